Context: an optimization exercise on an open-source flow, tuned for small area, a short achievable clock period and few clock cycles. The choices shown serve that exercise and are no tape-out recipe.
Where RTL was checked, it was by simulation tests only, not by an equivalence proof against the original.
Order is by start time. A run may have started before the one above it ended, and the first run may already hold edits.
Some runs may be left out. An edit can pass the tests and still lose a function that they never use.
No functional check of the RTL was part of runs 5 to 9, 20, 21 and 24.

==> flow/design.v <==
module float_adder_subtractor(
	inA,
	inB,
	clk,
	op,
	load,
	out,
	valid
);
parameter PRECISION = 32;
input [PRECISION-1:0] inA;
input [PRECISION-1:0] inB;
input clk;
input op;
input load;
output [PRECISION-1:0] out;
output valid;
localparam expSize = (PRECISION==32) ? 8 : 11;
localparam mantSize = (PRECISION==32) ? 23 : 52;
localparam expInf = (PRECISION==32) ? 8'hff : 11'hfff;
localparam mantInf = (PRECISION==32) ? 23'h0 : 52'h0;
localparam expNaN = (PRECISION==32) ? 8'hff : 11'hfff;
localparam mantNaN = (PRECISION==32) ? 23'hffffff : 52'hfffffffffffff;
localparam expZero = (PRECISION==32) ? 8'h0 : 11'h0;
localparam mantZero = (PRECISION==32) ? 23'h0 : 52'h0;
localparam neglectThreshold = (PRECISION==32) ? 5'd23 : 6'd52;
wire wire_signA = inA[PRECISION-1];
wire [expSize-1:0] wire_expA = inA[PRECISION-2:mantSize];
wire [mantSize:0] wire_mantA = {1'b1,inA[mantSize-1:0]};
wire wire_signB = inB[PRECISION-1] ^ op;
wire [expSize-1:0] wire_expB = inB[PRECISION-2:mantSize];
wire [mantSize:0] wire_mantB = {1'b1,inB[mantSize-1:0]};
wire wire_Aisbig = (wire_expA>wire_expB)||(wire_expA==wire_expB && wire_mantA>wire_mantB)?1'b1:1'b0;
wire wire_diffSign = wire_signA ^ wire_signB;
reg signA;
reg [expSize-1:0] expA;
reg [mantSize:0] mantA;
reg signB;
reg [expSize-1:0] expB;
reg [mantSize:0] mantB;
reg signOut;
reg [expSize-1:0] expOut;
reg [mantSize+1:0] mantOut;
reg Aisbig;
reg diffSign;
reg subShiftPhase;
reg addShiftPhase;
reg specialCase;
reg validOutput;
always @(posedge clk) begin
	if (load==1'b1) begin
		signA <= inA[PRECISION-1];
		expA <= inA[PRECISION-2:mantSize];
		mantA <= {1'b1,inA[mantSize-1:0]};
		signB <= inB[PRECISION-1] ^ op;
		expB <= inB[PRECISION-2:mantSize];
		mantB <= {1'b1,inB[mantSize-1:0]};
		if (wire_expA>wire_expB)
			Aisbig <= 1'b1;
		else if (wire_expB>wire_expA)
			Aisbig <= 1'b0;
		else
			if(wire_mantA>wire_mantB)
				Aisbig <= 1'b1;
			else
				Aisbig <= 1'b0;
		diffSign <= wire_signA ^ wire_signB;
		subShiftPhase <= 1'b0;
		addShiftPhase <= 1'b0;
		validOutput <= 1'b0;
		if((wire_expA==expNaN && wire_mantA[mantSize-1]==1'b1) || (wire_expB==expNaN && wire_mantB[mantSize-1]==1'b1)) begin
			signOut <= 1'b0;
			expOut <= expNaN;
			mantOut <= {2'h0,mantNaN};
			specialCase <= 1'b1;
		end
		else if(wire_expA==expInf && wire_mantA[mantSize-1:0]==mantInf) begin
			if(wire_expB==expInf && wire_mantB[mantSize-1:0]==mantInf && wire_diffSign==1'b1) begin
				signOut <= 1'b0;
				expOut <= expNaN;
				mantOut <= {2'h0,mantNaN};
			end
			else begin
				signOut <= wire_signA;
				expOut <= expInf;
				mantOut <= {2'h0,mantInf};
			end
			specialCase <= 1'b1;
		end
		else if(wire_expB==expInf && wire_mantB[mantSize-1]==1'b0) begin
			if(wire_expA==expInf &&wire_mantA[mantSize-1:0]==mantInf && wire_diffSign==1'b1) begin
				signOut <= 1'b0;
				expOut <= expNaN;
				mantOut <= {2'h0,mantNaN};
			end
			else begin
				signOut <= wire_signB;
				expOut <= expInf;
				mantOut <= {2'h0,mantInf};
			end
			specialCase <= 1'b1;
		end
		else if(wire_expA == expZero && wire_mantA[mantSize-1:0] == mantZero) begin
			signOut <= wire_signB;
			expOut <= wire_expB;
			mantOut <= {1'h0,wire_mantB};
			specialCase <= 1'b1;
		end
		else if(wire_expB == expZero && wire_mantB[mantSize-1:0] == mantZero) begin
			signOut <= wire_signA;
			expOut <= wire_expA;
			mantOut <= { 1'h0 , wire_mantA };
			specialCase <= 1'b1;
		end
		else if (wire_Aisbig==1'b1 && wire_expA-wire_expB > neglectThreshold) begin
			signOut <= wire_signA;
			expOut <= wire_expA;
			mantOut <= {1'h0,wire_mantA};
			specialCase <= 1'b1;
		end
		else if (wire_Aisbig==1'b0 && wire_expB-wire_expA > neglectThreshold) begin
			signOut <= wire_signB;
			expOut <= wire_expB;
			mantOut <= {1'h0,wire_mantB};
			specialCase <= 1'b1;
		end
		else
			specialCase <= 1'b0;
	end
	else if(specialCase==1'b1) begin
		validOutput <= 1'b1;
	end
	else if (addShiftPhase==1'b1) begin
		if (validOutput <= 1'b0) begin
			if(expOut+1'b1==expInf) begin
				mantOut <= {2'h0,mantInf};
				expOut <= expInf;
			end
			else if(mantOut[mantSize+1]==1'b1) begin
				mantOut[mantSize-1:0] <= mantOut[mantSize:1];
				expOut <= expOut + 1'b1;
			end
			validOutput <= 1'b1;
		end
	end
	else if (subShiftPhase==1'b1) begin
		if (validOutput <= 1'b0)
			if(mantOut[mantSize:mantSize-3]==4'b0000) begin
				if(expOut<3'h4) begin
					mantOut <= {2'h0,mantZero};
					expOut <= expZero;
					validOutput <= 1'b1;
				end
				else begin
					mantOut[mantSize:0] <= {mantOut[mantSize-4:0],4'b0000};
					expOut <= expOut - 3'h4;
				end
			end
			else if (mantOut[mantSize]==1'b0) begin
				if(expOut==expZero) begin
					mantOut <= {2'h0,mantZero};
					validOutput <= 1'b1;
				end
				else begin
					mantOut[mantSize:0] <= {mantOut[mantSize-1:0],1'b0};
					expOut <= expOut - 1'b1;
				end
			end
			else
				validOutput <= 1'b1;
	end
	else begin	
		if (Aisbig==1'b1) begin
			if (expA==expB) begin
				if(diffSign==1'b1) begin
					mantOut <= mantA - mantB;
					subShiftPhase <= 1'b1;
				end
				else begin
					mantOut <= mantA + mantB;
					addShiftPhase <= 1'b1;
				end
				signOut <= signA;
				expOut <= expA;
			end
			else if (expA-expB<4) begin
				mantB <= {1'b0,mantB[mantSize:1]};
				expB <= expB + 1'b1;
			end
			else begin
				mantB <= {4'b0000,mantB[mantSize:4]};
				expB <= expB + 3'h4;
			end
		end
		else begin
			if (expA==expB) begin
				if(diffSign==1'b1) begin
					mantOut <= mantB - mantA;
					subShiftPhase <= 1'b1;
				end
				else begin
					mantOut <= mantB + mantA;
					addShiftPhase <= 1'b1;
				end
				signOut <= signB;
				expOut <= expB;
			end
			else if (expB-expA<4) begin
				mantA <= {1'b0,mantA[mantSize:1]};
				expA <= expA + 1'b1;
			end
			else begin
				mantA <= {4'b0000,mantA[mantSize:4]};
				expA <= expA + 3'h4;
			end
		end
	end
end
assign out[PRECISION-1] = signOut;
assign out[PRECISION-2:mantSize] = expOut;
assign out[mantSize-1:0] = mantOut[mantSize-1:0];
assign valid = validOutput;
endmodule
module FP_Multiplier( 
Result, A, B); 
parameter N = 32; 
 input [N-1:0] A, B ;  
 output [N-1:0] Result ;  
 wire [N-1:0] Result ;
localparam M = (N==32)?23:52;
localparam E = (N==32)?8:11;
localparam Bias = (N==32)?9'd127 : 12'd1023;
 reg sign ;  
 reg [M-1:0] norm_mul ;  
 reg [E:0] exp_out ;  
 localparam zero ={1'b0,{E{1'b0}},{M{1'b0}}};
 localparam NaN = {1'b0,{E{1'b1}},{M{1'b1}}};
 localparam p_inf = {1'b0,{E{1'b1}},{M{1'b0}}};
 localparam n_inf = {1'b1,{E{1'b1}},{M{1'b0}}};
 wire s1, s2;  
 wire [(M-1):0] m1, m2 ;  
 wire [E:0] e1, e2, sum_e1_e2 ;  
 wire [(2*M+1):0] non_norm_mul ;  
 assign s1 = A[N-1];  
 assign e1 = {1'b0, A[N-2:M]};  
 assign m1 = A[M-1:0] ;  
 assign s2 = B[N-1]; 
 assign e2 = {1'b0, B[N-2:M]};  
 assign m2 = B[M-1:0] ; 
assign non_norm_mul={1'b1,m1}*{1'b1,m2}; 
assign sum_e1_e2 = (non_norm_mul[(2*M)+1] == 1'b1)? e1 + e2 + 1: e1 + e2;  
assign Result = {sign, exp_out[E-1:0], norm_mul} ; 
 always @(*)
 begin
 if (((A==zero)&&((B==p_inf)||(B==n_inf)))||((B==zero)&&((A==p_inf)||(A==n_inf))))
 begin
  sign = NaN[N-1];
 exp_out[E-1:0] = NaN[N-2:M];
 norm_mul[M-1:0] = NaN[M-1:0];
 end
 else if ((A==p_inf && B==p_inf) || (A==n_inf && B==n_inf))
 begin
 sign = 1'b0;
 exp_out[E-1:0] = {E{1'b1}};
 norm_mul[M-1:0] = {M{1'b0}};
 end
 else if (((A==p_inf) && (B==n_inf)) || ((A==n_inf) && (B==p_inf)))
 begin
 sign = 1'b1;
 exp_out[E-1:0] = {E{1'b1}};
 norm_mul[M-1:0] = {M{1'b0}};
 end
 else if (((A==p_inf) || (A==n_inf)) || ((B == p_inf) || (B==n_inf)) && (A!==B))
 begin
 sign = s1 ^ s2;
 exp_out[E-1:0] = {E{1'b1}};
 norm_mul[M-1:0] = {M{1'b0}};
 end
 else if((A==zero) || (B==zero))
 begin
 sign = 1'b0;
 exp_out[E-1:0] = {E{1'b0}};
 norm_mul[M-1:0] = {M{1'b0}};
 end
 else if((A==NaN) || (B==NaN))
 begin 
 sign = NaN[N-1];
 exp_out[E-1:0] = NaN[N-2:M];
 norm_mul[M-1:0] = NaN[M-1:0];
 end
 else
 begin
 sign = s1 ^ s2 ;  
 if (non_norm_mul[(2*M)+1]==1)  
 begin 
 exp_out = (N==32)?sum_e1_e2 - 9'd127:sum_e1_e2 - 11'd1023; 
 norm_mul = non_norm_mul[2*M:M+1];
 end 
else 
 begin 
 exp_out = (N==32)?sum_e1_e2 - 9'd127:sum_e1_e2 - 11'd1023; 
 norm_mul = non_norm_mul[(2*M)-1:M]; 
 end
 if(sum_e1_e2 > 3*Bias)
 begin
 exp_out[E-1:0] = p_inf[N-2:M];
 norm_mul[M-1:0] = p_inf[M-1:0];
 end
 if(sum_e1_e2 < Bias)
 begin
 exp_out[E-1:0] = zero[N-2:M];
 norm_mul[M-1:0] = zero[M-1:0];
 end
 end 
 end
endmodule
module FP_Divider
	#(
		parameter PRECISION = 32
	) (
		input [PRECISION-1:0] A,
		input [PRECISION-1:0] B,
		input Load,
		input Enable,
		input Clk,
		output reg [PRECISION-1:0] Result,  
		output reg Valid,  
		input fromAddValid,
		input [PRECISION-1:0] fromAddOut,
		input [PRECISION-1:0] fromMulResult,
		output reg [PRECISION-1:0] toAddA,
		output reg [PRECISION-1:0] toAddB,
		output reg toAddOp,
		output reg toAddLoad,
		output reg [PRECISION-1:0] toMulA,
		output reg [PRECISION-1:0] toMulB
	);
	localparam S = PRECISION - 1;
	localparam E = (PRECISION == 32) ? 30 : 62;
	localparam M = (PRECISION == 32) ? 22 : 51;
	localparam ZERO = (PRECISION==32) ? 32'b0_00000000_00000000000000000000000 : 64'b0_00000000000_0000000000000000000000000000000000000000000000000000;
	localparam HALF = (PRECISION==32) ? 32'b0_01111110_00000000000000000000000 : 64'b0_01111111110_0000000000000000000000000000000000000000000000000000;
	localparam ONE = (PRECISION==32) ? 32'b0_01111111_00000000000000000000000 : 64'b0_01111111111_0000000000000000000000000000000000000000000000000000;
	localparam THIRTYTWO_OVER_SEVENTEEN = (PRECISION==32) ? 32'b0_01111111_11100001111000011110001 : 64'b0_01111111111_1110000111100001111000011110000111100001111000011110;
	localparam TWO = (PRECISION==32) ? 32'b0_10000000_00000000000000000000000 : 64'b0_10000000000_0000000000000000000000000000000000000000000000000000;
	localparam FORTYEIGHT_OVER_SEVENTEEN = (PRECISION==32) ? 32'b0_10000000_01101001011010010110101 : 64'b0_10000000000_0110100101101001011010010110100101101001011010010111;
	localparam PINF = (PRECISION==32) ? 32'b0_11111111_00000000000000000000000 : 64'b0_11111111111_0000000000000000000000000000000000000000000000000000;
	localparam NINF = (PRECISION==32) ? 32'b1_11111111_00000000000000000000000 : 64'b1_11111111111_0000000000000000000000000000000000000000000000000000;
	localparam NAN = (PRECISION==32) ? 32'b0_11111111_11111111111111111111111 : 64'b0_11111111111_1111111111111111111111111111111111111111111111111111;
	reg [PRECISION-1:0] StoredA;  
	reg [PRECISION-1:0] StoredB;  
	reg [PRECISION-1:0] StoredX;  
	reg [E+1:M+1] ExponentDifference;
	reg [2:0] IterationCounter;
	reg [1:0] StepCounter;
	wire isInf_A = (&A[E:M+1]) & (~|A[M:0]);
	wire isZero_A = ~|A[E:0];
	wire isNaN_A = (&A[E:M+1]) & (|A[M:0]);
	wire isInf_B = (&B[E:M+1]) & (~|B[M:0]);
	wire isZero_B = ~|B[E:0];
	wire isNaN_B = (&B[E:M+1]) & (|B[M:0]);
	wire [E+1:M+1] exponentDifferenceCalculation = A[E:M+1] - B[E:M+1] + {ONE[E-1:M+1], 1'b0};  
	wire [E:M+1] resultExponent = ExponentDifference[E+1:M+1] - {ONE[E:M+1], 1'b0} + fromMulResult[E:M+1];
	always @(posedge Clk) begin
		if (Load & Enable) begin
			StoredA <= {A[S], HALF[E:M+1], A[M:0]};
			StoredB <= {B[S], HALF[E:M+1], B[M:0]};
			ExponentDifference <= exponentDifferenceCalculation;
			StoredX <= {PRECISION{1'b0}};
			toAddA <= {PRECISION{1'b0}};
			toAddB <= {PRECISION{1'b0}};
			toAddOp <= 1'b0;
			toAddLoad <= 1'b0;
			if (isNaN_A | isNaN_B | (isZero_A & isZero_B) | (isInf_A & isInf_B)) begin  
				IterationCounter <= 3'b111;
				StepCounter <= 2'b11;
				Valid <= 1'b1;
				Result <= NAN;
				toMulA <= {PRECISION{1'b0}};
				toMulB <= {PRECISION{1'b0}};
			end
			else if (isZero_A | (exponentDifferenceCalculation < ONE[E+1:M+1])) begin  
				IterationCounter <= 3'b111;
				StepCounter <= 2'b11;
				Valid <= 1'b1;
				Result <= ZERO;
				toMulA <= {PRECISION{1'b0}};
				toMulB <= {PRECISION{1'b0}};
			end
			else if (isInf_A | isZero_B | (exponentDifferenceCalculation > (3 * ONE[E-1:M+1]))) begin  
				IterationCounter <= 3'b111;
				StepCounter <= 2'b11;
				Valid <= 1'b1;
				Result <= {A[S] ^ B[S],PINF[E:0]};
				toMulA <= {PRECISION{1'b0}};
				toMulB <= {PRECISION{1'b0}};
			end
			else begin
				IterationCounter <= 3'b000;
				StepCounter <= 2'b00;
				Valid <= 1'b0;
				Result <= {PRECISION{1'b0}};
				toMulA <= THIRTYTWO_OVER_SEVENTEEN;
				toMulB <= {B[S], HALF[E:M+1], B[M:0]};
			end
		end
		else if (Enable) begin
			case (IterationCounter)
				3'b000: begin
					case (StepCounter)
						2'b00: begin
							StepCounter <= 2'b01;
							toMulA <= ZERO;
							toMulB <= ZERO;
							toAddA <= FORTYEIGHT_OVER_SEVENTEEN;
							toAddB <= fromMulResult;
							toAddOp <= 1'b1;
							toAddLoad <= 1'b1;
						end
						2'b01: begin  
							toAddLoad <= 1'b0;
							if (fromAddValid & ~toAddLoad) begin
								IterationCounter <= 3'b001;
								StepCounter <= 2'b00;
								toAddA <= ZERO;
								toAddB <= ZERO;
								toAddOp <= 1'b0;
								StoredX <= fromAddOut;
								toMulA <= fromAddOut;
								toMulB <= StoredB;
							end
						end
						default: begin
							IterationCounter <= 3'b111;
							StepCounter <= 2'b11;
						end
					endcase
				end
				3'b111: begin
					case (StepCounter)
						2'b00: begin
							StepCounter <= 2'b01;
							toMulA <= StoredA;
							toMulB <= StoredX;
						end
						2'b01: begin  
							StepCounter <= 2'b11;
							Result <= {fromMulResult[S], resultExponent, fromMulResult[M:0]};
							toMulA <= ZERO;
							toMulB <= ZERO;
							Valid <= 1'b1;
						end
						default: begin
							IterationCounter <= 3'b111;
							StepCounter <= 2'b11;
						end
					endcase
				end
				default: begin
					case (StepCounter)
						2'b00: begin
							StepCounter <= 2'b01;
							toMulA <= ZERO;
							toMulB <= ZERO;
							toAddA <= TWO;
							toAddB <= fromMulResult;
							toAddOp <= 1'b1;
							toAddLoad <= 1'b1;
						end
						2'b01: begin  
							toAddLoad <= 1'b0;
							if (fromAddValid & ~toAddLoad) begin
								StepCounter <= 2'b10;
								toAddA <= ZERO;
								toAddB <= ZERO;
								toAddOp <= 1'b0;
								toMulA <= fromAddOut;
								toMulB <= StoredX;
							end
						end
						3'b10: begin
							if (StoredX != fromMulResult)
								IterationCounter <= IterationCounter + 3'b001;
							else
								IterationCounter <= 3'b111;
							StepCounter <= 2'b00;
							StoredX <= fromMulResult;
							toMulA <= fromMulResult;
							toMulB <= StoredB;
						end
						default: begin
							IterationCounter <= 3'b111;
							StepCounter <= 2'b11;
						end
					endcase
				end
			endcase
		end
	end
endmodule
module FPU
	#(
		parameter PRECISION = 32
	) (
		input [PRECISION-1:0] A,
		input [PRECISION-1:0] B,
		input Clk,
		input Reset,
		input [1:0] Operation,
		output [PRECISION-1:0] Result,
		output Done
	);
	reg [PRECISION-1:0] StoredA;
	reg [PRECISION-1:0] StoredB;
	reg [1:0] StoredOperation;
	reg ExternalAddLoad;
	reg LoadDiv;
	wire [PRECISION-1:0] DivToAddA;
	wire [PRECISION-1:0] DivToAddB;
	wire DivToAddOp;
	wire DivToAddLoad;
	wire [PRECISION-1:0] DivToMulA;
	wire [PRECISION-1:0] DivToMulB;
	wire [PRECISION-1:0] DivResult;
	wire DivValid;
	wire [PRECISION-1:0] AddA = (~StoredOperation[1]) ? StoredA : DivToAddA;
	wire [PRECISION-1:0] AddB = (~StoredOperation[1]) ? StoredB : DivToAddB;
	wire AddOp = (~StoredOperation[1]) ? StoredOperation[0] : DivToAddOp;
	wire AddLoad = (~StoredOperation[1]) ? ExternalAddLoad : DivToAddLoad;
	wire [PRECISION-1:0] AddOut;
	wire AddValid;
	wire [PRECISION-1:0] MulA = (~StoredOperation[0]) ? StoredA : DivToMulA;
	wire [PRECISION-1:0] MulB = (~StoredOperation[0]) ? StoredB : DivToMulB;
	wire [PRECISION-1:0] MulResult;
	reg [1:0] counter;
	assign Result =	(LoadDiv | ExternalAddLoad) ? {PRECISION{1'b0}}:
					(~StoredOperation[1]) ? AddOut :
					(~StoredOperation[0]) ? MulResult : DivResult;
	assign Done =	(LoadDiv | ExternalAddLoad) ? 1'b0:
					(~StoredOperation[1]) ? AddValid :
					(~StoredOperation[0]) ? 1'b1 : DivValid;
	always @(negedge Clk) begin
		if (Reset) begin
			StoredA <= A;
			StoredB <= B;
			StoredOperation <= Operation;
			ExternalAddLoad <= ~Operation[1];
			LoadDiv <= &Operation;
			counter <= 2'b00;
		end
		else begin
			if (counter < 2'b10)
				counter <= counter + 2'b01;
			if (counter == 1'b1) begin
				ExternalAddLoad <= 1'b0;
				LoadDiv <= 1'b0;
			end
		end
	end
	float_adder_subtractor #(.PRECISION(PRECISION)) adder (.inA(AddA),.inB(AddB),.clk(Clk),.op(AddOp),.load(AddLoad),.out(AddOut),.valid(AddValid));
	FP_Multiplier #(.N(PRECISION)) multiplier (.Result(MulResult), .A(MulA), .B(MulB));
	FP_Divider #(.PRECISION(PRECISION)) divider (StoredA, StoredB, LoadDiv, &StoredOperation, Clk, DivResult, DivValid, AddValid, AddOut, MulResult, DivToAddA, DivToAddB, DivToAddOp, DivToAddLoad, DivToMulA, DivToMulB);
endmodule
==> flow/run.sh <==
#!/bin/bash
# synth_recipe.tcl (not shown) runs the flow's synth.tcl, then flattens the netlist and writes it again
# the make line also repeats each setting of config.mk as NAME=value (left out here)
make -C /OpenROAD-flow-scripts/flow DESIGN_CONFIG=/design/flow/config.mk WORK_HOME=/design/flow/orfs CLKGATE_MAP_FILE= SYNTH_SCRIPT=/design/flow/synth_recipe.tcl finish
==> flow/config.mk <==
export PLATFORM = sky130hd
export DESIGN_NAME = FPU
export DESIGN_NICKNAME = FPU
export VERILOG_FILES = /design/flow/design.v
export SDC_FILE = /design/flow/constraint.sdc
export NUM_CORES = 4
export LEC_CHECK = 0
export CAP_MARGIN = 20
export CORE_MARGIN = 2
export CORE_UTILIZATION = 40
export SLEW_MARGIN = 20
==> flow/constraint.sdc <==
create_clock -name core_clock -period 40.0 [get_ports {Clk}]
set_input_delay 8.0000 -clock core_clock [delete_from_list [all_inputs] [get_ports {Clk}]]
set_output_delay 8.0000 -clock core_clock [all_outputs]
set_load 0.01 [all_outputs]
==> run_results.csv, run 1 <==
group,metric,value,unit
critical_path,end_kind,"output pin",
routing,postRouteAntennaNets,0,
die,initial_core_util,40.4,%
placed_design,dp_hpwl,145,mm
timing,tightest_slew,1.28,ns
logic_synthesis,synth_simple_gate_area_share,15.6,%
critical_path,cp_top_family,"adder cells",
die,core,120000,µm²
logic_synthesis,synth.area.top_cells,"edfxtp_1 (20%), fa_1 (20%), ha_1 (9.6%)",
clock_network,cts_tree,"done",
logic_synthesis,yosysWarningCount,7,
layout,synthToLayoutAreaGrowth,11.2,%
logic_synthesis,syn_inst,5608,
clock_network,clkTransAtPathRegs,0.07,ns
routing,drtPass1Iterations,6,
logic_synthesis,synth-edff-count,327,
critical_path,crit_slowest_cell,"or4_4",
grt,grt_pass1_vias,42000,
logic_synthesis,ys_seq_elements,432,
routing,wl,184,mm
clock_network,clock_latency,0.64,ns
clock_network,numCtsBuffers,44,
critical_path,crit_buf_inv,8,
placed_design,placedInstanceArea,52000,µm²
logic_synthesis,synth-compound-area-share,15.8,%
clock_network,clockBufferDepth,3,
flow_run,drv_cap,0,
timing,hold_violations,0,
logic_synthesis,syn_area,48600,µm²
layout,fin_area,54100,µm²
die,die_w,353,µm
critical_path,worstPathArrival,31.66,ns
logic_synthesis,muxShareOfSynthArea,3.81,%
logic_synthesis,synth_xor_area_share,2.01,%
placed_design,io_buffers,100,
routing,vias,42900,
logic_synthesis,synth-main-ff-cell,"edfxtp_1",
routing,wl_per_cell,25.0,µm
worst_hold_path,worst_hold_path_type,"flip-flop to flip-flop",
grt,antenna_found_initial,1,
critical_path,slowest_delay,0.66,ns
logic_synthesis,synth_seq_area_share,24.5,%
layout,nets,6652,
timing,slew_headroom,14.7,%
logic_synthesis,synth.largest_area_cell,"edfxtp_1",
timing,setup_viol,0,
die,ios,101,
clock_network,cts_sinks,432,
die,num_rows,127,
logic_synthesis,synthAdderAreaFrac,29.7,%
critical_path,path_max_fanout,13,
logic_synthesis,synth.top_cell.area_share,20.2,%
routing,first_iter_violations,4603,
critical_path,setup.worst_path.start_class,"flip-flop",
die,die-area,124000,µm²
critical_path,crit_type,"flip-flop to output pin",
grt,gr-total-overflow,0,
grt,grt_pass1_wl,273,mm
routing,routed_via_density,5.81,
timing,timing.hold.ws,0.451,ns
clock_network,htreeDepth,2,
grt,grt_use_total,28.9,%
logic_synthesis,synth_top_family_by_area,"adder cells",
logic_synthesis,ys_types,100,
placed_design,gp_congestion,0.999,
critical_path,crit_top_cell,"fa_1",
timing,maxSlewViolCount,0,
outcome,outcome,"finished clean",
logic_synthesis,async_flop_share,0,%
grt,grt_max_degree,93,
critical_path,crit_required,32.00,ns
layout,drive_gt1_share,7.21,%
clock_network,cts-root-buf,"clkbuf_16",
timing,fin_skew,0.0617,ns
die,die-height,353,µm
routing,route.detailed.drc,0,
logic_synthesis,syn_avg_cell_area,8.67,µm²
-- final timing paths --
kind         slack (ns)  cells after the start                            start                         endpoint
max                0.34                     32     StoredOperation[0]$_DFFE_NP_                        Result[1]
min                0.45                      1  divider.toAddA[13]$_SDFFE_PP0P_  divider.toAddA[13]$_SDFFE_PP0P_
max reg2reg        7.90                     42     StoredOperation[0]$_DFFE_NP_     divider.Result[30]$_DFFE_PP_
min reg2reg        0.45                      1  divider.toAddA[13]$_SDFFE_PP0P_  divider.toAddA[13]$_SDFFE_PP0P_
-- synthesized netlist by cell type (15+ instances only) --
cell,number
a2111oi_0,19
o22ai_1,47
a211oi_1,69
o31ai_1,16
xnor2_1,78
xor2_1,30
dfxtp_1,105
o211ai_1,31
nand4_1,63
a21oi_1,411
mux2_2,41
nor2b_1,31
o21ai_0,215
or2_2,18
nor3_1,77
and2_1,39
nor4_1,45
edfxtp_1,327
nand2b_1,19
buf_1,21
or3_1,22
a21o_1,77
and3_1,20
inv_1,791
a31oi_1,30
clkinv_1,15
a22oi_1,51
ha_1,372
mux2i_1,139
o21a_1,32
buf_2,15
a221oi_1,30
nor2_1,678
nand2_1,590
fa_1,489
o21bai_1,24
clkbuf_1,260
nand3_1,62
-- registers in the layout (all words and copies together) (netlist names), 8 cells and up --
signal / flops
divider.toMulA: 32
divider.StoredX: 32
divider.toMulB: 32
divider.toAddA: 32
StoredB: 32
divider.StoredA: 24
divider.StoredB: 24
divider.ExponentDifference: 8
adder.expA: 8
divider.toAddB: 32
adder.mantB: 24
adder.mantA: 24
divider.Result: 32
adder.expOut: 8
adder.expB: 8
StoredA: 32
adder.mantOut: 25
-- cell usage in the layout, fill, tap and decap left out, types with 31 or more instances in the layout --
cell | Yosys | final
o22ai_1 | 47 | 47
a211oi_1 | 69 | 69
clkdlybuf4s50_1 | 0 | 99
nand4_1 | 63 | 63
nand2_1 | 590 | 586
dfxtp_1 | 105 | 105
ha_1 | 372 | 372
nor4_1 | 45 | 45
edfxtp_1 | 327 | 327
a21oi_1 | 411 | 408
nor3_1 | 77 | 77
o21ai_0 | 215 | 215
nand3_1 | 62 | 61
fa_1 | 489 | 489
mux2_2 | 41 | 41
buf_4 | 3 | 194
clkbuf_16 | 0 | 51
a22oi_1 | 51 | 51
inv_1 | 791 | 855
o21a_1 | 32 | 32
a21o_1 | 77 | 77
and2_1 | 39 | 39
nor2_1 | 678 | 676
xnor2_1 | 78 | 78
o211ai_1 | 31 | 31
mux2i_1 | 139 | 127
-- per-layer routing --
metal | share of wire (%) | track usage (%)
met5 | 0 | 0
met4 | 5.6 | 13.8
met3 | 8.0 | 3.25
met2 | 46 | 47.3
met1 | 40 | 38.1
-- layout make-up --
cell class | instances | area, µm²
well taps | 1612 | 2020
multi-input cells | 4071 | 32700
flip-flops and latches | 432 | 11900
clock buffers | 55 | 1310
clock inverters | 97 | 515
fillers | 11900 | 66200
diodes | 1 | 2.50
inverters | 806 | 3050
repair buffers | 298 | 2520
-- cells by family (layout without fill, tap and decap cells) --
| group | count (synthesis) | count (layout) |
|---|---|---|
| flops | 432 | 432 |
| mux | 180 | 180 |
| buf+inv | 1106 | 1256 |
| fa+ha+maj | 861 | 861 |
| other cells | 0 | 1 |
| compound gates | 1199 | 1200 |
| xor+xnor | 110 | 110 |
| simple gates | 1720 | 1720 |
-- metrics by stage --
| step | setup TNS (ns) | std cells | setup WS (ns) | util, % |
|---|---|---|---|---|
| after global routing | -0.000377 | 7371 | -0.000377 | 44.9 |
| after global placement | 0 | 7204 | 0.196 | 43.2 |
| after detailed placement | 0 | 7205 | 0.0511 | 43.2 |
| after floorplan | 0 | 5608 | 1.38 | - |
| after CTS | 0 | 7360 | 0.0637 | 44.8 |
| final | 0 | 7372 | 0.340 | 44.9 |
-- timing repair --
item,CTS,global route
setup endpoints to repair,28,21
pin swaps,0,1
gates resized for setup,1,17
hold buffers,0,0
gates cloned,0,1
setup buffers,4,10
Testbench counts, summed over its fixed seeds: cycles 209,384.
Power of run 1 is not shown: default switching activity piles up to over one toggle a cycle in this logic, so the estimate is an artifact.
==> run 2: changes to the inputs <==
==> flow/design.v (replaced) <==
module fadd_comb (
	input  [31:0] inA,
	input  [31:0] inB,
	input         op,
	output reg [31:0] out
);
	wire       sA = inA[31];
	wire [7:0] eA = inA[30:23];
	wire [23:0] mA = {1'b1, inA[22:0]};
	wire       sB = inB[31] ^ op;
	wire [7:0] eB = inB[30:23];
	wire [23:0] mB = {1'b1, inB[22:0]};
	wire eGt = eA > eB;
	wire eEq = eA == eB;
	wire Aisbig = eGt | (eEq & (mA > mB));
	wire diffSign = sA ^ sB;
	wire [7:0] dAB = eA - eB;
	wire [7:0] dBA = eB - eA;
	wire sBig = Aisbig ? sA : sB;
	wire [7:0] eBig = Aisbig ? eA : eB;
	wire [23:0] mBig = Aisbig ? mA : mB;
	wire [23:0] mSmall = Aisbig ? mB : mA;
	wire [7:0] d = Aisbig ? dAB : dBA;
	wire [23:0] mAl = mSmall >> d[4:0];
	wire [24:0] sum = {1'b0, mBig} + {1'b0, mAl};
	wire [23:0] dif = mBig - mAl;
	reg [4:0] lz;
	integer i;
	always @(*) begin
		lz = 5'd24;
		for (i = 0; i < 24; i = i + 1)
			if (dif[i]) lz = 5'd23 - i[4:0];
	end
	wire [23:0] difN = dif << lz;
	always @(*) begin
		if ((eA == 8'hff && inA[22]) || (eB == 8'hff && inB[22]))
			out = 32'h7fffffff;
		else if (eA == 8'hff && inA[22:0] == 23'd0) begin
			if (eB == 8'hff && inB[22:0] == 23'd0 && diffSign)
				out = 32'h7fffffff;
			else
				out = {sA, 8'hff, 23'd0};
		end
		else if (eB == 8'hff)
			out = {sB, 8'hff, 23'd0};
		else if (eA == 8'd0 && inA[22:0] == 23'd0)
			out = {sB, eB, inB[22:0]};
		else if (eB == 8'd0 && inB[22:0] == 23'd0)
			out = {sA, eA, inA[22:0]};
		else if (d > 8'd23)
			out = {sBig, eBig, mBig[22:0]};
		else if (diffSign) begin
			if (dif == 24'd0 || eBig < {3'd0, lz})
				out = {sBig, 8'd0, 23'd0};
			else
				out = {sBig, eBig - {3'd0, lz}, difN[22:0]};
		end
		else begin
			if (eBig == 8'hfe)
				out = {sBig, 8'hff, 23'd0};
			else if (sum[24])
				out = {sBig, eBig + 8'd1, sum[23:1]};
			else
				out = {sBig, eBig, sum[22:0]};
		end
	end
endmodule
module FP_Multiplier( 
Result, A, B); 
parameter N = 32; 
 input [N-1:0] A, B ;  
 output [N-1:0] Result ;  
 wire [N-1:0] Result ;
localparam M = (N==32)?23:52;
localparam E = (N==32)?8:11;
localparam Bias = (N==32)?9'd127 : 12'd1023;
 reg sign ;  
 reg [M-1:0] norm_mul ;  
 reg [E:0] exp_out ;  
 localparam zero ={1'b0,{E{1'b0}},{M{1'b0}}};
 localparam NaN = {1'b0,{E{1'b1}},{M{1'b1}}};
 localparam p_inf = {1'b0,{E{1'b1}},{M{1'b0}}};
 localparam n_inf = {1'b1,{E{1'b1}},{M{1'b0}}};
 wire s1, s2;  
 wire [(M-1):0] m1, m2 ;  
 wire [E:0] e1, e2, sum_e1_e2 ;  
 wire [(2*M+1):0] non_norm_mul ;  
 assign s1 = A[N-1];  
 assign e1 = {1'b0, A[N-2:M]};  
 assign m1 = A[M-1:0] ;  
 assign s2 = B[N-1]; 
 assign e2 = {1'b0, B[N-2:M]};  
 assign m2 = B[M-1:0] ; 
assign non_norm_mul={1'b1,m1}*{1'b1,m2}; 
assign sum_e1_e2 = (non_norm_mul[(2*M)+1] == 1'b1)? e1 + e2 + 1: e1 + e2;  
assign Result = {sign, exp_out[E-1:0], norm_mul} ; 
 always @(*)
 begin
 if (((A==zero)&&((B==p_inf)||(B==n_inf)))||((B==zero)&&((A==p_inf)||(A==n_inf))))
 begin
  sign = NaN[N-1];
 exp_out[E-1:0] = NaN[N-2:M];
 norm_mul[M-1:0] = NaN[M-1:0];
 end
 else if ((A==p_inf && B==p_inf) || (A==n_inf && B==n_inf))
 begin
 sign = 1'b0;
 exp_out[E-1:0] = {E{1'b1}};
 norm_mul[M-1:0] = {M{1'b0}};
 end
 else if (((A==p_inf) && (B==n_inf)) || ((A==n_inf) && (B==p_inf)))
 begin
 sign = 1'b1;
 exp_out[E-1:0] = {E{1'b1}};
 norm_mul[M-1:0] = {M{1'b0}};
 end
 else if (((A==p_inf) || (A==n_inf)) || ((B == p_inf) || (B==n_inf)) && (A!==B))
 begin
 sign = s1 ^ s2;
 exp_out[E-1:0] = {E{1'b1}};
 norm_mul[M-1:0] = {M{1'b0}};
 end
 else if((A==zero) || (B==zero))
 begin
 sign = 1'b0;
 exp_out[E-1:0] = {E{1'b0}};
 norm_mul[M-1:0] = {M{1'b0}};
 end
 else if((A==NaN) || (B==NaN))
 begin 
 sign = NaN[N-1];
 exp_out[E-1:0] = NaN[N-2:M];
 norm_mul[M-1:0] = NaN[M-1:0];
 end
 else
 begin
 sign = s1 ^ s2 ;  
 if (non_norm_mul[(2*M)+1]==1)  
 begin 
 exp_out = (N==32)?sum_e1_e2 - 9'd127:sum_e1_e2 - 11'd1023; 
 norm_mul = non_norm_mul[2*M:M+1];
 end 
else 
 begin 
 exp_out = (N==32)?sum_e1_e2 - 9'd127:sum_e1_e2 - 11'd1023; 
 norm_mul = non_norm_mul[(2*M)-1:M]; 
 end
 if(sum_e1_e2 > 3*Bias)
 begin
 exp_out[E-1:0] = p_inf[N-2:M];
 norm_mul[M-1:0] = p_inf[M-1:0];
 end
 if(sum_e1_e2 < Bias)
 begin
 exp_out[E-1:0] = zero[N-2:M];
 norm_mul[M-1:0] = zero[M-1:0];
 end
 end 
 end
endmodule
module FP_DivCheck (
	input  [31:0] A,
	input  [31:0] B,
	output        special,
	output [31:0] specialResult,
	output [8:0]  expDiff
);
	wire isInf_A = (&A[30:23]) & (~|A[22:0]);
	wire isZero_A = ~|A[30:0];
	wire isNaN_A = (&A[30:23]) & (|A[22:0]);
	wire isInf_B = (&B[30:23]) & (~|B[22:0]);
	wire isZero_B = ~|B[30:0];
	wire isNaN_B = (&B[30:23]) & (|B[22:0]);
	assign expDiff = A[30:23] - B[30:23] + 9'd254;
	wire nanCase = isNaN_A | isNaN_B | (isZero_A & isZero_B) | (isInf_A & isInf_B);
	wire zeroCase = isZero_A | (expDiff < 9'd127);
	wire infCase = isInf_A | isZero_B | (expDiff > 9'd381);
	assign special = nanCase | zeroCase | infCase;
	assign specialResult = nanCase ? 32'h7fffffff :
	                       zeroCase ? 32'h00000000 :
	                       {A[31] ^ B[31], 31'h7f800000};
endmodule
module FPU
	#(
		parameter PRECISION = 32
	) (
		input [PRECISION-1:0] A,
		input [PRECISION-1:0] B,
		input Clk,
		input Reset,
		input [1:0] Operation,
		output [PRECISION-1:0] Result,
		output Done
	);
	localparam [31:0] HALF_E = 32'h3f000000;
	localparam [31:0] C32 = 32'b0_01111111_11100001111000011110001;
	localparam [31:0] C48 = 32'b0_10000000_01101001011010010110101;
	localparam [31:0] TWO = 32'h40000000;
	localparam [2:0] S_IDLE = 3'd0, S_START = 3'd1, S_A0 = 3'd2, S_T = 3'd3,
	                 S_S = 3'd4, S_X = 3'd5, S_F = 3'd6;
	reg [31:0] rA, rB;
	reg [1:0] rOp;
	reg [31:0] X, Y, R;
	reg [2:0] state;
	reg [2:0] iter;
	reg D;
	wire [31:0] Nq = {rA[31], 8'd126, rA[22:0]};
	wire [31:0] Dq = {rB[31], 8'd126, rB[22:0]};
	wire divSpecial;
	wire [31:0] divSpecialResult;
	wire [8:0] expDiff;
	FP_DivCheck chk (.A(rA), .B(rB), .special(divSpecial), .specialResult(divSpecialResult), .expDiff(expDiff));
	reg [31:0] mulA, mulB;
	wire [31:0] mulR;
	always @(*) begin
		case (state)
			S_START: begin mulA = rOp[0] ? C32 : rA; mulB = rOp[0] ? Dq : rB; end
			S_T:     begin mulA = X;  mulB = Dq; end
			S_X:     begin mulA = Y;  mulB = X;  end
			default: begin mulA = Nq; mulB = X;  end
		endcase
	end
	FP_Multiplier #(.N(32)) mul (.Result(mulR), .A(mulA), .B(mulB));
	wire addDiv = rOp[1];
	wire [31:0] addA = addDiv ? ((state == S_A0) ? C48 : TWO) : rA;
	wire [31:0] addB = addDiv ? Y : rB;
	wire addOp = addDiv | rOp[0];
	wire [31:0] addR;
	fadd_comb add (.inA(addA), .inB(addB), .op(addOp), .out(addR));
	wire [7:0] finalExp = expDiff - 9'd254 + mulR[30:23];
	always @(posedge Clk) begin
		if (Reset) begin
			rA <= A;
			rB <= B;
			rOp <= Operation;
			state <= S_START;
			D <= 1'b0;
		end
		else begin
			case (state)
				S_START: begin
					if (~rOp[1]) begin
						R <= addR;
						D <= 1'b1;
						state <= S_IDLE;
					end
					else if (~rOp[0]) begin
						R <= mulR;
						D <= 1'b1;
						state <= S_IDLE;
					end
					else if (divSpecial) begin
						R <= divSpecialResult;
						D <= 1'b1;
						state <= S_IDLE;
					end
					else begin
						Y <= mulR;
						state <= S_A0;
					end
				end
				S_A0: begin
					X <= addR;
					iter <= 3'd1;
					state <= S_T;
				end
				S_T: begin
					Y <= mulR;
					state <= S_S;
				end
				S_S: begin
					Y <= addR;
					state <= S_X;
				end
				S_X: begin
					X <= mulR;
					iter <= iter + 3'd1;
					if (mulR == X || iter == 3'd6)
						state <= S_F;
					else
						state <= S_T;
				end
				S_F: begin
					R <= {mulR[31], finalExp, mulR[22:0]};
					D <= 1'b1;
					state <= S_IDLE;
				end
				default: ;
			endcase
		end
	end
	assign Result = R;
	assign Done = D;
endmodule
==> run 2 against run 1 <==
  * Sequential cell count down 263
  * Highest routed layer is now met5
  * Still clean on timing, DRC and antenna
  * Die area down 16%
  * Largest cell class unchanged
  * Synthesized area down 16%
==> run_results.csv, run 2 <==
group,metric,value,unit
grt,grt_max_degree,84,
critical_path,crit_slowest_cell,"a21o_1",
clock_network,cts_resized,0,
clock_network,htreeDepth,4,
logic_synthesis,syn_area,40600,µm²
layout,drive_gt1_share,5.62,%
die,num_rows,116,
logic_synthesis,yosysMostFrequentCell,"inv_1",
clock_network,cts_tree,"done",
grt,grt_use_total,34.4,%
logic_synthesis,synth_seq_area_share,12.4,%
timing,setup_slack,25.62,ns
critical_path,setup.worst_path.start_class,"flip-flop",
routing,first_iter_violations,5262,
die,die-height,323,µm
placed_design,io_buffers,100,
layout,register_area,5040,µm²
die,core,100000,µm²
routing,wl,181,mm
timing,setup_viol,0,
placed_design,placedInstanceArea,43200,µm²
clock_network,postCtsSetupBuffers,0,
timing,fin_skew,0.0333,ns
die,ios,101,
placed_design,dp_hpwl,142,mm
layout,antenna_cells,0,
critical_path,crit_top_cell,"fa_1",
logic_synthesis,async_flop_share,0,%
timing,hold_violations,0,
logic_synthesis,yosysWarningCount,3,
flow_run,drv_cap,0,
routing,vias,40200,
routing,route.detailed.drc,0,
critical_path,end_kind,"flip-flop",
layout,nets,5914,
grt,antenna_found_initial,5,
logic_synthesis,ys_types,117,
layout,fill_cells,10200,
critical_path,crit_type,"flip-flop to flip-flop",
clock_network,cts_sinks,169,
logic_synthesis,synth.top_cell.area_share,24.0,%
die,initial_core_util,40.5,%
clock_network,numCtsBuffers,17,
critical_path,path_max_fanout,83,
grt,grt_pass1_wl,261,mm
logic_synthesis,syn_avg_cell_area,8.01,µm²
logic_synthesis,ys_top_cells_by_count,"inv_1 (697), nand2_1 (554), nor2_1 (536)",
timing,max_freq,69.5,MHz
clock_network,cts-root-buf,"clkbuf_16",
clock_network,clock_latency,0.54,ns
timing,slew_headroom,17.4,%
routing,postRouteAntennaNets,0,
outcome,outcome,"finished clean",
grt,gr-total-overflow,0,
layout,final_cell_mix,"inv_1 (697), nand2_1 (553), nor2_1 (533), fa_1 (488), ha_1 (321)",
layout,fin_area,43700,µm²
critical_path,crit_required,40.23,ns
logic_synthesis,synth-main-ff-cell,"edfxtp_1",
logic_synthesis,syn_inst,5072,
timing,tightest_slew,1.23,ns
critical_path,slowest_delay,0.78,ns
logic_synthesis,ys_seq_elements,169,
routing,routed_via_density,6.27,
clock_network,cts_hold_buf,0,
placed_design,post-place-ws,25.83,ns
placed_design,gp_congestion,1.04,
routing,drtPass1Iterations,9,
layout,final_common_cell,"inv_1",
grt,grt_pass1_vias,39000,
worst_hold_path,worst_hold_path_type,"flip-flop to flip-flop",
logic_synthesis,synth-edff-count,165,
clock_network,clockBufferDepth,2,
timing,maxSlewViolCount,0,
timing,fin_crit,14.38,ns
die,die_w,323,µm
die,die-area,104000,µm²
critical_path,worstPathArrival,14.61,ns
clock_network,clkTransAtPathRegs,0.08,ns
layout,synthToLayoutAreaGrowth,7.59,%
layout,multi_input_area,31900,µm²
timing,tns,0,ns
logic_synthesis,synth.area.top_cells,"fa_1 (24%), edfxtp_1 (12%), ha_1 (9.9%)",
routing,wl_per_cell,28.2,µm
logic_synthesis,synth.largest_area_cell,"fa_1",
timing,rsz0062_at_grt,"no",
timing,fin_crit_sh,35.9,%
run 2: cell types whose count changed after synthesis, sizes merged, moves of 51 or more:
cell	previous run	this run
dfxtp	105	4
inv	792	703
nor2	680	537
o21ai	218	269
clkbuf	260	186
edfxtp	327	165
ha	372	321
a21oi	412	295
run 2: final timing paths:
check,from,to,slack [ns],cells after the start
worst max-delay path,state[1]$_SDFFE_PP0P_,R[30]$_DFFE_PP_,25.62,43
worst min-delay path,D$_SDFFE_PP0P_,D$_SDFFE_PP0P_,0.48,2
worst max register to register,state[1]$_SDFFE_PP0P_,R[30]$_DFFE_PP_,25.62,43
worst min register to register,D$_SDFFE_PP0P_,D$_SDFFE_PP0P_,0.48,2
run 2: per-stage QoR:
stage	std cells	hold slack (ns)	util [%]
after floorplan	5072	0.473	-
after global placement	6373	0.471	42.9
after detailed placement	6375	0.473	43.0
after CTS	6407	0.498	43.5
after global routing	6407	0.520	43.5
final	6407	0.482	43.5
run 2: final cells by class:
type / instances / area share, %
Inverter: 715 / 6.14
Tap cell: 1357 / 3.88
Clock inverter: 14 / 0.295
Multi-Input combinational cell: 3924 / 73.0
Clock buffer: 18 / 0.982
Sequential cell: 169 / 11.5
Timing Repair Buffer: 210 / 4.21
run 2: worst max-delay path, delay by kind of cell, from the launching register on:
family,cells,cell delay (ns)
AO/OA/AOI/OAI,16,4.83
AND/OR/NAND/NOR,4,1.66
adder cells (fa/ha/maj),10,4.61
flip-flops,1,0.33
XOR/XNOR,3,0.50
buffers and inverters,10,2.09
run 2: cell families (layout without fill, tap and decap cells):
family,count (synthesis),after routing,share of synthesized area [%]
AO/OA/AOI/OAI,1141,1141,18.7
XOR/XNOR,116,116,2.54
adder cells (fa/ha/maj),809,809,33.9
buffers and inverters,979,957,9.37
flip-flops,169,169,12.4
multiplexers,134,134,3.38
AND/OR/NAND/NOR,1724,1724,19.7
run 2: layer usage:
layer | wire length, µm | GRT usage (%)
met4 | 14500 | 22.9
met5 | 32 | 0
met3 | 19500 | 7.40
met2 | 79100 | 53.8
met1 | 67800 | 42.8
Testbench counts for the RTL of run 2, summed over its fixed seeds: cycles 87,176.
Power of run 2 is left out for the same reason.
==> run 3: changes to the inputs <==
==> flow/design.v (replaced) <==
module fadd_comb (
	input  [31:0] inA,
	input  [31:0] inB,
	input         op,
	output [31:0] out
);
	wire       sA = inA[31];
	wire [7:0] eA = inA[30:23];
	wire [23:0] mA = {1'b1, inA[22:0]};
	wire       sB = inB[31] ^ op;
	wire [7:0] eB = inB[30:23];
	wire [23:0] mB = {1'b1, inB[22:0]};
	wire diffSign = sA ^ sB;
	wire [8:0] dAB9 = {1'b0, eA} - {1'b0, eB};
	wire [7:0] dBA = eB - eA;
	wire eALt = dAB9[8];                
	wire eEq = (eA == eB);
	wire [7:0] d = eALt ? dBA : dAB9[7:0];
	wire neglect = (d > 8'd23);
	wire A_qnan = (eA == 8'hff) & inA[22];
	wire B_qnan = (eB == 8'hff) & inB[22];
	wire A_inf = (eA == 8'hff) & (inA[22:0] == 23'd0);
	wire B_ff = (eB == 8'hff);
	wire B_inf = B_ff & (inB[22:0] == 23'd0);
	wire A_zero = (eA == 8'd0) & (inA[22:0] == 23'd0);
	wire B_zero = (eB == 8'd0) & (inB[22:0] == 23'd0);
	reg [31:0] special;
	reg isSpecial;
	always @(*) begin
		isSpecial = 1'b1;
		if (A_qnan | B_qnan)
			special = 32'h7fffffff;
		else if (A_inf)
			special = (B_inf & diffSign) ? 32'h7fffffff : {sA, 8'hff, 23'd0};
		else if (B_ff)
			special = {sB, 8'hff, 23'd0};
		else if (A_zero)
			special = {sB, eB, inB[22:0]};
		else if (B_zero)
			special = {sA, eA, inA[22:0]};
		else begin
			special = 32'd0;
			isSpecial = 1'b0;
		end
	end
	wire        fS = eALt ? sB : sA;
	wire [7:0]  fE = eALt ? eB : eA;
	wire [23:0] fBig = eALt ? mB : mA;
	wire [23:0] fSmall = eALt ? mA : mB;
	wire [23:0] fAl = fSmall >> d[4:0];
	wire [24:0] fSum = {1'b0, fBig} + {1'b0, fAl};
	wire [23:0] fDif = fBig - fAl;
	reg [31:0] far;
	always @(*) begin
		if (diffSign)
			far = fDif[23] ? {fS, fE, fDif[22:0]} : {fS, fE - 8'd1, fDif[21:0], 1'b0};
		else if (fE == 8'hfe)
			far = {fS, 8'hff, 23'd0};
		else if (fSum[24])
			far = {fS, fE + 8'd1, fSum[23:1]};
		else
			far = {fS, fE, fSum[22:0]};
	end
	wire [23:0] nP = eALt ? mB : mA;
	wire [23:0] nQ = eEq ? mB : (eALt ? {1'b0, mA[23:1]} : {1'b0, mB[23:1]});
	wire [24:0] nR1 = {1'b0, nP} - {1'b0, nQ};
	wire [23:0] nR2 = mB - mA;
	wire useR2 = eEq & (nR1[24] | (nR1[23:0] == 24'd0));
	wire [23:0] nDif = useR2 ? nR2 : nR1[23:0];
	wire nS = eEq ? (useR2 ? sB : sA) : fS;
	reg [4:0] lz;
	integer i;
	always @(*) begin
		lz = 5'd24;
		for (i = 0; i < 24; i = i + 1)
			if (nDif[i]) lz = 5'd23 - i[4:0];
	end
	wire [23:0] nNorm = nDif << lz;
	wire nZero = (nDif == 24'd0) | (fE < {3'd0, lz});
	wire [31:0] near = nZero ? {nS, 31'd0} : {nS, fE - {3'd0, lz}, nNorm[22:0]};
	wire useNear = diffSign & (d[7:1] == 7'd0);
	assign out = isSpecial ? special :
	             neglect ? (eALt ? {sB, eB, inB[22:0]} : {sA, eA, inA[22:0]}) :
	             useNear ? near : far;
endmodule
module FP_Multiplier (
	input  [31:0] A,
	input  [31:0] B,
	input  [7:0]  expAdj,
	output [31:0] Result
);
	wire s1 = A[31];
	wire s2 = B[31];
	wire [8:0] e1 = {1'b0, A[30:23]};
	wire [8:0] e2 = {1'b0, B[30:23]};
	wire [47:0] P = {1'b1, A[22:0]} * {1'b1, B[22:0]};
	wire hi = P[47];
	wire A_zero = (A == 32'h00000000);
	wire B_zero = (B == 32'h00000000);
	wire A_inf = (A[30:0] == 31'h7f800000);
	wire B_inf = (B[30:0] == 31'h7f800000);
	wire A_nan = (A == 32'h7fffffff);
	wire B_nan = (B == 32'h7fffffff);
	wire [8:0] sum0 = e1 + e2;
	wire [8:0] sum1 = e1 + e2 + 9'd1;
	wire ov0 = sum0 > 9'd381;
	wire ov1 = sum1 > 9'd381;
	wire un0 = sum0 < 9'd127;
	wire un1 = sum1 < 9'd127;
	wire [7:0] x0 = sum0[7:0] - 8'd127 + expAdj;
	wire [7:0] x1 = sum1[7:0] - 8'd127 + expAdj;
	wire [7:0] xInf = 8'hff + expAdj;
	wire [7:0] xZero = expAdj;
	wire nanRes = ((A_zero & B_inf) | (B_zero & A_inf)) |
	              (~(A_inf | B_inf) & ~(A_zero | B_zero) & (A_nan | B_nan));
	wire infRes = ~nanRes & (A_inf | B_inf);
	wire zeroRes = ~nanRes & ~infRes & (A_zero | B_zero);
	wire special = nanRes | infRes | zeroRes;
	wire sSpecial = infRes ? (s1 ^ s2) : 1'b0;
	wire [7:0] eSpecial = nanRes ? 8'hff + expAdj : infRes ? xInf : xZero;
	wire [22:0] mSpecial = nanRes ? 23'h7fffff : 23'd0;
	wire ov = hi ? ov1 : ov0;
	wire un = hi ? un1 : un0;
	wire [7:0] eNorm = un ? xZero : ov ? xInf : (hi ? x1 : x0);
	wire [22:0] mNorm = (un | ov) ? 23'd0 : (hi ? P[46:24] : P[45:23]);
	assign Result = special ? {sSpecial, eSpecial, mSpecial} : {s1 ^ s2, eNorm, mNorm};
endmodule
module FP_DivCheck (
	input  [31:0] A,
	input  [31:0] B,
	output        special,
	output [31:0] specialResult,
	output [8:0]  expDiff
);
	wire isInf_A = (&A[30:23]) & (~|A[22:0]);
	wire isZero_A = ~|A[30:0];
	wire isNaN_A = (&A[30:23]) & (|A[22:0]);
	wire isInf_B = (&B[30:23]) & (~|B[22:0]);
	wire isZero_B = ~|B[30:0];
	wire isNaN_B = (&B[30:23]) & (|B[22:0]);
	assign expDiff = A[30:23] - B[30:23] + 9'd254;
	wire nanCase = isNaN_A | isNaN_B | (isZero_A & isZero_B) | (isInf_A & isInf_B);
	wire zeroCase = isZero_A | (expDiff < 9'd127);
	wire infCase = isInf_A | isZero_B | (expDiff > 9'd381);
	assign special = nanCase | zeroCase | infCase;
	assign specialResult = nanCase ? 32'h7fffffff :
	                       zeroCase ? 32'h00000000 :
	                       {A[31] ^ B[31], 31'h7f800000};
endmodule
module FPU
	#(
		parameter PRECISION = 32
	) (
		input [PRECISION-1:0] A,
		input [PRECISION-1:0] B,
		input Clk,
		input Reset,
		input [1:0] Operation,
		output [PRECISION-1:0] Result,
		output Done
	);
	localparam [31:0] C32 = 32'b0_01111111_11100001111000011110001;
	localparam [31:0] C48 = 32'b0_10000000_01101001011010010110101;
	localparam [31:0] TWO = 32'h40000000;
	reg [31:0] rA, rB;
	reg [1:0] rOp;
	reg [31:0] X, Y, R;
	reg [2:0] iter;
	reg D;
	reg sStart, sA0, sT, sS, sX, sF;
	wire [31:0] Nq = {rA[31], 8'd126, rA[22:0]};
	wire [31:0] Dq = {rB[31], 8'd126, rB[22:0]};
	wire divSpecial;
	wire [31:0] divSpecialResult;
	wire [8:0] expDiff;
	FP_DivCheck chk (.A(rA), .B(rB), .special(divSpecial), .specialResult(divSpecialResult), .expDiff(expDiff));
	wire [31:0] mulA = sStart ? (rOp[0] ? C32 : rA) : sT ? X : sX ? Y : Nq;
	wire [31:0] mulB = (sStart | sT) ? {rB[31], ((sStart & ~rOp[0]) ? rB[30:23] : 8'd126), rB[22:0]} : X;
	wire [7:0] mulAdj = sF ? expDiff[7:0] - 8'd254 : 8'd0;
	wire [31:0] mulR;
	FP_Multiplier mul (.A(mulA), .B(mulB), .expAdj(mulAdj), .Result(mulR));
	wire addDiv = rOp[1];
	wire [31:0] addA = addDiv ? (sA0 ? C48 : TWO) : rA;
	wire [31:0] addB = addDiv ? Y : rB;
	wire addOp = addDiv | rOp[0];
	wire [31:0] addR;
	fadd_comb add (.inA(addA), .inB(addB), .op(addOp), .out(addR));
	wire converged = (mulR[31:1] == 31'h1fc00000);
	always @(posedge Clk) begin
		if (Reset) begin
			rA <= A;
			rB <= B;
			rOp <= Operation;
			sStart <= 1'b1;
			sA0 <= 1'b0; sT <= 1'b0; sS <= 1'b0; sX <= 1'b0; sF <= 1'b0;
			D <= 1'b0;
		end
		else begin
			sStart <= 1'b0;
			sA0 <= 1'b0; sT <= 1'b0; sS <= 1'b0; sX <= 1'b0; sF <= 1'b0;
			if (sStart) begin
				if (~rOp[1]) begin
					R <= addR;
					D <= 1'b1;
				end
				else if (~rOp[0]) begin
					R <= mulR;
					D <= 1'b1;
				end
				else if (divSpecial) begin
					R <= divSpecialResult;
					D <= 1'b1;
				end
				else begin
					Y <= mulR;
					sA0 <= 1'b1;
				end
			end
			if (sA0) begin
				X <= addR;
				iter <= 3'd1;
				sT <= 1'b1;
			end
			if (sT) begin
				Y <= mulR;
				if (converged)
					sF <= 1'b1;
				else
					sS <= 1'b1;
			end
			if (sS) begin
				Y <= addR;
				sX <= 1'b1;
			end
			if (sX) begin
				X <= mulR;
				iter <= iter + 3'd1;
				if (mulR == X || iter == 3'd6)
					sF <= 1'b1;
				else
					sT <= 1'b1;
			end
			if (sF) begin
				R <= mulR;
				D <= 1'b1;
			end
		end
	end
	assign Result = R;
	assign Done = D;
endmodule
==> flow/flow/run.sh (new file) <==
#!/bin/bash
# Standard ORFS layout (standard.sh, unchanged synthesis), with
# repair_timing asked to leave a larger setup margin than the default so the
# resizer works on the critical paths although the 40 ns clock is met.
set -euo pipefail
cd "$(dirname "$0")/.."
bash standard.sh SETUP_SLACK_MARGIN=31 finish > standard_flow.log 2>&1
==> flow/standard.sh (new file) <==
#!/bin/bash
# synth_recipe.tcl (not shown) runs the flow's synth.tcl, then flattens the netlist and writes it again
# the make line also repeats each setting of config.mk as NAME=value (left out here)
make -C /OpenROAD-flow-scripts/flow DESIGN_CONFIG=/design/flow/config.mk WORK_HOME=/design/flow/orfs CLKGATE_MAP_FILE= SYNTH_SCRIPT=/design/flow/synth_recipe.tcl "${@:-finish}"
removed: flow/run.sh
==> run 3 against run 2 <==
  * Die area up 5.8%
  * Count of clock-buffer cells in the layout unchanged
  * Critical path type unchanged
  * Sequential cell count up 3
  * Highest routed layer unchanged
  * Via count up 15%
  * Hold slack worse by 0.024 ns
  * First-iteration DRC count up 22%
  * Clock skew down 0.019 ns
  * Register-to-register slack better by 4.8 ns
  * Routed wire length up 12%
  * Setup slack better by 4.8 ns
==> run_results.csv, run 3 <==
group,metric,value,unit
layout,final_common_cell,"inv_1",
grt,grt_use_total,35.2,%
logic_synthesis,syn_area,43000,µm²
layout,final_cell_mix,"inv_1 (682), nand2_1 (642), fa_1 (477), nor2_1 (452), buf_4 (387)",
logic_synthesis,ys_top_cells_by_count,"inv_1 (724), nand2_1 (689), nor2_1 (496)",
placed_design,io_buffers,100,
critical_path,r2r-start,"sT$_SDFF_PP0_",
logic_synthesis,synth-edff-count,165,
die,ios,101,
routing,vias,46400,
logic_synthesis,synth.largest_area_cell,"fa_1",
layout,nets,6746,
logic_synthesis,async_flop_share,0,%
critical_path,crit_type,"flip-flop to flip-flop",
clock_network,cts_tree,"done",
routing,postRouteAntennaNets,0,
critical_path,path_max_fanout,7,
routing,wl,203,mm
logic_synthesis,yosysMostFrequentCell,"inv_1",
clock_network,clkTransAtPathRegs,0.08,ns
layout,register_area,5100,µm²
logic_synthesis,synth-main-ff-cell,"edfxtp_1",
critical_path,slowest_delay,0.52,ns
timing,rsz0062_at_grt,"yes",
placed_design,dp_hpwl,144,mm
layout,fill_cells,10000,
die,die-height,332,µm
logic_synthesis,synth.top_cell.area_share,22.9,%
timing,maxSlewViolCount,0,
clock_network,htreeDepth,4,
routing,route.detailed.drc,0,
critical_path,reg2regPathDepth,43,
critical_path,regToRegSetupSlack,30.40,ns
critical_path,startpoint,"sT$_SDFF_PP0_",
die,initial_core_util,40.2,%
clock_network,cts-root-buf,"clkbuf_16",
critical_path,crit_slowest_cell,"fa_1",
timing,max_freq,104,MHz
timing,fin_skew,0.0143,ns
grt,grt_pass1_vias,44300,
flow_run,drv_cap,0,
logic_synthesis,syn_avg_cell_area,7.90,µm²
routing,first_iter_violations,6443,
clock_network,clock_latency,0.51,ns
layout,drive_gt1_share,23.3,%
outcome,outcome,"finished clean",
grt,grt_pass1_wl,290,mm
grt,grt_max_degree,77,
die,die_w,332,µm
critical_path,setup.worst_path.start_class,"flip-flop",
logic_synthesis,yosysWarningCount,2,
layout,multi_input_area,38300,µm²
logic_synthesis,ys_seq_elements,172,
critical_path,r2r-end,"sF$_SDFF_PP0_",
critical_path,crit_required,40.42,ns
die,num_rows,120,
routing,drtPass1Iterations,9,
critical_path,end_kind,"flip-flop",
logic_synthesis,synth.area.top_cells,"fa_1 (23%), edfxtp_1 (12%), ha_1 (9.8%)",
critical_path,crit_path_end,"sF$_SDFF_PP0_",
critical_path,worstPathArrival,10.02,ns
routing,routed_via_density,6.38,
grt,gr-total-overflow,0,
placed_design,gp_congestion,1.08,
logic_synthesis,syn_inst,5446,
routing,wl_per_cell,28.0,µm
grt,antenna_found_initial,10,
timing,fin_crit,9.60,ns
clock_network,numCtsBuffers,17,
die,core,107000,µm²
timing,fin_crit_sh,24.0,%
layout,synthToLayoutAreaGrowth,28.4,%
die,die-area,110000,µm²
timing,tightest_slew,1.30,ns
clock_network,clockBufferDepth,2,
logic_synthesis,synth_seq_area_share,11.8,%
critical_path,crit_top_cell,"fa_1",
timing,slew_headroom,12.5,%
timing,tns,0,ns
timing,setup_viol,0,
worst_hold_path,worst_hold_path_type,"flip-flop to flip-flop",
clock_network,cts_sinks,172,
logic_synthesis,ys_types,116,
timing,hold_violations,0,
## run 3: cell types whose count changed after synthesis, moves of 21 or more
| cell | change |
|---|---|
| nor2_1 | -40 |
| o21ai_0 | +29 |
| xor2_1 | +21 |
| inv_1 | +27 |
| nor4_1 | -21 |
| clkbuf_1 | +28 |
| nand2_1 | +135 |
| xnor2_1 | +41 |
| a21oi_1 | +68 |
| o21a_1 | +34 |
| mux2i_1 | +55 |
| buf_2 | -31 |
## run 3: logic make-up (layout without fill, tap and decap cells)
kind of cell	count (synthesis)	after routing	synth area share (%)
AND/OR/NAND/NOR	1762	1772	18.7
AO/OA/AOI/OAI	1283	1284	19.2
buffers and inverters	1019	1422	9.12
adder cells (fa/ha/maj)	831	831	32.7
multiplexers	202	203	4.85
XOR/XNOR	177	177	3.62
flip-flops	172	172	11.8
other	0	2	0
## run 3: through the flow
stage          hold slack, ns  instance area [µm²]  instances  setup slack [ns]  util, %
2_1_floorplan           0.465                43700       5446             30.53        -
3_3_place_gp            0.460                45800       6767             27.44     42.8
3_5_place_dp            0.446                45800       6767             27.33     42.8
4_1_cts                 0.460                52000       7105             30.64     48.6
5_1_grt                 0.476                55200       7264             30.19     51.7
6_report                0.458                55200       7266             30.40     51.7
## run 3: worst min-delay path by stage
stage | end | startpoint | cells past startpoint | slack (ns)
finish | D$_SDFFE_PP0P_ | D$_SDFFE_PP0P_ | 1 | 0.46
global route | D$_SDFFE_PP0P_ | D$_SDFFE_PP0P_ | 1 | 0.48
CTS | D$_SDFFE_PP0P_ | D$_SDFFE_PP0P_ | 1 | 0.46
detailed placement | D$_SDFFE_PP0P_ | D$_SDFFE_PP0P_ | 1 | 0.45
global placement | D$_SDFFE_PP0P_ | D$_SDFFE_PP0P_ | 1 | 0.46
floorplan | sT$_SDFF_PP0_ | sA0$_SDFF_PP0_ | 1 | 0.47
## run 3: worst max-delay path: cells and delay by family (launching register included)
kind	cells	cell delay [ns]
multiplexers	1	0.32
adder cells (fa/ha/maj)	8	3.76
XOR/XNOR	1	0.21
AO/OA/AOI/OAI	10	1.72
flip-flops	1	0.39
AND/OR/NAND/NOR	9	1.39
buffers and inverters	14	1.70
## run 3: final cells by class
type	instances	share of cell area [%]
Multi-Input combinational cell	4267	69.4
Inverter	749	5.45
Antenna cell	2	0.00906
Timing Repair Buffer	637	11.6
Clock inverter	14	0.358
Clock buffer	18	0.777
Timing Repair inverter	4	0.0476
Tap cell	1403	3.18
Sequential cell	172	9.24
## run 3: layer usage
layer  track usage, %  vias to the layer above  part of all wire [%]
li1                 -                    19400                     -
met1             43.2                    22300                    35
met2             53.0                     3590                    42
met3             10.6                     1080                    13
met4             24.0                       14                   9.2
met5                0                        -                 0.048
## run 3: timing repair
action | CTS | global route
gates cloned | 33 | 11
hold buffers | 0 | 0
gates resized for setup | 777 | 414
endpoints found under the setup margin | 198 | 195
buffers inserted | 273 | 147
pin swaps | 160 | 190
Testbench counts for the RTL of run 3, summed over its fixed seeds: cycles 84,080.
Power of run 3 is left out for the same reason.
==> run 4: changes to the inputs <==
--- a/flow/flow/run.sh
+++ b/flow/flow/run.sh
@@ -6,2 +6,2 @@
 cd "$(dirname "$0")/.."
-bash standard.sh SETUP_SLACK_MARGIN=31 finish > standard_flow.log 2>&1
+bash standard.sh SETUP_SLACK_MARGIN=30 finish > standard_flow.log 2>&1
==> run 4 against run 3 <==
  * Die area unchanged
  * Synthesized cell count unchanged
  * Via count down 4.9%
  * Synthesized area unchanged
  * Register-to-register slack worse by 0.30 ns
  * Critical path type unchanged
  * Highest routed layer unchanged
==> run_results.csv, run 4 <==
group,metric,value,unit
timing,maxSlewViolCount,0,
logic_synthesis,synth.area.top_cells,"fa_1 (23%), edfxtp_1 (12%), ha_1 (9.8%)",
worst_hold_path,holdCritStartpoint,"D$_SDFFE_PP0P_",
critical_path,r2r-start,"rOp[1]$_DFFE_PP_",
routing,wl_per_cell,27.2,µm
logic_synthesis,ys_types,116,
grt,grt_pass1_wl,275,mm
routing,postRouteAntennaNets,0,
logic_synthesis,yosysMostFrequentCell,"inv_1",
grt,grt_pass1_vias,41800,
logic_synthesis,ys_top_cells_by_count,"inv_1 (724), nand2_1 (689), nor2_1 (496)",
logic_synthesis,syn_inst,5446,
logic_synthesis,syn_area,43000,µm²
critical_path,crit_required,40.24,ns
clock_network,cts-root-buf,"clkbuf_16",
worst_hold_path,hold_end,"D$_SDFFE_PP0P_",
timing,fin_crit_sh,24.7,%
timing,hold_violations,0,
logic_synthesis,ys_seq_elements,172,
die,num_rows,120,
placed_design,dp_hpwl,146,mm
critical_path,r2r-end,"R[28]$_DFFE_PP_",
placed_design,io_buffers,100,
worst_hold_path,whs_path_depth,1,
placed_design,gp_congestion,1.13,
logic_synthesis,synth.top_cell.area_share,22.9,%
logic_synthesis,synth_top_family_by_area,"adder cells",
logic_synthesis,yosysWarningCount,2,
logic_synthesis,synth-main-ff-cell,"edfxtp_1",
critical_path,regToRegSetupSlack,30.10,ns
timing,tightest_slew,1.35,ns
timing,slew_headroom,10.3,%
die,core,107000,µm²
logic_synthesis,synth.largest_area_cell,"fa_1",
logic_synthesis,synth-edff-count,165,
grt,gr-total-overflow,0,
placed_design,placed_cells,6785,
routing,routed_via_density,6.29,
clock_network,numCtsBuffers,17,
clock_network,clkTransAtPathRegs,0.10,ns
grt,grt_use_total,33.1,%
routing,wl,191,mm
layout,final_cells,7011,
routing,drtPass1Iterations,7,
grt,antenna_found_initial,6,
grt,grt_max_degree,58,
critical_path,crit_slowest_cell,"o311ai_0",
layout,fill_cells,10600,
clock_network,clock_latency,0.51,ns
die,die-height,332,µm
logic_synthesis,muxShareOfSynthArea,4.85,%
logic_synthesis,synthAdderAreaFrac,32.7,%
critical_path,path_max_fanout,12,
layout,drive_gt1_share,13.1,%
critical_path,setup.worst_path.start_class,"flip-flop",
timing,fin_skew,0.0296,ns
layout,synthToLayoutAreaGrowth,17.1,%
critical_path,worstPathArrival,10.14,ns
critical_path,crit_type,"flip-flop to flip-flop",
timing,fin_crit,9.90,ns
logic_synthesis,synth-compound-area-share,19.2,%
routing,route.detailed.drc,0,
timing,setup_viol,0,
placed_design,post-place-ws,26.98,ns
logic_synthesis,async_flop_share,0,%
clock_network,clockBufferDepth,2,
clock_network,cts_hold_buf,0,
die,ios,101,
worst_hold_path,worst_hold_path_type,"flip-flop to flip-flop",
outcome,outcome,"finished clean",
critical_path,reg2regPathDepth,37,
logic_synthesis,synth_simple_gate_area_share,18.7,%
die,die-area,110000,µm²
critical_path,slowest_delay,0.88,ns
timing,setup_slack,30.10,ns
clock_network,htreeDepth,4,
clock_network,cts_tree,"done",
critical_path,end_kind,"flip-flop",
die,die_w,332,µm
logic_synthesis,syn_avg_cell_area,7.90,µm²
layout,final_common_cell,"inv_1",
routing,first_iter_violations,5743,
timing,rsz0062_at_grt,"no",
die,initial_core_util,40.2,%
layout,fin_util,47.1,%
logic_synthesis,synth_xor_area_share,3.62,%
logic_synthesis,synth_seq_area_share,11.8,%
clock_network,cts_sinks,172,
layout,nets,6491,
timing,max_freq,101,MHz
layout,final_cell_mix,"inv_1 (709), nand2_1 (678), fa_1 (488), nor2_1 (483), ha_1 (312)",
timing,tns,0,ns
flow_run,drv_cap,0,
routing,vias,44100,
run 4: cell counts after synthesis:
Identical to the previous run, type by type.
run 4: logic make-up after synthesis:
logic type | Yosys count
multiplexers | 202
AO/OA/AOI/OAI | 1283
AND/OR/NAND/NOR | 1762
flip-flops | 172
adder cells (fa/ha/maj) | 831
buffers and inverters | 1019
XOR/XNOR | 177
run 4: area by class of cell:
| class | count | area [µm²] | area share, % |
|---|---|---|---|
| Sequential cell | 172 | 5110 | 10.1 |
| Clock inverter | 15 | 223 | 0.442 |
| Tap cell | 1403 | 1760 | 3.48 |
| Timing Repair Buffer | 393 | 4100 | 8.14 |
| Clock buffer | 17 | 425 | 0.844 |
| Antenna cell | 2 | 5.00 | 0.00993 |
| Multi-Input combinational cell | 4260 | 35800 | 71.1 |
| Inverter | 749 | 2960 | 5.88 |
run 4: timing repair:
item / CTS / global route
endpoints found under the setup margin: 96 / 96
setup buffers: 60 / 107
resized for setup: 244 / 242
gates cloned: 11 / 13
pin swaps: 25 / 66
run 4: per-layer routing:
metal	GRT usage [%]	up-vias	part of all wire, %
li1	-	18900	-
met1	41.8	21300	37
met2	51.9	3088	43
met3	7.09	814	11
met4	20.2	4	8.2
met5	0	-	0.014
run 4: worst max path at each step:
stage | start | end | slack (ns) | depth (start not counted)
finish | rOp[1]$_DFFE_PP_ | R[28]$_DFFE_PP_ | 30.10 | 37
global route | sStart$_DFF_P_ | sF$_SDFF_PP0_ | 29.93 | 40
CTS | rOp[0]$_DFFE_PP_ | sF$_SDFF_PP0_ | 29.94 | 40
detailed placement | sX$_SDFF_PP0_ | sF$_SDFF_PP0_ | 26.98 | 35
global placement | sX$_SDFF_PP0_ | sF$_SDFF_PP0_ | 26.00 | 37
floorplan | sT$_SDFF_PP0_ | sF$_SDFF_PP0_ | 30.01 | 42
run 4: worst max-delay path: cells and delay by family (launching register included):
| kind | cells | cell delay, ns |
|---|---|---|
| AO/OA/AOI/OAI | 18 | 5.56 |
| AND/OR/NAND/NOR | 8 | 1.53 |
| buffers and inverters | 8 | 1.10 |
| adder cells (fa/ha/maj) | 3 | 0.96 |
| flip-flops | 1 | 0.44 |
run 4: stage by stage:
stage          hold WS [ns]  cell area (µm²)
4_1_cts               0.464            48200
3_3_place_gp          0.435            45700
2_1_floorplan         0.465            43300
6_report              0.459            50400
3_5_place_dp          0.442            45700
5_1_grt               0.493            50400
Power of run 4 is left out for the same reason.
==> run 5: changes to the inputs <==
--- a/flow/design.v
+++ b/flow/design.v
@@ -95,3 +95,4 @@
 	wire [8:0] e2 = {1'b0, B[30:23]};
-	wire [47:0] P = {1'b1, A[22:0]} * {1'b1, B[22:0]};
+	wire [47:0] P;
+	mul24_booth mm (.a({1'b1, A[22:0]}), .b({1'b1, B[22:0]}), .p(P));
 	wire hi = P[47];
@@ -127,2 +128,45 @@
 endmodule
+module mul24_booth #(parameter N = 24) (
+	input  [N-1:0] a,
+	input  [N-1:0] b,
+	output [2*N-1:0] p
+);
+	localparam R = N / 2 + 1;           
+	wire [N+1:0] bx = {2'b00, b};
+	wire [2*N-1:0] rows [0:R-1];
+	wire [2*N-1:0] negs [0:R-1];
+	genvar i;
+	generate
+		for (i = 0; i < R; i = i + 1) begin : g
+			wire b2 = bx[2*i+1];
+			wire b1 = bx[2*i];
+			wire b0 = (i == 0) ? 1'b0 : bx[2*i-1];
+			wire one = b1 ^ b0;
+			wire two = (b2 & ~b1 & ~b0) | (~b2 & b1 & b0);
+			wire neg = b2 & ~(b1 & b0);
+			wire [N:0] mag = ({N+1{one}} & {1'b0, a}) | ({N+1{two}} & {a, 1'b0});
+			wire [N:0] x = mag ^ {N+1{neg}};
+			assign rows[i] = {{(2*N){1'b0}}, ~neg, x} << (2*i);
+			assign negs[i] = {{(2*N-1){1'b0}}, neg} << (2*i);
+		end
+	endgenerate
+	function [2*N-1:0] kconst;
+		input dummy;
+		integer j;
+		begin
+			kconst = 0;
+			for (j = 0; j < R; j = j + 1)
+				kconst = kconst - ({{(2*N-1){1'b0}}, 1'b1} << (N + 1 + 2*j));
+		end
+	endfunction
+	localparam [2*N-1:0] K = kconst(1'b0);
+	reg [2*N-1:0] acc;
+	integer k;
+	always @(*) begin
+		acc = K;
+		for (k = 0; k < R; k = k + 1)
+			acc = acc + rows[k] + negs[k];
+	end
+	assign p = acc;
+endmodule
 module FP_DivCheck (
@@ -166,3 +210,3 @@
 	reg [1:0] rOp;
-	reg [31:0] X, Y, R;
+	reg [31:0] X, Y;
 	reg [2:0] iter;
@@ -176,2 +220,3 @@
 	FP_DivCheck chk (.A(rA), .B(rB), .special(divSpecial), .specialResult(divSpecialResult), .expDiff(expDiff));
+	wire isDiv = rOp[1] & rOp[0];
 	wire [31:0] mulA = sStart ? (rOp[0] ? C32 : rA) : sT ? X : sX ? Y : Nq;
@@ -188,2 +233,3 @@
 	wire converged = (mulR[31:1] == 31'h1fc00000);
+	wire stop = (mulR == X) | (iter == 3'd6);
 	always @(posedge Clk) begin
@@ -193,58 +239,26 @@
 			rOp <= Operation;
-			sStart <= 1'b1;
-			sA0 <= 1'b0; sT <= 1'b0; sS <= 1'b0; sX <= 1'b0; sF <= 1'b0;
-			D <= 1'b0;
-		end
-		else begin
-			sStart <= 1'b0;
-			sA0 <= 1'b0; sT <= 1'b0; sS <= 1'b0; sX <= 1'b0; sF <= 1'b0;
-			if (sStart) begin
-				if (~rOp[1]) begin
-					R <= addR;
-					D <= 1'b1;
-				end
-				else if (~rOp[0]) begin
-					R <= mulR;
-					D <= 1'b1;
-				end
-				else if (divSpecial) begin
-					R <= divSpecialResult;
-					D <= 1'b1;
-				end
-				else begin
-					Y <= mulR;
-					sA0 <= 1'b1;
-				end
-			end
-			if (sA0) begin
-				X <= addR;
-				iter <= 3'd1;
-				sT <= 1'b1;
-			end
-			if (sT) begin
-				Y <= mulR;
-				if (converged)
-					sF <= 1'b1;
-				else
-					sS <= 1'b1;
-			end
-			if (sS) begin
-				Y <= addR;
-				sX <= 1'b1;
-			end
-			if (sX) begin
-				X <= mulR;
-				iter <= iter + 3'd1;
-				if (mulR == X || iter == 3'd6)
-					sF <= 1'b1;
-				else
-					sT <= 1'b1;
-			end
-			if (sF) begin
-				R <= mulR;
-				D <= 1'b1;
-			end
-		end
-	end
-	assign Result = R;
+		end
+		sStart <= Reset;
+		sA0 <= ~Reset & sStart & isDiv & ~divSpecial;
+		sT <= ~Reset & (sA0 | (sX & ~stop));
+		sS <= ~Reset & sT & ~converged;
+		sX <= ~Reset & sS;
+		sF <= ~Reset & ((sT & converged) | (sX & stop));
+		D <= ~Reset & (D | (sStart & ~(isDiv & ~divSpecial)) | sF);
+		if (sStart)
+			X <= ~rOp[1] ? addR : ~rOp[0] ? mulR : divSpecialResult;
+		if (sA0)
+			X <= addR;
+		if (sX | sF)
+			X <= mulR;
+		if (sStart | sT)
+			Y <= mulR;
+		if (sS)
+			Y <= addR;
+		if (sA0)
+			iter <= 3'd1;
+		if (sX)
+			iter <= iter + 3'd1;
+	end
+	assign Result = X;
 	assign Done = D;
==> run 5 against run 4 <==
  * Utilization rose by 1.0 points
  * Synthesized cell count fell by 8.1%
  * Sequential cell count fell by 32
  * Register-to-register slack improved by 0.03 ns
  * Die area fell by 8.7%
  * Critical path type is now flip-flop to output pin
==> run_results.csv, run 5 <==
group,metric,value,unit
routing,routed_via_density,6.51,
placed_design,gp_congestion,1.07,
critical_path,setup.worst_path.start_class,"flip-flop",
critical_path,path_max_fanout,7,
outcome,outcome,"finished clean",
die,die-height,317,µm
logic_synthesis,muxShareOfSynthArea,6.80,%
grt,grt_max_degree,66,
routing,first_iter_violations,5454,
logic_synthesis,yosysMostFrequentCell,"inv_1",
clock_network,clock_latency,0.48,ns
routing,wl_per_cell,27.7,µm
layout,synthToLayoutAreaGrowth,19.1,%
critical_path,worstPathArrival,2.04,ns
routing,postRouteAntennaNets,0,
timing,hold_violations,0,
logic_synthesis,yosysWarningCount,3,
clock_network,cts-root-buf,"clkbuf_16",
logic_synthesis,synth-main-ff-cell,"edfxtp_1",
clock_network,numCtsBuffers,17,
timing,tns,0,ns
layout,final_cell_mix,"inv_1 (420), nand2_1 (394), nor2_1 (351), ha_1 (324)",
logic_synthesis,ys_types,105,
grt,antenna_found_initial,3,
clock_network,cts_hold_buf,0,
layout,final_cells,6450,
clock_network,cts_tree,"done",
timing,max_freq,99.6,MHz
grt,grt_use_total,33.6,%
die,num_rows,114,
critical_path,path_cells,"clkdlybuf4s50_1",
layout,fin_util,48.2,%
placed_design,io_buffers,100,
clock_network,cts_sinks,140,
die,die_w,317,µm
logic_synthesis,synth_seq_area_share,10.5,%
die,ios,101,
routing,vias,42000,
critical_path,cp_top_family,"flip-flops",
logic_synthesis,synth_top_family_by_area,"compound AO/OA/AOI/OAI gates",
timing,fin_skew,0.0154,ns
logic_synthesis,synth.area.top_cells,"fa_1 (13%), ha_1 (11%), edfxtp_1 (10%)",
logic_synthesis,synthAdderAreaFrac,24.4,%
logic_synthesis,synth.largest_area_cell,"fa_1",
timing,fin_crit,10.04,ns
logic_synthesis,syn_avg_cell_area,7.84,µm²
grt,gr-total-overflow,0,
timing,rsz0062_at_grt,"yes",
logic_synthesis,ys_top_cells_by_count,"inv_1 (430), nand2_1 (404), nor2_1 (377)",
clock_network,clkTransAtPathRegs,0.07,ns
logic_synthesis,syn_inst,5005,
logic_synthesis,synth-edff-count,133,
critical_path,crit_buf_inv,1,
placed_design,dp_hpwl,130,mm
timing,tightest_slew,1.17,ns
die,core,97000,µm²
logic_synthesis,ys_seq_elements,140,
clock_network,htreeDepth,4,
routing,drtPass1Iterations,9,
critical_path,crit_type,"flip-flop to output pin",
timing,fin_crit_sh,25.1,%
grt,grt_pass1_vias,38800,
flow_run,drv_cap,0,
layout,final_common_cell,"inv_1",
clock_network,clockBufferDepth,2,
logic_synthesis,async_flop_share,0,%
placed_design,placed_cells,6201,
logic_synthesis,synth-compound-area-share,25.1,%
routing,wl,179,mm
layout,nets,5835,
critical_path,slowest_delay,0.87,ns
layout,drive_gt1_share,15.1,%
logic_synthesis,synth_xor_area_share,9.72,%
routing,route.detailed.drc,0,
critical_path,end_kind,"output pin",
logic_synthesis,synth_simple_gate_area_share,16.1,%
worst_hold_path,worst_hold_path_type,"flip-flop to flip-flop",
grt,grt_pass1_wl,254,mm
die,initial_core_util,40.5,%
critical_path,crit_required,32.00,ns
timing,slew_headroom,20.0,%
logic_synthesis,syn_area,39200,µm²
critical_path,crit_slowest_cell,"edfxtp_1",
timing,maxSlewViolCount,0,
logic_synthesis,synth.top_cell.area_share,13.3,%
timing,setup_viol,0,
die,die-area,101000,µm²
-- run 5: final timing paths --
path,from,slack (ns),depth (start not counted),end
worst max-delay path,X[9]$_DFFE_PP_,29.96,1,Result[9]
worst min-delay path,D$_DFF_P_,0.51,2,D$_DFF_P_
worst max register to register,rA[2]$_DFFE_PP_,30.13,33,sF$_DFF_P_
worst min register to register,D$_DFF_P_,0.51,2,D$_DFF_P_
-- run 5: layer usage --
layer / part of all wire (%) / global-route usage [%] / wire length [µm]
met1: 39 / 44.9 / 70200
met2: 42 / 50.4 / 75500
met3: 12 / 7.45 / 21000
met4: 6.7 / 17.8 / 11900
met5: 0 / 0 / 0
-- run 5: logic make-up after synthesis --
logic type	Yosys count
AO/OA/AOI/OAI	1473
XOR/XNOR	434
adder cells (fa/ha/maj)	610
buffers and inverters	750
flip-flops	140
multiplexers	258
AND/OR/NAND/NOR	1340
-- run 5: stage by stage --
| step | cell area, µm² | setup WS, ns | hold slack (ns) |
|---|---|---|---|
| floorplan | 39500 | 30.00 | 0.519 |
| global placement | 41900 | 27.56 | 0.498 |
| detailed placement | 42000 | 27.63 | 0.490 |
| CTS | 44000 | 30.00 | 0.507 |
| global route | 46700 | 29.87 | 0.528 |
| finish | 46700 | 29.96 | 0.506 |
-- run 5: final cells by class --
cell class	instances	area [µm²]
clock buffers	17	425
multi-input cells	4123	34400
diodes	4	10.0
well taps	1276	1600
inverters	438	1690
clock inverters	15	159
flip-flops and latches	140	4140
fillers	9428	50300
repair buffers	437	4360
-- run 5: timing repair --
item	CTS	global route
resized for setup	179	291
pin swaps	27	91
cloned	12	16
setup endpoints to repair	65	66
buffers inserted	58	127
Power of run 5 is left out for the same reason.
==> run 6: changes to the inputs <==
==> flow/design.v (replaced) <==
module fadd_comb (
	input  [31:0] inA,
	input  [31:0] inB,
	input         op,
	output reg [31:0] out
);
	wire       sA = inA[31];
	wire [7:0] eA = inA[30:23];
	wire [23:0] mA = {1'b1, inA[22:0]};
	wire       sB = inB[31] ^ op;
	wire [7:0] eB = inB[30:23];
	wire [23:0] mB = {1'b1, inB[22:0]};
	wire eGt = eA > eB;
	wire eEq = eA == eB;
	wire Aisbig = eGt | (eEq & (mA > mB));
	wire diffSign = sA ^ sB;
	wire [7:0] dAB = eA - eB;
	wire [7:0] dBA = eB - eA;
	wire sBig = Aisbig ? sA : sB;
	wire [7:0] eBig = Aisbig ? eA : eB;
	wire [23:0] mBig = Aisbig ? mA : mB;
	wire [23:0] mSmall = Aisbig ? mB : mA;
	wire [7:0] d = Aisbig ? dAB : dBA;
	wire [23:0] mAl = mSmall >> d[4:0];
	wire [24:0] sum = {1'b0, mBig} + {1'b0, mAl};
	wire [23:0] dif = mBig - mAl;
	reg [4:0] lz;
	integer i;
	always @(*) begin
		lz = 5'd24;
		for (i = 0; i < 24; i = i + 1)
			if (dif[i]) lz = 5'd23 - i[4:0];
	end
	wire [23:0] difN = dif << lz;
	always @(*) begin
		if ((eA == 8'hff && inA[22]) || (eB == 8'hff && inB[22]))
			out = 32'h7fffffff;
		else if (eA == 8'hff && inA[22:0] == 23'd0) begin
			if (eB == 8'hff && inB[22:0] == 23'd0 && diffSign)
				out = 32'h7fffffff;
			else
				out = {sA, 8'hff, 23'd0};
		end
		else if (eB == 8'hff)
			out = {sB, 8'hff, 23'd0};
		else if (eA == 8'd0 && inA[22:0] == 23'd0)
			out = {sB, eB, inB[22:0]};
		else if (eB == 8'd0 && inB[22:0] == 23'd0)
			out = {sA, eA, inA[22:0]};
		else if (d > 8'd23)
			out = {sBig, eBig, mBig[22:0]};
		else if (diffSign) begin
			if (dif == 24'd0 || eBig < {3'd0, lz})
				out = {sBig, 8'd0, 23'd0};
			else
				out = {sBig, eBig - {3'd0, lz}, difN[22:0]};
		end
		else begin
			if (eBig == 8'hfe)
				out = {sBig, 8'hff, 23'd0};
			else if (sum[24])
				out = {sBig, eBig + 8'd1, sum[23:1]};
			else
				out = {sBig, eBig, sum[22:0]};
		end
	end
endmodule
module FP_Multiplier (
	input  [31:0] A,
	input  [31:0] B,
	input  [7:0]  expAdj,
	output [31:0] Result
);
	wire s1 = A[31];
	wire s2 = B[31];
	wire [8:0] e1 = {1'b0, A[30:23]};
	wire [8:0] e2 = {1'b0, B[30:23]};
	wire [47:0] P;
	mul24_dadda mm (.a({1'b1, A[22:0]}), .b({1'b1, B[22:0]}), .p(P));
	wire hi = P[47];
	wire A_zero = (A == 32'h00000000);
	wire B_zero = (B == 32'h00000000);
	wire A_inf = (A[30:0] == 31'h7f800000);
	wire B_inf = (B[30:0] == 31'h7f800000);
	wire A_nan = (A == 32'h7fffffff);
	wire B_nan = (B == 32'h7fffffff);
	wire [8:0] sum0 = e1 + e2;
	wire [8:0] sum1 = e1 + e2 + 9'd1;
	wire ov0 = sum0 > 9'd381;
	wire ov1 = sum1 > 9'd381;
	wire un0 = sum0 < 9'd127;
	wire un1 = sum1 < 9'd127;
	wire [7:0] x0 = sum0[7:0] - 8'd127 + expAdj;
	wire [7:0] x1 = sum1[7:0] - 8'd127 + expAdj;
	wire [7:0] xInf = 8'hff + expAdj;
	wire [7:0] xZero = expAdj;
	wire nanRes = ((A_zero & B_inf) | (B_zero & A_inf)) |
	              (~(A_inf | B_inf) & ~(A_zero | B_zero) & (A_nan | B_nan));
	wire infRes = ~nanRes & (A_inf | B_inf);
	wire zeroRes = ~nanRes & ~infRes & (A_zero | B_zero);
	wire special = nanRes | infRes | zeroRes;
	wire sSpecial = infRes ? (s1 ^ s2) : 1'b0;
	wire [7:0] eSpecial = nanRes ? 8'hff + expAdj : infRes ? xInf : xZero;
	wire [22:0] mSpecial = nanRes ? 23'h7fffff : 23'd0;
	wire ov = hi ? ov1 : ov0;
	wire un = hi ? un1 : un0;
	wire [7:0] eNorm = un ? xZero : ov ? xInf : (hi ? x1 : x0);
	wire [22:0] mNorm = (un | ov) ? 23'd0 : (hi ? P[46:24] : P[45:23]);
	assign Result = special ? {sSpecial, eSpecial, mSpecial} : {s1 ^ s2, eNorm, mNorm};
endmodule
module mul24_dadda (
	input  [23:0] a,
	input  [23:0] b,
	output [47:0] p
);
	wire [25:0] bx = {2'b00, b};
	wire one0 = bx[0] ^ 1'b0;
	wire two0 = (bx[1] & ~bx[0] & ~1'b0) | (~bx[1] & bx[0] & 1'b0);
	wire neg0 = bx[1] & ~(bx[0] & 1'b0);
	wire pp0_0 = ((one0 & a[0]) | (two0 & 1'b0)) ^ neg0;
	wire pp0_1 = ((one0 & a[1]) | (two0 & a[0])) ^ neg0;
	wire pp0_2 = ((one0 & a[2]) | (two0 & a[1])) ^ neg0;
	wire pp0_3 = ((one0 & a[3]) | (two0 & a[2])) ^ neg0;
	wire pp0_4 = ((one0 & a[4]) | (two0 & a[3])) ^ neg0;
	wire pp0_5 = ((one0 & a[5]) | (two0 & a[4])) ^ neg0;
	wire pp0_6 = ((one0 & a[6]) | (two0 & a[5])) ^ neg0;
	wire pp0_7 = ((one0 & a[7]) | (two0 & a[6])) ^ neg0;
	wire pp0_8 = ((one0 & a[8]) | (two0 & a[7])) ^ neg0;
	wire pp0_9 = ((one0 & a[9]) | (two0 & a[8])) ^ neg0;
	wire pp0_10 = ((one0 & a[10]) | (two0 & a[9])) ^ neg0;
	wire pp0_11 = ((one0 & a[11]) | (two0 & a[10])) ^ neg0;
	wire pp0_12 = ((one0 & a[12]) | (two0 & a[11])) ^ neg0;
	wire pp0_13 = ((one0 & a[13]) | (two0 & a[12])) ^ neg0;
	wire pp0_14 = ((one0 & a[14]) | (two0 & a[13])) ^ neg0;
	wire pp0_15 = ((one0 & a[15]) | (two0 & a[14])) ^ neg0;
	wire pp0_16 = ((one0 & a[16]) | (two0 & a[15])) ^ neg0;
	wire pp0_17 = ((one0 & a[17]) | (two0 & a[16])) ^ neg0;
	wire pp0_18 = ((one0 & a[18]) | (two0 & a[17])) ^ neg0;
	wire pp0_19 = ((one0 & a[19]) | (two0 & a[18])) ^ neg0;
	wire pp0_20 = ((one0 & a[20]) | (two0 & a[19])) ^ neg0;
	wire pp0_21 = ((one0 & a[21]) | (two0 & a[20])) ^ neg0;
	wire pp0_22 = ((one0 & a[22]) | (two0 & a[21])) ^ neg0;
	wire pp0_23 = ((one0 & a[23]) | (two0 & a[22])) ^ neg0;
	wire pp0_24 = ((one0 & 1'b0) | (two0 & a[23])) ^ neg0;
	wire ns0 = ~neg0;
	wire one1 = bx[2] ^ bx[1];
	wire two1 = (bx[3] & ~bx[2] & ~bx[1]) | (~bx[3] & bx[2] & bx[1]);
	wire neg1 = bx[3] & ~(bx[2] & bx[1]);
	wire pp1_0 = ((one1 & a[0]) | (two1 & 1'b0)) ^ neg1;
	wire pp1_1 = ((one1 & a[1]) | (two1 & a[0])) ^ neg1;
	wire pp1_2 = ((one1 & a[2]) | (two1 & a[1])) ^ neg1;
	wire pp1_3 = ((one1 & a[3]) | (two1 & a[2])) ^ neg1;
	wire pp1_4 = ((one1 & a[4]) | (two1 & a[3])) ^ neg1;
	wire pp1_5 = ((one1 & a[5]) | (two1 & a[4])) ^ neg1;
	wire pp1_6 = ((one1 & a[6]) | (two1 & a[5])) ^ neg1;
	wire pp1_7 = ((one1 & a[7]) | (two1 & a[6])) ^ neg1;
	wire pp1_8 = ((one1 & a[8]) | (two1 & a[7])) ^ neg1;
	wire pp1_9 = ((one1 & a[9]) | (two1 & a[8])) ^ neg1;
	wire pp1_10 = ((one1 & a[10]) | (two1 & a[9])) ^ neg1;
	wire pp1_11 = ((one1 & a[11]) | (two1 & a[10])) ^ neg1;
	wire pp1_12 = ((one1 & a[12]) | (two1 & a[11])) ^ neg1;
	wire pp1_13 = ((one1 & a[13]) | (two1 & a[12])) ^ neg1;
	wire pp1_14 = ((one1 & a[14]) | (two1 & a[13])) ^ neg1;
	wire pp1_15 = ((one1 & a[15]) | (two1 & a[14])) ^ neg1;
	wire pp1_16 = ((one1 & a[16]) | (two1 & a[15])) ^ neg1;
	wire pp1_17 = ((one1 & a[17]) | (two1 & a[16])) ^ neg1;
	wire pp1_18 = ((one1 & a[18]) | (two1 & a[17])) ^ neg1;
	wire pp1_19 = ((one1 & a[19]) | (two1 & a[18])) ^ neg1;
	wire pp1_20 = ((one1 & a[20]) | (two1 & a[19])) ^ neg1;
	wire pp1_21 = ((one1 & a[21]) | (two1 & a[20])) ^ neg1;
	wire pp1_22 = ((one1 & a[22]) | (two1 & a[21])) ^ neg1;
	wire pp1_23 = ((one1 & a[23]) | (two1 & a[22])) ^ neg1;
	wire pp1_24 = ((one1 & 1'b0) | (two1 & a[23])) ^ neg1;
	wire ns1 = ~neg1;
	wire one2 = bx[4] ^ bx[3];
	wire two2 = (bx[5] & ~bx[4] & ~bx[3]) | (~bx[5] & bx[4] & bx[3]);
	wire neg2 = bx[5] & ~(bx[4] & bx[3]);
	wire pp2_0 = ((one2 & a[0]) | (two2 & 1'b0)) ^ neg2;
	wire pp2_1 = ((one2 & a[1]) | (two2 & a[0])) ^ neg2;
	wire pp2_2 = ((one2 & a[2]) | (two2 & a[1])) ^ neg2;
	wire pp2_3 = ((one2 & a[3]) | (two2 & a[2])) ^ neg2;
	wire pp2_4 = ((one2 & a[4]) | (two2 & a[3])) ^ neg2;
	wire pp2_5 = ((one2 & a[5]) | (two2 & a[4])) ^ neg2;
	wire pp2_6 = ((one2 & a[6]) | (two2 & a[5])) ^ neg2;
	wire pp2_7 = ((one2 & a[7]) | (two2 & a[6])) ^ neg2;
	wire pp2_8 = ((one2 & a[8]) | (two2 & a[7])) ^ neg2;
	wire pp2_9 = ((one2 & a[9]) | (two2 & a[8])) ^ neg2;
	wire pp2_10 = ((one2 & a[10]) | (two2 & a[9])) ^ neg2;
	wire pp2_11 = ((one2 & a[11]) | (two2 & a[10])) ^ neg2;
	wire pp2_12 = ((one2 & a[12]) | (two2 & a[11])) ^ neg2;
	wire pp2_13 = ((one2 & a[13]) | (two2 & a[12])) ^ neg2;
	wire pp2_14 = ((one2 & a[14]) | (two2 & a[13])) ^ neg2;
	wire pp2_15 = ((one2 & a[15]) | (two2 & a[14])) ^ neg2;
	wire pp2_16 = ((one2 & a[16]) | (two2 & a[15])) ^ neg2;
	wire pp2_17 = ((one2 & a[17]) | (two2 & a[16])) ^ neg2;
	wire pp2_18 = ((one2 & a[18]) | (two2 & a[17])) ^ neg2;
	wire pp2_19 = ((one2 & a[19]) | (two2 & a[18])) ^ neg2;
	wire pp2_20 = ((one2 & a[20]) | (two2 & a[19])) ^ neg2;
	wire pp2_21 = ((one2 & a[21]) | (two2 & a[20])) ^ neg2;
	wire pp2_22 = ((one2 & a[22]) | (two2 & a[21])) ^ neg2;
	wire pp2_23 = ((one2 & a[23]) | (two2 & a[22])) ^ neg2;
	wire pp2_24 = ((one2 & 1'b0) | (two2 & a[23])) ^ neg2;
	wire ns2 = ~neg2;
	wire one3 = bx[6] ^ bx[5];
	wire two3 = (bx[7] & ~bx[6] & ~bx[5]) | (~bx[7] & bx[6] & bx[5]);
	wire neg3 = bx[7] & ~(bx[6] & bx[5]);
	wire pp3_0 = ((one3 & a[0]) | (two3 & 1'b0)) ^ neg3;
	wire pp3_1 = ((one3 & a[1]) | (two3 & a[0])) ^ neg3;
	wire pp3_2 = ((one3 & a[2]) | (two3 & a[1])) ^ neg3;
	wire pp3_3 = ((one3 & a[3]) | (two3 & a[2])) ^ neg3;
	wire pp3_4 = ((one3 & a[4]) | (two3 & a[3])) ^ neg3;
	wire pp3_5 = ((one3 & a[5]) | (two3 & a[4])) ^ neg3;
	wire pp3_6 = ((one3 & a[6]) | (two3 & a[5])) ^ neg3;
	wire pp3_7 = ((one3 & a[7]) | (two3 & a[6])) ^ neg3;
	wire pp3_8 = ((one3 & a[8]) | (two3 & a[7])) ^ neg3;
	wire pp3_9 = ((one3 & a[9]) | (two3 & a[8])) ^ neg3;
	wire pp3_10 = ((one3 & a[10]) | (two3 & a[9])) ^ neg3;
	wire pp3_11 = ((one3 & a[11]) | (two3 & a[10])) ^ neg3;
	wire pp3_12 = ((one3 & a[12]) | (two3 & a[11])) ^ neg3;
	wire pp3_13 = ((one3 & a[13]) | (two3 & a[12])) ^ neg3;
	wire pp3_14 = ((one3 & a[14]) | (two3 & a[13])) ^ neg3;
	wire pp3_15 = ((one3 & a[15]) | (two3 & a[14])) ^ neg3;
	wire pp3_16 = ((one3 & a[16]) | (two3 & a[15])) ^ neg3;
	wire pp3_17 = ((one3 & a[17]) | (two3 & a[16])) ^ neg3;
	wire pp3_18 = ((one3 & a[18]) | (two3 & a[17])) ^ neg3;
	wire pp3_19 = ((one3 & a[19]) | (two3 & a[18])) ^ neg3;
	wire pp3_20 = ((one3 & a[20]) | (two3 & a[19])) ^ neg3;
	wire pp3_21 = ((one3 & a[21]) | (two3 & a[20])) ^ neg3;
	wire pp3_22 = ((one3 & a[22]) | (two3 & a[21])) ^ neg3;
	wire pp3_23 = ((one3 & a[23]) | (two3 & a[22])) ^ neg3;
	wire pp3_24 = ((one3 & 1'b0) | (two3 & a[23])) ^ neg3;
	wire ns3 = ~neg3;
	wire one4 = bx[8] ^ bx[7];
	wire two4 = (bx[9] & ~bx[8] & ~bx[7]) | (~bx[9] & bx[8] & bx[7]);
	wire neg4 = bx[9] & ~(bx[8] & bx[7]);
	wire pp4_0 = ((one4 & a[0]) | (two4 & 1'b0)) ^ neg4;
	wire pp4_1 = ((one4 & a[1]) | (two4 & a[0])) ^ neg4;
	wire pp4_2 = ((one4 & a[2]) | (two4 & a[1])) ^ neg4;
	wire pp4_3 = ((one4 & a[3]) | (two4 & a[2])) ^ neg4;
	wire pp4_4 = ((one4 & a[4]) | (two4 & a[3])) ^ neg4;
	wire pp4_5 = ((one4 & a[5]) | (two4 & a[4])) ^ neg4;
	wire pp4_6 = ((one4 & a[6]) | (two4 & a[5])) ^ neg4;
	wire pp4_7 = ((one4 & a[7]) | (two4 & a[6])) ^ neg4;
	wire pp4_8 = ((one4 & a[8]) | (two4 & a[7])) ^ neg4;
	wire pp4_9 = ((one4 & a[9]) | (two4 & a[8])) ^ neg4;
	wire pp4_10 = ((one4 & a[10]) | (two4 & a[9])) ^ neg4;
	wire pp4_11 = ((one4 & a[11]) | (two4 & a[10])) ^ neg4;
	wire pp4_12 = ((one4 & a[12]) | (two4 & a[11])) ^ neg4;
	wire pp4_13 = ((one4 & a[13]) | (two4 & a[12])) ^ neg4;
	wire pp4_14 = ((one4 & a[14]) | (two4 & a[13])) ^ neg4;
	wire pp4_15 = ((one4 & a[15]) | (two4 & a[14])) ^ neg4;
	wire pp4_16 = ((one4 & a[16]) | (two4 & a[15])) ^ neg4;
	wire pp4_17 = ((one4 & a[17]) | (two4 & a[16])) ^ neg4;
	wire pp4_18 = ((one4 & a[18]) | (two4 & a[17])) ^ neg4;
	wire pp4_19 = ((one4 & a[19]) | (two4 & a[18])) ^ neg4;
	wire pp4_20 = ((one4 & a[20]) | (two4 & a[19])) ^ neg4;
	wire pp4_21 = ((one4 & a[21]) | (two4 & a[20])) ^ neg4;
	wire pp4_22 = ((one4 & a[22]) | (two4 & a[21])) ^ neg4;
	wire pp4_23 = ((one4 & a[23]) | (two4 & a[22])) ^ neg4;
	wire pp4_24 = ((one4 & 1'b0) | (two4 & a[23])) ^ neg4;
	wire ns4 = ~neg4;
	wire one5 = bx[10] ^ bx[9];
	wire two5 = (bx[11] & ~bx[10] & ~bx[9]) | (~bx[11] & bx[10] & bx[9]);
	wire neg5 = bx[11] & ~(bx[10] & bx[9]);
	wire pp5_0 = ((one5 & a[0]) | (two5 & 1'b0)) ^ neg5;
	wire pp5_1 = ((one5 & a[1]) | (two5 & a[0])) ^ neg5;
	wire pp5_2 = ((one5 & a[2]) | (two5 & a[1])) ^ neg5;
	wire pp5_3 = ((one5 & a[3]) | (two5 & a[2])) ^ neg5;
	wire pp5_4 = ((one5 & a[4]) | (two5 & a[3])) ^ neg5;
	wire pp5_5 = ((one5 & a[5]) | (two5 & a[4])) ^ neg5;
	wire pp5_6 = ((one5 & a[6]) | (two5 & a[5])) ^ neg5;
	wire pp5_7 = ((one5 & a[7]) | (two5 & a[6])) ^ neg5;
	wire pp5_8 = ((one5 & a[8]) | (two5 & a[7])) ^ neg5;
	wire pp5_9 = ((one5 & a[9]) | (two5 & a[8])) ^ neg5;
	wire pp5_10 = ((one5 & a[10]) | (two5 & a[9])) ^ neg5;
	wire pp5_11 = ((one5 & a[11]) | (two5 & a[10])) ^ neg5;
	wire pp5_12 = ((one5 & a[12]) | (two5 & a[11])) ^ neg5;
	wire pp5_13 = ((one5 & a[13]) | (two5 & a[12])) ^ neg5;
	wire pp5_14 = ((one5 & a[14]) | (two5 & a[13])) ^ neg5;
	wire pp5_15 = ((one5 & a[15]) | (two5 & a[14])) ^ neg5;
	wire pp5_16 = ((one5 & a[16]) | (two5 & a[15])) ^ neg5;
	wire pp5_17 = ((one5 & a[17]) | (two5 & a[16])) ^ neg5;
	wire pp5_18 = ((one5 & a[18]) | (two5 & a[17])) ^ neg5;
	wire pp5_19 = ((one5 & a[19]) | (two5 & a[18])) ^ neg5;
	wire pp5_20 = ((one5 & a[20]) | (two5 & a[19])) ^ neg5;
	wire pp5_21 = ((one5 & a[21]) | (two5 & a[20])) ^ neg5;
	wire pp5_22 = ((one5 & a[22]) | (two5 & a[21])) ^ neg5;
	wire pp5_23 = ((one5 & a[23]) | (two5 & a[22])) ^ neg5;
	wire pp5_24 = ((one5 & 1'b0) | (two5 & a[23])) ^ neg5;
	wire ns5 = ~neg5;
	wire one6 = bx[12] ^ bx[11];
	wire two6 = (bx[13] & ~bx[12] & ~bx[11]) | (~bx[13] & bx[12] & bx[11]);
	wire neg6 = bx[13] & ~(bx[12] & bx[11]);
	wire pp6_0 = ((one6 & a[0]) | (two6 & 1'b0)) ^ neg6;
	wire pp6_1 = ((one6 & a[1]) | (two6 & a[0])) ^ neg6;
	wire pp6_2 = ((one6 & a[2]) | (two6 & a[1])) ^ neg6;
	wire pp6_3 = ((one6 & a[3]) | (two6 & a[2])) ^ neg6;
	wire pp6_4 = ((one6 & a[4]) | (two6 & a[3])) ^ neg6;
	wire pp6_5 = ((one6 & a[5]) | (two6 & a[4])) ^ neg6;
	wire pp6_6 = ((one6 & a[6]) | (two6 & a[5])) ^ neg6;
	wire pp6_7 = ((one6 & a[7]) | (two6 & a[6])) ^ neg6;
	wire pp6_8 = ((one6 & a[8]) | (two6 & a[7])) ^ neg6;
	wire pp6_9 = ((one6 & a[9]) | (two6 & a[8])) ^ neg6;
	wire pp6_10 = ((one6 & a[10]) | (two6 & a[9])) ^ neg6;
	wire pp6_11 = ((one6 & a[11]) | (two6 & a[10])) ^ neg6;
	wire pp6_12 = ((one6 & a[12]) | (two6 & a[11])) ^ neg6;
	wire pp6_13 = ((one6 & a[13]) | (two6 & a[12])) ^ neg6;
	wire pp6_14 = ((one6 & a[14]) | (two6 & a[13])) ^ neg6;
	wire pp6_15 = ((one6 & a[15]) | (two6 & a[14])) ^ neg6;
	wire pp6_16 = ((one6 & a[16]) | (two6 & a[15])) ^ neg6;
	wire pp6_17 = ((one6 & a[17]) | (two6 & a[16])) ^ neg6;
	wire pp6_18 = ((one6 & a[18]) | (two6 & a[17])) ^ neg6;
	wire pp6_19 = ((one6 & a[19]) | (two6 & a[18])) ^ neg6;
	wire pp6_20 = ((one6 & a[20]) | (two6 & a[19])) ^ neg6;
	wire pp6_21 = ((one6 & a[21]) | (two6 & a[20])) ^ neg6;
	wire pp6_22 = ((one6 & a[22]) | (two6 & a[21])) ^ neg6;
	wire pp6_23 = ((one6 & a[23]) | (two6 & a[22])) ^ neg6;
	wire pp6_24 = ((one6 & 1'b0) | (two6 & a[23])) ^ neg6;
	wire ns6 = ~neg6;
	wire one7 = bx[14] ^ bx[13];
	wire two7 = (bx[15] & ~bx[14] & ~bx[13]) | (~bx[15] & bx[14] & bx[13]);
	wire neg7 = bx[15] & ~(bx[14] & bx[13]);
	wire pp7_0 = ((one7 & a[0]) | (two7 & 1'b0)) ^ neg7;
	wire pp7_1 = ((one7 & a[1]) | (two7 & a[0])) ^ neg7;
	wire pp7_2 = ((one7 & a[2]) | (two7 & a[1])) ^ neg7;
	wire pp7_3 = ((one7 & a[3]) | (two7 & a[2])) ^ neg7;
	wire pp7_4 = ((one7 & a[4]) | (two7 & a[3])) ^ neg7;
	wire pp7_5 = ((one7 & a[5]) | (two7 & a[4])) ^ neg7;
	wire pp7_6 = ((one7 & a[6]) | (two7 & a[5])) ^ neg7;
	wire pp7_7 = ((one7 & a[7]) | (two7 & a[6])) ^ neg7;
	wire pp7_8 = ((one7 & a[8]) | (two7 & a[7])) ^ neg7;
	wire pp7_9 = ((one7 & a[9]) | (two7 & a[8])) ^ neg7;
	wire pp7_10 = ((one7 & a[10]) | (two7 & a[9])) ^ neg7;
	wire pp7_11 = ((one7 & a[11]) | (two7 & a[10])) ^ neg7;
	wire pp7_12 = ((one7 & a[12]) | (two7 & a[11])) ^ neg7;
	wire pp7_13 = ((one7 & a[13]) | (two7 & a[12])) ^ neg7;
	wire pp7_14 = ((one7 & a[14]) | (two7 & a[13])) ^ neg7;
	wire pp7_15 = ((one7 & a[15]) | (two7 & a[14])) ^ neg7;
	wire pp7_16 = ((one7 & a[16]) | (two7 & a[15])) ^ neg7;
	wire pp7_17 = ((one7 & a[17]) | (two7 & a[16])) ^ neg7;
	wire pp7_18 = ((one7 & a[18]) | (two7 & a[17])) ^ neg7;
	wire pp7_19 = ((one7 & a[19]) | (two7 & a[18])) ^ neg7;
	wire pp7_20 = ((one7 & a[20]) | (two7 & a[19])) ^ neg7;
	wire pp7_21 = ((one7 & a[21]) | (two7 & a[20])) ^ neg7;
	wire pp7_22 = ((one7 & a[22]) | (two7 & a[21])) ^ neg7;
	wire pp7_23 = ((one7 & a[23]) | (two7 & a[22])) ^ neg7;
	wire pp7_24 = ((one7 & 1'b0) | (two7 & a[23])) ^ neg7;
	wire ns7 = ~neg7;
	wire one8 = bx[16] ^ bx[15];
	wire two8 = (bx[17] & ~bx[16] & ~bx[15]) | (~bx[17] & bx[16] & bx[15]);
	wire neg8 = bx[17] & ~(bx[16] & bx[15]);
	wire pp8_0 = ((one8 & a[0]) | (two8 & 1'b0)) ^ neg8;
	wire pp8_1 = ((one8 & a[1]) | (two8 & a[0])) ^ neg8;
	wire pp8_2 = ((one8 & a[2]) | (two8 & a[1])) ^ neg8;
	wire pp8_3 = ((one8 & a[3]) | (two8 & a[2])) ^ neg8;
	wire pp8_4 = ((one8 & a[4]) | (two8 & a[3])) ^ neg8;
	wire pp8_5 = ((one8 & a[5]) | (two8 & a[4])) ^ neg8;
	wire pp8_6 = ((one8 & a[6]) | (two8 & a[5])) ^ neg8;
	wire pp8_7 = ((one8 & a[7]) | (two8 & a[6])) ^ neg8;
	wire pp8_8 = ((one8 & a[8]) | (two8 & a[7])) ^ neg8;
	wire pp8_9 = ((one8 & a[9]) | (two8 & a[8])) ^ neg8;
	wire pp8_10 = ((one8 & a[10]) | (two8 & a[9])) ^ neg8;
	wire pp8_11 = ((one8 & a[11]) | (two8 & a[10])) ^ neg8;
	wire pp8_12 = ((one8 & a[12]) | (two8 & a[11])) ^ neg8;
	wire pp8_13 = ((one8 & a[13]) | (two8 & a[12])) ^ neg8;
	wire pp8_14 = ((one8 & a[14]) | (two8 & a[13])) ^ neg8;
	wire pp8_15 = ((one8 & a[15]) | (two8 & a[14])) ^ neg8;
	wire pp8_16 = ((one8 & a[16]) | (two8 & a[15])) ^ neg8;
	wire pp8_17 = ((one8 & a[17]) | (two8 & a[16])) ^ neg8;
	wire pp8_18 = ((one8 & a[18]) | (two8 & a[17])) ^ neg8;
	wire pp8_19 = ((one8 & a[19]) | (two8 & a[18])) ^ neg8;
	wire pp8_20 = ((one8 & a[20]) | (two8 & a[19])) ^ neg8;
	wire pp8_21 = ((one8 & a[21]) | (two8 & a[20])) ^ neg8;
	wire pp8_22 = ((one8 & a[22]) | (two8 & a[21])) ^ neg8;
	wire pp8_23 = ((one8 & a[23]) | (two8 & a[22])) ^ neg8;
	wire pp8_24 = ((one8 & 1'b0) | (two8 & a[23])) ^ neg8;
	wire ns8 = ~neg8;
	wire one9 = bx[18] ^ bx[17];
	wire two9 = (bx[19] & ~bx[18] & ~bx[17]) | (~bx[19] & bx[18] & bx[17]);
	wire neg9 = bx[19] & ~(bx[18] & bx[17]);
	wire pp9_0 = ((one9 & a[0]) | (two9 & 1'b0)) ^ neg9;
	wire pp9_1 = ((one9 & a[1]) | (two9 & a[0])) ^ neg9;
	wire pp9_2 = ((one9 & a[2]) | (two9 & a[1])) ^ neg9;
	wire pp9_3 = ((one9 & a[3]) | (two9 & a[2])) ^ neg9;
	wire pp9_4 = ((one9 & a[4]) | (two9 & a[3])) ^ neg9;
	wire pp9_5 = ((one9 & a[5]) | (two9 & a[4])) ^ neg9;
	wire pp9_6 = ((one9 & a[6]) | (two9 & a[5])) ^ neg9;
	wire pp9_7 = ((one9 & a[7]) | (two9 & a[6])) ^ neg9;
	wire pp9_8 = ((one9 & a[8]) | (two9 & a[7])) ^ neg9;
	wire pp9_9 = ((one9 & a[9]) | (two9 & a[8])) ^ neg9;
	wire pp9_10 = ((one9 & a[10]) | (two9 & a[9])) ^ neg9;
	wire pp9_11 = ((one9 & a[11]) | (two9 & a[10])) ^ neg9;
	wire pp9_12 = ((one9 & a[12]) | (two9 & a[11])) ^ neg9;
	wire pp9_13 = ((one9 & a[13]) | (two9 & a[12])) ^ neg9;
	wire pp9_14 = ((one9 & a[14]) | (two9 & a[13])) ^ neg9;
	wire pp9_15 = ((one9 & a[15]) | (two9 & a[14])) ^ neg9;
	wire pp9_16 = ((one9 & a[16]) | (two9 & a[15])) ^ neg9;
	wire pp9_17 = ((one9 & a[17]) | (two9 & a[16])) ^ neg9;
	wire pp9_18 = ((one9 & a[18]) | (two9 & a[17])) ^ neg9;
	wire pp9_19 = ((one9 & a[19]) | (two9 & a[18])) ^ neg9;
	wire pp9_20 = ((one9 & a[20]) | (two9 & a[19])) ^ neg9;
	wire pp9_21 = ((one9 & a[21]) | (two9 & a[20])) ^ neg9;
	wire pp9_22 = ((one9 & a[22]) | (two9 & a[21])) ^ neg9;
	wire pp9_23 = ((one9 & a[23]) | (two9 & a[22])) ^ neg9;
	wire pp9_24 = ((one9 & 1'b0) | (two9 & a[23])) ^ neg9;
	wire ns9 = ~neg9;
	wire one10 = bx[20] ^ bx[19];
	wire two10 = (bx[21] & ~bx[20] & ~bx[19]) | (~bx[21] & bx[20] & bx[19]);
	wire neg10 = bx[21] & ~(bx[20] & bx[19]);
	wire pp10_0 = ((one10 & a[0]) | (two10 & 1'b0)) ^ neg10;
	wire pp10_1 = ((one10 & a[1]) | (two10 & a[0])) ^ neg10;
	wire pp10_2 = ((one10 & a[2]) | (two10 & a[1])) ^ neg10;
	wire pp10_3 = ((one10 & a[3]) | (two10 & a[2])) ^ neg10;
	wire pp10_4 = ((one10 & a[4]) | (two10 & a[3])) ^ neg10;
	wire pp10_5 = ((one10 & a[5]) | (two10 & a[4])) ^ neg10;
	wire pp10_6 = ((one10 & a[6]) | (two10 & a[5])) ^ neg10;
	wire pp10_7 = ((one10 & a[7]) | (two10 & a[6])) ^ neg10;
	wire pp10_8 = ((one10 & a[8]) | (two10 & a[7])) ^ neg10;
	wire pp10_9 = ((one10 & a[9]) | (two10 & a[8])) ^ neg10;
	wire pp10_10 = ((one10 & a[10]) | (two10 & a[9])) ^ neg10;
	wire pp10_11 = ((one10 & a[11]) | (two10 & a[10])) ^ neg10;
	wire pp10_12 = ((one10 & a[12]) | (two10 & a[11])) ^ neg10;
	wire pp10_13 = ((one10 & a[13]) | (two10 & a[12])) ^ neg10;
	wire pp10_14 = ((one10 & a[14]) | (two10 & a[13])) ^ neg10;
	wire pp10_15 = ((one10 & a[15]) | (two10 & a[14])) ^ neg10;
	wire pp10_16 = ((one10 & a[16]) | (two10 & a[15])) ^ neg10;
	wire pp10_17 = ((one10 & a[17]) | (two10 & a[16])) ^ neg10;
	wire pp10_18 = ((one10 & a[18]) | (two10 & a[17])) ^ neg10;
	wire pp10_19 = ((one10 & a[19]) | (two10 & a[18])) ^ neg10;
	wire pp10_20 = ((one10 & a[20]) | (two10 & a[19])) ^ neg10;
	wire pp10_21 = ((one10 & a[21]) | (two10 & a[20])) ^ neg10;
	wire pp10_22 = ((one10 & a[22]) | (two10 & a[21])) ^ neg10;
	wire pp10_23 = ((one10 & a[23]) | (two10 & a[22])) ^ neg10;
	wire pp10_24 = ((one10 & 1'b0) | (two10 & a[23])) ^ neg10;
	wire ns10 = ~neg10;
	wire one11 = bx[22] ^ bx[21];
	wire two11 = (bx[23] & ~bx[22] & ~bx[21]) | (~bx[23] & bx[22] & bx[21]);
	wire neg11 = bx[23] & ~(bx[22] & bx[21]);
	wire pp11_0 = ((one11 & a[0]) | (two11 & 1'b0)) ^ neg11;
	wire pp11_1 = ((one11 & a[1]) | (two11 & a[0])) ^ neg11;
	wire pp11_2 = ((one11 & a[2]) | (two11 & a[1])) ^ neg11;
	wire pp11_3 = ((one11 & a[3]) | (two11 & a[2])) ^ neg11;
	wire pp11_4 = ((one11 & a[4]) | (two11 & a[3])) ^ neg11;
	wire pp11_5 = ((one11 & a[5]) | (two11 & a[4])) ^ neg11;
	wire pp11_6 = ((one11 & a[6]) | (two11 & a[5])) ^ neg11;
	wire pp11_7 = ((one11 & a[7]) | (two11 & a[6])) ^ neg11;
	wire pp11_8 = ((one11 & a[8]) | (two11 & a[7])) ^ neg11;
	wire pp11_9 = ((one11 & a[9]) | (two11 & a[8])) ^ neg11;
	wire pp11_10 = ((one11 & a[10]) | (two11 & a[9])) ^ neg11;
	wire pp11_11 = ((one11 & a[11]) | (two11 & a[10])) ^ neg11;
	wire pp11_12 = ((one11 & a[12]) | (two11 & a[11])) ^ neg11;
	wire pp11_13 = ((one11 & a[13]) | (two11 & a[12])) ^ neg11;
	wire pp11_14 = ((one11 & a[14]) | (two11 & a[13])) ^ neg11;
	wire pp11_15 = ((one11 & a[15]) | (two11 & a[14])) ^ neg11;
	wire pp11_16 = ((one11 & a[16]) | (two11 & a[15])) ^ neg11;
	wire pp11_17 = ((one11 & a[17]) | (two11 & a[16])) ^ neg11;
	wire pp11_18 = ((one11 & a[18]) | (two11 & a[17])) ^ neg11;
	wire pp11_19 = ((one11 & a[19]) | (two11 & a[18])) ^ neg11;
	wire pp11_20 = ((one11 & a[20]) | (two11 & a[19])) ^ neg11;
	wire pp11_21 = ((one11 & a[21]) | (two11 & a[20])) ^ neg11;
	wire pp11_22 = ((one11 & a[22]) | (two11 & a[21])) ^ neg11;
	wire pp11_23 = ((one11 & a[23]) | (two11 & a[22])) ^ neg11;
	wire pp11_24 = ((one11 & 1'b0) | (two11 & a[23])) ^ neg11;
	wire ns11 = ~neg11;
	wire one12 = bx[24] ^ bx[23];
	wire two12 = (bx[25] & ~bx[24] & ~bx[23]) | (~bx[25] & bx[24] & bx[23]);
	wire neg12 = bx[25] & ~(bx[24] & bx[23]);
	wire pp12_0 = bx[23] & a[0];
	wire pp12_1 = bx[23] & a[1];
	wire pp12_2 = bx[23] & a[2];
	wire pp12_3 = bx[23] & a[3];
	wire pp12_4 = bx[23] & a[4];
	wire pp12_5 = bx[23] & a[5];
	wire pp12_6 = bx[23] & a[6];
	wire pp12_7 = bx[23] & a[7];
	wire pp12_8 = bx[23] & a[8];
	wire pp12_9 = bx[23] & a[9];
	wire pp12_10 = bx[23] & a[10];
	wire pp12_11 = bx[23] & a[11];
	wire pp12_12 = bx[23] & a[12];
	wire pp12_13 = bx[23] & a[13];
	wire pp12_14 = bx[23] & a[14];
	wire pp12_15 = bx[23] & a[15];
	wire pp12_16 = bx[23] & a[16];
	wire pp12_17 = bx[23] & a[17];
	wire pp12_18 = bx[23] & a[18];
	wire pp12_19 = bx[23] & a[19];
	wire pp12_20 = bx[23] & a[20];
	wire pp12_21 = bx[23] & a[21];
	wire pp12_22 = bx[23] & a[22];
	wire pp12_23 = bx[23] & a[23];
	wire kf0 = ~ns0;
	wire kf1 = ~pp1_24;
	wire kf2 = ~pp2_24;
	wire kf3 = ~pp3_24;
	wire kf4 = ~pp4_24;
	wire hs0 = pp0_16 ^ pp1_14;
	wire hc0 = pp0_16 & pp1_14;
	wire hs1 = pp0_17 ^ pp1_15;
	wire hc1 = pp0_17 & pp1_15;
	wire fs2 = pp0_18 ^ pp1_16 ^ pp2_14;
	wire fc2 = (pp0_18 & pp1_16) | (pp0_18 & pp2_14) | (pp1_16 & pp2_14);
	wire hs3 = pp3_12 ^ pp4_10;
	wire hc3 = pp3_12 & pp4_10;
	wire fs4 = pp0_19 ^ pp1_17 ^ pp2_15;
	wire fc4 = (pp0_19 & pp1_17) | (pp0_19 & pp2_15) | (pp1_17 & pp2_15);
	wire hs5 = pp3_13 ^ pp4_11;
	wire hc5 = pp3_13 & pp4_11;
	wire fs6 = pp0_20 ^ pp1_18 ^ pp2_16;
	wire fc6 = (pp0_20 & pp1_18) | (pp0_20 & pp2_16) | (pp1_18 & pp2_16);
	wire fs7 = pp3_14 ^ pp4_12 ^ pp5_10;
	wire fc7 = (pp3_14 & pp4_12) | (pp3_14 & pp5_10) | (pp4_12 & pp5_10);
	wire hs8 = pp6_8 ^ pp7_6;
	wire hc8 = pp6_8 & pp7_6;
	wire fs9 = pp0_21 ^ pp1_19 ^ pp2_17;
	wire fc9 = (pp0_21 & pp1_19) | (pp0_21 & pp2_17) | (pp1_19 & pp2_17);
	wire fs10 = pp3_15 ^ pp4_13 ^ pp5_11;
	wire fc10 = (pp3_15 & pp4_13) | (pp3_15 & pp5_11) | (pp4_13 & pp5_11);
	wire hs11 = pp6_9 ^ pp7_7;
	wire hc11 = pp6_9 & pp7_7;
	wire fs12 = pp0_22 ^ pp1_20 ^ pp2_18;
	wire fc12 = (pp0_22 & pp1_20) | (pp0_22 & pp2_18) | (pp1_20 & pp2_18);
	wire fs13 = pp3_16 ^ pp4_14 ^ pp5_12;
	wire fc13 = (pp3_16 & pp4_14) | (pp3_16 & pp5_12) | (pp4_14 & pp5_12);
	wire fs14 = pp6_10 ^ pp7_8 ^ pp8_6;
	wire fc14 = (pp6_10 & pp7_8) | (pp6_10 & pp8_6) | (pp7_8 & pp8_6);
	wire hs15 = pp9_4 ^ pp10_2;
	wire hc15 = pp9_4 & pp10_2;
	wire fs16 = pp0_23 ^ pp1_21 ^ pp2_19;
	wire fc16 = (pp0_23 & pp1_21) | (pp0_23 & pp2_19) | (pp1_21 & pp2_19);
	wire fs17 = pp3_17 ^ pp4_15 ^ pp5_13;
	wire fc17 = (pp3_17 & pp4_15) | (pp3_17 & pp5_13) | (pp4_15 & pp5_13);
	wire fs18 = pp6_11 ^ pp7_9 ^ pp8_7;
	wire fc18 = (pp6_11 & pp7_9) | (pp6_11 & pp8_7) | (pp7_9 & pp8_7);
	wire hs19 = pp9_5 ^ pp10_3;
	wire hc19 = pp9_5 & pp10_3;
	wire fs20 = pp0_24 ^ pp1_22 ^ pp2_20;
	wire fc20 = (pp0_24 & pp1_22) | (pp0_24 & pp2_20) | (pp1_22 & pp2_20);
	wire fs21 = pp3_18 ^ pp4_16 ^ pp5_14;
	wire fc21 = (pp3_18 & pp4_16) | (pp3_18 & pp5_14) | (pp4_16 & pp5_14);
	wire fs22 = pp6_12 ^ pp7_10 ^ pp8_8;
	wire fc22 = (pp6_12 & pp7_10) | (pp6_12 & pp8_8) | (pp7_10 & pp8_8);
	wire fs23 = pp9_6 ^ pp10_4 ^ pp11_2;
	wire fc23 = (pp9_6 & pp10_4) | (pp9_6 & pp11_2) | (pp10_4 & pp11_2);
	wire fs24 = pp1_23 ^ pp2_21 ^ pp3_19;
	wire fc24 = (pp1_23 & pp2_21) | (pp1_23 & pp3_19) | (pp2_21 & pp3_19);
	wire fs25 = pp4_17 ^ pp5_15 ^ pp6_13;
	wire fc25 = (pp4_17 & pp5_15) | (pp4_17 & pp6_13) | (pp5_15 & pp6_13);
	wire fs26 = pp7_11 ^ pp8_9 ^ pp9_7;
	wire fc26 = (pp7_11 & pp8_9) | (pp7_11 & pp9_7) | (pp8_9 & pp9_7);
	wire fs27 = pp10_5 ^ pp11_3 ^ pp12_1;
	wire fc27 = (pp10_5 & pp11_3) | (pp10_5 & pp12_1) | (pp11_3 & pp12_1);
	wire fs28 = pp2_22 ^ pp3_20 ^ pp4_18;
	wire fc28 = (pp2_22 & pp3_20) | (pp2_22 & pp4_18) | (pp3_20 & pp4_18);
	wire fs29 = pp5_16 ^ pp6_14 ^ pp7_12;
	wire fc29 = (pp5_16 & pp6_14) | (pp5_16 & pp7_12) | (pp6_14 & pp7_12);
	wire fs30 = pp8_10 ^ pp9_8 ^ pp10_6;
	wire fc30 = (pp8_10 & pp9_8) | (pp8_10 & pp10_6) | (pp9_8 & pp10_6);
	wire fs31 = pp11_4 ^ pp12_2 ^ ns0;
	wire fc31 = (pp11_4 & pp12_2) | (pp11_4 & ns0) | (pp12_2 & ns0);
	wire fs32 = ns1 ^ pp2_23 ^ pp3_21;
	wire fc32 = (ns1 & pp2_23) | (ns1 & pp3_21) | (pp2_23 & pp3_21);
	wire fs33 = pp4_19 ^ pp5_17 ^ pp6_15;
	wire fc33 = (pp4_19 & pp5_17) | (pp4_19 & pp6_15) | (pp5_17 & pp6_15);
	wire fs34 = pp7_13 ^ pp8_11 ^ pp9_9;
	wire fc34 = (pp7_13 & pp8_11) | (pp7_13 & pp9_9) | (pp8_11 & pp9_9);
	wire fs35 = pp10_7 ^ pp11_5 ^ pp12_3;
	wire fc35 = (pp10_7 & pp11_5) | (pp10_7 & pp12_3) | (pp11_5 & pp12_3);
	wire fs36 = pp3_22 ^ pp4_20 ^ pp5_18;
	wire fc36 = (pp3_22 & pp4_20) | (pp3_22 & pp5_18) | (pp4_20 & pp5_18);
	wire fs37 = pp6_16 ^ pp7_14 ^ pp8_12;
	wire fc37 = (pp6_16 & pp7_14) | (pp6_16 & pp8_12) | (pp7_14 & pp8_12);
	wire fs38 = pp9_10 ^ pp10_8 ^ pp11_6;
	wire fc38 = (pp9_10 & pp10_8) | (pp9_10 & pp11_6) | (pp10_8 & pp11_6);
	wire fs39 = ns2 ^ pp3_23 ^ pp4_21;
	wire fc39 = (ns2 & pp3_23) | (ns2 & pp4_21) | (pp3_23 & pp4_21);
	wire fs40 = pp5_19 ^ pp6_17 ^ pp7_15;
	wire fc40 = (pp5_19 & pp6_17) | (pp5_19 & pp7_15) | (pp6_17 & pp7_15);
	wire fs41 = pp8_13 ^ pp9_11 ^ pp10_9;
	wire fc41 = (pp8_13 & pp9_11) | (pp8_13 & pp10_9) | (pp9_11 & pp10_9);
	wire fs42 = pp4_22 ^ pp5_20 ^ pp6_18;
	wire fc42 = (pp4_22 & pp5_20) | (pp4_22 & pp6_18) | (pp5_20 & pp6_18);
	wire fs43 = pp7_16 ^ pp8_14 ^ pp9_12;
	wire fc43 = (pp7_16 & pp8_14) | (pp7_16 & pp9_12) | (pp8_14 & pp9_12);
	wire fs44 = ns3 ^ pp4_23 ^ pp5_21;
	wire fc44 = (ns3 & pp4_23) | (ns3 & pp5_21) | (pp4_23 & pp5_21);
	wire fs45 = pp6_19 ^ pp7_17 ^ pp8_15;
	wire fc45 = (pp6_19 & pp7_17) | (pp6_19 & pp8_15) | (pp7_17 & pp8_15);
	wire fs46 = pp5_22 ^ pp6_20 ^ pp7_18;
	wire fc46 = (pp5_22 & pp6_20) | (pp5_22 & pp7_18) | (pp6_20 & pp7_18);
	wire fs47 = ns4 ^ pp5_23 ^ pp6_21;
	wire fc47 = (ns4 & pp5_23) | (ns4 & pp6_21) | (pp5_23 & pp6_21);
	wire hs48 = pp5_24 ^ pp6_22;
	wire hc48 = pp5_24 & pp6_22;
	wire hs49 = pp0_10 ^ pp1_8;
	wire hc49 = pp0_10 & pp1_8;
	wire hs50 = pp0_11 ^ pp1_9;
	wire hc50 = pp0_11 & pp1_9;
	wire fs51 = pp0_12 ^ pp1_10 ^ pp2_8;
	wire fc51 = (pp0_12 & pp1_10) | (pp0_12 & pp2_8) | (pp1_10 & pp2_8);
	wire hs52 = pp3_6 ^ pp4_4;
	wire hc52 = pp3_6 & pp4_4;
	wire fs53 = pp0_13 ^ pp1_11 ^ pp2_9;
	wire fc53 = (pp0_13 & pp1_11) | (pp0_13 & pp2_9) | (pp1_11 & pp2_9);
	wire hs54 = pp3_7 ^ pp4_5;
	wire hc54 = pp3_7 & pp4_5;
	wire fs55 = pp0_14 ^ pp1_12 ^ pp2_10;
	wire fc55 = (pp0_14 & pp1_12) | (pp0_14 & pp2_10) | (pp1_12 & pp2_10);
	wire fs56 = pp3_8 ^ pp4_6 ^ pp5_4;
	wire fc56 = (pp3_8 & pp4_6) | (pp3_8 & pp5_4) | (pp4_6 & pp5_4);
	wire hs57 = pp6_2 ^ pp7_0;
	wire hc57 = pp6_2 & pp7_0;
	wire fs58 = pp0_15 ^ pp1_13 ^ pp2_11;
	wire fc58 = (pp0_15 & pp1_13) | (pp0_15 & pp2_11) | (pp1_13 & pp2_11);
	wire fs59 = pp3_9 ^ pp4_7 ^ pp5_5;
	wire fc59 = (pp3_9 & pp4_7) | (pp3_9 & pp5_5) | (pp4_7 & pp5_5);
	wire hs60 = pp6_3 ^ pp7_1;
	wire hc60 = pp6_3 & pp7_1;
	wire fs61 = hs0 ^ pp2_12 ^ pp3_10;
	wire fc61 = (hs0 & pp2_12) | (hs0 & pp3_10) | (pp2_12 & pp3_10);
	wire fs62 = pp4_8 ^ pp5_6 ^ pp6_4;
	wire fc62 = (pp4_8 & pp5_6) | (pp4_8 & pp6_4) | (pp5_6 & pp6_4);
	wire fs63 = pp7_2 ^ pp8_0 ^ neg8;
	wire fc63 = (pp7_2 & pp8_0) | (pp7_2 & neg8) | (pp8_0 & neg8);
	wire fs64 = hc0 ^ hs1 ^ pp2_13;
	wire fc64 = (hc0 & hs1) | (hc0 & pp2_13) | (hs1 & pp2_13);
	wire fs65 = pp3_11 ^ pp4_9 ^ pp5_7;
	wire fc65 = (pp3_11 & pp4_9) | (pp3_11 & pp5_7) | (pp4_9 & pp5_7);
	wire fs66 = pp6_5 ^ pp7_3 ^ pp8_1;
	wire fc66 = (pp6_5 & pp7_3) | (pp6_5 & pp8_1) | (pp7_3 & pp8_1);
	wire fs67 = hc1 ^ fs2 ^ hs3;
	wire fc67 = (hc1 & fs2) | (hc1 & hs3) | (fs2 & hs3);
	wire fs68 = pp5_8 ^ pp6_6 ^ pp7_4;
	wire fc68 = (pp5_8 & pp6_6) | (pp5_8 & pp7_4) | (pp6_6 & pp7_4);
	wire fs69 = pp8_2 ^ pp9_0 ^ neg9;
	wire fc69 = (pp8_2 & pp9_0) | (pp8_2 & neg9) | (pp9_0 & neg9);
	wire fs70 = fc2 ^ hc3 ^ fs4;
	wire fc70 = (fc2 & hc3) | (fc2 & fs4) | (hc3 & fs4);
	wire fs71 = hs5 ^ pp5_9 ^ pp6_7;
	wire fc71 = (hs5 & pp5_9) | (hs5 & pp6_7) | (pp5_9 & pp6_7);
	wire fs72 = pp7_5 ^ pp8_3 ^ pp9_1;
	wire fc72 = (pp7_5 & pp8_3) | (pp7_5 & pp9_1) | (pp8_3 & pp9_1);
	wire fs73 = fc4 ^ hc5 ^ fs6;
	wire fc73 = (fc4 & hc5) | (fc4 & fs6) | (hc5 & fs6);
	wire fs74 = fs7 ^ hs8 ^ pp8_4;
	wire fc74 = (fs7 & hs8) | (fs7 & pp8_4) | (hs8 & pp8_4);
	wire fs75 = pp9_2 ^ pp10_0 ^ neg10;
	wire fc75 = (pp9_2 & pp10_0) | (pp9_2 & neg10) | (pp10_0 & neg10);
	wire fs76 = fc6 ^ fc7 ^ hc8;
	wire fc76 = (fc6 & fc7) | (fc6 & hc8) | (fc7 & hc8);
	wire fs77 = fs9 ^ fs10 ^ hs11;
	wire fc77 = (fs9 & fs10) | (fs9 & hs11) | (fs10 & hs11);
	wire fs78 = pp8_5 ^ pp9_3 ^ pp10_1;
	wire fc78 = (pp8_5 & pp9_3) | (pp8_5 & pp10_1) | (pp9_3 & pp10_1);
	wire fs79 = fc9 ^ fc10 ^ hc11;
	wire fc79 = (fc9 & fc10) | (fc9 & hc11) | (fc10 & hc11);
	wire fs80 = fs12 ^ fs13 ^ fs14;
	wire fc80 = (fs12 & fs13) | (fs12 & fs14) | (fs13 & fs14);
	wire fs81 = hs15 ^ pp11_0 ^ neg11;
	wire fc81 = (hs15 & pp11_0) | (hs15 & neg11) | (pp11_0 & neg11);
	wire fs82 = fc12 ^ fc13 ^ fc14;
	wire fc82 = (fc12 & fc13) | (fc12 & fc14) | (fc13 & fc14);
	wire fs83 = hc15 ^ fs16 ^ fs17;
	wire fc83 = (hc15 & fs16) | (hc15 & fs17) | (fs16 & fs17);
	wire fs84 = fs18 ^ hs19 ^ pp11_1;
	wire fc84 = (fs18 & hs19) | (fs18 & pp11_1) | (hs19 & pp11_1);
	wire fs85 = fc16 ^ fc17 ^ fc18;
	wire fc85 = (fc16 & fc17) | (fc16 & fc18) | (fc17 & fc18);
	wire fs86 = hc19 ^ fs20 ^ fs21;
	wire fc86 = (hc19 & fs20) | (hc19 & fs21) | (fs20 & fs21);
	wire fs87 = fs22 ^ fs23 ^ pp12_0;
	wire fc87 = (fs22 & fs23) | (fs22 & pp12_0) | (fs23 & pp12_0);
	wire fs88 = fc20 ^ fc21 ^ fc22;
	wire fc88 = (fc20 & fc21) | (fc20 & fc22) | (fc21 & fc22);
	wire fs89 = fc23 ^ fs24 ^ fs25;
	wire fc89 = (fc23 & fs24) | (fc23 & fs25) | (fs24 & fs25);
	wire fs90 = fs26 ^ fs27 ^ kf0;
	wire fc90 = (fs26 & fs27) | (fs26 & kf0) | (fs27 & kf0);
	wire fs91 = fc24 ^ fc25 ^ fc26;
	wire fc91 = (fc24 & fc25) | (fc24 & fc26) | (fc25 & fc26);
	wire fs92 = fc27 ^ fs28 ^ fs29;
	wire fc92 = (fc27 & fs28) | (fc27 & fs29) | (fs28 & fs29);
	wire fs93 = fs30 ^ fs31 ^ kf1;
	wire fc93 = (fs30 & fs31) | (fs30 & kf1) | (fs31 & kf1);
	wire fs94 = fc28 ^ fc29 ^ fc30;
	wire fc94 = (fc28 & fc29) | (fc28 & fc30) | (fc29 & fc30);
	wire fs95 = fc31 ^ fs32 ^ fs33;
	wire fc95 = (fc31 & fs32) | (fc31 & fs33) | (fs32 & fs33);
	wire fs96 = fs34 ^ fs35 ^ pp1_24;
	wire fc96 = (fs34 & fs35) | (fs34 & pp1_24) | (fs35 & pp1_24);
	wire fs97 = fc32 ^ fc33 ^ fc34;
	wire fc97 = (fc32 & fc33) | (fc32 & fc34) | (fc33 & fc34);
	wire fs98 = fc35 ^ fs36 ^ fs37;
	wire fc98 = (fc35 & fs36) | (fc35 & fs37) | (fs36 & fs37);
	wire fs99 = fs38 ^ pp12_4 ^ kf2;
	wire fc99 = (fs38 & pp12_4) | (fs38 & kf2) | (pp12_4 & kf2);
	wire fs100 = fc36 ^ fc37 ^ fc38;
	wire fc100 = (fc36 & fc37) | (fc36 & fc38) | (fc37 & fc38);
	wire fs101 = fs39 ^ fs40 ^ fs41;
	wire fc101 = (fs39 & fs40) | (fs39 & fs41) | (fs40 & fs41);
	wire fs102 = pp11_7 ^ pp12_5 ^ pp2_24;
	wire fc102 = (pp11_7 & pp12_5) | (pp11_7 & pp2_24) | (pp12_5 & pp2_24);
	wire fs103 = fc39 ^ fc40 ^ fc41;
	wire fc103 = (fc39 & fc40) | (fc39 & fc41) | (fc40 & fc41);
	wire fs104 = fs42 ^ fs43 ^ pp10_10;
	wire fc104 = (fs42 & fs43) | (fs42 & pp10_10) | (fs43 & pp10_10);
	wire fs105 = pp11_8 ^ pp12_6 ^ kf3;
	wire fc105 = (pp11_8 & pp12_6) | (pp11_8 & kf3) | (pp12_6 & kf3);
	wire fs106 = fc42 ^ fc43 ^ fs44;
	wire fc106 = (fc42 & fc43) | (fc42 & fs44) | (fc43 & fs44);
	wire fs107 = fs45 ^ pp9_13 ^ pp10_11;
	wire fc107 = (fs45 & pp9_13) | (fs45 & pp10_11) | (pp9_13 & pp10_11);
	wire fs108 = pp11_9 ^ pp12_7 ^ pp3_24;
	wire fc108 = (pp11_9 & pp12_7) | (pp11_9 & pp3_24) | (pp12_7 & pp3_24);
	wire fs109 = fc44 ^ fc45 ^ fs46;
	wire fc109 = (fc44 & fc45) | (fc44 & fs46) | (fc45 & fs46);
	wire fs110 = pp8_16 ^ pp9_14 ^ pp10_12;
	wire fc110 = (pp8_16 & pp9_14) | (pp8_16 & pp10_12) | (pp9_14 & pp10_12);
	wire fs111 = pp11_10 ^ pp12_8 ^ kf4;
	wire fc111 = (pp11_10 & pp12_8) | (pp11_10 & kf4) | (pp12_8 & kf4);
	wire fs112 = fc46 ^ fs47 ^ pp7_19;
	wire fc112 = (fc46 & fs47) | (fc46 & pp7_19) | (fs47 & pp7_19);
	wire fs113 = pp8_17 ^ pp9_15 ^ pp10_13;
	wire fc113 = (pp8_17 & pp9_15) | (pp8_17 & pp10_13) | (pp9_15 & pp10_13);
	wire fs114 = pp11_11 ^ pp12_9 ^ pp4_24;
	wire fc114 = (pp11_11 & pp12_9) | (pp11_11 & pp4_24) | (pp12_9 & pp4_24);
	wire fs115 = fc47 ^ hs48 ^ pp7_20;
	wire fc115 = (fc47 & hs48) | (fc47 & pp7_20) | (hs48 & pp7_20);
	wire fs116 = pp8_18 ^ pp9_16 ^ pp10_14;
	wire fc116 = (pp8_18 & pp9_16) | (pp8_18 & pp10_14) | (pp9_16 & pp10_14);
	wire fs117 = pp11_12 ^ pp12_10 ^ 1'b1;
	wire fc117 = (pp11_12 & pp12_10) | (pp11_12 & 1'b1) | (pp12_10 & 1'b1);
	wire fs118 = hc48 ^ ns5 ^ pp6_23;
	wire fc118 = (hc48 & ns5) | (hc48 & pp6_23) | (ns5 & pp6_23);
	wire fs119 = pp7_21 ^ pp8_19 ^ pp9_17;
	wire fc119 = (pp7_21 & pp8_19) | (pp7_21 & pp9_17) | (pp8_19 & pp9_17);
	wire fs120 = pp10_15 ^ pp11_13 ^ pp12_11;
	wire fc120 = (pp10_15 & pp11_13) | (pp10_15 & pp12_11) | (pp11_13 & pp12_11);
	wire fs121 = pp6_24 ^ pp7_22 ^ pp8_20;
	wire fc121 = (pp6_24 & pp7_22) | (pp6_24 & pp8_20) | (pp7_22 & pp8_20);
	wire fs122 = pp9_18 ^ pp10_16 ^ pp11_14;
	wire fc122 = (pp9_18 & pp10_16) | (pp9_18 & pp11_14) | (pp10_16 & pp11_14);
	wire hs123 = pp12_12 ^ 1'b1;
	wire hc123 = pp12_12 & 1'b1;
	wire fs124 = ns6 ^ pp7_23 ^ pp8_21;
	wire fc124 = (ns6 & pp7_23) | (ns6 & pp8_21) | (pp7_23 & pp8_21);
	wire fs125 = pp9_19 ^ pp10_17 ^ pp11_15;
	wire fc125 = (pp9_19 & pp10_17) | (pp9_19 & pp11_15) | (pp10_17 & pp11_15);
	wire fs126 = pp7_24 ^ pp8_22 ^ pp9_20;
	wire fc126 = (pp7_24 & pp8_22) | (pp7_24 & pp9_20) | (pp8_22 & pp9_20);
	wire hs127 = pp10_18 ^ pp11_16;
	wire hc127 = pp10_18 & pp11_16;
	wire fs128 = ns7 ^ pp8_23 ^ pp9_21;
	wire fc128 = (ns7 & pp8_23) | (ns7 & pp9_21) | (pp8_23 & pp9_21);
	wire hs129 = pp8_24 ^ pp9_22;
	wire hc129 = pp8_24 & pp9_22;
	wire hs130 = pp0_6 ^ pp1_4;
	wire hc130 = pp0_6 & pp1_4;
	wire hs131 = pp0_7 ^ pp1_5;
	wire hc131 = pp0_7 & pp1_5;
	wire fs132 = pp0_8 ^ pp1_6 ^ pp2_4;
	wire fc132 = (pp0_8 & pp1_6) | (pp0_8 & pp2_4) | (pp1_6 & pp2_4);
	wire hs133 = pp3_2 ^ pp4_0;
	wire hc133 = pp3_2 & pp4_0;
	wire fs134 = pp0_9 ^ pp1_7 ^ pp2_5;
	wire fc134 = (pp0_9 & pp1_7) | (pp0_9 & pp2_5) | (pp1_7 & pp2_5);
	wire hs135 = pp3_3 ^ pp4_1;
	wire hc135 = pp3_3 & pp4_1;
	wire fs136 = hs49 ^ pp2_6 ^ pp3_4;
	wire fc136 = (hs49 & pp2_6) | (hs49 & pp3_4) | (pp2_6 & pp3_4);
	wire fs137 = pp4_2 ^ pp5_0 ^ neg5;
	wire fc137 = (pp4_2 & pp5_0) | (pp4_2 & neg5) | (pp5_0 & neg5);
	wire fs138 = hc49 ^ hs50 ^ pp2_7;
	wire fc138 = (hc49 & hs50) | (hc49 & pp2_7) | (hs50 & pp2_7);
	wire fs139 = pp3_5 ^ pp4_3 ^ pp5_1;
	wire fc139 = (pp3_5 & pp4_3) | (pp3_5 & pp5_1) | (pp4_3 & pp5_1);
	wire fs140 = hc50 ^ fs51 ^ hs52;
	wire fc140 = (hc50 & fs51) | (hc50 & hs52) | (fs51 & hs52);
	wire fs141 = pp5_2 ^ pp6_0 ^ neg6;
	wire fc141 = (pp5_2 & pp6_0) | (pp5_2 & neg6) | (pp6_0 & neg6);
	wire fs142 = fc51 ^ hc52 ^ fs53;
	wire fc142 = (fc51 & hc52) | (fc51 & fs53) | (hc52 & fs53);
	wire fs143 = hs54 ^ pp5_3 ^ pp6_1;
	wire fc143 = (hs54 & pp5_3) | (hs54 & pp6_1) | (pp5_3 & pp6_1);
	wire fs144 = fc53 ^ hc54 ^ fs55;
	wire fc144 = (fc53 & hc54) | (fc53 & fs55) | (hc54 & fs55);
	wire fs145 = fs56 ^ hs57 ^ neg7;
	wire fc145 = (fs56 & hs57) | (fs56 & neg7) | (hs57 & neg7);
	wire fs146 = fc55 ^ fc56 ^ hc57;
	wire fc146 = (fc55 & fc56) | (fc55 & hc57) | (fc56 & hc57);
	wire fs147 = fs58 ^ fs59 ^ hs60;
	wire fc147 = (fs58 & fs59) | (fs58 & hs60) | (fs59 & hs60);
	wire fs148 = fc58 ^ fc59 ^ hc60;
	wire fc148 = (fc58 & fc59) | (fc58 & hc60) | (fc59 & hc60);
	wire fs149 = fs61 ^ fs62 ^ fs63;
	wire fc149 = (fs61 & fs62) | (fs61 & fs63) | (fs62 & fs63);
	wire fs150 = fc61 ^ fc62 ^ fc63;
	wire fc150 = (fc61 & fc62) | (fc61 & fc63) | (fc62 & fc63);
	wire fs151 = fs64 ^ fs65 ^ fs66;
	wire fc151 = (fs64 & fs65) | (fs64 & fs66) | (fs65 & fs66);
	wire fs152 = fc64 ^ fc65 ^ fc66;
	wire fc152 = (fc64 & fc65) | (fc64 & fc66) | (fc65 & fc66);
	wire fs153 = fs67 ^ fs68 ^ fs69;
	wire fc153 = (fs67 & fs68) | (fs67 & fs69) | (fs68 & fs69);
	wire fs154 = fc67 ^ fc68 ^ fc69;
	wire fc154 = (fc67 & fc68) | (fc67 & fc69) | (fc68 & fc69);
	wire fs155 = fs70 ^ fs71 ^ fs72;
	wire fc155 = (fs70 & fs71) | (fs70 & fs72) | (fs71 & fs72);
	wire fs156 = fc70 ^ fc71 ^ fc72;
	wire fc156 = (fc70 & fc71) | (fc70 & fc72) | (fc71 & fc72);
	wire fs157 = fs73 ^ fs74 ^ fs75;
	wire fc157 = (fs73 & fs74) | (fs73 & fs75) | (fs74 & fs75);
	wire fs158 = fc73 ^ fc74 ^ fc75;
	wire fc158 = (fc73 & fc74) | (fc73 & fc75) | (fc74 & fc75);
	wire fs159 = fs76 ^ fs77 ^ fs78;
	wire fc159 = (fs76 & fs77) | (fs76 & fs78) | (fs77 & fs78);
	wire fs160 = fc76 ^ fc77 ^ fc78;
	wire fc160 = (fc76 & fc77) | (fc76 & fc78) | (fc77 & fc78);
	wire fs161 = fs79 ^ fs80 ^ fs81;
	wire fc161 = (fs79 & fs80) | (fs79 & fs81) | (fs80 & fs81);
	wire fs162 = fc79 ^ fc80 ^ fc81;
	wire fc162 = (fc79 & fc80) | (fc79 & fc81) | (fc80 & fc81);
	wire fs163 = fs82 ^ fs83 ^ fs84;
	wire fc163 = (fs82 & fs83) | (fs82 & fs84) | (fs83 & fs84);
	wire fs164 = fc82 ^ fc83 ^ fc84;
	wire fc164 = (fc82 & fc83) | (fc82 & fc84) | (fc83 & fc84);
	wire fs165 = fs85 ^ fs86 ^ fs87;
	wire fc165 = (fs85 & fs86) | (fs85 & fs87) | (fs86 & fs87);
	wire fs166 = fc85 ^ fc86 ^ fc87;
	wire fc166 = (fc85 & fc86) | (fc85 & fc87) | (fc86 & fc87);
	wire fs167 = fs88 ^ fs89 ^ fs90;
	wire fc167 = (fs88 & fs89) | (fs88 & fs90) | (fs89 & fs90);
	wire fs168 = fc88 ^ fc89 ^ fc90;
	wire fc168 = (fc88 & fc89) | (fc88 & fc90) | (fc89 & fc90);
	wire fs169 = fs91 ^ fs92 ^ fs93;
	wire fc169 = (fs91 & fs92) | (fs91 & fs93) | (fs92 & fs93);
	wire fs170 = fc91 ^ fc92 ^ fc93;
	wire fc170 = (fc91 & fc92) | (fc91 & fc93) | (fc92 & fc93);
	wire fs171 = fs94 ^ fs95 ^ fs96;
	wire fc171 = (fs94 & fs95) | (fs94 & fs96) | (fs95 & fs96);
	wire fs172 = fc94 ^ fc95 ^ fc96;
	wire fc172 = (fc94 & fc95) | (fc94 & fc96) | (fc95 & fc96);
	wire fs173 = fs97 ^ fs98 ^ fs99;
	wire fc173 = (fs97 & fs98) | (fs97 & fs99) | (fs98 & fs99);
	wire fs174 = fc97 ^ fc98 ^ fc99;
	wire fc174 = (fc97 & fc98) | (fc97 & fc99) | (fc98 & fc99);
	wire fs175 = fs100 ^ fs101 ^ fs102;
	wire fc175 = (fs100 & fs101) | (fs100 & fs102) | (fs101 & fs102);
	wire fs176 = fc100 ^ fc101 ^ fc102;
	wire fc176 = (fc100 & fc101) | (fc100 & fc102) | (fc101 & fc102);
	wire fs177 = fs103 ^ fs104 ^ fs105;
	wire fc177 = (fs103 & fs104) | (fs103 & fs105) | (fs104 & fs105);
	wire fs178 = fc103 ^ fc104 ^ fc105;
	wire fc178 = (fc103 & fc104) | (fc103 & fc105) | (fc104 & fc105);
	wire fs179 = fs106 ^ fs107 ^ fs108;
	wire fc179 = (fs106 & fs107) | (fs106 & fs108) | (fs107 & fs108);
	wire fs180 = fc106 ^ fc107 ^ fc108;
	wire fc180 = (fc106 & fc107) | (fc106 & fc108) | (fc107 & fc108);
	wire fs181 = fs109 ^ fs110 ^ fs111;
	wire fc181 = (fs109 & fs110) | (fs109 & fs111) | (fs110 & fs111);
	wire fs182 = fc109 ^ fc110 ^ fc111;
	wire fc182 = (fc109 & fc110) | (fc109 & fc111) | (fc110 & fc111);
	wire fs183 = fs112 ^ fs113 ^ fs114;
	wire fc183 = (fs112 & fs113) | (fs112 & fs114) | (fs113 & fs114);
	wire fs184 = fc112 ^ fc113 ^ fc114;
	wire fc184 = (fc112 & fc113) | (fc112 & fc114) | (fc113 & fc114);
	wire fs185 = fs115 ^ fs116 ^ fs117;
	wire fc185 = (fs115 & fs116) | (fs115 & fs117) | (fs116 & fs117);
	wire fs186 = fc115 ^ fc116 ^ fc117;
	wire fc186 = (fc115 & fc116) | (fc115 & fc117) | (fc116 & fc117);
	wire fs187 = fs118 ^ fs119 ^ fs120;
	wire fc187 = (fs118 & fs119) | (fs118 & fs120) | (fs119 & fs120);
	wire fs188 = fc118 ^ fc119 ^ fc120;
	wire fc188 = (fc118 & fc119) | (fc118 & fc120) | (fc119 & fc120);
	wire fs189 = fs121 ^ fs122 ^ hs123;
	wire fc189 = (fs121 & fs122) | (fs121 & hs123) | (fs122 & hs123);
	wire fs190 = fc121 ^ fc122 ^ hc123;
	wire fc190 = (fc121 & fc122) | (fc121 & hc123) | (fc122 & hc123);
	wire fs191 = fs124 ^ fs125 ^ pp12_13;
	wire fc191 = (fs124 & fs125) | (fs124 & pp12_13) | (fs125 & pp12_13);
	wire fs192 = fc124 ^ fc125 ^ fs126;
	wire fc192 = (fc124 & fc125) | (fc124 & fs126) | (fc125 & fs126);
	wire fs193 = hs127 ^ pp12_14 ^ 1'b1;
	wire fc193 = (hs127 & pp12_14) | (hs127 & 1'b1) | (pp12_14 & 1'b1);
	wire fs194 = fc126 ^ hc127 ^ fs128;
	wire fc194 = (fc126 & hc127) | (fc126 & fs128) | (hc127 & fs128);
	wire fs195 = pp10_19 ^ pp11_17 ^ pp12_15;
	wire fc195 = (pp10_19 & pp11_17) | (pp10_19 & pp12_15) | (pp11_17 & pp12_15);
	wire fs196 = fc128 ^ hs129 ^ pp10_20;
	wire fc196 = (fc128 & hs129) | (fc128 & pp10_20) | (hs129 & pp10_20);
	wire fs197 = pp11_18 ^ pp12_16 ^ 1'b1;
	wire fc197 = (pp11_18 & pp12_16) | (pp11_18 & 1'b1) | (pp12_16 & 1'b1);
	wire fs198 = hc129 ^ ns8 ^ pp9_23;
	wire fc198 = (hc129 & ns8) | (hc129 & pp9_23) | (ns8 & pp9_23);
	wire fs199 = pp10_21 ^ pp11_19 ^ pp12_17;
	wire fc199 = (pp10_21 & pp11_19) | (pp10_21 & pp12_17) | (pp11_19 & pp12_17);
	wire fs200 = pp9_24 ^ pp10_22 ^ pp11_20;
	wire fc200 = (pp9_24 & pp10_22) | (pp9_24 & pp11_20) | (pp10_22 & pp11_20);
	wire hs201 = pp12_18 ^ 1'b1;
	wire hc201 = pp12_18 & 1'b1;
	wire fs202 = ns9 ^ pp10_23 ^ pp11_21;
	wire fc202 = (ns9 & pp10_23) | (ns9 & pp11_21) | (pp10_23 & pp11_21);
	wire hs203 = pp10_24 ^ pp11_22;
	wire hc203 = pp10_24 & pp11_22;
	wire hs204 = pp0_4 ^ pp1_2;
	wire hc204 = pp0_4 & pp1_2;
	wire hs205 = pp0_5 ^ pp1_3;
	wire hc205 = pp0_5 & pp1_3;
	wire fs206 = hs130 ^ pp2_2 ^ pp3_0;
	wire fc206 = (hs130 & pp2_2) | (hs130 & pp3_0) | (pp2_2 & pp3_0);
	wire fs207 = hc130 ^ hs131 ^ pp2_3;
	wire fc207 = (hc130 & hs131) | (hc130 & pp2_3) | (hs131 & pp2_3);
	wire fs208 = hc131 ^ fs132 ^ hs133;
	wire fc208 = (hc131 & fs132) | (hc131 & hs133) | (fs132 & hs133);
	wire fs209 = fc132 ^ hc133 ^ fs134;
	wire fc209 = (fc132 & hc133) | (fc132 & fs134) | (hc133 & fs134);
	wire fs210 = fc134 ^ hc135 ^ fs136;
	wire fc210 = (fc134 & hc135) | (fc134 & fs136) | (hc135 & fs136);
	wire fs211 = fc136 ^ fc137 ^ fs138;
	wire fc211 = (fc136 & fc137) | (fc136 & fs138) | (fc137 & fs138);
	wire fs212 = fc138 ^ fc139 ^ fs140;
	wire fc212 = (fc138 & fc139) | (fc138 & fs140) | (fc139 & fs140);
	wire fs213 = fc140 ^ fc141 ^ fs142;
	wire fc213 = (fc140 & fc141) | (fc140 & fs142) | (fc141 & fs142);
	wire fs214 = fc142 ^ fc143 ^ fs144;
	wire fc214 = (fc142 & fc143) | (fc142 & fs144) | (fc143 & fs144);
	wire fs215 = fc144 ^ fc145 ^ fs146;
	wire fc215 = (fc144 & fc145) | (fc144 & fs146) | (fc145 & fs146);
	wire fs216 = fc146 ^ fc147 ^ fs148;
	wire fc216 = (fc146 & fc147) | (fc146 & fs148) | (fc147 & fs148);
	wire fs217 = fc148 ^ fc149 ^ fs150;
	wire fc217 = (fc148 & fc149) | (fc148 & fs150) | (fc149 & fs150);
	wire fs218 = fc150 ^ fc151 ^ fs152;
	wire fc218 = (fc150 & fc151) | (fc150 & fs152) | (fc151 & fs152);
	wire fs219 = fc152 ^ fc153 ^ fs154;
	wire fc219 = (fc152 & fc153) | (fc152 & fs154) | (fc153 & fs154);
	wire fs220 = fc154 ^ fc155 ^ fs156;
	wire fc220 = (fc154 & fc155) | (fc154 & fs156) | (fc155 & fs156);
	wire fs221 = fc156 ^ fc157 ^ fs158;
	wire fc221 = (fc156 & fc157) | (fc156 & fs158) | (fc157 & fs158);
	wire fs222 = fc158 ^ fc159 ^ fs160;
	wire fc222 = (fc158 & fc159) | (fc158 & fs160) | (fc159 & fs160);
	wire fs223 = fc160 ^ fc161 ^ fs162;
	wire fc223 = (fc160 & fc161) | (fc160 & fs162) | (fc161 & fs162);
	wire fs224 = fc162 ^ fc163 ^ fs164;
	wire fc224 = (fc162 & fc163) | (fc162 & fs164) | (fc163 & fs164);
	wire fs225 = fc164 ^ fc165 ^ fs166;
	wire fc225 = (fc164 & fc165) | (fc164 & fs166) | (fc165 & fs166);
	wire fs226 = fc166 ^ fc167 ^ fs168;
	wire fc226 = (fc166 & fc167) | (fc166 & fs168) | (fc167 & fs168);
	wire fs227 = fc168 ^ fc169 ^ fs170;
	wire fc227 = (fc168 & fc169) | (fc168 & fs170) | (fc169 & fs170);
	wire fs228 = fc170 ^ fc171 ^ fs172;
	wire fc228 = (fc170 & fc171) | (fc170 & fs172) | (fc171 & fs172);
	wire fs229 = fc172 ^ fc173 ^ fs174;
	wire fc229 = (fc172 & fc173) | (fc172 & fs174) | (fc173 & fs174);
	wire fs230 = fc174 ^ fc175 ^ fs176;
	wire fc230 = (fc174 & fc175) | (fc174 & fs176) | (fc175 & fs176);
	wire fs231 = fc176 ^ fc177 ^ fs178;
	wire fc231 = (fc176 & fc177) | (fc176 & fs178) | (fc177 & fs178);
	wire fs232 = fc178 ^ fc179 ^ fs180;
	wire fc232 = (fc178 & fc179) | (fc178 & fs180) | (fc179 & fs180);
	wire fs233 = fc180 ^ fc181 ^ fs182;
	wire fc233 = (fc180 & fc181) | (fc180 & fs182) | (fc181 & fs182);
	wire fs234 = fc182 ^ fc183 ^ fs184;
	wire fc234 = (fc182 & fc183) | (fc182 & fs184) | (fc183 & fs184);
	wire fs235 = fc184 ^ fc185 ^ fs186;
	wire fc235 = (fc184 & fc185) | (fc184 & fs186) | (fc185 & fs186);
	wire fs236 = fc186 ^ fc187 ^ fs188;
	wire fc236 = (fc186 & fc187) | (fc186 & fs188) | (fc187 & fs188);
	wire fs237 = fc188 ^ fc189 ^ fs190;
	wire fc237 = (fc188 & fc189) | (fc188 & fs190) | (fc189 & fs190);
	wire fs238 = fc190 ^ fc191 ^ fs192;
	wire fc238 = (fc190 & fc191) | (fc190 & fs192) | (fc191 & fs192);
	wire fs239 = fc192 ^ fc193 ^ fs194;
	wire fc239 = (fc192 & fc193) | (fc192 & fs194) | (fc193 & fs194);
	wire fs240 = fc194 ^ fc195 ^ fs196;
	wire fc240 = (fc194 & fc195) | (fc194 & fs196) | (fc195 & fs196);
	wire fs241 = fc196 ^ fc197 ^ fs198;
	wire fc241 = (fc196 & fc197) | (fc196 & fs198) | (fc197 & fs198);
	wire fs242 = fc198 ^ fc199 ^ fs200;
	wire fc242 = (fc198 & fc199) | (fc198 & fs200) | (fc199 & fs200);
	wire fs243 = fc200 ^ hc201 ^ fs202;
	wire fc243 = (fc200 & hc201) | (fc200 & fs202) | (hc201 & fs202);
	wire fs244 = fc202 ^ hs203 ^ pp12_20;
	wire fc244 = (fc202 & hs203) | (fc202 & pp12_20) | (hs203 & pp12_20);
	wire fs245 = hc203 ^ ns10 ^ pp11_23;
	wire fc245 = (hc203 & ns10) | (hc203 & pp11_23) | (ns10 & pp11_23);
	wire hs246 = pp11_24 ^ pp12_22;
	wire hc246 = pp11_24 & pp12_22;
	wire hs247 = pp0_2 ^ pp1_0;
	wire hc247 = pp0_2 & pp1_0;
	wire hs248 = pp0_3 ^ pp1_1;
	wire hc248 = pp0_3 & pp1_1;
	wire fs249 = hs204 ^ pp2_0 ^ neg2;
	wire fc249 = (hs204 & pp2_0) | (hs204 & neg2) | (pp2_0 & neg2);
	wire fs250 = hc204 ^ hs205 ^ pp2_1;
	wire fc250 = (hc204 & hs205) | (hc204 & pp2_1) | (hs205 & pp2_1);
	wire fs251 = hc205 ^ fs206 ^ neg3;
	wire fc251 = (hc205 & fs206) | (hc205 & neg3) | (fs206 & neg3);
	wire fs252 = fc206 ^ fs207 ^ pp3_1;
	wire fc252 = (fc206 & fs207) | (fc206 & pp3_1) | (fs207 & pp3_1);
	wire fs253 = fc207 ^ fs208 ^ neg4;
	wire fc253 = (fc207 & fs208) | (fc207 & neg4) | (fs208 & neg4);
	wire fs254 = fc208 ^ fs209 ^ hs135;
	wire fc254 = (fc208 & fs209) | (fc208 & hs135) | (fs209 & hs135);
	wire fs255 = fc209 ^ fs210 ^ fs137;
	wire fc255 = (fc209 & fs210) | (fc209 & fs137) | (fs210 & fs137);
	wire fs256 = fc210 ^ fs211 ^ fs139;
	wire fc256 = (fc210 & fs211) | (fc210 & fs139) | (fs211 & fs139);
	wire fs257 = fc211 ^ fs212 ^ fs141;
	wire fc257 = (fc211 & fs212) | (fc211 & fs141) | (fs212 & fs141);
	wire fs258 = fc212 ^ fs213 ^ fs143;
	wire fc258 = (fc212 & fs213) | (fc212 & fs143) | (fs213 & fs143);
	wire fs259 = fc213 ^ fs214 ^ fs145;
	wire fc259 = (fc213 & fs214) | (fc213 & fs145) | (fs214 & fs145);
	wire fs260 = fc214 ^ fs215 ^ fs147;
	wire fc260 = (fc214 & fs215) | (fc214 & fs147) | (fs215 & fs147);
	wire fs261 = fc215 ^ fs216 ^ fs149;
	wire fc261 = (fc215 & fs216) | (fc215 & fs149) | (fs216 & fs149);
	wire fs262 = fc216 ^ fs217 ^ fs151;
	wire fc262 = (fc216 & fs217) | (fc216 & fs151) | (fs217 & fs151);
	wire fs263 = fc217 ^ fs218 ^ fs153;
	wire fc263 = (fc217 & fs218) | (fc217 & fs153) | (fs218 & fs153);
	wire fs264 = fc218 ^ fs219 ^ fs155;
	wire fc264 = (fc218 & fs219) | (fc218 & fs155) | (fs219 & fs155);
	wire fs265 = fc219 ^ fs220 ^ fs157;
	wire fc265 = (fc219 & fs220) | (fc219 & fs157) | (fs220 & fs157);
	wire fs266 = fc220 ^ fs221 ^ fs159;
	wire fc266 = (fc220 & fs221) | (fc220 & fs159) | (fs221 & fs159);
	wire fs267 = fc221 ^ fs222 ^ fs161;
	wire fc267 = (fc221 & fs222) | (fc221 & fs161) | (fs222 & fs161);
	wire fs268 = fc222 ^ fs223 ^ fs163;
	wire fc268 = (fc222 & fs223) | (fc222 & fs163) | (fs223 & fs163);
	wire fs269 = fc223 ^ fs224 ^ fs165;
	wire fc269 = (fc223 & fs224) | (fc223 & fs165) | (fs224 & fs165);
	wire fs270 = fc224 ^ fs225 ^ fs167;
	wire fc270 = (fc224 & fs225) | (fc224 & fs167) | (fs225 & fs167);
	wire fs271 = fc225 ^ fs226 ^ fs169;
	wire fc271 = (fc225 & fs226) | (fc225 & fs169) | (fs226 & fs169);
	wire fs272 = fc226 ^ fs227 ^ fs171;
	wire fc272 = (fc226 & fs227) | (fc226 & fs171) | (fs227 & fs171);
	wire fs273 = fc227 ^ fs228 ^ fs173;
	wire fc273 = (fc227 & fs228) | (fc227 & fs173) | (fs228 & fs173);
	wire fs274 = fc228 ^ fs229 ^ fs175;
	wire fc274 = (fc228 & fs229) | (fc228 & fs175) | (fs229 & fs175);
	wire fs275 = fc229 ^ fs230 ^ fs177;
	wire fc275 = (fc229 & fs230) | (fc229 & fs177) | (fs230 & fs177);
	wire fs276 = fc230 ^ fs231 ^ fs179;
	wire fc276 = (fc230 & fs231) | (fc230 & fs179) | (fs231 & fs179);
	wire fs277 = fc231 ^ fs232 ^ fs181;
	wire fc277 = (fc231 & fs232) | (fc231 & fs181) | (fs232 & fs181);
	wire fs278 = fc232 ^ fs233 ^ fs183;
	wire fc278 = (fc232 & fs233) | (fc232 & fs183) | (fs233 & fs183);
	wire fs279 = fc233 ^ fs234 ^ fs185;
	wire fc279 = (fc233 & fs234) | (fc233 & fs185) | (fs234 & fs185);
	wire fs280 = fc234 ^ fs235 ^ fs187;
	wire fc280 = (fc234 & fs235) | (fc234 & fs187) | (fs235 & fs187);
	wire fs281 = fc235 ^ fs236 ^ fs189;
	wire fc281 = (fc235 & fs236) | (fc235 & fs189) | (fs236 & fs189);
	wire fs282 = fc236 ^ fs237 ^ fs191;
	wire fc282 = (fc236 & fs237) | (fc236 & fs191) | (fs237 & fs191);
	wire fs283 = fc237 ^ fs238 ^ fs193;
	wire fc283 = (fc237 & fs238) | (fc237 & fs193) | (fs238 & fs193);
	wire fs284 = fc238 ^ fs239 ^ fs195;
	wire fc284 = (fc238 & fs239) | (fc238 & fs195) | (fs239 & fs195);
	wire fs285 = fc239 ^ fs240 ^ fs197;
	wire fc285 = (fc239 & fs240) | (fc239 & fs197) | (fs240 & fs197);
	wire fs286 = fc240 ^ fs241 ^ fs199;
	wire fc286 = (fc240 & fs241) | (fc240 & fs199) | (fs241 & fs199);
	wire fs287 = fc241 ^ fs242 ^ hs201;
	wire fc287 = (fc241 & fs242) | (fc241 & hs201) | (fs242 & hs201);
	wire fs288 = fc242 ^ fs243 ^ pp12_19;
	wire fc288 = (fc242 & fs243) | (fc242 & pp12_19) | (fs243 & pp12_19);
	wire fs289 = fc243 ^ fs244 ^ 1'b1;
	wire fc289 = (fc243 & fs244) | (fc243 & 1'b1) | (fs244 & 1'b1);
	wire fs290 = fc244 ^ fs245 ^ pp12_21;
	wire fc290 = (fc244 & fs245) | (fc244 & pp12_21) | (fs245 & pp12_21);
	wire fs291 = fc245 ^ hs246 ^ 1'b1;
	wire fc291 = (fc245 & hs246) | (fc245 & 1'b1) | (hs246 & 1'b1);
	wire fs292 = hc246 ^ ns11 ^ pp12_23;
	wire fc292 = (hc246 & ns11) | (hc246 & pp12_23) | (ns11 & pp12_23);
	wire [47:0] ra = {fc291 , fc290 , fc289 , fc288 , fc287 , fc286 , fc285 , fc284 , fc283 , fc282 , fc281 , fc280 , fc279 , fc278 , fc277 , fc276 , fc275 , fc274 , fc273 , fc272 , fc271 , fc270 , fc269 , fc268 , fc267 , fc266 , fc265 , fc264 , fc263 , fc262 , fc261 , fc260 , fc259 , fc258 , fc257 , fc256 , fc255 , fc254 , fc253 , fc252 , fc251 , fc250 , fc249 , hc248 , hc247 , hs247 , pp0_1 , pp0_0};
	wire [47:0] rb = {fs292 , fs291 , fs290 , fs289 , fs288 , fs287 , fs286 , fs285 , fs284 , fs283 , fs282 , fs281 , fs280 , fs279 , fs278 , fs277 , fs276 , fs275 , fs274 , fs273 , fs272 , fs271 , fs270 , fs269 , fs268 , fs267 , fs266 , fs265 , fs264 , fs263 , fs262 , fs261 , fs260 , fs259 , fs258 , fs257 , fs256 , fs255 , fs254 , fs253 , fs252 , fs251 , fs250 , fs249 , hs248 , neg1 , 1'b0 , neg0};
	assign p = ra + rb;
endmodule
module FP_DivCheck (
	input  [31:0] A,
	input  [31:0] B,
	output        special,
	output [31:0] specialResult,
	output [8:0]  expDiff
);
	wire isInf_A = (&A[30:23]) & (~|A[22:0]);
	wire isZero_A = ~|A[30:0];
	wire isNaN_A = (&A[30:23]) & (|A[22:0]);
	wire isInf_B = (&B[30:23]) & (~|B[22:0]);
	wire isZero_B = ~|B[30:0];
	wire isNaN_B = (&B[30:23]) & (|B[22:0]);
	assign expDiff = A[30:23] - B[30:23] + 9'd254;
	wire nanCase = isNaN_A | isNaN_B | (isZero_A & isZero_B) | (isInf_A & isInf_B);
	wire zeroCase = isZero_A | (expDiff < 9'd127);
	wire infCase = isInf_A | isZero_B | (expDiff > 9'd381);
	assign special = nanCase | zeroCase | infCase;
	assign specialResult = nanCase ? 32'h7fffffff :
	                       zeroCase ? 32'h00000000 :
	                       {A[31] ^ B[31], 31'h7f800000};
endmodule
module FPU
	#(
		parameter PRECISION = 32
	) (
		input [PRECISION-1:0] A,
		input [PRECISION-1:0] B,
		input Clk,
		input Reset,
		input [1:0] Operation,
		output [PRECISION-1:0] Result,
		output Done
	);
	localparam [31:0] C32 = 32'b0_01111111_11100001111000011110001;
	localparam [31:0] C48 = 32'b0_10000000_01101001011010010110101;
	localparam [31:0] TWO = 32'h40000000;
	reg [31:0] rA, rB;
	reg [1:0] rOp;
	reg [31:0] X, Y;
	reg [2:0] iter;
	reg D;
	reg sStart, sA0, sT, sS, sX, sF;
	wire [31:0] Nq = {rA[31], 8'd126, rA[22:0]};
	wire [31:0] Dq = {rB[31], 8'd126, rB[22:0]};
	wire divSpecial;
	wire [31:0] divSpecialResult;
	wire [8:0] expDiff;
	FP_DivCheck chk (.A(rA), .B(rB), .special(divSpecial), .specialResult(divSpecialResult), .expDiff(expDiff));
	wire isDiv = rOp[1] & rOp[0];
	wire [31:0] mulA = sStart ? (rOp[0] ? C32 : rA) : sT ? X : sX ? Y : Nq;
	wire [31:0] mulB = (sStart | sT) ? {rB[31], ((sStart & ~rOp[0]) ? rB[30:23] : 8'd126), rB[22:0]} : X;
	wire [7:0] mulAdj = sF ? expDiff[7:0] - 8'd254 : 8'd0;
	wire [31:0] mulR;
	FP_Multiplier mul (.A(mulA), .B(mulB), .expAdj(mulAdj), .Result(mulR));
	wire addDiv = rOp[1];
	wire [31:0] addA = addDiv ? (sA0 ? C48 : TWO) : rA;
	wire [31:0] addB = addDiv ? Y : rB;
	wire addOp = addDiv | rOp[0];
	wire [31:0] addR;
	fadd_comb add (.inA(addA), .inB(addB), .op(addOp), .out(addR));
	wire converged = (mulR[31:1] == 31'h1fc00000);
	wire stop = (mulR == X) | (iter == 3'd6);
	always @(posedge Clk) begin
		if (Reset) begin
			rA <= A;
			rB <= B;
			rOp <= Operation;
		end
		sStart <= Reset;
		sA0 <= ~Reset & sStart & isDiv & ~divSpecial;
		sT <= ~Reset & (sA0 | (sX & ~stop));
		sS <= ~Reset & sT & ~converged;
		sX <= ~Reset & sS;
		sF <= ~Reset & ((sT & converged) | (sX & stop));
		D <= ~Reset & (D | (sStart & ~(isDiv & ~divSpecial)) | sF);
		if (sStart)
			X <= ~rOp[1] ? addR : ~rOp[0] ? mulR : divSpecialResult;
		if (sA0)
			X <= addR;
		if (sX | sF)
			X <= mulR;
		if (sStart | sT)
			Y <= mulR;
		if (sS)
			Y <= addR;
		if (sA0)
			iter <= 3'd1;
		if (sX)
			iter <= iter + 3'd1;
	end
	assign Result = X;
	assign Done = D;
endmodule
==> run 6 against run 5 <==
  * Maximum frequency is 0.28% higher
  * Utilization decreased by 1.0 points
  * Synthesized cell count decreased by 7.2%
  * Sequential cell count did not move
  * Final area decreased by 8.0%
==> run_results.csv, run 6 <==
group,metric,value,unit
outcome,outcome,"finished clean",
worst_hold_path,worst_hold_path_type,"flip-flop to flip-flop",
critical_path,path_max_fanout,8,
layout,synthToLayoutAreaGrowth,17.3,%
logic_synthesis,synth.area.top_cells,"fa_1 (14%), edfxtp_1 (11%), ha_1 (8.1%)",
placed_design,dp_hpwl,130,mm
layout,fill_cells,9004,
timing,tns,0,ns
logic_synthesis,synth.largest_area_cell,"fa_1",
routing,route.detailed.drc,0,
routing,wl,177,mm
die,die-area,94100,µm²
worst_hold_path,holdCritStartpoint,"D$_DFF_P_",
critical_path,crit_type,"flip-flop to output pin",
logic_synthesis,synthAdderAreaFrac,22.1,%
timing,fin_crit_sh,25.0,%
logic_synthesis,async_flop_share,0,%
logic_synthesis,syn_inst,4646,
clock_network,cts-root-buf,"clkbuf_16",
logic_synthesis,synth.top_cell.area_share,14.0,%
placed_design,gp_congestion,1.02,
die,die_w,307,µm
logic_synthesis,muxShareOfSynthArea,5.50,%
critical_path,worstPathArrival,2.01,ns
placed_design,io_buffers,100,
routing,wl_per_cell,29.9,µm
grt,antenna_found_initial,5,
routing,postRouteAntennaNets,0,
timing,rsz0062_at_grt,"yes",
critical_path,path_cells,"clkdlybuf4s50_1",
clock_network,cts_hold_buf,0,
critical_path,r2r-start,"rOp[1]$_DFFE_PP_",
die,initial_core_util,40.2,%
logic_synthesis,synth-compound-area-share,26.8,%
timing,fin_skew,0.0174,ns
timing,max_freq,99.9,MHz
logic_synthesis,yosysMostFrequentCell,"inv_1",
flow_run,drv_cap,0,
logic_synthesis,synth_xor_area_share,10.4,%
die,core,91200,µm²
layout,nets,5283,
logic_synthesis,synth_seq_area_share,11.3,%
timing,setup_viol,0,
critical_path,crit_slowest_cell,"edfxtp_1",
clock_network,clockBufferDepth,2,
logic_synthesis,ys_top_cells_by_count,"inv_1 (427), nand2_1 (344), nor2_1 (314), xnor2_1 (314), a21oi_1 (277)",
routing,first_iter_violations,5016,
logic_synthesis,ys_types,120,
grt,gr-total-overflow,0,
logic_synthesis,synth-main-ff-cell,"edfxtp_1",
timing,tightest_slew,1.22,ns
critical_path,cp_top_family,"flip-flops",
layout,final_cell_mix,"inv_1 (417), nand2_1 (336), xnor2_1 (306), nor2_1 (297), a22oi_1 (265)",
critical_path,crit_buf_inv,1,
clock_network,cts_tree,"done",
clock_network,clkTransAtPathRegs,0.07,ns
logic_synthesis,yosysWarningCount,2,
routing,top_layer,"met5",
critical_path,slowest_delay,0.84,ns
logic_synthesis,ys_seq_elements,140,
grt,grt_max_degree,69,
critical_path,startpoint,"X[8]$_DFFE_PP_",
layout,final_common_cell,"inv_1",
clock_network,clock_latency,0.50,ns
die,die-height,307,µm
timing,fin_crit,10.01,ns
die,num_rows,111,
routing,routed_via_density,6.64,
logic_synthesis,synth_simple_gate_area_share,16.1,%
clock_network,cts_sinks,140,
logic_synthesis,syn_area,36700,µm²
critical_path,end_kind,"output pin",
grt,grt_use_total,36.5,%
routing,dr_wl_met3,17.6,mm
timing,hold_violations,0,
routing,vias,39300,
logic_synthesis,syn_avg_cell_area,7.89,µm²
clock_network,numCtsBuffers,17,
layout,drive_gt1_share,14.9,%
logic_synthesis,synth_top_family_by_area,"compound AO/OA/AOI/OAI gates",
critical_path,setup.worst_path.start_class,"flip-flop",
grt,grt_pass1_vias,37700,
grt,grt_pass1_wl,256,mm
logic_synthesis,synth-edff-count,133,
timing,slew_headroom,17.8,%
die,ios,101,
routing,wl_met1,66.7,mm
timing,maxSlewViolCount,0,
critical_path,crit_required,32.00,ns
routing,drtPass1Iterations,9,
clock_network,htreeDepth,4,
timing,timing.hold.ws,0.532,ns
routing,wl_met2,77.9,mm
## run 6: changes by cell type in the layout (fill, tap and decap cells not counted), sizes merged, moves of 15 or more
cell	change
a21oi	-39
a221oi	+15
a31oi	-16
buf	-72
ha	-113
mux2i	-59
nand2	-59
nor2	-65
nor3	+18
o22ai	-40
xnor2	+16
xor2	-16
## run 6: tightest hold or removal path, stage by stage, from the launching register on
cell and delay, ns:
dfxtp_1 0.35, a211oi_1 0.06, nor2_1 0.08
## run 6: repair_timing
item                       CTS  global route
resized for setup          243           193
setup endpoints to repair   66            67
hold endpoints to repair     0             0
gates cloned                15             4
buffers inserted            56            69
pin swaps                   46            63
## run 6: final timing paths
path,end,slack (ns),cells after the start
worst max-delay path,Result[8],29.99,1
worst max register to register,X[12]$_DFFE_PP_,30.22,45
worst min register to register,D$_DFF_P_,0.53,2
worst min-delay path,D$_DFF_P_,0.53,2
## run 6: through the flow
| step | worst slack (ns) | cells | utilization, % | cell area [µm²] |
|---|---|---|---|---|
| floorplan | 29.98 | 4646 | - | 36800 |
| global placement | 26.89 | 5745 | 42.9 | 39100 |
| detailed placement | 26.78 | 5745 | 42.9 | 39100 |
| CTS | 29.99 | 5848 | 45.4 | 41500 |
| global route | 29.94 | 5921 | 47.1 | 43000 |
| finish | 29.99 | 5922 | 47.1 | 43000 |
## run 6: logic make-up after synthesis
| kind of cell | count (synthesis) |
|---|---|
| flops | 140 |
| simple gates | 1215 |
| xor+xnor | 432 |
| fa+ha+maj | 494 |
| buf+inv | 746 |
| mux | 193 |
| compound gates | 1426 |
## run 6: metal layers
metal  vias to the layer above  track usage, %
met2                      2523            56.2
met4                         6            26.7
li1                      17000               -
met1                     19100            45.1
met5                         -               0
met3                       665            7.66
## run 6: layout make-up
class                   instances  area, µm²  share of cell area [%]
multi-input cells            3770      31800                    73.8
flip-flops and latches        140       4140                    9.62
repair buffers                352       3310                    7.69
inverters                     440       1730                    4.03
well taps                    1186       1480                    3.45
clock buffers                  17        425                   0.989
clock inverters                15        153                   0.355
repair inverters                1       6.26                  0.0145
diodes                          1       2.50                 0.00582
Power of run 6 is left out for the same reason.
==> run 7: changes to the inputs <==
--- a/flow/design.v
+++ b/flow/design.v
@@ -4,3 +4,3 @@
 	input         op,
-	output reg [31:0] out
+	output [31:0] out
 );
@@ -12,16 +12,60 @@
 	wire [23:0] mB = {1'b1, inB[22:0]};
-	wire eGt = eA > eB;
-	wire eEq = eA == eB;
-	wire Aisbig = eGt | (eEq & (mA > mB));
 	wire diffSign = sA ^ sB;
-	wire [7:0] dAB = eA - eB;
+	wire [8:0] dAB9 = {1'b0, eA} - {1'b0, eB};
 	wire [7:0] dBA = eB - eA;
-	wire sBig = Aisbig ? sA : sB;
-	wire [7:0] eBig = Aisbig ? eA : eB;
-	wire [23:0] mBig = Aisbig ? mA : mB;
-	wire [23:0] mSmall = Aisbig ? mB : mA;
-	wire [7:0] d = Aisbig ? dAB : dBA;
-	wire [23:0] mAl = mSmall >> d[4:0];
-	wire [24:0] sum = {1'b0, mBig} + {1'b0, mAl};
-	wire [23:0] dif = mBig - mAl;
+	wire eALt = dAB9[8];                
+	wire eEq = (eA == eB);
+	wire [7:0] d = eALt ? dBA : dAB9[7:0];
+	wire neglect = (d > 8'd23);
+	wire A_qnan = (eA == 8'hff) & inA[22];
+	wire B_qnan = (eB == 8'hff) & inB[22];
+	wire A_inf = (eA == 8'hff) & (inA[22:0] == 23'd0);
+	wire B_ff = (eB == 8'hff);
+	wire B_inf = B_ff & (inB[22:0] == 23'd0);
+	wire A_zero = (eA == 8'd0) & (inA[22:0] == 23'd0);
+	wire B_zero = (eB == 8'd0) & (inB[22:0] == 23'd0);
+	reg [31:0] special;
+	reg isSpecial;
+	always @(*) begin
+		isSpecial = 1'b1;
+		if (A_qnan | B_qnan)
+			special = 32'h7fffffff;
+		else if (A_inf)
+			special = (B_inf & diffSign) ? 32'h7fffffff : {sA, 8'hff, 23'd0};
+		else if (B_ff)
+			special = {sB, 8'hff, 23'd0};
+		else if (A_zero)
+			special = {sB, eB, inB[22:0]};
+		else if (B_zero)
+			special = {sA, eA, inA[22:0]};
+		else begin
+			special = 32'd0;
+			isSpecial = 1'b0;
+		end
+	end
+	wire        fS = eALt ? sB : sA;
+	wire [7:0]  fE = eALt ? eB : eA;
+	wire [23:0] fBig = eALt ? mB : mA;
+	wire [23:0] fSmall = eALt ? mA : mB;
+	wire [23:0] fAl = fSmall >> d[4:0];
+	wire [24:0] fSum = {1'b0, fBig} + {1'b0, fAl};
+	wire [23:0] fDif = fBig - fAl;
+	reg [31:0] far;
+	always @(*) begin
+		if (diffSign)
+			far = fDif[23] ? {fS, fE, fDif[22:0]} : {fS, fE - 8'd1, fDif[21:0], 1'b0};
+		else if (fE == 8'hfe)
+			far = {fS, 8'hff, 23'd0};
+		else if (fSum[24])
+			far = {fS, fE + 8'd1, fSum[23:1]};
+		else
+			far = {fS, fE, fSum[22:0]};
+	end
+	wire [23:0] nP = eALt ? mB : mA;
+	wire [23:0] nQ = eEq ? mB : (eALt ? {1'b0, mA[23:1]} : {1'b0, mB[23:1]});
+	wire [24:0] nR1 = {1'b0, nP} - {1'b0, nQ};
+	wire [23:0] nR2 = mB - mA;
+	wire useR2 = eEq & (nR1[24] | (nR1[23:0] == 24'd0));
+	wire [23:0] nDif = useR2 ? nR2 : nR1[23:0];
+	wire nS = eEq ? (useR2 ? sB : sA) : fS;
 	reg [4:0] lz;
@@ -31,37 +75,11 @@
 		for (i = 0; i < 24; i = i + 1)
-			if (dif[i]) lz = 5'd23 - i[4:0];
-	end
-	wire [23:0] difN = dif << lz;
-	always @(*) begin
-		if ((eA == 8'hff && inA[22]) || (eB == 8'hff && inB[22]))
-			out = 32'h7fffffff;
-		else if (eA == 8'hff && inA[22:0] == 23'd0) begin
-			if (eB == 8'hff && inB[22:0] == 23'd0 && diffSign)
-				out = 32'h7fffffff;
-			else
-				out = {sA, 8'hff, 23'd0};
-		end
-		else if (eB == 8'hff)
-			out = {sB, 8'hff, 23'd0};
-		else if (eA == 8'd0 && inA[22:0] == 23'd0)
-			out = {sB, eB, inB[22:0]};
-		else if (eB == 8'd0 && inB[22:0] == 23'd0)
-			out = {sA, eA, inA[22:0]};
-		else if (d > 8'd23)
-			out = {sBig, eBig, mBig[22:0]};
-		else if (diffSign) begin
-			if (dif == 24'd0 || eBig < {3'd0, lz})
-				out = {sBig, 8'd0, 23'd0};
-			else
-				out = {sBig, eBig - {3'd0, lz}, difN[22:0]};
-		end
-		else begin
-			if (eBig == 8'hfe)
-				out = {sBig, 8'hff, 23'd0};
-			else if (sum[24])
-				out = {sBig, eBig + 8'd1, sum[23:1]};
-			else
-				out = {sBig, eBig, sum[22:0]};
-		end
+			if (nDif[i]) lz = 5'd23 - i[4:0];
 	end
+	wire [23:0] nNorm = nDif << lz;
+	wire nZero = (nDif == 24'd0) | (fE < {3'd0, lz});
+	wire [31:0] near = nZero ? {nS, 31'd0} : {nS, fE - {3'd0, lz}, nNorm[22:0]};
+	wire useNear = diffSign & (d[7:1] == 7'd0);
+	assign out = isSpecial ? special :
+	             neglect ? (eALt ? {sB, eB, inB[22:0]} : {sA, eA, inA[22:0]}) :
+	             useNear ? near : far;
 endmodule
==> run 7 against run 6 <==
  * Critical path type unchanged
  * Die area grew 1.8%
  * Critical path depth is the same
  * Synthesized area grew 1.9%
  * Final cell count grew 4.9%
==> run_results.csv, run 7 <==
group,metric,value,unit
critical_path,path_cells,"clkdlybuf4s50_1",
routing,wl_per_cell,27.5,µm
critical_path,setup.worst_path.start_class,"flip-flop",
clock_network,numCtsBuffers,17,
logic_synthesis,synth_simple_gate_area_share,15.7,%
grt,grt_use_total,34.3,%
logic_synthesis,synthAdderAreaFrac,22.6,%
grt,gr-total-overflow,0,
logic_synthesis,syn_avg_cell_area,7.75,µm²
logic_synthesis,syn_inst,4821,
clock_network,clkTransAtPathRegs,0.07,ns
die,die-area,95800,µm²
timing,fin_skew,0.0228,ns
routing,vias,39700,
critical_path,crit_buf_inv,1,
routing,first_iter_violations,4982,
layout,fill_cells,9138,
critical_path,slowest_delay,0.82,ns
logic_synthesis,yosysMostFrequentCell,"inv_1",
logic_synthesis,ys_seq_elements,140,
logic_synthesis,synth.area.top_cells,"fa_1 (14%), edfxtp_1 (11%), ha_1 (8.6%)",
placed_design,placed_cells,6007,
critical_path,crit_type,"flip-flop to output pin",
logic_synthesis,synth_xor_area_share,10.5,%
logic_synthesis,ys_types,104,
logic_synthesis,muxShareOfSynthArea,6.16,%
layout,fin_area,44200,µm²
critical_path,cp_top_family,"flip-flops",
outcome,outcome,"finished clean",
placed_design,placedInstanceArea,40100,µm²
routing,wl,171,mm
critical_path,crit_required,32.00,ns
logic_synthesis,ys_top_cells_by_count,"inv_1 (473), nor2_1 (379), a21oi_1 (347)",
clock_network,clockBufferDepth,2,
layout,final_cell_mix,"inv_1 (461), nor2_1 (360), xnor2_1 (321), nand2_1 (315), a21oi_1 (313)",
logic_synthesis,syn_area,37300,µm²
die,die-height,310,µm
logic_synthesis,yosysWarningCount,2,
logic_synthesis,async_flop_share,0,%
layout,multi_input_area,32000,µm²
clock_network,cts_tree,"done",
layout,drive_gt1_share,14.5,%
critical_path,path_max_fanout,8,
timing,fin_crit,9.99,ns
routing,routed_via_density,6.40,
layout,final_cells,6211,
logic_synthesis,synth.largest_area_cell,"fa_1",
timing,rsz0062_at_grt,"no",
clock_network,cts-root-buf,"clkbuf_16",
placed_design,gp_congestion,1.07,
layout,register_area,4140,µm²
routing,route.detailed.drc,0,
die,die_w,310,µm
timing,fin_crit_sh,25.0,%
layout,nets,5528,
die,ios,101,
flow_run,drv_cap,0,
clock_network,cts_sinks,140,
placed_design,dp_hpwl,127,mm
logic_synthesis,synth_top_family_by_area,"compound AO/OA/AOI/OAI gates",
die,initial_core_util,40.2,%
timing,setup_viol,0,
grt,antenna_found_initial,1,
die,num_rows,112,
die,core,92900,µm²
timing,slew_headroom,23.7,%
logic_synthesis,synth_seq_area_share,11.1,%
timing,tns,0,ns
critical_path,crit_slowest_cell,"edfxtp_1",
layout,final_common_cell,"inv_1",
routing,postRouteAntennaNets,0,
timing,maxSlewViolCount,0,
logic_synthesis,synth.top_cell.area_share,13.9,%
placed_design,io_buffers,100,
logic_synthesis,synth-edff-count,133,
grt,grt_pass1_vias,37300,
clock_network,clock_latency,0.50,ns
worst_hold_path,worst_hold_path_type,"flip-flop to flip-flop",
clock_network,htreeDepth,4,
critical_path,worstPathArrival,1.99,ns
timing,tightest_slew,1.14,ns
timing,max_freq,100,MHz
grt,grt_pass1_wl,247,mm
logic_synthesis,synth-compound-area-share,25.9,%
timing,hold_violations,0,
routing,drtPass1Iterations,9,
layout,synthToLayoutAreaGrowth,18.4,%
logic_synthesis,synth-main-ff-cell,"edfxtp_1",
grt,grt_max_degree,46,
critical_path,end_kind,"output pin",
## run 7: area by class of cell
class	count	share of cell area, %
diodes	1	0.00566
clock buffers	17	0.962
clock inverters	15	0.351
inverters	491	4.29
multi-input cells	3889	72.4
flip-flops and latches	140	9.37
well taps	1254	3.55
repair buffers	404	9.08
## run 7: per-stage QoR
step           utilization, %  hold slack, ns  setup WS, ns
2_1_floorplan               -           0.501         29.98
3_3_place_gp             43.2           0.540         26.10
3_5_place_dp             43.2           0.547         26.16
4_1_cts                  45.3           0.564         29.98
5_1_grt                  47.6           0.627         29.87
6_report                 47.6           0.561         30.01
## run 7: worst paths after layout
kind                                       start               to  slack [ns]  depth (start not counted)
worst max register to register  rOp[1]$_DFFE_PP_  X[27]$_DFFE_PP_       30.13                         42
worst min register to register         D$_DFF_P_        D$_DFF_P_        0.56                          3
worst min-delay path                   D$_DFF_P_        D$_DFF_P_        0.56                          3
worst max-delay path              X[1]$_DFFE_PP_        Result[1]       30.01                          1
## run 7: layer usage
| layer | share of wire (%) | track usage, % | vias up |
|---|---|---|---|
| met4 | 6.6 | 17.6 | 0 |
| met3 | 11 | 6.87 | 565 |
| met1 | 39 | 45.1 | 19000 |
| met5 | 0 | 0 | - |
| li1 | - | - | 17400 |
| met2 | 43 | 53.3 | 2679 |
## run 7: cells by family (layout without fill, tap and decap cells)
| group | count (synthesis) | after routing |
|---|---|---|
| fa+ha+maj | 518 | 518 |
| flops | 140 | 140 |
| simple gates | 1231 | 1233 |
| mux | 221 | 223 |
| xor+xnor | 448 | 448 |
| other cells | 0 | 1 |
| compound gates | 1465 | 1467 |
| buf+inv | 798 | 927 |
## run 7: timing repair
item                                    in CTS  in global routing
endpoints found under the hold margin        0                  0
pin swaps                                   27                 89
endpoints found under the setup margin      65                 66
resized for setup                          165                248
hold buffers                                 0                  0
setup buffers                               51                 95
gates cloned                                12                 13
Power of run 7 is left out for the same reason.
==> run 8: changes to the inputs <==
--- a/flow/design.v
+++ b/flow/design.v
@@ -4,3 +4,3 @@
 	input         op,
-	output [31:0] out
+	output reg [31:0] out
 );
@@ -12,60 +12,16 @@
 	wire [23:0] mB = {1'b1, inB[22:0]};
+	wire eGt = eA > eB;
+	wire eEq = eA == eB;
+	wire Aisbig = eGt | (eEq & (mA > mB));
 	wire diffSign = sA ^ sB;
-	wire [8:0] dAB9 = {1'b0, eA} - {1'b0, eB};
+	wire [7:0] dAB = eA - eB;
 	wire [7:0] dBA = eB - eA;
-	wire eALt = dAB9[8];                
-	wire eEq = (eA == eB);
-	wire [7:0] d = eALt ? dBA : dAB9[7:0];
-	wire neglect = (d > 8'd23);
-	wire A_qnan = (eA == 8'hff) & inA[22];
-	wire B_qnan = (eB == 8'hff) & inB[22];
-	wire A_inf = (eA == 8'hff) & (inA[22:0] == 23'd0);
-	wire B_ff = (eB == 8'hff);
-	wire B_inf = B_ff & (inB[22:0] == 23'd0);
-	wire A_zero = (eA == 8'd0) & (inA[22:0] == 23'd0);
-	wire B_zero = (eB == 8'd0) & (inB[22:0] == 23'd0);
-	reg [31:0] special;
-	reg isSpecial;
-	always @(*) begin
-		isSpecial = 1'b1;
-		if (A_qnan | B_qnan)
-			special = 32'h7fffffff;
-		else if (A_inf)
-			special = (B_inf & diffSign) ? 32'h7fffffff : {sA, 8'hff, 23'd0};
-		else if (B_ff)
-			special = {sB, 8'hff, 23'd0};
-		else if (A_zero)
-			special = {sB, eB, inB[22:0]};
-		else if (B_zero)
-			special = {sA, eA, inA[22:0]};
-		else begin
-			special = 32'd0;
-			isSpecial = 1'b0;
-		end
-	end
-	wire        fS = eALt ? sB : sA;
-	wire [7:0]  fE = eALt ? eB : eA;
-	wire [23:0] fBig = eALt ? mB : mA;
-	wire [23:0] fSmall = eALt ? mA : mB;
-	wire [23:0] fAl = fSmall >> d[4:0];
-	wire [24:0] fSum = {1'b0, fBig} + {1'b0, fAl};
-	wire [23:0] fDif = fBig - fAl;
-	reg [31:0] far;
-	always @(*) begin
-		if (diffSign)
-			far = fDif[23] ? {fS, fE, fDif[22:0]} : {fS, fE - 8'd1, fDif[21:0], 1'b0};
-		else if (fE == 8'hfe)
-			far = {fS, 8'hff, 23'd0};
-		else if (fSum[24])
-			far = {fS, fE + 8'd1, fSum[23:1]};
-		else
-			far = {fS, fE, fSum[22:0]};
-	end
-	wire [23:0] nP = eALt ? mB : mA;
-	wire [23:0] nQ = eEq ? mB : (eALt ? {1'b0, mA[23:1]} : {1'b0, mB[23:1]});
-	wire [24:0] nR1 = {1'b0, nP} - {1'b0, nQ};
-	wire [23:0] nR2 = mB - mA;
-	wire useR2 = eEq & (nR1[24] | (nR1[23:0] == 24'd0));
-	wire [23:0] nDif = useR2 ? nR2 : nR1[23:0];
-	wire nS = eEq ? (useR2 ? sB : sA) : fS;
+	wire sBig = Aisbig ? sA : sB;
+	wire [7:0] eBig = Aisbig ? eA : eB;
+	wire [23:0] mBig = Aisbig ? mA : mB;
+	wire [23:0] mSmall = Aisbig ? mB : mA;
+	wire [7:0] d = Aisbig ? dAB : dBA;
+	wire [23:0] mAl = mSmall >> d[4:0];
+	wire [24:0] sum = {1'b0, mBig} + {1'b0, mAl};
+	wire [23:0] dif = mBig - mAl;
 	reg [4:0] lz;
@@ -75,11 +31,37 @@
 		for (i = 0; i < 24; i = i + 1)
-			if (nDif[i]) lz = 5'd23 - i[4:0];
+			if (dif[i]) lz = 5'd23 - i[4:0];
+	end
+	wire [23:0] difN = dif << lz;
+	always @(*) begin
+		if ((eA == 8'hff && inA[22]) || (eB == 8'hff && inB[22]))
+			out = 32'h7fffffff;
+		else if (eA == 8'hff && inA[22:0] == 23'd0) begin
+			if (eB == 8'hff && inB[22:0] == 23'd0 && diffSign)
+				out = 32'h7fffffff;
+			else
+				out = {sA, 8'hff, 23'd0};
+		end
+		else if (eB == 8'hff)
+			out = {sB, 8'hff, 23'd0};
+		else if (eA == 8'd0 && inA[22:0] == 23'd0)
+			out = {sB, eB, inB[22:0]};
+		else if (eB == 8'd0 && inB[22:0] == 23'd0)
+			out = {sA, eA, inA[22:0]};
+		else if (d > 8'd23)
+			out = {sBig, eBig, mBig[22:0]};
+		else if (diffSign) begin
+			if (dif == 24'd0 || eBig < {3'd0, lz})
+				out = {sBig, 8'd0, 23'd0};
+			else
+				out = {sBig, eBig - {3'd0, lz}, difN[22:0]};
+		end
+		else begin
+			if (eBig == 8'hfe)
+				out = {sBig, 8'hff, 23'd0};
+			else if (sum[24])
+				out = {sBig, eBig + 8'd1, sum[23:1]};
+			else
+				out = {sBig, eBig, sum[22:0]};
+		end
 	end
-	wire [23:0] nNorm = nDif << lz;
-	wire nZero = (nDif == 24'd0) | (fE < {3'd0, lz});
-	wire [31:0] near = nZero ? {nS, 31'd0} : {nS, fE - {3'd0, lz}, nNorm[22:0]};
-	wire useNear = diffSign & (d[7:1] == 7'd0);
-	assign out = isSpecial ? special :
-	             neglect ? (eALt ? {sB, eB, inB[22:0]} : {sA, eA, inA[22:0]}) :
-	             useNear ? near : far;
 endmodule
@@ -1147,2 +1129,3 @@
 	reg sStart, sA0, sT, sS, sX, sF;
+	reg negY;
 	wire [31:0] Nq = {rA[31], 8'd126, rA[22:0]};
@@ -1154,3 +1137,3 @@
 	wire isDiv = rOp[1] & rOp[0];
-	wire [31:0] mulA = sStart ? (rOp[0] ? C32 : rA) : sT ? X : sX ? Y : Nq;
+	wire [31:0] mulA = sStart ? (rOp[0] ? C32 : rA) : sT ? X : sX ? {Y[31] ^ negY, Y[30:0]} : Nq;
 	wire [31:0] mulB = (sStart | sT) ? {rB[31], ((sStart & ~rOp[0]) ? rB[30:23] : 8'd126), rB[22:0]} : X;
@@ -1167,2 +1150,3 @@
 	wire stop = (mulR == X) | (iter == 3'd6);
+	wire bigT = (mulR[30:23] >= 8'd152) & (mulR[30:23] != 8'hff);
 	always @(posedge Clk) begin
@@ -1176,4 +1160,5 @@
 		sT <= ~Reset & (sA0 | (sX & ~stop));
-		sS <= ~Reset & sT & ~converged;
-		sX <= ~Reset & sS;
+		sS <= ~Reset & sT & ~converged & ~bigT;
+		sX <= ~Reset & (sS | (sT & ~converged & bigT));
+		negY <= sT;
 		sF <= ~Reset & ((sT & converged) | (sX & stop));
--- a/flow/flow/run.sh
+++ b/flow/flow/run.sh
@@ -6,2 +6,2 @@
 cd "$(dirname "$0")/.."
-bash standard.sh SETUP_SLACK_MARGIN=30 finish > standard_flow.log 2>&1
+bash standard.sh SETUP_SLACK_MARGIN=30 REMOVE_ABC_BUFFERS=1 finish > standard_flow.log 2>&1
==> run 8 against run 7 <==
  * Routed wire length decreased by 3.9%
  * Sequential share of layout area increased by 0.077 points
  * Still clean
  * Non-clock buffer count is 39 higher
  * Setup slack worse by 0.53 ns
  * First-iteration DRC count rose by 7.4%
==> run_results.csv, run 8 <==
group,metric,value,unit
outcome,outcome,"finished clean",
routing,wl_per_cell,28.0,µm
grt,grt_pass1_vias,35400,
die,die-height,302,µm
flow_run,drv_cap,0,
clock_network,clock_latency,0.46,ns
routing,route.detailed.drc,0,
grt,grt_pass1_wl,235,mm
timing,tightest_slew,1.40,ns
logic_synthesis,syn_avg_cell_area,7.96,µm²
critical_path,crit_slowest_cell,"or4_4",
routing,drtPass1Iterations,6,
critical_path,crit_top_cell,"buf_6",
layout,nets,5228,
logic_synthesis,syn_inst,4475,
critical_path,slowest_delay,0.58,ns
logic_synthesis,synth.top_cell.area_share,14.4,%
die,num_rows,109,
critical_path,crit_required,40.21,ns
critical_path,cp_top_family,"compound AO/OA/AOI/OAI gates",
critical_path,path_max_fanout,8,
timing,max_freq,95.0,MHz
routing,first_iter_violations,5351,
clock_network,clkTransAtPathRegs,0.07,ns
layout,final_common_cell,"inv_1",
clock_network,cts_tree,"done",
layout,fill_cells,8481,
layout,synthToLayoutAreaGrowth,23.7,%
grt,use_met2,51.8,%
logic_synthesis,synth_seq_area_share,11.7,%
grt,grt_use_met1,47.8,%
placed_design,dp_hpwl,118,mm
critical_path,worstPathArrival,10.73,ns
clock_network,cts_hold_buf,0,
logic_synthesis,ys_types,120,
placed_design,io_buffers,100,
timing,slew_headroom,6.29,%
logic_synthesis,ys_top_cells_by_count,"inv_1 (430), nand2_1 (331), xnor2_1 (319)",
timing,tns,0,ns
timing,fin_skew,0.0206,ns
routing,postRouteAntennaNets,0,
clock_network,clockBufferDepth,2,
logic_synthesis,yosysWarningCount,2,
logic_synthesis,async_flop_share,0,%
die,initial_core_util,40.3,%
routing,wl,164,mm
logic_synthesis,synth-edff-count,133,
grt,grt_use_total,34.1,%
logic_synthesis,syn_area,35600,µm²
placed_design,gp_congestion,0.998,
logic_synthesis,synth-main-ff-cell,"edfxtp_1",
logic_synthesis,yosysMostFrequentCell,"inv_1",
critical_path,crit_type,"flip-flop to flip-flop",
logic_synthesis,synth.largest_area_cell,"fa_1",
timing,maxSlewViolCount,0,
clock_network,htreeDepth,4,
worst_hold_path,worst_hold_path_type,"flip-flop to flip-flop",
layout,drive_gt1_share,19.4,%
critical_path,setup.worst_path.start_class,"flip-flop",
timing,hold_violations,0,
grt,grtUsageMet3,8.39,%
clock_network,cts_sinks,141,
timing,setup_viol,0,
clock_network,cts-root-buf,"clkbuf_16",
grt,top_usage_layer,"met2",
timing,fin_crit_sh,26.3,%
die,die_w,302,µm
routing,routed_via_density,6.57,
timing,fin_crit,10.52,ns
grt,gr-total-overflow,0,
layout,final_cell_mix,"inv_1 (413), nand2_1 (316), xnor2_1 (306), nor2_1 (286), buf_4 (261)",
timing,rsz0062_at_grt,"yes",
critical_path,end_kind,"flip-flop",
grt,antenna_found_initial,1,
logic_synthesis,ys_seq_elements,141,
die,die-area,91500,µm²
grt,grt_max_degree,44,
die,ios,101,
die,core,88400,µm²
logic_synthesis,synth.area.top_cells,"fa_1 (14%), edfxtp_1 (11%), ha_1 (8.3%)",
clock_network,numCtsBuffers,17,
critical_path,crit_buf_inv,12,
routing,vias,38400,
## run 8: what timing repair did
item                       in CTS  in global routing
gates resized for setup       419                310
setup buffers                 106                111
cloned                         17                  7
setup endpoints to repair      66                 69
pin swaps                      78                121
## run 8: metrics by stage
stage / utilization [%] / cells / instance area, µm² / worst slack (ns) / hold slack, ns
after floorplan: - / 4196 / 34500 / 24.90 / 0.519
after global placement: 42.9 / 5572 / 37900 / 25.26 / 0.522
after detailed placement: 42.9 / 5572 / 37900 / 24.93 / 0.497
after CTS: 47.1 / 5727 / 41700 / 29.95 / 0.487
after global routing: 49.9 / 5845 / 44100 / 29.31 / 0.472
final: 49.9 / 5847 / 44100 / 29.48 / 0.470
## run 8: path summary, 6_finish.rpt
check                         from  cells past startpoint  slack, ns         endpoint
setup / recovery  rOp[1]$_DFFE_PP_                     49      29.48  X[27]$_DFFE_PP_
hold / removal          sT$_DFF_P_                      0       0.47     negY$_DFF_P_
setup reg to reg  rOp[1]$_DFFE_PP_                     49      29.48  X[27]$_DFFE_PP_
hold reg to reg         sT$_DFF_P_                      0       0.47     negY$_DFF_P_
## run 8: routing by layer
layer | part of all wire [%] | vias to the layer above
met5 | 0.081 | -
met4 | 3.8 | 2
met3 | 12 | 444
met2 | 43 | 2734
met1 | 41 | 18700
li1 | - | 16500
## run 8: logic make-up (layout without fill, tap and decap cells)
family                   after synthesis  in the layout  synth area share (%)
AO/OA/AOI/OAI                       1352           1357                  25.8
XOR/XNOR                             409            411                  10.1
adder cells (fa/ha/maj)              495            495                  22.8
buffers and inverters                721            918                  7.89
flip-flops                           141            141                  11.7
multiplexers                         203            203                  6.02
other                                  0              2                     0
AND/OR/NAND/NOR                     1154           1155                  15.8
## run 8: area by class of cell
type,count,area (µm²),share of cell area (%)
repair inverters,1,11.3,0.0256
diodes,2,5.00,0.0114
multi-input cells,3621,31700,72.1
well taps,1165,1460,3.31
clock inverters,15,216,0.491
clock buffers,17,425,0.965
flip-flops and latches,141,4160,9.44
inverters,442,1740,3.96
repair buffers,443,4290,9.75
## run 8: worst register-to-register path, delay by kind of cell (launching register included)
family	cells	cell delay [ns]
buffers and inverters	12	1.74
AOI/OAI and AO/OA	17	3.46
adders and majority gates	3	0.97
and+or+nand+nor	12	2.53
xor gates and xnor gates	1	0.19
DFF	1	0.39
muxes	4	1.02
Power of run 8 is left out for the same reason.
==> run 9: changes to the inputs <==
--- a/flow/flow/run.sh
+++ b/flow/flow/run.sh
@@ -6,2 +6,2 @@
 cd "$(dirname "$0")/.."
-bash standard.sh SETUP_SLACK_MARGIN=30 REMOVE_ABC_BUFFERS=1 finish > standard_flow.log 2>&1
+bash standard.sh SETUP_SLACK_MARGIN=30 finish > standard_flow.log 2>&1
==> run 9 against run 8 <==
  * Still clean
  * Register-to-register slack gained 0.11 ns
  * Non-clock buffer count shrank 38
  * Synthesized area is the same
  * Global-route usage grew 0.97 points
  * Maximum frequency grew 1.1%
==> run_results.csv, run 9 <==
group,metric,value,unit
layout,nets,5186,
logic_synthesis,async_flop_share,0,%
clock_network,numCtsBuffers,17,
critical_path,crit_top_cell,"buf_12",
grt,grt_max_degree,55,
grt,grt_use_met1,47.3,%
logic_synthesis,yosysMostFrequentCell,"inv_1",
timing,slew_headroom,13.1,%
logic_synthesis,syn_area,35600,µm²
routing,drtPass1Iterations,6,
logic_synthesis,synth-edff-count,133,
grt,use_met2,50.8,%
routing,routed_via_density,6.58,
die,die-area,91500,µm²
critical_path,end_kind,"flip-flop",
timing,tns,0,ns
timing,hold_violations,0,
critical_path,slowest_delay,0.56,ns
timing,tightest_slew,1.30,ns
logic_synthesis,ys_seq_elements,141,
critical_path,crit_slowest_cell,"or4_4",
logic_synthesis,synth_seq_area_share,11.7,%
placed_design,post-place-ws,25.60,ns
die,num_rows,109,
placed_design,io_buffers,100,
clock_network,cts_sinks,141,
flow_run,drv_cap,0,
clock_network,htreeDepth,4,
timing,fin_crit,10.41,ns
routing,wl,167,mm
logic_synthesis,synth.largest_area_cell,"fa_1",
timing,rsz0062_at_grt,"yes",
timing,max_freq,96.1,MHz
routing,first_iter_violations,5437,
layout,drive_gt1_share,18.3,%
logic_synthesis,synth.area.top_cells,"fa_1 (14%), edfxtp_1 (11%), ha_1 (8.3%)",
timing,maxSlewViolCount,0,
timing,fin_skew,0.0181,ns
critical_path,path_max_fanout,28,
logic_synthesis,yosysWarningCount,2,
routing,wl_per_cell,28.7,µm
placed_design,dp_hpwl,119,mm
clock_network,cts-root-buf,"clkbuf_16",
clock_network,clock_latency,0.48,ns
critical_path,worstPathArrival,10.75,ns
grt,gr-total-overflow,0,
critical_path,setup.worst_path.start_class,"flip-flop",
critical_path,cp_top_family,"simple AND/OR/NAND/NOR gates",
grt,grt_pass1_wl,240,mm
die,die-height,302,µm
logic_synthesis,syn_avg_cell_area,7.96,µm²
die,core,88400,µm²
clock_network,clockBufferDepth,2,
layout,final_cell_mix,"inv_1 (410), nand2_1 (322), xnor2_1 (308), nor2_1 (284), fa_1 (255)",
layout,multi_input_area,31500,µm²
critical_path,crit_type,"flip-flop to flip-flop",
timing,setup_viol,0,
worst_hold_path,worst_hold_path_type,"flip-flop to flip-flop",
layout,fill_cells,8425,
logic_synthesis,synth.top_cell.area_share,14.4,%
critical_path,crit_required,40.34,ns
grt,antenna_found_initial,5,
grt,grt_pass1_vias,35800,
outcome,outcome,"finished clean",
timing,fin_crit_sh,26.0,%
logic_synthesis,ys_types,120,
placed_design,gp_congestion,1.02,
routing,route.detailed.drc,0,
grt,grt_use_total,35.1,%
layout,final_common_cell,"inv_1",
die,initial_core_util,40.3,%
clock_network,cts_tree,"done",
layout,synthToLayoutAreaGrowth,21.9,%
routing,vias,38200,
timing,setup_slack,29.59,ns
grt,top_usage_layer,"met2",
die,die_w,302,µm
clock_network,clkTransAtPathRegs,0.08,ns
layout,register_area,4160,µm²
critical_path,crit_buf_inv,12,
logic_synthesis,synth-main-ff-cell,"edfxtp_1",
logic_synthesis,syn_inst,4475,
logic_synthesis,ys_top_cells_by_count,"inv_1 (430), nand2_1 (331), xnor2_1 (319)",
die,ios,101,
routing,postRouteAntennaNets,0,
grt,grtUsageMet3,11.3,%
[run 9: timing repair]
| item | in CTS | in global routing |
|---|---|---|
| setup endpoints to repair | 66 | 68 |
| buffers inserted | 127 | 55 |
| gates cloned | 15 | 5 |
| gates resized for setup | 431 | 230 |
| hold buffers | 0 | 0 |
| pin swaps | 83 | 108 |
[run 9: worst paths after layout]
kind                            slack [ns]  cells after the start              to        startpoint
worst max-delay path                 29.59                     47  Y[9]$_DFFE_PP_  rOp[1]$_DFFE_PP_
worst min-delay path                  0.53                      2       D$_DFF_P_         D$_DFF_P_
worst max register to register       29.59                     47  Y[9]$_DFFE_PP_  rOp[1]$_DFFE_PP_
worst min register to register        0.53                      2       D$_DFF_P_         D$_DFF_P_
[run 9: per-layer routing]
metal | routed length, µm | vias to the layer above
met4 | 8960 | 10
met2 | 69400 | 2707
met5 | 74 | -
met1 | 66500 | 18500
li1 | - | 16400
met3 | 22000 | 555
[run 9: cell families after synthesis]
group / Yosys count / synth area share [%]
AND/OR/NAND/NOR: 1154 / 15.8
AO/OA/AOI/OAI: 1352 / 25.8
buffers and inverters: 721 / 7.89
XOR/XNOR: 409 / 10.1
flip-flops: 141 / 11.7
multiplexers: 203 / 6.02
adder cells (fa/ha/maj): 495 / 22.8
[run 9: area by class of cell]
class	count	area share, %
inverter	442	4.00
clock buffer	17	0.979
timing repair buffer	405	9.24
clock inverter	15	0.400
antenna	3	0.0173
sequential	141	9.57
tap	1165	3.36
multi-input combinational	3618	72.4
[run 9: worst reg2reg max path, delay by kind of cell (launching register included)]
kind	cells	cell delay, ns
buffers and inverters	12	1.73
xor gates and xnor gates	1	0.24
muxes	1	0.25
adders and majority gates	3	0.88
and+or+nand+nor	14	3.50
DFF	1	0.38
AOI/OAI and AO/OA	16	3.32
[run 9: per-stage QoR]
stage          hold slack (ns)  util [%]  instance area [µm²]  cells
2_1_floorplan            0.332         -                36000   4475
3_3_place_gp             0.476      43.1                38100   5568
3_5_place_dp             0.506      43.1                38100   5568
4_1_cts                  0.524      47.4                41900   5742
5_1_grt                  0.595      49.1                43400   5803
6_report                 0.531      49.2                43400   5806
Power of run 9 is left out for the same reason.
==> run 10: changes to the inputs <==
--- a/flow/design.v
+++ b/flow/design.v
@@ -12,5 +12,3 @@
 	wire [23:0] mB = {1'b1, inB[22:0]};
-	wire eGt = eA > eB;
-	wire eEq = eA == eB;
-	wire Aisbig = eGt | (eEq & (mA > mB));
+	wire Aisbig = inA[30:0] > inB[30:0];
 	wire diffSign = sA ^ sB;
@@ -18,2 +16,4 @@
 	wire [7:0] dBA = eB - eA;
+	wire [23:0] mBal = mB >> dAB[4:0];
+	wire [23:0] mAal = mA >> dBA[4:0];
 	wire sBig = Aisbig ? sA : sB;
@@ -21,5 +21,4 @@
 	wire [23:0] mBig = Aisbig ? mA : mB;
-	wire [23:0] mSmall = Aisbig ? mB : mA;
+	wire [23:0] mAl = Aisbig ? mBal : mAal;
 	wire [7:0] d = Aisbig ? dAB : dBA;
-	wire [23:0] mAl = mSmall >> d[4:0];
 	wire [24:0] sum = {1'b0, mBig} + {1'b0, mAl};
@@ -1144,3 +1143,3 @@
 	wire [31:0] addA = addDiv ? (sA0 ? C48 : TWO) : rA;
-	wire [31:0] addB = addDiv ? Y : rB;
+	wire [31:0] addB = Y;
 	wire addOp = addDiv | rOp[0];
@@ -1175,2 +1174,4 @@
 			Y <= addR;
+		if (Reset)
+			Y <= B;
 		if (sA0)
--- a/flow/flow/run.sh
+++ b/flow/flow/run.sh
@@ -6,2 +6,2 @@
 cd "$(dirname "$0")/.."
-bash standard.sh SETUP_SLACK_MARGIN=30 finish > standard_flow.log 2>&1
+bash standard.sh SETUP_SLACK_MARGIN=31 finish > standard_flow.log 2>&1
==> run 10 against run 9 <==
  * Utilization increased by 1.2 points
  * Via count increased by 8.3%
  * Hold slack improved by 0.060 ns
  * Still clean on timing, DRC and antenna
  * Final cell count increased by 6.0%
  * Count of clock-buffer cells in the layout increased by 1
  * Die area increased by 3.8%
  * Critical path depth decreased by 46
  * Clock skew decreased by 0.00051 ns
  * First-iteration DRC count increased by 21%
  * Sequential cell count unchanged
  * Setup slack improved by 1.2 ns
  * Critical path type is now flip-flop to output pin
  * Register-to-register slack improved by 1.5 ns
==> run_results.csv, run 10 <==
group,metric,value,unit
timing,setup_viol,0,
grt,gr-total-overflow,0,
routing,drtPass1Iterations,9,
timing,slew_headroom,19.6,%
grt,grt_pass1_wl,252,mm
clock_network,clock_latency,0.47,ns
logic_synthesis,yosysMostFrequentCell,"inv_1",
logic_synthesis,synth.top_cell.area_share,13.9,%
critical_path,setup.worst_path.start_class,"flip-flop",
grt,grt_use_total,35.5,%
logic_synthesis,synth_seq_area_share,11.2,%
logic_synthesis,yosysWarningCount,2,
logic_synthesis,synth.largest_area_cell,"fa_1",
die,die-height,308,µm
critical_path,path_cells,"buf_2",
timing,maxSlewViolCount,0,
logic_synthesis,ys_top_cells_by_count,"inv_1 (433), nand2_1 (392), xnor2_1 (299)",
timing,rsz0062_at_grt,"yes",
routing,wl_per_cell,29.3,µm
critical_path,cp_top_family,"flip-flops",
die,core,91700,µm²
grt,grt_max_degree,84,
die,die-area,94900,µm²
timing,timing.hold.ws,0.591,ns
layout,synthToLayoutAreaGrowth,24.8,%
clock_network,clockBufferDepth,2,
logic_synthesis,async_flop_share,0,%
layout,final_common_cell,"inv_1",
layout,drive_gt1_share,21.1,%
logic_synthesis,ys_types,118,
layout,nets,5510,
timing,max_freq,109,MHz
clock_network,cts_hold_buf,0,
die,num_rows,111,
timing,hold_violations,0,
critical_path,crit_type,"flip-flop to output pin",
logic_synthesis,syn_avg_cell_area,7.88,µm²
placed_design,io_buffers,100,
critical_path,worstPathArrival,1.21,ns
routing,postRouteAntennaNets,0,
grt,antenna_found_initial,4,
routing,first_iter_violations,6584,
clock_network,cts_sinks,141,
routing,vias,41400,
critical_path,r2r-start,"X[2]$_DFFE_PP_",
flow_run,drv_cap,0,
timing,fin_skew,0.0176,ns
logic_synthesis,syn_area,37000,µm²
layout,final_cells,6153,
die,ios,101,
routing,routed_via_density,6.73,
timing,fin_crit,9.21,ns
critical_path,end_kind,"output pin",
die,initial_core_util,40.4,%
logic_synthesis,synth-edff-count,133,
critical_path,crit_buf_inv,1,
logic_synthesis,ys_seq_elements,141,
timing,fin_crit_sh,23.0,%
layout,fill_cells,8726,
placed_design,dp_hpwl,128,mm
critical_path,startpoint,"X[0]$_DFFE_PP_",
critical_path,crit_slowest_cell,"edfxtp_1",
timing,tns,0,ns
clock_network,cts_tree,"done",
clock_network,clkTransAtPathRegs,0.08,ns
timing,tightest_slew,1.20,ns
outcome,outcome,"finished clean",
critical_path,crit_required,32.00,ns
placed_design,placed_cells,5792,
logic_synthesis,synth.area.top_cells,"fa_1 (14%), edfxtp_1 (11%), ha_1 (7.9%)",
routing,route.detailed.drc,0,
die,die_w,308,µm
clock_network,cts-root-buf,"clkbuf_16",
critical_path,slowest_delay,0.54,ns
critical_path,path_max_fanout,2,
layout,final_cell_mix,"inv_1 (402), nand2_1 (376), buf_4 (334), xnor2_1 (286), nor2_1 (261)",
logic_synthesis,synth-main-ff-cell,"edfxtp_1",
placed_design,gp_congestion,1.06,
worst_hold_path,holdCritStartpoint,"D$_DFF_P_",
layout,fin_util,50.4,%
clock_network,numCtsBuffers,17,
grt,grt_pass1_vias,37000,
logic_synthesis,syn_inst,4693,
routing,wl,180,mm
clock_network,htreeDepth,4,
worst_hold_path,worst_hold_path_type,"flip-flop to flip-flop",
-- run 10: final cells by class --
class,instances,area (µm²),share of cell area [%]
Antenna cell,1,2.50,0.00542
Timing Repair inverter,1,5.00,0.0108
Inverter,444,1780,3.86
Timing Repair Buffer,548,5510,11.9
Sequential cell,141,4170,9.02
Clock inverter,14,155,0.336
Multi-Input combinational cell,3800,32600,70.7
Tap cell,1186,1480,3.21
Clock buffer,18,429,0.930
-- run 10: routing by layer --
layer | share of wire (%) | global-route usage (%) | wire length [µm]
met5 | 0.0067 | 0 | 12
met4 | 5.1 | 13.0 | 9150
met3 | 14 | 10.2 | 25900
met2 | 41 | 51.9 | 74700
met1 | 39 | 49.2 | 70500
-- run 10: worst paths after layout --
path / slack (ns) / to / depth (start not counted)
worst max register to register: 31.09 / sF$_DFF_P_ / 35
worst min register to register: 0.59 / D$_DFF_P_ / 3
worst max-delay path: 30.79 / Result[0] / 1
worst min-delay path: 0.59 / D$_DFF_P_ / 3
-- run 10: logic make-up (layout without fill, tap and decap cells) --
family | count (synthesis) | in the layout | share of synthesized area, %
flip-flops | 141 | 141 | 11.2
multiplexers | 186 | 186 | 5.72
AND/OR/NAND/NOR | 1229 | 1232 | 16.2
adder cells (fa/ha/maj) | 490 | 490 | 21.8
other | 0 | 1 | 0
XOR/XNOR | 414 | 414 | 9.85
AO/OA/AOI/OAI | 1477 | 1478 | 27.3
buffers and inverters | 756 | 1025 | 7.95
-- run 10: stage by stage --
stage / setup WS [ns] / area, µm²
6_report: 30.79 / 46200
5_1_grt: 30.79 / 46200
4_1_cts: 30.81 / 42100
3_5_place_dp: 28.54 / 39400
3_3_place_gp: 28.69 / 39400
2_1_floorplan: 31.01 / 37100
-- run 10: timing repair --
action,in CTS,in global routing
buffers inserted,96,200
gates cloned,11,21
pin swaps,36,138
gates resized for setup,409,449
endpoints found under the setup margin,149,98
Testbench counts for the RTL of run 10, summed over its fixed seeds: cycles 81,175.
Power of run 10 is left out for the same reason.
==> run 11: changes to the inputs <==
--- a/flow/flow/run.sh
+++ b/flow/flow/run.sh
@@ -6,2 +6,2 @@
 cd "$(dirname "$0")/.."
-bash standard.sh SETUP_SLACK_MARGIN=31 finish > standard_flow.log 2>&1
+bash standard.sh SETUP_SLACK_MARGIN=30 finish > standard_flow.log 2>&1
==> run 11 against run 10 <==
  * Final area shrank 11%
  * Register-to-register slack worse by 0.77 ns
  * Count of clock-buffer cells in the layout decreased by 1
  * Hold slack worse by 0.0043 ns
  * Die area stayed put
  * Sequential share of layout area increased by 1.1 points
  * Synthesized area unchanged
  * Critical path depth stayed put
  * Maximum frequency decreased by 8.3%
  * Routed wire length is 6.8% lower
  * Utilization fell by 5.7 points
  * Critical endpoint is now Result[2]
==> run_results.csv, run 11 <==
group,metric,value,unit
routing,routed_via_density,6.68,
layout,drive_gt1_share,9.79,%
critical_path,crit_path_end,"Result[2]",
clock_network,numCtsBuffers,17,
die,die-height,308,µm
routing,vias,39200,
grt,grtUsageMet3,9.04,%
logic_synthesis,async_flop_share,0,%
critical_path,reg2regPathDepth,31,
routing,wl,168,mm
grt,grt_pass1_vias,36100,
clock_network,clockBufferDepth,2,
die,die_w,308,µm
timing,hold_violations,0,
placed_design,post-place-ws,28.55,ns
critical_path,cp.depth,1,
critical_path,end_kind,"output pin",
routing,postRouteAntennaNets,0,
logic_synthesis,yosysMostFrequentCell,"inv_1",
routing,route.detailed.drc,0,
placed_design,gp_congestion,1.06,
clock_network,cts_hold_buf,0,
grt,use_met2,50.2,%
layout,synthToLayoutAreaGrowth,10.6,%
logic_synthesis,synth.top_cell.area_share,13.9,%
timing,max_freq,99.5,MHz
critical_path,path_cells,"clkdlybuf4s50_1",
critical_path,slowest_delay,0.90,ns
logic_synthesis,syn_avg_cell_area,7.88,µm²
timing,timing.hold.ws,0.587,ns
worst_hold_path,worst_hold_path_type,"flip-flop to flip-flop",
timing,fin_skew,0.0214,ns
critical_path,regToRegSetupSlack,30.32,ns
critical_path,cp_top_family,"flip-flops",
critical_path,r2r-start,"sX$_DFF_P_",
logic_synthesis,synthAdderAreaFrac,21.8,%
logic_synthesis,synth-compound-area-share,27.3,%
timing,slew_headroom,26.7,%
die,die-area,94900,µm²
logic_synthesis,ys_top_cells_by_count,"inv_1 (433), nand2_1 (392), xnor2_1 (299)",
logic_synthesis,yosysWarningCount,2,
logic_synthesis,synth_simple_gate_area_share,16.2,%
grt,antenna_found_initial,5,
logic_synthesis,synth_seq_area_share,11.2,%
critical_path,crit_required,32.00,ns
timing,setup_slack,29.95,ns
critical_path,crit_type,"flip-flop to output pin",
layout,final_common_cell,"inv_1",
critical_path,worstPathArrival,2.05,ns
die,num_rows,111,
flow_run,drv_cap,0,
die,initial_core_util,40.4,%
placed_design,placedInstanceArea,39300,µm²
logic_synthesis,syn_area,37000,µm²
critical_path,path_max_fanout,7,
critical_path,r2r-end,"sF$_DFF_P_",
logic_synthesis,ys_types,118,
timing,rsz0062_at_grt,"no",
logic_synthesis,syn_inst,4693,
clock_network,clkTransAtPathRegs,0.08,ns
logic_synthesis,synth_top_family_by_area,"compound AO/OA/AOI/OAI gates",
timing,fin_crit,10.05,ns
layout,nets,5214,
logic_synthesis,ys_seq_elements,141,
grt,grt_use_total,34.2,%
routing,drtPass1Iterations,6,
grt,grt_max_degree,84,
clock_network,htreeDepth,4,
logic_synthesis,muxShareOfSynthArea,5.72,%
logic_synthesis,synth_xor_area_share,9.85,%
grt,gr-total-overflow,0,
layout,final_cell_mix,"inv_1 (431), nand2_1 (391), xnor2_1 (296), nor2_1 (276), o21ai_0 (275)",
timing,maxSlewViolCount,0,
clock_network,cts-root-buf,"clkbuf_16",
placed_design,io_buffers,100,
logic_synthesis,synth.largest_area_cell,"fa_1",
layout,fin_area,40900,µm²
logic_synthesis,synth.area.top_cells,"fa_1 (14%), edfxtp_1 (11%), ha_1 (7.9%)",
worst_hold_path,whs_path_depth,1,
critical_path,startpoint,"X[2]$_DFFE_PP_",
grt,grt_pass1_wl,243,mm
outcome,outcome,"finished clean",
routing,wl_per_cell,28.7,µm
die,core,91700,µm²
critical_path,crit_slowest_cell,"edfxtp_1",
grt,grt_use_met1,47.9,%
die,ios,101,
grt,top_usage_layer,"met2",
placed_design,dp_hpwl,127,mm
logic_synthesis,synth-main-ff-cell,"edfxtp_1",
routing,first_iter_violations,5993,
clock_network,cts_tree,"done",
logic_synthesis,synth-edff-count,133,
clock_network,cts_sinks,141,
critical_path,setup.worst_path.start_class,"flip-flop",
critical_path,crit_buf_inv,1,
timing,tightest_slew,1.10,ns
timing,tns,0,ns
timing,fin_crit_sh,25.1,%
clock_network,clock_latency,0.46,ns
timing,setup_viol,0,
## run 11: changes by cell type in the layout (fill, tap and decap cells not counted), sizes merged
cell	delta
nor2	-2
clkinv	-4
clkbuf	-18
o21ai	+1
clkdlybuf4s50	+33
inv	+14
clkinvlp	-9
buf	-301
a21oi	-1
nand2	-1
diode	+2
bufbuf	-8
bufinv	-1
## run 11: per-stage QoR
step           std cells  util (%)
2_1_floorplan       4693         -
4_1_cts             5825      43.8
3_5_place_dp        5790      42.8
5_1_grt             5855      44.6
6_report            5858      44.6
3_3_place_gp        5790      42.8
## run 11: per-layer routing
metal / share of wire (%) / vias to the layer above
li1: - / 16900
met1: 40 / 18900
met2: 41 / 2811
met3: 14 / 496
met4: 4.7 / 6
met5: 0.022 / -
## run 11: logic make-up (layout without fill, tap and decap cells)
kind of cell | after synthesis | count (layout)
mux | 186 | 186
flops | 141 | 141
buf+inv | 756 | 731
simple gates | 1229 | 1229
fa+ha+maj | 490 | 490
other cells | 0 | 3
xor+xnor | 414 | 414
compound gates | 1477 | 1478
## run 11: repair_timing
action | 4_1_cts | 5_1_grt
pin swaps | 3 | 16
buffers inserted | 2 | 28
gates cloned | 2 | 2
gates resized for setup | 62 | 121
setup endpoints to repair | 66 | 67
## run 11: how the worst min path moves through the flow
stage                             to                  start  slack [ns]
6_report                negY$_DFF_P_             sT$_DFF_P_        0.59
5_1_grt                 negY$_DFF_P_             sT$_DFF_P_        0.60
4_1_cts        iter[0]$_SDFFCE_PN1P_  iter[0]$_SDFFCE_PN1P_        0.61
3_5_place_dp   iter[0]$_SDFFCE_PN1P_  iter[0]$_SDFFCE_PN1P_        0.60
3_3_place_gp   iter[0]$_SDFFCE_PN1P_  iter[0]$_SDFFCE_PN1P_        0.59
2_1_floorplan           negY$_DFF_P_             sT$_DFF_P_        0.33
## run 11: area by class of cell
class	instances	area (µm²)
Fill cell	9282	50700
Multi-Input combinational cell	3797	30700
Sequential cell	141	4160
Timing Repair Buffer	255	2340
Inverter	444	1700
Tap cell	1186	1480
Clock buffer	17	425
Clock inverter	14	149
Antenna cell	3	7.51
Timing Repair inverter	1	5.00
Power of run 11 is left out for the same reason.
==> run 12: changes to the inputs <==
--- a/flow/flow/run.sh
+++ b/flow/flow/run.sh
@@ -6,2 +6,2 @@
 cd "$(dirname "$0")/.."
-bash standard.sh SETUP_SLACK_MARGIN=30 finish > standard_flow.log 2>&1
+bash standard.sh SETUP_SLACK_MARGIN=30.5 finish > standard_flow.log 2>&1
==> run 12 against run 11 <==
  * Die area unchanged
  * Final cell count increased by 1.6%
  * Setup slack better by 0.39 ns
  * Critical path depth is 4 higher
  * Still clean
  * Largest cell class unchanged
  * Hold slack improved by 0.022 ns
  * Maximum frequency up 4.0%
==> run_results.csv, run 12 <==
group,metric,value,unit
die,core,91700,µm²
layout,final_common_cell,"inv_1",
logic_synthesis,synth_seq_area_share,11.2,%
logic_synthesis,synth.largest_area_cell,"fa_1",
critical_path,setup.worst_path.start_class,"primary input",
logic_synthesis,yosysMostFrequentCell,"inv_1",
logic_synthesis,ys_seq_elements,141,
critical_path,slowest_delay,0.47,ns
die,die_w,308,µm
grt,gr-total-overflow,0,
timing,fin_crit_sh,24.2,%
routing,wl,172,mm
flow_run,drv_cap,0,
critical_path,crit_required,40.18,ns
timing,slew_headroom,31.6,%
clock_network,clockBufferDepth,2,
critical_path,path_max_fanout,41,
routing,wl_per_cell,28.9,µm
worst_hold_path,whs_path_depth,1,
timing,max_freq,104,MHz
timing,tightest_slew,1.02,ns
die,die-height,308,µm
timing,hold_violations,0,
logic_synthesis,syn_area,37000,µm²
logic_synthesis,synth-main-ff-cell,"edfxtp_1",
placed_design,gp_congestion,1.05,
logic_synthesis,yosysWarningCount,2,
clock_network,cts_sinks,141,
routing,vias,39800,
grt,antenna_found_initial,12,
routing,route.detailed.drc,0,
placed_design,dp_hpwl,126,mm
critical_path,crit_type,"primary input to flip-flop",
grt,grt_max_degree,84,
clock_network,cts_tree,"done",
placed_design,io_buffers,100,
timing,fin_crit,9.66,ns
timing,tns,0,ns
die,num_rows,111,
worst_hold_path,worst_hold_path_type,"flip-flop to flip-flop",
routing,first_iter_violations,5558,
die,die-area,94900,µm²
outcome,outcome,"finished clean",
logic_synthesis,synth.area.top_cells,"fa_1 (14%), edfxtp_1 (11%), ha_1 (7.9%)",
layout,synthToLayoutAreaGrowth,15.0,%
timing,maxSlewViolCount,0,
critical_path,worstPathArrival,9.85,ns
logic_synthesis,syn_inst,4693,
routing,dr_wl_met3,23.1,mm
die,ios,101,
routing,top_layer,"met5",
critical_path,end_kind,"flip-flop",
timing,fin_skew,0.0200,ns
clock_network,htreeDepth,4,
layout,final_cell_mix,"inv_1 (423), nand2_1 (387), xnor2_1 (295), nor2_1 (268), a21oi_1 (266)",
logic_synthesis,synth-edff-count,133,
logic_synthesis,ys_top_cells_by_count,"inv_1 (433), nand2_1 (392), xnor2_1 (299)",
critical_path,path_cells,"buf_4 -> clkinv_2 -> nand3_2 -> nor2_1 -> a211oi_1",
routing,wl_met1,68.9,mm
clock_network,clock_latency,0.46,ns
routing,postRouteAntennaNets,0,
layout,drive_gt1_share,13.0,%
clock_network,cts-root-buf,"clkbuf_16",
timing,rsz0062_at_grt,"yes",
timing,setup_viol,0,
die,initial_core_util,40.4,%
routing,routed_via_density,6.69,
grt,grt_pass1_vias,37000,
critical_path,reg2regPathDepth,38,
critical_path,crit_slowest_cell,"buf_4",
logic_synthesis,synth.top_cell.area_share,13.9,%
logic_synthesis,ys_types,118,
routing,drtPass1Iterations,7,
routing,wl_met2,70.7,mm
layout,nets,5308,
clock_network,cts_hold_buf,0,
layout,fin_util,46.4,%
clock_network,numCtsBuffers,17,
grt,grt_use_total,34.6,%
clock_network,clkTransAtPathRegs,0.07,ns
grt,grt_pass1_wl,246,mm
logic_synthesis,async_flop_share,0,%
logic_synthesis,syn_avg_cell_area,7.88,µm²
## run 12: cell counts after synthesis
Identical to the previous run, type by type.
## run 12: logic make-up (layout without fill, tap and decap cells)
family	Yosys count	after routing	share of synthesized area, %
adder cells (fa/ha/maj)	490	490	21.8
other	0	5	0
buffers and inverters	756	822	7.95
XOR/XNOR	414	414	9.85
AO/OA/AOI/OAI	1477	1477	27.3
multiplexers	186	186	5.72
flip-flops	141	141	11.2
AND/OR/NAND/NOR	1229	1232	16.2
## run 12: final timing paths
kind | startpoint | endpoint | slack [ns]
hold / removal | iter[0]$_SDFFCE_PN1P_ | iter[0]$_SDFFCE_PN1P_ | 0.61
setup / recovery | Reset | Y[9]$_DFFE_PP_ | 30.34
hold reg to reg | iter[0]$_SDFFCE_PN1P_ | iter[0]$_SDFFCE_PN1P_ | 0.61
setup reg to reg | rOp[1]$_DFFE_PP_ | Y[9]$_DFFE_PP_ | 30.58
## run 12: area by class of cell
type                    count  area [µm²]
clock inverters            13         188
inverters                 444        1730
clock buffers              17         425
well taps                1186        1480
fillers                  9066       49100
flip-flops and latches    141        4160
repair buffers            347        3320
diodes                      5        12.5
multi-input cells        3799       31200
repair inverters            1        5.00
## run 12: what timing repair did
action	CTS	global route
setup buffers	46	70
hold endpoints to repair	0	0
gates cloned	4	9
resized for setup	167	206
pin swaps	7	22
setup endpoints to repair	97	73
## run 12: stage by stage
stage | area [µm²] | worst slack [ns] | hold slack, ns | cells
floorplan | 37000 | 30.46 | 0.326 | 4693
global placement | 39300 | 28.71 | 0.589 | 5789
detailed placement | 39300 | 28.54 | 0.590 | 5789
CTS | 40900 | 30.50 | 0.590 | 5869
global route | 42500 | 30.39 | 0.638 | 5948
finish | 42600 | 30.34 | 0.608 | 5953
## run 12: routing by layer
| metal | vias up | GRT usage (%) |
|---|---|---|
| li1 | 17100 | - |
| met1 | 19300 | 48.1 |
| met2 | 2878 | 50.2 |
| met3 | 574 | 9.49 |
| met4 | 18 | 14.2 |
| met5 | - | 0 |
## run 12: worst max-delay path: cells and delay by family
| family | cells | cell delay [ns] |
|---|---|---|
| buffers and inverters | 2 | 0.91 |
| and+or+nand+nor | 2 | 0.45 |
| AOI/OAI and AO/OA | 1 | 0.46 |
Power of run 12 is left out for the same reason.
==> run 13: changes to the inputs <==
--- a/flow/flow/run.sh
+++ b/flow/flow/run.sh
@@ -6,2 +6,2 @@
 cd "$(dirname "$0")/.."
-bash standard.sh SETUP_SLACK_MARGIN=30.5 finish > standard_flow.log 2>&1
+bash standard.sh SETUP_SLACK_MARGIN=30 finish > standard_flow.log 2>&1
--- a/flow/config.mk
+++ b/flow/config.mk
@@ -7,2 +7,3 @@
 export LEC_CHECK = 0
+export ABC_AREA = 1
 export CAP_MARGIN = 20
==> run 13 against run 12 <==
  * Sequential cell count stayed put
  * Setup slack worse by 0.14 ns
  * Via count is 0.64% higher
==> run_results.csv, run 13 <==
group,metric,value,unit
timing,slew_headroom,31.6,%
grt,grt_pass1_vias,37400,
timing,fin_skew,0.0132,ns
logic_synthesis,synth-edff-count,133,
layout,drive_gt1_share,6.82,%
logic_synthesis,syn_inst,5446,
placed_design,gp_congestion,1.01,
logic_synthesis,synth-main-ff-cell,"edfxtp_1",
layout,synthToLayoutAreaGrowth,10.4,%
routing,wl,167,mm
logic_synthesis,synth_seq_area_share,11.6,%
logic_synthesis,syn_area,35900,µm²
routing,vias,40100,
grt,grt_pass1_wl,241,mm
critical_path,end_kind,"output pin",
grt,grt_max_degree,80,
critical_path,slowest_delay,0.71,ns
placed_design,io_buffers,100,
critical_path,crit_required,32.00,ns
timing,maxSlewViolCount,0,
routing,route.detailed.drc,0,
clock_network,clkTransAtPathRegs,0.07,ns
clock_network,clock_latency,0.45,ns
clock_network,numCtsBuffers,17,
die,die_w,304,µm
clock_network,clockBufferDepth,2,
timing,hold_violations,0,
outcome,outcome,"finished clean",
timing,tns,0,ns
logic_synthesis,yosysMostFrequentCell,"nand2_1",
logic_synthesis,synth.largest_area_cell,"fa_1",
clock_network,htreeDepth,4,
clock_network,cts_sinks,141,
layout,nets,6000,
routing,first_iter_violations,5073,
clock_network,cts_tree,"done",
placed_design,dp_hpwl,127,mm
logic_synthesis,syn_avg_cell_area,6.59,µm²
layout,final_common_cell,"nand2_1",
routing,routed_via_density,6.05,
die,initial_core_util,40.5,%
die,die-height,304,µm
timing,setup_viol,0,
timing,fin_crit,9.80,ns
grt,antenna_found_initial,4,
flow_run,drv_cap,0,
grt,gr-total-overflow,0,
routing,drtPass1Iterations,7,
routing,postRouteAntennaNets,0,
critical_path,crit_type,"flip-flop to output pin",
critical_path,cp_top_family,"flip-flops",
logic_synthesis,ys_seq_elements,141,
layout,final_cell_mix,"nand2_1 (1167), inv_1 (767), xor2_1 (355), o21ai_0 (346), nor2_1 (341)",
logic_synthesis,ys_types,66,
timing,fin_crit_sh,24.5,%
logic_synthesis,synth.top_cell.area_share,14.3,%
layout,fill_cells,9430,
critical_path,path_max_fanout,5,
layout,final_cells,6624,
clock_network,cts_hold_buf,0,
logic_synthesis,synth.area.top_cells,"fa_1 (14%), nand2_1 (12%), edfxtp_1 (11%)",
grt,grt_use_total,35.0,%
critical_path,crit_buf_inv,1,
die,die-area,92100,µm²
placed_design,placed_cells,6510,
critical_path,worstPathArrival,1.80,ns
layout,fin_util,44.7,%
timing,max_freq,102,MHz
die,ios,101,
critical_path,setup.worst_path.start_class,"flip-flop",
logic_synthesis,async_flop_share,0,%
die,num_rows,109,
logic_synthesis,ys_top_cells_by_count,"nand2_1 (1172), inv_1 (784), o21ai_0 (361)",
logic_synthesis,yosysWarningCount,2,
timing,rsz0062_at_grt,"no",
die,core,88600,µm²
worst_hold_path,worst_hold_path_type,"flip-flop to flip-flop",
clock_network,cts-root-buf,"clkbuf_16",
routing,wl_per_cell,25.3,µm
critical_path,crit_slowest_cell,"edfxtp_1",
timing,tightest_slew,1.02,ns
critical_path,path_cells,"clkdlybuf4s50_1",
## run 13: cell count changes after synthesis, moves of 75 or more
| cell | delta |
|---|---|
| nand2_1 | +780 |
| inv_1 | +351 |
| xnor2_1 | -272 |
| xor2_1 | +245 |
| o22ai_1 | +242 |
| nand3_1 | +238 |
| a22oi_1 | -231 |
| mux2i_1 | -112 |
| o21ai_0 | +75 |
## run 13: worst paths after layout
check	startpoint	endpoint	slack, ns	cells after the start
worst max-delay path	X[10]$_DFFE_PP_	Result[10]	30.20	1
worst min-delay path	sT$_DFF_P_	negY$_DFF_P_	0.45	0
worst min register to register	sT$_DFF_P_	negY$_DFF_P_	0.45	0
worst max register to register	sT$_DFF_P_	sF$_DFF_P_	30.49	42
## run 13: cell type report
class	instances	area (µm²)	area share (%)
multi-input cells	4197	27900	70.4
flip-flops and latches	141	4160	10.5
inverters	830	3250	8.20
repair buffers	241	2250	5.67
well taps	1165	1460	3.68
clock buffers	18	429	1.08
clock inverters	14	108	0.272
repair inverters	15	87.6	0.221
diodes	3	7.51	0.0189
## run 13: timing repair
| item | 4_1_cts | 5_1_grt |
|---|---|---|
| setup endpoints to repair | 66 | 66 |
| gates resized for setup | 55 | 111 |
| buffers inserted | 20 | 38 |
| pin swaps | 2 | 9 |
| gates cloned | 8 | 12 |
## run 13: cell families (layout without fill, tap and decap cells)
kind of cell / Yosys count / count (layout) / synth area share [%]
AND/OR/NAND/NOR: 2073 / 2076 / 24.4
adder cells (fa/ha/maj): 490 / 490 / 22.4
other: 0 / 3 / 0
AO/OA/AOI/OAI: 1227 / 1227 / 19.8
buffers and inverters: 1111 / 1118 / 11.9
flip-flops: 141 / 141 / 11.6
XOR/XNOR: 386 / 386 / 9.42
multiplexers: 18 / 18 / 0.502
## run 13: metrics by stage
| step | hold slack, ns | setup slack, ns | instance area, µm² |
|---|---|---|---|
| after floorplan | 0.326 | 30.23 | 35900 |
| after global placement | 0.492 | 28.35 | 37900 |
| after detailed placement | 0.506 | 27.97 | 37900 |
| after CTS | 0.502 | 30.01 | 38800 |
| after global routing | 0.448 | 30.01 | 39600 |
| final | 0.445 | 30.20 | 39600 |
## run 13: per-layer routing
layer	track usage [%]	vias to the layer above	share of wire, %
met3	5.55	593	9.5
li1	-	18000	-
met4	21.5	6	7.5
met1	44.9	18900	39
met2	55.2	2522	44
met5	0	-	0.050
Power of run 13 is left out for the same reason.
==> run 14: changes to the inputs <==
--- a/flow/flow/run.sh
+++ b/flow/flow/run.sh
@@ -6,2 +6,2 @@
 cd "$(dirname "$0")/.."
-bash standard.sh SETUP_SLACK_MARGIN=30 finish > standard_flow.log 2>&1
+bash standard.sh SETUP_SLACK_MARGIN=31 finish > standard_flow.log 2>&1
==> run 14 against run 13 <==
  * Non-clock buffer count grew 118
  * Highest routed layer unchanged
  * Final cell count grew 1.8%
  * Sequential cell count is the same
  * Via count grew 2.0%
  * Maximum frequency grew 6.5%
  * Die area is the same
  * Utilization grew 2.3 points
  * Count of clock-buffer cells in the layout is the same
==> run_results.csv, run 14 <==
group,metric,value,unit
logic_synthesis,synth.largest_area_cell,"fa_1",
die,die_w,304,µm
die,core,88600,µm²
layout,nets,6119,
logic_synthesis,synth-edff-count,133,
critical_path,crit_buf_inv,1,
logic_synthesis,synth.top_cell.area_share,14.3,%
grt,grt_max_degree,80,
layout,final_common_cell,"nand2_1",
layout,synthToLayoutAreaGrowth,16.0,%
critical_path,path_max_fanout,2,
timing,max_freq,109,MHz
die,die-height,304,µm
critical_path,worstPathArrival,1.21,ns
logic_synthesis,synth.area.top_cells,"fa_1 (14%), nand2_1 (12%), edfxtp_1 (11%)",
logic_synthesis,syn_avg_cell_area,6.59,µm²
placed_design,dp_hpwl,128,mm
timing,tightest_slew,1.25,ns
timing,slew_headroom,16.5,%
critical_path,setup.worst_path.start_class,"flip-flop",
grt,grt_use_total,36.2,%
clock_network,cts_hold_buf,0,
placed_design,gp_congestion,1.03,
logic_synthesis,synth-main-ff-cell,"edfxtp_1",
logic_synthesis,yosysWarningCount,2,
timing,fin_crit,9.21,ns
timing,fin_skew,0.0154,ns
critical_path,crit_required,32.00,ns
outcome,outcome,"finished clean",
clock_network,cts-root-buf,"clkbuf_16",
routing,first_iter_violations,5392,
die,num_rows,109,
logic_synthesis,synth_seq_area_share,11.6,%
logic_synthesis,syn_area,35900,µm²
grt,antenna_found_initial,4,
timing,fin_crit_sh,23.0,%
clock_network,clockBufferDepth,2,
timing,setup_viol,0,
critical_path,regToRegSetupSlack,31.30,ns
logic_synthesis,async_flop_share,0,%
die,initial_core_util,40.5,%
clock_network,htreeDepth,4,
routing,wl,174,mm
critical_path,slowest_delay,0.55,ns
clock_network,clkTransAtPathRegs,0.08,ns
clock_network,clock_latency,0.45,ns
layout,fill_cells,9282,
critical_path,end_kind,"output pin",
timing,hold_violations,0,
critical_path,crit_slowest_cell,"edfxtp_1",
grt,grt_pass1_wl,248,mm
die,ios,101,
layout,final_cell_mix,"nand2_1 (1147), inv_1 (754), xor2_1 (350), nor2_1 (333), nand3_1 (316)",
worst_hold_path,worst_hold_path_type,"flip-flop to flip-flop",
timing,rsz0062_at_grt,"yes",
timing,maxSlewViolCount,0,
routing,vias,40900,
routing,route.detailed.drc,0,
die,die-area,92100,µm²
grt,grt_pass1_vias,37600,
logic_synthesis,ys_seq_elements,141,
logic_synthesis,syn_inst,5446,
logic_synthesis,ys_types,66,
critical_path,cp_top_family,"flip-flops",
logic_synthesis,ys_top_cells_by_count,"nand2_1 (1172), inv_1 (784), o21ai_0 (361)",
routing,postRouteAntennaNets,0,
timing,tns,0,ns
layout,drive_gt1_share,11.7,%
logic_synthesis,yosysMostFrequentCell,"nand2_1",
placed_design,io_buffers,100,
critical_path,path_cells,"buf_6",
routing,drtPass1Iterations,8,
clock_network,cts_sinks,141,
clock_network,numCtsBuffers,17,
grt,gr-total-overflow,0,
routing,routed_via_density,6.06,
clock_network,cts_tree,"done",
critical_path,crit_type,"flip-flop to output pin",
routing,wl_per_cell,25.9,µm
flow_run,drv_cap,0,
run 14: cell types whose count changed in the layout (fill, tap and decap cells not counted), sizes merged:
cell	change
buf	+139
bufbuf	+1
bufinv	+1
clkbuf	+11
clkdlybuf4s50	-33
clkinv	-4
clkinvlp	+1
diode	-2
inv	+2
nor2	+1
run 14: logic make-up after synthesis:
family | after synthesis | share of synthesized area (%)
flip-flops | 141 | 11.6
AND/OR/NAND/NOR | 2073 | 24.4
AO/OA/AOI/OAI | 1227 | 19.8
adder cells (fa/ha/maj) | 490 | 22.4
buffers and inverters | 1111 | 11.9
multiplexers | 18 | 0.502
XOR/XNOR | 386 | 9.42
run 14: final cells by class:
class | instances | area, µm² | share of cell area (%)
diodes | 1 | 2.50 | 0.00601
clock buffers | 18 | 439 | 1.06
clock inverters | 14 | 125 | 0.301
inverters | 830 | 3320 | 7.98
multi-input cells | 4198 | 28700 | 68.9
flip-flops and latches | 141 | 4160 | 10.0
well taps | 1165 | 1460 | 3.50
repair buffers | 359 | 3330 | 8.01
repair inverters | 15 | 95.1 | 0.228
run 14: metrics by stage:
stage / hold slack, ns / util [%] / setup WS, ns / cells / cell area (µm²)
5_1_grt: 0.441 / 46.9 / 30.81 / 6740 / 41600
3_3_place_gp: 0.532 / 42.8 / 28.82 / 6513 / 37900
2_1_floorplan: 0.326 / - / 31.06 / 5446 / 35900
4_1_cts: 0.447 / 44.9 / 30.79 / 6647 / 39800
3_5_place_dp: 0.522 / 42.8 / 28.44 / 6513 / 37900
6_report: 0.440 / 47.0 / 30.79 / 6741 / 41600
run 14: final timing paths:
kind                   start            to  depth (start not counted)
max          X[15]$_DFFE_PP_    Result[15]                          1
max reg2reg   sStart$_DFF_P_    sF$_DFF_P_                         40
min               sT$_DFF_P_  negY$_DFF_P_                          0
min reg2reg       sT$_DFF_P_  negY$_DFF_P_                          0
run 14: metal layers:
layer  vias up  routed length, µm  track usage (%)
li1      18300                  -                -
met1     19200              66400             46.4
met2      2681              76000             56.8
met3       683              19000             7.00
met4         2              12900             20.9
met5         -                 13                0
run 14: repair_timing:
action,in CTS,in global routing
setup buffers,82,81
setup endpoints to repair,161,99
pin swaps,7,30
gates cloned,20,12
resized for setup,324,243
Power of run 14 is left out for the same reason.
==> run 15: changes to the inputs <==
--- a/flow/flow/run.sh
+++ b/flow/flow/run.sh
@@ -6,2 +6,2 @@
 cd "$(dirname "$0")/.."
-bash standard.sh SETUP_SLACK_MARGIN=31 finish > standard_flow.log 2>&1
+bash standard.sh SETUP_SLACK_MARGIN=30.8 finish > standard_flow.log 2>&1
==> run 15 against run 14 <==
  * Die area unchanged
  * Non-clock buffer count down 36
  * Routed wire length down 3.8%
==> run_results.csv, run 15 <==
group,metric,value,unit
outcome,outcome,"finished clean",
logic_synthesis,syn_avg_cell_area,6.59,µm²
timing,maxSlewViolCount,0,
critical_path,reg2regPathDepth,45,
logic_synthesis,synth.largest_area_cell,"fa_1",
worst_hold_path,worst_hold_path_type,"flip-flop to flip-flop",
logic_synthesis,synth-compound-area-share,19.8,%
timing,slew_headroom,28.8,%
clock_network,clock_latency,0.44,ns
clock_network,clockBufferDepth,2,
critical_path,crit_slowest_cell,"edfxtp_1",
layout,final_cell_mix,"nand2_1 (1159), inv_1 (756), xor2_1 (353), nor2_1 (333), o21ai_0 (324)",
logic_synthesis,ys_seq_elements,141,
die,initial_core_util,40.5,%
logic_synthesis,synth_simple_gate_area_share,24.4,%
layout,drive_gt1_share,10.2,%
clock_network,numCtsBuffers,17,
critical_path,regToRegSetupSlack,31.15,ns
grt,grt_pass1_wl,240,mm
layout,antenna_cells,0,
logic_synthesis,synth-main-ff-cell,"edfxtp_1",
timing,fin_crit,9.21,ns
clock_network,cts_tree,"done",
logic_synthesis,synth-edff-count,133,
critical_path,crit_type,"flip-flop to output pin",
logic_synthesis,yosysMostFrequentCell,"nand2_1",
critical_path,r2r-end,"sF$_DFF_P_",
die,die-height,304,µm
placed_design,io_buffers,100,
routing,wl_per_cell,25.0,µm
die,die-area,92100,µm²
timing,fin_skew,0.0157,ns
worst_hold_path,whs_path_depth,0,
worst_hold_path,hold_end,"negY$_DFF_P_",
logic_synthesis,async_flop_share,0,%
grt,grt_use_total,34.6,%
critical_path,crit_buf_inv,1,
die,core,88600,µm²
timing,tns,0,ns
logic_synthesis,ys_types,66,
routing,wl,168,mm
layout,synthToLayoutAreaGrowth,14.2,%
critical_path,crit_required,32.00,ns
logic_synthesis,synth_top_family_by_area,"simple AND/OR/NAND/NOR gates",
layout,final_common_cell,"nand2_1",
critical_path,setup.worst_path.start_class,"flip-flop",
routing,route.detailed.drc,0,
logic_synthesis,syn_area,35900,µm²
clock_network,cts_hold_buf,0,
logic_synthesis,syn_inst,5446,
clock_network,clkTransAtPathRegs,0.07,ns
die,die_w,304,µm
clock_network,cts-root-buf,"clkbuf_16",
die,ios,101,
clock_network,htreeDepth,4,
timing,hold_violations,0,
logic_synthesis,synth_xor_area_share,9.42,%
logic_synthesis,synthAdderAreaFrac,22.4,%
routing,drtPass1Iterations,9,
critical_path,path_cells,"buf_2",
critical_path,slowest_delay,0.56,ns
routing,routed_via_density,6.07,
placed_design,gp_congestion,1.02,
logic_synthesis,muxShareOfSynthArea,0.502,%
grt,gr-total-overflow,0,
grt,grt_max_degree,80,
timing,tightest_slew,1.06,ns
critical_path,cp_top_family,"flip-flops",
flow_run,drv_cap,0,
timing,setup_viol,0,
logic_synthesis,yosysWarningCount,2,
grt,antenna_found_initial,1,
critical_path,end_kind,"output pin",
layout,nets,6086,
grt,grt_pass1_vias,37400,
critical_path,worstPathArrival,1.21,ns
timing,rsz0062_at_grt,"yes",
placed_design,dp_hpwl,125,mm
critical_path,path_max_fanout,5,
routing,vias,40700,
logic_synthesis,ys_top_cells_by_count,"nand2_1 (1172), inv_1 (784), o21ai_0 (361)",
timing,max_freq,109,MHz
clock_network,cts_sinks,141,
critical_path,r2r-start,"sT$_DFF_P_",
routing,postRouteAntennaNets,0,
timing,fin_crit_sh,23.0,%
die,num_rows,109,
logic_synthesis,synth.area.top_cells,"fa_1 (14%), nand2_1 (12%), edfxtp_1 (11%)",
routing,first_iter_violations,5376,
logic_synthesis,synth_seq_area_share,11.6,%
logic_synthesis,synth.top_cell.area_share,14.3,%
worst_hold_path,holdCritStartpoint,"sT$_DFF_P_",
## run 15: cell families (layout without fill, tap and decap cells)
logic type / after synthesis / in the layout
fa+ha+maj: 490 / 490
compound gates: 1227 / 1227
buf+inv: 1111 / 1203
simple gates: 2073 / 2077
flops: 141 / 141
mux: 18 / 18
xor+xnor: 386 / 386
## run 15: per-layer routing
metal,part of all wire [%],global-route usage (%),vias to the layer above
met5,0.0078,0,-
met4,7.9,21.5,2
met3,11,6.21,655
met2,43,53.7,2699
met1,38,44.7,19100
li1,-,-,18200
## run 15: worst max path at each step
| stage | from | endpoint | slack (ns) | cells after the start |
|---|---|---|---|---|
| after floorplan | Reset | Y[0]$_DFFE_PP_ | 30.82 | 4 |
| after global placement | rOp[1]$_DFFE_PP_ | X[11]$_DFFE_PP_ | 28.97 | 50 |
| after detailed placement | rOp[1]$_DFFE_PP_ | X[11]$_DFFE_PP_ | 28.86 | 52 |
| after CTS | X[27]$_DFFE_PP_ | Result[27] | 30.79 | 1 |
| after global routing | rOp[1]$_DFFE_PP_ | Y[26]$_DFFE_PP_ | 30.70 | 55 |
| final | X[27]$_DFFE_PP_ | Result[27] | 30.79 | 1 |
## run 15: layout make-up
type                       count  area [µm²]
inverter                     830        3310
multi-input combinational   4198       28400
sequential                   141        4170
fill                        9290       47700
clock inverter                15         168
timing repair inverter        18         121
tap                         1165        1460
clock buffer                  17         425
timing repair buffer         323        2990
## run 15: timing repair
item                       CTS  global route
setup endpoints to repair  132            82
setup buffers               55            79
gates resized for setup    226           223
cloned                      13            16
pin swaps                    3            12
## run 15: metrics by stage
| step | cell area [µm²] | hold WS [ns] | instances | util [%] | worst slack, ns |
|---|---|---|---|---|---|
| after floorplan | 35900 | 0.326 | 5446 | - | 30.82 |
| after global placement | 37900 | 0.512 | 6510 | 42.7 | 28.97 |
| after detailed placement | 37900 | 0.508 | 6511 | 42.7 | 28.86 |
| after CTS | 39400 | 0.463 | 6611 | 44.4 | 30.79 |
| after global routing | 41000 | 0.470 | 6707 | 46.2 | 30.70 |
| final | 41000 | 0.472 | 6707 | 46.2 | 30.79 |
Power of run 15 is left out for the same reason.
==> run 16: changes to the inputs <==
--- a/flow/config.mk
+++ b/flow/config.mk
@@ -11,2 +11,3 @@
 export CORE_UTILIZATION = 40
+export PLACE_DENSITY = 0.72
 export SLEW_MARGIN = 20
==> run 16 against run 15 <==
  * Still clean on timing, DRC and antenna
  * Die area did not move
  * Sequential share of layout area is essentially flat
  * Hold slack lost 0.020 ns
  * Routed wire length is 0.39% higher
  * Synthesized area did not move
  * Utilization up 0.11 points
  * Critical path type is now primary input to flip-flop
==> run_results.csv, run 16 <==
group,metric,value,unit
placed_design,post-place-ws,28.70,ns
worst_hold_path,worst_hold_path_type,"flip-flop to flip-flop",
logic_synthesis,ys_top_cells_by_count,"nand2_1 (1172), inv_1 (784), o21ai_0 (361)",
flow_run,drv_cap,0,
clock_network,htreeDepth,4,
critical_path,crit_required,40.16,ns
routing,first_iter_violations,6076,
logic_synthesis,ys_types,66,
routing,drtPass1Iterations,9,
layout,nets,6113,
clock_network,cts_sinks,141,
die,die_w,304,µm
timing,timing.hold.ws,0.452,ns
timing,max_freq,108,MHz
critical_path,setup.worst_path.start_class,"primary input",
routing,wl,168,mm
critical_path,crit_type,"primary input to flip-flop",
clock_network,cts-root-buf,"clkbuf_16",
routing,postRouteAntennaNets,0,
critical_path,crit_slowest_cell,"a22oi_1",
critical_path,path_cells,"buf_8 -> nor2_2 -> buf_4 -> a22oi_1 -> o21ai_1",
routing,wl_met1,63.0,mm
logic_synthesis,synth.top_cell.area_share,14.3,%
logic_synthesis,yosysMostFrequentCell,"nand2_1",
placed_design,dp_hpwl,124,mm
critical_path,slowest_delay,0.52,ns
layout,fill_cells,9218,
layout,drive_gt1_share,10.5,%
critical_path,regToRegSetupSlack,31.20,ns
critical_path,path_max_fanout,51,
critical_path,startpoint,"Reset",
logic_synthesis,synth.largest_area_cell,"fa_1",
logic_synthesis,async_flop_share,0,%
die,core,88600,µm²
worst_hold_path,holdCritStartpoint,"sT$_DFF_P_",
timing,hold_violations,0,
timing,tns,0,ns
logic_synthesis,ys_seq_elements,141,
logic_synthesis,syn_area,35900,µm²
grt,gr-total-overflow,0,
worst_hold_path,hold_end,"negY$_DFF_P_",
clock_network,clockBufferDepth,2,
logic_synthesis,syn_inst,5446,
routing,dr_wl_met3,21.7,mm
timing,slew_headroom,26.1,%
worst_hold_path,whs_path_depth,0,
timing,rsz0062_at_grt,"yes",
logic_synthesis,synth-edff-count,133,
logic_synthesis,synth-main-ff-cell,"edfxtp_1",
logic_synthesis,synth.area.top_cells,"fa_1 (14%), nand2_1 (12%), edfxtp_1 (11%)",
routing,wl_met2,70.9,mm
layout,final_common_cell,"nand2_1",
clock_network,numCtsBuffers,17,
grt,grt_pass1_vias,37700,
timing,tightest_slew,1.11,ns
critical_path,reg2regPathDepth,46,
timing,fin_crit,9.24,ns
grt,grt_pass1_wl,240,mm
die,ios,101,
critical_path,end_kind,"flip-flop",
timing,fin_crit_sh,23.1,%
timing,fin_skew,0.0128,ns
critical_path,r2r-end,"X[30]$_DFFE_PP_",
critical_path,crit_buf_inv,2,
layout,final_cell_mix,"nand2_1 (1159), inv_1 (755), xor2_1 (352), nor2_1 (332), a21oi_1 (315)",
grt,grt_use_total,34.8,%
routing,route.detailed.drc,0,
die,initial_core_util,40.5,%
clock_network,clock_latency,0.45,ns
logic_synthesis,synth_seq_area_share,11.6,%
logic_synthesis,yosysWarningCount,2,
die,die-height,304,µm
placed_design,io_buffers,100,
timing,setup_slack,30.76,ns
critical_path,r2r-start,"rOp[1]$_DFFE_PP_",
critical_path,cp.depth,5,
grt,antenna_found_initial,3,
die,num_rows,109,
layout,synthToLayoutAreaGrowth,14.5,%
routing,wl_per_cell,25.0,µm
routing,top_layer,"met4",
clock_network,clkTransAtPathRegs,0.06,ns
timing,setup_viol,0,
outcome,outcome,"finished clean",
routing,routed_via_density,6.14,
grt,grt_max_degree,80,
timing,maxSlewViolCount,0,
logic_synthesis,syn_avg_cell_area,6.59,µm²
placed_design,gp_congestion,1.04,
clock_network,cts_tree,"done",
critical_path,worstPathArrival,9.40,ns
routing,vias,41400,
critical_path,cp_top_family,"compound AO/OA/AOI/OAI gates",
die,die-area,92100,µm²
[run 16: metal layers]
layer,vias to the layer above,global-route usage [%]
li1,18300,-
met1,19300,44.8
met2,3093,52.6
met3,719,9.15
met4,0,20.2
met5,-,0
[run 16: worst max path at each step]
stage	slack (ns)	to
2_1_floorplan	30.82	Y[0]$_DFFE_PP_
3_3_place_gp	28.86	X[10]$_DFFE_PP_
3_5_place_dp	28.70	X[5]$_DFFE_PP_
4_1_cts	30.80	Result[10]
5_1_grt	30.67	X[21]$_DFFE_PP_
6_report	30.76	Y[21]$_DFFE_PP_
[run 16: cell families (layout without fill, tap and decap cells)]
group,after synthesis,in the layout,share of synthesized area (%)
muxes,18,18,0.502
adders and majority gates,490,490,22.4
buffers and inverters,1111,1232,11.9
other,0,4,0
xor gates and xnor gates,386,386,9.42
and+or+nand+nor,2073,2075,24.4
AOI/OAI and AO/OA,1227,1227,19.8
DFF,141,141,11.6
[run 16: area by class of cell]
| cell class | instances | area, µm² | area share (%) |
|---|---|---|---|
| Multi-Input combinational cell | 4196 | 28300 | 69.0 |
| Sequential cell | 141 | 4160 | 10.1 |
| Inverter | 830 | 3290 | 8.01 |
| Timing Repair Buffer | 348 | 3090 | 7.51 |
| Tap cell | 1165 | 1460 | 3.55 |
| Clock buffer | 21 | 450 | 1.10 |
| Timing Repair inverter | 22 | 148 | 0.359 |
| Clock inverter | 11 | 144 | 0.350 |
| Antenna cell | 4 | 10.0 | 0.0244 |
[run 16: worst register-to-register path: cells and delay by family, from the launching register on]
kind,cells,cell delay (ns)
buffers and inverters,8,1.30
AOI/OAI and AO/OA,13,2.69
and+or+nand+nor,19,2.20
DFF,1,0.43
xor gates and xnor gates,2,0.35
adders and majority gates,4,1.58
[run 16: what timing repair did]
item / 4_1_cts / 5_1_grt
resized for setup: 256 / 199
hold buffers: 0 / 0
pin swaps: 7 / 19
endpoints found under the setup margin: 132 / 92
cloned: 20 / 11
buffers inserted: 87 / 73
[run 16: metrics by stage]
stage / utilization [%] / cell area (µm²) / std cells
floorplan: - / 35900 / 5446
global placement: 42.7 / 37900 / 6510
detailed placement: 42.7 / 37900 / 6511
CTS: 44.8 / 39800 / 6650
global route: 46.3 / 41100 / 6734
finish: 46.4 / 41100 / 6738
Power of run 16 is left out for the same reason.
==> run 17: changes to the inputs <==
--- a/flow/design.v
+++ b/flow/design.v
@@ -12,3 +12,5 @@
 	wire [23:0] mB = {1'b1, inB[22:0]};
-	wire Aisbig = inA[30:0] > inB[30:0];
+	wire eGt = eA > eB;
+	wire eEq = eA == eB;
+	wire Aisbig = eGt | (eEq & (mA > mB));
 	wire diffSign = sA ^ sB;
@@ -16,4 +18,2 @@
 	wire [7:0] dBA = eB - eA;
-	wire [23:0] mBal = mB >> dAB[4:0];
-	wire [23:0] mAal = mA >> dBA[4:0];
 	wire sBig = Aisbig ? sA : sB;
@@ -21,4 +21,5 @@
 	wire [23:0] mBig = Aisbig ? mA : mB;
-	wire [23:0] mAl = Aisbig ? mBal : mAal;
+	wire [23:0] mSmall = Aisbig ? mB : mA;
 	wire [7:0] d = Aisbig ? dAB : dBA;
+	wire [23:0] mAl = mSmall >> d[4:0];
 	wire [24:0] sum = {1'b0, mBig} + {1'b0, mAl};
@@ -86,10 +87,9 @@
 	wire [8:0] sum0 = e1 + e2;
-	wire [8:0] sum1 = e1 + e2 + 9'd1;
 	wire ov0 = sum0 > 9'd381;
-	wire ov1 = sum1 > 9'd381;
+	wire ov1 = sum0 > 9'd380;           
 	wire un0 = sum0 < 9'd127;
-	wire un1 = sum1 < 9'd127;
-	wire [7:0] x0 = sum0[7:0] - 8'd127 + expAdj;
-	wire [7:0] x1 = sum1[7:0] - 8'd127 + expAdj;
-	wire [7:0] xInf = 8'hff + expAdj;
+	wire un1 = sum0 < 9'd126;           
+	wire [7:0] x0 = sum0[7:0] + 8'd129 + expAdj;    
+	wire [7:0] x1 = x0 + 8'd1;
+	wire [7:0] xInf = expAdj - 8'd1;    
 	wire [7:0] xZero = expAdj;
@@ -1138,3 +1138,3 @@
 	wire [31:0] mulB = (sStart | sT) ? {rB[31], ((sStart & ~rOp[0]) ? rB[30:23] : 8'd126), rB[22:0]} : X;
-	wire [7:0] mulAdj = sF ? expDiff[7:0] - 8'd254 : 8'd0;
+	wire [7:0] mulAdj = sF ? rA[30:23] - rB[30:23] : 8'd0;    
 	wire [31:0] mulR;
--- a/flow/config.mk
+++ b/flow/config.mk
@@ -10,4 +10,4 @@
 export CORE_MARGIN = 2
-export CORE_UTILIZATION = 40
-export PLACE_DENSITY = 0.72
+export CORE_UTILIZATION = 55
+export PLACE_DENSITY = 0.7
 export SLEW_MARGIN = 20
==> run 17 against run 16 <==
  * Clock skew is 0.0036 ns higher
  * Critical path depth shrank 4
  * Maximum frequency shrank 0.38%
  * Utilization is 19 points higher
  * Non-clock buffer count rose by 31
  * Highest routed layer is now met5
==> run_results.csv, run 17 <==
group,metric,value,unit
outcome,outcome,"finished clean",
critical_path,cp_top_family,"flip-flops",
placed_design,io_buffers,100,
routing,first_iter_violations,6367,
grt,top_usage_layer,"met2",
routing,drtPass1Iterations,8,
logic_synthesis,yosysMostFrequentCell,"nand2_1",
layout,final_cell_mix,"nand2_1 (1054), inv_1 (734), xor2_1 (359), nand3_1 (344), nor2_1 (303)",
die,num_rows,91,
critical_path,cp.depth,1,
timing,max_freq,108,MHz
critical_path,end_kind,"output pin",
worst_hold_path,worst_hold_path_type,"flip-flop to flip-flop",
layout,synthToLayoutAreaGrowth,17.2,%
clock_network,cts_tree,"done",
grt,grt_pass1_vias,36200,
logic_synthesis,synth-main-ff-cell,"edfxtp_1",
critical_path,path_max_fanout,3,
routing,route.detailed.drc,0,
die,die-area,64800,µm²
timing,rsz0062_at_grt,"yes",
clock_network,clock_latency,0.45,ns
die,ios,101,
logic_synthesis,syn_avg_cell_area,6.68,µm²
die,die_w,255,µm
logic_synthesis,synth_seq_area_share,12.0,%
grt,grt_use_total,44.4,%
timing,tightest_slew,1.12,ns
timing,tns,0,ns
grt,grtUsageMet3,13.9,%
logic_synthesis,ys_types,68,
routing,wl,152,mm
timing,hold_violations,0,
clock_network,cts-root-buf,"clkbuf_16",
logic_synthesis,syn_inst,5169,
logic_synthesis,yosysWarningCount,2,
grt,grt_pass1_wl,217,mm
critical_path,startpoint,"X[2]$_DFFE_PP_",
logic_synthesis,synth.largest_area_cell,"fa_1",
timing,fin_skew,0.0164,ns
clock_network,htreeDepth,4,
clock_network,numCtsBuffers,17,
placed_design,placed_cells,5917,
routing,postRouteAntennaNets,0,
logic_synthesis,synth.top_cell.area_share,14.8,%
logic_synthesis,ys_seq_elements,141,
timing,slew_headroom,25.1,%
die,core,61900,µm²
grt,grt_max_degree,116,
routing,wl_per_cell,24.7,µm
critical_path,r2r-start,"sT$_DFF_P_",
grt,grt_use_met1,55.9,%
timing,setup_viol,0,
layout,final_common_cell,"nand2_1",
critical_path,crit_type,"flip-flop to output pin",
critical_path,crit_path_end,"Result[2]",
flow_run,drv_cap,0,
placed_design,dp_hpwl,111,mm
layout,final_cells,6169,
grt,antenna_found_initial,0,
timing,maxSlewViolCount,0,
placed_design,gp_congestion,1.07,
logic_synthesis,async_flop_share,0,%
grt,gr-total-overflow,0,
grt,use_met2,66.0,%
clock_network,clkTransAtPathRegs,0.07,ns
layout,fin_util,65.3,%
critical_path,worstPathArrival,1.27,ns
logic_synthesis,ys_top_cells_by_count,"nand2_1 (1085), inv_1 (769), xor2_1 (364)",
logic_synthesis,synth.area.top_cells,"fa_1 (15%), nand2_1 (12%), edfxtp_1 (12%)",
critical_path,crit_slowest_cell,"edfxtp_1",
critical_path,r2r-end,"sS$_DFF_P_",
critical_path,crit_buf_inv,1,
logic_synthesis,syn_area,34500,µm²
clock_network,cts_hold_buf,0,
critical_path,setup.worst_path.start_class,"flip-flop",
timing,fin_crit_sh,23.2,%
layout,drive_gt1_share,12.8,%
routing,routed_via_density,6.44,
timing,fin_crit,9.27,ns
die,die-height,255,µm
critical_path,crit_required,32.00,ns
critical_path,path_cells,"buf_2",
layout,nets,5868,
logic_synthesis,synth-edff-count,133,
critical_path,regToRegSetupSlack,31.01,ns
critical_path,slowest_delay,0.60,ns
clock_network,clockBufferDepth,2,
routing,vias,39800,
die,initial_core_util,55.8,%
clock_network,cts_sinks,141,
critical_path,reg2regPathDepth,48,
==> run 17: cell types whose count changed after synthesis, moves of 10 or more <==
cell,before,now
o21ai_0,361,271
clkbuf_1,204,190
o21a_1,21,11
o21ai_1,41,56
nor2_1,352,341
a21oi_1,329,271
inv_1,784,769
nand2_1,1172,1085
mux2i_1,18,3
o211ai_1,48,35
nor4_1,42,58
nand3_1,324,353
nand4_1,59,72
==> run 17: worst min-delay path by stage <==
stage | startpoint | end | slack (ns) | cells after the start
after floorplan | sT$_DFF_P_ | negY$_DFF_P_ | 0.33 | 0
after global placement | D$_DFF_P_ | D$_DFF_P_ | 0.50 | 2
after detailed placement | D$_DFF_P_ | D$_DFF_P_ | 0.51 | 2
after CTS | sT$_DFF_P_ | negY$_DFF_P_ | 0.49 | 0
after global routing | D$_DFF_P_ | D$_DFF_P_ | 0.60 | 2
final | D$_DFF_P_ | D$_DFF_P_ | 0.53 | 2
==> run 17: cells by family (layout without fill, tap and decap cells) <==
| kind of cell | after synthesis | in the layout | share of synthesized area, % |
|---|---|---|---|
| compound gates | 1059 | 1059 | 17.9 |
| flops | 141 | 141 | 12.0 |
| buf+inv | 1076 | 1233 | 12.0 |
| xor+xnor | 389 | 389 | 9.87 |
| other cells | 0 | 1 | 0 |
| fa+ha+maj | 483 | 483 | 23.1 |
| mux | 3 | 3 | 0.0870 |
| simple gates | 2018 | 2023 | 25.0 |
==> run 17: layout make-up <==
| class | count | area [µm²] |
|---|---|---|
| multi-input cells | 3957 | 27700 |
| fillers | 5713 | 21500 |
| flip-flops and latches | 141 | 4160 |
| repair buffers | 379 | 3630 |
| inverters | 811 | 3220 |
| well taps | 837 | 1050 |
| clock buffers | 17 | 425 |
| clock inverters | 15 | 155 |
| repair inverters | 11 | 78.8 |
| diodes | 1 | 2.50 |
==> run 17: per-layer routing <==
| layer | part of all wire, % | wire length (µm) |
|---|---|---|
| met5 | 0.083 | 126 |
| met3 | 15 | 22600 |
| met4 | 7.9 | 12000 |
| met1 | 36 | 54100 |
| met2 | 42 | 63400 |
==> run 17: metrics by stage <==
stage	setup WS, ns	area, µm²	hold WS, ns
2_1_floorplan	30.86	34500	0.326
3_3_place_gp	28.33	36100	0.498
3_5_place_dp	28.01	36100	0.505
4_1_cts	30.80	37500	0.487
5_1_grt	30.56	40500	0.597
6_report	30.73	40500	0.531
==> run 17: timing repair <==
item | CTS | global route
setup buffers | 48 | 136
setup endpoints to repair | 132 | 109
resized for setup | 228 | 371
pin swaps | 10 | 67
gates cloned | 8 | 25
Testbench counts for the RTL of run 17, summed over its fixed seeds: cycles 81,175.
Power of run 17 is left out for the same reason.
==> run 18: changes to the inputs <==
--- a/flow/config.mk
+++ b/flow/config.mk
@@ -10,4 +10,3 @@
 export CORE_MARGIN = 2
-export CORE_UTILIZATION = 55
-export PLACE_DENSITY = 0.7
+export CORE_UTILIZATION = 40
 export SLEW_MARGIN = 20
==> run 18 against run 17 <==
  * Die area rose by 37%
  * Critical endpoint is now Result[9]
  * Synthesized area unchanged
  * Final area grew 0.67%
  * Maximum frequency is 0.27% higher
  * Utilization down 18 points
  * Still clean
  * Register-to-register slack better by 0.08 ns
  * Synthesized cell count did not move
  * First-iteration DRC count decreased by 24%
  * Largest cell class unchanged
  * Hold slack improved by 0.027 ns
  * Sequential cell count unchanged
  * Clock skew up 0.00050 ns
  * Critical path depth up 1
==> run_results.csv, run 18 <==
group,metric,value,unit
logic_synthesis,synth.top_cell.area_share,14.8,%
layout,synthToLayoutAreaGrowth,18.0,%
timing,rsz0062_at_grt,"yes",
routing,route.detailed.drc,0,
logic_synthesis,async_flop_share,0,%
clock_network,cts-root-buf,"clkbuf_16",
logic_synthesis,syn_area,34500,µm²
die,num_rows,107,
timing,tns,0,ns
layout,nets,5882,
clock_network,cts_sinks,141,
logic_synthesis,synth_seq_area_share,12.0,%
worst_hold_path,worst_hold_path_type,"flip-flop to flip-flop",
die,die-area,88700,µm²
grt,grt_pass1_wl,228,mm
placed_design,dp_hpwl,117,mm
clock_network,clkTransAtPathRegs,0.07,ns
critical_path,r2r-start,"sStart$_DFF_P_",
logic_synthesis,ys_types,68,
clock_network,htreeDepth,4,
die,ios,101,
logic_synthesis,syn_inst,5169,
timing,maxSlewViolCount,0,
critical_path,reg2regPathDepth,46,
critical_path,crit_type,"flip-flop to output pin",
clock_network,cts_tree,"done",
layout,fin_area,40700,µm²
timing,hold_violations,0,
die,die-height,298,µm
outcome,outcome,"finished clean",
grt,gr-total-overflow,0,
logic_synthesis,ys_top_cells_by_count,"nand2_1 (1085), inv_1 (769), xor2_1 (364)",
logic_synthesis,yosysMostFrequentCell,"nand2_1",
die,die_w,298,µm
routing,first_iter_violations,4854,
placed_design,placedInstanceArea,36500,µm²
timing,fin_crit,9.25,ns
critical_path,setup.worst_path.start_class,"flip-flop",
logic_synthesis,synth.area.top_cells,"fa_1 (15%), nand2_1 (12%), edfxtp_1 (12%)",
routing,wl,156,mm
logic_synthesis,synth-main-ff-cell,"edfxtp_1",
layout,fill_cells,8940,
timing,setup_viol,0,
worst_hold_path,holdCritStartpoint,"sT$_DFF_P_",
timing,tightest_slew,1.17,ns
routing,routed_via_density,5.99,
critical_path,worstPathArrival,1.25,ns
flow_run,drv_cap,0,
routing,wl_per_cell,24.0,µm
worst_hold_path,hold_end,"negY$_DFF_P_",
die,initial_core_util,40.4,%
timing,fin_skew,0.0169,ns
layout,final_common_cell,"nand2_1",
placed_design,io_buffers,100,
grt,grt_use_total,33.6,%
timing,fin_crit_sh,23.1,%
grt,antenna_found_initial,1,
critical_path,path_max_fanout,2,
grt,grt_pass1_vias,36500,
critical_path,crit_required,32.00,ns
logic_synthesis,synth.largest_area_cell,"fa_1",
clock_network,clock_latency,0.46,ns
worst_hold_path,whs_path_depth,1,
routing,drtPass1Iterations,9,
timing,max_freq,108,MHz
placed_design,gp_congestion,0.988,
clock_network,clockBufferDepth,2,
critical_path,r2r-end,"sF$_DFF_P_",
logic_synthesis,synth-edff-count,133,
critical_path,startpoint,"X[9]$_DFFE_PP_",
layout,drive_gt1_share,14.0,%
routing,postRouteAntennaNets,0,
clock_network,numCtsBuffers,17,
routing,vias,38800,
grt,grt_max_degree,83,
logic_synthesis,syn_avg_cell_area,6.68,µm²
logic_synthesis,ys_seq_elements,141,
critical_path,end_kind,"output pin",
logic_synthesis,yosysWarningCount,2,
timing,slew_headroom,20.9,%
layout,final_cell_mix,"nand2_1 (1035), inv_1 (732), xor2_1 (355), nand3_1 (346), nor2_1 (299)",
die,core,85400,µm²
critical_path,regToRegSetupSlack,31.09,ns
run 18: cell type report:
type,instances,area (µm²),share of cell area (%)
Multi-Input combinational cell,3961,27800,68.2
Sequential cell,141,4160,10.2
Timing Repair Buffer,391,3520,8.64
Inverter,811,3190,7.83
Tap cell,1144,1430,3.51
Clock buffer,17,425,1.04
Clock inverter,15,149,0.366
Timing Repair inverter,9,60.1,0.147
Antenna cell,1,2.50,0.00614
run 18: repair_timing:
item	4_1_cts	5_1_grt
hold buffers	0	0
endpoints found under the hold margin	0	0
cloned	14	13
pin swaps	13	93
resized for setup	258	387
endpoints found under the setup margin	100	80
buffers inserted	68	128
run 18: worst max-delay path by stage:
stage,to,slack (ns),depth (start not counted)
after CTS,Result[12],30.78,1
after global placement,X[30]$_DFFE_PP_,27.97,54
final,Result[9],30.75,2
after detailed placement,X[25]$_DFFE_PP_,27.72,54
after floorplan,Y[0]$_DFFE_PP_,30.86,3
after global routing,X[2]$_DFFE_PP_,30.66,65
run 18: kinds of logic after synthesis:
| logic type | after synthesis | share of synthesized area, % |
|---|---|---|
| compound gates | 1059 | 17.9 |
| xor+xnor | 389 | 9.87 |
| fa+ha+maj | 483 | 23.1 |
| buf+inv | 1076 | 12.0 |
| flops | 141 | 12.0 |
| mux | 3 | 0.0870 |
| simple gates | 2018 | 25.0 |
run 18: critical path, stage by stage (launching register included):
cell and delay [ns]:
edfxtp_1 0.45, buf_4 0.20, buf_2 0.14
run 18: through the flow:
step | hold slack (ns) | instances | setup WS, ns | utilization [%]
3_5_place_dp | 0.523 | 6234 | 27.72 | 42.8
3_3_place_gp | 0.513 | 6234 | 27.97 | 42.8
6_report | 0.558 | 6490 | 30.75 | 47.7
5_1_grt | 0.556 | 6489 | 30.66 | 47.7
2_1_floorplan | 0.326 | 5169 | 30.86 | -
4_1_cts | 0.453 | 6348 | 30.78 | 44.7
run 18: layer usage:
metal | vias to the layer above | routed length [µm] | GRT usage, %
met5 | - | 0 | 0
met4 | 0 | 7280 | 13.3
met3 | 401 | 18500 | 8.25
met2 | 2517 | 66700 | 50.9
met1 | 18500 | 63400 | 45.8
li1 | 17400 | - | -
Power of run 18 is left out for the same reason.
==> run 19: changes to the inputs <==
--- a/flow/config.mk
+++ b/flow/config.mk
@@ -8,5 +8,5 @@
 export ABC_AREA = 1
-export CAP_MARGIN = 20
+export CAP_MARGIN = 5
 export CORE_MARGIN = 2
 export CORE_UTILIZATION = 40
-export SLEW_MARGIN = 20
+export SLEW_MARGIN = 5
==> run 19 against run 18 <==
  * Synthesized cell count did not move
  * Global-route usage did not move
  * Sequential cell count did not move
  * Die area did not move
  * Via count did not move
  * Largest cell class unchanged
==> run_results.csv, run 19 <==
group,metric,value,unit
outcome,outcome,"finished clean",
timing,maxSlewViolCount,0,
grt,grt_max_degree,83,
timing,hold_violations,0,
critical_path,r2r-end,"sF$_DFF_P_",
die,ios,101,
critical_path,reg2regPathDepth,46,
logic_synthesis,syn_area,34500,µm²
logic_synthesis,synth_seq_area_share,12.0,%
logic_synthesis,yosysWarningCount,2,
clock_network,cts_hold_buf,0,
die,initial_core_util,40.4,%
layout,final_common_cell,"nand2_1",
die,die-height,298,µm
clock_network,clkTransAtPathRegs,0.07,ns
clock_network,numCtsBuffers,17,
routing,wl_per_cell,24.0,µm
logic_synthesis,ys_types,68,
clock_network,htreeDepth,4,
timing,setup_viol,0,
critical_path,r2r-start,"sStart$_DFF_P_",
critical_path,end_kind,"output pin",
layout,nets,5882,
logic_synthesis,synth.top_cell.area_share,14.8,%
logic_synthesis,synth-edff-count,133,
flow_run,drv_cap,0,
worst_hold_path,worst_hold_path_type,"flip-flop to flip-flop",
timing,fin_skew,0.0169,ns
logic_synthesis,ys_seq_elements,141,
clock_network,cts-root-buf,"clkbuf_16",
die,core,85400,µm²
layout,synthToLayoutAreaGrowth,18.0,%
timing,max_freq,108,MHz
grt,grt_pass1_vias,36500,
die,die_w,298,µm
timing,rsz0062_at_grt,"yes",
logic_synthesis,syn_avg_cell_area,6.68,µm²
grt,grt_pass1_wl,228,mm
critical_path,worstPathArrival,1.25,ns
clock_network,cts_sinks,141,
routing,route.detailed.drc,0,
grt,grt_use_total,33.6,%
critical_path,regToRegSetupSlack,31.09,ns
logic_synthesis,yosysMostFrequentCell,"nand2_1",
layout,drive_gt1_share,14.0,%
die,die-area,88700,µm²
logic_synthesis,async_flop_share,0,%
critical_path,crit_type,"flip-flop to output pin",
logic_synthesis,synth.area.top_cells,"fa_1 (15%), nand2_1 (12%), edfxtp_1 (12%)",
critical_path,crit_required,32.00,ns
grt,antenna_found_initial,1,
timing,slew_headroom,20.9,%
die,num_rows,107,
logic_synthesis,syn_inst,5169,
clock_network,cts_tree,"done",
critical_path,setup.worst_path.start_class,"flip-flop",
routing,first_iter_violations,4854,
critical_path,crit_slowest_cell,"edfxtp_1",
routing,wl,156,mm
routing,vias,38800,
placed_design,io_buffers,100,
critical_path,startpoint,"X[9]$_DFFE_PP_",
grt,gr-total-overflow,0,
critical_path,path_cells,"buf_4 -> buf_2",
timing,tns,0,ns
routing,postRouteAntennaNets,0,
critical_path,path_max_fanout,2,
placed_design,dp_hpwl,117,mm
clock_network,clock_latency,0.46,ns
placed_design,gp_congestion,0.988,
logic_synthesis,synth.largest_area_cell,"fa_1",
routing,drtPass1Iterations,9,
logic_synthesis,synth-main-ff-cell,"edfxtp_1",
logic_synthesis,ys_top_cells_by_count,"nand2_1 (1085), inv_1 (769), xor2_1 (364)",
timing,tightest_slew,1.17,ns
timing,fin_crit,9.25,ns
routing,routed_via_density,5.99,
clock_network,clockBufferDepth,2,
critical_path,slowest_delay,0.45,ns
layout,final_cell_mix,"nand2_1 (1035), inv_1 (732), xor2_1 (355), nand3_1 (346), nor2_1 (299)",
critical_path,crit_path_end,"Result[9]",
timing,fin_crit_sh,23.1,%
[run 19: cell counts in the layout (fill, tap and decap cells not counted)]
Identical to the previous run, type by type.
[run 19: logic make-up (layout without fill, tap and decap cells)]
kind of cell | after synthesis | after routing | synth area share [%]
fa+ha+maj | 483 | 483 | 23.1
other cells | 0 | 1 | 0
xor+xnor | 389 | 389 | 9.87
simple gates | 2018 | 2027 | 25.0
buf+inv | 1076 | 1243 | 12.0
mux | 3 | 3 | 0.0870
compound gates | 1059 | 1059 | 17.9
flops | 141 | 141 | 12.0
[run 19: repair_timing]
action                                 CTS  global route
resized for setup                      258           387
pin swaps                               13            93
cloned                                  14            13
setup endpoints to repair              100            80
buffers inserted                        68           128
endpoints found under the hold margin    0             0
[run 19: through the flow]
step / area (µm²) / setup WS [ns] / instances / utilization (%) / hold slack, ns
after floorplan: 34500 / 30.86 / 5169 / - / 0.326
after global routing: 40700 / 30.66 / 6489 / 47.7 / 0.556
after CTS: 38200 / 30.78 / 6348 / 44.7 / 0.453
final: 40700 / 30.75 / 6490 / 47.7 / 0.558
after detailed placement: 36500 / 27.72 / 6234 / 42.8 / 0.523
after global placement: 36500 / 27.97 / 6234 / 42.8 / 0.513
[run 19: routing by layer]
metal / vias up / part of all wire [%] / GRT usage [%]
met5: - / 0 / 0
met4: 0 / 4.7 / 13.3
met3: 401 / 12 / 8.25
met2: 2517 / 43 / 50.9
met1: 18500 / 41 / 45.8
li1: 17400 / - / -
[run 19: how the worst min path moves through the flow]
stage               start           end  slack (ns)  cells past startpoint
2_1_floorplan  sT$_DFF_P_  negY$_DFF_P_        0.33                      0
3_3_place_gp   sT$_DFF_P_  negY$_DFF_P_        0.51                      0
3_5_place_dp   sT$_DFF_P_  negY$_DFF_P_        0.52                      0
4_1_cts        sT$_DFF_P_  negY$_DFF_P_        0.45                      0
5_1_grt        sT$_DFF_P_  negY$_DFF_P_        0.56                      1
6_report       sT$_DFF_P_  negY$_DFF_P_        0.56                      1
[run 19: final cells by class]
class / instances / area [µm²]
diodes: 1 / 2.50
inverters: 811 / 3190
flip-flops and latches: 141 / 4160
clock inverters: 15 / 149
repair buffers: 391 / 3520
repair inverters: 9 / 60.1
well taps: 1144 / 1430
fillers: 8940 / 44700
clock buffers: 17 / 425
multi-input cells: 3961 / 27800
[run 19: critical path: cells and delay by family (launching register included)]
kind	cells	cell delay, ns
buffers and inverters	2	0.34
flip-flops	1	0.45
Power of run 19 is left out for the same reason.
==> run 20: changes to the inputs <==
--- a/flow/design.v
+++ b/flow/design.v
@@ -24,4 +24,5 @@
 	wire [23:0] mAl = mSmall >> d[4:0];
-	wire [24:0] sum = {1'b0, mBig} + {1'b0, mAl};
-	wire [23:0] dif = mBig - mAl;
+	wire [24:0] sd = {1'b0, mBig} + {1'b0, mAl ^ {24{diffSign}}} + {24'd0, diffSign};
+	wire [24:0] sum = sd;
+	wire [23:0] dif = sd[23:0];
 	reg [4:0] lz;
--- a/flow/flow/run.sh
+++ b/flow/flow/run.sh
@@ -6,2 +6,2 @@
 cd "$(dirname "$0")/.."
-bash standard.sh SETUP_SLACK_MARGIN=30.8 finish > standard_flow.log 2>&1
+bash standard.sh SETUP_SLACK_MARGIN=31 finish > standard_flow.log 2>&1
--- a/flow/config.mk
+++ b/flow/config.mk
@@ -8,5 +8,5 @@
 export ABC_AREA = 1
-export CAP_MARGIN = 5
+export CAP_MARGIN = 20
 export CORE_MARGIN = 2
 export CORE_UTILIZATION = 40
-export SLEW_MARGIN = 5
+export SLEW_MARGIN = 20
==> run 20 against run 19 <==
  * Synthesized cell count down 7.9%
  * Utilization up 4.3 points
  * Highest routed layer is now met5
  * Hold slack worse by 0.012 ns
==> run_results.csv, run 20 <==
group,metric,value,unit
critical_path,setup.worst_path.start_class,"flip-flop",
logic_synthesis,yosysMostFrequentCell,"nand2_1",
outcome,outcome,"finished clean",
clock_network,numCtsBuffers,17,
routing,postRouteAntennaNets,0,
critical_path,r2r-start,"rOp[1]$_DFFE_PP_",
die,die-height,291,µm
layout,nets,5631,
timing,setup_viol,0,
timing,fin_skew,0.0187,ns
routing,route.detailed.drc,0,
logic_synthesis,synth-main-ff-cell,"edfxtp_1",
die,ios,101,
worst_hold_path,whs_path_depth,1,
placed_design,gp_congestion,1.04,
layout,synthToLayoutAreaGrowth,29.1,%
routing,routed_via_density,6.15,
timing,tightest_slew,1.16,ns
flow_run,drv_cap,0,
grt,gr-total-overflow,0,
clock_network,cts-root-buf,"clkbuf_16",
critical_path,reg2regPathDepth,60,
layout,final_cell_mix,"nand2_1 (851), inv_1 (590), xor2_1 (353), buf_4 (318), nand3_1 (304)",
logic_synthesis,synth_seq_area_share,12.6,%
placed_design,dp_hpwl,109,mm
logic_synthesis,syn_avg_cell_area,6.93,µm²
grt,grt_max_degree,78,
logic_synthesis,async_flop_share,0,%
timing,tns,0,ns
grt,grt_pass1_vias,35200,
logic_synthesis,yosysWarningCount,2,
layout,drive_gt1_share,22.1,%
clock_network,cts_sinks,141,
layout,antenna_cells,0,
die,num_rows,105,
critical_path,crit_required,32.00,ns
clock_network,clock_latency,0.47,ns
critical_path,crit_slowest_cell,"edfxtp_1",
clock_network,cts_tree,"done",
die,die-area,84700,µm²
timing,fin_crit_sh,23.1,%
timing,slew_headroom,21.9,%
clock_network,clockBufferDepth,2,
grt,grt_use_total,34.8,%
timing,max_freq,108,MHz
logic_synthesis,synth.area.top_cells,"fa_1 (16%), edfxtp_1 (12%), nand2_1 (11%)",
routing,first_iter_violations,5459,
logic_synthesis,synth-edff-count,133,
die,die_w,291,µm
layout,final_common_cell,"nand2_1",
logic_synthesis,ys_types,71,
logic_synthesis,syn_area,33000,µm²
critical_path,crit_buf_inv,1,
timing,maxSlewViolCount,0,
timing,fin_crit,9.24,ns
critical_path,cp_top_family,"flip-flops",
critical_path,crit_type,"flip-flop to output pin",
routing,vias,38100,
clock_network,cts_hold_buf,0,
logic_synthesis,ys_seq_elements,141,
critical_path,startpoint,"X[5]$_DFFE_PP_",
worst_hold_path,worst_hold_path_type,"flip-flop to flip-flop",
placed_design,placed_cells,5764,
layout,fill_cells,7879,
routing,wl_per_cell,25.5,µm
routing,drtPass1Iterations,8,
critical_path,regToRegSetupSlack,30.79,ns
grt,antenna_found_initial,1,
critical_path,end_kind,"output pin",
critical_path,r2r-end,"Y[6]$_DFFE_PP_",
layout,final_cells,6188,
clock_network,clkTransAtPathRegs,0.07,ns
critical_path,path_cells,"buf_2",
grt,grt_pass1_wl,223,mm
routing,wl,158,mm
die,core,81800,µm²
timing,rsz0062_at_grt,"yes",
placed_design,io_buffers,100,
critical_path,worstPathArrival,1.24,ns
timing,hold_violations,0,
critical_path,path_max_fanout,2,
die,initial_core_util,40.3,%
logic_synthesis,ys_top_cells_by_count,"nand2_1 (941), inv_1 (662), xor2_1 (374)",
logic_synthesis,syn_inst,4760,
logic_synthesis,synth.top_cell.area_share,15.5,%
critical_path,slowest_delay,0.56,ns
clock_network,htreeDepth,4,
critical_path,cp.depth,1,
critical_path,crit_path_end,"Result[5]",
logic_synthesis,synth.largest_area_cell,"fa_1",
## run 20: cell type report
class | instances | area (µm²) | share of cell area, %
inverter | 696 | 2820 | 6.62
clock buffer | 17 | 425 | 1.00
tap | 1070 | 1340 | 3.15
sequential | 141 | 4160 | 9.78
clock inverter | 15 | 155 | 0.365
timing repair buffer | 554 | 5620 | 13.2
multi-input combinational | 3683 | 28000 | 65.7
timing repair inverter | 12 | 82.6 | 0.194
## run 20: logic make-up (layout without fill, tap and decap cells)
kind of cell               Yosys count  after routing  share of synthesized area, %
and+or+nand+nor                   1769           1779                          23.3
AOI/OAI and AO/OA                 1030           1033                          18.7
buffers and inverters              949           1294                          11.2
adders and majority gates          459            459                          23.2
xor gates and xnor gates           410            410                          10.9
DFF                                141            141                          12.6
muxes                                2              2                        0.0607
## run 20: repair_timing
action                                  4_1_cts  5_1_grt
gates cloned                                 36       18
endpoints found under the setup margin      179      131
gates resized for setup                     565      459
setup buffers                               172      166
pin swaps                                    82      236
## run 20: how the worst min path moves through the flow
stage,startpoint,to,slack (ns)
2_1_floorplan,sT$_DFF_P_,negY$_DFF_P_,0.41
3_3_place_gp,sT$_DFF_P_,negY$_DFF_P_,0.48
3_5_place_dp,sT$_DFF_P_,negY$_DFF_P_,0.47
4_1_cts,sT$_DFF_P_,negY$_DFF_P_,0.53
5_1_grt,sT$_DFF_P_,negY$_DFF_P_,0.55
6_report,sT$_DFF_P_,negY$_DFF_P_,0.55
## run 20: per-layer routing
metal	track usage [%]	vias up	wire length [µm]
met5	0	-	13
met4	13.9	2	8340
met3	10.1	547	21800
met2	51.9	2667	66500
met1	47.1	18200	61300
li1	-	16700	-
## run 20: metrics by stage
stage	hold WS, ns	setup slack (ns)	cell area, µm²	util, %
after detailed placement	0.471	27.69	35000	42.8
after global routing	0.553	30.34	42600	52.0
after floorplan	0.409	31.00	33000	-
final	0.546	30.76	42600	52.0
after global placement	0.476	27.94	35000	42.8
after CTS	0.531	30.76	39000	47.7
Power of run 20 is left out for the same reason.
==> run 21: changes to the inputs <==
--- a/flow/flow/run.sh
+++ b/flow/flow/run.sh
@@ -6,2 +6,2 @@
 cd "$(dirname "$0")/.."
-bash standard.sh SETUP_SLACK_MARGIN=31 finish > standard_flow.log 2>&1
+bash standard.sh SETUP_SLACK_MARGIN=30.8 finish > standard_flow.log 2>&1
==> run 21 against run 20 <==
  * Still clean on timing, DRC and antenna
  * Critical path depth grew 68
  * Final cell count shrank 0.84%
  * Clock skew grew 0.0058 ns
  * Synthesized cell count is the same
  * Die area is the same
  * Hold slack gained 0.030 ns
  * Via count shrank 1.5%
  * Routed wire length grew 0.24%
==> run_results.csv, run 21 <==
group,metric,value,unit
outcome,outcome,"finished clean",
die,die_w,291,µm
layout,multi_input_area,27800,µm²
clock_network,cts_hold_buf,0,
logic_synthesis,yosysMostFrequentCell,"nand2_1",
worst_hold_path,worst_hold_path_type,"flip-flop to flip-flop",
layout,final_cell_mix,"nand2_1 (829), inv_1 (613), xor2_1 (363), buf_4 (300), nand3_1 (289)",
grt,grt_max_degree,76,
routing,route.detailed.drc,0,
logic_synthesis,syn_area,33000,µm²
critical_path,cp.depth,69,
logic_synthesis,synth.largest_area_cell,"fa_1",
critical_path,path_max_fanout,11,
routing,wl_per_cell,25.8,µm
routing,wl,158,mm
logic_synthesis,synth-edff-count,133,
placed_design,gp_congestion,1.04,
timing,setup_viol,0,
timing,tns,0,ns
grt,grt_pass1_vias,34700,
die,num_rows,105,
clock_network,cts-root-buf,"clkbuf_16",
grt,antenna_found_initial,7,
layout,register_area,4170,µm²
logic_synthesis,ys_top_cells_by_count,"nand2_1 (941), inv_1 (662), xor2_1 (374)",
logic_synthesis,syn_avg_cell_area,6.93,µm²
timing,max_freq,107,MHz
critical_path,r2r-end,"X[4]$_DFFE_PP_",
routing,vias,37500,
clock_network,clkTransAtPathRegs,0.08,ns
clock_network,cts_tree,"done",
logic_synthesis,synthAdderAreaFrac,23.2,%
critical_path,slowest_delay,0.44,ns
placed_design,dp_hpwl,112,mm
routing,routed_via_density,6.11,
layout,nets,5578,
logic_synthesis,synth_top_family_by_area,"simple AND/OR/NAND/NOR gates",
logic_synthesis,synth.area.top_cells,"fa_1 (16%), edfxtp_1 (12%), nand2_1 (11%)",
clock_network,clockBufferDepth,2,
logic_synthesis,syn_inst,4760,
die,core,81800,µm²
logic_synthesis,synth-compound-area-share,18.7,%
critical_path,worstPathArrival,9.68,ns
placed_design,io_buffers,100,
critical_path,regToRegSetupSlack,30.64,ns
logic_synthesis,muxShareOfSynthArea,0.0607,%
die,die-area,84700,µm²
critical_path,r2r-start,"rOp[1]$_DFFE_PP_",
critical_path,crit_required,40.32,ns
grt,grt_use_total,35.0,%
clock_network,cts_sinks,141,
timing,rsz0062_at_grt,"yes",
critical_path,cp_top_family,"simple AND/OR/NAND/NOR gates",
logic_synthesis,ys_seq_elements,141,
placed_design,post-place-ws,27.38,ns
clock_network,clock_latency,0.46,ns
critical_path,reg2regPathDepth,69,
logic_synthesis,synth_seq_area_share,12.6,%
timing,fin_skew,0.0244,ns
critical_path,crit_type,"flip-flop to flip-flop",
routing,first_iter_violations,5343,
logic_synthesis,synth_simple_gate_area_share,23.3,%
grt,grt_pass1_wl,224,mm
critical_path,crit_path_end,"X[4]$_DFFE_PP_",
timing,tightest_slew,1.21,ns
critical_path,crit_slowest_cell,"edfxtp_1",
critical_path,crit_top_cell,"nand2_2",
grt,gr-total-overflow,0,
routing,postRouteAntennaNets,0,
critical_path,setup.worst_path.start_class,"flip-flop",
timing,setup_slack,30.64,ns
logic_synthesis,synth_xor_area_share,10.9,%
timing,maxSlewViolCount,0,
layout,synthToLayoutAreaGrowth,25.9,%
timing,slew_headroom,18.5,%
layout,final_common_cell,"nand2_1",
timing,fin_crit_sh,23.4,%
timing,hold_violations,0,
logic_synthesis,synth-main-ff-cell,"edfxtp_1",
critical_path,startpoint,"rOp[1]$_DFFE_PP_",
logic_synthesis,yosysWarningCount,2,
routing,drtPass1Iterations,7,
critical_path,crit_buf_inv,12,
critical_path,end_kind,"flip-flop",
die,ios,101,
layout,fill_cells,7995,
die,die-height,291,µm
logic_synthesis,ys_types,71,
clock_network,htreeDepth,4,
die,initial_core_util,40.3,%
logic_synthesis,async_flop_share,0,%
timing,fin_crit,9.36,ns
clock_network,numCtsBuffers,17,
layout,drive_gt1_share,20.7,%
logic_synthesis,synth.top_cell.area_share,15.5,%
flow_run,drv_cap,0,
[run 21: worst min-delay path, cell delays in order, from the launching register on]
cell and delay, ns:
dfxtp_1 0.34, inv_1 0.13, a21oi_1 0.08
[run 21: how the worst min path moves through the flow]
stage,cells after the start,startpoint,to
after floorplan,0,sT$_DFF_P_,negY$_DFF_P_
after global placement,0,sT$_DFF_P_,negY$_DFF_P_
after detailed placement,0,sT$_DFF_P_,negY$_DFF_P_
after CTS,2,sA0$_DFF_P_,sT$_DFF_P_
after global routing,2,sA0$_DFF_P_,sT$_DFF_P_
final,2,sA0$_DFF_P_,sT$_DFF_P_
[run 21: what timing repair did]
item                       4_1_cts  5_1_grt
resized for setup              423      484
setup endpoints to repair      132       80
buffers inserted               142      156
gates cloned                    24       17
pin swaps                       78      213
hold endpoints to repair         0        0
[run 21: cell type report]
cell class | instances | area share, %
multi-input combinational | 3686 | 67.1
timing repair buffer | 500 | 11.4
sequential | 141 | 10.0
inverter | 696 | 6.70
tap | 1070 | 3.23
clock buffer | 18 | 1.03
clock inverter | 14 | 0.359
timing repair inverter | 10 | 0.142
antenna | 1 | 0.00603
[run 21: logic make-up after synthesis]
kind of cell    Yosys count
buf+inv                 949
fa+ha+maj               459
xor+xnor                410
simple gates           1769
compound gates         1030
mux                       2
flops                   141
[run 21: metrics by stage]
| step | hold WS [ns] | util [%] | instances | area [µm²] |
|---|---|---|---|---|
| 6_report | 0.577 | 50.7 | 6136 | 41500 |
| 5_1_grt | 0.594 | 50.7 | 6136 | 41500 |
| 4_1_cts | 0.581 | 46.5 | 5962 | 38000 |
| 3_5_place_dp | 0.465 | 42.8 | 5764 | 35000 |
| 3_3_place_gp | 0.450 | 42.8 | 5764 | 35000 |
| 2_1_floorplan | 0.409 | - | 4760 | 33000 |
[run 21: per-layer routing]
| layer | global-route usage [%] | vias up | part of all wire, % |
|---|---|---|---|
| li1 | - | 16600 | - |
| met1 | 48.2 | 17900 | 40 |
| met2 | 52.0 | 2590 | 42 |
| met5 | 0 | - | 0.020 |
| met4 | 13.4 | 6 | 5.0 |
| met3 | 9.27 | 484 | 13 |
Power of run 21 is left out for the same reason.
==> run 22: changes to the inputs <==
--- a/flow/design.v
+++ b/flow/design.v
@@ -24,5 +24,4 @@
 	wire [23:0] mAl = mSmall >> d[4:0];
-	wire [24:0] sd = {1'b0, mBig} + {1'b0, mAl ^ {24{diffSign}}} + {24'd0, diffSign};
-	wire [24:0] sum = sd;
-	wire [23:0] dif = sd[23:0];
+	wire [24:0] sum = {1'b0, mBig} + {1'b0, mAl};
+	wire [23:0] dif = mBig - mAl;
 	reg [4:0] lz;
--- a/flow/config.mk
+++ b/flow/config.mk
@@ -7,3 +7,2 @@
 export LEC_CHECK = 0
-export ABC_AREA = 1
 export CAP_MARGIN = 20
==> run 22 against run 21 <==
  * Critical endpoint is now Y[9]$_DFFE_PP_
  * Register-to-register slack lost 0.13 ns
  * Synthesized area increased by 8.4%
  * Utilization increased by 0.57 points
  * Non-clock buffer count increased by 64
  * Setup slack lost 0.13 ns
  * Critical path depth is 22 lower
  * Highest routed layer unchanged
==> run_results.csv, run 22 <==
group,metric,value,unit
logic_synthesis,synth_top_family_by_area,"compound AO/OA/AOI/OAI gates",
die,initial_core_util,40.4,%
timing,hold_violations,0,
layout,fill_cells,8280,
logic_synthesis,muxShareOfSynthArea,6.00,%
grt,grt_pass1_vias,36200,
critical_path,crit_slowest_cell,"dfxtp_1",
routing,wl_per_cell,28.9,µm
timing,fin_skew,0.0221,ns
die,die-area,91800,µm²
grt,grtUsageMet3,11.4,%
routing,drtPass1Iterations,22,
routing,route.detailed.drc,0,
timing,tns,0,ns
logic_synthesis,synth.area.top_cells,"fa_1 (14%), edfxtp_1 (11%), ha_1 (7.9%)",
routing,routed_via_density,6.67,
layout,final_cells,6001,
logic_synthesis,synth-compound-area-share,25.7,%
logic_synthesis,syn_inst,4520,
logic_synthesis,synthAdderAreaFrac,22.3,%
logic_synthesis,synth_seq_area_share,11.6,%
grt,gr-total-overflow,0,
routing,postRouteAntennaNets,0,
clock_network,clockBufferDepth,2,
logic_synthesis,syn_avg_cell_area,7.91,µm²
die,ios,101,
layout,final_cell_mix,"inv_1 (421), buf_4 (358), nand2_1 (304), xnor2_1 (279), nor2_1 (268)",
placed_design,io_buffers,100,
logic_synthesis,synth_simple_gate_area_share,16.2,%
grt,antenna_found_initial,7,
placed_design,gp_congestion,1.03,
grt,grt_use_met1,48.2,%
logic_synthesis,synth_xor_area_share,9.91,%
clock_network,numCtsBuffers,17,
die,die_w,303,µm
critical_path,regToRegSetupSlack,30.51,ns
logic_synthesis,async_flop_share,0,%
clock_network,clkTransAtPathRegs,0.07,ns
grt,top_usage_layer,"met2",
clock_network,cts-root-buf,"clkbuf_16",
layout,synthToLayoutAreaGrowth,26.9,%
clock_network,cts_tree,"done",
routing,vias,40000,
critical_path,crit_required,40.23,ns
logic_synthesis,synth.largest_area_cell,"fa_1",
logic_synthesis,yosysWarningCount,2,
die,num_rows,109,
placed_design,placed_cells,5602,
worst_hold_path,worst_hold_path_type,"flip-flop to flip-flop",
logic_synthesis,ys_types,120,
timing,rsz0062_at_grt,"yes",
critical_path,worstPathArrival,9.72,ns
grt,grt_use_total,35.7,%
logic_synthesis,ys_seq_elements,141,
critical_path,crit_type,"flip-flop to flip-flop",
critical_path,end_kind,"flip-flop",
critical_path,path_max_fanout,8,
layout,final_common_cell,"inv_1",
timing,fin_crit,9.49,ns
timing,fin_crit_sh,23.7,%
timing,max_freq,105,MHz
logic_synthesis,yosysMostFrequentCell,"inv_1",
grt,use_met2,51.7,%
clock_network,htreeDepth,4,
grt,grt_max_degree,54,
critical_path,slowest_delay,0.64,ns
clock_network,clock_latency,0.47,ns
layout,drive_gt1_share,23.1,%
timing,slew_headroom,12.2,%
critical_path,setup.worst_path.start_class,"flip-flop",
logic_synthesis,syn_area,35700,µm²
routing,first_iter_violations,6159,
timing,setup_viol,0,
placed_design,dp_hpwl,122,mm
grt,grt_pass1_wl,244,mm
routing,wl,173,mm
logic_synthesis,synth-main-ff-cell,"edfxtp_1",
clock_network,cts_sinks,141,
timing,tightest_slew,1.31,ns
layout,nets,5366,
timing,maxSlewViolCount,0,
outcome,outcome,"finished clean",
logic_synthesis,synth.top_cell.area_share,14.3,%
logic_synthesis,ys_top_cells_by_count,"inv_1 (444), nand2_1 (325), nor2_1 (305)",
die,die-height,303,µm
flow_run,drv_cap,0,
logic_synthesis,synth-edff-count,133,
die,core,88500,µm²
==> run 22: cell count changes after synthesis, sizes merged, moves of 44 or more <==
cell,previous run,this run
mux2i,2,162
nand2,959,325
o22ai,271,33
mux2,0,44
xnor2,34,293
xor2,376,107
a211oi,11,55
a22oi,36,271
inv,687,453
nand3,356,88
a21o,8,67
==> run 22: kinds of logic (layout without fill, tap and decap cells) <==
kind of cell / after synthesis / in the layout
AOI/OAI and AO/OA: 1368 / 1369
xor gates and xnor gates: 401 / 401
adders and majority gates: 484 / 484
buffers and inverters: 750 / 1053
DFF: 141 / 141
muxes: 207 / 207
other: 0 / 7
and+or+nand+nor: 1169 / 1174
==> run 22: cell type report <==
type                       instances  area (µm²)  share of cell area (%)
timing repair inverter             1        16.3                  0.0358
clock inverter                    14         184                   0.405
clock buffer                      18         429                   0.946
multi-input combinational       3635       31900                    70.4
tap                             1165        1460                    3.21
inverter                         456        1810                    3.99
timing repair buffer             564        5360                    11.8
sequential                       141        4160                    9.17
antenna                            7        17.5                  0.0386
==> run 22: metrics by stage <==
stage	cell area (µm²)	setup WS, ns	hold WS, ns	util, %
floorplan	36100	30.80	0.448	-
global placement	38200	28.30	0.524	43.1
detailed placement	38200	27.98	0.507	43.1
CTS	42200	30.77	0.535	47.7
global route	45400	30.28	0.581	51.2
finish	45400	30.51	0.545	51.3
==> run 22: path summary, 6_finish.rpt <==
| path | depth (start not counted) | start | endpoint |
|---|---|---|---|
| hold / removal | 2 | D$_DFF_P_ | D$_DFF_P_ |
| hold reg to reg | 2 | D$_DFF_P_ | D$_DFF_P_ |
| setup / recovery | 47 | sA0$_DFF_P_ | Y[9]$_DFFE_PP_ |
| setup reg to reg | 47 | sA0$_DFF_P_ | Y[9]$_DFFE_PP_ |
==> run 22: repair_timing <==
item,in CTS,in global routing
endpoints found under the setup margin,138,75
hold buffers,0,0
pin swaps,91,182
resized for setup,517,392
setup buffers,184,150
cloned,16,10
==> run 22: worst max-delay path: cells and delay by family, from the launching register on <==
family | cells | cell delay [ns]
muxes | 3 | 0.68
and+or+nand+nor | 12 | 2.18
adders and majority gates | 4 | 0.97
buffers and inverters | 8 | 0.89
xor gates and xnor gates | 1 | 0.07
AOI/OAI and AO/OA | 19 | 3.79
DFF | 1 | 0.64
==> run 22: per-layer routing <==
metal | vias to the layer above | share of wire [%]
met1 | 19200 | 38
met4 | 6 | 6.7
met5 | - | 0.16
met2 | 3183 | 41
li1 | 16900 | -
met3 | 732 | 14
Testbench counts for the RTL of run 22, summed over its fixed seeds: cycles 81,175.
Power of run 22 is left out for the same reason.
==> run 23: changes to the inputs <==
--- a/flow/flow/run.sh
+++ b/flow/flow/run.sh
@@ -6,2 +6,2 @@
 cd "$(dirname "$0")/.."
-bash standard.sh SETUP_SLACK_MARGIN=30.8 finish > standard_flow.log 2>&1
+bash standard.sh SETUP_SLACK_MARGIN=30.6 finish > standard_flow.log 2>&1
--- a/flow/config.mk
+++ b/flow/config.mk
@@ -7,2 +7,3 @@
 export LEC_CHECK = 0
+export ABC_AREA = 1
 export CAP_MARGIN = 20
==> run 23 against run 22 <==
  * Critical path type is now flip-flop to output pin
  * Die area is 3.3% lower
  * Non-clock buffer count is 222 lower
  * Highest routed layer unchanged
  * Still clean on timing, DRC and antenna
  * Synthesized area is 3.4% lower
  * Final area is 12% lower
  * Utilization is 4.4 points lower
==> run_results.csv, run 23 <==
group,metric,value,unit
layout,final_common_cell,"nand2_1",
clock_network,cts_tree,"done",
routing,drtPass1Iterations,9,
timing,rsz0062_at_grt,"no",
grt,gr-total-overflow,0,
clock_network,cts_sinks,141,
critical_path,r2r-start,"sStart$_DFF_P_",
logic_synthesis,syn_inst,5169,
critical_path,path_max_fanout,2,
layout,fill_cells,8965,
die,die_w,298,µm
logic_synthesis,synth_xor_area_share,9.87,%
clock_network,clockBufferDepth,2,
layout,drive_gt1_share,11.1,%
timing,fin_skew,0.0142,ns
critical_path,reg2regPathDepth,47,
routing,wl,156,mm
grt,grt_pass1_vias,36100,
critical_path,cp_top_family,"flip-flops",
routing,wl_per_cell,24.2,µm
logic_synthesis,synth_seq_area_share,12.0,%
logic_synthesis,ys_seq_elements,141,
critical_path,crit_type,"flip-flop to output pin",
die,ios,101,
worst_hold_path,worst_hold_path_type,"flip-flop to flip-flop",
timing,hold_violations,0,
logic_synthesis,synth-edff-count,133,
logic_synthesis,synth.top_cell.area_share,14.8,%
die,die-height,298,µm
logic_synthesis,ys_top_cells_by_count,"nand2_1 (1085), inv_1 (769), xor2_1 (364)",
routing,routed_via_density,5.99,
critical_path,worstPathArrival,1.38,ns
placed_design,dp_hpwl,116,mm
clock_network,cts-root-buf,"clkbuf_16",
layout,final_cell_mix,"nand2_1 (1053), inv_1 (743), xor2_1 (360), nand3_1 (347), nor2_1 (315)",
grt,antenna_found_initial,7,
grt,grt_max_degree,78,
routing,first_iter_violations,4975,
logic_synthesis,synth-main-ff-cell,"edfxtp_1",
logic_synthesis,ys_types,68,
critical_path,slowest_delay,0.56,ns
clock_network,htreeDepth,4,
die,core,85400,µm²
timing,maxSlewViolCount,0,
logic_synthesis,synth.largest_area_cell,"fa_1",
timing,setup_viol,0,
critical_path,crit_path_end,"Result[3]",
critical_path,crit_buf_inv,1,
logic_synthesis,synth-compound-area-share,17.9,%
grt,grt_pass1_wl,226,mm
timing,fin_crit_sh,23.4,%
timing,max_freq,107,MHz
logic_synthesis,synth.area.top_cells,"fa_1 (15%), nand2_1 (12%), edfxtp_1 (12%)",
clock_network,clock_latency,0.46,ns
clock_network,numCtsBuffers,17,
logic_synthesis,async_flop_share,0,%
routing,vias,38600,
routing,wl_met2,65.3,mm
critical_path,cp.depth,1,
routing,top_layer,"met5",
critical_path,crit_slowest_cell,"edfxtp_1",
timing,tns,0,ns
outcome,outcome,"finished clean",
logic_synthesis,synth_simple_gate_area_share,25.0,%
logic_synthesis,syn_area,34500,µm²
clock_network,clkTransAtPathRegs,0.07,ns
critical_path,regToRegSetupSlack,30.90,ns
critical_path,startpoint,"X[3]$_DFFE_PP_",
logic_synthesis,yosysWarningCount,2,
critical_path,path_cells,"dlygate4sd2_1",
placed_design,gp_congestion,1.03,
clock_network,cts_hold_buf,0,
logic_synthesis,syn_avg_cell_area,6.68,µm²
logic_synthesis,synthAdderAreaFrac,23.1,%
layout,nets,5829,
die,die-area,88700,µm²
routing,postRouteAntennaNets,0,
logic_synthesis,muxShareOfSynthArea,0.0870,%
grt,grt_use_total,33.4,%
routing,route.detailed.drc,0,
critical_path,end_kind,"output pin",
critical_path,r2r-end,"sS$_DFF_P_",
logic_synthesis,synth_top_family_by_area,"simple AND/OR/NAND/NOR gates",
timing,fin_crit,9.38,ns
die,initial_core_util,40.4,%
critical_path,setup.worst_path.start_class,"flip-flop",
critical_path,crit_required,32.00,ns
flow_run,drv_cap,0,
die,num_rows,107,
timing,slew_headroom,29.3,%
routing,wl_met1,62.1,mm
logic_synthesis,yosysMostFrequentCell,"nand2_1",
timing,tightest_slew,1.05,ns
placed_design,io_buffers,100,
layout,synthToLayoutAreaGrowth,16.0,%
routing,dr_wl_met3,19.6,mm
## run 23: per-stage QoR
stage	setup slack (ns)	hold slack, ns	cells	utilization, %	instance area [µm²]
after floorplan	30.70	0.326	5169	-	34500
after global placement	28.52	0.505	6237	42.8	36600
after detailed placement	28.29	0.504	6237	42.8	36600
after CTS	30.60	0.446	6325	44.4	38000
after global routing	30.50	0.448	6436	46.9	40100
final	30.62	0.441	6439	46.9	40100
## run 23: per-layer routing
layer  global-route usage, %  vias up
met3                    8.69      505
met2                    50.9     2473
met4                    14.2        6
li1                        -    17300
met5                       0        -
met1                    44.6    18300
## run 23: how the worst min path moves through the flow
stage,depth (start not counted),endpoint,from
after floorplan,0,negY$_DFF_P_,sT$_DFF_P_
after global placement,0,negY$_DFF_P_,sT$_DFF_P_
after detailed placement,0,negY$_DFF_P_,sT$_DFF_P_
after CTS,0,negY$_DFF_P_,sT$_DFF_P_
after global routing,0,negY$_DFF_P_,sT$_DFF_P_
final,0,negY$_DFF_P_,sT$_DFF_P_
## run 23: repair_timing
item,in CTS,in global routing
gates cloned,8,20
setup buffers,48,91
pin swaps,6,45
setup endpoints to repair,99,69
gates resized for setup,151,306
## run 23: logic make-up (layout without fill, tap and decap cells)
family / after synthesis / count (layout)
AO/OA/AOI/OAI: 1059 / 1059
XOR/XNOR: 389 / 389
adder cells (fa/ha/maj): 483 / 483
buffers and inverters: 1076 / 1193
flip-flops: 141 / 141
multiplexers: 3 / 3
other: 0 / 3
AND/OR/NAND/NOR: 2018 / 2024
## run 23: cell type report
| cell class | instances | area [µm²] | share of cell area [%] |
|---|---|---|---|
| multi-input combinational | 3958 | 27400 | 68.3 |
| sequential | 141 | 4160 | 10.4 |
| timing repair buffer | 342 | 3220 | 8.03 |
| inverter | 811 | 3210 | 8.02 |
| tap | 1144 | 1430 | 3.57 |
| clock buffer | 17 | 425 | 1.06 |
| clock inverter | 15 | 171 | 0.428 |
| timing repair inverter | 8 | 58.8 | 0.147 |
| antenna | 3 | 7.51 | 0.0187 |
## run 23: worst register-to-register path, delay by kind of cell (launching register included)
family,cells,cell delay (ns)
DFF,1,0.41
and+or+nand+nor,23,3.05
AOI/OAI and AO/OA,6,0.93
adders and majority gates,6,2.74
buffers and inverters,12,1.84
Power of run 23 is left out for the same reason.
==> run 24: changes to the inputs <==
--- a/flow/design.v
+++ b/flow/design.v
@@ -4,3 +4,3 @@
 	input         op,
-	output reg [31:0] out
+	output [31:0] out
 );
@@ -12,16 +12,60 @@
 	wire [23:0] mB = {1'b1, inB[22:0]};
-	wire eGt = eA > eB;
-	wire eEq = eA == eB;
-	wire Aisbig = eGt | (eEq & (mA > mB));
 	wire diffSign = sA ^ sB;
-	wire [7:0] dAB = eA - eB;
+	wire [8:0] dAB9 = {1'b0, eA} - {1'b0, eB};
 	wire [7:0] dBA = eB - eA;
-	wire sBig = Aisbig ? sA : sB;
-	wire [7:0] eBig = Aisbig ? eA : eB;
-	wire [23:0] mBig = Aisbig ? mA : mB;
-	wire [23:0] mSmall = Aisbig ? mB : mA;
-	wire [7:0] d = Aisbig ? dAB : dBA;
-	wire [23:0] mAl = mSmall >> d[4:0];
-	wire [24:0] sum = {1'b0, mBig} + {1'b0, mAl};
-	wire [23:0] dif = mBig - mAl;
+	wire eALt = dAB9[8];                
+	wire eEq = (eA == eB);
+	wire [7:0] d = eALt ? dBA : dAB9[7:0];
+	wire neglect = (d > 8'd23);
+	wire A_qnan = (eA == 8'hff) & inA[22];
+	wire B_qnan = (eB == 8'hff) & inB[22];
+	wire A_inf = (eA == 8'hff) & (inA[22:0] == 23'd0);
+	wire B_ff = (eB == 8'hff);
+	wire B_inf = B_ff & (inB[22:0] == 23'd0);
+	wire A_zero = (eA == 8'd0) & (inA[22:0] == 23'd0);
+	wire B_zero = (eB == 8'd0) & (inB[22:0] == 23'd0);
+	reg [31:0] special;
+	reg isSpecial;
+	always @(*) begin
+		isSpecial = 1'b1;
+		if (A_qnan | B_qnan)
+			special = 32'h7fffffff;
+		else if (A_inf)
+			special = (B_inf & diffSign) ? 32'h7fffffff : {sA, 8'hff, 23'd0};
+		else if (B_ff)
+			special = {sB, 8'hff, 23'd0};
+		else if (A_zero)
+			special = {sB, eB, inB[22:0]};
+		else if (B_zero)
+			special = {sA, eA, inA[22:0]};
+		else begin
+			special = 32'd0;
+			isSpecial = 1'b0;
+		end
+	end
+	wire        fS = eALt ? sB : sA;
+	wire [7:0]  fE = eALt ? eB : eA;
+	wire [23:0] fBig = eALt ? mB : mA;
+	wire [23:0] fSmall = eALt ? mA : mB;
+	wire [23:0] fAl = fSmall >> d[4:0];
+	wire [24:0] fSum = {1'b0, fBig} + {1'b0, fAl};
+	wire [23:0] fDif = fBig - fAl;
+	reg [31:0] far;
+	always @(*) begin
+		if (diffSign)
+			far = fDif[23] ? {fS, fE, fDif[22:0]} : {fS, fE - 8'd1, fDif[21:0], 1'b0};
+		else if (fE == 8'hfe)
+			far = {fS, 8'hff, 23'd0};
+		else if (fSum[24])
+			far = {fS, fE + 8'd1, fSum[23:1]};
+		else
+			far = {fS, fE, fSum[22:0]};
+	end
+	wire [23:0] nP = eALt ? mB : mA;
+	wire [23:0] nQ = eEq ? mB : (eALt ? {1'b0, mA[23:1]} : {1'b0, mB[23:1]});
+	wire [24:0] nR1 = {1'b0, nP} - {1'b0, nQ};
+	wire [23:0] nR2 = mB - mA;
+	wire useR2 = eEq & (nR1[24] | (nR1[23:0] == 24'd0));
+	wire [23:0] nDif = useR2 ? nR2 : nR1[23:0];
+	wire nS = eEq ? (useR2 ? sB : sA) : fS;
 	reg [4:0] lz;
@@ -31,37 +75,11 @@
 		for (i = 0; i < 24; i = i + 1)
-			if (dif[i]) lz = 5'd23 - i[4:0];
-	end
-	wire [23:0] difN = dif << lz;
-	always @(*) begin
-		if ((eA == 8'hff && inA[22]) || (eB == 8'hff && inB[22]))
-			out = 32'h7fffffff;
-		else if (eA == 8'hff && inA[22:0] == 23'd0) begin
-			if (eB == 8'hff && inB[22:0] == 23'd0 && diffSign)
-				out = 32'h7fffffff;
-			else
-				out = {sA, 8'hff, 23'd0};
-		end
-		else if (eB == 8'hff)
-			out = {sB, 8'hff, 23'd0};
-		else if (eA == 8'd0 && inA[22:0] == 23'd0)
-			out = {sB, eB, inB[22:0]};
-		else if (eB == 8'd0 && inB[22:0] == 23'd0)
-			out = {sA, eA, inA[22:0]};
-		else if (d > 8'd23)
-			out = {sBig, eBig, mBig[22:0]};
-		else if (diffSign) begin
-			if (dif == 24'd0 || eBig < {3'd0, lz})
-				out = {sBig, 8'd0, 23'd0};
-			else
-				out = {sBig, eBig - {3'd0, lz}, difN[22:0]};
-		end
-		else begin
-			if (eBig == 8'hfe)
-				out = {sBig, 8'hff, 23'd0};
-			else if (sum[24])
-				out = {sBig, eBig + 8'd1, sum[23:1]};
-			else
-				out = {sBig, eBig, sum[22:0]};
-		end
+			if (nDif[i]) lz = 5'd23 - i[4:0];
 	end
+	wire [23:0] nNorm = nDif << lz;
+	wire nZero = (nDif == 24'd0) | (fE < {3'd0, lz});
+	wire [31:0] near = nZero ? {nS, 31'd0} : {nS, fE - {3'd0, lz}, nNorm[22:0]};
+	wire useNear = diffSign & (d[7:1] == 7'd0);
+	assign out = isSpecial ? special :
+	             neglect ? (eALt ? {sB, eB, inB[22:0]} : {sA, eA, inA[22:0]}) :
+	             useNear ? near : far;
 endmodule
--- a/flow/flow/run.sh
+++ b/flow/flow/run.sh
@@ -6,2 +6,2 @@
 cd "$(dirname "$0")/.."
-bash standard.sh SETUP_SLACK_MARGIN=30.6 finish > standard_flow.log 2>&1
+bash standard.sh SETUP_SLACK_MARGIN=30.8 finish > standard_flow.log 2>&1
==> run 24 against run 23 <==
  * Synthesized cell count increased by 2.0%
  * Global-route usage is 2.6 points higher
  * Synthesized area is 4.2% higher
  * Critical endpoint is now Result[12]
  * Still clean
  * Final cell count increased by 3.4%
==> run_results.csv, run 24 <==
group,metric,value,unit
outcome,outcome,"finished clean",
logic_synthesis,synth_seq_area_share,11.5,%
routing,first_iter_violations,5186,
die,core,88800,µm²
clock_network,numCtsBuffers,17,
clock_network,htreeDepth,4,
logic_synthesis,syn_inst,5270,
clock_network,clockBufferDepth,2,
critical_path,crit_slowest_cell,"edfxtp_1",
layout,nets,6051,
timing,hold_violations,0,
layout,final_cell_mix,"nand2_1 (956), inv_1 (712), xor2_1 (386), a21oi_1 (295), o22ai_1 (272)",
critical_path,slowest_delay,0.57,ns
layout,antenna_cells,0,
layout,drive_gt1_share,15.4,%
grt,antenna_found_initial,4,
critical_path,path_cells,"buf_6",
die,die-area,92300,µm²
timing,rsz0062_at_grt,"yes",
logic_synthesis,async_flop_share,0,%
die,die_w,304,µm
routing,vias,40600,
routing,wl,175,mm
logic_synthesis,synth-edff-count,133,
worst_hold_path,worst_hold_path_type,"flip-flop to flip-flop",
clock_network,clkTransAtPathRegs,0.07,ns
placed_design,gp_congestion,1.04,
die,initial_core_util,40.5,%
grt,grt_pass1_vias,38200,
clock_network,cts_tree,"done",
grt,grt_use_total,36.0,%
timing,slew_headroom,27.5,%
critical_path,crit_type,"flip-flop to output pin",
logic_synthesis,yosysWarningCount,2,
grt,gr-total-overflow,0,
timing,max_freq,108,MHz
logic_synthesis,synth.largest_area_cell,"fa_1",
timing,tns,0,ns
critical_path,worstPathArrival,1.24,ns
routing,postRouteAntennaNets,0,
die,ios,101,
timing,tightest_slew,1.08,ns
clock_network,clock_latency,0.46,ns
logic_synthesis,synth.area.top_cells,"fa_1 (14%), edfxtp_1 (11%), nand2_1 (10%)",
placed_design,io_buffers,100,
critical_path,cp_top_family,"flip-flops",
die,num_rows,109,
placed_design,dp_hpwl,131,mm
timing,setup_viol,0,
logic_synthesis,ys_seq_elements,141,
critical_path,cp.depth,1,
clock_network,cts_hold_buf,0,
logic_synthesis,synth-main-ff-cell,"edfxtp_1",
logic_synthesis,ys_types,78,
clock_network,cts-root-buf,"clkbuf_16",
logic_synthesis,ys_top_cells_by_count,"nand2_1 (995), inv_1 (767), xor2_1 (394)",
die,die-height,304,µm
logic_synthesis,synth.top_cell.area_share,14.4,%
critical_path,reg2regPathDepth,47,
routing,routed_via_density,6.10,
critical_path,end_kind,"output pin",
timing,fin_skew,0.0112,ns
grt,grt_pass1_wl,251,mm
timing,maxSlewViolCount,0,
critical_path,path_max_fanout,3,
worst_hold_path,whs_path_depth,1,
layout,synthToLayoutAreaGrowth,19.7,%
clock_network,cts_sinks,141,
routing,drtPass1Iterations,9,
logic_synthesis,yosysMostFrequentCell,"nand2_1",
critical_path,setup.worst_path.start_class,"flip-flop",
layout,final_common_cell,"nand2_1",
routing,wl_per_cell,26.3,µm
logic_synthesis,syn_area,36000,µm²
logic_synthesis,syn_avg_cell_area,6.83,µm²
timing,fin_crit,9.24,ns
critical_path,crit_required,32.00,ns
critical_path,crit_buf_inv,1,
grt,grt_max_degree,60,
routing,route.detailed.drc,0,
timing,fin_crit_sh,23.1,%
flow_run,drv_cap,0,
run 24: changes by cell type in the layout (fill, tap and decap cells not counted), sizes merged, moves of 21 or more:
cell	before	now
buf	231	347
nor2	352	313
o21ai	336	398
nand2	1098	1023
dlygate4sd2	32	5
xnor2	25	46
o211ai	35	69
a21oi	278	332
xor2	364	394
ha	226	248
nand3	353	280
run 24: timing repair:
item,CTS,global route
gates resized for setup,393,362
buffers inserted,102,117
setup endpoints to repair,171,75
pin swaps,51,105
gates cloned,15,14
run 24: kinds of logic (layout without fill, tap and decap cells):
group           count (synthesis)  after routing  share of synthesized area [%]
simple gates                 1826           1831                           21.9
buf+inv                      1070           1285                           11.5
compound gates               1278           1278                           21.1
fa+ha+maj                     507            507                           23.0
mux                             8              8                          0.223
xor+xnor                      440            440                           10.7
flops                         141            141                           11.5
run 24: area by class of cell:
type / instances / area [µm²]
Fill cell: 9053 / 45700
Multi-Input combinational cell: 4064 / 29500
Sequential cell: 141 / 4160
Timing Repair Buffer: 433 / 4030
Inverter: 809 / 3260
Tap cell: 1165 / 1460
Clock buffer: 18 / 429
Clock inverter: 14 / 151
Timing Repair inverter: 11 / 82.6
run 24: worst paths after layout:
kind                   start               endpoint  slack, ns
min               sX$_DFF_P_  iter[0]$_SDFFCE_PN1P_       0.52
min reg2reg       sX$_DFF_P_  iter[0]$_SDFFCE_PN1P_       0.52
max          X[12]$_DFFE_PP_             Result[12]      30.76
max reg2reg       sT$_DFF_P_             sX$_DFF_P_      31.03
run 24: through the flow:
step | worst slack, ns | util [%] | hold WS, ns | instances | area (µm²)
2_1_floorplan | 30.84 | - | 0.351 | 5270 | 36000
3_3_place_gp | 27.65 | 43.0 | 0.482 | 6374 | 38100
3_5_place_dp | 27.51 | 43.0 | 0.499 | 6375 | 38100
4_1_cts | 30.78 | 45.7 | 0.446 | 6524 | 40500
5_1_grt | 30.67 | 48.5 | 0.536 | 6655 | 43000
6_report | 30.76 | 48.5 | 0.522 | 6655 | 43000
run 24: metal layers:
| metal | GRT usage (%) | vias to the layer above | part of all wire, % |
|---|---|---|---|
| met4 | 24.4 | 0 | 8.3 |
| li1 | - | 18100 | - |
| met1 | 44.5 | 19200 | 37 |
| met2 | 56.9 | 2626 | 44 |
| met5 | 0 | - | 0 |
| met3 | 6.76 | 630 | 10 |
Power of run 24 is left out for the same reason.
==> run 25: changes to the inputs <==
==> flow/design.v: back to that of run 17 <==
==> flow/run.sh (new file) <==
#!/bin/bash
# synth_recipe.tcl (not shown) runs the flow's synth.tcl, then flattens the netlist and writes it again
# the make line also repeats each setting of config.mk as NAME=value (left out here)
make -C /OpenROAD-flow-scripts/flow DESIGN_CONFIG=/design/flow/config.mk WORK_HOME=/design/flow/orfs CLKGATE_MAP_FILE= SYNTH_SCRIPT=/design/flow/synth_recipe.tcl finish
removed: flow/flow/run.sh
removed: flow/standard.sh
==> run 25 against run 24 <==
  * Register-to-register slack worse by 3.1 ns
  * Count of clock-buffer cells in the layout is 1 lower
  * Routed wire length is 15% lower
  * Final area is 14% lower
  * Critical path depth is 51 higher
  * Synthesized area is 4.0% lower
  * Largest cell class unchanged
  * Still clean on timing, DRC and antenna
  * Die area is 3.9% lower
  * Highest routed layer unchanged
  * Maximum frequency is 23% lower
  * Global-route usage is 3.1 points lower
==> run_results.csv, run 25 <==
group,metric,value,unit
logic_synthesis,async_flop_share,0,%
placed_design,dp_hpwl,117,mm
critical_path,setup.worst_path.start_class,"flip-flop",
worst_hold_path,worst_hold_path_type,"flip-flop to flip-flop",
die,core,85400,µm²
clock_network,numCtsBuffers,17,
clock_network,clock_latency,0.46,ns
critical_path,slowest_delay,0.63,ns
grt,grt_use_total,32.9,%
logic_synthesis,ys_top_cells_by_count,"nand2_1 (1085), inv_1 (769), xor2_1 (364)",
critical_path,regToRegSetupSlack,27.94,ns
timing,setup_slack,27.94,ns
logic_synthesis,yosysWarningCount,2,
die,num_rows,107,
timing,fin_crit_sh,30.1,%
die,initial_core_util,40.4,%
layout,fill_cells,9210,
logic_synthesis,synth_seq_area_share,12.0,%
routing,routed_via_density,5.93,
clock_network,cts_hold_buf,0,
clock_network,cts_tree,"done",
timing,maxSlewViolCount,0,
logic_synthesis,syn_area,34500,µm²
die,die-area,88700,µm²
critical_path,crit_path_end,"Y[8]$_DFFE_PP_",
logic_synthesis,ys_seq_elements,141,
timing,fin_crit,12.06,ns
critical_path,r2r-end,"Y[8]$_DFFE_PP_",
critical_path,crit_slowest_cell,"buf_4",
routing,vias,37200,
logic_synthesis,synth.area.top_cells,"fa_1 (15%), nand2_1 (12%), edfxtp_1 (12%)",
routing,wl,149,mm
critical_path,crit_required,40.29,ns
logic_synthesis,synth.largest_area_cell,"fa_1",
routing,wl_per_cell,23.8,µm
die,die-height,298,µm
routing,top_layer,"met4",
grt,grt_pass1_wl,223,mm
outcome,outcome,"finished clean",
flow_run,drv_cap,0,
grt,grt_pass1_vias,35500,
layout,antenna_cells,0,
grt,gr-total-overflow,0,
critical_path,reg2regPathDepth,52,
critical_path,end_kind,"flip-flop",
timing,slew_headroom,19.1,%
routing,dr_wl_met3,17.2,mm
timing,timing.hold.ws,0.512,ns
layout,nets,5658,
placed_design,io_buffers,100,
logic_synthesis,ys_types,68,
timing,fin_skew,0.0154,ns
grt,antenna_found_initial,1,
grt,grt_max_degree,71,
timing,max_freq,82.9,MHz
timing,setup_viol,0,
routing,route.detailed.drc,0,
clock_network,cts_sinks,141,
logic_synthesis,yosysMostFrequentCell,"nand2_1",
critical_path,path_max_fanout,70,
clock_network,clkTransAtPathRegs,0.07,ns
routing,wl_met2,62.5,mm
clock_network,clockBufferDepth,2,
logic_synthesis,synth.top_cell.area_share,14.8,%
clock_network,postCtsSetupBuffers,0,
layout,final_cell_mix,"nand2_1 (1085), inv_1 (768), xor2_1 (364), nand3_1 (352), nor2_1 (334)",
clock_network,cts_resized,0,
critical_path,crit_type,"flip-flop to flip-flop",
die,die_w,298,µm
logic_synthesis,syn_inst,5169,
logic_synthesis,synth-edff-count,133,
placed_design,post-place-ws,28.01,ns
logic_synthesis,syn_avg_cell_area,6.68,µm²
clock_network,cts-root-buf,"clkbuf_16",
clock_network,htreeDepth,4,
critical_path,r2r-start,"rOp[1]$_DFFE_PP_",
timing,tns,0,ns
routing,drtPass1Iterations,9,
critical_path,worstPathArrival,12.35,ns
routing,wl_met1,61.8,mm
placed_design,gp_congestion,0.994,
critical_path,startpoint,"rOp[1]$_DFFE_PP_",
critical_path,crit_top_cell,"nand2_1",
timing,tightest_slew,1.20,ns
layout,synthToLayoutAreaGrowth,7.50,%
timing,hold_violations,0,
timing,rsz0062_at_grt,"no",
layout,final_common_cell,"nand2_1",
die,ios,101,
layout,drive_gt1_share,4.18,%
routing,first_iter_violations,4613,
routing,postRouteAntennaNets,0,
logic_synthesis,synth-main-ff-cell,"edfxtp_1",
[run 25: changes by cell type after synthesis, moves of 14 or more]
| cell | before | now |
|---|---|---|
| nor2_1 | 305 | 341 |
| a32o_1 | 16 | 0 |
| xnor2_1 | 46 | 25 |
| a31oi_1 | 34 | 20 |
| nand3_1 | 274 | 353 |
| xor2_1 | 394 | 364 |
| ha_1 | 248 | 226 |
| o211ai_1 | 69 | 35 |
| nand2_1 | 995 | 1085 |
| a21oi_1 | 325 | 271 |
| o21ai_0 | 344 | 271 |
[run 25: cells by family after synthesis]
kind of cell             synth area share, %
AO/OA/AOI/OAI                           17.9
XOR/XNOR                                9.87
adder cells (fa/ha/maj)                 23.1
buffers and inverters                   12.0
flip-flops                              12.0
multiplexers                          0.0870
AND/OR/NAND/NOR                         25.0
[run 25: worst min-delay path by stage]
stage               slack [ns]  cells past startpoint            to       start
finish                    0.51                      0  negY$_DFF_P_  sT$_DFF_P_
global placement          0.51                      0  negY$_DFF_P_  sT$_DFF_P_
detailed placement        0.50                      0  negY$_DFF_P_  sT$_DFF_P_
CTS                       0.51                      0  negY$_DFF_P_  sT$_DFF_P_
global route              0.53                      0  negY$_DFF_P_  sT$_DFF_P_
floorplan                 0.33                      0  negY$_DFF_P_  sT$_DFF_P_
[run 25: metrics by stage]
step,util (%),area [µm²],instances
6_report,43.5,37100,6265
4_1_cts,43.4,37100,6264
3_5_place_dp,42.8,36500,6232
5_1_grt,43.5,37100,6265
3_3_place_gp,42.8,36500,6232
2_1_floorplan,-,34500,5169
[run 25: worst max-delay path: cells and delay by family (launching register included)]
family	cells	cell delay (ns)
and+or+nand+nor	28	5.89
AOI/OAI and AO/OA	12	2.64
buffers and inverters	9	2.03
adders and majority gates	3	0.96
DFF	1	0.32
[run 25: routing by layer]
layer / GRT usage, % / vias up
met5: 0 / -
met4: 13.8 / 0
met3: 7.74 / 385
met2: 49.4 / 2206
met1: 45.2 / 17600
li1: - / 17000
[run 25: cell type report]
cell class / instances / area, µm² / area share (%)
inverter: 811 / 3050 / 8.21
multi-input combinational: 3952 / 26300 / 70.7
clock inverter: 15 / 153 / 0.411
tap: 1144 / 1430 / 3.86
timing repair buffer: 185 / 1650 / 4.44
clock buffer: 17 / 425 / 1.15
sequential: 141 / 4150 / 11.2
Testbench counts for the RTL of run 25, summed over its fixed seeds: cycles 81,175.
Power of run 25 is left out for the same reason.
==> run 26: changes to the inputs <==
==> flow/flow/run.sh (new file) <==
#!/bin/bash
# Standard ORFS layout (standard.sh, unchanged synthesis), with
# repair_timing asked to leave a larger setup margin than the default so the
# resizer works on the critical paths although the 40 ns clock is met.
set -euo pipefail
cd "$(dirname "$0")/.."
bash standard.sh SETUP_SLACK_MARGIN=30.8 finish > standard_flow.log 2>&1
==> flow/standard.sh (new file) <==
#!/bin/bash
# synth_recipe.tcl (not shown) runs the flow's synth.tcl, then flattens the netlist and writes it again
# the make line also repeats each setting of config.mk as NAME=value (left out here)
make -C /OpenROAD-flow-scripts/flow DESIGN_CONFIG=/design/flow/config.mk WORK_HOME=/design/flow/orfs CLKGATE_MAP_FILE= SYNTH_SCRIPT=/design/flow/synth_recipe.tcl "${@:-finish}"
--- a/flow/config.mk
+++ b/flow/config.mk
@@ -11,2 +11,3 @@
 export CORE_UTILIZATION = 40
+export GPL_ROUTABILITY_DRIVEN = 0
 export SLEW_MARGIN = 20
removed: flow/run.sh
==> run 26 against run 25 <==
  * Via count grew 3.7%
  * Setup slack gained 2.8 ns
  * Global-route usage shrank 0.24 points
  * Sequential share of layout area shrank 0.81 points
  * Maximum frequency grew 30%
  * Synthesized area is the same
  * Still clean on timing, DRC and antenna
  * Final area grew 8.0%
  * Hold slack gained 0.030 ns
  * Count of clock-buffer cells in the layout is the same
==> run_results.csv, run 26 <==
group,metric,value,unit
die,core,85400,µm²
clock_network,clkTransAtPathRegs,0.07,ns
flow_run,drv_cap,0,
layout,fin_area,40100,µm²
layout,fin_util,46.9,%
outcome,outcome,"finished clean",
logic_synthesis,syn_inst,5169,
clock_network,numCtsBuffers,17,
timing,tightest_slew,1.17,ns
layout,final_cell_mix,"nand2_1 (1059), inv_1 (741), xor2_1 (356), nand3_1 (351), nor2_1 (310)",
grt,grt_pass1_wl,223,mm
grt,antenna_found_initial,3,
routing,routed_via_density,5.98,
placed_design,dp_hpwl,113,mm
timing,hold_violations,0,
layout,nets,5838,
logic_synthesis,synth_simple_gate_area_share,25.0,%
die,num_rows,107,
layout,final_common_cell,"nand2_1",
timing,fin_skew,0.0142,ns
critical_path,end_kind,"output pin",
critical_path,crit_type,"flip-flop to output pin",
logic_synthesis,synth.top_cell.area_share,14.8,%
die,die-area,88700,µm²
worst_hold_path,worst_hold_path_type,"flip-flop to flip-flop",
logic_synthesis,ys_types,68,
timing,rsz0062_at_grt,"yes",
critical_path,slowest_delay,0.58,ns
clock_network,clockBufferDepth,2,
critical_path,crit_required,32.00,ns
logic_synthesis,ys_top_cells_by_count,"nand2_1 (1085), inv_1 (769), xor2_1 (364)",
logic_synthesis,synth_xor_area_share,9.87,%
timing,fin_crit_sh,23.1,%
layout,drive_gt1_share,11.9,%
critical_path,worstPathArrival,1.25,ns
logic_synthesis,synth-edff-count,133,
critical_path,path_max_fanout,3,
logic_synthesis,muxShareOfSynthArea,0.0870,%
grt,grt_max_degree,77,
logic_synthesis,synth_top_family_by_area,"simple AND/OR/NAND/NOR gates",
grt,grt_pass1_vias,36300,
grt,grt_use_total,32.7,%
placed_design,io_buffers,100,
routing,first_iter_violations,5335,
logic_synthesis,yosysMostFrequentCell,"nand2_1",
die,initial_core_util,40.4,%
logic_synthesis,syn_area,34500,µm²
logic_synthesis,syn_avg_cell_area,6.68,µm²
timing,setup_slack,30.75,ns
logic_synthesis,synth-compound-area-share,17.9,%
logic_synthesis,async_flop_share,0,%
logic_synthesis,synth_seq_area_share,12.0,%
routing,wl_per_cell,23.5,µm
die,ios,101,
logic_synthesis,ys_seq_elements,141,
timing,tns,0,ns
routing,wl_met2,63.8,mm
clock_network,cts_tree,"done",
logic_synthesis,synth-main-ff-cell,"edfxtp_1",
routing,wl_met1,60.0,mm
timing,fin_crit,9.25,ns
timing,max_freq,108,MHz
critical_path,crit_slowest_cell,"edfxtp_1",
layout,fill_cells,8945,
placed_design,post-place-ws,27.75,ns
die,die_w,298,µm
logic_synthesis,synth.largest_area_cell,"fa_1",
clock_network,clock_latency,0.45,ns
critical_path,crit_buf_inv,1,
layout,synthToLayoutAreaGrowth,16.1,%
routing,top_layer,"met5",
routing,vias,38500,
routing,dr_wl_met3,19.0,mm
critical_path,path_cells,"buf_2",
clock_network,cts_sinks,141,
critical_path,setup.worst_path.start_class,"flip-flop",
logic_synthesis,synth.area.top_cells,"fa_1 (15%), nand2_1 (12%), edfxtp_1 (12%)",
routing,drtPass1Iterations,7,
die,die-height,298,µm
timing,maxSlewViolCount,0,
routing,postRouteAntennaNets,0,
critical_path,regToRegSetupSlack,31.05,ns
routing,wl,151,mm
critical_path,cp_top_family,"flip-flops",
timing,slew_headroom,22.0,%
clock_network,htreeDepth,4,
clock_network,cts-root-buf,"clkbuf_16",
timing,setup_viol,0,
placed_design,placedInstanceArea,36500,µm²
logic_synthesis,yosysWarningCount,2,
routing,route.detailed.drc,0,
logic_synthesis,synthAdderAreaFrac,23.1,%
grt,gr-total-overflow,0,
==> run 26: cell counts after synthesis <==
No cell type changed its count.
==> run 26: area by class of cell <==
class / instances / area (µm²) / area share (%)
timing repair inverter: 13 / 86.3 / 0.215
inverter: 811 / 3210 / 8.01
clock buffer: 17 / 425 / 1.06
multi-input combinational: 3958 / 27500 / 68.6
antenna: 2 / 5.00 / 0.0125
tap: 1144 / 1430 / 3.57
clock inverter: 15 / 164 / 0.409
sequential: 141 / 4160 / 10.4
timing repair buffer: 346 / 3120 / 7.79
==> run 26: what timing repair did <==
action | in CTS | in global routing
buffers inserted | 64 | 92
pin swaps | 15 | 46
hold buffers | 0 | 0
gates resized for setup | 272 | 270
cloned | 16 | 10
setup endpoints to repair | 132 | 107
==> run 26: cells by family after synthesis <==
group                    Yosys count
buffers and inverters           1076
XOR/XNOR                         389
AO/OA/AOI/OAI                   1059
multiplexers                       3
flip-flops                       141
adder cells (fa/ha/maj)          483
AND/OR/NAND/NOR                 2018
==> run 26: worst min-delay path, delay by kind of cell (launching register included) <==
kind            cells  cell delay, ns
compound gates      2            0.16
flops               1            0.35
==> run 26: routing by layer <==
| metal | global-route usage, % | vias to the layer above |
|---|---|---|
| met5 | 0 | - |
| met4 | 14.9 | 4 |
| met3 | 7.73 | 483 |
| met2 | 49.5 | 2565 |
| met1 | 43.9 | 18200 |
| li1 | - | 17300 |
==> run 26: per-stage QoR <==
step,hold WS (ns),instances
finish,0.542,6447
global route,0.557,6445
CTS,0.455,6343
detailed placement,0.494,6231
global placement,0.490,6231
floorplan,0.326,5169
==> run 26: path summary, 6_finish.rpt <==
check                 startpoint          to  depth (start not counted)
setup / recovery  X[6]$_DFFE_PP_   Result[6]                          1
hold / removal         D$_DFF_P_   D$_DFF_P_                          2
setup reg to reg      sT$_DFF_P_  sF$_DFF_P_                         47
hold reg to reg        D$_DFF_P_   D$_DFF_P_                          2
Power of run 26 is left out for the same reason.

## separate check: timing with driven ports
The flow's constraints put no driver on any port. The routed layouts listed below were extracted and timed again, unchanged, in two steps.
Step 1 assumes that a clkbuf_16 drives the clock port and a buf_2 every other input.
Step 2 adds t to the input delays and takes it off the output delays; t is the mean of the earliest and latest rising clock arrival at the registers after step 1. Input paths then give back, and output paths get back, about the clock's delay inside the block.
Three values: ideal, step 1, step 2; two values: the first two.
run | shift t [ns] | setup slack, ns | worst data-port slew with drivers (ns)
run 2 | 0.599 | 25.621 / 25.621 / 25.621 | 0.08
run 3 | 0.562 | 30.403 / 30.403 / 30.294 | 0.05
run 4 | 0.556 | 30.102 / 30.102 / 29.981 | 0.05
run 5 | 0.524 | 29.964 / 29.917 / 30.133 | 0.05
run 6 | 0.548 | 29.992 / 29.935 / 30.221 | 0.06
run 7 | 0.548 | 30.008 / 29.950 / 30.126 | 0.05
run 8 | 0.519 | 29.478 / 29.478 / 29.478 | 0.05
run 9 | 0.519 | 29.591 / 29.591 / 29.591 | 0.06
run 10 | 0.514 | 30.790 / 30.735 / 30.569 | 0.10
run 11 | 0.508 | 29.952 / 29.897 / 29.643 | 0.11
run 12 | 0.506 | 30.339 / 30.371 / 29.865 | 0.10
run 13 | 0.493 | 30.196 / 30.144 / 29.830 | 0.12
run 14 | 0.500 | 30.793 / 30.739 / 30.562 | 0.06
run 15 | 0.486 | 30.792 / 30.742 / 30.384 | 0.07
run 16 | 0.490 | 30.765 / 30.750 / 30.272 | 0.05
run 17 | 0.491 | 30.729 / 30.680 / 30.399 | 0.05
run 18 | 0.512 | 30.754 / 30.697 / 30.342 | 0.07
run 19 | 0.512 | 30.754 / 30.697 / 30.342 | 0.07
run 20 | 0.512 | 30.755 / 30.706 / 30.522 | 0.05
run 21 | 0.501 | 30.640 / 30.640 / 30.396 | 0.05
run 22 | 0.504 | 30.511 / 30.511 / 30.261 | 0.06
run 23 | 0.512 | 30.621 / 30.565 / 30.239 | 0.05
run 24 | 0.510 | 30.757 / 30.706 / 30.334 | 0.04
run 25 | 0.514 | 27.942 / 27.942 / 27.942 | 0.05
run 26 | 0.503 | 30.751 / 30.695 / 30.382 | 0.08
After both steps setup and hold are still met in every run listed. The setup slack of run 16, which loses most, moves by -0.015 ns with the drivers and by -0.493 ns with both steps.
